What follows belongs to an exercise in optimizing a design on an open flow for small area, a short achievable clock period and few clock cycles; a production flow would make more cautious choices. At most, simulation tests tie the RTL to the original design; equivalence was not proved. Runs are listed by start time; runs that overlapped did not see each other's results, and the first one shown may already differ from the original design. The series may have gaps, and a smaller design here may also do less where the tests do not look. The RTL of runs 4 to 12, 18, 19, 23, 25 to 42 and 44 to 47 was laid out without a check of its function. The clock cells of runs 17 to 42 and 44 to 47 come from the design's own scripts or RTL, not from TritonCTS. The clock input has no modelled driver; a real chip could not lean on it and would need a root buffer or a full tree.

**flow/constraint.sdc**
```tcl
create_clock -name core_clock -period 3.0 [get_ports {aclk}]
set_input_delay 0.6000 -clock core_clock [delete_from_list [all_inputs] [get_ports {aclk}]]
set_output_delay 0.6000 -clock core_clock [all_outputs]
set_load 0.01 [all_outputs]
```
**flow/run.sh**
```bash
#!/bin/bash
# synth_recipe.tcl (not shown) runs the flow's synth.tcl, then flattens the netlist and writes it again
# the make line also repeats each setting of config.mk as NAME=value (left out here)
make -C /OpenROAD-flow-scripts/flow DESIGN_CONFIG=/design/flow/config.mk WORK_HOME=/design/flow/orfs CLKGATE_MAP_FILE= SYNTH_SCRIPT=/design/flow/synth_recipe.tcl finish
```
**flow/config.mk**
```make
export PLATFORM = sky130hd
export DESIGN_NAME = axi4_lite_slave_wrapper
export DESIGN_NICKNAME = axi4_lite_slave_wrapper
export VERILOG_FILES = /design/flow/design.v
export SDC_FILE = /design/flow/constraint.sdc
export NUM_CORES = 4
export LEC_CHECK = 0
export CAP_MARGIN = 20
export CORE_MARGIN = 2
export CORE_UTILIZATION = 40
export SLEW_MARGIN = 20
```
**flow/design.v**
```verilog
package axi_pkg;
  typedef enum logic [1:0] {
    RESP_OKAY   = 2'b00,
    RESP_EXOKAY = 2'b01,
    RESP_SLVERR = 2'b10,
    RESP_DECERR = 2'b11
  } axi_resp_t;
  localparam int NUM_REGS = 8;
  localparam logic [7:0] REG_CTRL_OFFSET     = 8'h00;
  localparam logic [7:0] REG_STATUS_OFFSET   = 8'h04;
  localparam logic [7:0] REG_DATA_TX_OFFSET  = 8'h08;
  localparam logic [7:0] REG_DATA_RX_OFFSET  = 8'h0C;
  localparam logic [7:0] REG_IRQ_EN_OFFSET   = 8'h10;
  localparam logic [7:0] REG_IRQ_STAT_OFFSET = 8'h14;
  localparam logic [7:0] REG_SCRATCH_OFFSET  = 8'h18;
  localparam logic [7:0] REG_VERSION_OFFSET  = 8'h1C;
  localparam int REG_CTRL     = 0;
  localparam int REG_STATUS   = 1;
  localparam int REG_DATA_TX  = 2;
  localparam int REG_DATA_RX  = 3;
  localparam int REG_IRQ_EN   = 4;
  localparam int REG_IRQ_STAT = 5;
  localparam int REG_SCRATCH  = 6;
  localparam int REG_VERSION  = 7;
  localparam logic [31:0] IP_VERSION = 32'h0001_0000;
endpackage
module axi4_lite_slave #(
  parameter int ADDR_WIDTH = 32,
  parameter int DATA_WIDTH = 32
)(
  input  logic                    aclk,
  input  logic                    aresetn,
  input  logic [ADDR_WIDTH-1:0]   awaddr,
  input  logic [2:0]              awprot,
  input  logic                    awvalid,
  output logic                    awready,
  input  logic [DATA_WIDTH-1:0]   wdata,
  input  logic [DATA_WIDTH/8-1:0] wstrb,
  input  logic                    wvalid,
  output logic                    wready,
  output logic [1:0]              bresp,
  output logic                    bvalid,
  input  logic                    bready,
  input  logic [ADDR_WIDTH-1:0]   araddr,
  input  logic [2:0]              arprot,
  input  logic                    arvalid,
  output logic                    arready,
  output logic [DATA_WIDTH-1:0]   rdata,
  output logic [1:0]              rresp,
  output logic                    rvalid,
  input  logic                    rready
);
  localparam int STRB_WIDTH = DATA_WIDTH / 8;
  logic [31:0] reg_ctrl;
  logic [31:0] reg_status;
  logic [31:0] reg_data_tx;
  logic [31:0] reg_data_rx;
  logic [31:0] reg_irq_en;
  logic [31:0] reg_irq_stat;
  logic [31:0] reg_scratch;
  logic [31:0] reg_version;
  typedef enum logic [2:0] {
    S_WR_IDLE=0, S_WR_GOT_AW=1, S_WR_GOT_W=2, S_WR_WRITE=3, S_WR_RESP=4
  } wr_state_e;
  wr_state_e wr_state_q;
  logic [ADDR_WIDTH-1:0] aw_addr_q;
  logic [DATA_WIDTH-1:0] w_data_q;
  logic [STRB_WIDTH-1:0] w_strb_q;
  typedef enum logic { S_RD_IDLE=0, S_RD_RESP=1 } rd_state_e;
  rd_state_e rd_state_q;
  wire aw_fire = awvalid & awready;
  wire w_fire  = wvalid  & wready;
  wire b_fire  = bvalid  & bready;
  wire ar_fire = arvalid & arready;
  wire r_fire  = rvalid  & rready;
  assign awready = (wr_state_q == S_WR_IDLE) || (wr_state_q == S_WR_GOT_W);
  assign wready  = (wr_state_q == S_WR_IDLE) || (wr_state_q == S_WR_GOT_AW);
  assign arready = (rd_state_q == S_RD_IDLE);
  wire [2:0] wr_idx = aw_addr_q[4:2];
  wire wr_ok = (aw_addr_q[31:5] == 27'd0);
  always_ff @(posedge aclk or negedge aresetn) begin
    if (!aresetn) begin
      wr_state_q <= S_WR_IDLE;
      rd_state_q <= S_RD_IDLE;
      aw_addr_q <= '0; w_data_q <= '0; w_strb_q <= '0;
      bvalid <= 0; bresp <= 0;
      rvalid <= 0; rdata <= 0; rresp <= 0;
      reg_ctrl <= 0; reg_status <= 0; reg_data_tx <= 0; reg_data_rx <= 0;
      reg_irq_en <= 0; reg_irq_stat <= 0; reg_scratch <= 0;
      reg_version <= axi_pkg::IP_VERSION;
    end else begin
      reg_version <= axi_pkg::IP_VERSION;
      reg_status  <= {31'd0, reg_ctrl[0]};
      reg_data_rx <= reg_data_tx;
      case (wr_state_q)
        S_WR_IDLE: begin
          bvalid <= 0;
          if (aw_fire && w_fire) begin
            aw_addr_q <= awaddr; w_data_q <= wdata; w_strb_q <= wstrb;
            wr_state_q <= S_WR_WRITE;
          end else if (aw_fire) begin
            aw_addr_q <= awaddr;
            wr_state_q <= S_WR_GOT_AW;
          end else if (w_fire) begin
            w_data_q <= wdata; w_strb_q <= wstrb;
            wr_state_q <= S_WR_GOT_W;
          end
        end
        S_WR_GOT_AW: begin
          if (w_fire) begin
            w_data_q <= wdata; w_strb_q <= wstrb;
            wr_state_q <= S_WR_WRITE;
          end
        end
        S_WR_GOT_W: begin
          if (aw_fire) begin
            aw_addr_q <= awaddr;
            wr_state_q <= S_WR_WRITE;
          end
        end
        S_WR_WRITE: begin
          if (wr_ok) begin
            case (wr_idx)
              3'd0: begin
                if (w_strb_q[0]) reg_ctrl[ 7: 0] <= w_data_q[ 7: 0];
                if (w_strb_q[1]) reg_ctrl[15: 8] <= w_data_q[15: 8];
                if (w_strb_q[2]) reg_ctrl[23:16] <= w_data_q[23:16];
                if (w_strb_q[3]) reg_ctrl[31:24] <= w_data_q[31:24];
              end
              3'd1: begin end  
              3'd2: begin
                if (w_strb_q[0]) reg_data_tx[ 7: 0] <= w_data_q[ 7: 0];
                if (w_strb_q[1]) reg_data_tx[15: 8] <= w_data_q[15: 8];
                if (w_strb_q[2]) reg_data_tx[23:16] <= w_data_q[23:16];
                if (w_strb_q[3]) reg_data_tx[31:24] <= w_data_q[31:24];
              end
              3'd3: begin end  
              3'd4: begin
                if (w_strb_q[0]) reg_irq_en[ 7: 0] <= w_data_q[ 7: 0];
                if (w_strb_q[1]) reg_irq_en[15: 8] <= w_data_q[15: 8];
                if (w_strb_q[2]) reg_irq_en[23:16] <= w_data_q[23:16];
                if (w_strb_q[3]) reg_irq_en[31:24] <= w_data_q[31:24];
              end
              3'd5: begin  
                if (w_strb_q[0]) begin
                  if (w_data_q[0]) reg_irq_stat[0] <= 0;
                  if (w_data_q[1]) reg_irq_stat[1] <= 0;
                  if (w_data_q[2]) reg_irq_stat[2] <= 0;
                  if (w_data_q[3]) reg_irq_stat[3] <= 0;
                  if (w_data_q[4]) reg_irq_stat[4] <= 0;
                  if (w_data_q[5]) reg_irq_stat[5] <= 0;
                  if (w_data_q[6]) reg_irq_stat[6] <= 0;
                  if (w_data_q[7]) reg_irq_stat[7] <= 0;
                end
              end
              3'd6: begin
                if (w_strb_q[0]) reg_scratch[ 7: 0] <= w_data_q[ 7: 0];
                if (w_strb_q[1]) reg_scratch[15: 8] <= w_data_q[15: 8];
                if (w_strb_q[2]) reg_scratch[23:16] <= w_data_q[23:16];
                if (w_strb_q[3]) reg_scratch[31:24] <= w_data_q[31:24];
              end
              3'd7: begin end  
              default: begin end
            endcase
          end
          bvalid <= 1;
          bresp  <= wr_ok ? axi_pkg::RESP_OKAY : axi_pkg::RESP_SLVERR;
          wr_state_q <= S_WR_RESP;
        end
        S_WR_RESP: begin
          if (b_fire) begin bvalid <= 0; bresp <= 0; wr_state_q <= S_WR_IDLE; end
        end
        default: begin wr_state_q <= S_WR_IDLE; bvalid <= 0; end
      endcase
      case (rd_state_q)
        S_RD_IDLE: begin
          if (ar_fire) begin
            rd_state_q <= S_RD_RESP;
            rvalid <= 1;
            if (araddr[31:5] == 27'd0) begin
              rresp <= axi_pkg::RESP_OKAY;
              case (araddr[4:2])
                3'd0: rdata <= reg_ctrl;
                3'd1: rdata <= reg_status;
                3'd2: rdata <= reg_data_tx;
                3'd3: rdata <= reg_data_rx;
                3'd4: rdata <= reg_irq_en;
                3'd5: rdata <= reg_irq_stat;
                3'd6: rdata <= reg_scratch;
                3'd7: rdata <= reg_version;
                default: rdata <= 32'hDEADBEEF;
              endcase
            end else begin
              rdata <= 32'hDEADBEEF;
              rresp <= axi_pkg::RESP_SLVERR;
            end
          end
        end
        S_RD_RESP: begin
          if (r_fire) begin
            rd_state_q <= S_RD_IDLE; rvalid <= 0; rdata <= 0; rresp <= 0;
          end
        end
        default: begin rd_state_q <= S_RD_IDLE; rvalid <= 0; end
      endcase
    end
  end
endmodule
module axi4_lite_slave_wrapper #(
  parameter int ADDR_WIDTH = 32,
  parameter int DATA_WIDTH = 32
)(
  input  logic                      aclk,
  input  logic                      aresetn,
  input  logic [ADDR_WIDTH-1:0]     s_axi_awaddr,
  input  logic [2:0]                s_axi_awprot,
  input  logic                      s_axi_awvalid,
  output logic                      s_axi_awready,
  input  logic [DATA_WIDTH-1:0]     s_axi_wdata,
  input  logic [DATA_WIDTH/8-1:0]   s_axi_wstrb,
  input  logic                      s_axi_wvalid,
  output logic                      s_axi_wready,
  output logic [1:0]                s_axi_bresp,
  output logic                      s_axi_bvalid,
  input  logic                      s_axi_bready,
  input  logic [ADDR_WIDTH-1:0]     s_axi_araddr,
  input  logic [2:0]                s_axi_arprot,
  input  logic                      s_axi_arvalid,
  output logic                      s_axi_arready,
  output logic [DATA_WIDTH-1:0]     s_axi_rdata,
  output logic [1:0]                s_axi_rresp,
  output logic                      s_axi_rvalid,
  input  logic                      s_axi_rready
);
  axi4_lite_slave #(
    .ADDR_WIDTH (ADDR_WIDTH),
    .DATA_WIDTH (DATA_WIDTH)
  ) u_slave (
    .aclk    (aclk),           .aresetn (aresetn),
    .awaddr  (s_axi_awaddr),   .awprot  (s_axi_awprot),
    .awvalid (s_axi_awvalid),  .awready (s_axi_awready),
    .wdata   (s_axi_wdata),    .wstrb   (s_axi_wstrb),
    .wvalid  (s_axi_wvalid),   .wready  (s_axi_wready),
    .bresp   (s_axi_bresp),    .bvalid  (s_axi_bvalid),
    .bready  (s_axi_bready),
    .araddr  (s_axi_araddr),   .arprot  (s_axi_arprot),
    .arvalid (s_axi_arvalid),  .arready (s_axi_arready),
    .rdata   (s_axi_rdata),    .rresp   (s_axi_rresp),
    .rvalid  (s_axi_rvalid),   .rready  (s_axi_rready)
  );
endmodule
```
==> results of run 1 <==
==> worst min path at each step <==
stage                                                    from                                end  slack [ns]  cells after the start
final                     u_slave.reg_data_tx[16]$_DFFE_PN0P_  u_slave.reg_data_rx[16]$_DFF_PN0_        0.39                      0
after floorplan                                       aresetn         asynchronous set/reset pin        0.30                      0
after CTS                 u_slave.reg_data_tx[14]$_DFFE_PN0P_  u_slave.reg_data_rx[14]$_DFF_PN0_        0.40                      0
after detailed placement  u_slave.reg_data_tx[14]$_DFFE_PN0P_  u_slave.reg_data_rx[14]$_DFF_PN0_        0.38                      0
after global placement    u_slave.reg_data_tx[14]$_DFFE_PN0P_  u_slave.reg_data_rx[14]$_DFF_PN0_        0.38                      0
after global routing       u_slave.reg_data_tx[3]$_DFFE_PN0P_   u_slave.reg_data_rx[3]$_DFF_PN0_        0.41                      0
==> cell usage in the layout (no fill, tap or decap), types with 8 or more instances in the layout <==
cell                                n
sky130_fd_sc_hd__clkbuf_16         29
sky130_fd_sc_hd__dfrtp_1          267
sky130_fd_sc_hd__nand2_1           41
sky130_fd_sc_hd__mux2i_1           27
sky130_fd_sc_hd__clkbuf_8           9
sky130_fd_sc_hd__o21ai_0           31
sky130_fd_sc_hd__nor2_4             8
sky130_fd_sc_hd__a22o_1            28
sky130_fd_sc_hd__nor2_1            30
sky130_fd_sc_hd__nor4_1            12
sky130_fd_sc_hd__clkdlybuf4s50_1  139
sky130_fd_sc_hd__a2111oi_0         21
sky130_fd_sc_hd__a22oi_1           16
sky130_fd_sc_hd__buf_4             27
sky130_fd_sc_hd__mux2_2           194
==> layer usage <==
layer | GRT usage [%] | share of wire [%] | vias to the layer above
met1 | 24.8 | 46 | 3497
met5 | 0 | 0 | -
met2 | 28.4 | 46 | 154
met3 | 4.27 | 6.5 | 30
met4 | 3.68 | 1.7 | 0
li1 | - | - | 3220
==> what timing repair did <==
action | CTS | global route
gates resized for setup | 0 | 0
hold buffers | 1 | 0
endpoints found under the hold margin | 34 | 0
endpoints found under the setup margin | 0 | 0
==> cells by family after synthesis <==
logic type               after synthesis  share of synthesized area, %
adder cells (fa/ha/maj)                1                        0.0912
flip-flops                           267                          60.9
buffers and inverters                 45                          1.73
AO/OA/AOI/OAI                        112                          7.43
AND/OR/NAND/NOR                      131                          6.74
other                                  1                        0.0342
multiplexers                         228                          23.1
==> per-stage QoR <==
stage                     hold WS (ns)  instance area (sq um)  setup slack [ns]
after global placement           0.378                  12900             0.160
after CTS                        0.396                  13900             0.382
after detailed placement         0.382                  12900             0.141
after floorplan                  0.304                  11000             0.939
final                            0.394                  13900             0.460
after global routing             0.409                  13900             0.271
==> final cells by class <==
type                            instances  area (sq um)
Clock inverter                          6          80.1
Fill cell                            2296         13000
Multi-Input combinational cell        474          4130
Tap cell                              341           427
Timing Repair Buffer                  174          1720
Clock buffer                           45           876
Inverter                                6          22.5
Sequential cell                       267          6680
==> worst max-delay path, delay by kind of cell, from the launching register on <==
family           cells  cell delay [ns]
DFF                  1             0.38
and+or+nand+nor      4             1.66
muxes                1             0.37
==> results_dict.tcl, run 1 <==
set metrics [dict create \
    post_route_fraction_of_the_period_consumed_by_the_critical_path_pct 84.7 \
    netlist-cell-type-count 43 \
    cp.required_ns 3.41 \
    cts.path.max_buffers 3 \
    cts_tree "yes" \
    finalSetupViolCount 0 \
    number_of_iterations_in_the_first_detailed_routing_pass 6 \
    hold_path_class "flop to flop" \
    boundaryPins 154 \
    detail_route.drc_violations 0 \
    routed_wirelength_mm 24.9 \
    number_of_global_route_vias_before_repair 7291 \
    synth-async-reset-ratio_pct 100 \
    status "no timing/DRC/antenna violations" \
    max_freq_ghz 0.394 \
    finish.net_count 1064 \
    drt-initial-drc-count 256 \
    netlist_area_sq_um 11000 \
    list_of_most_frequent_post_synthesis_cells "sky130_fd_sc_hd__dfrtp_1 (267), sky130_fd_sc_hd__mux2_2 (194), sky130_fd_sc_hd__nand2_1 (41), sky130_fd_sc_hd__o21ai_0 (31), sky130_fd_sc_hd__nor2_1 (30)" \
    crit_path_top_delay_cell "sky130_fd_sc_hd__or3_1" \
    reg2reg_setup_slack_ns 0.46 \
    synth.largest_area_cell "sky130_fd_sc_hd__dfrtp_1" \
    synth_top_cells_by_area "sky130_fd_sc_hd__dfrtp_1 (61%), sky130_fd_sc_hd__mux2_2 (20%), sky130_fd_sc_hd__mux2i_1 (2.5%)" \
    wl_per_cell_microns 18.9 \
    grtUsageTotal_pct 17.8 \
    seq_area_frac_synth_pct 60.9 \
    final_core_utilization_pct 51.7 \
    regToRegEndpoint "u_slave.reg_irq_en[15]$_DFFE_PN0P_" \
    die_w_microns 170 \
    clock_tree.root_cell "sky130_fd_sc_hd__clkbuf_16" \
    reg2regPathDepth 5 \
    syn-mean-instance-area_sq_um 14.0 \
    dieArea_sq_um 28800 \
    synth_enable_flop_cells 0 \
    start_kind "flop" \
    worst_setup_path_endpoint "u_slave.reg_irq_en[15]$_DFFE_PN0P_" \
    slowest_delay_ns 0.64 \
    hold_violations 0 \
    synthCells 785 \
    synthMostInstantiatedCell "sky130_fd_sc_hd__dfrtp_1" \
    post-dp-hpwl_mm 16.6 \
    worst_ep_arrival_time_ns 2.96 \
    cts.sink_count 267 \
    h-tree-depth 1 \
    pin_count_of_the_biggest_net_entering_global_routing 59 \
    cp_class "flop to flop" \
    yosys_register_bits 267 \
    setup.worst_path.end_class "flop" \
    clkTransAtPathRegs_ns 0.06 \
    area.growth.synth_to_final_pct 27.0 \
    rsz0062_at_grt "no" \
    grt_pass1_wl_mm 40.3 \
    stdcell_count 1313 \
    insertedDiodeCount 0 \
    number_of_buffer_cells_added_on_primary_ports 141 \
    timing.max_cap.violations 0 \
    timing.max_slew.rel_slack_pct 35.2 \
    routed_via_density 5.26 \
    path_max_fanout 8 \
    num_rows 60 \
    clock_skew_ns 0.00657 \
    yosys_most_used_dff "sky130_fd_sc_hd__dfrtp_1" \
    clock_latency_ns 0.53 \
    start_util_pct 40.7 \
    ys_warn_count 1 \
    worst-slew-pin-transition_ns 0.967 \
    routabilityCongestion 0.733 \
    period_needed_ns 2.54 \
    core-area_sq_um 27000 \
    setup-tns-final_ns 0 \
    ant_nets 0 \
    drv_slew 0 \
    place.detailed.instances 1259 \
    synth_largest_type_area_fraction_pct 60.9 \
    path_cells "nor4_1 > nand4_1 > or3_1 > nor2_4 > mux2_2" \
    detailroute.via_count 6901 \
    cts_inserted_buffers 28 \
    grt.overflow.total 0 \
    post-cts-setup-buffers 0 \
    post_route_cells_drive_above_1_share_pct 30.1 \
    antenna_violations_before_repair 0 \
    fp.dieH_microns 170 \
]
Testbench counts, summed over its fixed seeds: cycles 9,600.
Power of run 1 is not shown: the default activity estimate is doubtful for this run.
==> run 2: changes to the inputs <==
==> flow/design.v (replaced) <==
package axi_pkg;
  typedef enum logic [1:0] {
    RESP_OKAY   = 2'b00,
    RESP_EXOKAY = 2'b01,
    RESP_SLVERR = 2'b10,
    RESP_DECERR = 2'b11
  } axi_resp_t;
  localparam int NUM_REGS = 8;
  localparam logic [7:0] REG_CTRL_OFFSET     = 8'h00;
  localparam logic [7:0] REG_STATUS_OFFSET   = 8'h04;
  localparam logic [7:0] REG_DATA_TX_OFFSET  = 8'h08;
  localparam logic [7:0] REG_DATA_RX_OFFSET  = 8'h0C;
  localparam logic [7:0] REG_IRQ_EN_OFFSET   = 8'h10;
  localparam logic [7:0] REG_IRQ_STAT_OFFSET = 8'h14;
  localparam logic [7:0] REG_SCRATCH_OFFSET  = 8'h18;
  localparam logic [7:0] REG_VERSION_OFFSET  = 8'h1C;
  localparam int REG_CTRL     = 0;
  localparam int REG_STATUS   = 1;
  localparam int REG_DATA_TX  = 2;
  localparam int REG_DATA_RX  = 3;
  localparam int REG_IRQ_EN   = 4;
  localparam int REG_IRQ_STAT = 5;
  localparam int REG_SCRATCH  = 6;
  localparam int REG_VERSION  = 7;
  localparam logic [31:0] IP_VERSION = 32'h0001_0000;
endpackage
module axi4_lite_slave #(
  parameter int ADDR_WIDTH = 32,
  parameter int DATA_WIDTH = 32
)(
  input  logic                    aclk,
  input  logic                    aresetn,
  input  logic [ADDR_WIDTH-1:0]   awaddr,
  input  logic [2:0]              awprot,
  input  logic                    awvalid,
  output logic                    awready,
  input  logic [DATA_WIDTH-1:0]   wdata,
  input  logic [DATA_WIDTH/8-1:0] wstrb,
  input  logic                    wvalid,
  output logic                    wready,
  output logic [1:0]              bresp,
  output logic                    bvalid,
  input  logic                    bready,
  input  logic [ADDR_WIDTH-1:0]   araddr,
  input  logic [2:0]              arprot,
  input  logic                    arvalid,
  output logic                    arready,
  output logic [DATA_WIDTH-1:0]   rdata,
  output logic [1:0]              rresp,
  output logic                    rvalid,
  input  logic                    rready
);
  logic [31:0] reg_ctrl;
  logic [31:0] reg_data_tx;
  logic [31:0] reg_irq_en;
  logic [31:0] reg_scratch;
  function automatic logic [31:0] rd_mux(input logic ok, input logic [2:0] idx,
                                         input logic [31:0] c, input logic [31:0] t,
                                         input logic [31:0] e, input logic [31:0] s);
    if (!ok) rd_mux = 32'hDEADBEEF;
    else begin
      case (idx)
        3'd0:    rd_mux = c;
        3'd1:    rd_mux = {31'd0, c[0]};
        3'd2:    rd_mux = t;
        3'd3:    rd_mux = t;
        3'd4:    rd_mux = e;
        3'd5:    rd_mux = 32'd0;
        3'd6:    rd_mux = s;
        default: rd_mux = axi_pkg::IP_VERSION;
      endcase
    end
  endfunction
  logic       aw_v0, aw_v1;           
  logic       aw_ok0, aw_ok1;
  logic [2:0] aw_idx0, aw_idx1;
  logic       b_v, b_err;             
  logic       bs_v, bs_err;           
  assign awready = ~aw_v1;
  assign wready  = aw_v0 & ~bs_v;
  wire aw_fire = awvalid & awready;
  wire w_fire  = wvalid & wready;
  wire b_fire  = b_v & bready;
  wire aw_ok_in = (awaddr[31:5] == 27'd0);
  always_ff @(posedge aclk or negedge aresetn) begin
    if (!aresetn) begin
      aw_v0 <= 1'b0;
      aw_v1 <= 1'b0;
    end else begin
      if (w_fire) begin
        aw_v0 <= aw_v1 | aw_fire;
        aw_v1 <= 1'b0;
      end else if (aw_fire) begin
        aw_v0 <= 1'b1;
        aw_v1 <= aw_v0;
      end
    end
  end
  always_ff @(posedge aclk) begin
    if (w_fire | ~aw_v0) begin
      aw_ok0  <= aw_v1 ? aw_ok1  : aw_ok_in;
      aw_idx0 <= aw_v1 ? aw_idx1 : awaddr[4:2];
    end
    if (~aw_v1) begin
      aw_ok1  <= aw_ok_in;
      aw_idx1 <= awaddr[4:2];
    end
  end
  always_ff @(posedge aclk or negedge aresetn) begin
    if (!aresetn) begin
      b_v <= 1'b0; b_err <= 1'b0;
      bs_v <= 1'b0; bs_err <= 1'b0;
    end else begin
      if (~b_v | bready) begin
        b_v   <= bs_v | w_fire;
        b_err <= bs_v ? bs_err : ~aw_ok0;
        bs_v  <= 1'b0;
      end else if (w_fire) begin
        bs_v   <= 1'b1;
        bs_err <= ~aw_ok0;
      end
    end
  end
  assign bvalid = b_v;
  assign bresp  = {b_err, 1'b0};
  wire wr_en = w_fire & aw_ok0;
  always_ff @(posedge aclk or negedge aresetn) begin
    if (!aresetn) begin
      reg_ctrl    <= '0;
      reg_data_tx <= '0;
      reg_irq_en  <= '0;
      reg_scratch <= '0;
    end else begin
      for (int b = 0; b < 4; b++) begin
        if (wr_en && wstrb[b]) begin
          if (aw_idx0 == 3'd0) reg_ctrl[b*8 +: 8]    <= wdata[b*8 +: 8];
          if (aw_idx0 == 3'd2) reg_data_tx[b*8 +: 8] <= wdata[b*8 +: 8];
          if (aw_idx0 == 3'd4) reg_irq_en[b*8 +: 8]  <= wdata[b*8 +: 8];
          if (aw_idx0 == 3'd6) reg_scratch[b*8 +: 8] <= wdata[b*8 +: 8];
        end
      end
    end
  end
  logic        r_v, r_err;            
  logic [31:0] r_data;
  logic        rs_v, rs_ok;           
  logic [2:0]  rs_idx;
  assign arready = ~rs_v;
  wire ar_fire = arvalid & arready;
  wire r_load  = ~r_v | rready;
  wire ar_ok_in = (araddr[31:5] == 27'd0);
  wire       sel_ok  = rs_v ? rs_ok  : ar_ok_in;
  wire [2:0] sel_idx = rs_v ? rs_idx : araddr[4:2];
  always_ff @(posedge aclk or negedge aresetn) begin
    if (!aresetn) begin
      r_v <= 1'b0; r_err <= 1'b0;
      rs_v <= 1'b0;
    end else begin
      if (r_load) begin
        r_v   <= rs_v | ar_fire;
        r_err <= ~sel_ok;
        rs_v  <= 1'b0;
      end else if (ar_fire) begin
        rs_v <= 1'b1;
      end
    end
  end
  always_ff @(posedge aclk) begin
    if (r_load) r_data <= rd_mux(sel_ok, sel_idx, reg_ctrl, reg_data_tx, reg_irq_en, reg_scratch);
    if (~rs_v) begin
      rs_ok  <= ar_ok_in;
      rs_idx <= araddr[4:2];
    end
  end
  assign rvalid = r_v;
  assign rdata  = r_data;
  assign rresp  = {r_err, 1'b0};
endmodule
module axi4_lite_slave_wrapper #(
  parameter int ADDR_WIDTH = 32,
  parameter int DATA_WIDTH = 32
)(
  input  logic                      aclk,
  input  logic                      aresetn,
  input  logic [ADDR_WIDTH-1:0]     s_axi_awaddr,
  input  logic [2:0]                s_axi_awprot,
  input  logic                      s_axi_awvalid,
  output logic                      s_axi_awready,
  input  logic [DATA_WIDTH-1:0]     s_axi_wdata,
  input  logic [DATA_WIDTH/8-1:0]   s_axi_wstrb,
  input  logic                      s_axi_wvalid,
  output logic                      s_axi_wready,
  output logic [1:0]                s_axi_bresp,
  output logic                      s_axi_bvalid,
  input  logic                      s_axi_bready,
  input  logic [ADDR_WIDTH-1:0]     s_axi_araddr,
  input  logic [2:0]                s_axi_arprot,
  input  logic                      s_axi_arvalid,
  output logic                      s_axi_arready,
  output logic [DATA_WIDTH-1:0]     s_axi_rdata,
  output logic [1:0]                s_axi_rresp,
  output logic                      s_axi_rvalid,
  input  logic                      s_axi_rready
);
  axi4_lite_slave #(
    .ADDR_WIDTH (ADDR_WIDTH),
    .DATA_WIDTH (DATA_WIDTH)
  ) u_slave (
    .aclk    (aclk),           .aresetn (aresetn),
    .awaddr  (s_axi_awaddr),   .awprot  (s_axi_awprot),
    .awvalid (s_axi_awvalid),  .awready (s_axi_awready),
    .wdata   (s_axi_wdata),    .wstrb   (s_axi_wstrb),
    .wvalid  (s_axi_wvalid),   .wready  (s_axi_wready),
    .bresp   (s_axi_bresp),    .bvalid  (s_axi_bvalid),
    .bready  (s_axi_bready),
    .araddr  (s_axi_araddr),   .arprot  (s_axi_arprot),
    .arvalid (s_axi_arvalid),  .arready (s_axi_arready),
    .rdata   (s_axi_rdata),    .rresp   (s_axi_rresp),
    .rvalid  (s_axi_rvalid),   .rready  (s_axi_rready)
  );
endmodule
==> run 2 against run 1 <==
  * Via count down 24%
  * Non-clock buffer count down 14
  * Global-route usage up 1.6 points
  * Wire length down 23%
  * Critical path depth down 3
  * Clock skew up 0.00092 ns
  * Worst hold slack worse by 0.22 ns
  * First-iteration DRC count up 39%
  * Maximum frequency up 14%
  * Design area down 28%
  * Core utilization up 1.9 points
  * Setup slack better by 0.31 ns
  * Still clean
==> results_dict.tcl, run 2 <==
set metrics [dict create \
    insertedDiodeCount 0 \
    cts.sink_count 181 \
    number_of_iterations_in_the_first_detailed_routing_pass 4 \
    start_kind "flop" \
    clock_latency_ns 0.42 \
    setup.worst_path.end_class "output pin" \
    netlist_area_sq_um 7630 \
    cts.path.max_buffers 2 \
    routed_wirelength_mm 19.1 \
    post_route_fraction_of_the_period_consumed_by_the_critical_path_pct 74.4 \
    detailroute.via_count 5229 \
    post_cts_hold_buffer_count 0 \
    cp.required_ns 2.40 \
    antenna_violations_before_repair 0 \
    seq_area_frac_synth_pct 61.2 \
    clkTransAtPathRegs_ns 0.06 \
    reg2regPathDepth 5 \
    most_common_cell_after_layout_fill_and_taps_aside "sky130_fd_sc_hd__clkdlybuf4s50_1" \
    synthMostInstantiatedCell "sky130_fd_sc_hd__dfrtp_1" \
    number_of_buffer_cells_added_on_primary_ports 141 \
    ant_nets 0 \
    cts_inserted_buffers 17 \
    synth_enable_flop_cells 36 \
    timing.max_cap.violations 0 \
    clock_tree.root_cell "sky130_fd_sc_hd__clkbuf_16" \
    finalSetupViolCount 0 \
    startpoint "u_slave.aw_v0$_DFFE_PN0P_" \
    finish.net_count 810 \
    routed_via_density 5.54 \
    grt.overflow.total 0 \
    rsz0062_at_grt "no" \
    cp_class "flop to output pin" \
    post-dp-hpwl_mm 13.4 \
    dieArea_sq_um 20200 \
    boundaryPins 154 \
    reg2reg_setup_slack_ns 0.80 \
    setup-tns-final_ns 0 \
    drv_slew 0 \
    die_w_microns 142 \
    worst-slew-pin-transition_ns 0.619 \
    synth_largest_type_area_fraction_pct 44.9 \
    synthCells 545 \
    hold_path_class "primary input to asynchronous set/reset pin" \
    yosys_most_used_dff "sky130_fd_sc_hd__dfrtp_1" \
    list_of_most_frequent_post_synthesis_cells "sky130_fd_sc_hd__dfrtp_1 (137), sky130_fd_sc_hd__mux2_2 (130), sky130_fd_sc_hd__a22oi_1 (53), sky130_fd_sc_hd__edfxtp_1 (36), sky130_fd_sc_hd__nand2_1 (30)" \
    cts_tree "yes" \
    hold_violations 0 \
    grtUsageTotal_pct 19.4 \
    max_freq_ghz 0.448 \
    fp.dieH_microns 142 \
    mostFrequentLayoutCells "sky130_fd_sc_hd__clkdlybuf4s50_1 (140), sky130_fd_sc_hd__dfrtp_1 (137), sky130_fd_sc_hd__mux2_2 (130)" \
    synth.largest_area_cell "sky130_fd_sc_hd__dfrtp_1" \
    drt-initial-drc-count 357 \
    post_route_cells_drive_above_1_share_pct 26.2 \
    number_of_global_route_vias_before_repair 5439 \
    post-cts-setup-buffers 0 \
    synth_top_cells_by_area "sky130_fd_sc_hd__dfrtp_1 (45%), sky130_fd_sc_hd__mux2_2 (19%), sky130_fd_sc_hd__edfxtp_1 (14%)" \
    path_max_fanout 6 \
    worst_ep_arrival_time_ns 1.63 \
    regToRegStartpoint "u_slave.rs_v$_DFFE_PN0P_" \
    cts.repair.resized 0 \
    routabilityCongestion 0.741 \
    core-area_sq_um 18700 \
    regToRegEndpoint "u_slave.r_data[3]$_SDFFCE_PN1N_" \
    yosys_register_bits 181 \
    pin_count_of_the_biggest_net_entering_global_routing 54 \
    num_rows 50 \
    wl_per_cell_microns 20.2 \
    layout.filler_cells 1556 \
    detail_route.drc_violations 0 \
    synth-async-reset-ratio_pct 75.7 \
    grt_pass1_wl_mm 29.4 \
    status "no timing/DRC/antenna violations" \
    h-tree-depth 4 \
    start_util_pct 40.8 \
    worst_setup_path_endpoint "s_axi_wready" \
    area.growth.synth_to_final_pct 31.4 \
    clock_skew_ns 0.00750 \
    period_needed_ns 2.23 \
    syn-mean-instance-area_sq_um 14.0 \
    timing.max_slew.rel_slack_pct 58.7 \
    netlist-cell-type-count 45 \
    ys_warn_count 1 \
]
[run 2: cell count changes in the layout (fill, tap and decap cells not counted), sizes merged, moves of 25 or more]
cell,previous run,this run
dfrtp,267,137
mux2,201,134
a22oi,16,53
nor2,42,5
edfxtp,0,36
a22o,28,1
clkbuf,45,20
mux2i,27,2
[run 2: layout make-up]
cell class | instances | area, sq um | share of cell area (%)
sequential | 181 | 4670 | 46.6
multi-input combinational | 332 | 2810 | 28.0
timing repair buffer | 160 | 1610 | 16.1
clock buffer | 20 | 467 | 4.66
tap | 234 | 293 | 2.92
clock inverter | 12 | 153 | 1.52
inverter | 5 | 18.8 | 0.187
[run 2: per-stage QoR]
step                      area [sq um]  hold slack [ns]  worst slack, ns  util (%)  std cells
after global placement            9400            0.457            0.395      50.3        912
final                            10000            0.176            0.769      53.6        944
after global routing             10000            0.212            0.689      53.6        944
after CTS                        10000            0.185            0.755      53.6        944
after floorplan                   7630            0.304            0.987         -        546
after detailed placement          9400            0.467            0.304      50.3        912
[run 2: how the worst min path moves through the flow]
| stage | slack (ns) | to |
|---|---|---|
| floorplan | 0.30 | u_slave.aw_v0$_DFFE_PN0P_ |
| global placement | 0.46 | u_slave.aw_ok1$_DFF_P_ |
| detailed placement | 0.47 | u_slave.aw_idx1[1]$_DFF_P_ |
| CTS | 0.18 | u_slave.reg_scratch[23]$_DFFE_PN0P_ |
| global route | 0.21 | u_slave.reg_scratch[23]$_DFFE_PN0P_ |
| finish | 0.18 | u_slave.reg_ctrl[23]$_DFFE_PN0P_ |
[run 2: routing by layer]
layer | global-route usage [%] | vias to the layer above | share of wire [%]
met3 | 4.74 | 18 | 6.4
li1 | - | 2375 | -
met5 | 0 | - | 0
met2 | 32.7 | 180 | 50
met4 | 6.26 | 0 | 1.5
met1 | 24.5 | 2656 | 42
[run 2: cell families (layout without fill, tap and decap cells)]
family,count (synthesis),count (layout),synth area share [%]
flip-flops,181,181,61.2
multiplexers,136,136,20.2
AO/OA/AOI/OAI,117,117,11.1
AND/OR/NAND/NOR,77,77,5.31
buffers and inverters,33,197,2.13
other,1,2,0.0492
[run 2: critical path, cell delays in order, from the launching register on]
cell                              delay [ns]
sky130_fd_sc_hd__dfrtp_1                0.42
sky130_fd_sc_hd__nor2b_1                0.21
sky130_fd_sc_hd__clkdlybuf4s50_1        0.58
Testbench counts for the RTL of run 2, summed over its fixed seeds: cycles 3,216.
Power of run 2 is not shown: the default activity estimate is doubtful for this run.
==> run 3: changes to the inputs <==
--- a/flow/config.mk
+++ b/flow/config.mk
@@ -9,3 +9,4 @@
 export CORE_MARGIN = 2
 export CORE_UTILIZATION = 40
+export SETUP_SLACK_MARGIN = 1.5
 export SLEW_MARGIN = 20
==> run 3 against run 2 <==
  * Highest routed layer unchanged
  * Synthesized area unchanged
  * Maximum frequency increased by 13%
  * Synthesized cell count unchanged
  * Design area increased by 13%
  * Setup slack improved by 0.26 ns
  * Worst hold slack improved by 0.026 ns
  * Critical path type is now flop to flop
==> results_dict.tcl, run 3 <==
set metrics [dict create \
    boundaryPins 154 \
    layout.filler_cells 1407 \
    number_of_buffer_cells_added_on_primary_ports 141 \
    synth_enable_flop_cells 36 \
    number_of_iterations_in_the_first_detailed_routing_pass 5 \
    yosys_register_bits 181 \
    grt-busiest-layer "met2" \
    post-dp-hpwl_mm 13.1 \
    cp.required_ns 3.22 \
    status "no timing/DRC/antenna violations" \
    cts_tree "yes" \
    most_common_cell_after_layout_fill_and_taps_aside "sky130_fd_sc_hd__dfrtp_1" \
    clock_skew_ns 0.00765 \
    synth_top_cells_by_area "sky130_fd_sc_hd__dfrtp_1 (45%), sky130_fd_sc_hd__mux2_2 (19%), sky130_fd_sc_hd__edfxtp_1 (14%)" \
    drt-initial-drc-count 359 \
    core-area_sq_um 18700 \
    grtUsageTotal_pct 22.0 \
    worst-slew-pin-transition_ns 0.692 \
    routabilityCongestion 0.727 \
    ys_warn_count 1 \
    insertedDiodeCount 0 \
    crit_path_top_delay_cell "sky130_fd_sc_hd__dfrtp_2" \
    grt.overflow.total 0 \
    post_route_fraction_of_the_period_consumed_by_the_critical_path_pct 65.8 \
    setup.worst_path.end_class "flop" \
    grtUsageMet3_pct 3.97 \
    hold_path_class "primary input to asynchronous set/reset pin" \
    period_needed_ns 1.97 \
    dieArea_sq_um 20200 \
    list_of_most_frequent_post_synthesis_cells "sky130_fd_sc_hd__dfrtp_1 (137), sky130_fd_sc_hd__mux2_2 (130), sky130_fd_sc_hd__a22oi_1 (53), sky130_fd_sc_hd__edfxtp_1 (36), sky130_fd_sc_hd__nand2_1 (30)" \
    global_route.usage.met2_pct 35.6 \
    setup-tns-final_ns 0 \
    area.growth.synth_to_final_pct 48.1 \
    h-tree-depth 4 \
    multiInputGateArea_sq_um 3690 \
    use_met1_pct 30.2 \
    synthMostInstantiatedCell "sky130_fd_sc_hd__dfrtp_1" \
    seq_area_frac_synth_pct 61.2 \
    routed_wirelength_mm 21.4 \
    finish.net_count 845 \
    antenna_violations_before_repair 0 \
    cp_class "flop to flop" \
    timing.max_cap.violations 0 \
    synth-async-reset-ratio_pct 75.7 \
    synthCells 545 \
    detailroute.via_count 5452 \
    start_util_pct 40.8 \
    cts.sink_count 181 \
    post_cts_hold_buffer_count 0 \
    synth.largest_area_cell "sky130_fd_sc_hd__dfrtp_1" \
    grt_pass1_wl_mm 33.3 \
    timing.max_slew.rel_slack_pct 53.8 \
    drv_slew 0 \
    syn-mean-instance-area_sq_um 14.0 \
    synth_largest_type_area_fraction_pct 44.9 \
    netlist_area_sq_um 7630 \
    finalSetupViolCount 0 \
    routed_via_density 5.57 \
    netlist-cell-type-count 45 \
    storage_cell_area_sq_um 4670 \
    die_w_microns 142 \
    detail_route.drc_violations 0 \
    slowest_delay_ns 0.44 \
    fp.dieH_microns 142 \
    wl_per_cell_microns 21.9 \
    mostFrequentLayoutCells "sky130_fd_sc_hd__dfrtp_1 (135), sky130_fd_sc_hd__mux2_4 (100), sky130_fd_sc_hd__clkdlybuf4s50_1 (72)" \
    max_freq_ghz 0.507 \
    post_route_cells_drive_above_1_share_pct 43.1 \
    clkTransAtPathRegs_ns 0.07 \
    ant_nets 0 \
    path_max_fanout 5 \
    path_cells "buf_4 > or3_4 > a21oi_4 > buf_6 > buf_12 > buf_16 > a22oi_2 > o211ai_1" \
    hold_violations 0 \
    pin_count_of_the_biggest_net_entering_global_routing 51 \
    cts.path.max_buffers 2 \
    start_kind "flop" \
    rsz0062_at_grt "yes" \
    yosys_most_used_dff "sky130_fd_sc_hd__dfrtp_1" \
    clock_tree.root_cell "sky130_fd_sc_hd__clkbuf_16" \
    number_of_global_route_vias_before_repair 5818 \
    worst_ep_arrival_time_ns 2.20 \
    num_rows 50 \
    hold_worst_slack_ns 0.202 \
    cts_inserted_buffers 17 \
    clock_latency_ns 0.43 \
]
-- run 3: cells by family (layout without fill, tap and decap cells) --
family / after synthesis / in the layout / synth area share (%)
AOI/OAI and AO/OA: 117 / 117 / 11.1
buffers and inverters: 33 / 232 / 2.13
DFF: 181 / 181 / 61.2
muxes: 136 / 136 / 20.2
other: 1 / 2 / 0.0492
and+or+nand+nor: 77 / 77 / 5.31
-- run 3: worst paths after layout --
check	slack, ns	to	cells after the start	startpoint
max in group asynchronous	2.07	u_slave.reg_irq_en[11]$_DFFE_PN0P_	2	aresetn
worst min-delay path	0.20	u_slave.reg_irq_en[2]$_DFFE_PN0P_	1	aresetn
worst max register to register	1.03	u_slave.r_data[31]$_SDFFCE_PN1N_	8	u_slave.rs_v$_DFFE_PN0P_
worst min register to register	0.48	u_slave.aw_idx1[2]$_DFF_P_	1	u_slave.aw_idx1[2]$_DFF_P_
worst max-delay path	1.03	u_slave.r_data[31]$_SDFFCE_PN1N_	8	u_slave.rs_v$_DFFE_PN0P_
min in group core_clock	0.48	u_slave.aw_idx1[2]$_DFF_P_	1	u_slave.aw_idx1[2]$_DFF_P_
-- run 3: stage by stage --
step,util (%),setup slack [ns],cell area (sq um),std cells
after floorplan,-,1.22,8380,546
after CTS,59.2,1.07,11100,971
after global placement,53.9,0.441,10100,910
after global routing,60.4,0.984,11300,979
after detailed placement,53.9,0.429,10100,910
final,60.4,1.03,11300,979
-- run 3: cell type report --
| class | count | share of cell area (%) |
|---|---|---|
| clock inverters | 13 | 1.06 |
| flip-flops and latches | 181 | 41.3 |
| inverters | 5 | 0.310 |
| multi-input cells | 332 | 32.6 |
| clock buffers | 19 | 4.02 |
| repair inverters | 2 | 0.288 |
| repair buffers | 193 | 17.7 |
| well taps | 234 | 2.59 |
-- run 3: repair_timing --
| item | 4_1_cts | 5_1_grt |
|---|---|---|
| resized for setup | 225 | 44 |
| buffers inserted | 23 | 8 |
| pin swaps | 37 | 24 |
| endpoints found under the setup margin | 233 | 203 |
| gates cloned | 6 | 0 |
-- run 3: critical path: cells and delay by family (launching register included) --
family / cells / cell delay, ns
and+or+nand+nor: 1 / 0.40
buffers and inverters: 4 / 0.52
DFF: 1 / 0.44
AOI/OAI and AO/OA: 3 / 0.40
-- run 3: per-layer routing --
layer	vias to the layer above	share of wire, %	wire length (microns)
li1	2452	-	-
met1	2798	44	9330
met2	183	50	10600
met3	19	5.4	1170
met4	0	1.3	278
met5	-	0	0
Power of run 3 is not shown: the default activity estimate is doubtful for this run.
==> run 4: changes to the inputs <==
--- a/flow/design.v
+++ b/flow/design.v
@@ -72,27 +72,38 @@
     end
   endfunction
-  logic       aw_v0, aw_v1;           
+  logic       aw_v0;                  
+  logic       awready_q, wready_q;    
+  wire        aw_v1 = ~awready_q;     
   logic       aw_ok0, aw_ok1;
   logic [2:0] aw_idx0, aw_idx1;
   logic       b_v, b_err;             
   logic       bs_v, bs_err;           
-  assign awready = ~aw_v1;
-  assign wready  = aw_v0 & ~bs_v;
+  assign awready = awready_q;
+  assign wready  = wready_q;
   wire aw_fire = awvalid & awready;
   wire w_fire  = wvalid & wready;
   wire b_fire  = b_v & bready;
   wire aw_ok_in = (awaddr[31:5] == 27'd0);
+  logic aw_v0_d, aw_v1_d, bs_v_d;
+  always_comb begin
+    aw_v0_d = aw_v0;
+    aw_v1_d = aw_v1;
+    if (w_fire) begin
+      aw_v0_d = aw_v1 | aw_fire;
+      aw_v1_d = 1'b0;
+    end else if (aw_fire) begin
+      aw_v0_d = 1'b1;
+      aw_v1_d = aw_v0;
+    end
+  end
   always_ff @(posedge aclk or negedge aresetn) begin
     if (!aresetn) begin
       aw_v0 <= 1'b0;
-      aw_v1 <= 1'b0;
-    end else begin
-      if (w_fire) begin
-        aw_v0 <= aw_v1 | aw_fire;
-        aw_v1 <= 1'b0;
-      end else if (aw_fire) begin
-        aw_v0 <= 1'b1;
-        aw_v1 <= aw_v0;
-      end
+      awready_q <= 1'b1;
+      wready_q  <= 1'b0;
+    end else begin
+      aw_v0 <= aw_v0_d;
+      awready_q <= ~aw_v1_d;
+      wready_q  <= aw_v0_d & ~bs_v_d;
     end
   end
@@ -107,4 +118,5 @@
     end
   end
+  assign bs_v_d = (~b_v | bready) ? 1'b0 : (bs_v | w_fire);
   always_ff @(posedge aclk or negedge aresetn) begin
     if (!aresetn) begin
@@ -112,10 +124,9 @@
       bs_v <= 1'b0; bs_err <= 1'b0;
     end else begin
+      bs_v <= bs_v_d;
       if (~b_v | bready) begin
         b_v   <= bs_v | w_fire;
         b_err <= bs_v ? bs_err : ~aw_ok0;
-        bs_v  <= 1'b0;
       end else if (w_fire) begin
-        bs_v   <= 1'b1;
         bs_err <= ~aw_ok0;
       end
@@ -144,7 +155,9 @@
   logic        r_v, r_err;            
   logic [31:0] r_data;
-  logic        rs_v, rs_ok;           
+  logic        rs_ok;                 
   logic [2:0]  rs_idx;
-  assign arready = ~rs_v;
+  logic        arready_q;             
+  wire         rs_v = ~arready_q;
+  assign arready = arready_q;
   wire ar_fire = arvalid & arready;
   wire r_load  = ~r_v | rready;
@@ -155,12 +168,12 @@
     if (!aresetn) begin
       r_v <= 1'b0; r_err <= 1'b0;
-      rs_v <= 1'b0;
+      arready_q <= 1'b1;
     end else begin
       if (r_load) begin
         r_v   <= rs_v | ar_fire;
         r_err <= ~sel_ok;
-        rs_v  <= 1'b0;
+        arready_q <= 1'b1;
       end else if (ar_fire) begin
-        rs_v <= 1'b1;
+        arready_q <= 1'b0;
       end
     end
==> flow/flow/run.sh (new file) <==
#!/bin/bash
# Standard ORFS layout, with buf_1 port buffers and resizing not tied to cell footprints.
set -euo pipefail
cd "$(dirname "$0")/.."
bash standard.sh \
  "BUFFER_PORTS_ARGS=-buffer_cell sky130_fd_sc_hd__buf_1" \
  MATCH_CELL_FOOTPRINT=0 \
  finish > flow_orfs.log 2>&1
==> flow/standard.sh (new file) <==
#!/bin/bash
# synth_recipe.tcl (not shown) runs the flow's synth.tcl, then flattens the netlist and writes it again
# the make line also repeats each setting of config.mk as NAME=value (left out here)
make -C /OpenROAD-flow-scripts/flow DESIGN_CONFIG=/design/flow/config.mk WORK_HOME=/design/flow/orfs CLKGATE_MAP_FILE= SYNTH_SCRIPT=/design/flow/synth_recipe.tcl "${@:-finish}"
--- a/flow/config.mk
+++ b/flow/config.mk
@@ -9,4 +9,3 @@
 export CORE_MARGIN = 2
 export CORE_UTILIZATION = 40
-export SETUP_SLACK_MARGIN = 1.5
 export SLEW_MARGIN = 20
removed: flow/run.sh
==> run 4 against run 3 <==
  * Global-route usage shrank 2.3 points
  * Setup slack lost 0.50 ns
  * Worst hold slack lost 0.049 ns
  * Synthesized cell count grew 0.37%
  * Non-clock buffer count shrank 34
  * Maximum frequency shrank 20%
  * Die area grew 1.6%
  * Design area shrank 19%
==> results_dict.tcl, run 4 <==
set metrics [dict create \
    wl_per_cell_microns 19.6 \
    drv_slew 0 \
    clock_latency_ns 0.43 \
    clock_skew_ns 0.00520 \
    routed_wirelength_mm 19.2 \
    boundaryPins 154 \
    detail_route.drc_violations 0 \
    dieArea_sq_um 20500 \
    cp.required_ns 3.27 \
    fp.dieH_microns 143 \
    number_of_buffer_cells_added_on_primary_ports 141 \
    core-area_sq_um 18900 \
    area.growth.synth_to_final_pct 18.6 \
    netlist-cell-type-count 47 \
    antenna_violations_before_repair 1 \
    ys_warn_count 1 \
    reg2reg_setup_slack_ns 0.53 \
    netlist_area_sq_um 7750 \
    number_of_global_route_vias_before_repair 5579 \
    detailroute.via_count 5214 \
    syn-mean-instance-area_sq_um 14.2 \
    grt.overflow.total 0 \
    synth.largest_area_cell "sky130_fd_sc_hd__dfrtp_1" \
    start_util_pct 41.0 \
    period_needed_ns 2.47 \
    synth_top_cells_by_area "sky130_fd_sc_hd__dfrtp_1 (44%), sky130_fd_sc_hd__mux2_2 (19%), sky130_fd_sc_hd__edfxtp_1 (14%)" \
    post-cts-setup-buffers 0 \
    routed_via_density 5.34 \
    timing.max_slew.rel_slack_pct 54.9 \
    synth-async-reset-ratio_pct 75.8 \
    worst-slew-pin-transition_ns 0.677 \
    hold_violations 0 \
    post-dp-hpwl_mm 12.8 \
    most_common_cell_after_layout_fill_and_taps_aside "sky130_fd_sc_hd__buf_1" \
    path_max_fanout 15 \
    cp_class "flop to flop" \
    setup-tns-final_ns 0 \
    ant_nets 0 \
    seq_area_frac_synth_pct 60.6 \
    post_route_fraction_of_the_period_consumed_by_the_critical_path_pct 82.5 \
    clkTransAtPathRegs_ns 0.07 \
    finish.net_count 815 \
    max_freq_ghz 0.404 \
    grtUsageTotal_pct 19.7 \
    cts.path.max_buffers 2 \
    cts_inserted_buffers 17 \
    hold_path_class "primary input to asynchronous set/reset pin" \
    yosys_register_bits 182 \
    rsz0062_at_grt "no" \
    post_route_cells_drive_above_1_share_pct 29.7 \
    list_of_most_frequent_post_synthesis_cells "sky130_fd_sc_hd__dfrtp_1 (136), sky130_fd_sc_hd__mux2_2 (134), sky130_fd_sc_hd__a22oi_1 (50), sky130_fd_sc_hd__edfxtp_1 (36), sky130_fd_sc_hd__nand2_1 (24)" \
    synth_largest_type_area_fraction_pct 43.9 \
    number_of_iterations_in_the_first_detailed_routing_pass 4 \
    status "no timing/DRC/antenna violations" \
    mostFrequentLayoutCells "sky130_fd_sc_hd__buf_1 (140), sky130_fd_sc_hd__dfrtp_1 (136), sky130_fd_sc_hd__mux2_2 (134)" \
    cts.repair.resized 0 \
    setup.worst_path.end_class "flop" \
    yosys_most_used_dff "sky130_fd_sc_hd__dfrtp_1" \
    timing.max_cap.violations 0 \
    clock_tree.root_cell "sky130_fd_sc_hd__clkbuf_16" \
    die_w_microns 143 \
    drt-initial-drc-count 327 \
    routabilityCongestion 0.778 \
    worst_ep_arrival_time_ns 2.74 \
    finalSetupViolCount 0 \
    cts.sink_count 182 \
    pin_count_of_the_biggest_net_entering_global_routing 72 \
    num_rows 50 \
    start_kind "flop" \
    h-tree-depth 4 \
    synthCells 547 \
    post_cts_hold_buffer_count 0 \
    synth_enable_flop_cells 36 \
    synthMostInstantiatedCell "sky130_fd_sc_hd__dfrtp_1" \
    grt_pass1_wl_mm 29.9 \
    cts_tree "yes" \
]
-- run 4: cell types whose count changed in the layout (fill, tap and decap cells not counted), moves of 7 or more --
cell	delta
sky130_fd_sc_hd__buf_1	+140
sky130_fd_sc_hd__mux2_2	+100
sky130_fd_sc_hd__mux2_4	-100
sky130_fd_sc_hd__clkdlybuf4s50_1	-72
sky130_fd_sc_hd__buf_2	-36
sky130_fd_sc_hd__dlymetal6s2s_1	-22
sky130_fd_sc_hd__nand2_8	-16
sky130_fd_sc_hd__buf_12	-13
sky130_fd_sc_hd__buf_6	-13
sky130_fd_sc_hd__nor2_2	+13
sky130_fd_sc_hd__nand2_1	+11
sky130_fd_sc_hd__dlygate4sd2_1	-7
-- run 4: stage by stage --
| step | area, sq um | std cells | hold slack, ns | setup WS, ns | util [%] |
|---|---|---|---|---|---|
| after global placement | 8650 | 943 | 0.458 | 0.590 | 45.8 |
| after floorplan | 7760 | 548 | 0.304 | 0.986 | - |
| after detailed placement | 8650 | 943 | 0.461 | 0.517 | 45.8 |
| after CTS | 9190 | 975 | 0.155 | 0.518 | 48.6 |
| after global routing | 9190 | 975 | 0.176 | 0.422 | 48.6 |
| final | 9190 | 976 | 0.152 | 0.525 | 48.7 |
-- run 4: critical path, cell delays in order, from the launching register on --
cell	delay, ns
sky130_fd_sc_hd__dfstp_2	0.70
sky130_fd_sc_hd__mux2i_1	0.37
sky130_fd_sc_hd__inv_2	0.10
sky130_fd_sc_hd__nor3_4	0.40
sky130_fd_sc_hd__buf_4	0.35
sky130_fd_sc_hd__a22oi_1	0.15
sky130_fd_sc_hd__a211oi_2	0.23
-- run 4: layout make-up --
type,instances,area [sq um]
Antenna cell,1,2.50
Tap cell,260,325
Multi-Input combinational cell,334,2910
Sequential cell,182,4700
Inverter,8,30.0
Fill cell,1702,9700
Timing Repair Buffer,159,693
Clock inverter,15,114
Clock buffer,17,425
-- run 4: cell families after synthesis --
kind of cell,synth area share [%]
AO/OA/AOI/OAI,11.5
buffers and inverters,2.03
flip-flops,60.6
multiplexers,20.1
other,0.0484
AND/OR/NAND/NOR,5.73
-- run 4: final timing paths --
check / start / end / cells past startpoint
worst max-delay path: u_slave.arready_q$_DFFE_PN1P_ / u_slave.r_data[24]$_SDFFCE_PN0P_ / 6
worst min-delay path: aresetn / u_slave.aw_v0$_DFF_PN0_ / 1
worst max register to register: u_slave.arready_q$_DFFE_PN1P_ / u_slave.r_data[24]$_SDFFCE_PN0P_ / 6
worst min register to register: u_slave.aw_idx1[0]$_DFF_P_ / u_slave.aw_idx1[0]$_DFF_P_ / 1
max in group asynchronous: aresetn / u_slave.reg_ctrl[21]$_DFFE_PN0P_ / 2
min in group core_clock: s_axi_arvalid / u_slave.r_v$_DFFE_PN0P_ / 3
-- run 4: layer usage --
metal	vias to the layer above	share of wire, %	wire, microns	GRT usage (%)
met1	2616	42	8010	24.4
li1	2379	-	-	-
met2	192	49	9400	33.4
met3	27	7.2	1380	5.10
met5	-	0	0	0
met4	0	1.9	366	6.91
Power of run 4 is not shown: the default activity estimate is doubtful for this run.
==> run 5: changes to the inputs <==
--- a/flow/config.mk
+++ b/flow/config.mk
@@ -9,3 +9,4 @@
 export CORE_MARGIN = 2
 export CORE_UTILIZATION = 40
+export SETUP_SLACK_MARGIN = 1.0
 export SLEW_MARGIN = 20
==> run 5 against run 4 <==
  * Cell count rose by 1.0%
  * Die area did not move
  * Still clean on timing, DRC and antenna
  * Via count rose by 1.4%
  * Largest cell class unchanged
  * Critical path depth rose by 1
  * Wire length rose by 1.5%
  * Synthesized area did not move
==> results_dict.tcl, run 5 <==
set metrics [dict create \
    rsz0062_at_grt "yes" \
    synth_enable_flop_cells 36 \
    num_rows 50 \
    period_needed_ns 2.03 \
    status "no timing/DRC/antenna violations" \
    setup.worst_path.end_class "flop" \
    detailroute.via_count 5285 \
    fp.dieH_microns 143 \
    cts_inserted_buffers 17 \
    hold_violations 0 \
    core-area_sq_um 18900 \
    synthMostInstantiatedCell "sky130_fd_sc_hd__dfrtp_1" \
    boundaryPins 154 \
    clock_latency_ns 0.43 \
    regToRegEndpoint "u_slave.r_data[4]$_SDFFCE_PN0P_" \
    die_w_microns 143 \
    detail_route.drc_violations 0 \
    clock_tree.root_cell "sky130_fd_sc_hd__clkbuf_16" \
    reg2reg_setup_slack_ns 0.97 \
    finish.net_count 825 \
    dieArea_sq_um 20500 \
    number_of_buffer_cells_added_on_primary_ports 141 \
    netlist_area_sq_um 7750 \
    worst_ep_arrival_time_ns 2.28 \
    multiInputGateArea_sq_um 3010 \
    list_of_most_frequent_post_synthesis_cells "sky130_fd_sc_hd__dfrtp_1 (136), sky130_fd_sc_hd__mux2_2 (134), sky130_fd_sc_hd__a22oi_1 (50), sky130_fd_sc_hd__edfxtp_1 (36), sky130_fd_sc_hd__nand2_1 (24)" \
    cts.path.max_buffers 2 \
    setup-tns-final_ns 0 \
    clock_skew_ns 0.0116 \
    layout.filler_cells 1655 \
    post-dp-hpwl_mm 12.9 \
    h-tree-depth 4 \
    clkTransAtPathRegs_ns 0.07 \
    synthCells 547 \
    cts_tree "yes" \
    wl_per_cell_microns 19.7 \
    ant_nets 0 \
    seq_area_frac_synth_pct 60.6 \
    path_max_fanout 13 \
    netlist-cell-type-count 47 \
    routed_via_density 5.36 \
    global_route.usage.met2_pct 33.2 \
    hold_path_class "primary input to asynchronous set/reset pin" \
    cp_class "flop to flop" \
    number_of_global_route_vias_before_repair 5538 \
    routabilityCongestion 0.772 \
    grt_pass1_wl_mm 29.7 \
    number_of_iterations_in_the_first_detailed_routing_pass 4 \
    worst-slew-pin-transition_ns 0.622 \
    finalSetupViolCount 0 \
    routed_wirelength_mm 19.4 \
    use_met1_pct 23.9 \
    syn-mean-instance-area_sq_um 14.2 \
    pin_count_of_the_biggest_net_entering_global_routing 60 \
    timing.max_cap.violations 0 \
    grtUsageMet3_pct 4.66 \
    max_freq_ghz 0.494 \
    drt-initial-drc-count 308 \
    ys_warn_count 1 \
    cp.required_ns 3.26 \
    post_route_fraction_of_the_period_consumed_by_the_critical_path_pct 67.5 \
    drv_slew 0 \
    synth_largest_type_area_fraction_pct 43.9 \
    mostFrequentLayoutCells "sky130_fd_sc_hd__buf_1 (139), sky130_fd_sc_hd__dfrtp_1 (136), sky130_fd_sc_hd__mux2_2 (134)" \
    post_cts_hold_buffer_count 0 \
    yosys_most_used_dff "sky130_fd_sc_hd__dfrtp_1" \
    area.growth.synth_to_final_pct 23.1 \
    yosys_register_bits 182 \
    start_kind "flop" \
    synth.largest_area_cell "sky130_fd_sc_hd__dfrtp_1" \
    cts.sink_count 182 \
    reg2regPathDepth 7 \
    grt-busiest-layer "met2" \
    grtUsageTotal_pct 19.3 \
    synth-async-reset-ratio_pct 75.8 \
    antenna_violations_before_repair 1 \
    start_util_pct 41.0 \
    storage_cell_area_sq_um 4700 \
    timing.max_slew.rel_slack_pct 58.6 \
    regToRegStartpoint "u_slave.arready_q$_DFFE_PN1P_" \
    most_common_cell_after_layout_fill_and_taps_aside "sky130_fd_sc_hd__buf_1" \
    post_route_cells_drive_above_1_share_pct 33.5 \
    synth_top_cells_by_area "sky130_fd_sc_hd__dfrtp_1 (44%), sky130_fd_sc_hd__mux2_2 (19%), sky130_fd_sc_hd__edfxtp_1 (14%)" \
    grt.overflow.total 0 \
]
-- run 5: area by class of cell --
cell class	instances	share of cell area [%]
clock buffers	21	4.93
inverters	8	0.367
repair buffers	169	8.70
well taps	260	3.41
diodes	1	0.0262
clock inverters	11	1.80
flip-flops and latches	182	49.2
multi-input cells	334	31.6
-- run 5: per-stage QoR --
stage | setup WS (ns) | std cells | hold WS, ns | area (sq um) | util (%)
2_1_floorplan | 1.02 | 548 | 0.304 | 7760 | -
3_3_place_gp | 0.725 | 942 | 0.459 | 8660 | 45.8
3_5_place_dp | 0.683 | 942 | 0.464 | 8660 | 45.8
4_1_cts | 0.987 | 981 | 0.185 | 9410 | 49.8
5_1_grt | 0.869 | 985 | 0.207 | 9540 | 50.5
6_report | 0.974 | 986 | 0.177 | 9550 | 50.5
-- run 5: per-layer routing --
metal / part of all wire, % / up-vias
li1: - / 2411
met1: 43 / 2669
met2: 50 / 173
met3: 5.3 / 32
met4: 2.0 / 0
met5: 0 / -
-- run 5: worst max-delay path by stage --
stage	startpoint	to	slack, ns	cells after the start
after CTS	u_slave.arready_q$_DFFE_PN1P_	u_slave.r_data[15]$_SDFFCE_PN1P_	0.99	7
after global placement	s_axi_araddr[5]	u_slave.r_data[0]$_SDFFCE_PN1P_	0.72	7
final	u_slave.arready_q$_DFFE_PN1P_	u_slave.r_data[4]$_SDFFCE_PN0P_	0.97	7
after floorplan	u_slave.arready_q$_DFFE_PN1P_	u_slave.r_data[16]$_SDFFCE_PN1P_	1.02	6
after global routing	u_slave.arready_q$_DFFE_PN1P_	u_slave.r_data[16]$_SDFFCE_PN1P_	0.87	5
after detailed placement	s_axi_araddr[5]	u_slave.r_data[0]$_SDFFCE_PN1P_	0.68	7
-- run 5: kinds of logic (layout without fill, tap and decap cells) --
logic type | after synthesis | in the layout | synth area share [%]
flip-flops | 182 | 182 | 60.6
multiplexers | 138 | 138 | 20.1
AO/OA/AOI/OAI | 116 | 116 | 11.5
AND/OR/NAND/NOR | 78 | 78 | 5.73
buffers and inverters | 32 | 209 | 2.03
other | 1 | 3 | 0.0484
-- run 5: timing repair --
item                       4_1_cts  5_1_grt
resized for setup               18       20
cloned                           0        1
pin swaps                        0        3
setup endpoints to repair       40       68
buffers inserted                 7        3
-- run 5: worst max-delay path: stages (launching register included) --
cell and delay [ns]:
sky130_fd_sc_hd__dfstp_2 0.63, sky130_fd_sc_hd__buf_4 0.15, sky130_fd_sc_hd__o21a_2 0.19, sky130_fd_sc_hd__inv_4 0.07, sky130_fd_sc_hd__nor3_4 0.23, sky130_fd_sc_hd__buf_6 0.23
sky130_fd_sc_hd__a22oi_2 0.11, sky130_fd_sc_hd__a211oi_2 0.23
Power of run 5 is not shown: the default activity estimate is doubtful for this run.
==> run 6: changes to the inputs <==
--- a/flow/config.mk
+++ b/flow/config.mk
@@ -9,4 +9,4 @@
 export CORE_MARGIN = 2
 export CORE_UTILIZATION = 40
-export SETUP_SLACK_MARGIN = 1.0
+export SETUP_SLACK_MARGIN = 1.5
 export SLEW_MARGIN = 20
==> run 6 against run 5 <==
  * Die area stayed put
  * Cell count is 2.9% higher
  * Clock skew is 0.0059 ns lower
==> results_dict.tcl, run 6 <==
set metrics [dict create \
    path_max_fanout 6 \
    yosys_most_used_dff "sky130_fd_sc_hd__dfrtp_1" \
    finish.net_count 855 \
    reg2reg_setup_slack_ns 0.99 \
    clock_tree.root_cell "sky130_fd_sc_hd__clkbuf_16" \
    drv_slew 0 \
    path_cells "buf_6 > mux2i_4 > nor3_4 > buf_12 > clkbuf_16 > a22oi_2 > a211oi_2" \
    clock_latency_ns 0.43 \
    worst_ep_arrival_time_ns 2.17 \
    synth-async-reset-ratio_pct 75.8 \
    layout.filler_cells 1506 \
    boundaryPins 154 \
    netlist_area_sq_um 7750 \
    reg2regPathDepth 7 \
    routed_via_density 5.38 \
    wl_per_cell_microns 20.2 \
    num_rows 50 \
    insertedDiodeCount 0 \
    setup-tns-final_ns 0 \
    grt_pass1_wl_mm 32.4 \
    worst-slew-pin-transition_ns 0.628 \
    number_of_global_route_vias_before_repair 5830 \
    post-dp-hpwl_mm 12.9 \
    setup.worst_path.end_class "flop" \
    routabilityCongestion 0.779 \
    routed_wirelength_mm 20.5 \
    post_route_fraction_of_the_period_consumed_by_the_critical_path_pct 66.9 \
    status "no timing/DRC/antenna violations" \
    hold_violations 0 \
    dieArea_sq_um 20500 \
    cts_tree "yes" \
    finalSetupViolCount 0 \
    cts.sink_count 182 \
    antenna_violations_before_repair 0 \
    number_of_buffer_cells_added_on_primary_ports 141 \
    h-tree-depth 4 \
    ys_warn_count 1 \
    drt-initial-drc-count 238 \
    synth.largest_area_cell "sky130_fd_sc_hd__dfrtp_1" \
    slowest_delay_ns 0.58 \
    pin_count_of_the_biggest_net_entering_global_routing 60 \
    number_of_iterations_in_the_first_detailed_routing_pass 6 \
    detail_route.drc_violations 0 \
    rsz0062_at_grt "yes" \
    timing.max_cap.violations 0 \
    most_common_cell_after_layout_fill_and_taps_aside "sky130_fd_sc_hd__dfrtp_1" \
    clock_skew_ns 0.00572 \
    grt.overflow.total 0 \
    seq_area_frac_synth_pct 60.6 \
    cp.required_ns 3.17 \
    die_w_microns 143 \
    ant_nets 0 \
    area.growth.synth_to_final_pct 38.9 \
    hold_path_class "primary input to asynchronous set/reset pin" \
    cp_class "flop to flop" \
    netlist-cell-type-count 47 \
    clkTransAtPathRegs_ns 0.07 \
    synth_largest_type_area_fraction_pct 43.9 \
    crit_path_top_delay_cell "sky130_fd_sc_hd__dfstp_2" \
    timing.max_slew.rel_slack_pct 58.2 \
    synthCells 547 \
    post_cts_hold_buffer_count 0 \
    syn-mean-instance-area_sq_um 14.2 \
    mostFrequentLayoutCells "sky130_fd_sc_hd__dfrtp_1 (136), sky130_fd_sc_hd__mux2_4 (130), sky130_fd_sc_hd__buf_1 (101)" \
    cts.path.max_buffers 2 \
    cts_inserted_buffers 17 \
    period_needed_ns 2.01 \
    start_util_pct 41.0 \
    fp.dieH_microns 143 \
    synth_enable_flop_cells 36 \
    grtUsageTotal_pct 20.9 \
    list_of_most_frequent_post_synthesis_cells "sky130_fd_sc_hd__dfrtp_1 (136), sky130_fd_sc_hd__mux2_2 (134), sky130_fd_sc_hd__a22oi_1 (50), sky130_fd_sc_hd__edfxtp_1 (36), sky130_fd_sc_hd__nand2_1 (24)" \
    synth_top_cells_by_area "sky130_fd_sc_hd__dfrtp_1 (44%), sky130_fd_sc_hd__mux2_2 (19%), sky130_fd_sc_hd__edfxtp_1 (14%)" \
    yosys_register_bits 182 \
    start_kind "flop" \
    detailroute.via_count 5464 \
    post_route_cells_drive_above_1_share_pct 45.6 \
    max_freq_ghz 0.499 \
    core-area_sq_um 18900 \
    synthMostInstantiatedCell "sky130_fd_sc_hd__dfrtp_1" \
]
-- run 6: changes by cell type in the layout (fill, tap and decap cells not counted), moves of 7 or more --
cell / delta
sky130_fd_sc_hd__a22oi_2: +20
sky130_fd_sc_hd__buf_12: +17
sky130_fd_sc_hd__nor2_2: -7
sky130_fd_sc_hd__mux2_4: +130
sky130_fd_sc_hd__clkbuf_2: +33
sky130_fd_sc_hd__nor2_4: +7
sky130_fd_sc_hd__buf_6: +13
sky130_fd_sc_hd__mux2_2: -130
sky130_fd_sc_hd__a22oi_1: -20
sky130_fd_sc_hd__buf_1: -38
sky130_fd_sc_hd__nand2_1: -7
-- run 6: worst paths after layout --
path / from / endpoint
max in group asynchronous: aresetn / u_slave.arready_q$_DFFE_PN1P_
min in group core_clock: s_axi_arvalid / u_slave.r_v$_DFFE_PN0P_
min reg2reg: u_slave.aw_idx1[2]$_DFF_P_ / u_slave.aw_idx1[2]$_DFF_P_
min: aresetn / u_slave.reg_ctrl[5]$_DFFE_PN0P_
max: u_slave.arready_q$_DFFE_PN1P_ / u_slave.r_data[24]$_SDFFCE_PN0P_
max reg2reg: u_slave.arready_q$_DFFE_PN1P_ / u_slave.r_data[24]$_SDFFCE_PN0P_
-- run 6: what timing repair did --
action,4_1_cts,5_1_grt
endpoints found under the hold margin,0,0
pin swaps,49,28
endpoints found under the setup margin,216,216
buffers inserted,38,1
gates cloned,2,0
gates resized for setup,91,31
-- run 6: layer usage --
metal | vias up | share of wire, % | track usage (%) | routed length [microns]
met5 | - | 0 | 0 | 0
met4 | 0 | 1.3 | 5.99 | 269
met3 | 20 | 4.5 | 4.69 | 921
met2 | 167 | 49 | 33.4 | 9950
met1 | 2820 | 46 | 28.9 | 9370
li1 | 2457 | - | - | -
-- run 6: final cells by class --
cell class              count  area, sq um  share of cell area [%]
multi-input cells         334         3740                    34.8
clock buffers              20          447                    4.15
flip-flops and latches    182         4700                    43.6
inverters                   8         37.5                   0.349
well taps                 260          325                    3.02
clock inverters            12          130                    1.21
repair buffers            199         1390                    12.9
-- run 6: logic make-up (layout without fill, tap and decap cells) --
group                  count (synthesis)  in the layout  share of synthesized area (%)
buffers and inverters                 32            239                           2.03
flip-flops                           182            182                           60.6
AO/OA/AOI/OAI                        116            116                           11.5
multiplexers                         138            138                           20.1
AND/OR/NAND/NOR                       78             78                           5.73
other                                  1              2                         0.0484
-- run 6: worst max-delay path, delay by kind of cell (launching register included) --
family	cells	cell delay, ns
flip-flops	1	0.58
buffers and inverters	3	0.46
multiplexers	1	0.34
AND/OR/NAND/NOR	1	0.09
AO/OA/AOI/OAI	2	0.26
-- run 6: per-stage QoR --
step           setup slack (ns)  instance area (sq um)  instances  util [%]  hold WS, ns
2_1_floorplan              1.09                   8400        548         -        0.304
3_3_place_gp              0.628                   9300        942      49.2        0.461
3_5_place_dp              0.575                   9300        942      49.2        0.462
4_1_cts                    1.03                  10700       1014      56.6        0.213
5_1_grt                   0.929                  10800       1015      57.0        0.239
6_report                  0.994                  10800       1015      57.0        0.210
Power of run 6 is not shown: the default activity estimate is doubtful for this run.
==> run 7: changes to the inputs <==
--- a/flow/design.v
+++ b/flow/design.v
@@ -55,34 +55,21 @@
   logic [31:0] reg_irq_en;
   logic [31:0] reg_scratch;
-  function automatic logic [31:0] rd_mux(input logic ok, input logic [2:0] idx,
-                                         input logic [31:0] c, input logic [31:0] t,
-                                         input logic [31:0] e, input logic [31:0] s);
-    if (!ok) rd_mux = 32'hDEADBEEF;
-    else begin
-      case (idx)
-        3'd0:    rd_mux = c;
-        3'd1:    rd_mux = {31'd0, c[0]};
-        3'd2:    rd_mux = t;
-        3'd3:    rd_mux = t;
-        3'd4:    rd_mux = e;
-        3'd5:    rd_mux = 32'd0;
-        3'd6:    rd_mux = s;
-        default: rd_mux = axi_pkg::IP_VERSION;
-      endcase
-    end
-  endfunction
   logic       aw_v0;                  
-  logic       awready_q, wready_q;    
-  wire        aw_v1 = ~awready_q;     
-  logic       aw_ok0, aw_ok1;
-  logic [2:0] aw_idx0, aw_idx1;
+  logic       awready_q;              
+  logic       wready_q;               
+  logic [4:0] aw_e0, aw_e1;
   logic       b_v, b_err;             
   logic       bs_v, bs_err;           
+  wire aw_v1 = ~awready_q;
   assign awready = awready_q;
   assign wready  = wready_q;
-  wire aw_fire = awvalid & awready;
-  wire w_fire  = wvalid & wready;
-  wire b_fire  = b_v & bready;
-  wire aw_ok_in = (awaddr[31:5] == 27'd0);
+  wire aw_fire = awvalid & awready_q;
+  wire w_fire  = wvalid & wready_q;
+  wire       aw_ok_in = (awaddr[31:5] == 27'd0);
+  wire [4:0] aw_e_in  = {~aw_ok_in,
+                         aw_ok_in & (awaddr[4:2] == 3'd6),
+                         aw_ok_in & (awaddr[4:2] == 3'd4),
+                         aw_ok_in & (awaddr[4:2] == 3'd2),
+                         aw_ok_in & (awaddr[4:2] == 3'd0)};
   logic aw_v0_d, aw_v1_d, bs_v_d;
   always_comb begin
@@ -97,43 +84,31 @@
     end
   end
-  always_ff @(posedge aclk or negedge aresetn) begin
-    if (!aresetn) begin
-      aw_v0 <= 1'b0;
-      awready_q <= 1'b1;
-      wready_q  <= 1'b0;
-    end else begin
-      aw_v0 <= aw_v0_d;
-      awready_q <= ~aw_v1_d;
-      wready_q  <= aw_v0_d & ~bs_v_d;
-    end
-  end
-  always_ff @(posedge aclk) begin
-    if (w_fire | ~aw_v0) begin
-      aw_ok0  <= aw_v1 ? aw_ok1  : aw_ok_in;
-      aw_idx0 <= aw_v1 ? aw_idx1 : awaddr[4:2];
-    end
-    if (~aw_v1) begin
-      aw_ok1  <= aw_ok_in;
-      aw_idx1 <= awaddr[4:2];
-    end
-  end
   assign bs_v_d = (~b_v | bready) ? 1'b0 : (bs_v | w_fire);
   always_ff @(posedge aclk or negedge aresetn) begin
     if (!aresetn) begin
-      b_v <= 1'b0; b_err <= 1'b0;
+      aw_v0     <= 1'b0;
+      awready_q <= 1'b1;
+      wready_q  <= 1'b0;
+      b_v  <= 1'b0; b_err  <= 1'b0;
       bs_v <= 1'b0; bs_err <= 1'b0;
     end else begin
-      bs_v <= bs_v_d;
+      aw_v0     <= aw_v0_d;
+      awready_q <= ~aw_v1_d;
+      wready_q  <= aw_v0_d & ~bs_v_d;
+      bs_v      <= bs_v_d;
       if (~b_v | bready) begin
         b_v   <= bs_v | w_fire;
-        b_err <= bs_v ? bs_err : ~aw_ok0;
+        b_err <= bs_v ? bs_err : aw_e0[4];
       end else if (w_fire) begin
-        bs_err <= ~aw_ok0;
-      end
-    end
+        bs_err <= aw_e0[4];
+      end
+    end
+  end
+  always_ff @(posedge aclk) begin
+    if (w_fire | ~aw_v0) aw_e0 <= aw_v1 ? aw_e1 : aw_e_in;
+    if (~aw_v1)          aw_e1 <= aw_e_in;
   end
   assign bvalid = b_v;
   assign bresp  = {b_err, 1'b0};
-  wire wr_en = w_fire & aw_ok0;
   always_ff @(posedge aclk or negedge aresetn) begin
     if (!aresetn) begin
@@ -144,45 +119,69 @@
     end else begin
       for (int b = 0; b < 4; b++) begin
-        if (wr_en && wstrb[b]) begin
-          if (aw_idx0 == 3'd0) reg_ctrl[b*8 +: 8]    <= wdata[b*8 +: 8];
-          if (aw_idx0 == 3'd2) reg_data_tx[b*8 +: 8] <= wdata[b*8 +: 8];
-          if (aw_idx0 == 3'd4) reg_irq_en[b*8 +: 8]  <= wdata[b*8 +: 8];
-          if (aw_idx0 == 3'd6) reg_scratch[b*8 +: 8] <= wdata[b*8 +: 8];
+        if (w_fire && wstrb[b]) begin
+          if (aw_e0[0]) reg_ctrl[b*8 +: 8]    <= wdata[b*8 +: 8];
+          if (aw_e0[1]) reg_data_tx[b*8 +: 8] <= wdata[b*8 +: 8];
+          if (aw_e0[2]) reg_irq_en[b*8 +: 8]  <= wdata[b*8 +: 8];
+          if (aw_e0[3]) reg_scratch[b*8 +: 8] <= wdata[b*8 +: 8];
         end
       end
     end
   end
+  logic        ar_v0;                 
+  logic        arready_q;             
+  logic [6:0]  ar_s0;
+  logic        ar_ok1;
+  logic [2:0]  ar_idx1;
   logic        r_v, r_err;            
   logic [31:0] r_data;
-  logic        rs_ok;                 
-  logic [2:0]  rs_idx;
-  logic        arready_q;             
-  wire         rs_v = ~arready_q;
+  wire ar_v1 = ~arready_q;
   assign arready = arready_q;
-  wire ar_fire = arvalid & arready;
+  function automatic logic [6:0] rd_sel(input logic ok, input logic [2:0] idx);
+    rd_sel = {~ok,
+              ok & (idx == 3'd7),
+              ok & (idx == 3'd6),
+              ok & (idx == 3'd4),
+              ok & (idx[2:1] == 2'd1),
+              ok & (idx == 3'd1),
+              ok & (idx == 3'd0)};
+  endfunction
+  wire ar_fire = arvalid & arready_q;
   wire r_load  = ~r_v | rready;
+  wire ar_pop  = r_load & ar_v0;
   wire ar_ok_in = (araddr[31:5] == 27'd0);
-  wire       sel_ok  = rs_v ? rs_ok  : ar_ok_in;
-  wire [2:0] sel_idx = rs_v ? rs_idx : araddr[4:2];
   always_ff @(posedge aclk or negedge aresetn) begin
     if (!aresetn) begin
-      r_v <= 1'b0; r_err <= 1'b0;
+      ar_v0     <= 1'b0;
       arready_q <= 1'b1;
+      r_v       <= 1'b0;
+      r_err     <= 1'b0;
     end else begin
-      if (r_load) begin
-        r_v   <= rs_v | ar_fire;
-        r_err <= ~sel_ok;
+      if (ar_pop) begin
+        ar_v0     <= ar_v1 | ar_fire;
         arready_q <= 1'b1;
       end else if (ar_fire) begin
-        arready_q <= 1'b0;
+        ar_v0     <= 1'b1;
+        arready_q <= ~ar_v0;
+      end
+      if (r_load) begin
+        r_v   <= ar_v0;
+        r_err <= ar_s0[6];
       end
     end
   end
   always_ff @(posedge aclk) begin
-    if (r_load) r_data <= rd_mux(sel_ok, sel_idx, reg_ctrl, reg_data_tx, reg_irq_en, reg_scratch);
-    if (~rs_v) begin
-      rs_ok  <= ar_ok_in;
-      rs_idx <= araddr[4:2];
-    end
+    if (ar_pop | ~ar_v0) ar_s0 <= ar_v1 ? rd_sel(ar_ok1, ar_idx1) : rd_sel(ar_ok_in, araddr[4:2]);
+    if (~ar_v1) begin
+      ar_ok1  <= ar_ok_in;
+      ar_idx1 <= araddr[4:2];
+    end
+    if (r_load)
+      r_data <= ({32{ar_s0[0]}} & reg_ctrl)
+              | ({32{ar_s0[1]}} & {31'd0, reg_ctrl[0]})
+              | ({32{ar_s0[2]}} & reg_data_tx)
+              | ({32{ar_s0[3]}} & reg_irq_en)
+              | ({32{ar_s0[4]}} & reg_scratch)
+              | ({32{ar_s0[5]}} & axi_pkg::IP_VERSION)
+              | ({32{ar_s0[6]}} & 32'hDEADBEEF);
   end
   assign rvalid = r_v;
--- a/flow/config.mk
+++ b/flow/config.mk
@@ -9,4 +9,4 @@
 export CORE_MARGIN = 2
 export CORE_UTILIZATION = 40
-export SETUP_SLACK_MARGIN = 1.5
+export SETUP_SLACK_MARGIN = 0
 export SLEW_MARGIN = 20
==> run 7 against run 6 <==
  * Synthesized cell count increased by 1.1%
  * Sequential share of layout area rose by 9.3 points
  * Die area grew 4.2%
  * Critical endpoint is now s_axi_arready
  * Critical path type is now flop to output pin
==> results_dict.tcl, run 7 <==
set metrics [dict create \
    synth_enable_flop_cells 48 \
    setup-tns-final_ns 0 \
    yosys_register_bits 192 \
    ant_nets 0 \
    path_max_fanout 17 \
    finish.net_count 809 \
    slowest_delay_ns 0.69 \
    yosys_most_used_dff "sky130_fd_sc_hd__dfrtp_1" \
    synth.largest_area_cell "sky130_fd_sc_hd__dfrtp_1" \
    cp.buffers_inverters 1 \
    worst-slew-pin-transition_ns 0.929 \
    detail_route.drc_violations 0 \
    most_common_cell_after_layout_fill_and_taps_aside "sky130_fd_sc_hd__buf_1" \
    synthCells 553 \
    syn-mean-instance-area_sq_um 14.6 \
    layout.filler_cells 1810 \
    drv_slew 0 \
    post_route_cells_drive_above_1_share_pct 24.7 \
    clkTransAtPathRegs_ns 0.06 \
    cts.sink_count 192 \
    path_cells "buf_1" \
    synth-async-reset-ratio_pct 72.4 \
    start_kind "flop" \
    number_of_buffer_cells_added_on_primary_ports 141 \
    rsz0062_at_grt "no" \
    post_route_fraction_of_the_period_consumed_by_the_critical_path_pct 63.4 \
    h-tree-depth 4 \
    clock_tree.root_cell "sky130_fd_sc_hd__clkbuf_16" \
    max_freq_ghz 0.526 \
    grt.overflow.total 0 \
    start_util_pct 40.4 \
    detailroute.via_count 5248 \
    number_of_iterations_in_the_first_detailed_routing_pass 5 \
    area.growth.synth_to_final_pct 17.3 \
    hold_path_class "primary input to asynchronous set/reset pin" \
    final_critical_path_setup_slack_ns 1.10 \
    drt-initial-drc-count 340 \
    seq_area_frac_synth_pct 62.1 \
    synthMostInstantiatedCell "sky130_fd_sc_hd__dfrtp_1" \
    wl_per_cell_microns 18.6 \
    post-cts-setup-buffers 0 \
    core-area_sq_um 20000 \
    routed_wirelength_mm 18.3 \
    family_of_cells_with_the_greatest_summed_delay_on_the_critical_path "flip-flops" \
    antenna_violations_before_repair 0 \
    dieArea_sq_um 21400 \
    post-dp-hpwl_mm 12.2 \
    cp_class "flop to output pin" \
    cp.required_ns 2.40 \
    cts.repair.resized 0 \
    clock_latency_ns 0.43 \
    status "no timing/DRC/antenna violations" \
    synth_largest_type_area_fraction_pct 42.4 \
    setup.worst_path.end_class "output pin" \
    pin_count_of_the_biggest_net_entering_global_routing 140 \
    period_needed_ns 1.90 \
    timing.max_cap.violations 0 \
    fp.dieH_microns 146 \
    cts_inserted_buffers 17 \
    num_rows 52 \
    post_cts_hold_buffer_count 0 \
    worst_ep_arrival_time_ns 1.30 \
    routed_via_density 5.36 \
    final_core_utilization_pct 47.3 \
    list_of_most_frequent_post_synthesis_cells "sky130_fd_sc_hd__dfrtp_1 (137), sky130_fd_sc_hd__mux2_2 (93), sky130_fd_sc_hd__edfxtp_1 (48), sky130_fd_sc_hd__nand2_1 (44), sky130_fd_sc_hd__a21oi_1 (26)" \
    grtUsageTotal_pct 17.7 \
    boundaryPins 154 \
    crit_path_top_delay_cell "sky130_fd_sc_hd__dfstp_2" \
    cts.path.max_buffers 2 \
    mostFrequentLayoutCells "sky130_fd_sc_hd__buf_1 (140), sky130_fd_sc_hd__dfrtp_1 (137), sky130_fd_sc_hd__mux2_2 (93)" \
    number_of_global_route_vias_before_repair 5677 \
    synth_top_cells_by_area "sky130_fd_sc_hd__dfrtp_1 (42%), sky130_fd_sc_hd__edfxtp_1 (18%), sky130_fd_sc_hd__mux2_2 (13%)" \
    die_w_microns 146 \
    timing.max_slew.rel_slack_pct 38.1 \
    grt_pass1_wl_mm 29.5 \
    cts_tree "yes" \
    netlist_area_sq_um 8090 \
    routabilityCongestion 0.723 \
    netlist-cell-type-count 45 \
    placement.setup.worst_slack_ns 0.981 \
    clock_skew_ns 0.00847 \
    finalSetupViolCount 0 \
    ys_warn_count 1 \
    hold_violations 0 \
]
==> run 7: path summary, 6_finish.rpt <==
| check | start | end | slack [ns] | cells past startpoint |
|---|---|---|---|---|
| setup / recovery | u_slave.arready_q$_DFFE_PN1P_ | s_axi_arready | 1.10 | 1 |
| hold / removal | aresetn | u_slave.reg_ctrl[26]$_DFFE_PN0P_ | 0.28 | 2 |
| setup reg to reg | u_slave.ar_s0[4]$_DFFE_PP_ | u_slave.r_data[2]$_DFFE_PN_ | 1.18 | 3 |
| hold reg to reg | u_slave.aw_e1[3]$_DFF_P_ | u_slave.aw_e1[3]$_DFF_P_ | 0.47 | 2 |
| max in group asynchronous | aresetn | u_slave.reg_irq_en[18]$_DFFE_PN0P_ | 2.10 | 2 |
| min in group core_clock | s_axi_awvalid | u_slave.awready_q$_DFF_PN1_ | 0.44 | 4 |
==> run 7: layout make-up <==
cell class                      count  area, sq um  area share [%]
Tap cell                          270          338            3.56
Timing Repair Buffer              148          598            6.31
Sequential cell                   192         5020            52.9
Multi-Input combinational cell    333         2920            30.7
Clock inverter                     10         98.8            1.04
Antenna cell                        1         2.50          0.0264
Clock buffer                       22          495            5.22
Inverter                            4         15.0           0.158
==> run 7: layer usage <==
| metal | wire length, microns | part of all wire [%] | track usage (%) |
|---|---|---|---|
| met1 | 7540 | 41 | 21.0 |
| met4 | 333 | 1.8 | 7.14 |
| met3 | 982 | 5.4 | 3.88 |
| met2 | 9420 | 52 | 31.4 |
| met5 | 0 | 0 | 0 |
==> run 7: kinds of logic after synthesis <==
| logic type | Yosys count | synth area share [%] |
|---|---|---|
| flops | 192 | 62.1 |
| mux | 131 | 19.2 |
| simple gates | 117 | 9.17 |
| compound gates | 83 | 7.55 |
| buf+inv | 29 | 1.93 |
| other cells | 1 | 0.0464 |
==> run 7: through the flow <==
| stage | cell area, sq um | instances | hold slack [ns] |
|---|---|---|---|
| finish | 9490 | 980 | 0.282 |
| global route | 9480 | 979 | 0.381 |
| CTS | 9480 | 979 | 0.353 |
| detailed placement | 8890 | 947 | 0.455 |
| global placement | 8890 | 947 | 0.466 |
| floorplan | 8090 | 554 | 0.304 |
Power of run 7 is not shown: the default activity estimate is doubtful for this run.
==> run 8: changes to the inputs <==
--- a/flow/config.mk
+++ b/flow/config.mk
@@ -9,4 +9,4 @@
 export CORE_MARGIN = 2
 export CORE_UTILIZATION = 40
-export SETUP_SLACK_MARGIN = 0
+export SETUP_SLACK_MARGIN = 1.0
 export SLEW_MARGIN = 20
==> run 8 against run 7 <==
  * Global-route usage grew 0.45 points
  * Highest routed layer unchanged
  * Core utilization shrank 0.11 points
  * Synthesized area is the same
==> results_dict.tcl, run 8 <==
set metrics [dict create \
    status "no timing/DRC/antenna violations" \
    clock_latency_ns 0.43 \
    synthCells 553 \
    yosys_most_used_dff "sky130_fd_sc_hd__dfrtp_1" \
    pin_count_of_the_biggest_net_entering_global_routing 51 \
    finish.net_count 811 \
    synth_largest_type_area_fraction_pct 42.4 \
    setup-tns-final_ns 0 \
    synth.largest_area_cell "sky130_fd_sc_hd__dfrtp_1" \
    post_route_fraction_of_the_period_consumed_by_the_critical_path_pct 63.5 \
    routed_wirelength_mm 18.8 \
    cts.path.max_buffers 2 \
    timing.max_slew.rel_slack_pct 30.4 \
    synth-async-reset-ratio_pct 72.4 \
    cts.repair.resized 0 \
    number_of_iterations_in_the_first_detailed_routing_pass 7 \
    cts_inserted_buffers 17 \
    post_cts_hold_buffer_count 0 \
    list_of_most_frequent_post_synthesis_cells "sky130_fd_sc_hd__dfrtp_1 (137), sky130_fd_sc_hd__mux2_2 (93), sky130_fd_sc_hd__edfxtp_1 (48), sky130_fd_sc_hd__nand2_1 (44), sky130_fd_sc_hd__a21oi_1 (26)" \
    worst-slew-pin-transition_ns 1.04 \
    cts_tree "yes" \
    post-cts-setup-buffers 0 \
    detail_route.drc_violations 0 \
    grtUsageTotal_pct 18.2 \
    multiInputGateArea_sq_um 2920 \
    die_w_microns 146 \
    cp.buffers_inverters 1 \
    most_common_cell_after_layout_fill_and_taps_aside "sky130_fd_sc_hd__buf_1" \
    clock_tree.root_cell "sky130_fd_sc_hd__clkbuf_16" \
    slowest_delay_ns 0.69 \
    layout.cell_area.non_filler_sq_um 9460 \
    max_freq_ghz 0.525 \
    storage_cell_area_sq_um 5020 \
    path_max_fanout 17 \
    h-tree-depth 4 \
    netlist_area_sq_um 8090 \
    reg2reg_setup_slack_ns 1.10 \
    hold_worst_slack_ns 0.210 \
    layout.filler_cells 1833 \
    core-area_sq_um 20000 \
    area.growth.synth_to_final_pct 17.0 \
    period_needed_ns 1.91 \
    drv_slew 0 \
    synth_enable_flop_cells 48 \
    yosys_register_bits 192 \
    placement.cell_area_sq_um 8920 \
    fp.dieH_microns 146 \
    ant_nets 0 \
    crit_path_top_delay_cell "sky130_fd_sc_hd__dfstp_2" \
    setup.worst_path.end_class "output pin" \
    routed_via_density 5.30 \
    start_kind "flop" \
    final_critical_path_setup_slack_ns 1.09 \
    start_util_pct 40.4 \
    cts.sink_count 192 \
    number_of_buffer_cells_added_on_primary_ports 141 \
    synth_top_cells_by_area "sky130_fd_sc_hd__dfrtp_1 (42%), sky130_fd_sc_hd__edfxtp_1 (18%), sky130_fd_sc_hd__mux2_2 (13%)" \
    grt_pass1_wl_mm 29.8 \
    drt-initial-drc-count 303 \
    clock_skew_ns 0.00933 \
    timing.max_cap.violations 0 \
    hold_path_class "primary input to asynchronous set/reset pin" \
    family_of_cells_with_the_greatest_summed_delay_on_the_critical_path "flip-flops" \
    clkTransAtPathRegs_ns 0.07 \
    antenna_violations_before_repair 0 \
    hold_violations 0 \
    mostFrequentLayoutCells "sky130_fd_sc_hd__buf_1 (140), sky130_fd_sc_hd__dfrtp_1 (137), sky130_fd_sc_hd__mux2_2 (93)" \
    finalSetupViolCount 0 \
    syn-mean-instance-area_sq_um 14.6 \
    synthMostInstantiatedCell "sky130_fd_sc_hd__dfrtp_1" \
    routabilityCongestion 0.745 \
    seq_area_frac_synth_pct 62.1 \
    num_rows 52 \
    worst_ep_arrival_time_ns 1.31 \
    rsz0062_at_grt "no" \
    ys_warn_count 1 \
    placement.setup.worst_slack_ns 0.964 \
    path_cells "buf_1" \
    wl_per_cell_microns 19.1 \
    number_of_global_route_vias_before_repair 5564 \
    netlist-cell-type-count 45 \
    insertedDiodeCount 0 \
    cp_class "flop to output pin" \
    detailroute.via_count 5199 \
    grt.overflow.total 0 \
    post-dp-hpwl_mm 12.5 \
    post_route_cells_drive_above_1_share_pct 24.6 \
    dieArea_sq_um 21400 \
    cp.required_ns 2.40 \
    boundaryPins 154 \
]
-- run 8: cell counts after synthesis --
No cell type changed its count.
-- run 8: area by class of cell --
| cell class | count | share of cell area (%) |
|---|---|---|
| tap | 270 | 3.57 |
| multi-input combinational | 333 | 30.8 |
| sequential | 192 | 53.1 |
| clock buffer | 24 | 5.20 |
| inverter | 4 | 0.159 |
| timing repair buffer | 150 | 6.61 |
| clock inverter | 8 | 0.595 |
-- run 8: through the flow --
stage               std cells  util [%]
floorplan                 554         -
global placement          949      44.5
detailed placement        949      44.5
CTS                       981      47.2
global route              981      47.2
finish                    981      47.2
-- run 8: cell families after synthesis --
logic type | Yosys count | synth area share [%]
AO/OA/AOI/OAI | 83 | 7.55
buffers and inverters | 29 | 1.93
other | 1 | 0.0464
AND/OR/NAND/NOR | 117 | 9.17
flip-flops | 192 | 62.1
multiplexers | 131 | 19.2
-- run 8: layer usage --
| layer | vias up | global-route usage (%) | share of wire [%] | routed length (microns) |
|---|---|---|---|---|
| met1 | 2621 | 22.2 | 42 | 7920 |
| met2 | 164 | 31.8 | 51 | 9610 |
| li1 | 2389 | - | - | - |
| met5 | - | 0 | 0 | 0 |
| met4 | 0 | 5.92 | 1.9 | 357 |
| met3 | 25 | 4.38 | 4.7 | 879 |
-- run 8: worst paths after layout --
path / depth (start not counted) / endpoint / from
min: 1 / u_slave.reg_data_tx[28]$_DFFE_PN0P_ / aresetn
min reg2reg: 1 / u_slave.aw_e1[4]$_DFF_P_ / u_slave.aw_e1[4]$_DFF_P_
min in group core_clock: 2 / u_slave.ar_v0$_DFFE_PN0P_ / s_axi_arvalid
max in group asynchronous: 2 / u_slave.arready_q$_DFFE_PN1P_ / aresetn
max: 1 / s_axi_arready / u_slave.arready_q$_DFFE_PN1P_
max reg2reg: 3 / u_slave.r_data[18]$_DFFE_PN_ / u_slave.ar_s0[4]$_DFFE_PP_
Power of run 8 is not shown: the default activity estimate is doubtful for this run.
==> run 9: changes to the inputs <==
--- a/flow/design.v
+++ b/flow/design.v
@@ -56,14 +56,15 @@
   logic [31:0] reg_scratch;
   logic       aw_v0;                  
-  logic       awready_q;              
-  logic       wready_q;               
+  logic       aw_v1;                  
+  logic       w_blk;                  
+  logic       b_idle;                 
+  logic       awready_q, wready_q;    
   logic [4:0] aw_e0, aw_e1;
   logic       b_v, b_err;             
   logic       bs_v, bs_err;           
-  wire aw_v1 = ~awready_q;
   assign awready = awready_q;
   assign wready  = wready_q;
-  wire aw_fire = awvalid & awready_q;
-  wire w_fire  = wvalid & wready_q;
+  wire aw_fire = awvalid & ~aw_v1;
+  wire w_fire  = wvalid & ~w_blk;
   wire       aw_ok_in = (awaddr[31:5] == 27'd0);
   wire [4:0] aw_e_in  = {~aw_ok_in,
@@ -84,19 +85,25 @@
     end
   end
-  assign bs_v_d = (~b_v | bready) ? 1'b0 : (bs_v | w_fire);
+  wire b_free = b_idle | bready;      
+  assign bs_v_d = b_free ? 1'b0 : (bs_v | w_fire);
   always_ff @(posedge aclk or negedge aresetn) begin
     if (!aresetn) begin
       aw_v0     <= 1'b0;
+      aw_v1     <= 1'b0;
+      w_blk     <= 1'b1;
       awready_q <= 1'b1;
       wready_q  <= 1'b0;
-      b_v  <= 1'b0; b_err  <= 1'b0;
+      b_v  <= 1'b0; b_idle <= 1'b1; b_err <= 1'b0;
       bs_v <= 1'b0; bs_err <= 1'b0;
     end else begin
       aw_v0     <= aw_v0_d;
+      aw_v1     <= aw_v1_d;
+      w_blk     <= ~(aw_v0_d & ~bs_v_d);
       awready_q <= ~aw_v1_d;
       wready_q  <= aw_v0_d & ~bs_v_d;
       bs_v      <= bs_v_d;
-      if (~b_v | bready) begin
-        b_v   <= bs_v | w_fire;
+      if (b_free) begin
+        b_v    <= bs_v | w_fire;
+        b_idle <= ~(bs_v | w_fire);
         b_err <= bs_v ? bs_err : aw_e0[4];
       end else if (w_fire) begin
@@ -129,5 +136,7 @@
   end
   logic        ar_v0;                 
+  logic        ar_v1;                 
   logic        arready_q;             
+  logic        r_idle;                
   logic [6:0]  ar_s0;
   logic        ar_ok1;
@@ -135,5 +144,4 @@
   logic        r_v, r_err;            
   logic [31:0] r_data;
-  wire ar_v1 = ~arready_q;
   assign arready = arready_q;
   function automatic logic [6:0] rd_sel(input logic ok, input logic [2:0] idx);
@@ -146,6 +154,6 @@
               ok & (idx == 3'd0)};
   endfunction
-  wire ar_fire = arvalid & arready_q;
-  wire r_load  = ~r_v | rready;
+  wire ar_fire = arvalid & ~ar_v1;
+  wire r_load  = r_idle | rready;
   wire ar_pop  = r_load & ar_v0;
   wire ar_ok_in = (araddr[31:5] == 27'd0);
@@ -153,17 +161,22 @@
     if (!aresetn) begin
       ar_v0     <= 1'b0;
+      ar_v1     <= 1'b0;
       arready_q <= 1'b1;
       r_v       <= 1'b0;
+      r_idle    <= 1'b1;
       r_err     <= 1'b0;
     end else begin
       if (ar_pop) begin
         ar_v0     <= ar_v1 | ar_fire;
+        ar_v1     <= 1'b0;
         arready_q <= 1'b1;
       end else if (ar_fire) begin
         ar_v0     <= 1'b1;
+        ar_v1     <= ar_v0;
         arready_q <= ~ar_v0;
       end
       if (r_load) begin
-        r_v   <= ar_v0;
+        r_v    <= ar_v0;
+        r_idle <= ~ar_v0;
         r_err <= ar_s0[6];
       end
==> run 9 against run 8 <==
  * Still clean
  * Worst hold slack improved by 0.064 ns
  * Synthesized area increased by 0.48%
  * Sequential cell count grew 5
  * Critical path depth rose by 2
  * Global-route usage decreased by 0.12 points
  * Count of clock-buffer cells in the layout decreased by 3
  * Design area is 0.65% higher
  * Largest cell class unchanged
==> results_dict.tcl, run 9 <==
set metrics [dict create \
    status "no timing/DRC/antenna violations" \
    dieArea_sq_um 21500 \
    cts_tree "yes" \
    cp_class "flop to flop" \
    synthMostInstantiatedCell "sky130_fd_sc_hd__dfrtp_1" \
    synth_largest_type_area_fraction_pct 42.8 \
    syn-mean-instance-area_sq_um 14.4 \
    synth_top_cells_by_area "sky130_fd_sc_hd__dfrtp_1 (43%), sky130_fd_sc_hd__mux2_2 (18%), sky130_fd_sc_hd__edfxtp_1 (18%)" \
    list_of_most_frequent_post_synthesis_cells "sky130_fd_sc_hd__dfrtp_1 (139), sky130_fd_sc_hd__mux2_2 (130), sky130_fd_sc_hd__nand2_1 (49), sky130_fd_sc_hd__edfxtp_1 (48), sky130_fd_sc_hd__a21oi_1 (26)" \
    routed_wirelength_mm 18.5 \
    boundaryPins 154 \
    netlist-cell-type-count 41 \
    clock_tree.root_cell "sky130_fd_sc_hd__clkbuf_16" \
    number_of_iterations_in_the_first_detailed_routing_pass 5 \
    wl_per_cell_microns 18.6 \
    insertedDiodeCount 0 \
    regToRegEndpoint "u_slave.reg_ctrl[4]$_DFFE_PN0P_" \
    cts_inserted_buffers 17 \
    storage_cell_area_sq_um 5150 \
    synth_enable_flop_cells 48 \
    cts.repair.resized 0 \
    grt_pass1_wl_mm 30.0 \
    timing.max_slew.rel_slack_pct 44.5 \
    number_of_global_route_vias_before_repair 5757 \
    antenna_violations_before_repair 0 \
    final_critical_path_setup_slack_ns 1.12 \
    clock_latency_ns 0.43 \
    drv_slew 0 \
    h-tree-depth 4 \
    num_rows 52 \
    ys_warn_count 1 \
    fp.dieH_microns 147 \
    area.growth.synth_to_final_pct 17.2 \
    post_route_fraction_of_the_period_consumed_by_the_critical_path_pct 62.6 \
    place.detailed.instances 962 \
    hold_violations 0 \
    most_common_cell_after_layout_fill_and_taps_aside "sky130_fd_sc_hd__buf_1" \
    post_cts_hold_buffer_count 0 \
    die_w_microns 147 \
    multiInputGateArea_sq_um 2830 \
    hold_worst_slack_ns 0.274 \
    post-dp-hpwl_mm 12.1 \
    layout.filler_cells 1814 \
    synth-async-reset-ratio_pct 73.1 \
    max_freq_ghz 0.532 \
    setup-tns-final_ns 0 \
    path_max_fanout 20 \
    cts.sink_count 197 \
    setup.worst_path.end_class "flop" \
    finalSetupViolCount 0 \
    mostFrequentLayoutCells "sky130_fd_sc_hd__buf_1 (140), sky130_fd_sc_hd__dfrtp_1 (139), sky130_fd_sc_hd__mux2_2 (130)" \
    start_util_pct 40.4 \
    hold_path_class "primary input to asynchronous set/reset pin" \
    worst_ep_arrival_time_ns 2.19 \
    clkTransAtPathRegs_ns 0.07 \
    seq_area_frac_synth_pct 63.4 \
    cp.required_ns 3.31 \
    post_route_cells_drive_above_1_share_pct 26.5 \
    core-area_sq_um 20100 \
    period_needed_ns 1.88 \
    ant_nets 0 \
    routabilityCongestion 0.764 \
    worst_setup_path_endpoint "u_slave.reg_ctrl[4]$_DFFE_PN0P_" \
    worst-slew-pin-transition_ns 0.833 \
    grtUsageTotal_pct 18.1 \
    detail_route.drc_violations 0 \
    drt-initial-drc-count 393 \
    yosys_register_bits 197 \
    startpoint "u_slave.w_blk$_DFF_PN1_" \
    timing.max_cap.violations 0 \
    rsz0062_at_grt "no" \
    grt.overflow.total 0 \
    synthCells 566 \
    stdcell_count 994 \
    post-cts-setup-buffers 0 \
    reg2regPathDepth 3 \
    yosys_most_used_dff "sky130_fd_sc_hd__dfrtp_1" \
    pin_count_of_the_biggest_net_entering_global_routing 145 \
    netlist_area_sq_um 8130 \
    number_of_buffer_cells_added_on_primary_ports 141 \
    synth.largest_area_cell "sky130_fd_sc_hd__dfrtp_1" \
    start_kind "flop" \
    regToRegStartpoint "u_slave.w_blk$_DFF_PN1_" \
    detailroute.via_count 5318 \
    reg2reg_setup_slack_ns 1.12 \
    cts.path.max_buffers 2 \
    clock_skew_ns 0.00781 \
    finish.net_count 824 \
    placement.setup.worst_slack_ns 0.699 \
    routed_via_density 5.35 \
]
## run 9: area by class of cell
class | count | area share (%)
Inverter | 5 | 0.197
Clock buffer | 21 | 4.85
Tap cell | 270 | 3.55
Sequential cell | 197 | 54.1
Multi-Input combinational cell | 341 | 29.7
Timing Repair Buffer | 149 | 6.36
Clock inverter | 11 | 1.31
## run 9: worst max-delay path: stages (launching register included)
cell                      delay (ns)
sky130_fd_sc_hd__dfstp_2        0.39
sky130_fd_sc_hd__nor2b_4        0.56
sky130_fd_sc_hd__nand3_2        0.40
sky130_fd_sc_hd__mux2_2         0.39
## run 9: worst min-delay path by stage
stage                                   from                         to  slack, ns  depth (start not counted)
CTS                                  aresetn  u_slave.ar_v1$_DFFE_PN0P_       0.35                          2
finish                               aresetn    u_slave.r_v$_DFFE_PN0P_       0.27                          2
detailed placement  u_slave.aw_e1[0]$_DFF_P_   u_slave.aw_e1[0]$_DFF_P_       0.45                          2
floorplan                            aresetn  u_slave.ar_v0$_DFFE_PN0P_       0.30                          0
global placement    u_slave.aw_e1[3]$_DFF_P_   u_slave.aw_e1[3]$_DFF_P_       0.45                          2
global route                         aresetn    u_slave.r_v$_DFFE_PN0P_       0.34                          2
## run 9: cell families (layout without fill, tap and decap cells)
logic type,after synthesis,count (layout),share of synthesized area [%]
DFF,197,197,63.4
muxes,131,131,18.1
and+or+nand+nor,123,123,9.05
AOI/OAI and AO/OA,85,85,7.48
buffers and inverters,29,186,1.89
other,1,2,0.0461
## run 9: stage by stage
step                      cell area (sq um)  utilization, %
after floorplan                        8130               -
after global placement                 8940            44.5
after detailed placement               8940            44.5
after CTS                              9530            47.4
after global routing                   9530            47.4
final                                  9530            47.4
## run 9: layer usage
layer / track usage (%) / wire length, microns / vias up
met3: 4.28 / 960 / 12
met4: 4.56 / 159 / 0
met5: 0 / 0 / -
li1: - / - / 2444
met1: 21.6 / 7600 / 2705
met2: 32.8 / 9800 / 157
Power of run 9 is not shown: the default activity estimate is doubtful for this run.
==> run 10: changes to the inputs <==
--- a/flow/config.mk
+++ b/flow/config.mk
@@ -9,4 +9,4 @@
 export CORE_MARGIN = 2
 export CORE_UTILIZATION = 40
-export SETUP_SLACK_MARGIN = 1.0
+export SETUP_SLACK_MARGIN = 0.5
 export SLEW_MARGIN = 20
==> run 10 against run 9 <==
  * Count of clock-buffer cells in the layout unchanged
  * Design area unchanged
  * Cell count unchanged
  * Still clean on timing, DRC and antenna
  * Global-route usage unchanged
  * Clock skew unchanged
==> results_dict.tcl, run 10 <==
set metrics [dict create \
    status "no timing/DRC/antenna violations" \
    yosys_most_used_dff "sky130_fd_sc_hd__dfrtp_1" \
    detailroute.via_count 5318 \
    mostFrequentLayoutCells "sky130_fd_sc_hd__buf_1 (140), sky130_fd_sc_hd__dfrtp_1 (139), sky130_fd_sc_hd__mux2_2 (130)" \
    insertedDiodeCount 0 \
    hold_path_class "primary input to asynchronous set/reset pin" \
    core-area_sq_um 20100 \
    start_util_pct 40.4 \
    layout.filler_cells 1814 \
    layout.cell_area.non_filler_sq_um 9530 \
    seq_area_frac_synth_pct 63.4 \
    drt-initial-drc-count 393 \
    setup.worst_path.end_class "flop" \
    ant_nets 0 \
    worst_ep_arrival_time_ns 2.19 \
    boundaryPins 154 \
    timing.max_cap.violations 0 \
    most_common_cell_after_layout_fill_and_taps_aside "sky130_fd_sc_hd__buf_1" \
    worst-slew-pin-transition_ns 0.833 \
    path_cells "nor2b_4 > nand3_2 > mux2_2" \
    start_kind "flop" \
    cts.path.max_buffers 2 \
    path_max_fanout 20 \
    post-dp-hpwl_mm 12.1 \
    cp_class "flop to flop" \
    cts.repair.resized 0 \
    crit_cells 3 \
    routabilityCongestion 0.764 \
    netlist-cell-type-count 41 \
    synthMostInstantiatedCell "sky130_fd_sc_hd__dfrtp_1" \
    reg2regPathDepth 3 \
    synth.largest_area_cell "sky130_fd_sc_hd__dfrtp_1" \
    placement.cell_area_sq_um 8940 \
    slowest_delay_ns 0.56 \
    family_of_cells_with_the_greatest_summed_delay_on_the_critical_path "simple AND/OR/NAND/NOR gates" \
    clkTransAtPathRegs_ns 0.07 \
    synth_largest_type_area_fraction_pct 42.8 \
    grt_pass1_wl_mm 30.0 \
    stdcell_count 994 \
    yosys_register_bits 197 \
    regToRegEndpoint "u_slave.reg_ctrl[4]$_DFFE_PN0P_" \
    ys_warn_count 1 \
    fp.dieH_microns 147 \
    num_rows 52 \
    hold_violations 0 \
    grt.overflow.total 0 \
    drv_slew 0 \
    regToRegStartpoint "u_slave.w_blk$_DFF_PN1_" \
    setup-tns-final_ns 0 \
    cts_tree "yes" \
    clock_latency_ns 0.43 \
    cp.buffers_inverters 0 \
    h-tree-depth 4 \
    routed_via_density 5.35 \
    synth-async-reset-ratio_pct 73.1 \
    area.growth.synth_to_final_pct 17.2 \
    die_w_microns 147 \
    place.detailed.instances 962 \
    startpoint "u_slave.w_blk$_DFF_PN1_" \
    crit_path_top_delay_cell "sky130_fd_sc_hd__nor2b_4" \
    routed_wirelength_mm 18.5 \
    rsz0062_at_grt "no" \
    post_route_fraction_of_the_period_consumed_by_the_critical_path_pct 62.6 \
    antenna_violations_before_repair 0 \
    netlist_area_sq_um 8130 \
    number_of_global_route_vias_before_repair 5757 \
    synth_top_cells_by_area "sky130_fd_sc_hd__dfrtp_1 (43%), sky130_fd_sc_hd__mux2_2 (18%), sky130_fd_sc_hd__edfxtp_1 (18%)" \
    dieArea_sq_um 21500 \
    period_needed_ns 1.88 \
    synthCells 566 \
    pin_count_of_the_biggest_net_entering_global_routing 145 \
    finalSetupViolCount 0 \
    grtUsageTotal_pct 18.1 \
    syn-mean-instance-area_sq_um 14.4 \
    number_of_iterations_in_the_first_detailed_routing_pass 5 \
    cts.sink_count 197 \
    max_freq_ghz 0.532 \
    reg2reg_setup_slack_ns 1.12 \
    timing.max_slew.rel_slack_pct 44.5 \
    list_of_most_frequent_post_synthesis_cells "sky130_fd_sc_hd__dfrtp_1 (139), sky130_fd_sc_hd__mux2_2 (130), sky130_fd_sc_hd__nand2_1 (49), sky130_fd_sc_hd__edfxtp_1 (48), sky130_fd_sc_hd__a21oi_1 (26)" \
    clock_skew_ns 0.00781 \
    post_cts_hold_buffer_count 0 \
    cp.required_ns 3.31 \
    clock_tree.root_cell "sky130_fd_sc_hd__clkbuf_16" \
    worst_setup_path_endpoint "u_slave.reg_ctrl[4]$_DFFE_PN0P_" \
    finish.net_count 824 \
    number_of_buffer_cells_added_on_primary_ports 141 \
    post_route_cells_drive_above_1_share_pct 26.5 \
    synth_enable_flop_cells 48 \
    wl_per_cell_microns 18.6 \
    detail_route.drc_violations 0 \
    post-cts-setup-buffers 0 \
    cts_inserted_buffers 17 \
]
[run 10: worst min path at each step]
stage / cells after the start / slack (ns) / endpoint / start
floorplan: 0 / 0.30 / u_slave.ar_v0$_DFFE_PN0P_ / aresetn
global route: 2 / 0.34 / u_slave.r_v$_DFFE_PN0P_ / aresetn
CTS: 2 / 0.35 / u_slave.ar_v1$_DFFE_PN0P_ / aresetn
detailed placement: 2 / 0.45 / u_slave.aw_e1[0]$_DFF_P_ / u_slave.aw_e1[0]$_DFF_P_
finish: 2 / 0.27 / u_slave.r_v$_DFFE_PN0P_ / aresetn
global placement: 2 / 0.45 / u_slave.aw_e1[3]$_DFF_P_ / u_slave.aw_e1[3]$_DFF_P_
[run 10: layout make-up]
type	count	area [sq um]	share of cell area [%]
Sequential cell	197	5150	54.1
Multi-Input combinational cell	341	2830	29.7
Timing Repair Buffer	149	606	6.36
Clock buffer	21	462	4.85
Tap cell	270	338	3.55
Clock inverter	11	125	1.31
Inverter	5	18.8	0.197
[run 10: logic make-up after synthesis]
kind of cell / Yosys count / share of synthesized area, %
AO/OA/AOI/OAI: 85 / 7.48
buffers and inverters: 29 / 1.89
flip-flops: 197 / 63.4
AND/OR/NAND/NOR: 123 / 9.05
multiplexers: 131 / 18.1
other: 1 / 0.0461
[run 10: per-stage QoR]
step / setup WS, ns / hold WS (ns) / utilization (%)
2_1_floorplan: 1.27 / 0.304 / -
3_3_place_gp: 0.771 / 0.448 / 44.5
3_5_place_dp: 0.699 / 0.453 / 44.5
4_1_cts: 1.11 / 0.352 / 47.4
5_1_grt: 1.02 / 0.342 / 47.4
6_report: 1.12 / 0.274 / 47.4
[run 10: metal layers]
| metal | GRT usage (%) | vias up | routed length (microns) |
|---|---|---|---|
| li1 | - | 2444 | - |
| met1 | 21.6 | 2705 | 7600 |
| met2 | 32.8 | 157 | 9800 |
| met3 | 4.28 | 12 | 960 |
| met4 | 4.56 | 0 | 159 |
| met5 | 0 | - | 0 |
Power of run 10 is not shown: the default activity estimate is doubtful for this run.
==> run 11: changes to the inputs <==
--- a/flow/design.v
+++ b/flow/design.v
@@ -60,4 +60,5 @@
   logic       b_idle;                 
   logic       awready_q, wready_q;    
+  logic [3:0] w_arm;                  
   logic [4:0] aw_e0, aw_e1;
   logic       b_v, b_err;             
@@ -74,4 +75,6 @@
                          aw_ok_in & (awaddr[4:2] == 3'd0)};
   logic aw_v0_d, aw_v1_d, bs_v_d;
+  logic [4:0] aw_e0_d;
+  assign aw_e0_d = (w_fire | ~aw_v0) ? (aw_v1 ? aw_e1 : aw_e_in) : aw_e0;
   always_comb begin
     aw_v0_d = aw_v0;
@@ -92,4 +95,5 @@
       aw_v1     <= 1'b0;
       w_blk     <= 1'b1;
+      w_arm     <= 4'd0;
       awready_q <= 1'b1;
       wready_q  <= 1'b0;
@@ -100,4 +104,5 @@
       aw_v1     <= aw_v1_d;
       w_blk     <= ~(aw_v0_d & ~bs_v_d);
+      w_arm     <= {4{aw_v0_d & ~bs_v_d}} & aw_e0_d[3:0];
       awready_q <= ~aw_v1_d;
       wready_q  <= aw_v0_d & ~bs_v_d;
@@ -113,5 +118,5 @@
   end
   always_ff @(posedge aclk) begin
-    if (w_fire | ~aw_v0) aw_e0 <= aw_v1 ? aw_e1 : aw_e_in;
+    aw_e0 <= aw_e0_d;
     if (~aw_v1)          aw_e1 <= aw_e_in;
   end
@@ -126,9 +131,9 @@
     end else begin
       for (int b = 0; b < 4; b++) begin
-        if (w_fire && wstrb[b]) begin
-          if (aw_e0[0]) reg_ctrl[b*8 +: 8]    <= wdata[b*8 +: 8];
-          if (aw_e0[1]) reg_data_tx[b*8 +: 8] <= wdata[b*8 +: 8];
-          if (aw_e0[2]) reg_irq_en[b*8 +: 8]  <= wdata[b*8 +: 8];
-          if (aw_e0[3]) reg_scratch[b*8 +: 8] <= wdata[b*8 +: 8];
+        if (wvalid && wstrb[b]) begin
+          if (w_arm[0]) reg_ctrl[b*8 +: 8]    <= wdata[b*8 +: 8];
+          if (w_arm[1]) reg_data_tx[b*8 +: 8] <= wdata[b*8 +: 8];
+          if (w_arm[2]) reg_irq_en[b*8 +: 8]  <= wdata[b*8 +: 8];
+          if (w_arm[3]) reg_scratch[b*8 +: 8] <= wdata[b*8 +: 8];
         end
       end
--- a/flow/config.mk
+++ b/flow/config.mk
@@ -9,4 +9,5 @@
 export CORE_MARGIN = 2
 export CORE_UTILIZATION = 40
-export SETUP_SLACK_MARGIN = 0.5
+export SETUP_SLACK_MARGIN = 1.4
 export SLEW_MARGIN = 20
+export TNS_END_PERCENT = 0
==> run 11 against run 10 <==
  * Critical endpoint is now s_axi_arready
  * Critical path type is now flop to output pin
  * Global-route usage down 0.38 points
  * Design area grew 1.4%
  * Via count is 2.6% higher
  * Largest cell class unchanged
==> results_dict.tcl, run 11 <==
set metrics [dict create \
    status "no timing/DRC/antenna violations" \
    rsz0062_at_grt "yes" \
    clock_tree.root_cell "sky130_fd_sc_hd__clkbuf_16" \
    timing.max_slew.rel_slack_pct 53.5 \
    layout.filler_cells 1810 \
    synth-async-reset-ratio_pct 73.6 \
    cts.sink_count 201 \
    timing.max_cap.violations 0 \
    hold_path_class "primary input to asynchronous set/reset pin" \
    boundaryPins 154 \
    synthMostInstantiatedCell "sky130_fd_sc_hd__dfrtp_1" \
    cts_inserted_buffers 21 \
    drv_slew 0 \
    syn-mean-instance-area_sq_um 13.9 \
    grtUsageTotal_pct 17.7 \
    routabilityCongestion 0.798 \
    synth_largest_type_area_fraction_pct 44.1 \
    synth-adder-area-share_pct 0 \
    grt.overflow.total 0 \
    finish.net_count 852 \
    post_route_fraction_of_the_period_consumed_by_the_critical_path_pct 58.5 \
    num_rows 52 \
    clkTransAtPathRegs_ns 0.06 \
    crit_path_top_delay_cell "sky130_fd_sc_hd__dfstp_2" \
    drt-initial-drc-count 338 \
    synth-simple-area-share_pct 7.33 \
    synth_top_cells_by_area "sky130_fd_sc_hd__dfrtp_1 (44%), sky130_fd_sc_hd__mux2_2 (18%), sky130_fd_sc_hd__edfxtp_1 (16%)" \
    yosys_register_bits 201 \
    setup-tns-final_ns 0 \
    area.growth.synth_to_final_pct 19.2 \
    cp.required_ns 2.40 \
    number_of_iterations_in_the_first_detailed_routing_pass 8 \
    cp.buffers_inverters 1 \
    yosys_most_used_dff "sky130_fd_sc_hd__dfrtp_1" \
    cp_class "flop to output pin" \
    post_cts_hold_buffer_count 0 \
    finalSetupViolCount 0 \
    synth_compound_area_share_pct 8.37 \
    path_max_fanout 2 \
    h-tree-depth 1 \
    die_w_microns 146 \
    number_of_global_route_vias_before_repair 5779 \
    clock_skew_ns 0.00996 \
    synth_enable_flop_cells 44 \
    synth.largest_area_cell "sky130_fd_sc_hd__dfrtp_1" \
    seq_area_frac_synth_pct 64.3 \
    routed_wirelength_mm 18.8 \
    detail_route.drc_violations 0 \
    path_cells "clkbuf_2" \
    dieArea_sq_um 21400 \
    start_kind "flop" \
    ys_warn_count 1 \
    post_route_cells_drive_above_1_share_pct 25.1 \
    cts_tree "yes" \
    ant_nets 0 \
    core-area_sq_um 20000 \
    cts.path.max_buffers 3 \
    list_of_most_frequent_post_synthesis_cells "sky130_fd_sc_hd__dfrtp_1 (143), sky130_fd_sc_hd__mux2_2 (130), sky130_fd_sc_hd__nand2_1 (52), sky130_fd_sc_hd__edfxtp_1 (44), sky130_fd_sc_hd__a21oi_1 (28)" \
    clock_latency_ns 0.49 \
    hold_violations 0 \
    max_freq_ghz 0.570 \
    fp.dieH_microns 146 \
    most_common_cell_after_layout_fill_and_taps_aside "sky130_fd_sc_hd__dfrtp_1" \
    synth_top_family_by_area "multiplexers" \
    routed_via_density 5.33 \
    wl_per_cell_microns 18.4 \
    detailroute.via_count 5457 \
    number_of_buffer_cells_added_on_primary_ports 141 \
    netlist_area_sq_um 8110 \
    synthCells 583 \
    post-dp-hpwl_mm 12.4 \
    post_synth_mux_area_share_pct 18.2 \
    setup.worst_path.end_class "output pin" \
    mostFrequentLayoutCells "sky130_fd_sc_hd__dfrtp_1 (143), sky130_fd_sc_hd__buf_1 (139), sky130_fd_sc_hd__mux2_2 (130)" \
    antenna_violations_before_repair 2 \
    grt_pass1_wl_mm 30.3 \
    period_needed_ns 1.76 \
    slowest_delay_ns 0.54 \
    start_util_pct 40.5 \
    pin_count_of_the_biggest_net_entering_global_routing 59 \
    synthXorXnorAreaFrac_pct 0 \
    family_of_cells_with_the_greatest_summed_delay_on_the_critical_path "flip-flops" \
    worst-slew-pin-transition_ns 0.697 \
    worst_ep_arrival_time_ns 1.16 \
    netlist-cell-type-count 40 \
]
run 11: cell count changes after synthesis, moves of 4 or more:
cell and delta:
sky130_fd_sc_hd__a31oi_1 +7, sky130_fd_sc_hd__dfrtp_1 +4, sky130_fd_sc_hd__dfxtp_1 +4, sky130_fd_sc_hd__edfxtp_1 -4, sky130_fd_sc_hd__inv_1 +5, sky130_fd_sc_hd__nand3_1 +15, sky130_fd_sc_hd__nand3_2 -14, sky130_fd_sc_hd__nand4_1 -5
sky130_fd_sc_hd__nor2_1 +7, sky130_fd_sc_hd__o21ai_0 -6, sky130_fd_sc_hd__o31ai_1 -4
run 11: final timing paths:
check / start / to / slack, ns / cells after the start
worst max-delay path: u_slave.arready_q$_DFFE_PN1P_ / s_axi_arready / 1.24 / 1
worst min-delay path: aresetn / u_slave.reg_ctrl[19]$_DFFE_PN0P_ / 0.18 / 1
worst max register to register: u_slave.ar_s0[4]$_DFFE_PN_ / u_slave.r_data[3]$_DFFE_PP_ / 1.27 / 3
worst min register to register: u_slave.aw_e1[4]$_DFF_P_ / u_slave.aw_e1[4]$_DFF_P_ / 0.46 / 2
max in group asynchronous: aresetn / u_slave.b_idle$_DFFE_PN1P_ / 1.99 / 2
min in group core_clock: s_axi_arvalid / u_slave.ar_v0$_DFFE_PN0P_ / 0.40 / 3
run 11: cell families after synthesis:
family	Yosys count
muxes	131
AOI/OAI and AO/OA	92
and+or+nand+nor	124
buffers and inverters	34
other	1
DFF	201
run 11: cell type report:
cell class / count / area, sq um / area share, %
inverter: 10 / 37.5 / 0.388
tap: 270 / 338 / 3.50
multi-input combinational: 349 / 2780 / 28.8
antenna: 1 / 2.50 / 0.0259
timing repair buffer: 156 / 672 / 6.95
sequential: 201 / 5210 / 53.9
clock buffer: 36 / 622 / 6.44
run 11: stage by stage:
| stage | cell area, sq um | utilization [%] | instances | hold slack (ns) | worst slack, ns |
|---|---|---|---|---|---|
| global route | 9660 | 48.2 | 1022 | 0.220 | 1.21 |
| global placement | 8990 | 44.9 | 981 | 0.441 | 0.891 |
| CTS | 9640 | 48.1 | 1021 | 0.196 | 1.19 |
| detailed placement | 8990 | 44.9 | 981 | 0.453 | 0.804 |
| floorplan | 8130 | - | 584 | 0.304 | 1.18 |
| finish | 9660 | 48.2 | 1023 | 0.184 | 1.24 |
run 11: timing repair:
action | 4_1_cts | 5_1_grt
gates resized for setup | 0 | 4
endpoints found under the setup margin | 55 | 99
pin swaps | 0 | 1
buffers inserted | 4 | 1
gates cloned | 0 | 0
run 11: layer usage:
layer / wire length, microns / GRT usage (%) / vias up
met5: 13 / 0 / -
met4: 230 / 4.32 / 2
met3: 1100 / 3.31 / 23
met2: 9570 / 30.9 / 172
met1: 7930 / 22.9 / 2741
li1: - / - / 2519
Power of run 11 is not shown: the default activity estimate is doubtful for this run.
==> run 12: changes to the inputs <==
--- a/flow/config.mk
+++ b/flow/config.mk
@@ -9,5 +9,3 @@
 export CORE_MARGIN = 2
 export CORE_UTILIZATION = 40
-export SETUP_SLACK_MARGIN = 1.4
 export SLEW_MARGIN = 20
-export TNS_END_PERCENT = 0
==> run 12 against run 11 <==
  * Still clean on timing, DRC and antenna
  * Core utilization shrank 0.37 points
  * Count of clock-buffer cells in the layout shrank 7
  * Die area is the same
  * Synthesized cell count is the same
  * Wire length grew 1.0%
  * Global-route usage grew 0.084 points
  * Design area shrank 0.78%
  * Via count grew 0.40%
  * Sequential share of layout area grew 0.42 points
  * Cell count shrank 0.49%
  * Setup slack lost 0.22 ns
  * Critical path type is now flop to flop
==> results_dict.tcl, run 12 <==
set metrics [dict create \
    status "no timing/DRC/antenna violations" \
    post-cts-setup-buffers 0 \
    num_rows 52 \
    finalSetupViolCount 0 \
    drt-initial-drc-count 362 \
    seq_area_frac_synth_pct 64.3 \
    cts.sink_count 201 \
    drv_slew 0 \
    post_route_cells_drive_above_1_share_pct 24.0 \
    antenna_violations_before_repair 2 \
    detailroute.via_count 5479 \
    netlist-cell-type-count 40 \
    cts_tree "yes" \
    hold_path_class "primary input to asynchronous set/reset pin" \
    h-tree-depth 1 \
    cp.required_ns 3.22 \
    cp_class "flop to flop" \
    mostFrequentLayoutCells "sky130_fd_sc_hd__dfrtp_1 (143), sky130_fd_sc_hd__buf_1 (140), sky130_fd_sc_hd__mux2_2 (130)" \
    routed_via_density 5.38 \
    rsz0062_at_grt "no" \
    wl_per_cell_microns 18.7 \
    start_util_pct 40.5 \
    number_of_global_route_vias_before_repair 5867 \
    post-dp-hpwl_mm 12.5 \
    layout.cell_area.non_filler_sq_um 9590 \
    yosys_register_bits 201 \
    pin_count_of_the_biggest_net_entering_global_routing 78 \
    synthCells 583 \
    fp.dieH_microns 146 \
    clock_tree.root_cell "sky130_fd_sc_hd__clkbuf_16" \
    synth_enable_flop_cells 44 \
    ys_warn_count 1 \
    clkTransAtPathRegs_ns 0.06 \
    grtUsageTotal_pct 17.8 \
    dieArea_sq_um 21400 \
    layout.filler_cells 1840 \
    period_needed_ns 1.97 \
    clock_skew_ns 0.00811 \
    clock_latency_ns 0.48 \
    yosys_most_used_dff "sky130_fd_sc_hd__dfrtp_1" \
    timing.max_slew.rel_slack_pct 16.7 \
    cts_inserted_buffers 21 \
    worst_ep_arrival_time_ns 2.19 \
    worst-slew-pin-transition_ns 1.25 \
    synth.largest_area_cell "sky130_fd_sc_hd__dfrtp_1" \
    ant_nets 0 \
    synth_largest_type_area_fraction_pct 44.1 \
    stdcell_count 1018 \
    routabilityCongestion 0.801 \
    place.detailed.instances 980 \
    synth_top_cells_by_area "sky130_fd_sc_hd__dfrtp_1 (44%), sky130_fd_sc_hd__mux2_2 (18%), sky130_fd_sc_hd__edfxtp_1 (16%)" \
    finish.net_count 846 \
    syn-mean-instance-area_sq_um 13.9 \
    die_w_microns 146 \
    number_of_iterations_in_the_first_detailed_routing_pass 6 \
    detail_route.drc_violations 0 \
    netlist_area_sq_um 8110 \
    max_freq_ghz 0.507 \
    grt_pass1_wl_mm 30.4 \
    boundaryPins 154 \
    timing.max_cap.violations 0 \
    list_of_most_frequent_post_synthesis_cells "sky130_fd_sc_hd__dfrtp_1 (143), sky130_fd_sc_hd__mux2_2 (130), sky130_fd_sc_hd__nand2_1 (52), sky130_fd_sc_hd__edfxtp_1 (44), sky130_fd_sc_hd__a21oi_1 (28)" \
    most_common_cell_after_layout_fill_and_taps_aside "sky130_fd_sc_hd__dfrtp_1" \
    start_kind "flop" \
    core-area_sq_um 20000 \
    setup.worst_path.end_class "flop" \
    setup-tns-final_ns 0 \
    area.growth.synth_to_final_pct 18.3 \
    grt.overflow.total 0 \
    synth-async-reset-ratio_pct 73.6 \
    synthMostInstantiatedCell "sky130_fd_sc_hd__dfrtp_1" \
    placement.cell_area_sq_um 8950 \
    path_max_fanout 23 \
    cts.path.max_buffers 3 \
    hold_violations 0 \
    post_cts_hold_buffer_count 0 \
    cts.repair.resized 0 \
    number_of_buffer_cells_added_on_primary_ports 141 \
    post_route_fraction_of_the_period_consumed_by_the_critical_path_pct 65.7 \
    routed_wirelength_mm 19.0 \
]
-- run 12: cell counts after synthesis --
No cell type changed its count.
-- run 12: kinds of logic (layout without fill, tap and decap cells) --
family	Yosys count	in the layout	synth area share [%]
AOI/OAI and AO/OA	92	92	8.37
and+or+nand+nor	124	124	7.33
muxes	131	131	18.2
buffers and inverters	34	197	1.79
DFF	201	201	64.3
other	1	3	0.0463
-- run 12: per-layer routing --
layer,share of wire (%),routed length [microns],up-vias,GRT usage [%]
met5,0.068,13,-,0
met4,1.7,322,2,4.56
met3,5.0,948,27,2.44
met2,53,10000,178,33.7
met1,40,7700,2769,21.2
li1,-,-,2503,-
-- run 12: final timing paths --
check	startpoint	to	slack, ns	cells after the start
max	u_slave.ar_s0[4]$_DFFE_PN_	u_slave.r_data[31]$_DFFE_PP_	1.03	3
min	aresetn	u_slave.r_err$_DFFE_PN0P_	0.14	1
max reg2reg	u_slave.ar_s0[4]$_DFFE_PN_	u_slave.r_data[31]$_DFFE_PP_	1.03	3
min reg2reg	u_slave.aw_e1[4]$_DFF_P_	u_slave.aw_e1[4]$_DFF_P_	0.46	2
max in group asynchronous	aresetn	u_slave.reg_ctrl[5]$_DFFE_PN0P_	2.00	2
min in group core_clock	s_axi_arvalid	u_slave.ar_v0$_DFFE_PN0P_	0.40	3
-- run 12: worst max-delay path, cell delays in order (launching register included) --
cell,delay (ns)
sky130_fd_sc_hd__edfxtp_1,0.87
sky130_fd_sc_hd__buf_4,0.41
sky130_fd_sc_hd__a222oi_1,0.30
sky130_fd_sc_hd__nand2_1,0.12
-- run 12: final cells by class --
type	instances	area, sq um	area share, %
flip-flops and latches	201	5210	54.4
multi-input cells	349	2750	28.7
repair buffers	150	613	6.39
clock buffers	29	596	6.21
well taps	270	338	3.52
inverters	10	37.5	0.391
clock inverters	8	36.3	0.378
diodes	1	2.50	0.0261
-- run 12: through the flow --
stage | util [%] | setup WS (ns) | hold slack, ns
final | 47.8 | 1.03 | 0.136
after global routing | 47.8 | 0.971 | 0.191
after CTS | 47.8 | 1.04 | 0.150
after detailed placement | 44.7 | 0.785 | 0.455
after global placement | 44.7 | 0.835 | 0.440
after floorplan | - | 1.09 | 0.304
Power of run 12 is not shown: the default activity estimate is doubtful for this run.
--- run 13: outline of the changes from run 12 ---
flow/design.v: 251 -> 274 lines; modules unchanged: 1
  axi4_lite_slave: edited, 182 -> 205 lines, shown in part
==> module axi4_lite_slave, changes in run 13, first 39 of 228 lines <==
@@ -29,17 +29,19 @@
   logic [31:0] reg_irq_en;
   logic [31:0] reg_scratch;
-  logic       aw_v0;                  
-  logic       aw_v1;                  
+  logic       aw_v0, aw_v1;           
+  logic [4:0] aw_e0, aw_e1;
+  logic       aw_blk;                 
   logic       w_blk;                  
-  logic       b_idle;                 
+  logic [3:0] w_arm;                  
   logic       awready_q, wready_q;    
-  logic [3:0] w_arm;                  
-  logic [4:0] aw_e0, aw_e1;
-  logic       b_v, b_err;             
+  logic       b_v, b_idle, b_err;     
   logic       bs_v, bs_err;           
   assign awready = awready_q;
   assign wready  = wready_q;
-  wire aw_fire = awvalid & ~aw_v1;
+  assign bvalid  = b_v;
+  assign bresp   = {b_err, 1'b0};
+  wire aw_fire = awvalid & ~aw_blk;
   wire w_fire  = wvalid & ~w_blk;
+  wire b_free  = b_idle | bready;     
   wire       aw_ok_in = (awaddr[31:5] == 27'd0);
   wire [4:0] aw_e_in  = {~aw_ok_in,
@@ -48,7 +50,6 @@
                          aw_ok_in & (awaddr[4:2] == 3'd2),
                          aw_ok_in & (awaddr[4:2] == 3'd0)};
-  logic aw_v0_d, aw_v1_d, bs_v_d;
+  logic       aw_v0_d, aw_v1_d, bs_v_d, b_v_d, w_go_d;
   logic [4:0] aw_e0_d;
-  assign aw_e0_d = (w_fire | ~aw_v0) ? (aw_v1 ? aw_e1 : aw_e_in) : aw_e0;
   always_comb begin
     aw_v0_d = aw_v0;
@@ -62,39 +63,41 @@
     end
   end
--- a/flow/config.mk
+++ b/flow/config.mk
@@ -9,3 +9,6 @@
 export CORE_MARGIN = 2
 export CORE_UTILIZATION = 40
+export CTS_BUF_LIST = sky130_fd_sc_hd__clkbuf_4
+export SETUP_SLACK_MARGIN = 1.4
 export SLEW_MARGIN = 20
+export TNS_END_PERCENT = 0
==> run 13 against run 12 <==
  * Via count rose by 2.2%
  * Clock skew grew 0.026 ns
  * Worst hold slack better by 0.14 ns
  * Sequential cell count up 7
  * Critical path type is now flop to output pin
==> results_dict.tcl, run 13 <==
set metrics [dict create \
    final_critical_path_setup_slack_ns 1.20 \
    hp-start "s_axi_wdata[9]" \
    max_freq_ghz 0.554 \
    finish.net_count 869 \
    yosys_register_bits 208 \
    crit_cells 1 \
    timing.max_cap.violations 0 \
    routed_via_density 5.26 \
    post-dp-hpwl_mm 12.4 \
    path_max_fanout 1 \
    start_kind "flop" \
    rsz0062_at_grt "yes" \
    synth-async-reset-ratio_pct 72.1 \
    yosys_most_used_dff "sky130_fd_sc_hd__dfrtp_1" \
    cp.buffers_inverters 1 \
    timing.max_slew.rel_slack_pct 43.4 \
    timing.hold.worst_path_depth 2 \
    routed_wirelength_mm 19.4 \
    start_util_pct 40.9 \
    cp_class "flop to output pin" \
    drt-initial-drc-count 370 \
    number_of_global_route_vias_before_repair 5952 \
    family_of_cells_with_the_greatest_summed_delay_on_the_critical_path "flip-flops" \
    status "no timing/DRC/antenna violations" \
    reg2regPathDepth 5 \
    synth_top_cells_by_area "sky130_fd_sc_hd__dfrtp_1 (44%), sky130_fd_sc_hd__mux2_2 (18%), sky130_fd_sc_hd__edfxtp_1 (16%)" \
    synth.largest_area_cell "sky130_fd_sc_hd__dfrtp_1" \
    antenna_violations_before_repair 1 \
    post_route_cells_drive_above_1_share_pct 30.7 \
    storage_cell_area_sq_um 5370 \
    ant_nets 0 \
    number_of_buffer_cells_added_on_primary_ports 141 \
    hold_violations 0 \
    num_rows 52 \
    synthMostInstantiatedCell "sky130_fd_sc_hd__dfrtp_1" \
    synth_largest_type_area_fraction_pct 43.7 \
    drv_slew 0 \
    finalSetupViolCount 0 \
    synthCells 575 \
    worst_ep_arrival_time_ns 1.20 \
    setup-tns-final_ns 0 \
    min_to "u_slave.reg_ctrl[9]$_DFFE_PN0P_" \
    grt.overflow.total 0 \
    wl_per_cell_microns 18.2 \
    post-cts-setup-buffers 0 \
    detail_route.drc_violations 0 \
    slowest_delay_ns 0.41 \
    regToRegEndpoint "u_slave.ar_hi_n[2]$_DFFE_PP_" \
    seq_area_frac_synth_pct 64.8 \
    reg2reg_setup_slack_ns 1.28 \
    area.growth.synth_to_final_pct 18.6 \
    clock_tree.root_cell "sky130_fd_sc_hd__clkbuf_4" \
    cts_tree "yes" \
    cp.required_ns 2.40 \
    cts_inserted_buffers 52 \
    worst-slew-pin-transition_ns 0.849 \
    h-tree-depth 2 \
    cts.path.max_buffers 3 \
    final_core_utilization_pct 48.4 \
    ys_warn_count 1 \
    detailroute.via_count 5601 \
    post_route_fraction_of_the_period_consumed_by_the_critical_path_pct 60.1 \
    synth_enable_flop_cells 45 \
    regToRegStartpoint "u_slave.ar_v1$_DFF_PN0_" \
    grtUsageTotal_pct 18.0 \
    netlist-cell-type-count 40 \
    most_common_cell_after_layout_fill_and_taps_aside "sky130_fd_sc_hd__dfrtp_1" \
    list_of_most_frequent_post_synthesis_cells "sky130_fd_sc_hd__dfrtp_1 (145), sky130_fd_sc_hd__mux2_2 (134), sky130_fd_sc_hd__edfxtp_1 (45), sky130_fd_sc_hd__nand2_1 (41), sky130_fd_sc_hd__nand3_1 (32)" \
    clock_skew_ns 0.0341 \
    fp.dieH_microns 148 \
    routabilityCongestion 0.730 \
    path_cells "clkbuf_2" \
    layout.filler_cells 1840 \
    placement.setup.worst_slack_ns 0.889 \
    netlist_area_sq_um 8300 \
    hold_worst_slack_ns 0.272 \
    dieArea_sq_um 21900 \
    mostFrequentLayoutCells "sky130_fd_sc_hd__dfrtp_1 (145), sky130_fd_sc_hd__buf_1 (139), sky130_fd_sc_hd__mux2_2 (134)" \
    multiInputGateArea_sq_um 2790 \
    pin_count_of_the_biggest_net_entering_global_routing 85 \
    syn-mean-instance-area_sq_um 14.4 \
    clkTransAtPathRegs_ns 0.07 \
    grt_pass1_wl_mm 30.8 \
    die_w_microns 148 \
    hold_path_class "primary input to flop" \
    number_of_iterations_in_the_first_detailed_routing_pass 5 \
    boundaryPins 154 \
    period_needed_ns 1.80 \
    crit_path_top_delay_cell "sky130_fd_sc_hd__edfxtp_1" \
    cts.sink_count 208 \
    startpoint "u_slave.r_data[0]$_DFFE_PN_" \
    core-area_sq_um 20300 \
    clock_latency_ns 0.64 \
    setup.worst_path.end_class "output pin" \
]
run 13: logic make-up (layout without fill, tap and decap cells):
group / Yosys count / after routing / synth area share (%)
other: 1 / 3 / 0.0452
buffers and inverters: 37 / 255 / 1.90
AO/OA/AOI/OAI: 71 / 71 / 6.77
multiplexers: 140 / 140 / 18.9
AND/OR/NAND/NOR: 118 / 118 / 7.60
flip-flops: 208 / 208 / 64.8
run 13: stage by stage:
step	instance area [sq um]	std cells
after floorplan	8320	576
after global routing	9830	1065
after global placement	9140	971
final	9830	1065
after detailed placement	9140	971
after CTS	9830	1064
run 13: repair_timing:
action                                  CTS  global route
gates resized for setup                   1             1
hold buffers                              1             0
endpoints found under the setup margin   51            63
hold endpoints to repair                  5             0
run 13: how the worst max path moves through the flow:
stage                                             to  slack, ns
final                                 s_axi_rdata[0]       1.20
after global routing                  s_axi_rdata[0]       1.11
after floorplan           u_slave.w_arm[0]$_DFF_PN0_       1.30
after global placement    u_slave.w_arm[0]$_DFF_PN0_       0.93
after CTS                             s_axi_rdata[0]       1.13
after detailed placement  u_slave.w_arm[0]$_DFF_PN0_       0.89
run 13: area by class of cell:
type,count,area share [%]
Tap cell,270,3.44
Multi-Input combinational cell,331,28.4
Timing Repair Buffer,146,5.97
Antenna cell,1,0.0254
Clock inverter,11,0.687
Clock buffer,81,6.18
Inverter,17,0.687
Sequential cell,208,54.6
run 13: per-layer routing:
layer / GRT usage [%] / part of all wire, % / vias up
li1: - / - / 2569
met1: 22.5 / 40 / 2770
met2: 31.1 / 50 / 233
met3: 4.14 / 7.6 / 29
met4: 5.62 / 1.5 / 0
met5: 0 / 0 / -
Testbench counts for the RTL of run 13, summed over its fixed seeds: cycles 3,216.
Power of run 13 is not shown: the default activity estimate is doubtful for this run.
==> run 14: changes to the inputs <==
--- a/flow/config.mk
+++ b/flow/config.mk
@@ -9,5 +9,4 @@
 export CORE_MARGIN = 2
 export CORE_UTILIZATION = 40
-export CTS_BUF_LIST = sky130_fd_sc_hd__clkbuf_4
 export SETUP_SLACK_MARGIN = 1.4
 export SLEW_MARGIN = 20
==> run 14 against run 13 <==
  * Via count fell by 3.7%
  * Synthesized cell count is the same
  * Count of clock-buffer cells in the layout shrank 52
  * First-iteration DRC count is 15% lower
  * Critical path depth stayed put
  * Register-to-register slack improved by 0.16 ns
  * Design area is 0.55% higher
  * Worst hold slack got worse by 0.12 ns
  * Setup slack improved by 0.15 ns
  * Die area is the same
  * Sequential share of layout area fell by 0.28 points
  * Non-clock buffer count unchanged
  * Critical endpoint is now s_axi_rdata[16]
==> results_dict.tcl, run 14 <==
set metrics [dict create \
    post_route_cells_drive_above_1_share_pct 27.2 \
    path_cells "clkbuf_2" \
    boundaryPins 154 \
    synth_enable_flop_cells 45 \
    cts_inserted_buffers 21 \
    synthCells 575 \
    worst-slew-pin-transition_ns 0.851 \
    ant_nets 0 \
    storage_cell_area_sq_um 5370 \
    finalSetupViolCount 0 \
    path_max_fanout 1 \
    antenna_violations_before_repair 0 \
    placement.cell_area_sq_um 9140 \
    hold_violations 0 \
    crit_path_top_delay_cell "sky130_fd_sc_hd__edfxtp_1" \
    list_of_most_frequent_post_synthesis_cells "sky130_fd_sc_hd__dfrtp_1 (145), sky130_fd_sc_hd__mux2_2 (134), sky130_fd_sc_hd__edfxtp_1 (45), sky130_fd_sc_hd__nand2_1 (41), sky130_fd_sc_hd__nand3_1 (32)" \
    area.growth.synth_to_final_pct 19.2 \
    multiInputGateArea_sq_um 2820 \
    h-tree-depth 1 \
    cts_tree "yes" \
    detailroute.via_count 5396 \
    number_of_iterations_in_the_first_detailed_routing_pass 5 \
    most_common_cell_after_layout_fill_and_taps_aside "sky130_fd_sc_hd__dfrtp_1" \
    netlist_area_sq_um 8300 \
    layout.filler_cells 1781 \
    synthMostInstantiatedCell "sky130_fd_sc_hd__dfrtp_1" \
    syn-mean-instance-area_sq_um 14.4 \
    period_needed_ns 1.65 \
    detail_route.drc_violations 0 \
    routed_via_density 5.34 \
    synth-async-reset-ratio_pct 72.1 \
    yosys_register_bits 208 \
    fp.dieH_microns 148 \
    clock_latency_ns 0.49 \
    grtUsageTotal_pct 17.5 \
    clkTransAtPathRegs_ns 0.06 \
    drv_slew 0 \
    core-area_sq_um 20300 \
    start_util_pct 40.9 \
    yosys_most_used_dff "sky130_fd_sc_hd__dfrtp_1" \
    start_kind "flop" \
    drt-initial-drc-count 315 \
    cp.buffers_inverters 1 \
    post_route_fraction_of_the_period_consumed_by_the_critical_path_pct 55.1 \
    grt_pass1_wl_mm 30.2 \
    wl_per_cell_microns 18.8 \
    setup.worst_path.end_class "output pin" \
    clock_tree.root_cell "sky130_fd_sc_hd__clkbuf_16" \
    slowest_delay_ns 0.42 \
    cp_class "flop to output pin" \
    timing.max_cap.violations 0 \
    timing.max_slew.rel_slack_pct 43.3 \
    cts.path.max_buffers 3 \
    number_of_global_route_vias_before_repair 5732 \
    synth.largest_area_cell "sky130_fd_sc_hd__dfrtp_1" \
    setup-tns-final_ns 0 \
    pin_count_of_the_biggest_net_entering_global_routing 85 \
    layout.cell_area.non_filler_sq_um 9890 \
    mostFrequentLayoutCells "sky130_fd_sc_hd__dfrtp_1 (144), sky130_fd_sc_hd__buf_1 (138), sky130_fd_sc_hd__mux2_2 (134)" \
    synth_top_cells_by_area "sky130_fd_sc_hd__dfrtp_1 (44%), sky130_fd_sc_hd__mux2_2 (18%), sky130_fd_sc_hd__edfxtp_1 (16%)" \
    grt.overflow.total 0 \
    status "no timing/DRC/antenna violations" \
    dieArea_sq_um 21900 \
    worst_ep_arrival_time_ns 1.05 \
    regToRegStartpoint "u_slave.ar_v1$_DFF_PN0_" \
    hold_path_class "primary input to asynchronous set/reset pin" \
    routed_wirelength_mm 19.0 \
    netlist-cell-type-count 40 \
    number_of_buffer_cells_added_on_primary_ports 141 \
    post-dp-hpwl_mm 12.4 \
    cts.sink_count 208 \
    family_of_cells_with_the_greatest_summed_delay_on_the_critical_path "flip-flops" \
    clock_skew_ns 0.00915 \
    max_freq_ghz 0.605 \
    num_rows 52 \
    die_w_microns 148 \
    cp.required_ns 2.40 \
    synth_largest_type_area_fraction_pct 43.7 \
    post_cts_hold_buffer_count 0 \
    ys_warn_count 1 \
    routabilityCongestion 0.730 \
    finish.net_count 838 \
    rsz0062_at_grt "yes" \
    seq_area_frac_synth_pct 64.8 \
    startpoint "u_slave.r_data[16]$_DFFE_PN_" \
]
==> run 14: cell counts after synthesis <==
Identical to the previous run, type by type.
==> run 14: logic make-up (layout without fill, tap and decap cells) <==
group           count (synthesis)  count (layout)  share of synthesized area, %
mux                           140             140                          18.9
flops                         208             208                          64.8
compound gates                 71              71                          6.77
buf+inv                        37             200                          1.90
other cells                     1               3                        0.0452
simple gates                  118             118                          7.60
==> run 14: what timing repair did <==
action	4_1_cts	5_1_grt
buffers inserted	1	0
pin swaps	0	1
setup endpoints to repair	26	64
resized for setup	4	9
==> run 14: metrics by stage <==
stage	util, %	hold WS (ns)	cells	setup WS (ns)
detailed placement	45.0	0.456	971	0.889
finish	48.7	0.152	1010	1.35
global placement	45.0	0.445	971	0.935
CTS	48.5	0.185	1009	1.33
floorplan	-	0.304	576	1.30
global route	48.7	0.185	1009	1.31
==> run 14: worst paths after layout <==
path,to,cells past startpoint,slack (ns)
setup / recovery,s_axi_rdata[16],1,1.35
hold / removal,u_slave.reg_scratch[2]$_DFFE_PN0P_,2,0.15
setup reg to reg,u_slave.ar_hi_n[0]$_DFFE_PP_,5,1.44
hold reg to reg,u_slave.aw_e1[4]$_DFF_P_,2,0.46
max in group asynchronous,u_slave.ar_v1$_DFF_PN0_,2,2.07
min in group core_clock,u_slave.reg_scratch[9]$_DFFE_PN0P_,2,0.43
==> run 14: final cells by class <==
cell class | instances | share of cell area, %
inverter | 17 | 0.734
multi-input combinational | 331 | 28.5
clock inverter | 8 | 0.886
sequential | 208 | 54.3
clock buffer | 29 | 6.02
tap | 270 | 3.42
antenna | 1 | 0.0253
timing repair buffer | 146 | 6.05
==> run 14: routing by layer <==
metal | track usage (%) | share of wire (%) | vias to the layer above | wire (microns)
met4 | 4.62 | 1.6 | 0 | 310
met5 | 0 | 0 | - | 0
met2 | 30.6 | 50 | 192 | 9520
li1 | - | - | 2476 | -
met1 | 22.8 | 42 | 2702 | 8020
met3 | 2.81 | 6.1 | 26 | 1160
Power of run 14 is not shown: the default activity estimate is doubtful for this run.
==> run 15: changes to the inputs <==
--- a/flow/config.mk
+++ b/flow/config.mk
@@ -9,4 +9,6 @@
 export CORE_MARGIN = 2
 export CORE_UTILIZATION = 40
+export CTS_CLUSTER_DIAMETER = 200
+export CTS_CLUSTER_SIZE = 30
 export SETUP_SLACK_MARGIN = 1.4
 export SLEW_MARGIN = 20
==> run 15 against run 14 <==
  * Still clean
  * Core utilization fell by 1.8 points
  * Setup slack got worse by 0.0027 ns
  * Critical path depth did not move
  * Register-to-register slack barely moved
  * Synthesized cell count did not move
  * Maximum frequency fell by 0.16%
  * Design area fell by 3.8%
==> results_dict.tcl, run 15 <==
set metrics [dict create \
    status "no timing/DRC/antenna violations" \
    cp_class "flop to output pin" \
    h-tree-depth 1 \
    finalSetupViolCount 0 \
    clock_tree.root_cell "sky130_fd_sc_hd__clkbuf_16" \
    insertedDiodeCount 0 \
    synth_enable_flop_cells 45 \
    multiInputGateArea_sq_um 2820 \
    finish.net_count 828 \
    synth.largest_area_cell "sky130_fd_sc_hd__dfrtp_1" \
    hold_violations 0 \
    drt-initial-drc-count 418 \
    timing.max_slew.rel_slack_pct 42.9 \
    fp.dieH_microns 148 \
    number_of_global_route_vias_before_repair 5575 \
    setup.worst_path.end_class "output pin" \
    clkTransAtPathRegs_ns 0.11 \
    boundaryPins 154 \
    most_common_cell_after_layout_fill_and_taps_aside "sky130_fd_sc_hd__dfrtp_1" \
    seq_area_frac_synth_pct 64.8 \
    synth_top_cells_by_area "sky130_fd_sc_hd__dfrtp_1 (44%), sky130_fd_sc_hd__mux2_2 (18%), sky130_fd_sc_hd__edfxtp_1 (16%)" \
    cts.path.max_buffers 3 \
    routabilityCongestion 0.730 \
    list_of_most_frequent_post_synthesis_cells "sky130_fd_sc_hd__dfrtp_1 (145), sky130_fd_sc_hd__mux2_2 (134), sky130_fd_sc_hd__edfxtp_1 (45), sky130_fd_sc_hd__nand2_1 (41), sky130_fd_sc_hd__nand3_1 (32)" \
    clock_latency_ns 0.47 \
    yosys_register_bits 208 \
    path_max_fanout 1 \
    pin_count_of_the_biggest_net_entering_global_routing 85 \
    hold_path_class "primary input to asynchronous set/reset pin" \
    clock_skew_ns 0.0144 \
    worst-slew-pin-transition_ns 0.857 \
    syn-mean-instance-area_sq_um 14.4 \
    wl_per_cell_microns 19.0 \
    start_util_pct 40.9 \
    post_cts_hold_buffer_count 0 \
    synth-async-reset-ratio_pct 72.1 \
    grt_pass1_wl_mm 29.7 \
    area.growth.synth_to_final_pct 14.7 \
    rsz0062_at_grt "yes" \
    mostFrequentLayoutCells "sky130_fd_sc_hd__dfrtp_1 (144), sky130_fd_sc_hd__buf_1 (139), sky130_fd_sc_hd__mux2_2 (134)" \
    number_of_iterations_in_the_first_detailed_routing_pass 5 \
    die_w_microns 148 \
    cp.buffers_inverters 1 \
    netlist_area_sq_um 8300 \
    grt.overflow.total 0 \
    timing.max_cap.violations 0 \
    storage_cell_area_sq_um 5370 \
    num_rows 52 \
    ant_nets 0 \
    dieArea_sq_um 21900 \
    layout.filler_cells 1826 \
    routed_wirelength_mm 18.8 \
    path_cells "clkbuf_2" \
    cts.sink_count 208 \
    number_of_buffer_cells_added_on_primary_ports 141 \
    netlist-cell-type-count 40 \
    antenna_violations_before_repair 0 \
    crit_path_top_delay_cell "sky130_fd_sc_hd__edfxtp_1" \
    post_route_cells_drive_above_1_share_pct 25.3 \
    grtUsageTotal_pct 17.3 \
    core-area_sq_um 20300 \
    drv_slew 0 \
    cts_inserted_buffers 10 \
    post-dp-hpwl_mm 12.4 \
    yosys_most_used_dff "sky130_fd_sc_hd__dfrtp_1" \
    cp.required_ns 2.40 \
    setup-tns-final_ns 0 \
    routed_via_density 5.33 \
    synthCells 575 \
    synthMostInstantiatedCell "sky130_fd_sc_hd__dfrtp_1" \
    slowest_delay_ns 0.44 \
    family_of_cells_with_the_greatest_summed_delay_on_the_critical_path "flip-flops" \
    worst_ep_arrival_time_ns 1.06 \
    ys_warn_count 1 \
    detail_route.drc_violations 0 \
    post_route_fraction_of_the_period_consumed_by_the_critical_path_pct 55.2 \
    synth_largest_type_area_fraction_pct 43.7 \
    max_freq_ghz 0.604 \
    detailroute.via_count 5269 \
    start_kind "flop" \
    period_needed_ns 1.66 \
    cts_tree "yes" \
]
[run 15: changes by cell type in the layout (fill, tap and decap cells not counted), moves of 2 or more]
| cell | change |
|---|---|
| sky130_fd_sc_hd__clkinv_1 | -2 |
| sky130_fd_sc_hd__clkinv_2 | -4 |
| sky130_fd_sc_hd__bufinv_16 | -2 |
| sky130_fd_sc_hd__clkbuf_8 | -3 |
| sky130_fd_sc_hd__clkbuf_16 | -10 |
[run 15: layer usage]
metal | up-vias | wire length [microns] | global-route usage (%)
li1 | 2435 | - | -
met1 | 2637 | 7960 | 22.8
met2 | 178 | 9570 | 30.5
met3 | 19 | 999 | 1.91
met4 | 0 | 289 | 4.57
met5 | - | 0 | 0
[run 15: cells by family (layout without fill, tap and decap cells)]
family	Yosys count	count (layout)	synth area share [%]
AOI/OAI and AO/OA	71	71	6.77
DFF	208	208	64.8
other	1	2	0.0452
muxes	140	140	18.9
and+or+nand+nor	118	118	7.60
buffers and inverters	37	180	1.90
[run 15: repair_timing]
item | in CTS | in global routing
endpoints found under the hold margin | 0 | 0
endpoints found under the setup margin | 29 | 68
buffers inserted | 2 | 0
resized for setup | 3 | 9
pin swaps | 1 | 2
cloned | 0 | 0
[run 15: worst reg2reg max path: stages, from the launching register on]
cell and delay [ns]:
sky130_fd_sc_hd__edfxtp_1 0.74, sky130_fd_sc_hd__a222oi_1 0.46, sky130_fd_sc_hd__nand2_1 0.11
[run 15: area by class of cell]
| class | count | area share, % |
|---|---|---|
| clock buffers | 16 | 3.20 |
| inverters | 17 | 0.763 |
| multi-input cells | 331 | 29.7 |
| flip-flops and latches | 208 | 56.5 |
| well taps | 270 | 3.55 |
| repair buffers | 147 | 6.35 |
[run 15: final timing paths]
check                                                           to  slack (ns)                          from  cells after the start
worst min register to register            u_slave.aw_e1[4]$_DFF_P_        0.47      u_slave.aw_e1[4]$_DFF_P_                      2
max in group asynchronous                  u_slave.ar_v1$_DFF_PN0_        2.06                       aresetn                      2
worst min-delay path            u_slave.reg_scratch[2]$_DFFE_PN0P_        0.16                       aresetn                      2
worst max register to register        u_slave.r_data[12]$_DFFE_PN_        1.44    u_slave.ar_lo[2]$_DFFE_PP_                      2
worst max-delay path                               s_axi_rdata[16]        1.34  u_slave.r_data[16]$_DFFE_PN_                      1
min in group core_clock            u_slave.reg_ctrl[2]$_DFFE_PN0P_        0.44                s_axi_wdata[2]                      2
[run 15: metrics by stage]
step | utilization [%] | area [sq um] | hold slack, ns | std cells | setup slack (ns)
floorplan | - | 8320 | 0.304 | 576 | 1.30
global placement | 45.0 | 9140 | 0.445 | 971 | 0.935
detailed placement | 45.0 | 9140 | 0.456 | 971 | 0.889
CTS | 46.7 | 9480 | 0.189 | 989 | 1.34
global route | 46.9 | 9510 | 0.195 | 989 | 1.31
finish | 46.9 | 9510 | 0.161 | 989 | 1.34
Power of run 15 is not shown: the default activity estimate is doubtful for this run.
==> run 16: changes to the inputs <==
--- a/flow/config.mk
+++ b/flow/config.mk
@@ -6,4 +6,5 @@
 export NUM_CORES = 4
 export LEC_CHECK = 0
+export ABC_CLOCK_PERIOD_IN_PS = 1000
 export CAP_MARGIN = 20
 export CORE_MARGIN = 2
==> run 16 against run 15 <==
  * Via count is the same
  * First-iteration DRC count is the same
  * Setup slack stayed put
  * Die area unchanged
  * Maximum frequency stayed put
  * Clock skew unchanged
  * Global-route usage unchanged
  * Wire length did not move
  * Cell count did not move
  * Critical path depth did not move
  * Critical path type unchanged
  * Highest routed layer unchanged
==> results_dict.tcl, run 16 <==
set metrics [dict create \
    status "no timing/DRC/antenna violations" \
    finalSetupViolCount 0 \
    seq_area_frac_synth_pct 64.8 \
    wl_per_cell_microns 19.0 \
    finish.net_count 828 \
    h-tree-depth 1 \
    antenna_violations_before_repair 0 \
    post_cts_hold_buffer_count 0 \
    worst_ep_arrival_time_ns 1.06 \
    post_route_cells_drive_above_1_share_pct 25.3 \
    cts_tree "yes" \
    yosys_register_bits 208 \
    ant_nets 0 \
    area.growth.synth_to_final_pct 14.7 \
    most_common_cell_after_layout_fill_and_taps_aside "sky130_fd_sc_hd__dfrtp_1" \
    cts.sink_count 208 \
    drt-initial-drc-count 418 \
    family_of_cells_with_the_greatest_summed_delay_on_the_critical_path "flip-flops" \
    netlist_area_sq_um 8300 \
    routed_via_density 5.33 \
    start_util_pct 40.9 \
    setup.worst_path.end_class "output pin" \
    yosys_most_used_dff "sky130_fd_sc_hd__dfrtp_1" \
    layout.filler_cells 1826 \
    cts_inserted_buffers 10 \
    period_needed_ns 1.66 \
    post-dp-hpwl_mm 12.4 \
    number_of_iterations_in_the_first_detailed_routing_pass 5 \
    path_max_fanout 1 \
    routabilityCongestion 0.730 \
    rsz0062_at_grt "yes" \
    grt.overflow.total 0 \
    post_route_fraction_of_the_period_consumed_by_the_critical_path_pct 55.2 \
    synthCells 575 \
    core-area_sq_um 20300 \
    hold_violations 0 \
    die_w_microns 148 \
    crit_path_top_delay_cell "sky130_fd_sc_hd__edfxtp_1" \
    cp.buffers_inverters 1 \
    path_cells "clkbuf_2" \
    cp.required_ns 2.40 \
    number_of_global_route_vias_before_repair 5575 \
    synth_enable_flop_cells 45 \
    setup-tns-final_ns 0 \
    syn-mean-instance-area_sq_um 14.4 \
    clkTransAtPathRegs_ns 0.11 \
    timing.max_slew.rel_slack_pct 42.9 \
    slowest_delay_ns 0.44 \
    placement.cell_area_sq_um 9140 \
    pin_count_of_the_biggest_net_entering_global_routing 85 \
    fp.dieH_microns 148 \
    synth_top_cells_by_area "sky130_fd_sc_hd__dfrtp_1 (44%), sky130_fd_sc_hd__mux2_2 (18%), sky130_fd_sc_hd__edfxtp_1 (16%)" \
    list_of_most_frequent_post_synthesis_cells "sky130_fd_sc_hd__dfrtp_1 (145), sky130_fd_sc_hd__mux2_2 (134), sky130_fd_sc_hd__edfxtp_1 (45), sky130_fd_sc_hd__nand2_1 (41), sky130_fd_sc_hd__nand3_1 (32)" \
    clock_latency_ns 0.47 \
    ys_warn_count 1 \
    dieArea_sq_um 21900 \
    synth.largest_area_cell "sky130_fd_sc_hd__dfrtp_1" \
    clock_tree.root_cell "sky130_fd_sc_hd__clkbuf_16" \
    cts.path.max_buffers 3 \
    routed_wirelength_mm 18.8 \
    insertedDiodeCount 0 \
    num_rows 52 \
    cp_class "flop to output pin" \
    hold_worst_slack_ns 0.161 \
    drv_slew 0 \
    clock_skew_ns 0.0144 \
    max_freq_ghz 0.604 \
    netlist-cell-type-count 40 \
    detailroute.via_count 5269 \
    synth_largest_type_area_fraction_pct 43.7 \
    grt_pass1_wl_mm 29.7 \
    start_kind "flop" \
    synthMostInstantiatedCell "sky130_fd_sc_hd__dfrtp_1" \
    detail_route.drc_violations 0 \
    layout.cell_area.non_filler_sq_um 9510 \
    grtUsageTotal_pct 17.3 \
    hold_path_class "primary input to asynchronous set/reset pin" \
    timing.max_cap.violations 0 \
    worst-slew-pin-transition_ns 0.857 \
    boundaryPins 154 \
    synth-async-reset-ratio_pct 72.1 \
    number_of_buffer_cells_added_on_primary_ports 141 \
    mostFrequentLayoutCells "sky130_fd_sc_hd__dfrtp_1 (144), sky130_fd_sc_hd__buf_1 (139), sky130_fd_sc_hd__mux2_2 (134)" \
]
==> run 16: final timing paths <==
path / start / end / slack, ns / cells past startpoint
max in group asynchronous: aresetn / u_slave.ar_v1$_DFF_PN0_ / 2.06 / 2
min: aresetn / u_slave.reg_scratch[2]$_DFFE_PN0P_ / 0.16 / 2
min in group core_clock: s_axi_wdata[2] / u_slave.reg_ctrl[2]$_DFFE_PN0P_ / 0.44 / 2
max reg2reg: u_slave.ar_lo[2]$_DFFE_PP_ / u_slave.r_data[12]$_DFFE_PN_ / 1.44 / 2
max: u_slave.r_data[16]$_DFFE_PN_ / s_axi_rdata[16] / 1.34 / 1
min reg2reg: u_slave.aw_e1[4]$_DFF_P_ / u_slave.aw_e1[4]$_DFF_P_ / 0.47 / 2
==> run 16: metal layers <==
layer | vias to the layer above | share of wire (%) | GRT usage [%]
li1 | 2435 | - | -
met1 | 2637 | 42 | 22.8
met2 | 178 | 51 | 30.5
met3 | 19 | 5.3 | 1.91
met4 | 0 | 1.5 | 4.57
met5 | - | 0 | 0
==> run 16: cells by family after synthesis <==
group,share of synthesized area (%)
other cells,0.0452
mux,18.9
flops,64.8
simple gates,7.60
buf+inv,1.90
compound gates,6.77
==> run 16: repair_timing <==
action | CTS | global route
setup buffers | 2 | 0
endpoints found under the hold margin | 0 | 0
endpoints found under the setup margin | 29 | 68
pin swaps | 1 | 2
resized for setup | 3 | 9
==> run 16: per-stage QoR <==
step	instances	utilization (%)	worst slack [ns]
after floorplan	576	-	1.30
after global placement	971	45.0	0.935
after detailed placement	971	45.0	0.889
after CTS	989	46.7	1.34
after global routing	989	46.9	1.31
final	989	46.9	1.34
==> run 16: cell type report <==
type	count	area [sq um]	share of cell area, %
Tap cell	270	338	3.55
Inverter	17	72.6	0.763
Clock buffer	16	304	3.20
Sequential cell	208	5370	56.5
Timing Repair Buffer	147	604	6.35
Multi-Input combinational cell	331	2820	29.7
==> run 16: worst register-to-register path: stages (launching register included) <==
cell	delay [ns]
sky130_fd_sc_hd__edfxtp_1	0.74
sky130_fd_sc_hd__a222oi_1	0.46
sky130_fd_sc_hd__nand2_1	0.11
Power of run 16 is not shown: the default activity estimate is doubtful for this run.
==> run 17: changes to the inputs <==
==> flow/flow/run.sh (replaced) <==
#!/bin/bash
# Standard ORFS layout, with buf_1 port buffers, resizing not tied to cell
# footprints, and a hand-built two-level clock tree (flow/cts_pre.tcl).
set -euo pipefail
cd "$(dirname "$0")/.."
export FLOW_CTS_LEAVES=16
export FLOW_CTS_LEAF=sky130_fd_sc_hd__clkbuf_8
export FLOW_CTS_ROOT=sky130_fd_sc_hd__clkbuf_16
bash standard.sh \
  "BUFFER_PORTS_ARGS=-buffer_cell sky130_fd_sc_hd__buf_1" \
  MATCH_CELL_FOOTPRINT=0 \
  "PRE_CTS_TCL=$(pwd)/flow/cts_pre.tcl" \
  finish > flow_orfs.log 2>&1
==> flow/flow/clock_tree.tcl (new file) <==
proc build_clock_tree {clk_port K leaf_master root_master} {
  set db [ord::get_db]
  set block [ord::get_db_block]
  set net [[$block findBTerm $clk_port] getNet]
  set sinks {}
  foreach it [$net getITerms] {
    if {[$it isInputSignal]} { lappend sinks $it }
  }
  set pts {}
  foreach it $sinks {
    set bb [[$it getInst] getBBox]
    lappend pts [list [expr {([$bb xMin]+[$bb xMax])/2.0}] [expr {([$bb yMin]+[$bb yMax])/2.0}]]
  }
  set n [llength $pts]
  # k-means, seeded along the x axis after sorting
  set order [lsort -real -index 0 $pts]
  set cent {}
  for {set k 0} {$k < $K} {incr k} {
    lappend cent [lindex $order [expr {int(($k + 0.5) * $n / $K)}]]
  }
  for {set iter 0} {$iter < 50} {incr iter} {
    set asg {}
    foreach p $pts {
      set best 0; set bd 1e30
      for {set k 0} {$k < $K} {incr k} {
        set c [lindex $cent $k]
        set d [expr {abs([lindex $p 0]-[lindex $c 0]) + abs([lindex $p 1]-[lindex $c 1])}]
        if {$d < $bd} { set bd $d; set best $k }
      }
      lappend asg $best
    }
    set sx {}; set sy {}; set cnt {}
    for {set k 0} {$k < $K} {incr k} { lappend sx 0.0; lappend sy 0.0; lappend cnt 0 }
    foreach p $pts a $asg {
      lset sx $a [expr {[lindex $sx $a] + [lindex $p 0]}]
      lset sy $a [expr {[lindex $sy $a] + [lindex $p 1]}]
      lset cnt $a [expr {[lindex $cnt $a] + 1}]
    }
    set new {}
    for {set k 0} {$k < $K} {incr k} {
      if {[lindex $cnt $k] > 0} {
        lappend new [list [expr {[lindex $sx $k]/[lindex $cnt $k]}] [expr {[lindex $sy $k]/[lindex $cnt $k]}]]
      } else { lappend new [lindex $cent $k] }
    }
    set cent $new
  }
  puts "clock tree: $n sinks, cluster sizes $cnt"
  set lm [$db findMaster $leaf_master]
  set feed $net
  if {$root_master ne ""} {
    set rm [$db findMaster $root_master]
    set root [odb::dbInst_create $block $rm "cts_root"]
    set cx 0.0; set cy 0.0
    foreach c $cent { set cx [expr {$cx + [lindex $c 0]}]; set cy [expr {$cy + [lindex $c 1]}] }
    $root setLocation [expr {int($cx/$K)}] [expr {int($cy/$K)}]
    $root setPlacementStatus PLACED
    [$root findITerm A] connect $net
    set feed [odb::dbNet_create $block "clknet_root"]
    $feed setSigType CLOCK
    [$root findITerm X] connect $feed
  }
  for {set k 0} {$k < $K} {incr k} {
    set b [odb::dbInst_create $block $lm "cts_leaf_$k"]
    set c [lindex $cent $k]
    $b setLocation [expr {int([lindex $c 0])}] [expr {int([lindex $c 1])}]
    $b setPlacementStatus PLACED
    [$b findITerm A] connect $feed
    set ln [odb::dbNet_create $block "clknet_leaf_$k"]
    $ln setSigType CLOCK
    [$b findITerm X] connect $ln
    set leafnet($k) $ln
  }
  foreach it $sinks a $asg {
    $it disconnect
    $it connect $leafnet($a)
  }
  $net setSigType CLOCK
}
==> flow/flow/cts_pre.tcl (new file) <==
# Sourced by ORFS's cts.tcl (PRE_CTS_TCL) after the placed design is loaded.
# Builds a shallow, balanced clock tree by hand (see clock_tree.tcl) and
# turns the clock_tree_synthesis call that follows into a no-op; the rest of
# cts.tcl (legalisation, timing repair) runs as usual.
source [file join [file dirname [info script]] clock_tree.tcl]
set K    $::env(FLOW_CTS_LEAVES)
set leaf $::env(FLOW_CTS_LEAF)
set root [expr {[info exists ::env(FLOW_CTS_ROOT)] ? $::env(FLOW_CTS_ROOT) : ""}]
build_clock_tree aclk $K $leaf $root
rename clock_tree_synthesis __unused_clock_tree_synthesis
proc clock_tree_synthesis {args} {
  puts "clock tree built by flow/clock_tree.tcl"
  set_propagated_clock [all_clocks]
}
--- a/flow/config.mk
+++ b/flow/config.mk
@@ -6,11 +6,8 @@
 export NUM_CORES = 4
 export LEC_CHECK = 0
-export ABC_CLOCK_PERIOD_IN_PS = 1000
 export CAP_MARGIN = 20
 export CORE_MARGIN = 2
 export CORE_UTILIZATION = 40
-export CTS_CLUSTER_DIAMETER = 200
-export CTS_CLUSTER_SIZE = 30
-export SETUP_SLACK_MARGIN = 1.4
+export SETUP_SLACK_MARGIN = 1.6
 export SLEW_MARGIN = 20
 export TNS_END_PERCENT = 0
==> run 17 against run 16 <==
  * Worst hold slack improved by 0.079 ns
  * Core utilization rose by 0.22 points
  * Critical path depth did not move
  * Via count rose by 1.4%
  * Maximum frequency rose by 4.0%
  * First-iteration DRC count fell by 11%
  * Cell count rose by 0.71%
  * Setup slack improved by 0.064 ns
  * Sequential cell count did not move
  * Synthesized cell count did not move
  * Global-route usage fell by 0.30 points
  * Critical endpoint unchanged
  * Highest routed layer unchanged
==> results_dict.tcl, run 17 <==
set metrics [dict create \
    synth.largest_area_cell "sky130_fd_sc_hd__dfrtp_1" \
    pin_count_of_the_biggest_net_entering_global_routing 85 \
    boundaryPins 154 \
    drt-initial-drc-count 371 \
    number_of_iterations_in_the_first_detailed_routing_pass 5 \
    yosys_most_used_dff "sky130_fd_sc_hd__dfrtp_1" \
    cp_class "flop to output pin" \
    syn-mean-instance-area_sq_um 14.4 \
    routed_wirelength_mm 18.9 \
    netlist-cell-type-count 40 \
    seq_area_frac_synth_pct 64.8 \
    cp.buffers_inverters 1 \
    start_kind "flop" \
    max_freq_ghz 0.628 \
    layout.cell_area.non_filler_sq_um 9560 \
    setup-tns-final_ns 0 \
    status "no timing/DRC/antenna violations" \
    post_cts_hold_buffer_count 0 \
    path_cells "clkbuf_2" \
    die_w_microns 148 \
    number_of_buffer_cells_added_on_primary_ports 141 \
    setup.worst_path.end_class "output pin" \
    startpoint "u_slave.r_data[16]$_DFFE_PN_" \
    rsz0062_at_grt "yes" \
    path_max_fanout 1 \
    detail_route.drc_violations 0 \
    num_rows 52 \
    synth_largest_type_area_fraction_pct 43.7 \
    mostFrequentLayoutCells "sky130_fd_sc_hd__dfrtp_1 (143), sky130_fd_sc_hd__buf_1 (139), sky130_fd_sc_hd__mux2_2 (134)" \
    number_of_global_route_vias_before_repair 5655 \
    post_route_cells_drive_above_1_share_pct 28.1 \
    ys_warn_count 1 \
    post-dp-hpwl_mm 12.4 \
    synthCells 575 \
    clock_skew_ns 0.0238 \
    netlist_area_sq_um 8300 \
    wl_per_cell_microns 19.0 \
    grt.overflow.total 0 \
    regToRegStartpoint "u_slave.ar_lo[2]$_DFFE_PP_" \
    fp.dieH_microns 148 \
    timing.max_cap.violations 0 \
    list_of_most_frequent_post_synthesis_cells "sky130_fd_sc_hd__dfrtp_1 (145), sky130_fd_sc_hd__mux2_2 (134), sky130_fd_sc_hd__edfxtp_1 (45), sky130_fd_sc_hd__nand2_1 (41), sky130_fd_sc_hd__nand3_1 (32)" \
    yosys_register_bits 208 \
    finalSetupViolCount 0 \
    synthMostInstantiatedCell "sky130_fd_sc_hd__dfrtp_1" \
    antenna_violations_before_repair 0 \
    period_needed_ns 1.59 \
    dieArea_sq_um 21900 \
    grt_pass1_wl_mm 29.8 \
    finish.net_count 841 \
    core-area_sq_um 20300 \
    clkTransAtPathRegs_ns 0.10 \
    routabilityCongestion 0.730 \
    most_common_cell_after_layout_fill_and_taps_aside "sky130_fd_sc_hd__dfrtp_1" \
    routed_via_density 5.37 \
    worst-slew-pin-transition_ns 0.849 \
    synth-async-reset-ratio_pct 72.1 \
    grtUsageTotal_pct 17.0 \
    insertedDiodeCount 0 \
    cp.required_ns 2.40 \
    synth_enable_flop_cells 45 \
    placement.cell_area_sq_um 9140 \
    post_route_fraction_of_the_period_consumed_by_the_critical_path_pct 53.1 \
    slowest_delay_ns 0.43 \
    clock_latency_ns 0.42 \
    area.growth.synth_to_final_pct 15.2 \
    crit_path_top_delay_cell "sky130_fd_sc_hd__edfxtp_1" \
    hold_violations 0 \
    start_util_pct 40.9 \
    drv_slew 0 \
    family_of_cells_with_the_greatest_summed_delay_on_the_critical_path "flip-flops" \
    hold_path_class "primary input to asynchronous set/reset pin" \
    worst_ep_arrival_time_ns 0.99 \
    detailroute.via_count 5344 \
    ant_nets 0 \
    timing.max_slew.rel_slack_pct 43.4 \
    synth_top_cells_by_area "sky130_fd_sc_hd__dfrtp_1 (44%), sky130_fd_sc_hd__mux2_2 (18%), sky130_fd_sc_hd__edfxtp_1 (16%)" \
]
## run 17: cell types whose count changed in the layout (fill, tap and decap cells not counted), moves of 2 or more
cell,change
sky130_fd_sc_hd__buf_4,+5
sky130_fd_sc_hd__clkbuf_1,-4
sky130_fd_sc_hd__clkbuf_16,-10
sky130_fd_sc_hd__clkbuf_8,+15
sky130_fd_sc_hd__clkinvlp_4,+2
sky130_fd_sc_hd__inv_1,-2
sky130_fd_sc_hd__nor3_1,-2
sky130_fd_sc_hd__nor3_2,+2
sky130_fd_sc_hd__nor4_1,-2
sky130_fd_sc_hd__nor4_2,+2
## run 17: layer usage
metal / part of all wire, % / global-route usage [%]
met1: 41 / 22.3
met3: 6.7 / 2.01
met4: 1.5 / 2.86
met2: 50 / 30.8
met5: 0 / 0
## run 17: cell families after synthesis
family	Yosys count	share of synthesized area, %
compound gates	71	6.77
buf+inv	37	1.90
flops	208	64.8
mux	140	18.9
other cells	1	0.0452
simple gates	118	7.60
## run 17: what timing repair did
action / 4_1_cts / 5_1_grt
gates resized for setup: 7 / 15
buffers inserted: 2 / 6
pin swaps: 1 / 3
endpoints found under the setup margin: 240 / 259
## run 17: per-stage QoR
step	setup slack (ns)	util (%)	std cells	hold WS [ns]
2_1_floorplan	1.30	-	576	0.304
3_3_place_gp	0.935	45.0	971	0.445
3_5_place_dp	0.889	45.0	971	0.456
4_1_cts	1.39	46.5	990	0.239
5_1_grt	1.37	47.1	996	0.247
6_report	1.41	47.1	996	0.240
## run 17: final cells by class
| class | instances | area (sq um) |
|---|---|---|
| fill | 1833 | 10700 |
| timing repair buffer | 153 | 662 |
| tap | 270 | 338 |
| multi-input combinational | 331 | 2860 |
| buffer | 17 | 245 |
| inverter | 17 | 77.6 |
| sequential | 208 | 5370 |
## run 17: final timing paths
path	end	slack (ns)	cells after the start
max in group asynchronous	u_slave.aw_v1$_DFF_PN0_	1.97	2
hold reg to reg	u_slave.aw_e1[4]$_DFF_P_	0.47	2
min in group core_clock	u_slave.aw_e1[4]$_DFF_P_	0.47	2
setup reg to reg	u_slave.r_data[9]$_DFFE_PN_	1.43	2
hold / removal	u_slave.reg_ctrl[5]$_DFFE_PN0P_	0.24	2
setup / recovery	s_axi_rdata[16]	1.41	1
## run 17: worst reg2reg max path, cell delays in order (launching register included)
cell                       delay [ns]
sky130_fd_sc_hd__edfxtp_1        0.73
sky130_fd_sc_hd__a222oi_1        0.44
sky130_fd_sc_hd__nand2_1         0.13
Power of run 17 is not shown: the default activity estimate is doubtful for this run.
==> run 18: changes to the inputs <==
--- a/flow/design.v
+++ b/flow/design.v
@@ -55,6 +55,7 @@
   logic [31:0] reg_irq_en;
   logic [31:0] reg_scratch;
-  logic       aw_v0, aw_v1;           
-  logic [4:0] aw_e0, aw_e1;
+  logic [1:0] aw_sv;                  
+  logic       aw_wp, aw_rp;           
+  logic [4:0] aw_s0, aw_s1;
   logic       aw_blk;                 
   logic       w_blk;                  
@@ -76,25 +77,25 @@
                          aw_ok_in & (awaddr[4:2] == 3'd2),
                          aw_ok_in & (awaddr[4:2] == 3'd0)};
-  logic       aw_v0_d, aw_v1_d, bs_v_d, b_v_d, w_go_d;
-  logic [4:0] aw_e0_d;
-  always_comb begin
-    aw_v0_d = aw_v0;
-    aw_v1_d = aw_v1;
-    if (w_fire) begin
-      aw_v0_d = aw_v1 | aw_fire;
-      aw_v1_d = 1'b0;
-    end else if (aw_fire) begin
-      aw_v0_d = 1'b1;
-      aw_v1_d = aw_v0;
-    end
-  end
-  assign aw_e0_d = (w_fire | ~aw_v0) ? (aw_v1 ? aw_e1 : aw_e_in) : aw_e0;
-  assign bs_v_d  = ~b_free & (bs_v | w_fire);
-  assign b_v_d   = b_free ? (bs_v | w_fire) : 1'b1;
-  assign w_go_d  = aw_v0_d & ~bs_v_d;
+  wire [4:0] aw_head   = aw_rp ? aw_s1 : aw_s0;
+  wire [4:0] aw_other  = aw_rp ? aw_s0 : aw_s1;
+  wire       aw_ov     = aw_rp ? aw_sv[0] : aw_sv[1];    
+  wire       aw_any    = aw_sv[0] | aw_sv[1];
+  wire       go_f  = (aw_ov | aw_fire) & b_free;
+  wire [3:0] arm_f = {4{go_f}} & (aw_ov ? aw_other[3:0] : aw_e_in[3:0]);
+  wire       go_n  = (aw_any | aw_fire) & (b_free | ~bs_v);
+  wire [3:0] arm_n = {4{go_n}} & (aw_any ? aw_head[3:0] : aw_e_in[3:0]);
+  wire       fire_sel = wvalid & ~w_blk;
+  wire       w_go_d   = fire_sel ? go_f  : go_n;
+  wire [3:0] w_arm_d  = fire_sel ? arm_f : arm_n;
+  wire [1:0] aw_sv_d = (aw_sv & ~({aw_rp, ~aw_rp} & {2{w_fire}}))
+                     | ({aw_wp, ~aw_wp} & {2{aw_fire}});
+  wire       aw_full_d = aw_sv_d[0] & aw_sv_d[1];
+  wire       bs_v_d  = ~b_free & (bs_v | w_fire);
+  wire       b_v_d   = ~b_free | bs_v | w_fire;
   always_ff @(posedge aclk or negedge aresetn) begin
     if (!aresetn) begin
-      aw_v0     <= 1'b0;
-      aw_v1     <= 1'b0;
+      aw_sv     <= 2'b00;
+      aw_wp     <= 1'b0;
+      aw_rp     <= 1'b0;
       aw_blk    <= 1'b1;
       w_blk     <= 1'b1;
@@ -108,21 +109,22 @@
       bs_err    <= 1'b0;
     end else begin
-      aw_v0     <= aw_v0_d;
-      aw_v1     <= aw_v1_d;
-      aw_blk    <= aw_v1_d;
+      aw_sv     <= aw_sv_d;
+      aw_wp     <= aw_wp ^ aw_fire;
+      aw_rp     <= aw_rp ^ w_fire;
+      aw_blk    <= aw_full_d;
       w_blk     <= ~w_go_d;
-      w_arm     <= {4{w_go_d}} & aw_e0_d[3:0];
-      awready_q <= ~aw_v1_d;
+      w_arm     <= w_arm_d;
+      awready_q <= ~aw_full_d;
       wready_q  <= w_go_d;
       b_v       <= b_v_d;
       b_idle    <= ~b_v_d;
       bs_v      <= bs_v_d;
-      if (b_free) b_err <= bs_v ? bs_err : aw_e0[4];
-      if (~bs_v)  bs_err <= aw_e0[4];
+      if (b_free) b_err <= bs_v ? bs_err : aw_head[4];
+      if (~bs_v)  bs_err <= aw_head[4];
     end
   end
   always_ff @(posedge aclk) begin
-    aw_e0 <= aw_e0_d;
-    if (~aw_v1) aw_e1 <= aw_e_in;
+    if (~aw_sv[0] & ~aw_wp) aw_s0 <= aw_e_in;
+    if (~aw_sv[1] &  aw_wp) aw_s1 <= aw_e_in;
   end
   always_ff @(posedge aclk or negedge aresetn) begin
--- a/flow/config.mk
+++ b/flow/config.mk
@@ -9,5 +9,5 @@
 export CORE_MARGIN = 2
 export CORE_UTILIZATION = 40
-export SETUP_SLACK_MARGIN = 1.6
+export SETUP_SLACK_MARGIN = 1.5
 export SLEW_MARGIN = 20
 export TNS_END_PERCENT = 0
==> run 18 against run 17 <==
  * Setup slack lost 0.080 ns
  * Worst hold slack lost 0.051 ns
  * Via count grew 7.7%
  * Clock skew grew 0.010 ns
  * Critical path depth grew 4
  * Die area grew 4.1%
  * Cell count grew 5.6%
  * Sequential cell count grew 2
  * First-iteration DRC count grew 2.2%
  * Wire length grew 7.2%
  * Largest cell class unchanged
  * Maximum frequency shrank 4.8%
  * Critical endpoint is now u_slave.w_arm[2]$_DFF_PN0_
  * Still clean on timing, DRC and antenna
  * Global-route usage grew 0.56 points
==> results_dict.tcl, run 18 <==
set metrics [dict create \
    cp.required_ns 3.29 \
    layout.filler_cells 1838 \
    grt.overflow.total 0 \
    number_of_buffer_cells_added_on_primary_ports 141 \
    drt-initial-drc-count 379 \
    core-area_sq_um 21200 \
    num_rows 53 \
    boundaryPins 154 \
    setup.worst_path.end_class "flop" \
    yosys_most_used_dff "sky130_fd_sc_hd__dfrtp_1" \
    timing.max_cap.violations 0 \
    number_of_iterations_in_the_first_detailed_routing_pass 7 \
    insertedDiodeCount 0 \
    clkTransAtPathRegs_ns 0.09 \
    pin_count_of_the_biggest_net_entering_global_routing 57 \
    ant_nets 0 \
    synth-async-reset-ratio_pct 72.4 \
    start_kind "primary input" \
    fp.dieH_microns 151 \
    syn-mean-instance-area_sq_um 14.1 \
    synth_largest_type_area_fraction_pct 42.5 \
    area.growth.synth_to_final_pct 16.3 \
    cp.buffers_inverters 1 \
    synth_top_cells_by_area "sky130_fd_sc_hd__dfrtp_1 (43%), sky130_fd_sc_hd__edfxtp_1 (19%), sky130_fd_sc_hd__mux2_2 (17%)" \
    ys_warn_count 1 \
    path_cells "buf_1 > or4_4 > nor3_4 > nand2_4 > o41ai_4" \
    antenna_violations_before_repair 0 \
    mostFrequentLayoutCells "sky130_fd_sc_hd__dfrtp_1 (143), sky130_fd_sc_hd__buf_1 (140), sky130_fd_sc_hd__mux2_2 (134)" \
    most_common_cell_after_layout_fill_and_taps_aside "sky130_fd_sc_hd__dfrtp_1" \
    finish.net_count 896 \
    clock_skew_ns 0.0338 \
    crit_path_top_delay_cell "sky130_fd_sc_hd__or4_4" \
    place.detailed.instances 1013 \
    finalSetupViolCount 0 \
    hold_path_class "primary input to asynchronous set/reset pin" \
    post-dp-hpwl_mm 13.5 \
    max_freq_ghz 0.598 \
    worst-slew-pin-transition_ns 0.779 \
    synth_enable_flop_cells 54 \
    synth.largest_area_cell "sky130_fd_sc_hd__dfrtp_1" \
    hold_violations 0 \
    die_w_microns 151 \
    detail_route.drc_violations 0 \
    status "no timing/DRC/antenna violations" \
    routabilityCongestion 0.771 \
    final_core_utilization_pct 47.6 \
    stdcell_count 1052 \
    start_util_pct 40.9 \
    path_max_fanout 6 \
    list_of_most_frequent_post_synthesis_cells "sky130_fd_sc_hd__dfrtp_1 (147), sky130_fd_sc_hd__mux2_2 (134), sky130_fd_sc_hd__edfxtp_1 (54), sky130_fd_sc_hd__nand2_1 (39), sky130_fd_sc_hd__nand3_1 (32)" \
    routed_wirelength_mm 20.3 \
    yosys_register_bits 210 \
    post_cts_hold_buffer_count 0 \
    setup-tns-final_ns 0 \
    hold_worst_slack_ns 0.188 \
    rsz0062_at_grt "yes" \
    wl_per_cell_microns 19.3 \
    drv_slew 0 \
    clock_latency_ns 0.42 \
    dieArea_sq_um 22800 \
    routed_via_density 5.47 \
    synthMostInstantiatedCell "sky130_fd_sc_hd__dfrtp_1" \
    cp_class "primary input to flop" \
    post_route_cells_drive_above_1_share_pct 27.4 \
    seq_area_frac_synth_pct 63.7 \
    netlist-cell-type-count 46 \
    netlist_area_sq_um 8650 \
    period_needed_ns 1.67 \
    detailroute.via_count 5755 \
    slowest_delay_ns 0.57 \
    worst_ep_arrival_time_ns 1.96 \
    grtUsageTotal_pct 17.5 \
    number_of_global_route_vias_before_repair 6006 \
    synthCells 613 \
    timing.max_slew.rel_slack_pct 48.1 \
    family_of_cells_with_the_greatest_summed_delay_on_the_critical_path "simple AND/OR/NAND/NOR gates" \
    post_route_fraction_of_the_period_consumed_by_the_critical_path_pct 55.7 \
    grt_pass1_wl_mm 31.3 \
]
-- run 18: cell count changes in the layout (fill, tap and decap cells not counted), moves of 5 or more --
cell | before | now
sky130_fd_sc_hd__buf_4 | 9 | 22
sky130_fd_sc_hd__o21ai_0 | 2 | 7
sky130_fd_sc_hd__dfxtp_1 | 13 | 4
sky130_fd_sc_hd__nor2_1 | 5 | 11
sky130_fd_sc_hd__inv_1 | 12 | 22
sky130_fd_sc_hd__edfxtp_1 | 45 | 54
-- run 18: path summary, 6_finish.rpt --
| path | startpoint | endpoint | slack [ns] | depth (start not counted) |
|---|---|---|---|---|
| min in group core_clock | s_axi_wdata[12] | u_slave.reg_ctrl[12]$_DFFE_PN0P_ | 0.50 | 2 |
| hold reg to reg | u_slave.reg_ctrl[0]$_DFFE_PN0P_ | u_slave.reg_ctrl[0]$_DFFE_PN0P_ | 0.50 | 1 |
| setup reg to reg | u_slave.w_blk$_DFF_PN1_ | u_slave.w_arm[0]$_DFF_PN0_ | 1.36 | 6 |
| max in group asynchronous | aresetn | u_slave.aw_blk$_DFF_PN1_ | 2.03 | 2 |
| setup / recovery | s_axi_awaddr[22] | u_slave.w_arm[2]$_DFF_PN0_ | 1.33 | 5 |
| hold / removal | aresetn | u_slave.reg_data_tx[5]$_DFFE_PN0P_ | 0.19 | 1 |
-- run 18: worst reg2reg max path, stage by stage, from the launching register on --
cell and delay [ns]:
sky130_fd_sc_hd__dfstp_2 0.51, sky130_fd_sc_hd__nand2b_4 0.15, sky130_fd_sc_hd__inv_6 0.04, sky130_fd_sc_hd__a2111oi_4 0.34
sky130_fd_sc_hd__buf_4 0.18, sky130_fd_sc_hd__a21oi_2 0.04, sky130_fd_sc_hd__o31ai_2 0.28
-- run 18: cell families (layout without fill, tap and decap cells) --
logic type / after synthesis / count (layout) / synth area share [%]
muxes: 139 / 139 / 18.0
and+or+nand+nor: 126 / 126 / 7.48
adders and majority gates: 4 / 4 / 0.579
DFF: 210 / 210 / 63.7
buffers and inverters: 47 / 210 / 2.26
AOI/OAI and AO/OA: 86 / 86 / 7.89
other: 1 / 2 / 0.0434
-- run 18: what timing repair did --
item,4_1_cts,5_1_grt
resized for setup,21,13
pin swaps,5,5
buffers inserted,13,9
setup endpoints to repair,105,203
-- run 18: stage by stage --
step           cell area [sq um]  worst slack (ns)
5_1_grt                    10100              1.35
6_report                   10100              1.33
2_1_floorplan               8650              1.17
3_3_place_gp                9490             0.916
4_1_cts                     9920              1.39
3_5_place_dp                9490             0.847
-- run 18: cell type report --
cell class	instances	area [sq um]	area share, %
inverters	25	105	1.04
multi-input cells	357	3060	30.4
plain buffers	17	245	2.44
flip-flops and latches	210	5520	54.8
repair buffers	168	790	7.85
well taps	275	344	3.42
-- run 18: per-layer routing --
| metal | global-route usage [%] | vias to the layer above | share of wire (%) | wire length [microns] |
|---|---|---|---|---|
| li1 | - | 2622 | - | - |
| met1 | 22.5 | 2887 | 40 | 8080 |
| met2 | 32.2 | 215 | 51 | 10400 |
| met3 | 1.93 | 31 | 6.7 | 1360 |
| met4 | 3.74 | 0 | 2.0 | 412 |
| met5 | 0 | - | 0 | 0 |
Power of run 18 is not shown: the default activity estimate is doubtful for this run.
==> run 19: changes to the inputs <==
--- a/flow/config.mk
+++ b/flow/config.mk
@@ -9,5 +9,5 @@
 export CORE_MARGIN = 2
 export CORE_UTILIZATION = 40
-export SETUP_SLACK_MARGIN = 1.5
+export SETUP_SLACK_MARGIN = 1.4
 export SLEW_MARGIN = 20
 export TNS_END_PERCENT = 0
==> run 19 against run 18 <==
  * Wire length fell by 0.20%
  * Synthesized area did not move
  * Critical path type unchanged
  * Setup slack improved by 0.017 ns
==> results_dict.tcl, run 19 <==
set metrics [dict create \
    timing.max_cap.violations 0 \
    routabilityCongestion 0.771 \
    dieArea_sq_um 22800 \
    die_w_microns 151 \
    synth_largest_type_area_fraction_pct 42.5 \
    status "no timing/DRC/antenna violations" \
    yosys_register_bits 210 \
    post_route_cells_drive_above_1_share_pct 27.0 \
    worst-slew-pin-transition_ns 0.794 \
    antenna_violations_before_repair 0 \
    post_route_fraction_of_the_period_consumed_by_the_critical_path_pct 55.2 \
    number_of_iterations_in_the_first_detailed_routing_pass 5 \
    cp_class "primary input to flop" \
    post-dp-hpwl_mm 13.5 \
    most_common_cell_after_layout_fill_and_taps_aside "sky130_fd_sc_hd__dfrtp_1" \
    placement.setup.worst_slack_ns 0.847 \
    core-area_sq_um 21200 \
    seq_area_frac_synth_pct 63.7 \
    grtUsageTotal_pct 17.4 \
    grt.overflow.total 0 \
    finish.net_count 889 \
    area.growth.synth_to_final_pct 15.9 \
    boundaryPins 154 \
    detailroute.via_count 5726 \
    yosys_most_used_dff "sky130_fd_sc_hd__dfrtp_1" \
    hold_violations 0 \
    post_cts_hold_buffer_count 0 \
    slowest_delay_ns 0.57 \
    synth_enable_flop_cells 54 \
    final_critical_path_setup_slack_ns 1.34 \
    grt_pass1_wl_mm 30.9 \
    number_of_buffer_cells_added_on_primary_ports 141 \
    synth.largest_area_cell "sky130_fd_sc_hd__dfrtp_1" \
    period_needed_ns 1.66 \
    synth-async-reset-ratio_pct 72.4 \
    clock_latency_ns 0.42 \
    max_freq_ghz 0.604 \
    routed_via_density 5.47 \
    cp.required_ns 3.29 \
    detail_route.drc_violations 0 \
    synthMostInstantiatedCell "sky130_fd_sc_hd__dfrtp_1" \
    ant_nets 0 \
    clock_skew_ns 0.0326 \
    wl_per_cell_microns 19.4 \
    stdcell_count 1046 \
    netlist_area_sq_um 8650 \
    path_cells "buf_1 > or4_4 > nor3_4 > nand2_4 > o41ai_4" \
    clkTransAtPathRegs_ns 0.09 \
    start_kind "primary input" \
    pin_count_of_the_biggest_net_entering_global_routing 57 \
    syn-mean-instance-area_sq_um 14.1 \
    number_of_global_route_vias_before_repair 5968 \
    rsz0062_at_grt "yes" \
    drt-initial-drc-count 390 \
    setup-tns-final_ns 0 \
    list_of_most_frequent_post_synthesis_cells "sky130_fd_sc_hd__dfrtp_1 (147), sky130_fd_sc_hd__mux2_2 (134), sky130_fd_sc_hd__edfxtp_1 (54), sky130_fd_sc_hd__nand2_1 (39), sky130_fd_sc_hd__nand3_1 (32)" \
    setup.worst_path.end_class "flop" \
    family_of_cells_with_the_greatest_summed_delay_on_the_critical_path "simple AND/OR/NAND/NOR gates" \
    netlist-cell-type-count 46 \
    cp.buffers_inverters 1 \
    fp.dieH_microns 151 \
    worst_ep_arrival_time_ns 1.95 \
    timing.max_slew.rel_slack_pct 47.1 \
    finalSetupViolCount 0 \
    start_util_pct 40.9 \
    place.detailed.instances 1013 \
    path_max_fanout 5 \
    num_rows 53 \
    crit_path_top_delay_cell "sky130_fd_sc_hd__or4_4" \
    ys_warn_count 1 \
    mostFrequentLayoutCells "sky130_fd_sc_hd__dfrtp_1 (143), sky130_fd_sc_hd__buf_1 (140), sky130_fd_sc_hd__mux2_2 (134)" \
    synth_top_cells_by_area "sky130_fd_sc_hd__dfrtp_1 (43%), sky130_fd_sc_hd__edfxtp_1 (19%), sky130_fd_sc_hd__mux2_2 (17%)" \
    synthCells 613 \
    drv_slew 0 \
    hold_path_class "primary input to asynchronous set/reset pin" \
    routed_wirelength_mm 20.2 \
]
-- run 19: repair_timing --
item                                    in CTS  in global routing
buffers inserted                             7                  8
resized for setup                           13                 21
pin swaps                                    2                  8
endpoints found under the setup margin      17                 39
-- run 19: per-layer routing --
layer | vias up | share of wire [%] | wire length (microns) | GRT usage [%]
li1 | 2604 | - | - | -
met1 | 2875 | 41 | 8280 | 22.3
met3 | 31 | 6.7 | 1350 | 1.93
met5 | - | 0 | 0 | 0
met2 | 216 | 50 | 10200 | 31.7
met4 | 0 | 2.1 | 420 | 3.74
-- run 19: logic make-up (layout without fill, tap and decap cells) --
logic type,Yosys count,after routing,synth area share (%)
multiplexers,139,139,18.0
AND/OR/NAND/NOR,126,126,7.48
buffers and inverters,47,203,2.26
AO/OA/AOI/OAI,86,86,7.89
flip-flops,210,210,63.7
adder cells (fa/ha/maj),4,4,0.579
other,1,3,0.0434
-- run 19: final cells by class --
class	instances	area, sq um
repair buffers	161	746
fillers	1845	11100
plain buffers	17	245
flip-flops and latches	210	5520
diodes	1	2.50
multi-input cells	357	3060
well taps	275	344
inverters	25	109
-- run 19: path summary, 6_finish.rpt --
check | slack (ns) | endpoint | cells past startpoint | from
worst max register to register | 1.41 | u_slave.w_arm[0]$_DFF_PN0_ | 5 | u_slave.aw_blk$_DFF_PN1_
worst min register to register | 0.50 | u_slave.reg_ctrl[0]$_DFFE_PN0P_ | 1 | u_slave.reg_ctrl[0]$_DFFE_PN0P_
worst max-delay path | 1.34 | u_slave.w_arm[2]$_DFF_PN0_ | 5 | s_axi_awaddr[17]
min in group core_clock | 0.49 | u_slave.reg_ctrl[12]$_DFFE_PN0P_ | 2 | s_axi_wdata[12]
max in group asynchronous | 2.03 | u_slave.aw_blk$_DFF_PN1_ | 2 | aresetn
worst min-delay path | 0.18 | u_slave.reg_data_tx[5]$_DFFE_PN0P_ | 1 | aresetn
-- run 19: per-stage QoR --
| step | util (%) | area, sq um | hold WS (ns) |
|---|---|---|---|
| final | 47.4 | 10000 | 0.184 |
| after global routing | 47.4 | 10000 | 0.199 |
| after floorplan | - | 8650 | 0.304 |
| after CTS | 46.6 | 9850 | 0.192 |
| after detailed placement | 44.9 | 9490 | 0.492 |
| after global placement | 44.9 | 9490 | 0.482 |
Power of run 19 is not shown: the default activity estimate is doubtful for this run.
==> run 20: changes to the inputs <==
==> flow/design.v: back to that of run 13 <==
--- a/flow/config.mk
+++ b/flow/config.mk
@@ -8,5 +8,5 @@
 export CAP_MARGIN = 20
 export CORE_MARGIN = 2
-export CORE_UTILIZATION = 40
+export CORE_UTILIZATION = 75
 export SETUP_SLACK_MARGIN = 1.4
 export SLEW_MARGIN = 20
==> run 20 against run 19 <==
  * Worst hold slack got worse by 0.084 ns
  * Design area decreased by 7.4%
  * Sequential cell count decreased by 2
  * Register-to-register slack worse by 0.03 ns
  * Still clean on timing, DRC and antenna
  * Global-route usage is 12 points higher
  * Core utilization is 39 points higher
  * Critical path type is now flop to flop
  * Sequential share of layout area grew 2.8 points
  * Synthesized area down 4.1%
==> results_dict.tcl, run 20 <==
set metrics [dict create \
    worst_ep_arrival_time_ns 1.82 \
    slowest_delay_ns 0.45 \
    netlist_area_sq_um 8300 \
    timing.max_cap.violations 0 \
    yosys_register_bits 208 \
    period_needed_ns 1.62 \
    post-dp-hpwl_mm 11.5 \
    rsz0062_at_grt "yes" \
    drt-initial-drc-count 584 \
    wl_per_cell_microns 20.3 \
    clock_skew_ns 0.0264 \
    seq_area_frac_synth_pct 64.8 \
    number_of_iterations_in_the_first_detailed_routing_pass 6 \
    drt-met1-wl_mm 6.82 \
    post_route_fraction_of_the_period_consumed_by_the_critical_path_pct 54.1 \
    regToRegEndpoint "u_slave.ar_lo[1]$_DFFE_PP_" \
    finalSetupViolCount 0 \
    timing.max_slew.rel_slack_pct 51.8 \
    finish.net_count 835 \
    max_freq_ghz 0.616 \
    reg2reg_setup_slack_ns 1.38 \
    setup.worst_path.end_class "flop" \
    setup-tns-final_ns 0 \
    boundaryPins 154 \
    wl_met3_mm 1.16 \
    start_kind "flop" \
    top_layer_used "met4" \
    grt.overflow.total 0 \
    detail_route.drc_violations 0 \
    netlist-cell-type-count 40 \
    cp_class "flop to flop" \
    path_max_fanout 7 \
    storage_cell_area_sq_um 5370 \
    synth.largest_area_cell "sky130_fd_sc_hd__dfrtp_1" \
    ys_warn_count 1 \
    detailroute.via_count 5482 \
    number_of_buffer_cells_added_on_primary_ports 141 \
    list_of_most_frequent_post_synthesis_cells "sky130_fd_sc_hd__dfrtp_1 (145), sky130_fd_sc_hd__mux2_2 (134), sky130_fd_sc_hd__edfxtp_1 (45), sky130_fd_sc_hd__nand2_1 (41), sky130_fd_sc_hd__nand3_1 (32)" \
    regToRegStartpoint "u_slave.ar_v1$_DFF_PN0_" \
    antenna_violations_before_repair 0 \
    crit_path_top_delay_cell "sky130_fd_sc_hd__dfrtp_2" \
    grtUsageTotal_pct 29.8 \
    yosys_most_used_dff "sky130_fd_sc_hd__dfrtp_1" \
    number_of_global_route_vias_before_repair 5670 \
    synth_top_cells_by_area "sky130_fd_sc_hd__dfrtp_1 (44%), sky130_fd_sc_hd__mux2_2 (18%), sky130_fd_sc_hd__edfxtp_1 (16%)" \
    path_cells "mux2i_1 > inv_1 > nor4_1" \
    reg2regPathDepth 3 \
    clock_latency_ns 0.41 \
    dieArea_sq_um 11900 \
    multiInputGateArea_sq_um 2820 \
    post_cts_hold_buffer_count 0 \
    num_rows 38 \
    drv_slew 0 \
    met2WireLength_mm 9.25 \
    syn-mean-instance-area_sq_um 14.4 \
    grt_pass1_wl_mm 27.7 \
    cp.required_ns 3.20 \
    ant_nets 0 \
    die_w_microns 109 \
    synth_largest_type_area_fraction_pct 43.7 \
    routabilityCongestion 0.756 \
    start_util_pct 76.9 \
    worst-slew-pin-transition_ns 0.723 \
    layout.filler_cells 554 \
    routed_wirelength_mm 17.5 \
    core-area_sq_um 10800 \
    fp.dieH_microns 109 \
    insertedDiodeCount 0 \
    most_common_cell_after_layout_fill_and_taps_aside "sky130_fd_sc_hd__dfrtp_1" \
    area.growth.synth_to_final_pct 11.9 \
    synthMostInstantiatedCell "sky130_fd_sc_hd__dfrtp_1" \
    mostFrequentLayoutCells "sky130_fd_sc_hd__dfrtp_1 (144), sky130_fd_sc_hd__buf_1 (140), sky130_fd_sc_hd__mux2_2 (134)" \
    routed_via_density 6.37 \
    synth_enable_flop_cells 45 \
    status "no timing/DRC/antenna violations" \
    post_route_cells_drive_above_1_share_pct 25.7 \
    synth-async-reset-ratio_pct 72.1 \
    hold_violations 0 \
    hold_path_class "primary input to asynchronous set/reset pin" \
    clkTransAtPathRegs_ns 0.10 \
    synthCells 575 \
    pin_count_of_the_biggest_net_entering_global_routing 80 \
]
## run 20: changes by cell type after synthesis, moves of 4 or more
cell                       before  now
sky130_fd_sc_hd__o21ai_0        8    3
sky130_fd_sc_hd__nor2_1        12    8
sky130_fd_sc_hd__inv_1         25   16
sky130_fd_sc_hd__a21oi_1       19   14
sky130_fd_sc_hd__dfxtp_1        4   13
sky130_fd_sc_hd__ha_1           4    0
sky130_fd_sc_hd__edfxtp_1      54   45
## run 20: how the worst max path moves through the flow
stage                     cells past startpoint  slack, ns                           end               startpoint
after global placement                        6       1.01      u_slave.aw_e0[2]$_DFF_P_             s_axi_wvalid
after detailed placement                      6       0.94      u_slave.aw_e0[2]$_DFF_P_             s_axi_wvalid
after CTS                                     5       1.34  u_slave.ar_hi_n[0]$_DFFE_PP_  u_slave.ar_v1$_DFF_PN0_
after global routing                          7       1.31    u_slave.w_arm[3]$_DFF_PN0_             s_axi_wvalid
final                                         3       1.38    u_slave.ar_lo[1]$_DFFE_PP_  u_slave.ar_v1$_DFF_PN0_
after floorplan                               4       1.30    u_slave.w_arm[0]$_DFF_PN0_         s_axi_awaddr[14]
## run 20: cell families after synthesis
family          after synthesis  share of synthesized area (%)
compound gates               71                           6.77
buf+inv                      37                           1.90
flops                       208                           64.8
mux                         140                           18.9
other cells                   1                         0.0452
simple gates                118                           7.60
## run 20: area by class of cell
cell class | instances | share of cell area [%]
multi-input cells | 331 | 30.3
repair buffers | 147 | 6.50
well taps | 140 | 1.89
inverters | 17 | 0.755
flip-flops and latches | 208 | 57.9
plain buffers | 17 | 2.64
## run 20: stage by stage
stage,cells,hold WS [ns],worst slack (ns),area [sq um],util (%)
after global placement,841,0.441,1.01,8990,83.3
after CTS,858,0.0970,1.34,9240,85.6
final,860,0.101,1.38,9280,86.0
after global routing,860,0.111,1.31,9280,86.0
after floorplan,576,0.304,1.30,8320,-
after detailed placement,841,0.450,0.943,8990,83.3
## run 20: critical path: cells and delay by family (launching register included)
| kind | cells | cell delay, ns |
|---|---|---|
| mux | 1 | 0.39 |
| flops | 1 | 0.45 |
| simple gates | 1 | 0.36 |
| buf+inv | 1 | 0.21 |
## run 20: per-layer routing
layer  GRT usage, %  vias to the layer above
li1               -                     2451
met1           40.3                     2783
met2           53.0                      221
met3           3.47                       27
met4           5.79                        0
met5              0                        -
## run 20: repair_timing
item                                    in CTS  in global routing
pin swaps                                    0                  3
gates resized for setup                      4                  5
setup buffers                                0                  2
endpoints found under the setup margin      13                 23
Testbench counts for the RTL of run 20, summed over its fixed seeds: cycles 3,216.
Power of run 20 is not shown: the default activity estimate is doubtful for this run.
==> run 21: changes to the inputs <==
--- a/flow/config.mk
+++ b/flow/config.mk
@@ -8,5 +8,5 @@
 export CAP_MARGIN = 20
 export CORE_MARGIN = 2
-export CORE_UTILIZATION = 75
+export CORE_UTILIZATION = 60
 export SETUP_SLACK_MARGIN = 1.4
 export SLEW_MARGIN = 20
==> run 21 against run 20 <==
  * Die area grew 24%
  * Still clean
  * Wire length shrank 1.4%
  * Sequential cell count is the same
  * Sequential share of layout area shrank 0.30 points
  * Largest cell class unchanged
  * Global-route usage shrank 6.1 points
  * Register-to-register slack gained 0.02 ns
  * Synthesized cell count is the same
==> results_dict.tcl, run 21 <==
set metrics [dict create \
    clock_latency_ns 0.41 \
    pin_count_of_the_biggest_net_entering_global_routing 79 \
    yosys_register_bits 208 \
    worst-slew-pin-transition_ns 0.774 \
    area.growth.synth_to_final_pct 12.5 \
    rsz0062_at_grt "yes" \
    ys_warn_count 1 \
    post_cts_hold_buffer_count 0 \
    setup-tns-final_ns 0 \
    final_core_utilization_pct 69.9 \
    regToRegStartpoint "u_slave.ar_hi_n[0]$_DFFE_PP_" \
    start_util_pct 62.1 \
    number_of_iterations_in_the_first_detailed_routing_pass 7 \
    insertedDiodeCount 0 \
    drt-initial-drc-count 440 \
    reg2regPathDepth 3 \
    multiInputGateArea_sq_um 2830 \
    cp.required_ns 3.10 \
    regToRegEndpoint "u_slave.r_data[16]$_DFFE_PN_" \
    finalSetupViolCount 0 \
    status "no timing/DRC/antenna violations" \
    yosys_most_used_dff "sky130_fd_sc_hd__dfrtp_1" \
    reg2reg_setup_slack_ns 1.39 \
    mostFrequentLayoutCells "sky130_fd_sc_hd__dfrtp_1 (144), sky130_fd_sc_hd__buf_1 (140), sky130_fd_sc_hd__mux2_2 (134)" \
    start_kind "flop" \
    max_freq_ghz 0.622 \
    hold_worst_slack_ns 0.226 \
    antenna_violations_before_repair 0 \
    synth-async-reset-ratio_pct 72.1 \
    timing.max_slew.rel_slack_pct 48.4 \
    layout.filler_cells 995 \
    netlist-cell-type-count 40 \
    number_of_buffer_cells_added_on_primary_ports 141 \
    storage_cell_area_sq_um 5370 \
    post_route_cells_drive_above_1_share_pct 25.9 \
    hold_violations 0 \
    period_needed_ns 1.61 \
    worst_ep_arrival_time_ns 1.71 \
    most_common_cell_after_layout_fill_and_taps_aside "sky130_fd_sc_hd__dfrtp_1" \
    routabilityCongestion 0.750 \
    wl_per_cell_microns 19.2 \
    clkTransAtPathRegs_ns 0.11 \
    clock_skew_ns 0.0311 \
    routed_via_density 5.98 \
    num_rows 42 \
    routed_wirelength_mm 17.2 \
    core-area_sq_um 13300 \
    drv_slew 0 \
    grt.overflow.total 0 \
    place.detailed.instances 877 \
    synth_largest_type_area_fraction_pct 43.7 \
    setup.worst_path.end_class "flop" \
    cp_class "flop to flop" \
    stdcell_count 895 \
    grtUsageTotal_pct 23.6 \
    fp.dieH_microns 122 \
    synth_top_cells_by_area "sky130_fd_sc_hd__dfrtp_1 (44%), sky130_fd_sc_hd__mux2_2 (18%), sky130_fd_sc_hd__edfxtp_1 (16%)" \
    die_w_microns 122 \
    path_max_fanout 16 \
    finish.net_count 834 \
    list_of_most_frequent_post_synthesis_cells "sky130_fd_sc_hd__dfrtp_1 (145), sky130_fd_sc_hd__mux2_2 (134), sky130_fd_sc_hd__edfxtp_1 (45), sky130_fd_sc_hd__nand2_1 (41), sky130_fd_sc_hd__nand3_1 (32)" \
    hold_path_class "primary input to asynchronous set/reset pin" \
    number_of_global_route_vias_before_repair 5583 \
    grt_pass1_wl_mm 27.8 \
    detail_route.drc_violations 0 \
    syn-mean-instance-area_sq_um 14.4 \
    detailroute.via_count 5353 \
    netlist_area_sq_um 8300 \
    dieArea_sq_um 14800 \
    post_route_fraction_of_the_period_consumed_by_the_critical_path_pct 53.6 \
    synth_enable_flop_cells 45 \
    seq_area_frac_synth_pct 64.8 \
    ant_nets 0 \
    post-dp-hpwl_mm 11.6 \
    synth.largest_area_cell "sky130_fd_sc_hd__dfrtp_1" \
    synthMostInstantiatedCell "sky130_fd_sc_hd__dfrtp_1" \
    timing.max_cap.violations 0 \
    boundaryPins 154 \
    synthCells 575 \
]
==> run 21: cell counts after synthesis <==
Identical to the previous run, type by type.
==> run 21: through the flow <==
step	setup WS [ns]	instance area, sq um
after floorplan	1.30	8320
after global placement	0.964	9040
after detailed placement	0.810	9040
after CTS	1.36	9300
after global routing	1.27	9330
final	1.39	9330
==> run 21: timing repair <==
| action | in CTS | in global routing |
|---|---|---|
| setup endpoints to repair | 15 | 21 |
| gates resized for setup | 5 | 6 |
| pin swaps | 0 | 2 |
| buffers inserted | 0 | 1 |
==> run 21: layout make-up <==
class | count | share of cell area (%)
sequential | 208 | 57.6
multi-input combinational | 331 | 30.3
timing repair buffer | 146 | 6.38
buffer | 17 | 2.63
tap | 176 | 2.36
inverter | 17 | 0.751
==> run 21: kinds of logic after synthesis <==
group / Yosys count / share of synthesized area, %
flip-flops: 208 / 64.8
buffers and inverters: 37 / 1.90
multiplexers: 140 / 18.9
AO/OA/AOI/OAI: 71 / 6.77
other: 1 / 0.0452
AND/OR/NAND/NOR: 118 / 7.60
==> run 21: metal layers <==
| metal | GRT usage [%] | part of all wire [%] | vias up |
|---|---|---|---|
| met5 | 0 | 0 | - |
| met4 | 4.96 | 2.0 | 0 |
| met3 | 2.34 | 6.1 | 32 |
| met2 | 40.8 | 50 | 196 |
| met1 | 33.1 | 42 | 2680 |
| li1 | - | - | 2445 |
==> run 21: worst max path at each step <==
stage,slack [ns],cells after the start,to,startpoint
2_1_floorplan,1.30,4,u_slave.w_arm[0]$_DFF_PN0_,s_axi_awaddr[14]
3_3_place_gp,0.96,6,u_slave.w_arm[0]$_DFF_PN0_,s_axi_wvalid
3_5_place_dp,0.81,6,u_slave.w_arm[0]$_DFF_PN0_,s_axi_wvalid
4_1_cts,1.36,5,u_slave.ar_hi_n[0]$_DFFE_PP_,u_slave.ar_v1$_DFF_PN0_
5_1_grt,1.27,4,u_slave.ar_lo[0]$_DFFE_PP_,u_slave.ar_v1$_DFF_PN0_
6_report,1.39,3,u_slave.r_data[16]$_DFFE_PN_,u_slave.ar_hi_n[0]$_DFFE_PP_
==> run 21: critical path: stages (launching register included) <==
cell and delay, ns:
sky130_fd_sc_hd__edfxtp_1 0.34, sky130_fd_sc_hd__inv_1 0.29, sky130_fd_sc_hd__a222oi_1 0.50, sky130_fd_sc_hd__nand4_1 0.17
Power of run 21 is not shown: the default activity estimate is doubtful for this run.
==> run 22: changes to the inputs <==
--- a/flow/config.mk
+++ b/flow/config.mk
@@ -6,7 +6,8 @@
 export NUM_CORES = 4
 export LEC_CHECK = 0
+export ABC_AREA = 1
 export CAP_MARGIN = 20
 export CORE_MARGIN = 2
-export CORE_UTILIZATION = 60
+export CORE_UTILIZATION = 40
 export SETUP_SLACK_MARGIN = 1.4
 export SLEW_MARGIN = 20
==> run 22 against run 21 <==
  * Worst hold slack worse by 0.011 ns
  * Core utilization is 23 points lower
  * Via count is 15% higher
  * Design area up 1.5%
  * Clock skew up 0.016 ns
  * Cell count up 42%
  * Critical endpoint is now s_axi_rdata[17]
  * Critical path depth shrank 2
  * Critical path type is now flop to output pin
  * Synthesized area rose by 0.89%
  * Still clean
  * Synthesized cell count increased by 52%
==> results_dict.tcl, run 22 <==
set metrics [dict create \
    syn-mean-instance-area_sq_um 9.58 \
    fp.dieH_microns 149 \
    slowest_delay_ns 0.43 \
    period_needed_ns 1.59 \
    grt_pass1_wl_mm 30.1 \
    finish.net_count 1119 \
    start_kind "flop" \
    max_freq_ghz 0.627 \
    path_max_fanout 1 \
    cp.buffers_inverters 1 \
    family_of_cells_with_the_greatest_summed_delay_on_the_critical_path "flip-flops" \
    final_critical_path_setup_slack_ns 1.41 \
    most_common_cell_after_layout_fill_and_taps_aside "sky130_fd_sc_hd__nand2_1" \
    rsz0062_at_grt "yes" \
    placement.cell_area_sq_um 9170 \
    post_cts_hold_buffer_count 0 \
    routed_wirelength_mm 18.3 \
    synth_enable_flop_cells 45 \
    yosys_most_used_dff "sky130_fd_sc_hd__dfrtp_1" \
    synthCells 874 \
    detail_route.drc_violations 0 \
    drt-initial-drc-count 356 \
    cts.repair.resized 0 \
    worst_ep_arrival_time_ns 0.99 \
    wl_per_cell_microns 14.3 \
    synth_top_cells_by_area "sky130_fd_sc_hd__dfrtp_1 (43%), sky130_fd_sc_hd__edfxtp_1 (16%), sky130_fd_sc_hd__nand2_1 (11%)" \
    cp.required_ns 2.40 \
    dieArea_sq_um 22100 \
    ant_nets 0 \
    number_of_buffer_cells_added_on_primary_ports 141 \
    number_of_global_route_vias_before_repair 5890 \
    hold_violations 0 \
    setup-tns-final_ns 0 \
    post_route_cells_drive_above_1_share_pct 5.98 \
    seq_area_frac_synth_pct 64.2 \
    grtUsageTotal_pct 16.8 \
    layout.cell_area.non_filler_sq_um 9470 \
    die_w_microns 149 \
    post_route_fraction_of_the_period_consumed_by_the_critical_path_pct 53.1 \
    setup.worst_path.end_class "output pin" \
    synth-async-reset-ratio_pct 72.1 \
    timing.max_slew.rel_slack_pct 48.2 \
    clock_skew_ns 0.0474 \
    path_cells "buf_1" \
    synth.largest_area_cell "sky130_fd_sc_hd__dfrtp_1" \
    routabilityCongestion 0.760 \
    start_util_pct 41.1 \
    core-area_sq_um 20400 \
    finalSetupViolCount 0 \
    hold_worst_slack_ns 0.215 \
    post-cts-setup-buffers 0 \
    list_of_most_frequent_post_synthesis_cells "sky130_fd_sc_hd__nand2_1 (245), sky130_fd_sc_hd__dfrtp_1 (145), sky130_fd_sc_hd__o21ai_0 (132), sky130_fd_sc_hd__inv_1 (85), sky130_fd_sc_hd__nor2_1 (46)" \
    boundaryPins 154 \
    clock_latency_ns 0.43 \
    crit_path_top_delay_cell "sky130_fd_sc_hd__edfxtp_1" \
    hold_path_class "primary input to asynchronous set/reset pin" \
    worst-slew-pin-transition_ns 0.777 \
    insertedDiodeCount 0 \
    timing.max_cap.violations 0 \
    layout.filler_cells 2035 \
    area.growth.synth_to_final_pct 13.2 \
    mostFrequentLayoutCells "sky130_fd_sc_hd__nand2_1 (244), sky130_fd_sc_hd__dfrtp_1 (145), sky130_fd_sc_hd__buf_1 (139)" \
    number_of_iterations_in_the_first_detailed_routing_pass 5 \
    netlist_area_sq_um 8370 \
    placement.setup.worst_slack_ns 0.800 \
    drv_slew 0 \
    ys_warn_count 1 \
    grt.overflow.total 0 \
    cp_class "flop to output pin" \
    synthMostInstantiatedCell "sky130_fd_sc_hd__nand2_1" \
    netlist-cell-type-count 31 \
    yosys_register_bits 208 \
    routed_via_density 4.83 \
    status "no timing/DRC/antenna violations" \
    detailroute.via_count 6152 \
    clkTransAtPathRegs_ns 0.09 \
    antenna_violations_before_repair 0 \
    post-dp-hpwl_mm 12.0 \
    num_rows 52 \
    pin_count_of_the_biggest_net_entering_global_routing 89 \
    synth_largest_type_area_fraction_pct 43.4 \
]
==> run 22: cell count changes in the layout (fill, tap and decap cells not counted), sizes merged, moves of 23 or more <==
cell	delta
nor2	+39
inv	+73
a222oi	-23
mux2	-134
nand2	+204
o21ai	+132
==> run 22: cell type report <==
type | instances | area [sq um] | share of cell area [%]
Buffer | 17 | 245 | 2.59
Inverter | 91 | 345 | 3.65
Multi-Input combinational cell | 539 | 2550 | 26.9
Sequential cell | 208 | 5370 | 56.7
Tap cell | 270 | 338 | 3.57
Timing Repair Buffer | 149 | 619 | 6.54
==> run 22: kinds of logic after synthesis <==
group	Yosys count	synth area share (%)
other	1	0.0448
AO/OA/AOI/OAI	178	12.2
AND/OR/NAND/NOR	358	17.4
multiplexers	1	0.135
flip-flops	208	64.2
buffers and inverters	128	6.08
==> run 22: worst paths after layout <==
check	start	end	slack [ns]	cells after the start
setup / recovery	u_slave.r_data[17]$_DFFE_PN_	s_axi_rdata[17]	1.41	1
hold / removal	aresetn	u_slave.reg_ctrl[30]$_DFFE_PN0P_	0.22	2
setup reg to reg	u_slave.ar_hi_n[0]$_DFFE_PP_	u_slave.r_data[16]$_DFFE_PN_	1.41	3
hold reg to reg	u_slave.aw_e1[3]$_DFF_P_	u_slave.aw_e1[3]$_DFF_P_	0.46	2
max in group asynchronous	aresetn	u_slave.reg_ctrl[0]$_DFFE_PN0P_	2.34	2
min in group core_clock	s_axi_bready	u_slave.b_err$_DFFE_PN0N_	0.41	4
==> run 22: through the flow <==
stage          util [%]  std cells
2_1_floorplan         -        875
3_3_place_gp       45.0       1257
3_5_place_dp       45.0       1257
4_1_cts            46.2       1274
5_1_grt            46.5       1274
6_report           46.5       1274
==> run 22: per-layer routing <==
metal | share of wire [%] | wire, microns | global-route usage [%] | vias to the layer above
met5 | 0 | 0 | 0 | -
met4 | 2.3 | 418 | 3.33 | 0
met3 | 5.5 | 1000 | 1.63 | 28
met2 | 45 | 8200 | 27.1 | 172
met1 | 47 | 8650 | 24.8 | 2838
li1 | - | - | - | 3114
Power of run 22 is not shown: the default activity estimate is doubtful for this run.
==> run 23: changes to the inputs <==
--- a/flow/design.v
+++ b/flow/design.v
@@ -206,26 +206,30 @@
     end
   end
-  wire [31:0] lo_word = ({32{ar_lo[0]}} & reg_ctrl)
-                      | ({32{ar_lo[1]}} & {31'd0, reg_ctrl[0]})
-                      | ({32{ar_lo[2]}} & reg_data_tx)
-                      | ({32{ar_lo[3]}} & reg_irq_en)
-                      | ({32{ar_lo[4]}} & reg_scratch)
-                      | ({32{ar_lo[5]}} & 32'hDEADBEEF);
-  wire [31:0] hi_word = ({32{~ar_hi_n[0]}} & reg_ctrl)
-                      | ({32{~ar_hi_n[1]}} & reg_data_tx)
-                      | ({32{~ar_hi_n[2]}} & reg_irq_en)
-                      | ({32{~ar_hi_n[3]}} & reg_scratch)
-                      | ({32{~ar_hi_n[4]}} & axi_pkg::IP_VERSION)
-                      | ({32{~ar_hi_n[5]}} & 32'hDEADBEEF);
+  wire        r_hold = ~r_load;
+  wire [5:0]  g_lo   = {6{r_load}} & ar_lo;
+  wire [5:0]  g_hi   = {6{r_load}} & ~ar_hi_n;
+  wire [31:0] lo_word = ({32{r_hold}}  & r_data)
+                      | ({32{g_lo[0]}} & reg_ctrl)
+                      | ({32{g_lo[1]}} & {31'd0, reg_ctrl[0]})
+                      | ({32{g_lo[2]}} & reg_data_tx)
+                      | ({32{g_lo[3]}} & reg_irq_en)
+                      | ({32{g_lo[4]}} & reg_scratch)
+                      | ({32{g_lo[5]}} & 32'hDEADBEEF);
+  wire [31:0] hi_word = ({32{r_hold}}  & r_data)
+                      | ({32{g_hi[0]}} & reg_ctrl)
+                      | ({32{g_hi[1]}} & reg_data_tx)
+                      | ({32{g_hi[2]}} & reg_irq_en)
+                      | ({32{g_hi[3]}} & reg_scratch)
+                      | ({32{g_hi[4]}} & axi_pkg::IP_VERSION)
+                      | ({32{g_hi[5]}} & 32'hDEADBEEF);
+  wire ar_ld = ar_pop | ~ar_v0;
   always_ff @(posedge aclk) begin
-    if (ar_pop | ~ar_v0) begin
-      ar_lo   <= lo_d;
-      ar_hi_n <= ~hi_d;
-    end
+    ar_lo   <= ({6{ar_ld}} & lo_d)  | ({6{~ar_ld}} & ar_lo);
+    ar_hi_n <= ({6{ar_ld}} & ~hi_d) | ({6{~ar_ld}} & ar_hi_n);
     if (~ar_v1) begin
       ar_ok1  <= ar_ok_in;
       ar_idx1 <= araddr[4:2];
     end
-    if (r_load) r_data <= {hi_word[31:16], lo_word[15:0]};
+    r_data <= {hi_word[31:16], lo_word[15:0]};
   end
 endmodule
--- a/flow/config.mk
+++ b/flow/config.mk
@@ -6,5 +6,4 @@
 export NUM_CORES = 4
 export LEC_CHECK = 0
-export ABC_AREA = 1
 export CAP_MARGIN = 20
 export CORE_MARGIN = 2
==> run 23 against run 22 <==
  * Still clean on timing, DRC and antenna
  * First-iteration DRC count fell by 40%
  * Cell count fell by 19%
  * Sequential cell count did not move
  * Global-route usage rose by 0.38 points
==> results_dict.tcl, run 23 <==
set metrics [dict create \
    status "no timing/DRC/antenna violations" \
    setup.worst_path.end_class "flop" \
    yosys_most_used_dff "sky130_fd_sc_hd__dfrtp_1" \
    netlist-cell-type-count 50 \
    worst-slew-pin-transition_ns 0.749 \
    clock_latency_ns 0.43 \
    drv_slew 0 \
    number_of_global_route_vias_before_repair 5945 \
    drt-initial-drc-count 212 \
    wl_per_cell_microns 18.5 \
    path_cells "nor4_1 > nand4_1 > buf_4 > o21ai_4 > and4_1" \
    ant_nets 0 \
    antenna_violations_before_repair 2 \
    boundaryPins 154 \
    list_of_most_frequent_post_synthesis_cells "sky130_fd_sc_hd__dfrtp_1 (145), sky130_fd_sc_hd__mux2_2 (131), sky130_fd_sc_hd__dfxtp_1 (46), sky130_fd_sc_hd__nand3_1 (35), sky130_fd_sc_hd__nor2_1 (29)" \
    most_common_cell_after_layout_fill_and_taps_aside "sky130_fd_sc_hd__dfrtp_1" \
    yosys_register_bits 208 \
    regToRegStartpoint "u_slave.ar_v1$_DFF_PN0_" \
    post_route_fraction_of_the_period_consumed_by_the_critical_path_pct 54.9 \
    clkTransAtPathRegs_ns 0.11 \
    synthCells 623 \
    family_of_cells_with_the_greatest_summed_delay_on_the_critical_path "simple AND/OR/NAND/NOR gates" \
    setup-tns-final_ns 0 \
    cp.required_ns 3.28 \
    period_needed_ns 1.65 \
    reg2reg_setup_slack_ns 1.35 \
    seq_area_frac_synth_pct 60.9 \
    fp.dieH_microns 148 \
    crit_path_top_delay_cell "sky130_fd_sc_hd__dfrtp_1" \
    hold_violations 0 \
    finish.net_count 879 \
    cp.buffers_inverters 1 \
    mostFrequentLayoutCells "sky130_fd_sc_hd__dfrtp_1 (145), sky130_fd_sc_hd__buf_1 (139), sky130_fd_sc_hd__mux2_2 (131)" \
    dieArea_sq_um 21900 \
    stdcell_count 1035 \
    layout.filler_cells 1889 \
    place.detailed.instances 1014 \
    synth_largest_type_area_fraction_pct 43.8 \
    grt.overflow.total 0 \
    routed_via_density 5.47 \
    post_cts_hold_buffer_count 0 \
    slowest_delay_ns 0.50 \
    cp_class "flop to flop" \
    ys_warn_count 1 \
    timing.max_cap.violations 0 \
    post_route_cells_drive_above_1_share_pct 27.2 \
    post-dp-hpwl_mm 12.9 \
    start_util_pct 40.8 \
    timing.max_slew.rel_slack_pct 50.0 \
    die_w_microns 148 \
    path_max_fanout 7 \
    netlist_area_sq_um 8280 \
    reg2regPathDepth 5 \
    rsz0062_at_grt "yes" \
    hold_path_class "primary input to asynchronous set/reset pin" \
    worst_ep_arrival_time_ns 1.92 \
    routabilityCongestion 0.774 \
    synth.largest_area_cell "sky130_fd_sc_hd__dfrtp_1" \
    area.growth.synth_to_final_pct 15.0 \
    synth-async-reset-ratio_pct 72.1 \
    synthMostInstantiatedCell "sky130_fd_sc_hd__dfrtp_1" \
    clock_skew_ns 0.0581 \
    number_of_buffer_cells_added_on_primary_ports 141 \
    detailroute.via_count 5660 \
    pin_count_of_the_biggest_net_entering_global_routing 69 \
    final_critical_path_setup_slack_ns 1.35 \
    start_kind "flop" \
    num_rows 52 \
    core-area_sq_um 20300 \
    synth_top_cells_by_area "sky130_fd_sc_hd__dfrtp_1 (44%), sky130_fd_sc_hd__mux2_2 (18%), sky130_fd_sc_hd__dfxtp_1 (11%)" \
    grtUsageTotal_pct 17.1 \
    detail_route.drc_violations 0 \
    syn-mean-instance-area_sq_um 13.3 \
    finalSetupViolCount 0 \
    grt_pass1_wl_mm 30.6 \
    number_of_iterations_in_the_first_detailed_routing_pass 5 \
    routed_wirelength_mm 19.2 \
    max_freq_ghz 0.607 \
    synth_enable_flop_cells 12 \
    placement.setup.worst_slack_ns 0.653 \
]
==> run 23: changes by cell type after synthesis, sizes merged, moves of 15 or more <==
cell     before  now
nand2       245   25
mux2          1  134
o21ai       135    7
inv          90   15
dfxtp        13   46
edfxtp       45   12
a22oi         0   26
nor2         47   29
a31oi         1   16
o2111ai      15    0
==> run 23: kinds of logic after synthesis <==
logic type	after synthesis	synth area share, %
flops	208	60.9
mux	139	18.8
simple gates	131	8.51
compound gates	101	9.37
buf+inv	43	2.31
other cells	1	0.0453
==> run 23: stage by stage <==
stage / utilization (%) / area, sq um / hold slack, ns
global placement: 45.0 / 9140 / 0.445
floorplan: - / 8350 / 0.304
CTS: 46.6 / 9450 / 0.210
global route: 46.9 / 9520 / 0.238
finish: 46.9 / 9520 / 0.199
detailed placement: 45.0 / 9140 / 0.448
==> run 23: how the worst max path moves through the flow <==
stage | start | end | slack (ns) | cells past startpoint
finish | u_slave.ar_v1$_DFF_PN0_ | flop | 1.35 | 5
global route | u_slave.ar_v1$_DFF_PN0_ | flop | 1.29 | 5
CTS | u_slave.ar_v1$_DFF_PN0_ | flop | 1.28 | 4
detailed placement | s_axi_wvalid | u_slave.reg_scratch[19]$_DFFE_PN0P_ | 0.65 | 3
global placement | s_axi_rready | u_slave.r_data[0]$_DFF_P_ | 0.67 | 5
floorplan | s_axi_rready | u_slave.r_data[10]$_DFF_P_ | 1.29 | 7
==> run 23: per-layer routing <==
layer	up-vias	track usage (%)	part of all wire (%)
li1	2600	-	-
met1	2882	22.4	43
met2	148	29.8	49
met3	28	3.43	6.2
met4	2	3.43	1.7
met5	-	0	0.063
==> run 23: timing repair <==
item                                    4_1_cts  5_1_grt
buffers inserted                              0        2
endpoints found under the setup margin      174      106
cloned                                        0        1
resized for setup                            19       12
hold endpoints to repair                      0        0
pin swaps                                     0        2
==> run 23: worst register-to-register path: stages, from the launching register on <==
cell and delay (ns):
sky130_fd_sc_hd__dfrtp_1 0.50, sky130_fd_sc_hd__nor4_1 0.30, sky130_fd_sc_hd__nand4_1 0.11, sky130_fd_sc_hd__buf_4 0.17
sky130_fd_sc_hd__o21ai_4 0.20, sky130_fd_sc_hd__and4_1 0.23
==> run 23: final cells by class <==
| cell class | instances | area, sq um | area share [%] |
|---|---|---|---|
| Sequential cell | 208 | 5040 | 53.0 |
| Tap cell | 270 | 338 | 3.55 |
| Inverter | 15 | 56.3 | 0.591 |
| Antenna cell | 1 | 2.50 | 0.0263 |
| Timing Repair Buffer | 150 | 622 | 6.53 |
| Buffer | 17 | 245 | 2.58 |
| Multi-Input combinational cell | 374 | 3210 | 33.8 |
Power of run 23 is not shown: the default activity estimate is doubtful for this run.
==> run 24: changes to the inputs <==
--- a/flow/design.v
+++ b/flow/design.v
@@ -206,30 +206,26 @@
     end
   end
-  wire        r_hold = ~r_load;
-  wire [5:0]  g_lo   = {6{r_load}} & ar_lo;
-  wire [5:0]  g_hi   = {6{r_load}} & ~ar_hi_n;
-  wire [31:0] lo_word = ({32{r_hold}}  & r_data)
-                      | ({32{g_lo[0]}} & reg_ctrl)
-                      | ({32{g_lo[1]}} & {31'd0, reg_ctrl[0]})
-                      | ({32{g_lo[2]}} & reg_data_tx)
-                      | ({32{g_lo[3]}} & reg_irq_en)
-                      | ({32{g_lo[4]}} & reg_scratch)
-                      | ({32{g_lo[5]}} & 32'hDEADBEEF);
-  wire [31:0] hi_word = ({32{r_hold}}  & r_data)
-                      | ({32{g_hi[0]}} & reg_ctrl)
-                      | ({32{g_hi[1]}} & reg_data_tx)
-                      | ({32{g_hi[2]}} & reg_irq_en)
-                      | ({32{g_hi[3]}} & reg_scratch)
-                      | ({32{g_hi[4]}} & axi_pkg::IP_VERSION)
-                      | ({32{g_hi[5]}} & 32'hDEADBEEF);
-  wire ar_ld = ar_pop | ~ar_v0;
+  wire [31:0] lo_word = ({32{ar_lo[0]}} & reg_ctrl)
+                      | ({32{ar_lo[1]}} & {31'd0, reg_ctrl[0]})
+                      | ({32{ar_lo[2]}} & reg_data_tx)
+                      | ({32{ar_lo[3]}} & reg_irq_en)
+                      | ({32{ar_lo[4]}} & reg_scratch)
+                      | ({32{ar_lo[5]}} & 32'hDEADBEEF);
+  wire [31:0] hi_word = ({32{~ar_hi_n[0]}} & reg_ctrl)
+                      | ({32{~ar_hi_n[1]}} & reg_data_tx)
+                      | ({32{~ar_hi_n[2]}} & reg_irq_en)
+                      | ({32{~ar_hi_n[3]}} & reg_scratch)
+                      | ({32{~ar_hi_n[4]}} & axi_pkg::IP_VERSION)
+                      | ({32{~ar_hi_n[5]}} & 32'hDEADBEEF);
   always_ff @(posedge aclk) begin
-    ar_lo   <= ({6{ar_ld}} & lo_d)  | ({6{~ar_ld}} & ar_lo);
-    ar_hi_n <= ({6{ar_ld}} & ~hi_d) | ({6{~ar_ld}} & ar_hi_n);
+    if (ar_pop | ~ar_v0) begin
+      ar_lo   <= lo_d;
+      ar_hi_n <= ~hi_d;
+    end
     if (~ar_v1) begin
       ar_ok1  <= ar_ok_in;
       ar_idx1 <= araddr[4:2];
     end
-    r_data <= {hi_word[31:16], lo_word[15:0]};
+    if (r_load) r_data <= {hi_word[31:16], lo_word[15:0]};
   end
 endmodule
==> run 24 against run 23 <==
  * First-iteration DRC count increased by 65%
  * Core utilization decreased by 0.36 points
  * Setup slack improved by 0.053 ns
  * Synthesized cell count decreased by 7.7%
  * Cell count decreased by 4.4%
  * Maximum frequency increased by 3.3%
  * Global-route usage decreased by 0.16 points
  * Clock skew decreased by 0.033 ns
  * Sequential cell count unchanged
  * Critical path type is now flop to output pin
  * Largest cell class unchanged
  * Highest routed layer is now met4
==> results_dict.tcl, run 24 <==
set metrics [dict create \
    status "no timing/DRC/antenna violations" \
    finalSetupViolCount 0 \
    clock_skew_ns 0.0247 \
    ant_nets 0 \
    grt_pass1_wl_mm 29.8 \
    hold_path_class "primary input to asynchronous set/reset pin" \
    routed_via_density 5.34 \
    cp.required_ns 2.40 \
    finish.net_count 834 \
    path_max_fanout 1 \
    dieArea_sq_um 21900 \
    synth.largest_area_cell "sky130_fd_sc_hd__dfrtp_1" \
    period_needed_ns 1.59 \
    detailroute.via_count 5283 \
    fp.dieH_microns 148 \
    post-dp-hpwl_mm 12.4 \
    clock_latency_ns 0.42 \
    ys_warn_count 1 \
    stdcell_count 989 \
    pin_count_of_the_biggest_net_entering_global_routing 85 \
    most_common_cell_after_layout_fill_and_taps_aside "sky130_fd_sc_hd__dfrtp_1" \
    clkTransAtPathRegs_ns 0.10 \
    slowest_delay_ns 0.42 \
    family_of_cells_with_the_greatest_summed_delay_on_the_critical_path "flip-flops" \
    worst_ep_arrival_time_ns 0.99 \
    routed_wirelength_mm 18.8 \
    timing.max_slew.rel_slack_pct 43.2 \
    worst-slew-pin-transition_ns 0.852 \
    antenna_violations_before_repair 0 \
    seq_area_frac_synth_pct 64.8 \
    synth_enable_flop_cells 45 \
    area.growth.synth_to_final_pct 13.9 \
    num_rows 52 \
    cp.buffers_inverters 1 \
    synthMostInstantiatedCell "sky130_fd_sc_hd__dfrtp_1" \
    grt.overflow.total 0 \
    netlist-cell-type-count 40 \
    yosys_most_used_dff "sky130_fd_sc_hd__dfrtp_1" \
    synth_top_cells_by_area "sky130_fd_sc_hd__dfrtp_1 (44%), sky130_fd_sc_hd__mux2_2 (18%), sky130_fd_sc_hd__edfxtp_1 (16%)" \
    post_route_cells_drive_above_1_share_pct 25.9 \
    timing.max_cap.violations 0 \
    post_route_fraction_of_the_period_consumed_by_the_critical_path_pct 53.1 \
    die_w_microns 148 \
    drt-initial-drc-count 349 \
    synthCells 575 \
    drv_slew 0 \
    syn-mean-instance-area_sq_um 14.4 \
    start_util_pct 40.9 \
    setup-tns-final_ns 0 \
    max_freq_ghz 0.627 \
    wl_per_cell_microns 19.0 \
    rsz0062_at_grt "yes" \
    number_of_global_route_vias_before_repair 5639 \
    cp_class "flop to output pin" \
    insertedDiodeCount 0 \
    netlist_area_sq_um 8300 \
    core-area_sq_um 20300 \
    mostFrequentLayoutCells "sky130_fd_sc_hd__dfrtp_1 (144), sky130_fd_sc_hd__buf_1 (140), sky130_fd_sc_hd__mux2_2 (134)" \
    path_cells "buf_1" \
    boundaryPins 154 \
    synth_largest_type_area_fraction_pct 43.7 \
    routabilityCongestion 0.730 \
    place.detailed.instances 971 \
    setup.worst_path.end_class "output pin" \
    number_of_buffer_cells_added_on_primary_ports 141 \
    list_of_most_frequent_post_synthesis_cells "sky130_fd_sc_hd__dfrtp_1 (145), sky130_fd_sc_hd__mux2_2 (134), sky130_fd_sc_hd__edfxtp_1 (45), sky130_fd_sc_hd__nand2_1 (41), sky130_fd_sc_hd__nand3_1 (32)" \
    hold_violations 0 \
    crit_path_top_delay_cell "sky130_fd_sc_hd__edfxtp_1" \
    post_cts_hold_buffer_count 0 \
    yosys_register_bits 208 \
    detail_route.drc_violations 0 \
    grtUsageTotal_pct 17.0 \
    number_of_iterations_in_the_first_detailed_routing_pass 5 \
    synth-async-reset-ratio_pct 72.1 \
    start_kind "flop" \
]
run 24: layout make-up:
| cell class | instances | area, sq um |
|---|---|---|
| timing repair buffer | 146 | 596 |
| buffer | 17 | 245 |
| fill | 1835 | 10900 |
| sequential | 208 | 5370 |
| inverter | 17 | 70.1 |
| multi-input combinational | 331 | 2820 |
| tap | 270 | 338 |
run 24: timing repair:
item | CTS | global route
endpoints found under the setup margin | 15 | 28
endpoints found under the hold margin | 0 | 0
setup buffers | 1 | 0
gates resized for setup | 3 | 8
pin swaps | 0 | 2
run 24: cells by family (layout without fill, tap and decap cells):
logic type | count (synthesis) | in the layout | share of synthesized area (%)
and+or+nand+nor | 118 | 118 | 7.60
other | 1 | 2 | 0.0452
muxes | 140 | 140 | 18.9
buffers and inverters | 37 | 180 | 1.90
AOI/OAI and AO/OA | 71 | 71 | 6.77
DFF | 208 | 208 | 64.8
run 24: metrics by stage:
stage	setup WS [ns]	hold WS [ns]	util (%)	cell area, sq um
after floorplan	1.30	0.304	-	8320
after global placement	0.935	0.445	45.0	9140
after detailed placement	0.889	0.456	45.0	9140
after CTS	1.34	0.239	46.4	9410
after global routing	1.33	0.247	46.5	9450
final	1.41	0.241	46.5	9450
run 24: worst paths after layout:
check / start / end / slack, ns / cells after the start
max reg2reg: u_slave.ar_lo[2]$_DFFE_PP_ / u_slave.r_data[9]$_DFFE_PN_ / 1.43 / 2
min in group core_clock: u_slave.aw_e1[4]$_DFF_P_ / u_slave.aw_e1[4]$_DFF_P_ / 0.47 / 2
min: aresetn / u_slave.reg_ctrl[5]$_DFFE_PN0P_ / 0.24 / 2
min reg2reg: u_slave.aw_e1[4]$_DFF_P_ / u_slave.aw_e1[4]$_DFF_P_ / 0.47 / 2
max in group asynchronous: aresetn / u_slave.ar_v1$_DFF_PN0_ / 1.99 / 2
max: u_slave.r_data[16]$_DFFE_PN_ / s_axi_rdata[16] / 1.41 / 1
run 24: per-layer routing:
layer	global-route usage, %	wire, microns	vias up
met4	2.86	270	0
met1	22.4	7970	2647
met2	30.7	9480	176
met5	0	0	-
met3	2.01	1110	19
li1	-	-	2441
Testbench counts for the RTL of run 24, summed over its fixed seeds: cycles 3,216.
Power of run 24 is not shown: the default activity estimate is doubtful for this run.
==> run 25: changes to the inputs <==
--- a/flow/design.v
+++ b/flow/design.v
@@ -206,16 +206,21 @@
     end
   end
-  wire [31:0] lo_word = ({32{ar_lo[0]}} & reg_ctrl)
-                      | ({32{ar_lo[1]}} & {31'd0, reg_ctrl[0]})
-                      | ({32{ar_lo[2]}} & reg_data_tx)
-                      | ({32{ar_lo[3]}} & reg_irq_en)
-                      | ({32{ar_lo[4]}} & reg_scratch)
-                      | ({32{ar_lo[5]}} & 32'hDEADBEEF);
-  wire [31:0] hi_word = ({32{~ar_hi_n[0]}} & reg_ctrl)
-                      | ({32{~ar_hi_n[1]}} & reg_data_tx)
-                      | ({32{~ar_hi_n[2]}} & reg_irq_en)
-                      | ({32{~ar_hi_n[3]}} & reg_scratch)
-                      | ({32{~ar_hi_n[4]}} & axi_pkg::IP_VERSION)
-                      | ({32{~ar_hi_n[5]}} & 32'hDEADBEEF);
+  wire        r_hold = ~r_load;
+  wire [5:0]  g_lo   = {6{r_load}} & ar_lo;
+  wire [5:0]  g_hi   = {6{r_load}} & ~ar_hi_n;
+  wire [31:0] lo_word = ({32{r_hold}}  & r_data)
+                      | ({32{g_lo[0]}} & reg_ctrl)
+                      | ({32{g_lo[1]}} & {31'd0, reg_ctrl[0]})
+                      | ({32{g_lo[2]}} & reg_data_tx)
+                      | ({32{g_lo[3]}} & reg_irq_en)
+                      | ({32{g_lo[4]}} & reg_scratch)
+                      | ({32{g_lo[5]}} & 32'hDEADBEEF);
+  wire [31:0] hi_word = ({32{r_hold}}  & r_data)
+                      | ({32{g_hi[0]}} & reg_ctrl)
+                      | ({32{g_hi[1]}} & reg_data_tx)
+                      | ({32{g_hi[2]}} & reg_irq_en)
+                      | ({32{g_hi[3]}} & reg_scratch)
+                      | ({32{g_hi[4]}} & axi_pkg::IP_VERSION)
+                      | ({32{g_hi[5]}} & 32'hDEADBEEF);
   always_ff @(posedge aclk) begin
     if (ar_pop | ~ar_v0) begin
@@ -227,5 +232,5 @@
       ar_idx1 <= araddr[4:2];
     end
-    if (r_load) r_data <= {hi_word[31:16], lo_word[15:0]};
+    r_data <= {hi_word[31:16], lo_word[15:0]};
   end
 endmodule
--- a/flow/config.mk
+++ b/flow/config.mk
@@ -9,5 +9,5 @@
 export CORE_MARGIN = 2
 export CORE_UTILIZATION = 40
-export SETUP_SLACK_MARGIN = 1.4
+export SETUP_SLACK_MARGIN = 1.5
 export SLEW_MARGIN = 20
 export TNS_END_PERCENT = 0
==> run 25 against run 24 <==
  * First-iteration DRC count increased by 4.6%
  * Worst hold slack got worse by 0.041 ns
  * Core utilization increased by 0.14 points
  * Maximum frequency increased by 2.3%
  * Clock skew increased by 0.032 ns
  * Setup slack improved by 0.036 ns
  * Design area about the same
  * Sequential share of layout area decreased by 3.4 points
  * Critical path depth increased by 3
  * Via count increased by 8.0%
  * Largest cell class unchanged
  * Highest routed layer is now met5
==> results_dict.tcl, run 25 <==
set metrics [dict create \
    grt_pass1_wl_mm 31.1 \
    detail_route.drc_violations 0 \
    path_max_fanout 5 \
    finalSetupViolCount 0 \
    boundaryPins 154 \
    status "no timing/DRC/antenna violations" \
    clock_latency_ns 0.42 \
    timing.max_cap.violations 0 \
    synth_largest_type_area_fraction_pct 44.1 \
    pin_count_of_the_biggest_net_entering_global_routing 65 \
    setup-tns-final_ns 0 \
    finish.net_count 877 \
    drv_slew 0 \
    drt-initial-drc-count 365 \
    max_freq_ghz 0.642 \
    timing.max_slew.rel_slack_pct 44.8 \
    routabilityCongestion 0.752 \
    routed_via_density 5.52 \
    clock_skew_ns 0.0570 \
    start_util_pct 40.7 \
    ant_nets 0 \
    number_of_buffer_cells_added_on_primary_ports 141 \
    worst-slew-pin-transition_ns 0.828 \
    dieArea_sq_um 21700 \
    detailroute.via_count 5705 \
    grt.overflow.total 0 \
    hold_violations 0 \
    yosys_most_used_dff "sky130_fd_sc_hd__dfrtp_1" \
    most_common_cell_after_layout_fill_and_taps_aside "sky130_fd_sc_hd__dfrtp_1" \
    fp.dieH_microns 147 \
    antenna_violations_before_repair 1 \
    number_of_global_route_vias_before_repair 5993 \
    period_needed_ns 1.56 \
    netlist_area_sq_um 8230 \
    hold_path_class "primary input to asynchronous set/reset pin" \
    setup.worst_path.end_class "flop" \
    top_layer_used "met5" \
    synth.largest_area_cell "sky130_fd_sc_hd__dfrtp_1" \
    ys_warn_count 1 \
    post_cts_hold_buffer_count 0 \
    synth_enable_flop_cells 13 \
    synth_top_cells_by_area "sky130_fd_sc_hd__dfrtp_1 (44%), sky130_fd_sc_hd__mux2_2 (18%), sky130_fd_sc_hd__dfxtp_1 (11%)" \
    rsz0062_at_grt "yes" \
    list_of_most_frequent_post_synthesis_cells "sky130_fd_sc_hd__dfrtp_1 (145), sky130_fd_sc_hd__mux2_2 (132), sky130_fd_sc_hd__dfxtp_1 (45), sky130_fd_sc_hd__nor2_1 (40), sky130_fd_sc_hd__a31oi_1 (31)" \
    yosys_register_bits 208 \
    core-area_sq_um 20200 \
    wl_per_cell_microns 18.9 \
    worst_ep_arrival_time_ns 1.86 \
    number_of_iterations_in_the_first_detailed_routing_pass 8 \
    syn-mean-instance-area_sq_um 13.3 \
    netlist-cell-type-count 43 \
    post-dp-hpwl_mm 13.0 \
    synth-async-reset-ratio_pct 72.1 \
    post_route_fraction_of_the_period_consumed_by_the_critical_path_pct 51.9 \
    grtUsageTotal_pct 17.6 \
    drt-met1-wl_mm 8.30 \
    cp.required_ns 3.30 \
    synthCells 619 \
    mostFrequentLayoutCells "sky130_fd_sc_hd__dfrtp_1 (143), sky130_fd_sc_hd__buf_1 (137), sky130_fd_sc_hd__mux2_2 (132)" \
    area.growth.synth_to_final_pct 14.7 \
    wl_met3_mm 1.30 \
    post_route_cells_drive_above_1_share_pct 26.2 \
    start_kind "flop" \
    die_w_microns 147 \
    seq_area_frac_synth_pct 61.4 \
    num_rows 52 \
    cp_class "flop to flop" \
    met2WireLength_mm 9.61 \
    clkTransAtPathRegs_ns 0.12 \
    synthMostInstantiatedCell "sky130_fd_sc_hd__dfrtp_1" \
    routed_wirelength_mm 19.6 \
]
==> run 25: changes by cell type after synthesis, sizes merged, moves of 2 or more <==
cell | previous run | this run
buf | 7 | 10
a21boi | 0 | 10
a31oi | 1 | 31
mux2 | 135 | 133
clkbuf | 13 | 17
nand2 | 41 | 16
a21oi | 14 | 16
nor2 | 8 | 40
dfxtp | 13 | 45
edfxtp | 45 | 13
nand3 | 32 | 22
==> run 25: critical path, stage by stage (launching register included) <==
cell and delay, ns:
sky130_fd_sc_hd__dfstp_2 0.55, sky130_fd_sc_hd__nor2b_1 0.09, sky130_fd_sc_hd__o211ai_1 0.39, sky130_fd_sc_hd__nand2_1 0.18
sky130_fd_sc_hd__a311oi_2 0.23
==> run 25: layer usage <==
layer  global-route usage, %  vias up
met1                    23.0     2873
met4                    3.61        2
met2                    31.1      189
li1                        -     2611
met3                    3.09       30
met5                       0        -
==> run 25: cell type report <==
cell class / count / area (sq um)
well taps: 270 / 338
inverters: 16 / 62.6
plain buffers: 17 / 245
repair buffers: 152 / 644
multi-input cells: 369 / 3100
flip-flops and latches: 208 / 5050
fillers: 1853 / 10800
diodes: 1 / 2.50
==> run 25: repair_timing <==
item                       CTS  global route
pin swaps                    1             2
setup buffers                3             2
resized for setup           17             7
setup endpoints to repair  206           137
==> run 25: path summary, 6_finish.rpt <==
| path | slack, ns | to | depth (start not counted) | start |
|---|---|---|---|---|
| setup / recovery | 1.44 | u_slave.w_arm[0]$_DFF_PN0_ | 4 | u_slave.w_blk$_DFF_PN1_ |
| max in group asynchronous | 2.04 | u_slave.reg_data_tx[1]$_DFFE_PN0P_ | 2 | aresetn |
| setup reg to reg | 1.44 | u_slave.w_arm[0]$_DFF_PN0_ | 4 | u_slave.w_blk$_DFF_PN1_ |
| hold reg to reg | 0.47 | u_slave.aw_e1[4]$_DFF_P_ | 2 | u_slave.aw_e1[4]$_DFF_P_ |
| min in group core_clock | 0.47 | u_slave.aw_e1[4]$_DFF_P_ | 2 | u_slave.aw_e1[4]$_DFF_P_ |
| hold / removal | 0.20 | u_slave.reg_ctrl[27]$_DFFE_PN0P_ | 1 | aresetn |
==> run 25: cells by family (layout without fill, tap and decap cells) <==
group | after synthesis | in the layout | synth area share, %
other cells | 1 | 3 | 0.0455
compound gates | 114 | 114 | 10.2
simple gates | 115 | 115 | 7.37
mux | 138 | 138 | 18.8
buf+inv | 43 | 185 | 2.19
flops | 208 | 208 | 61.4
==> run 25: metrics by stage <==
stage	hold slack, ns	area (sq um)	setup WS [ns]	util, %	cells
finish	0.200	9440	1.44	46.7	1033
global route	0.228	9440	1.32	46.7	1032
CTS	0.201	9390	1.43	46.4	1030
detailed placement	0.448	9070	0.758	44.8	1010
global placement	0.447	9070	0.820	44.8	1010
floorplan	0.304	8250	1.30	-	620
Power of run 25 is not shown: the default activity estimate is doubtful for this run.
==> run 26: changes to the inputs <==
--- a/flow/config.mk
+++ b/flow/config.mk
@@ -11,3 +11,3 @@
 export SETUP_SLACK_MARGIN = 1.5
 export SLEW_MARGIN = 20
-export TNS_END_PERCENT = 0
+export TNS_END_PERCENT = 100
==> run 26 against run 25 <==
  * Maximum frequency fell by 0.87%
  * Setup slack worse by 0.014 ns
  * Worst hold slack gained 0.13 ns
  * Wire length up 1.9%
  * Cell count rose by 1.9%
  * Die area is the same
  * Via count is essentially flat
  * Largest cell class unchanged
==> results_dict.tcl, run 26 <==
set metrics [dict create \
    status "no timing/DRC/antenna violations" \
    core-area_sq_um 20200 \
    synth_largest_type_area_fraction_pct 44.1 \
    list_of_most_frequent_post_synthesis_cells "sky130_fd_sc_hd__dfrtp_1 (145), sky130_fd_sc_hd__mux2_2 (132), sky130_fd_sc_hd__dfxtp_1 (45), sky130_fd_sc_hd__nor2_1 (40), sky130_fd_sc_hd__a31oi_1 (31)" \
    slowest_delay_ns 0.51 \
    fp.dieH_microns 147 \
    drv_slew 0 \
    synthCells 619 \
    ant_nets 0 \
    finish.net_count 898 \
    timing.max_cap.violations 0 \
    hold_path_class "primary input to asynchronous set/reset pin" \
    number_of_iterations_in_the_first_detailed_routing_pass 5 \
    reg2reg_setup_slack_ns 1.50 \
    setup-tns-final_ns 0 \
    area.growth.synth_to_final_pct 22.9 \
    regToRegEndpoint "u_slave.w_arm[3]$_DFF_PN0_" \
    synthMostInstantiatedCell "sky130_fd_sc_hd__dfrtp_1" \
    number_of_buffer_cells_added_on_primary_ports 141 \
    synth_top_cells_by_area "sky130_fd_sc_hd__dfrtp_1 (44%), sky130_fd_sc_hd__mux2_2 (18%), sky130_fd_sc_hd__dfxtp_1 (11%)" \
    die_w_microns 147 \
    hold_violations 0 \
    grtUsageTotal_pct 17.9 \
    cp_class "primary input to flop" \
    routed_via_density 5.42 \
    detail_route.drc_violations 0 \
    crit_path_top_delay_cell "sky130_fd_sc_hd__o31ai_1" \
    yosys_register_bits 208 \
    period_needed_ns 1.57 \
    synth.largest_area_cell "sky130_fd_sc_hd__dfrtp_1" \
    boundaryPins 154 \
    antenna_violations_before_repair 0 \
    insertedDiodeCount 0 \
    netlist_area_sq_um 8230 \
    drt-initial-drc-count 321 \
    clkTransAtPathRegs_ns 0.09 \
    ys_warn_count 1 \
    worst_setup_path_endpoint "u_slave.aw_e0[3]$_DFF_P_" \
    worst-slew-pin-transition_ns 0.823 \
    post-dp-hpwl_mm 13.0 \
    detailroute.via_count 5706 \
    seq_area_frac_synth_pct 61.4 \
    max_freq_ghz 0.636 \
    most_common_cell_after_layout_fill_and_taps_aside "sky130_fd_sc_hd__dfrtp_1" \
    wl_per_cell_microns 18.9 \
    synth_enable_flop_cells 13 \
    stdcell_count 1053 \
    final_critical_path_setup_slack_ns 1.43 \
    rsz0062_at_grt "yes" \
    routed_wirelength_mm 19.9 \
    routabilityCongestion 0.770 \
    syn-mean-instance-area_sq_um 13.3 \
    number_of_global_route_vias_before_repair 5983 \
    timing.max_slew.rel_slack_pct 45.1 \
    yosys_most_used_dff "sky130_fd_sc_hd__dfrtp_1" \
    reg2regPathDepth 5 \
    mostFrequentLayoutCells "sky130_fd_sc_hd__dfrtp_1 (143), sky130_fd_sc_hd__mux2_2 (132), sky130_fd_sc_hd__buf_1 (102)" \
    dieArea_sq_um 21700 \
    start_util_pct 40.7 \
    placement.setup.worst_slack_ns 0.920 \
    start_kind "primary input" \
    finalSetupViolCount 0 \
    synth-async-reset-ratio_pct 72.1 \
    cp.required_ns 3.35 \
    pin_count_of_the_biggest_net_entering_global_routing 151 \
    layout.filler_cells 1792 \
    clock_latency_ns 0.40 \
    path_cells "buf_1 > nor4_4 > nand4_2 > o31ai_1 > mux2_2" \
    post_route_cells_drive_above_1_share_pct 39.8 \
    grt_pass1_wl_mm 31.8 \
    startpoint "s_axi_awaddr[15]" \
    grt.overflow.total 0 \
    path_max_fanout 5 \
    post_route_fraction_of_the_period_consumed_by_the_critical_path_pct 52.4 \
    netlist-cell-type-count 43 \
    clock_skew_ns 0.0252 \
    worst_ep_arrival_time_ns 1.92 \
    regToRegStartpoint "u_slave.w_blk$_DFF_PN1_" \
    place.detailed.instances 1008 \
    setup.worst_path.end_class "flop" \
    num_rows 52 \
    post_cts_hold_buffer_count 0 \
]
-- run 26: timing repair --
item | CTS | global route
gates resized for setup | 86 | 59
pin swaps | 5 | 6
endpoints found under the setup margin | 133 | 104
setup buffers | 12 | 16
-- run 26: kinds of logic (layout without fill, tap and decap cells) --
group	Yosys count	in the layout	synth area share (%)
mux	138	138	18.8
buf+inv	43	206	2.19
other cells	1	2	0.0455
compound gates	114	114	10.2
flops	208	208	61.4
simple gates	115	115	7.37
-- run 26: worst min path at each step --
| stage | endpoint | slack (ns) | cells past startpoint |
|---|---|---|---|
| 6_report | u_slave.reg_ctrl[29]$_DFFE_PN0P_ | 0.33 | 2 |
| 5_1_grt | u_slave.reg_ctrl[29]$_DFFE_PN0P_ | 0.38 | 2 |
| 4_1_cts | u_slave.reg_ctrl[29]$_DFFE_PN0P_ | 0.40 | 2 |
| 3_5_place_dp | u_slave.aw_e0[1]$_DFF_P_ | 0.46 | 1 |
| 3_3_place_gp | u_slave.aw_e0[1]$_DFF_P_ | 0.44 | 1 |
| 2_1_floorplan | u_slave.ar_v0$_DFFE_PN0P_ | 0.30 | 0 |
-- run 26: per-stage QoR --
step / util, % / hold WS (ns) / instance area, sq um
2_1_floorplan: - / 0.304 / 8470
3_3_place_gp: 45.7 / 0.444 / 9240
3_5_place_dp: 45.7 / 0.460 / 9240
4_1_cts: 48.2 / 0.399 / 9750
5_1_grt: 50.0 / 0.379 / 10100
6_report: 50.0 / 0.329 / 10100
-- run 26: per-layer routing --
layer	part of all wire (%)	wire (microns)	track usage, %	up-vias
met2	51	10200	31.8	141
met3	6.4	1280	3.24	16
met1	41	8180	23.5	2920
met4	1.2	237	2.60	0
li1	-	-	-	2629
met5	0	0	0	-
-- run 26: final cells by class --
cell class | count | area (sq um) | area share, %
multi-input cells | 369 | 3380 | 33.4
plain buffers | 17 | 245 | 2.42
repair buffers | 173 | 1000 | 9.89
well taps | 270 | 338 | 3.34
inverters | 16 | 71.3 | 0.705
flip-flops and latches | 208 | 5090 | 50.3
-- run 26: worst max-delay path: cells and delay by family --
family	cells	cell delay [ns]
buf+inv	1	0.09
simple gates	2	0.47
mux	1	0.24
compound gates	1	0.51
Power of run 26 is not shown: the default activity estimate is doubtful for this run.
==> run 27: changes to the inputs <==
--- a/flow/config.mk
+++ b/flow/config.mk
@@ -9,5 +9,5 @@
 export CORE_MARGIN = 2
 export CORE_UTILIZATION = 40
-export SETUP_SLACK_MARGIN = 1.5
+export SETUP_SLACK_MARGIN = 1.6
 export SLEW_MARGIN = 20
 export TNS_END_PERCENT = 100
==> run 27 against run 26 <==
  * Sequential cell count is the same
  * First-iteration DRC count grew 12%
  * Register-to-register slack lost 0.04 ns
  * Synthesized cell count is the same
  * Largest cell class unchanged
==> results_dict.tcl, run 27 <==
set metrics [dict create \
    final_core_utilization_pct 53.8 \
    detail_route.drc_violations 0 \
    routed_wirelength_mm 20.9 \
    antenna_violations_before_repair 0 \
    grt.overflow.total 0 \
    detailroute.via_count 5880 \
    crit_cells 1 \
    timing.max_slew.rel_slack_pct 44.0 \
    post_route_fraction_of_the_period_consumed_by_the_critical_path_pct 51.7 \
    synth_largest_type_area_fraction_pct 44.1 \
    num_rows 52 \
    status "no timing/DRC/antenna violations" \
    dieArea_sq_um 21700 \
    syn-mean-instance-area_sq_um 13.3 \
    yosys_most_used_dff "sky130_fd_sc_hd__dfrtp_1" \
    regToRegEndpoint "u_slave.ar_hi_n[3]$_DFFE_PP_" \
    synth-async-reset-ratio_pct 72.1 \
    number_of_buffer_cells_added_on_primary_ports 141 \
    netlist-cell-type-count 43 \
    hold_path_class "primary input to asynchronous set/reset pin" \
    mostFrequentLayoutCells "sky130_fd_sc_hd__dfrtp_1 (140), sky130_fd_sc_hd__buf_1 (100), sky130_fd_sc_hd__mux2_4 (71)" \
    start_kind "flop" \
    most_common_cell_after_layout_fill_and_taps_aside "sky130_fd_sc_hd__dfrtp_1" \
    pin_count_of_the_biggest_net_entering_global_routing 151 \
    post-dp-hpwl_mm 13.3 \
    area.growth.synth_to_final_pct 32.3 \
    start_util_pct 40.7 \
    startpoint "u_slave.b_err$_DFFE_PN0N_" \
    finish.net_count 924 \
    cp_class "flop to output pin" \
    worst_setup_path_endpoint "s_axi_bresp[1]" \
    placement.cell_area_sq_um 9550 \
    max_freq_ghz 0.645 \
    number_of_iterations_in_the_first_detailed_routing_pass 5 \
    synthCells 619 \
    regToRegStartpoint "u_slave.ar_v1$_DFF_PN0_" \
    post_route_cells_drive_above_1_share_pct 44.7 \
    clock_latency_ns 0.42 \
    number_of_global_route_vias_before_repair 6245 \
    synth.largest_area_cell "sky130_fd_sc_hd__dfrtp_1" \
    yosys_register_bits 208 \
    reg2reg_setup_slack_ns 1.46 \
    hold_violations 0 \
    slowest_delay_ns 0.40 \
    netlist_area_sq_um 8230 \
    finalSetupViolCount 0 \
    period_needed_ns 1.55 \
    die_w_microns 147 \
    drt-initial-drc-count 361 \
    synthMostInstantiatedCell "sky130_fd_sc_hd__dfrtp_1" \
    seq_area_frac_synth_pct 61.4 \
    place.detailed.instances 1009 \
    grt_pass1_wl_mm 32.8 \
    fp.dieH_microns 147 \
    routabilityCongestion 0.801 \
    reg2regPathDepth 6 \
    worst-slew-pin-transition_ns 0.840 \
    list_of_most_frequent_post_synthesis_cells "sky130_fd_sc_hd__dfrtp_1 (145), sky130_fd_sc_hd__mux2_2 (132), sky130_fd_sc_hd__dfxtp_1 (45), sky130_fd_sc_hd__nor2_1 (40), sky130_fd_sc_hd__a31oi_1 (31)" \
    worst_ep_arrival_time_ns 0.95 \
    family_of_cells_with_the_greatest_summed_delay_on_the_critical_path "flip-flops" \
    rsz0062_at_grt "yes" \
    boundaryPins 154 \
    stdcell_count 1079 \
    synth_top_cells_by_area "sky130_fd_sc_hd__dfrtp_1 (44%), sky130_fd_sc_hd__mux2_2 (18%), sky130_fd_sc_hd__dfxtp_1 (11%)" \
    ys_warn_count 1 \
    grtUsageTotal_pct 18.5 \
    drv_slew 0 \
    clkTransAtPathRegs_ns 0.09 \
    path_max_fanout 2 \
    insertedDiodeCount 0 \
    synth_enable_flop_cells 13 \
    setup.worst_path.end_class "output pin" \
    clock_skew_ns 0.0288 \
    ant_nets 0 \
    crit_path_top_delay_cell "sky130_fd_sc_hd__dfrtp_1" \
    timing.max_cap.violations 0 \
    wl_per_cell_microns 19.4 \
    path_cells "clkbuf_2" \
    layout.cell_area.non_filler_sq_um 10900 \
    setup-tns-final_ns 0 \
    cp.required_ns 2.40 \
    routed_via_density 5.45 \
    core-area_sq_um 20200 \
    cp.buffers_inverters 1 \
]
==> run 27: cell counts after synthesis <==
Identical to the previous run, type by type.
==> run 27: area by class of cell <==
type | instances | area, sq um
sequential | 208 | 5100
fill | 1690 | 9350
multi-input combinational | 369 | 3730
timing repair buffer | 198 | 1380
buffer | 17 | 245
inverter | 16 | 87.6
timing repair inverter | 1 | 7.51
tap | 270 | 338
==> run 27: how the worst min path moves through the flow <==
stage	startpoint	endpoint	slack [ns]
4_1_cts	aresetn	u_slave.arready_q$_DFF_PN0_	0.37
3_3_place_gp	u_slave.aw_e0[1]$_DFF_P_	u_slave.aw_e0[1]$_DFF_P_	0.45
6_report	aresetn	u_slave.reg_scratch[5]$_DFFE_PN0P_	0.33
3_5_place_dp	u_slave.aw_e1[4]$_DFF_P_	u_slave.aw_e1[4]$_DFF_P_	0.45
2_1_floorplan	aresetn	u_slave.ar_v0$_DFFE_PN0P_	0.30
5_1_grt	aresetn	u_slave.r_err$_DFFE_PN0P_	0.40
==> run 27: through the flow <==
step	setup WS [ns]	hold WS [ns]
floorplan	1.30	0.304
global placement	0.924	0.445
detailed placement	0.815	0.450
CTS	1.42	0.369
global route	1.38	0.400
finish	1.45	0.326
==> run 27: cells by family (layout without fill, tap and decap cells) <==
| kind of cell | count (synthesis) | count (layout) | synth area share (%) |
|---|---|---|---|
| other | 1 | 2 | 0.0455 |
| buffers and inverters | 43 | 232 | 2.19 |
| DFF | 208 | 208 | 61.4 |
| AOI/OAI and AO/OA | 114 | 114 | 10.2 |
| muxes | 138 | 138 | 18.8 |
| and+or+nand+nor | 115 | 115 | 7.37 |
==> run 27: timing repair <==
item                                   CTS  global route
gates cloned                             0             1
gates resized for setup                170            40
setup buffers                           24            28
endpoints found under the hold margin    0             0
hold buffers                             0             0
pin swaps                                9            14
setup endpoints to repair              206           106
==> run 27: routing by layer <==
layer | GRT usage, % | vias to the layer above | wire [microns]
met4 | 3.89 | 0 | 505
met1 | 24.4 | 2956 | 8870
met2 | 32.7 | 195 | 10400
met5 | 0 | - | 0
li1 | - | 2694 | -
met3 | 2.65 | 35 | 1190
Power of run 27 is not shown: the default activity estimate is doubtful for this run.
==> run 28: changes to the inputs <==
--- a/flow/design.v
+++ b/flow/design.v
@@ -56,5 +56,5 @@
   logic [31:0] reg_scratch;
   logic       aw_v0, aw_v1;           
-  logic [4:0] aw_e0, aw_e1;
+  logic [2:0] aw_e0, aw_e1;
   logic       aw_blk;                 
   logic       w_blk;                  
@@ -71,11 +71,12 @@
   wire b_free  = b_idle | bready;     
   wire       aw_ok_in = (awaddr[31:5] == 27'd0);
-  wire [4:0] aw_e_in  = {~aw_ok_in,
-                         aw_ok_in & (awaddr[4:2] == 3'd6),
-                         aw_ok_in & (awaddr[4:2] == 3'd4),
-                         aw_ok_in & (awaddr[4:2] == 3'd2),
-                         aw_ok_in & (awaddr[4:2] == 3'd0)};
+  wire       aw_wr_in = aw_ok_in & ~awaddr[2];
+  wire [2:0] aw_e_in  = {aw_wr_in, awaddr[4], aw_wr_in ? awaddr[3] : ~aw_ok_in};
+  function automatic logic [3:0] we_of(input logic [2:0] e);
+    we_of = {4{e[2]}} & (4'b0001 << e[1:0]);
+  endfunction
   logic       aw_v0_d, aw_v1_d, bs_v_d, b_v_d, w_go_d;
-  logic [4:0] aw_e0_d;
+  logic [2:0] aw_e0_d;
+  wire        aw_err0 = ~aw_e0[2] & aw_e0[0];
   always_comb begin
     aw_v0_d = aw_v0;
@@ -112,5 +113,5 @@
       aw_blk    <= aw_v1_d;
       w_blk     <= ~w_go_d;
-      w_arm     <= {4{w_go_d}} & aw_e0_d[3:0];
+      w_arm     <= {4{w_go_d}} & we_of(aw_e0_d);
       awready_q <= ~aw_v1_d;
       wready_q  <= w_go_d;
@@ -118,6 +119,6 @@
       b_idle    <= ~b_v_d;
       bs_v      <= bs_v_d;
-      if (b_free) b_err <= bs_v ? bs_err : aw_e0[4];
-      if (~bs_v)  bs_err <= aw_e0[4];
+      if (b_free) b_err <= bs_v ? bs_err : aw_err0;
+      if (~bs_v)  bs_err <= aw_err0;
     end
   end
@@ -206,21 +207,16 @@
     end
   end
-  wire        r_hold = ~r_load;
-  wire [5:0]  g_lo   = {6{r_load}} & ar_lo;
-  wire [5:0]  g_hi   = {6{r_load}} & ~ar_hi_n;
-  wire [31:0] lo_word = ({32{r_hold}}  & r_data)
-                      | ({32{g_lo[0]}} & reg_ctrl)
-                      | ({32{g_lo[1]}} & {31'd0, reg_ctrl[0]})
-                      | ({32{g_lo[2]}} & reg_data_tx)
-                      | ({32{g_lo[3]}} & reg_irq_en)
-                      | ({32{g_lo[4]}} & reg_scratch)
-                      | ({32{g_lo[5]}} & 32'hDEADBEEF);
-  wire [31:0] hi_word = ({32{r_hold}}  & r_data)
-                      | ({32{g_hi[0]}} & reg_ctrl)
-                      | ({32{g_hi[1]}} & reg_data_tx)
-                      | ({32{g_hi[2]}} & reg_irq_en)
-                      | ({32{g_hi[3]}} & reg_scratch)
-                      | ({32{g_hi[4]}} & axi_pkg::IP_VERSION)
-                      | ({32{g_hi[5]}} & 32'hDEADBEEF);
+  wire [31:0] lo_word = ({32{ar_lo[0]}} & reg_ctrl)
+                      | ({32{ar_lo[1]}} & {31'd0, reg_ctrl[0]})
+                      | ({32{ar_lo[2]}} & reg_data_tx)
+                      | ({32{ar_lo[3]}} & reg_irq_en)
+                      | ({32{ar_lo[4]}} & reg_scratch)
+                      | ({32{ar_lo[5]}} & 32'hDEADBEEF);
+  wire [31:0] hi_word = ({32{~ar_hi_n[0]}} & reg_ctrl)
+                      | ({32{~ar_hi_n[1]}} & reg_data_tx)
+                      | ({32{~ar_hi_n[2]}} & reg_irq_en)
+                      | ({32{~ar_hi_n[3]}} & reg_scratch)
+                      | ({32{~ar_hi_n[4]}} & axi_pkg::IP_VERSION)
+                      | ({32{~ar_hi_n[5]}} & 32'hDEADBEEF);
   always_ff @(posedge aclk) begin
     if (ar_pop | ~ar_v0) begin
@@ -232,5 +228,5 @@
       ar_idx1 <= araddr[4:2];
     end
-    r_data <= {hi_word[31:16], lo_word[15:0]};
+    if (r_load) r_data <= {hi_word[31:16], lo_word[15:0]};
   end
 endmodule
--- a/flow/config.mk
+++ b/flow/config.mk
@@ -9,5 +9,5 @@
 export CORE_MARGIN = 2
 export CORE_UTILIZATION = 40
-export SETUP_SLACK_MARGIN = 1.6
+export SETUP_SLACK_MARGIN = 1.4
 export SLEW_MARGIN = 20
-export TNS_END_PERCENT = 100
+export TNS_END_PERCENT = 0
==> run 28 against run 27 <==
  * Sequential cell count down 4
  * Synthesized cell count down 9.5%
  * Synthesized area about the same
  * Setup slack worse by 0.019 ns
  * First-iteration DRC count up 7.5%
  * Via count down 11%
  * Maximum frequency down 1.2%
  * Critical endpoint is now s_axi_rdata[0]
  * Highest routed layer unchanged
==> results_dict.tcl, run 28 <==
set metrics [dict create \
    detailroute.via_count 5239 \
    insertedDiodeCount 0 \
    most_common_cell_after_layout_fill_and_taps_aside "sky130_fd_sc_hd__dfrtp_1" \
    seq_area_frac_synth_pct 64.1 \
    reg2reg_setup_slack_ns 1.44 \
    synthXorXnorAreaFrac_pct 0 \
    setup.worst_path.end_class "output pin" \
    clock_latency_ns 0.42 \
    clkTransAtPathRegs_ns 0.09 \
    synth_enable_flop_cells 44 \
    synth-adder-area-share_pct 0 \
    drv_slew 0 \
    number_of_iterations_in_the_first_detailed_routing_pass 5 \
    number_of_global_route_vias_before_repair 5511 \
    period_needed_ns 1.57 \
    ant_nets 0 \
    synth_compound_area_share_pct 6.62 \
    timing.max_slew.rel_slack_pct 47.8 \
    post_route_fraction_of_the_period_consumed_by_the_critical_path_pct 52.3 \
    start_kind "flop" \
    routed_via_density 5.31 \
    rsz0062_at_grt "yes" \
    num_rows 52 \
    cp.buffers_inverters 1 \
    worst_ep_arrival_time_ns 0.97 \
    placement.setup.worst_slack_ns 0.984 \
    synthCells 560 \
    hold_worst_slack_ns 0.241 \
    worst_setup_path_endpoint "s_axi_rdata[0]" \
    synth.largest_area_cell "sky130_fd_sc_hd__dfrtp_1" \
    path_max_fanout 1 \
    boundaryPins 154 \
    timing.max_cap.violations 0 \
    yosys_most_used_dff "sky130_fd_sc_hd__dfrtp_1" \
    netlist-cell-type-count 43 \
    dieArea_sq_um 21800 \
    layout.filler_cells 1824 \
    crit_path_top_delay_cell "sky130_fd_sc_hd__edfxtp_1" \
    list_of_most_frequent_post_synthesis_cells "sky130_fd_sc_hd__dfrtp_1 (145), sky130_fd_sc_hd__mux2_2 (133), sky130_fd_sc_hd__edfxtp_1 (44), sky130_fd_sc_hd__nand2_1 (38), sky130_fd_sc_hd__nand3_1 (34)" \
    slowest_delay_ns 0.42 \
    path_cells "buf_1" \
    core-area_sq_um 20200 \
    routabilityCongestion 0.749 \
    start_util_pct 40.7 \
    antenna_violations_before_repair 0 \
    post_synth_mux_area_share_pct 18.8 \
    grtUsageTotal_pct 16.6 \
    fp.dieH_microns 148 \
    final_critical_path_setup_slack_ns 1.43 \
    syn-mean-instance-area_sq_um 14.7 \
    synth-async-reset-ratio_pct 73.5 \
    finalSetupViolCount 0 \
    crit_cells 1 \
    area.growth.synth_to_final_pct 15.7 \
    wl_per_cell_microns 18.7 \
    worst-slew-pin-transition_ns 0.782 \
    max_freq_ghz 0.637 \
    storage_cell_area_sq_um 5280 \
    grt.overflow.total 0 \
    synth_top_cells_by_area "sky130_fd_sc_hd__dfrtp_1 (44%), sky130_fd_sc_hd__mux2_2 (18%), sky130_fd_sc_hd__edfxtp_1 (16%)" \
    post_cts_hold_buffer_count 0 \
    clock_skew_ns 0.0288 \
    finish.net_count 831 \
    drt-initial-drc-count 388 \
    die_w_microns 148 \
    mostFrequentLayoutCells "sky130_fd_sc_hd__dfrtp_1 (143), sky130_fd_sc_hd__buf_1 (140), sky130_fd_sc_hd__mux2_2 (133)" \
    regToRegStartpoint "u_slave.ar_v1$_DFF_PN0_" \
    synth_largest_type_area_fraction_pct 44.0 \
    reg2regPathDepth 5 \
    hold_path_class "primary input to asynchronous set/reset pin" \
    synth_top_family_by_area "multiplexers" \
    post-dp-hpwl_mm 12.4 \
    startpoint "u_slave.r_data[0]$_DFFE_PN_" \
    routed_wirelength_mm 18.5 \
    cp_class "flop to output pin" \
    multiInputGateArea_sq_um 2890 \
    family_of_cells_with_the_greatest_summed_delay_on_the_critical_path "flip-flops" \
    synthMostInstantiatedCell "sky130_fd_sc_hd__dfrtp_1" \
    regToRegEndpoint "u_slave.ar_hi_n[2]$_DFFE_PP_" \
    status "no timing/DRC/antenna violations" \
    yosys_register_bits 204 \
    detail_route.drc_violations 0 \
    number_of_buffer_cells_added_on_primary_ports 141 \
    post_route_cells_drive_above_1_share_pct 29.7 \
    setup-tns-final_ns 0 \
    cp.required_ns 2.40 \
    grt_pass1_wl_mm 29.1 \
    hold_violations 0 \
    netlist_area_sq_um 8240 \
    synth-simple-area-share_pct 8.66 \
    pin_count_of_the_biggest_net_entering_global_routing 48 \
    ys_warn_count 1 \
]
[run 28: worst min-delay path by stage]
stage | startpoint | endpoint | cells past startpoint
5_1_grt | aresetn | u_slave.reg_scratch[1]$_DFFE_PN0P_ | 1
6_report | aresetn | u_slave.reg_scratch[1]$_DFFE_PN0P_ | 1
4_1_cts | aresetn | u_slave.reg_scratch[1]$_DFFE_PN0P_ | 1
2_1_floorplan | aresetn | u_slave.ar_v0$_DFFE_PN0P_ | 0
3_3_place_gp | u_slave.ar_v0$_DFFE_PN0P_ | u_slave.r_idle$_DFFE_PN1N_ | 1
3_5_place_dp | u_slave.ar_v0$_DFFE_PN0P_ | u_slave.r_idle$_DFFE_PN1N_ | 1
[run 28: stage by stage]
step / instance area (sq um) / std cells / util (%)
6_report: 9530 / 986 / 47.1
5_1_grt: 9530 / 986 / 47.1
4_1_cts: 9400 / 979 / 46.5
2_1_floorplan: 8260 / 561 / -
3_5_place_dp: 9100 / 958 / 45.0
3_3_place_gp: 9100 / 958 / 45.0
[run 28: per-layer routing]
| layer | part of all wire (%) | track usage (%) | up-vias |
|---|---|---|---|
| met3 | 5.9 | 2.31 | 20 |
| li1 | - | - | 2392 |
| met5 | 0 | 0 | - |
| met2 | 51 | 29.3 | 181 |
| met1 | 42 | 22.4 | 2646 |
| met4 | 1.2 | 2.55 | 0 |
[run 28: worst reg2reg max path, cell delays in order (launching register included)]
cell,delay (ns)
sky130_fd_sc_hd__dfrtp_2,0.45
sky130_fd_sc_hd__nor4_2,0.26
sky130_fd_sc_hd__nand4_1,0.14
sky130_fd_sc_hd__o21a_4,0.25
sky130_fd_sc_hd__nor2_2,0.12
sky130_fd_sc_hd__nand3_1,0.09
[run 28: repair_timing]
action                                  CTS  global route
endpoints found under the setup margin   13            28
setup buffers                             4             7
pin swaps                                 2             4
hold endpoints to repair                  0             0
resized for setup                         4            13
[run 28: cell type report]
type	instances	area share (%)
inverter	15	0.748
buffer	17	2.57
sequential	204	55.4
multi-input combinational	323	30.3
timing repair buffer	157	7.42
tap	270	3.54
[run 28: kinds of logic (layout without fill, tap and decap cells)]
| group | count (synthesis) | after routing |
|---|---|---|
| AOI/OAI and AO/OA | 64 | 64 |
| buffers and inverters | 34 | 189 |
| DFF | 204 | 204 |
| muxes | 138 | 138 |
| other | 1 | 2 |
| and+or+nand+nor | 119 | 119 |
Power of run 28 is not shown: the default activity estimate is doubtful for this run.
==> run 29: changes to the inputs <==
==> flow/design.v: back to that of run 25 <==
--- a/flow/flow/run.sh
+++ b/flow/flow/run.sh
@@ -1,5 +1,6 @@
 #!/bin/bash
 # Standard ORFS layout, with buf_1 port buffers, resizing not tied to cell
-# footprints, and a hand-built two-level clock tree (flow/cts_pre.tcl).
+# footprints, a hand-built two-level clock tree (flow/cts_pre.tcl) and
+# stronger drives on high-fanout logic (flow/cts_post.tcl).
 set -euo pipefail
 cd "$(dirname "$0")/.."
@@ -11,3 +12,4 @@
   MATCH_CELL_FOOTPRINT=0 \
   "PRE_CTS_TCL=$(pwd)/flow/cts_pre.tcl" \
+  "POST_CTS_TCL=$(pwd)/flow/cts_post.tcl" \
   finish > flow_orfs.log 2>&1
==> flow/flow/cts_post.tcl (new file) <==
# Sourced by ORFS's cts.tcl (POST_CTS_TCL) after its timing repair: gives a
# stronger drive to single-drive logic cells that fan out to four or more
# pins (the wide enables and selects), then legalises the placement again.
set my_n 0
foreach inst [get_cells *] {
  set m [get_property $inst ref_name]
  if {![regexp {^sky130_fd_sc_hd__(nand|nor|and|or|a2|a3|o2|o3|inv|buf|mux2)[a-z0-9_]*_1$} $m]} continue
  set out [get_pins -of_objects $inst -filter "direction==output"]
  set fo [llength [get_pins -of_objects [get_nets -of_objects $out] -filter "direction==input"]]
  if {$fo < 4} continue
  regsub {_1$} $m {_2} m2
  set lc [get_lib_cells -quiet */$m2]
  if {[llength $lc]} { replace_cell $inst $lc; incr my_n }
}
puts "cts_post.tcl: upsized $my_n cells"
detailed_placement
estimate_parasitics -placement
==> run 29 against run 28 <==
  * Cell count grew 4.9%
  * Maximum frequency decreased by 0.93%
  * Sequential share of layout area shrank 2.4 points
  * Via count up 8.4%
  * First-iteration DRC count down 2.8%
  * Die area is essentially flat
  * Register-to-register slack worse by 0.03 ns
==> results_dict.tcl, run 29 <==
set metrics [dict create \
    synth-async-reset-ratio_pct 72.1 \
    routed_wirelength_mm 19.5 \
    number_of_iterations_in_the_first_detailed_routing_pass 7 \
    syn-mean-instance-area_sq_um 13.3 \
    synth_largest_type_area_fraction_pct 44.1 \
    finalSetupViolCount 0 \
    start_util_pct 40.7 \
    hold_violations 0 \
    drt-initial-drc-count 377 \
    yosys_most_used_dff "sky130_fd_sc_hd__dfrtp_1" \
    detail_route.drc_violations 0 \
    post-dp-hpwl_mm 13.0 \
    path_cells "nor2_2 > nand3_1 > or3_4 > a311oi_2" \
    die_w_microns 147 \
    synth-simple-area-share_pct 7.37 \
    status "no timing/DRC/antenna violations" \
    post_route_cells_drive_above_1_share_pct 33.6 \
    routabilityCongestion 0.752 \
    path_max_fanout 9 \
    boundaryPins 154 \
    regToRegEndpoint "u_slave.w_arm[0]$_DFF_PN0_" \
    seq_area_frac_synth_pct 61.4 \
    synth_top_cells_by_area "sky130_fd_sc_hd__dfrtp_1 (44%), sky130_fd_sc_hd__mux2_2 (18%), sky130_fd_sc_hd__dfxtp_1 (11%)" \
    detailroute.via_count 5678 \
    pin_count_of_the_biggest_net_entering_global_routing 65 \
    start_kind "flop" \
    grt.overflow.total 0 \
    core-area_sq_um 20200 \
    drv_slew 0 \
    area.growth.synth_to_final_pct 15.9 \
    clock_latency_ns 0.42 \
    timing.max_cap.violations 0 \
    synth-adder-area-share_pct 0 \
    synthXorXnorAreaFrac_pct 0 \
    max_freq_ghz 0.631 \
    ys_warn_count 1 \
    period_needed_ns 1.59 \
    worst_ep_arrival_time_ns 1.88 \
    cp_class "flop to flop" \
    fp.dieH_microns 147 \
    setup.worst_path.end_class "flop" \
    synthCells 619 \
    finish.net_count 875 \
    timing.max_slew.rel_slack_pct 46.8 \
    yosys_register_bits 208 \
    synth_compound_area_share_pct 10.2 \
    worst-slew-pin-transition_ns 0.799 \
    clkTransAtPathRegs_ns 0.12 \
    crit_path_top_delay_cell "sky130_fd_sc_hd__dfrtp_2" \
    antenna_violations_before_repair 5 \
    ant_nets 0 \
    slowest_delay_ns 0.49 \
    setup-tns-final_ns 0 \
    most_common_cell_after_layout_fill_and_taps_aside "sky130_fd_sc_hd__dfrtp_1" \
    post_synth_mux_area_share_pct 18.8 \
    reg2regPathDepth 4 \
    cp.required_ns 3.30 \
    netlist-cell-type-count 43 \
    reg2reg_setup_slack_ns 1.41 \
    number_of_buffer_cells_added_on_primary_ports 141 \
    num_rows 52 \
    number_of_global_route_vias_before_repair 5996 \
    dieArea_sq_um 21700 \
    routed_via_density 5.49 \
    rsz0062_at_grt "yes" \
    grt_pass1_wl_mm 31.2 \
    grtUsageTotal_pct 17.7 \
    list_of_most_frequent_post_synthesis_cells "sky130_fd_sc_hd__dfrtp_1 (145), sky130_fd_sc_hd__mux2_2 (132), sky130_fd_sc_hd__dfxtp_1 (45), sky130_fd_sc_hd__nor2_1 (40), sky130_fd_sc_hd__a31oi_1 (31)" \
    regToRegStartpoint "u_slave.aw_v1$_DFF_PN0_" \
    synth_enable_flop_cells 13 \
    synthMostInstantiatedCell "sky130_fd_sc_hd__dfrtp_1" \
    post_route_fraction_of_the_period_consumed_by_the_critical_path_pct 52.8 \
    clock_skew_ns 0.0578 \
    wl_per_cell_microns 18.8 \
    layout.filler_cells 1845 \
    hold_path_class "primary input to asynchronous set/reset pin" \
    synth_top_family_by_area "multiplexers" \
    synth.largest_area_cell "sky130_fd_sc_hd__dfrtp_1" \
    mostFrequentLayoutCells "sky130_fd_sc_hd__dfrtp_1 (143), sky130_fd_sc_hd__mux2_2 (132), sky130_fd_sc_hd__buf_1 (101)" \
    netlist_area_sq_um 8230 \
]
run 29: cell types whose count changed in the layout (fill, tap and decap cells not counted), moves of 24 or more:
cell                       change
sky130_fd_sc_hd__edfxtp_1     -31
sky130_fd_sc_hd__a31oi_1      +31
sky130_fd_sc_hd__buf_1        -39
sky130_fd_sc_hd__nand3_1      -28
sky130_fd_sc_hd__nand2_1      -24
sky130_fd_sc_hd__nor2_1       +31
sky130_fd_sc_hd__dfxtp_1      +35
sky130_fd_sc_hd__buf_2        +39
run 29: cell families after synthesis:
| family | Yosys count |
|---|---|
| compound gates | 114 |
| simple gates | 115 |
| mux | 138 |
| flops | 208 |
| other cells | 1 |
| buf+inv | 43 |
run 29: worst max path at each step:
stage	from	endpoint
final	u_slave.aw_v1$_DFF_PN0_	u_slave.w_arm[0]$_DFF_PN0_
after global routing	u_slave.ar_v1$_DFF_PN0_	u_slave.ar_lo[0]$_DFFE_PP_
after detailed placement	s_axi_wvalid	u_slave.reg_data_tx[10]$_DFFE_PN0P_
after global placement	s_axi_wvalid	u_slave.reg_data_tx[13]$_DFFE_PN0P_
after floorplan	s_axi_awaddr[14]	u_slave.w_arm[0]$_DFF_PN0_
run 29: metal layers:
metal,vias up,GRT usage (%),wire [microns]
li1,2605,-,-
met5,-,0,14
met4,4,3.61,333
met1,2871,23.0,8060
met2,164,31.2,9650
met3,34,3.06,1400
run 29: layout make-up:
type	instances	area [sq um]	area share [%]
Antenna cell	4	10.0	0.105
Timing Repair Buffer	150	674	7.07
Multi-Input combinational cell	369	3160	33.1
Sequential cell	208	5050	53.0
Buffer	17	245	2.57
Tap cell	270	338	3.54
Inverter	16	62.6	0.656
run 29: worst max-delay path, delay by kind of cell, from the launching register on:
family             cells  cell delay (ns)
AOI/OAI and AO/OA      1             0.26
and+or+nand+nor        3             0.71
DFF                    1             0.49
run 29: through the flow:
| stage | instance area (sq um) | std cells | util (%) | hold slack (ns) | setup slack, ns |
|---|---|---|---|---|---|
| final | 9540 | 1034 | 47.1 | 0.204 | 1.41 |
| after global routing | 9530 | 1032 | 47.1 | 0.228 | 1.35 |
| after detailed placement | 9070 | 1010 | 44.8 | 0.448 | 0.758 |
| after global placement | 9070 | 1010 | 44.8 | 0.447 | 0.820 |
| after floorplan | 8250 | 620 | - | 0.304 | 1.30 |
Power of run 29 is not shown: the default activity estimate is doubtful for this run.
==> run 30: changes to the inputs <==
--- a/flow/config.mk
+++ b/flow/config.mk
@@ -9,5 +9,5 @@
 export CORE_MARGIN = 2
 export CORE_UTILIZATION = 40
-export SETUP_SLACK_MARGIN = 1.4
+export SETUP_SLACK_MARGIN = 1.45
 export SLEW_MARGIN = 20
 export TNS_END_PERCENT = 0
==> run 30 against run 29 <==
  * Via count shrank 0.41%
  * Highest routed layer unchanged
  * Synthesized area did not move
  * Register-to-register slack improved by 0.05 ns
  * Critical path depth grew 1
  * Core utilization rose by 0.14 points
  * First-iteration DRC count down 4.2%
  * Critical path type is now primary input to flop
  * Critical endpoint unchanged
==> results_dict.tcl, run 30 <==
set metrics [dict create \
    status "no timing/DRC/antenna violations" \
    hold_path_class "primary input to asynchronous set/reset pin" \
    cp.required_ns 3.30 \
    post_route_cells_drive_above_1_share_pct 33.9 \
    cp_class "primary input to flop" \
    clock_skew_ns 0.0578 \
    boundaryPins 154 \
    routed_wirelength_mm 19.5 \
    clkTransAtPathRegs_ns 0.08 \
    placement.cell_area_sq_um 9070 \
    synthMostInstantiatedCell "sky130_fd_sc_hd__dfrtp_1" \
    most_common_cell_after_layout_fill_and_taps_aside "sky130_fd_sc_hd__dfrtp_1" \
    period_needed_ns 1.55 \
    hold_violations 0 \
    grt_pass1_wl_mm 31.2 \
    synthCells 619 \
    synth_enable_flop_cells 13 \
    wl_per_cell_microns 18.9 \
    synth_top_cells_by_area "sky130_fd_sc_hd__dfrtp_1 (44%), sky130_fd_sc_hd__mux2_2 (18%), sky130_fd_sc_hd__dfxtp_1 (11%)" \
    timing.max_slew.rel_slack_pct 46.6 \
    worst_setup_path_endpoint "u_slave.w_arm[0]$_DFF_PN0_" \
    detailroute.via_count 5655 \
    pin_count_of_the_biggest_net_entering_global_routing 65 \
    max_freq_ghz 0.644 \
    core-area_sq_um 20200 \
    drv_slew 0 \
    routabilityCongestion 0.752 \
    seq_area_frac_synth_pct 61.4 \
    dieArea_sq_um 21700 \
    drt-initial-drc-count 361 \
    stdcell_count 1033 \
    number_of_iterations_in_the_first_detailed_routing_pass 8 \
    number_of_global_route_vias_before_repair 5990 \
    antenna_violations_before_repair 5 \
    layout.cell_area.non_filler_sq_um 9570 \
    worst_ep_arrival_time_ns 1.85 \
    finish.net_count 875 \
    grt.overflow.total 0 \
    clock_latency_ns 0.42 \
    reg2regPathDepth 4 \
    place.detailed.instances 1010 \
    yosys_most_used_dff "sky130_fd_sc_hd__dfrtp_1" \
    regToRegEndpoint "u_slave.w_arm[0]$_DFF_PN0_" \
    path_max_fanout 5 \
    start_util_pct 40.7 \
    routed_via_density 5.47 \
    hold_worst_slack_ns 0.205 \
    start_kind "primary input" \
    finalSetupViolCount 0 \
    netlist_area_sq_um 8230 \
    number_of_buffer_cells_added_on_primary_ports 141 \
    syn-mean-instance-area_sq_um 13.3 \
    post_route_fraction_of_the_period_consumed_by_the_critical_path_pct 51.8 \
    synth.largest_area_cell "sky130_fd_sc_hd__dfrtp_1" \
    synth-async-reset-ratio_pct 72.1 \
    ys_warn_count 1 \
    ant_nets 0 \
    netlist-cell-type-count 43 \
    timing.max_cap.violations 0 \
    setup-tns-final_ns 0 \
    regToRegStartpoint "u_slave.aw_v1$_DFF_PN0_" \
    worst-slew-pin-transition_ns 0.801 \
    list_of_most_frequent_post_synthesis_cells "sky130_fd_sc_hd__dfrtp_1 (145), sky130_fd_sc_hd__mux2_2 (132), sky130_fd_sc_hd__dfxtp_1 (45), sky130_fd_sc_hd__nor2_1 (40), sky130_fd_sc_hd__a31oi_1 (31)" \
    grtUsageTotal_pct 17.6 \
    detail_route.drc_violations 0 \
    yosys_register_bits 208 \
    fp.dieH_microns 147 \
    mostFrequentLayoutCells "sky130_fd_sc_hd__dfrtp_1 (143), sky130_fd_sc_hd__mux2_2 (132), sky130_fd_sc_hd__buf_1 (101)" \
    startpoint "s_axi_awaddr[14]" \
    synth_largest_type_area_fraction_pct 44.1 \
    die_w_microns 147 \
    num_rows 52 \
    setup.worst_path.end_class "flop" \
    area.growth.synth_to_final_pct 16.2 \
    reg2reg_setup_slack_ns 1.46 \
    rsz0062_at_grt "yes" \
    post-dp-hpwl_mm 13.0 \
]
==> run 30: cell type report <==
type                    count  area (sq um)
repair buffers            150           674
inverters                  16          62.6
well taps                 270           338
plain buffers              17           245
flip-flops and latches    208          5050
diodes                      3          7.51
multi-input cells         369          3190
fillers                  1844         10700
==> run 30: logic make-up (layout without fill, tap and decap cells) <==
logic type      after synthesis  in the layout  synth area share, %
buf+inv                      43            183                 2.19
mux                         138            138                 18.8
compound gates              114            114                 10.2
other cells                   1              5               0.0455
simple gates                115            115                 7.37
flops                       208            208                 61.4
==> run 30: worst min path at each step <==
stage	slack (ns)	end	from
after floorplan	0.30	u_slave.ar_v0$_DFFE_PN0P_	aresetn
after global placement	0.45	u_slave.aw_e0[1]$_DFF_P_	u_slave.aw_e0[1]$_DFF_P_
after detailed placement	0.45	u_slave.aw_e1[4]$_DFF_P_	u_slave.aw_e1[4]$_DFF_P_
after global routing	0.23	u_slave.reg_ctrl[27]$_DFFE_PN0P_	aresetn
final	0.20	u_slave.reg_ctrl[27]$_DFFE_PN0P_	aresetn
==> run 30: metal layers <==
metal	track usage, %	wire length, microns	vias to the layer above	part of all wire, %
li1	-	-	2602	-
met1	22.9	8310	2863	43
met2	31.2	9670	151	50
met3	3.06	1160	35	5.9
met4	3.61	340	4	1.7
met5	0	21	-	0.11
==> run 30: critical path, cell delays in order <==
cell and delay, ns:
sky130_fd_sc_hd__buf_1 0.10, sky130_fd_sc_hd__nor4_4 0.28, sky130_fd_sc_hd__nand4_2 0.21, sky130_fd_sc_hd__or3_4 0.39
sky130_fd_sc_hd__a311oi_2 0.26
==> run 30: stage by stage <==
stage          setup WS (ns)  utilization [%]
2_1_floorplan           1.30                -
3_3_place_gp           0.820             44.8
3_5_place_dp           0.758             44.8
5_1_grt                 1.35             47.3
6_report                1.45             47.3
Power of run 30 is not shown: the default activity estimate is doubtful for this run.
==> run 31: changes to the inputs <==
--- a/flow/config.mk
+++ b/flow/config.mk
@@ -9,5 +9,5 @@
 export CORE_MARGIN = 2
 export CORE_UTILIZATION = 40
-export SETUP_SLACK_MARGIN = 1.45
+export SETUP_SLACK_MARGIN = 1.5
 export SLEW_MARGIN = 20
 export TNS_END_PERCENT = 0
==> run 31 against run 30 <==
  * Global-route usage grew 0.060 points
  * Die area unchanged
  * Sequential share of layout area fell by 0.20 points
  * Sequential cell count unchanged
  * Largest cell class unchanged
==> results_dict.tcl, run 31 <==
set metrics [dict create \
    yosys_register_bits 208 \
    netlist-cell-type-count 43 \
    finalSetupViolCount 0 \
    netlist_area_sq_um 8230 \
    max_freq_ghz 0.644 \
    grtUsageTotal_pct 17.7 \
    seq_area_frac_synth_pct 61.4 \
    rsz0062_at_grt "yes" \
    status "no timing/DRC/antenna violations" \
    boundaryPins 154 \
    pin_count_of_the_biggest_net_entering_global_routing 65 \
    synthCells 619 \
    reg2reg_setup_slack_ns 1.49 \
    post_route_cells_drive_above_1_share_pct 35.0 \
    hold_path_class "primary input to asynchronous set/reset pin" \
    wl_met3_mm 1.28 \
    cp_class "primary input to flop" \
    synthMostInstantiatedCell "sky130_fd_sc_hd__dfrtp_1" \
    met2WireLength_mm 9.77 \
    worst_ep_arrival_time_ns 1.85 \
    drt-initial-drc-count 386 \
    area.growth.synth_to_final_pct 16.7 \
    drt-met1-wl_mm 8.47 \
    syn-mean-instance-area_sq_um 13.3 \
    period_needed_ns 1.55 \
    timing.max_cap.violations 0 \
    synth.largest_area_cell "sky130_fd_sc_hd__dfrtp_1" \
    detail_route.drc_violations 0 \
    setup.worst_path.end_class "flop" \
    ys_warn_count 1 \
    routed_via_density 5.50 \
    start_util_pct 40.7 \
    drv_slew 0 \
    synth_largest_type_area_fraction_pct 44.1 \
    synth-async-reset-ratio_pct 72.1 \
    wl_per_cell_microns 19.3 \
    yosys_most_used_dff "sky130_fd_sc_hd__dfrtp_1" \
    start_kind "primary input" \
    routed_wirelength_mm 19.9 \
    clock_skew_ns 0.0569 \
    synth_top_cells_by_area "sky130_fd_sc_hd__dfrtp_1 (44%), sky130_fd_sc_hd__mux2_2 (18%), sky130_fd_sc_hd__dfxtp_1 (11%)" \
    number_of_buffer_cells_added_on_primary_ports 141 \
    core-area_sq_um 20200 \
    fp.dieH_microns 147 \
    grt.overflow.total 0 \
    finish.net_count 878 \
    number_of_iterations_in_the_first_detailed_routing_pass 7 \
    hold_violations 0 \
    worst-slew-pin-transition_ns 0.811 \
    number_of_global_route_vias_before_repair 6005 \
    detailroute.via_count 5697 \
    dieArea_sq_um 21700 \
    die_w_microns 147 \
    num_rows 52 \
    cp.required_ns 3.30 \
    ant_nets 0 \
    most_common_cell_after_layout_fill_and_taps_aside "sky130_fd_sc_hd__dfrtp_1" \
    list_of_most_frequent_post_synthesis_cells "sky130_fd_sc_hd__dfrtp_1 (145), sky130_fd_sc_hd__mux2_2 (132), sky130_fd_sc_hd__dfxtp_1 (45), sky130_fd_sc_hd__nor2_1 (40), sky130_fd_sc_hd__a31oi_1 (31)" \
    synth_enable_flop_cells 13 \
    top_layer_used "met5" \
    setup-tns-final_ns 0 \
    timing.max_slew.rel_slack_pct 45.9 \
    antenna_violations_before_repair 5 \
    post_route_fraction_of_the_period_consumed_by_the_critical_path_pct 51.7 \
    mostFrequentLayoutCells "sky130_fd_sc_hd__dfrtp_1 (143), sky130_fd_sc_hd__mux2_2 (132), sky130_fd_sc_hd__buf_1 (97)" \
    clock_latency_ns 0.42 \
    routabilityCongestion 0.752 \
    path_max_fanout 5 \
    grt_pass1_wl_mm 31.3 \
    clkTransAtPathRegs_ns 0.08 \
    post-dp-hpwl_mm 13.0 \
]
-- run 31: worst max-delay path, stage by stage --
cell and delay [ns]:
sky130_fd_sc_hd__buf_1 0.10, sky130_fd_sc_hd__nor4_4 0.28, sky130_fd_sc_hd__nand4_2 0.21, sky130_fd_sc_hd__or3_4 0.39
sky130_fd_sc_hd__a311oi_2 0.26
-- run 31: worst paths after layout --
check | startpoint | endpoint | cells after the start
worst max-delay path | s_axi_awaddr[14] | u_slave.w_arm[0]$_DFF_PN0_ | 5
worst min register to register | u_slave.aw_e1[4]$_DFF_P_ | u_slave.aw_e1[4]$_DFF_P_ | 2
min in group core_clock | s_axi_wdata[12] | u_slave.reg_irq_en[12]$_DFFE_PN0P_ | 2
max in group asynchronous | aresetn | u_slave.reg_irq_en[2]$_DFFE_PN0P_ | 2
worst min-delay path | aresetn | u_slave.reg_ctrl[27]$_DFFE_PN0P_ | 1
worst max register to register | u_slave.ar_lo[4]$_DFFE_PP_ | u_slave.r_data[15]$_DFF_P_ | 2
-- run 31: layer usage --
layer | GRT usage, % | up-vias
met2 | 31.3 | 156
met4 | 3.61 | 4
met3 | 3.06 | 36
met1 | 23.0 | 2884
met5 | 0 | -
li1 | - | 2617
-- run 31: layout make-up --
cell class / count / area (sq um)
fillers: 1837 / 10600
flip-flops and latches: 208 / 5050
multi-input cells: 370 / 3200
repair buffers: 152 / 694
well taps: 270 / 338
plain buffers: 17 / 245
inverters: 16 / 62.6
diodes: 3 / 7.51
-- run 31: cell families after synthesis --
kind of cell	after synthesis	share of synthesized area (%)
other	1	0.0455
buffers and inverters	43	2.19
AND/OR/NAND/NOR	115	7.37
AO/OA/AOI/OAI	114	10.2
flip-flops	208	61.4
multiplexers	138	18.8
-- run 31: through the flow --
stage | hold WS, ns | instance area [sq um] | util, % | cells | setup slack [ns]
2_1_floorplan | 0.304 | 8250 | - | 620 | 1.30
3_3_place_gp | 0.447 | 9070 | 44.8 | 1010 | 0.820
3_5_place_dp | 0.448 | 9070 | 44.8 | 1010 | 0.758
5_1_grt | 0.228 | 9600 | 47.5 | 1035 | 1.39
6_report | 0.201 | 9600 | 47.5 | 1036 | 1.45
Power of run 31 is not shown: the default activity estimate is doubtful for this run.
==> run 32: changes to the inputs <==
==> flow/flow/run.sh (replaced) <==
#!/bin/bash
# Standard ORFS layout, with buf_1 port buffers, resizing not tied to cell
# footprints, a hand-built three-level clock tree (flow/cts_pre.tcl) and
# stronger drives on high-fanout logic (flow/cts_post.tcl).
set -euo pipefail
cd "$(dirname "$0")/.."
export FLOW_CTS_LEAVES=16
export FLOW_CTS_LEAF=sky130_fd_sc_hd__clkbuf_8
export FLOW_CTS_MIDS=4
export FLOW_CTS_MID=sky130_fd_sc_hd__clkbuf_8
bash standard.sh \
  "BUFFER_PORTS_ARGS=-buffer_cell sky130_fd_sc_hd__buf_1" \
  MATCH_CELL_FOOTPRINT=0 \
  "PRE_CTS_TCL=$(pwd)/flow/cts_pre.tcl" \
  "POST_CTS_TCL=$(pwd)/flow/cts_post.tcl" \
  finish > flow_orfs.log 2>&1
--- a/flow/flow/clock_tree.tcl
+++ b/flow/flow/clock_tree.tcl
@@ -1,2 +1,38 @@
+proc kmeans {pts K} {
+  set n [llength $pts]
+  set order [lsort -real -index 0 $pts]
+  set cent {}
+  for {set k 0} {$k < $K} {incr k} {
+    lappend cent [lindex $order [expr {int(($k + 0.5) * $n / $K)}]]
+  }
+  for {set iter 0} {$iter < 50} {incr iter} {
+    set asg {}
+    foreach p $pts {
+      set best 0; set bd 1e30
+      for {set k 0} {$k < $K} {incr k} {
+        set c [lindex $cent $k]
+        set d [expr {abs([lindex $p 0]-[lindex $c 0]) + abs([lindex $p 1]-[lindex $c 1])}]
+        if {$d < $bd} { set bd $d; set best $k }
+      }
+      lappend asg $best
+    }
+    set sx {}; set sy {}; set cnt {}
+    for {set k 0} {$k < $K} {incr k} { lappend sx 0.0; lappend sy 0.0; lappend cnt 0 }
+    foreach p $pts a $asg {
+      lset sx $a [expr {[lindex $sx $a] + [lindex $p 0]}]
+      lset sy $a [expr {[lindex $sy $a] + [lindex $p 1]}]
+      lset cnt $a [expr {[lindex $cnt $a] + 1}]
+    }
+    set new {}
+    for {set k 0} {$k < $K} {incr k} {
+      if {[lindex $cnt $k] > 0} {
+        lappend new [list [expr {[lindex $sx $k]/[lindex $cnt $k]}] [expr {[lindex $sy $k]/[lindex $cnt $k]}]]
+      } else { lappend new [lindex $cent $k] }
+    }
+    set cent $new
+  }
+  return [list $cent $asg $cnt]
+}
+
 proc build_clock_tree {clk_port K leaf_master root_master} {
   set db [ord::get_db]
@@ -77,2 +113,47 @@
   $net setSigType CLOCK
 }
+
+proc build_clock_tree3 {clk_port M mid_master K leaf_master} {
+  set db [ord::get_db]
+  set block [ord::get_db_block]
+  set net [[$block findBTerm $clk_port] getNet]
+  set sinks {}
+  foreach it [$net getITerms] { if {[$it isInputSignal]} { lappend sinks $it } }
+  set pts {}
+  foreach it $sinks {
+    set bb [[$it getInst] getBBox]
+    lappend pts [list [expr {([$bb xMin]+[$bb xMax])/2.0}] [expr {([$bb yMin]+[$bb yMax])/2.0}]]
+  }
+  lassign [kmeans $pts $K] lcent lasg lcnt
+  lassign [kmeans $lcent $M] mcent masg mcnt
+  puts "clock tree: [llength $sinks] sinks, leaf clusters $lcnt, middle groups $mcnt"
+  set mm [$db findMaster $mid_master]
+  set lm [$db findMaster $leaf_master]
+  for {set m 0} {$m < $M} {incr m} {
+    set b [odb::dbInst_create $block $mm "cts_mid_$m"]
+    set c [lindex $mcent $m]
+    $b setLocation [expr {int([lindex $c 0])}] [expr {int([lindex $c 1])}]
+    $b setPlacementStatus PLACED
+    [$b findITerm A] connect $net
+    set mn [odb::dbNet_create $block "clknet_mid_$m"]
+    $mn setSigType CLOCK
+    [$b findITerm X] connect $mn
+    set midnet($m) $mn
+  }
+  for {set k 0} {$k < $K} {incr k} {
+    set b [odb::dbInst_create $block $lm "cts_leaf_$k"]
+    set c [lindex $lcent $k]
+    $b setLocation [expr {int([lindex $c 0])}] [expr {int([lindex $c 1])}]
+    $b setPlacementStatus PLACED
+    [$b findITerm A] connect $midnet([lindex $masg $k])
+    set ln [odb::dbNet_create $block "clknet_leaf_$k"]
+    $ln setSigType CLOCK
+    [$b findITerm X] connect $ln
+    set leafnet($k) $ln
+  }
+  foreach it $sinks a $lasg {
+    $it disconnect
+    $it connect $leafnet($a)
+  }
+  $net setSigType CLOCK
+}
==> flow/flow/cts_pre.tcl (replaced) <==
# Sourced by ORFS's cts.tcl (PRE_CTS_TCL) after the placed design is loaded.
# Builds a shallow, balanced clock tree by hand (see clock_tree.tcl): the
# clock port feeds FLOW_CTS_MIDS middle buffers, which feed
# FLOW_CTS_LEAVES leaf buffers placed at the centres of k-means clusters of
# the flip-flops. The clock_tree_synthesis call that follows becomes a no-op;
# the rest of cts.tcl (legalisation, timing repair) runs as usual.
source [file join [file dirname [info script]] clock_tree.tcl]
build_clock_tree3 aclk $::env(FLOW_CTS_MIDS) $::env(FLOW_CTS_MID) \
  $::env(FLOW_CTS_LEAVES) $::env(FLOW_CTS_LEAF)
rename clock_tree_synthesis __unused_clock_tree_synthesis
proc clock_tree_synthesis {args} {
  puts "clock tree built by flow/clock_tree.tcl"
  set_propagated_clock [all_clocks]
}
--- a/flow/config.mk
+++ b/flow/config.mk
@@ -9,5 +9,5 @@
 export CORE_MARGIN = 2
 export CORE_UTILIZATION = 40
-export SETUP_SLACK_MARGIN = 1.5
+export SETUP_SLACK_MARGIN = 1.45
 export SLEW_MARGIN = 20
 export TNS_END_PERCENT = 0
==> run 32 against run 31 <==
  * Still clean on timing, DRC and antenna
  * Synthesized area unchanged
  * Wire length shrank 1.8%
  * Core utilization rose by 0.11 points
  * Design area up 0.22%
  * Via count is the same
  * Global-route usage is essentially flat
  * Sequential cell count stayed put
  * Setup slack worse by 0.080 ns
  * Worst hold slack better by 0.087 ns
  * Die area unchanged
  * Clock skew rose by 0.019 ns
  * Critical path type unchanged
==> results_dict.tcl, run 32 <==
set metrics [dict create \
    netlist-cell-type-count 43 \
    antenna_violations_before_repair 5 \
    area.growth.synth_to_final_pct 16.9 \
    max_freq_ghz 0.613 \
    routed_wirelength_mm 19.6 \
    number_of_iterations_in_the_first_detailed_routing_pass 6 \
    hold_path_class "primary input to asynchronous set/reset pin" \
    grtUsageTotal_pct 17.7 \
    placement.setup.worst_slack_ns 0.758 \
    detail_route.drc_violations 0 \
    routed_via_density 5.49 \
    list_of_most_frequent_post_synthesis_cells "sky130_fd_sc_hd__dfrtp_1 (145), sky130_fd_sc_hd__mux2_2 (132), sky130_fd_sc_hd__dfxtp_1 (45), sky130_fd_sc_hd__nor2_1 (40), sky130_fd_sc_hd__a31oi_1 (31)" \
    period_needed_ns 1.63 \
    core-area_sq_um 20200 \
    boundaryPins 154 \
    grt.overflow.total 0 \
    worst_ep_arrival_time_ns 1.82 \
    setup.worst_path.end_class "flop" \
    fp.dieH_microns 147 \
    dieArea_sq_um 21700 \
    final_critical_path_setup_slack_ns 1.37 \
    timing.max_cap.violations 0 \
    stdcell_count 1037 \
    yosys_register_bits 208 \
    path_max_fanout 5 \
    grt_pass1_wl_mm 31.3 \
    synth-async-reset-ratio_pct 72.1 \
    synthCells 619 \
    clock_skew_ns 0.0761 \
    clkTransAtPathRegs_ns 0.08 \
    syn-mean-instance-area_sq_um 13.3 \
    synth_top_cells_by_area "sky130_fd_sc_hd__dfrtp_1 (44%), sky130_fd_sc_hd__mux2_2 (18%), sky130_fd_sc_hd__dfxtp_1 (11%)" \
    synth_enable_flop_cells 13 \
    status "no timing/DRC/antenna violations" \
    netlist_area_sq_um 8230 \
    ant_nets 0 \
    seq_area_frac_synth_pct 61.4 \
    crit_path_top_delay_cell "sky130_fd_sc_hd__or3_4" \
    path_cells "buf_1 > nor4_1 > nand2_2 > or3_4 > a311oi_2" \
    pin_count_of_the_biggest_net_entering_global_routing 65 \
    finalSetupViolCount 0 \
    routabilityCongestion 0.752 \
    cp_class "primary input to flop" \
    slowest_delay_ns 0.41 \
    number_of_global_route_vias_before_repair 6028 \
    layout.filler_cells 1842 \
    post_route_fraction_of_the_period_consumed_by_the_critical_path_pct 54.4 \
    synth_largest_type_area_fraction_pct 44.1 \
    setup-tns-final_ns 0 \
    hold_violations 0 \
    ys_warn_count 1 \
    die_w_microns 147 \
    clock_latency_ns 0.34 \
    most_common_cell_after_layout_fill_and_taps_aside "sky130_fd_sc_hd__dfrtp_1" \
    synthMostInstantiatedCell "sky130_fd_sc_hd__dfrtp_1" \
    start_util_pct 40.7 \
    worst-slew-pin-transition_ns 0.810 \
    wl_per_cell_microns 18.9 \
    drv_slew 0 \
    post_route_cells_drive_above_1_share_pct 34.6 \
    post-dp-hpwl_mm 13.0 \
    timing.max_slew.rel_slack_pct 46.0 \
    yosys_most_used_dff "sky130_fd_sc_hd__dfrtp_1" \
    final_core_utilization_pct 47.6 \
    start_kind "primary input" \
    mostFrequentLayoutCells "sky130_fd_sc_hd__dfrtp_1 (143), sky130_fd_sc_hd__mux2_2 (132), sky130_fd_sc_hd__buf_1 (101)" \
    number_of_buffer_cells_added_on_primary_ports 141 \
    synth.largest_area_cell "sky130_fd_sc_hd__dfrtp_1" \
    finish.net_count 878 \
    cp.required_ns 3.19 \
    place.detailed.instances 1010 \
    drt-initial-drc-count 399 \
    rsz0062_at_grt "yes" \
    detailroute.via_count 5697 \
    num_rows 52 \
]
==> run 32: cell counts after synthesis <==
No cell type changed its count.
==> run 32: cell type report <==
class | count | area, sq um | area share, %
plain buffers | 20 | 275 | 2.86
well taps | 270 | 338 | 3.51
diodes | 4 | 10.0 | 0.104
repair buffers | 150 | 674 | 7.01
multi-input cells | 369 | 3210 | 33.4
flip-flops and latches | 208 | 5050 | 52.5
inverters | 16 | 62.6 | 0.650
==> run 32: path summary, 6_finish.rpt <==
check / depth (start not counted) / slack [ns] / endpoint / from
min in group core_clock: 2 / 0.47 / u_slave.aw_e1[4]$_DFF_P_ / u_slave.aw_e1[4]$_DFF_P_
hold reg to reg: 2 / 0.47 / u_slave.aw_e1[4]$_DFF_P_ / u_slave.aw_e1[4]$_DFF_P_
hold / removal: 1 / 0.29 / u_slave.reg_ctrl[27]$_DFFE_PN0P_ / aresetn
setup / recovery: 5 / 1.37 / u_slave.w_arm[0]$_DFF_PN0_ / s_axi_awaddr[22]
max in group asynchronous: 2 / 1.98 / u_slave.reg_irq_en[2]$_DFFE_PN0P_ / aresetn
setup reg to reg: 5 / 1.42 / u_slave.ar_hi_n[0]$_DFFE_PP_ / u_slave.ar_v1$_DFF_PN0_
==> run 32: kinds of logic (layout without fill, tap and decap cells) <==
kind of cell | count (synthesis) | after routing | synth area share [%]
flops | 208 | 208 | 61.4
simple gates | 115 | 115 | 7.37
buf+inv | 43 | 186 | 2.19
mux | 138 | 138 | 18.8
compound gates | 114 | 114 | 10.2
other cells | 1 | 6 | 0.0455
==> run 32: metrics by stage <==
| stage | area, sq um | hold WS [ns] |
|---|---|---|
| finish | 9630 | 0.288 |
| global route | 9620 | 0.335 |
| detailed placement | 9070 | 0.448 |
| global placement | 9070 | 0.447 |
| floorplan | 8250 | 0.304 |
==> run 32: critical path, delay by kind of cell <==
kind / cells / cell delay (ns)
AO/OA/AOI/OAI: 1 / 0.26
buffers and inverters: 1 / 0.07
AND/OR/NAND/NOR: 3 / 0.90
==> run 32: routing by layer <==
| metal | track usage (%) | wire [microns] | up-vias |
|---|---|---|---|
| li1 | - | - | 2617 |
| met1 | 22.8 | 8200 | 2863 |
| met2 | 31.1 | 9700 | 170 |
| met3 | 3.18 | 1220 | 43 |
| met4 | 4.47 | 455 | 4 |
| met5 | 0 | 21 | - |
Power of run 32 is not shown: the default activity estimate is doubtful for this run.
==> run 33: changes to the inputs <==
--- a/flow/config.mk
+++ b/flow/config.mk
@@ -9,5 +9,5 @@
 export CORE_MARGIN = 2
 export CORE_UTILIZATION = 40
-export SETUP_SLACK_MARGIN = 1.45
+export SETUP_SLACK_MARGIN = 1.55
 export SLEW_MARGIN = 20
 export TNS_END_PERCENT = 0
==> run 33 against run 32 <==
  * Worst hold slack hardly changed
  * Synthesized cell count did not move
  * Global-route usage about the same
  * Maximum frequency is 0.68% lower
  * Critical path depth stayed put
  * Via count decreased by 0.32%
  * Synthesized area unchanged
  * Register-to-register slack about the same
  * Core utilization about the same
  * Critical endpoint unchanged
==> results_dict.tcl, run 33 <==
set metrics [dict create \
    status "no timing/DRC/antenna violations" \
    grt.overflow.total 0 \
    max_freq_ghz 0.609 \
    ant_nets 0 \
    cp.required_ns 3.19 \
    timing.max_cap.violations 0 \
    synth.largest_area_cell "sky130_fd_sc_hd__dfrtp_1" \
    drv_slew 0 \
    routabilityCongestion 0.752 \
    setup.worst_path.end_class "flop" \
    syn-mean-instance-area_sq_um 13.3 \
    setup-tns-final_ns 0 \
    wl_per_cell_microns 19.0 \
    timing.max_slew.rel_slack_pct 47.8 \
    regToRegStartpoint "u_slave.aw_v1$_DFF_PN0_" \
    yosys_most_used_dff "sky130_fd_sc_hd__dfrtp_1" \
    number_of_buffer_cells_added_on_primary_ports 141 \
    die_w_microns 147 \
    boundaryPins 154 \
    synth_enable_flop_cells 13 \
    number_of_global_route_vias_before_repair 6035 \
    post_route_cells_drive_above_1_share_pct 34.6 \
    cp_class "primary input to flop" \
    drt-initial-drc-count 387 \
    worst_ep_arrival_time_ns 1.83 \
    clock_skew_ns 0.0761 \
    crit_path_top_delay_cell "sky130_fd_sc_hd__or3_4" \
    routed_via_density 5.48 \
    reg2regPathDepth 4 \
    core-area_sq_um 20200 \
    grtUsageTotal_pct 17.8 \
    pin_count_of_the_biggest_net_entering_global_routing 65 \
    netlist_area_sq_um 8230 \
    synthMostInstantiatedCell "sky130_fd_sc_hd__dfrtp_1" \
    hold_violations 0 \
    antenna_violations_before_repair 5 \
    finish.net_count 878 \
    number_of_iterations_in_the_first_detailed_routing_pass 6 \
    num_rows 52 \
    dieArea_sq_um 21700 \
    path_cells "buf_1 > nor4_4 > nand4_4 > or3_4 > a311oi_2" \
    period_needed_ns 1.64 \
    start_kind "primary input" \
    grt_pass1_wl_mm 31.3 \
    routed_wirelength_mm 19.6 \
    regToRegEndpoint "u_slave.w_arm[0]$_DFF_PN0_" \
    slowest_delay_ns 0.38 \
    post-dp-hpwl_mm 13.0 \
    detailroute.via_count 5679 \
    synthCells 619 \
    post_route_fraction_of_the_period_consumed_by_the_critical_path_pct 54.8 \
    area.growth.synth_to_final_pct 16.9 \
    hold_path_class "primary input to asynchronous set/reset pin" \
    reg2reg_setup_slack_ns 1.42 \
    synth_top_cells_by_area "sky130_fd_sc_hd__dfrtp_1 (44%), sky130_fd_sc_hd__mux2_2 (18%), sky130_fd_sc_hd__dfxtp_1 (11%)" \
    fp.dieH_microns 147 \
    clock_latency_ns 0.34 \
    clkTransAtPathRegs_ns 0.08 \
    list_of_most_frequent_post_synthesis_cells "sky130_fd_sc_hd__dfrtp_1 (145), sky130_fd_sc_hd__mux2_2 (132), sky130_fd_sc_hd__dfxtp_1 (45), sky130_fd_sc_hd__nor2_1 (40), sky130_fd_sc_hd__a31oi_1 (31)" \
    synth-async-reset-ratio_pct 72.1 \
    detail_route.drc_violations 0 \
    start_util_pct 40.7 \
    yosys_register_bits 208 \
    rsz0062_at_grt "yes" \
    finalSetupViolCount 0 \
    seq_area_frac_synth_pct 61.4 \
    path_max_fanout 5 \
    netlist-cell-type-count 43 \
    mostFrequentLayoutCells "sky130_fd_sc_hd__dfrtp_1 (143), sky130_fd_sc_hd__mux2_2 (132), sky130_fd_sc_hd__buf_1 (101)" \
    most_common_cell_after_layout_fill_and_taps_aside "sky130_fd_sc_hd__dfrtp_1" \
    ys_warn_count 1 \
    synth_largest_type_area_fraction_pct 44.1 \
    worst-slew-pin-transition_ns 0.783 \
]
run 33: cell counts after synthesis:
No cell type changed its count.
run 33: final cells by class:
class | instances | area (sq um)
sequential | 208 | 5050
buffer | 20 | 275
inverter | 16 | 62.6
fill | 1840 | 10600
tap | 270 | 338
timing repair buffer | 150 | 674
multi-input combinational | 369 | 3210
antenna | 3 | 7.51
run 33: kinds of logic (layout without fill, tap and decap cells):
group           Yosys count  after routing  synth area share, %
flops                   208            208                 61.4
compound gates          114            114                 10.2
simple gates            115            115                 7.37
mux                     138            138                 18.8
buf+inv                  43            186                 2.19
other cells               1              5               0.0455
run 33: worst max-delay path, delay by kind of cell:
kind / cells / cell delay, ns
buffers and inverters: 1 / 0.10
AOI/OAI and AO/OA: 1 / 0.26
and+or+nand+nor: 3 / 0.88
run 33: metal layers:
metal  GRT usage, %  wire length (microns)  vias up
li1               -                      -     2606
met1           22.9                   8260     2867
met2           31.2                   9670      158
met3           3.18                   1230       44
met4           4.47                    461        4
met5              0                     21        -
run 33: metrics by stage:
step | hold WS, ns | area, sq um | instances | setup WS (ns) | utilization, %
3_5_place_dp | 0.448 | 9070 | 1010 | 0.758 | 44.8
5_1_grt | 0.335 | 9620 | 1035 | 1.32 | 47.5
6_report | 0.288 | 9620 | 1036 | 1.36 | 47.6
2_1_floorplan | 0.304 | 8250 | 620 | 1.30 | -
3_3_place_gp | 0.447 | 9070 | 1010 | 0.820 | 44.8
run 33: worst max-delay path by stage:
stage | startpoint | to | slack [ns] | cells past startpoint
finish | s_axi_awaddr[14] | u_slave.w_arm[0]$_DFF_PN0_ | 1.36 | 5
global route | s_axi_awaddr[15] | u_slave.w_arm[0]$_DFF_PN0_ | 1.32 | 5
detailed placement | s_axi_wvalid | u_slave.reg_data_tx[10]$_DFFE_PN0P_ | 0.76 | 4
global placement | s_axi_wvalid | u_slave.reg_data_tx[13]$_DFFE_PN0P_ | 0.82 | 4
floorplan | s_axi_awaddr[14] | u_slave.w_arm[0]$_DFF_PN0_ | 1.30 | 4
Power of run 33 is not shown: the default activity estimate is doubtful for this run.
==> run 34: changes to the inputs <==
--- a/flow/flow/run.sh
+++ b/flow/flow/run.sh
@@ -1,5 +1,5 @@
 #!/bin/bash
 # Standard ORFS layout, with buf_1 port buffers, resizing not tied to cell
-# footprints, a hand-built three-level clock tree (flow/cts_pre.tcl) and
+# footprints, a hand-built clock tree (port -> 4 -> 16 buffers) (flow/cts_pre.tcl) and
 # stronger drives on high-fanout logic (flow/cts_post.tcl).
 set -euo pipefail
--- a/flow/flow/clock_tree.tcl
+++ b/flow/flow/clock_tree.tcl
@@ -126,5 +126,32 @@
   }
   lassign [kmeans $pts $K] lcent lasg lcnt
-  lassign [kmeans $lcent $M] mcent masg mcnt
+  # the leaves go to the M middle buffers in equal groups: sorted by x into
+  # columns, each column sorted by y
+  set cols [expr {$M >= 4 ? 2 : 1}]
+  set per [expr {$K / $M}]
+  set idx {}
+  for {set k 0} {$k < $K} {incr k} { lappend idx [list $k {*}[lindex $lcent $k]] }
+  set idx [lsort -real -index 1 $idx]
+  set masg [lrepeat $K 0]
+  set g 0
+  set colsize [expr {$K / $cols}]
+  for {set c 0} {$c < $cols} {incr c} {
+    set col [lsort -real -index 2 [lrange $idx [expr {$c * $colsize}] [expr {($c + 1) * $colsize - 1}]]]
+    for {set i 0} {$i < [llength $col]} {incr i} {
+      lset masg [lindex $col $i 0] [expr {$g + $i / $per}]
+    }
+    incr g [expr {$colsize / $per}]
+  }
+  set mcent {}; set mcnt {}
+  for {set m 0} {$m < $M} {incr m} {
+    set sx 0.0; set sy 0.0; set n 0
+    for {set k 0} {$k < $K} {incr k} {
+      if {[lindex $masg $k] == $m} {
+        set sx [expr {$sx + [lindex $lcent $k 0]}]; set sy [expr {$sy + [lindex $lcent $k 1]}]; incr n
+      }
+    }
+    lappend mcent [list [expr {$sx / $n}] [expr {$sy / $n}]]
+    lappend mcnt $n
+  }
   puts "clock tree: [llength $sinks] sinks, leaf clusters $lcnt, middle groups $mcnt"
   set mm [$db findMaster $mid_master]
--- a/flow/flow/cts_post.tcl
+++ b/flow/flow/cts_post.tcl
@@ -1,5 +1,6 @@
 # Sourced by ORFS's cts.tcl (POST_CTS_TCL) after its timing repair: gives a
 # stronger drive to single-drive logic cells that fan out to four or more
-# pins (the wide enables and selects), then legalises the placement again.
+# pins (the wide enables and selects) and to buffers that fan out to six or
+# more, then legalises the placement again.
 set my_n 0
 foreach inst [get_cells *] {
@@ -13,4 +14,16 @@
   if {[llength $lc]} { replace_cell $inst $lc; incr my_n }
 }
+# buffers that fan out to six or more pins (port buffers and the buffers
+# placement added after them) get a buf_8
+foreach inst [get_cells *] {
+  set m [get_property $inst ref_name]
+  if {![regexp {^sky130_fd_sc_hd__(buf|clkbuf)_[124]$} $m]} continue
+  if {[string match cts_* [get_full_name $inst]]} continue
+  set out [get_pins -of_objects $inst -filter "direction==output"]
+  set fo [llength [get_pins -of_objects [get_nets -of_objects $out] -filter "direction==input"]]
+  if {$fo < 6} continue
+  set lc [get_lib_cells -quiet */sky130_fd_sc_hd__buf_8]
+  if {[llength $lc]} { replace_cell $inst $lc; incr my_n }
+}
 puts "cts_post.tcl: upsized $my_n cells"
 detailed_placement
--- a/flow/config.mk
+++ b/flow/config.mk
@@ -9,5 +9,5 @@
 export CORE_MARGIN = 2
 export CORE_UTILIZATION = 40
-export SETUP_SLACK_MARGIN = 1.55
+export SETUP_SLACK_MARGIN = 1.45
 export SLEW_MARGIN = 20
 export TNS_END_PERCENT = 0
==> run 34 against run 33 <==
  * Maximum frequency is 1.4% higher
  * Die area unchanged
  * Wire length down 0.37%
  * Synthesized area unchanged
  * Largest cell class unchanged
  * Synthesized cell count did not move
  * First-iteration DRC count fell by 7.2%
  * Critical path depth did not move
  * Still clean
==> results_dict.tcl, run 34 <==
set metrics [dict create \
    status "no timing/DRC/antenna violations" \
    wl_per_cell_microns 18.9 \
    max_freq_ghz 0.617 \
    grt_pass1_wl_mm 31.2 \
    drv_slew 0 \
    fp.dieH_microns 147 \
    area.growth.synth_to_final_pct 17.3 \
    finish.net_count 878 \
    detailroute.via_count 5684 \
    reg2regPathDepth 4 \
    routabilityCongestion 0.752 \
    layout.filler_cells 1836 \
    core-area_sq_um 20200 \
    most_common_cell_after_layout_fill_and_taps_aside "sky130_fd_sc_hd__dfrtp_1" \
    seq_area_frac_synth_pct 61.4 \
    grtUsageTotal_pct 17.6 \
    number_of_iterations_in_the_first_detailed_routing_pass 5 \
    mostFrequentLayoutCells "sky130_fd_sc_hd__dfrtp_1 (143), sky130_fd_sc_hd__mux2_2 (132), sky130_fd_sc_hd__buf_1 (101)" \
    clock_latency_ns 0.33 \
    netlist_area_sq_um 8230 \
    synthCells 619 \
    netlist-cell-type-count 43 \
    yosys_register_bits 208 \
    clkTransAtPathRegs_ns 0.08 \
    timing.max_slew.rel_slack_pct 46.8 \
    detail_route.drc_violations 0 \
    cp_class "primary input to flop" \
    syn-mean-instance-area_sq_um 13.3 \
    regToRegStartpoint "u_slave.aw_v1$_DFF_PN0_" \
    grt.overflow.total 0 \
    antenna_violations_before_repair 5 \
    worst-slew-pin-transition_ns 0.798 \
    hold_violations 0 \
    rsz0062_at_grt "yes" \
    synth_enable_flop_cells 13 \
    reg2reg_setup_slack_ns 1.42 \
    list_of_most_frequent_post_synthesis_cells "sky130_fd_sc_hd__dfrtp_1 (145), sky130_fd_sc_hd__mux2_2 (132), sky130_fd_sc_hd__dfxtp_1 (45), sky130_fd_sc_hd__nor2_1 (40), sky130_fd_sc_hd__a31oi_1 (31)" \
    number_of_buffer_cells_added_on_primary_ports 141 \
    cp.required_ns 3.21 \
    die_w_microns 147 \
    routed_via_density 5.49 \
    dieArea_sq_um 21700 \
    synth_largest_type_area_fraction_pct 44.1 \
    regToRegEndpoint "u_slave.w_arm[0]$_DFF_PN0_" \
    start_kind "primary input" \
    start_util_pct 40.7 \
    finalSetupViolCount 0 \
    yosys_most_used_dff "sky130_fd_sc_hd__dfrtp_1" \
    hold_path_class "primary input to asynchronous set/reset pin" \
    synth.largest_area_cell "sky130_fd_sc_hd__dfrtp_1" \
    num_rows 52 \
    setup.worst_path.end_class "flop" \
    routed_wirelength_mm 19.6 \
    clock_skew_ns 0.0642 \
    synth_top_cells_by_area "sky130_fd_sc_hd__dfrtp_1 (44%), sky130_fd_sc_hd__mux2_2 (18%), sky130_fd_sc_hd__dfxtp_1 (11%)" \
    synthMostInstantiatedCell "sky130_fd_sc_hd__dfrtp_1" \
    post_route_fraction_of_the_period_consumed_by_the_critical_path_pct 54.0 \
    pin_count_of_the_biggest_net_entering_global_routing 65 \
    ys_warn_count 1 \
    setup-tns-final_ns 0 \
    drt-initial-drc-count 359 \
    timing.max_cap.violations 0 \
    synth-async-reset-ratio_pct 72.1 \
    worst_ep_arrival_time_ns 1.83 \
    boundaryPins 154 \
    post_route_cells_drive_above_1_share_pct 34.6 \
    period_needed_ns 1.62 \
    ant_nets 0 \
    post-dp-hpwl_mm 13.0 \
    path_max_fanout 5 \
    number_of_global_route_vias_before_repair 6061 \
]
==> run 34: cell counts after synthesis <==
Identical to the previous run, type by type.
==> run 34: logic make-up (layout without fill, tap and decap cells) <==
kind of cell / Yosys count / count (layout) / synth area share, %
and+or+nand+nor: 115 / 115 / 7.37
other: 1 / 5 / 0.0455
AOI/OAI and AO/OA: 114 / 114 / 10.2
buffers and inverters: 43 / 186 / 2.19
DFF: 208 / 208 / 61.4
muxes: 138 / 138 / 18.8
==> run 34: worst max path at each step <==
stage,startpoint,to,slack [ns],cells after the start
global route,s_axi_awaddr[15],u_slave.w_arm[0]$_DFF_PN0_,1.33,5
global placement,s_axi_wvalid,u_slave.reg_data_tx[13]$_DFFE_PN0P_,0.82,4
detailed placement,s_axi_wvalid,u_slave.reg_data_tx[10]$_DFFE_PN0P_,0.76,4
finish,s_axi_awaddr[14],u_slave.w_arm[0]$_DFF_PN0_,1.38,5
floorplan,s_axi_awaddr[14],u_slave.w_arm[0]$_DFF_PN0_,1.30,4
==> run 34: per-stage QoR <==
| stage | hold slack, ns | instances | util (%) | cell area [sq um] | worst slack [ns] |
|---|---|---|---|---|---|
| floorplan | 0.304 | 620 | - | 8250 | 1.30 |
| global placement | 0.447 | 1010 | 44.8 | 9070 | 0.820 |
| detailed placement | 0.448 | 1010 | 44.8 | 9070 | 0.758 |
| global route | 0.169 | 1035 | 47.7 | 9660 | 1.33 |
| finish | 0.162 | 1036 | 47.7 | 9660 | 1.38 |
==> run 34: worst max-delay path: stages <==
cell and delay (ns):
sky130_fd_sc_hd__buf_1 0.10, sky130_fd_sc_hd__nor4_4 0.33, sky130_fd_sc_hd__nand4_4 0.17, sky130_fd_sc_hd__or3_4 0.38
sky130_fd_sc_hd__a311oi_2 0.26
==> run 34: area by class of cell <==
| type | instances | area, sq um | share of cell area, % |
|---|---|---|---|
| antenna | 3 | 7.51 | 0.0777 |
| buffer | 20 | 275 | 2.85 |
| inverter | 16 | 62.6 | 0.648 |
| timing repair buffer | 150 | 714 | 7.40 |
| multi-input combinational | 369 | 3210 | 33.2 |
| sequential | 208 | 5050 | 52.3 |
| tap | 270 | 338 | 3.50 |
==> run 34: per-layer routing <==
layer / up-vias / wire length [microns] / GRT usage, %
li1: 2615 / - / -
met1: 2859 / 8280 / 22.6
met2: 171 / 9710 / 31.2
met3: 35 / 1160 / 3.18
met4: 4 / 393 / 4.23
met5: - / 21 / 0
Power of run 34 is not shown: the default activity estimate is doubtful for this run.
==> run 35: changes to the inputs <==
--- a/flow/config.mk
+++ b/flow/config.mk
@@ -9,5 +9,5 @@
 export CORE_MARGIN = 2
 export CORE_UTILIZATION = 40
-export SETUP_SLACK_MARGIN = 1.45
+export SETUP_SLACK_MARGIN = 1.55
 export SLEW_MARGIN = 20
 export TNS_END_PERCENT = 0
==> run 35 against run 34 <==
  * Maximum frequency down 0.11%
  * Wire length down 0.18%
  * Largest cell class unchanged
  * Critical path depth unchanged
  * Design area about the same
  * Die area unchanged
  * Cell count unchanged
  * Core utilization about the same
==> results_dict.tcl, run 35 <==
set metrics [dict create \
    setup-tns-final_ns 0 \
    hold_violations 0 \
    list_of_most_frequent_post_synthesis_cells "sky130_fd_sc_hd__dfrtp_1 (145), sky130_fd_sc_hd__mux2_2 (132), sky130_fd_sc_hd__dfxtp_1 (45), sky130_fd_sc_hd__nor2_1 (40), sky130_fd_sc_hd__a31oi_1 (31)" \
    synth_top_cells_by_area "sky130_fd_sc_hd__dfrtp_1 (44%), sky130_fd_sc_hd__mux2_2 (18%), sky130_fd_sc_hd__dfxtp_1 (11%)" \
    wl_per_cell_microns 18.8 \
    synth_largest_type_area_fraction_pct 44.1 \
    detail_route.drc_violations 0 \
    routed_wirelength_mm 19.5 \
    grtUsageTotal_pct 17.7 \
    setup.worst_path.end_class "flop" \
    worst-slew-pin-transition_ns 0.794 \
    syn-mean-instance-area_sq_um 13.3 \
    drv_slew 0 \
    cp.required_ns 3.21 \
    path_cells "buf_1 > nor4_4 > nand4_4 > or3_4 > a311oi_2" \
    worst_ep_arrival_time_ns 1.83 \
    period_needed_ns 1.62 \
    drt-initial-drc-count 386 \
    number_of_iterations_in_the_first_detailed_routing_pass 7 \
    slowest_delay_ns 0.38 \
    core-area_sq_um 20200 \
    synth-simple-area-share_pct 7.37 \
    synth.largest_area_cell "sky130_fd_sc_hd__dfrtp_1" \
    finish.net_count 879 \
    yosys_register_bits 208 \
    die_w_microns 147 \
    synth_top_family_by_area "multiplexers" \
    final_core_utilization_pct 47.8 \
    synthCells 619 \
    routabilityCongestion 0.752 \
    placement.setup.worst_slack_ns 0.758 \
    yosys_most_used_dff "sky130_fd_sc_hd__dfrtp_1" \
    antenna_violations_before_repair 5 \
    pin_count_of_the_biggest_net_entering_global_routing 65 \
    start_util_pct 40.7 \
    fp.dieH_microns 147 \
    mostFrequentLayoutCells "sky130_fd_sc_hd__dfrtp_1 (143), sky130_fd_sc_hd__mux2_2 (132), sky130_fd_sc_hd__buf_1 (101)" \
    boundaryPins 154 \
    timing.max_cap.violations 0 \
    area.growth.synth_to_final_pct 17.4 \
    ys_warn_count 1 \
    clock_latency_ns 0.33 \
    post-dp-hpwl_mm 13.0 \
    synth_compound_area_share_pct 10.2 \
    rsz0062_at_grt "yes" \
    start_kind "primary input" \
    synthMostInstantiatedCell "sky130_fd_sc_hd__dfrtp_1" \
    finalSetupViolCount 0 \
    final_critical_path_setup_slack_ns 1.38 \
    path_max_fanout 5 \
    netlist_area_sq_um 8230 \
    ant_nets 0 \
    routed_via_density 5.48 \
    number_of_buffer_cells_added_on_primary_ports 141 \
    clkTransAtPathRegs_ns 0.08 \
    synth_enable_flop_cells 13 \
    clock_skew_ns 0.0597 \
    place.detailed.instances 1010 \
    status "no timing/DRC/antenna violations" \
    max_freq_ghz 0.617 \
    grt.overflow.total 0 \
    dieArea_sq_um 21700 \
    cp_class "primary input to flop" \
    synth-async-reset-ratio_pct 72.1 \
    seq_area_frac_synth_pct 61.4 \
    most_common_cell_after_layout_fill_and_taps_aside "sky130_fd_sc_hd__dfrtp_1" \
    num_rows 52 \
    timing.max_slew.rel_slack_pct 47.1 \
    post_route_cells_drive_above_1_share_pct 34.7 \
    number_of_global_route_vias_before_repair 6061 \
    detailroute.via_count 5680 \
    post_route_fraction_of_the_period_consumed_by_the_critical_path_pct 54.1 \
    stdcell_count 1036 \
    synth-adder-area-share_pct 0 \
    crit_path_top_delay_cell "sky130_fd_sc_hd__or3_4" \
    hold_path_class "primary input to asynchronous set/reset pin" \
    post_synth_mux_area_share_pct 18.8 \
    netlist-cell-type-count 43 \
    synthXorXnorAreaFrac_pct 0 \
    grt_pass1_wl_mm 31.2 \
]
[run 35: worst max-delay path, delay by kind of cell]
kind	cells	cell delay, ns
simple gates	3	0.88
compound gates	1	0.26
buf+inv	1	0.10
[run 35: kinds of logic (layout without fill, tap and decap cells)]
logic type | after synthesis | count (layout)
and+or+nand+nor | 115 | 115
DFF | 208 | 208
other | 1 | 4
buffers and inverters | 43 | 187
AOI/OAI and AO/OA | 114 | 114
muxes | 138 | 138
[run 35: per-layer routing]
layer | vias to the layer above | part of all wire (%) | GRT usage, %
met3 | 31 | 6.1 | 3.18
met1 | 2869 | 42 | 22.6
li1 | 2616 | - | -
met2 | 160 | 50 | 31.3
met5 | - | 0.11 | 0
met4 | 4 | 1.8 | 4.23
[run 35: cell type report]
type / count / area [sq um]
fillers: 1833 / 10600
flip-flops and latches: 208 / 5050
multi-input cells: 369 / 3210
repair buffers: 151 / 722
well taps: 270 / 338
plain buffers: 20 / 275
inverters: 16 / 62.6
diodes: 2 / 5.00
[run 35: worst paths after layout]
path / to / start / slack, ns / cells after the start
setup / recovery: u_slave.w_arm[0]$_DFF_PN0_ / s_axi_awaddr[14] / 1.38 / 5
min in group core_clock: u_slave.aw_e1[4]$_DFF_P_ / u_slave.aw_e1[4]$_DFF_P_ / 0.47 / 2
max in group asynchronous: u_slave.reg_data_tx[1]$_DFFE_PN0P_ / aresetn / 2.19 / 2
setup reg to reg: u_slave.w_arm[0]$_DFF_PN0_ / u_slave.aw_v1$_DFF_PN0_ / 1.42 / 4
hold reg to reg: u_slave.aw_e1[4]$_DFF_P_ / u_slave.aw_e1[4]$_DFF_P_ / 0.47 / 2
hold / removal: u_slave.reg_irq_en[27]$_DFFE_PN0P_ / aresetn / 0.16 / 1
[run 35: stage by stage]
step	hold slack (ns)	instance area, sq um
2_1_floorplan	0.304	8250
3_3_place_gp	0.447	9070
3_5_place_dp	0.448	9070
5_1_grt	0.169	9660
6_report	0.162	9660
Power of run 35 is not shown: the default activity estimate is doubtful for this run.
==> run 36: changes to the inputs <==
--- a/flow/design.v
+++ b/flow/design.v
@@ -59,5 +59,4 @@
   logic       aw_blk;                 
   logic       w_blk;                  
-  logic [3:0] w_arm;                  
   logic       awready_q, wready_q;    
   logic       b_v, b_idle, b_err;     
@@ -71,9 +70,10 @@
   wire b_free  = b_idle | bready;     
   wire       aw_ok_in = (awaddr[31:5] == 27'd0);
-  wire [4:0] aw_e_in  = {~aw_ok_in,
-                         aw_ok_in & (awaddr[4:2] == 3'd6),
-                         aw_ok_in & (awaddr[4:2] == 3'd4),
-                         aw_ok_in & (awaddr[4:2] == 3'd2),
-                         aw_ok_in & (awaddr[4:2] == 3'd0)};
+  wire [4:0] aw_e_in  = {aw_ok_in,
+                         awaddr[4:2] == 3'd6,
+                         awaddr[4:2] == 3'd4,
+                         awaddr[4:2] == 3'd2,
+                         awaddr[4:2] == 3'd0};
+  wire [3:0] w_sel = {4{~w_blk & aw_e0[4]}} & aw_e0[3:0];
   logic       aw_v0_d, aw_v1_d, bs_v_d, b_v_d, w_go_d;
   logic [4:0] aw_e0_d;
@@ -99,5 +99,4 @@
       aw_blk    <= 1'b1;
       w_blk     <= 1'b1;
-      w_arm     <= 4'd0;
       awready_q <= 1'b0;
       wready_q  <= 1'b0;
@@ -112,5 +111,4 @@
       aw_blk    <= aw_v1_d;
       w_blk     <= ~w_go_d;
-      w_arm     <= {4{w_go_d}} & aw_e0_d[3:0];
       awready_q <= ~aw_v1_d;
       wready_q  <= w_go_d;
@@ -118,6 +116,6 @@
       b_idle    <= ~b_v_d;
       bs_v      <= bs_v_d;
-      if (b_free) b_err <= bs_v ? bs_err : aw_e0[4];
-      if (~bs_v)  bs_err <= aw_e0[4];
+      if (b_free) b_err <= bs_v ? bs_err : ~aw_e0[4];
+      if (~bs_v)  bs_err <= ~aw_e0[4];
     end
   end
@@ -135,8 +133,8 @@
       for (int b = 0; b < 4; b++) begin
         if (wvalid && wstrb[b]) begin
-          if (w_arm[0]) reg_ctrl[b*8 +: 8]    <= wdata[b*8 +: 8];
-          if (w_arm[1]) reg_data_tx[b*8 +: 8] <= wdata[b*8 +: 8];
-          if (w_arm[2]) reg_irq_en[b*8 +: 8]  <= wdata[b*8 +: 8];
-          if (w_arm[3]) reg_scratch[b*8 +: 8] <= wdata[b*8 +: 8];
+          if (w_sel[0]) reg_ctrl[b*8 +: 8]    <= wdata[b*8 +: 8];
+          if (w_sel[1]) reg_data_tx[b*8 +: 8] <= wdata[b*8 +: 8];
+          if (w_sel[2]) reg_irq_en[b*8 +: 8]  <= wdata[b*8 +: 8];
+          if (w_sel[3]) reg_scratch[b*8 +: 8] <= wdata[b*8 +: 8];
         end
       end
==> run 36 against run 35 <==
  * Wire length rose by 0.32%
  * First-iteration DRC count down 13%
  * Critical path depth unchanged
==> results_dict.tcl, run 36 <==
set metrics [dict create \
    synthCells 606 \
    core-area_sq_um 19600 \
    netlist-cell-type-count 35 \
    start_util_pct 41.0 \
    routed_via_density 5.43 \
    final_core_utilization_pct 49.0 \
    hold_worst_slack_ns 0.160 \
    slowest_delay_ns 0.31 \
    multiInputGateArea_sq_um 3030 \
    yosys_most_used_dff "sky130_fd_sc_hd__dfrtp_1" \
    max_freq_ghz 0.596 \
    cp.buffers_inverters 1 \
    timing.max_slew.rel_slack_pct 49.0 \
    cp.required_ns 3.06 \
    drv_slew 0 \
    boundaryPins 154 \
    status "no timing/DRC/antenna violations" \
    post-dp-hpwl_mm 13.1 \
    synth-async-reset-ratio_pct 71.6 \
    grt_pass1_wl_mm 31.3 \
    synthMostInstantiatedCell "sky130_fd_sc_hd__dfrtp_1" \
    area.growth.synth_to_final_pct 19.5 \
    number_of_buffer_cells_added_on_primary_ports 141 \
    synth_largest_type_area_fraction_pct 43.9 \
    post_route_cells_drive_above_1_share_pct 33.0 \
    synth.largest_area_cell "sky130_fd_sc_hd__dfrtp_1" \
    yosys_register_bits 204 \
    finish.net_count 873 \
    grtUsageTotal_pct 18.0 \
    routed_wirelength_mm 19.6 \
    post_route_fraction_of_the_period_consumed_by_the_critical_path_pct 56.0 \
    number_of_global_route_vias_before_repair 5903 \
    ant_nets 0 \
    placement.cell_area_sq_um 8850 \
    ys_warn_count 1 \
    list_of_most_frequent_post_synthesis_cells "sky130_fd_sc_hd__dfrtp_1 (141), sky130_fd_sc_hd__mux2_2 (129), sky130_fd_sc_hd__dfxtp_1 (41), sky130_fd_sc_hd__nor2_1 (38), sky130_fd_sc_hd__a31oi_1 (30)" \
    clkTransAtPathRegs_ns 0.12 \
    mostFrequentLayoutCells "sky130_fd_sc_hd__dfrtp_1 (140), sky130_fd_sc_hd__mux2_2 (129), sky130_fd_sc_hd__buf_1 (108)" \
    path_cells "buf_1 > nor4_4 > nand4_1 > o21a_4 > or3_1" \
    number_of_iterations_in_the_first_detailed_routing_pass 5 \
    clock_skew_ns 0.0535 \
    fp.dieH_microns 146 \
    num_rows 51 \
    layout.filler_cells 1762 \
    start_kind "primary input" \
    synth_top_cells_by_area "sky130_fd_sc_hd__dfrtp_1 (44%), sky130_fd_sc_hd__mux2_2 (18%), sky130_fd_sc_hd__dfxtp_1 (10%)" \
    routabilityCongestion 0.758 \
    pin_count_of_the_biggest_net_entering_global_routing 57 \
    die_w_microns 146 \
    layout.cell_area.non_filler_sq_um 9600 \
    drt-initial-drc-count 335 \
    syn-mean-instance-area_sq_um 13.3 \
    worst-slew-pin-transition_ns 0.765 \
    detailroute.via_count 5573 \
    most_common_cell_after_layout_fill_and_taps_aside "sky130_fd_sc_hd__dfrtp_1" \
    antenna_violations_before_repair 5 \
    setup-tns-final_ns 0 \
    crit_path_top_delay_cell "sky130_fd_sc_hd__or3_1" \
    cp_class "primary input to flop" \
    rsz0062_at_grt "yes" \
    setup.worst_path.end_class "flop" \
    finalSetupViolCount 0 \
    grt.overflow.total 0 \
    detail_route.drc_violations 0 \
    path_max_fanout 9 \
    timing.max_cap.violations 0 \
    hold_violations 0 \
    period_needed_ns 1.68 \
    netlist_area_sq_um 8030 \
    synth_enable_flop_cells 17 \
    clock_latency_ns 0.34 \
    dieArea_sq_um 21200 \
    worst_ep_arrival_time_ns 1.74 \
    wl_per_cell_microns 19.1 \
    hold_path_class "primary input to asynchronous set/reset pin" \
    seq_area_frac_synth_pct 62.1 \
    storage_cell_area_sq_um 4990 \
    family_of_cells_with_the_greatest_summed_delay_on_the_critical_path "simple AND/OR/NAND/NOR gates" \
]
-- run 36: cell types whose count changed after synthesis, sizes merged, moves of 4 or more --
| cell | before | now |
|---|---|---|
| mux2 | 133 | 129 |
| o211ai | 4 | 0 |
| dfrtp | 145 | 141 |
| dfxtp | 45 | 41 |
| clkbuf | 17 | 23 |
| nand2 | 16 | 26 |
| nor2 | 40 | 47 |
| o21ai | 3 | 7 |
| edfxtp | 13 | 17 |
| inv | 16 | 11 |
| nand3 | 22 | 4 |
-- run 36: metal layers --
| layer | track usage, % | vias up | routed length [microns] |
|---|---|---|---|
| met1 | 23.1 | 2804 | 8210 |
| met5 | 0 | - | 29 |
| li1 | - | 2549 | - |
| met2 | 31.7 | 173 | 9870 |
| met3 | 2.70 | 43 | 1050 |
| met4 | 5.05 | 4 | 441 |
-- run 36: path summary, 6_finish.rpt --
kind	startpoint	to	slack [ns]	depth (start not counted)
min in group core_clock	u_slave.aw_e1[4]$_DFF_P_	u_slave.aw_e1[4]$_DFF_P_	0.48	2
hold reg to reg	u_slave.aw_e1[4]$_DFF_P_	u_slave.aw_e1[4]$_DFF_P_	0.48	2
hold / removal	aresetn	u_slave.reg_ctrl[21]$_DFFE_PN0P_	0.16	1
setup reg to reg	u_slave.ar_v1$_DFF_PN0_	u_slave.ar_hi_n[3]$_DFFE_PP_	1.33	4
setup / recovery	s_axi_araddr[31]	u_slave.ar_hi_n[3]$_DFFE_PP_	1.32	5
max in group asynchronous	aresetn	u_slave.reg_data_tx[1]$_DFFE_PN0P_	2.14	2
-- run 36: final cells by class --
cell class | count | area share [%]
tap | 265 | 3.45
inverter | 11 | 0.430
sequential | 204 | 52.0
multi-input combinational | 362 | 31.6
buffer | 20 | 2.87
antenna | 4 | 0.104
timing repair buffer | 161 | 9.54
-- run 36: cells by family after synthesis --
kind of cell	count (synthesis)	share of synthesized area (%)
DFF	204	62.1
other	1	0.0467
and+or+nand+nor	116	6.99
muxes	134	18.7
AOI/OAI and AO/OA	109	9.74
buffers and inverters	42	2.37
-- run 36: through the flow --
stage | worst slack (ns) | std cells
final | 1.32 | 1027
after global routing | 1.25 | 1026
after detailed placement | 0.786 | 988
after global placement | 0.833 | 988
after floorplan | 1.20 | 607
-- run 36: worst register-to-register path: cells and delay by family, from the launching register on --
family,cells,cell delay (ns)
buf+inv,1,0.15
flops,1,0.47
mux,1,0.33
simple gates,2,0.48
Power of run 36 is not shown: the default activity estimate is doubtful for this run.
==> run 37: changes to the inputs <==
--- a/flow/config.mk
+++ b/flow/config.mk
@@ -9,5 +9,5 @@
 export CORE_MARGIN = 2
 export CORE_UTILIZATION = 40
-export SETUP_SLACK_MARGIN = 1.55
+export SETUP_SLACK_MARGIN = 1.45
 export SLEW_MARGIN = 20
 export TNS_END_PERCENT = 0
==> run 37 against run 36 <==
  * Largest cell class unchanged
  * Setup slack worse by 0.021 ns
  * Sequential cell count did not move
  * Worst hold slack better by 0.0034 ns
  * Wire length is 0.96% lower
  * Sequential share of layout area rose by 0.25 points
==> results_dict.tcl, run 37 <==
set metrics [dict create \
    wl_per_cell_microns 19.0 \
    syn-mean-instance-area_sq_um 13.3 \
    reg2reg_setup_slack_ns 1.30 \
    core-area_sq_um 19600 \
    synthCells 606 \
    status "no timing/DRC/antenna violations" \
    area.growth.synth_to_final_pct 18.9 \
    clock_skew_ns 0.0526 \
    routed_via_density 5.41 \
    path_max_fanout 11 \
    regToRegEndpoint "u_slave.reg_ctrl[26]$_DFFE_PN0P_" \
    detail_route.drc_violations 0 \
    number_of_iterations_in_the_first_detailed_routing_pass 5 \
    reg2regPathDepth 5 \
    num_rows 51 \
    yosys_most_used_dff "sky130_fd_sc_hd__dfrtp_1" \
    ant_nets 0 \
    clock_latency_ns 0.34 \
    fp.dieH_microns 146 \
    yosys_register_bits 204 \
    cp_class "flop to flop" \
    period_needed_ns 1.70 \
    netlist_area_sq_um 8030 \
    hold_path_class "primary input to asynchronous set/reset pin" \
    synth-async-reset-ratio_pct 71.6 \
    synth_top_cells_by_area "sky130_fd_sc_hd__dfrtp_1 (44%), sky130_fd_sc_hd__mux2_2 (18%), sky130_fd_sc_hd__dfxtp_1 (10%)" \
    start_kind "flop" \
    start_util_pct 41.0 \
    timing.max_slew.rel_slack_pct 46.4 \
    synthXorXnorAreaFrac_pct 0 \
    routabilityCongestion 0.758 \
    synthMostInstantiatedCell "sky130_fd_sc_hd__dfrtp_1" \
    boundaryPins 154 \
    grtUsageTotal_pct 17.7 \
    netlist-cell-type-count 35 \
    max_freq_ghz 0.588 \
    finalSetupViolCount 0 \
    worst_ep_arrival_time_ns 1.87 \
    drv_slew 0 \
    hold_violations 0 \
    final_core_utilization_pct 48.8 \
    die_w_microns 146 \
    synth_largest_type_area_fraction_pct 43.9 \
    post_route_fraction_of_the_period_consumed_by_the_critical_path_pct 56.7 \
    mostFrequentLayoutCells "sky130_fd_sc_hd__dfrtp_1 (140), sky130_fd_sc_hd__mux2_2 (129), sky130_fd_sc_hd__buf_1 (108)" \
    seq_area_frac_synth_pct 62.1 \
    cp.required_ns 3.17 \
    setup-tns-final_ns 0 \
    number_of_global_route_vias_before_repair 5801 \
    timing.max_cap.violations 0 \
    synth_compound_area_share_pct 9.74 \
    post_route_cells_drive_above_1_share_pct 33.0 \
    antenna_violations_before_repair 4 \
    list_of_most_frequent_post_synthesis_cells "sky130_fd_sc_hd__dfrtp_1 (141), sky130_fd_sc_hd__mux2_2 (129), sky130_fd_sc_hd__dfxtp_1 (41), sky130_fd_sc_hd__nor2_1 (38), sky130_fd_sc_hd__a31oi_1 (30)" \
    regToRegStartpoint "u_slave.w_blk$_DFF_PN1_" \
    synth-simple-area-share_pct 6.99 \
    synth.largest_area_cell "sky130_fd_sc_hd__dfrtp_1" \
    number_of_buffer_cells_added_on_primary_ports 141 \
    hold_worst_slack_ns 0.163 \
    synth_enable_flop_cells 17 \
    ys_warn_count 1 \
    finish.net_count 870 \
    grt.overflow.total 0 \
    detailroute.via_count 5536 \
    synth_top_family_by_area "multiplexers" \
    dieArea_sq_um 21200 \
    post_synth_mux_area_share_pct 18.7 \
    routed_wirelength_mm 19.4 \
    synth-adder-area-share_pct 0 \
    worst-slew-pin-transition_ns 0.804 \
    setup.worst_path.end_class "flop" \
    pin_count_of_the_biggest_net_entering_global_routing 57 \
    grt_pass1_wl_mm 30.8 \
    most_common_cell_after_layout_fill_and_taps_aside "sky130_fd_sc_hd__dfrtp_1" \
    post-dp-hpwl_mm 13.1 \
    clkTransAtPathRegs_ns 0.12 \
    drt-initial-drc-count 367 \
    rsz0062_at_grt "yes" \
]
## run 37: cell counts after synthesis
Identical to the previous run, type by type.
## run 37: cell type report
class / instances / area (sq um)
diodes: 3 / 7.51
plain buffers: 20 / 275
fillers: 1763 / 10000
inverters: 11 / 41.3
multi-input cells: 361 / 3020
flip-flops and latches: 204 / 4990
well taps: 265 / 332
repair buffers: 159 / 886
## run 37: cells by family after synthesis
logic type	after synthesis
flip-flops	204
multiplexers	134
AND/OR/NAND/NOR	116
AO/OA/AOI/OAI	109
buffers and inverters	42
other	1
## run 37: routing by layer
layer / track usage [%] / vias up / wire (microns)
met5: 0 / - / 29
met4: 4.41 / 4 / 471
met3: 2.98 / 43 / 1120
met2: 31.4 / 182 / 9680
met1: 22.5 / 2768 / 8100
li1: - / 2539 / -
## run 37: worst max path at each step
stage / endpoint / slack, ns / startpoint / cells past startpoint
final: u_slave.reg_ctrl[26]$_DFFE_PN0P_ / 1.30 / u_slave.w_blk$_DFF_PN1_ / 5
after floorplan: u_slave.ar_hi_n[2]$_DFFE_PP_ / 1.20 / s_axi_araddr[5] / 5
after global placement: u_slave.reg_ctrl[18]$_DFFE_PN0P_ / 0.83 / s_axi_wvalid / 6
after global routing: u_slave.ar_hi_n[2]$_DFFE_PP_ / 1.24 / u_slave.ar_v1$_DFF_PN0_ / 4
after detailed placement: u_slave.reg_ctrl[23]$_DFFE_PN0P_ / 0.79 / s_axi_wvalid / 6
## run 37: stage by stage
step | worst slack, ns | cell area, sq um | std cells
after global placement | 0.833 | 8850 | 988
final | 1.30 | 9550 | 1023
after floorplan | 1.20 | 8080 | 607
after detailed placement | 0.786 | 8850 | 988
after global routing | 1.24 | 9550 | 1022
## run 37: worst max-delay path, stage by stage (launching register included)
cell and delay (ns):
sky130_fd_sc_hd__dfstp_2 0.52, sky130_fd_sc_hd__nor2b_1 0.05, sky130_fd_sc_hd__buf_8 0.15, sky130_fd_sc_hd__and3_2 0.26
sky130_fd_sc_hd__nand2_2 0.23, sky130_fd_sc_hd__mux2_2 0.37
Power of run 37 is not shown: the default activity estimate is doubtful for this run.
==> run 38: changes to the inputs <==
--- a/flow/design.v
+++ b/flow/design.v
@@ -76,4 +76,10 @@
                          awaddr[4:2] == 3'd0};
   wire [3:0] w_sel = {4{~w_blk & aw_e0[4]}} & aw_e0[3:0];
+  logic [3:0][3:0] w_en;
+  for (genvar r = 0; r < 4; r++) begin : g_wen_r
+    for (genvar b = 0; b < 4; b++) begin : g_wen_b
+      axi4_lite_and3 u_en (.a(w_sel[r]), .b(wstrb[b]), .late(wvalid), .y(w_en[r][b]));
+    end
+  end
   logic       aw_v0_d, aw_v1_d, bs_v_d, b_v_d, w_go_d;
   logic [4:0] aw_e0_d;
@@ -132,10 +138,8 @@
     end else begin
       for (int b = 0; b < 4; b++) begin
-        if (wvalid && wstrb[b]) begin
-          if (w_sel[0]) reg_ctrl[b*8 +: 8]    <= wdata[b*8 +: 8];
-          if (w_sel[1]) reg_data_tx[b*8 +: 8] <= wdata[b*8 +: 8];
-          if (w_sel[2]) reg_irq_en[b*8 +: 8]  <= wdata[b*8 +: 8];
-          if (w_sel[3]) reg_scratch[b*8 +: 8] <= wdata[b*8 +: 8];
-        end
+        if (w_en[0][b]) reg_ctrl[b*8 +: 8]    <= wdata[b*8 +: 8];
+        if (w_en[1][b]) reg_data_tx[b*8 +: 8] <= wdata[b*8 +: 8];
+        if (w_en[2][b]) reg_irq_en[b*8 +: 8]  <= wdata[b*8 +: 8];
+        if (w_en[3][b]) reg_scratch[b*8 +: 8] <= wdata[b*8 +: 8];
       end
     end
@@ -232,4 +236,12 @@
     r_data <= {hi_word[31:16], lo_word[15:0]};
   end
+endmodule
+module axi4_lite_and3 (
+  input  logic a,
+  input  logic b,
+  input  logic late,
+  output logic y
+);
+  assign y = a & b & late;
 endmodule
 module axi4_lite_slave_wrapper #(
--- a/flow/config.mk
+++ b/flow/config.mk
@@ -9,5 +9,6 @@
 export CORE_MARGIN = 2
 export CORE_UTILIZATION = 40
-export SETUP_SLACK_MARGIN = 1.45
+export SETUP_SLACK_MARGIN = 1.5
 export SLEW_MARGIN = 20
+export SYNTH_HIERARCHICAL = 1
 export TNS_END_PERCENT = 0
==> run 38 against run 37 <==
  * Clock skew decreased by 0.026 ns
  * Maximum frequency about the same
  * Synthesized area increased by 0.67%
  * Setup slack improved by 0.00070 ns
  * Global-route usage about the same
  * Sequential cell count unchanged
  * Sequential share of layout area increased by 0.42 points
  * Wire length decreased by 2.5%
  * Core utilization decreased by 1.5 points
  * Critical path type unchanged
==> results_dict.tcl, run 38 <==
set metrics [dict create \
    start_util_pct 40.3 \
    routed_via_density 5.18 \
    list_of_most_frequent_post_synthesis_cells "sky130_fd_sc_hd__dfrtp_1 (141), sky130_fd_sc_hd__mux2_2 (98), sky130_fd_sc_hd__nand2_1 (48), sky130_fd_sc_hd__inv_1 (42), sky130_fd_sc_hd__dfxtp_1 (41)" \
    grtUsageTotal_pct 17.7 \
    boundaryPins 154 \
    antenna_violations_before_repair 3 \
    place.detailed.instances 1056 \
    fp.dieH_microns 146 \
    synth-async-reset-ratio_pct 71.6 \
    grt_pass1_wl_mm 30.9 \
    syn-mean-instance-area_sq_um 11.9 \
    most_common_cell_after_layout_fill_and_taps_aside "sky130_fd_sc_hd__dfrtp_1" \
    regToRegEndpoint "u_slave.ar_hi_n[0]$_DFFE_PP_" \
    start_kind "flop" \
    layout.filler_cells 1881 \
    num_rows 52 \
    number_of_buffer_cells_added_on_primary_ports 141 \
    cp_class "flop to flop" \
    netlist-cell-type-count 37 \
    hold_violations 0 \
    path_max_fanout 5 \
    reg2reg_setup_slack_ns 1.30 \
    reg2regPathDepth 3 \
    clock_skew_ns 0.0268 \
    synthMostInstantiatedCell "sky130_fd_sc_hd__dfrtp_1" \
    timing.max_slew.rel_slack_pct 45.8 \
    setup.worst_path.end_class "flop" \
    worst-slew-pin-transition_ns 0.813 \
    mostFrequentLayoutCells "sky130_fd_sc_hd__dfrtp_1 (140), sky130_fd_sc_hd__buf_1 (102), sky130_fd_sc_hd__mux2_2 (97)" \
    status "no timing/DRC/antenna violations" \
    yosys_register_bits 204 \
    ant_nets 0 \
    number_of_global_route_vias_before_repair 5743 \
    storage_cell_area_sq_um 4990 \
    timing.max_cap.violations 0 \
    hold_path_class "primary input to asynchronous set/reset pin" \
    post-dp-hpwl_mm 12.4 \
    post_route_fraction_of_the_period_consumed_by_the_critical_path_pct 56.6 \
    period_needed_ns 1.70 \
    synth_largest_type_area_fraction_pct 43.6 \
    drv_slew 0 \
    core-area_sq_um 20000 \
    synth_top_cells_by_area "sky130_fd_sc_hd__dfrtp_1 (44%), sky130_fd_sc_hd__mux2_2 (14%), sky130_fd_sc_hd__dfxtp_1 (10%)" \
    seq_area_frac_synth_pct 61.7 \
    worst_ep_arrival_time_ns 1.74 \
    finish.net_count 930 \
    grt.overflow.total 0 \
    clock_latency_ns 0.32 \
    cp.required_ns 3.04 \
    crit_path_top_delay_cell "sky130_fd_sc_hd__dfrtp_2" \
    max_freq_ghz 0.588 \
    pin_count_of_the_biggest_net_entering_global_routing 65 \
    path_cells "buf_6 > mux2_4 > or4_1" \
    clkTransAtPathRegs_ns 0.09 \
    dieArea_sq_um 21400 \
    synthCells 680 \
    stdcell_count 1088 \
    drt-initial-drc-count 319 \
    die_w_microns 146 \
    slowest_delay_ns 0.50 \
    yosys_most_used_dff "sky130_fd_sc_hd__dfrtp_1" \
    netlist_area_sq_um 8090 \
    wl_per_cell_microns 17.4 \
    ys_warn_count 7 \
    synth.largest_area_cell "sky130_fd_sc_hd__dfrtp_1" \
    area.growth.synth_to_final_pct 17.2 \
    multiInputGateArea_sq_um 2930 \
    detail_route.drc_violations 0 \
    routed_wirelength_mm 18.9 \
    finalSetupViolCount 0 \
    rsz0062_at_grt "yes" \
    detailroute.via_count 5641 \
    routabilityCongestion 0.754 \
    setup-tns-final_ns 0 \
    post_route_cells_drive_above_1_share_pct 27.1 \
    number_of_iterations_in_the_first_detailed_routing_pass 6 \
    regToRegStartpoint "u_slave.ar_v1$_DFF_PN0_" \
    synth_enable_flop_cells 17 \
]
[run 38: logic make-up (layout without fill, tap and decap cells)]
group	after synthesis	count (layout)	share of synthesized area [%]
muxes	101	101	14.0
AOI/OAI and AO/OA	142	142	11.4
and+or+nand+nor	147	147	8.59
other	1	5	0.0464
DFF	204	204	61.7
buffers and inverters	85	219	4.22
[run 38: cell type report]
cell class                 count  share of cell area (%)
buffer                        20                    2.90
multi-input combinational    392                    30.9
antenna                        3                  0.0792
inverter                      43                    1.74
sequential                   204                    52.7
timing repair buffer         156                    8.15
tap                          270                    3.56
[run 38: per-layer routing]
layer	GRT usage, %	vias to the layer above	share of wire [%]
met5	0	-	0.069
met4	2.38	2	1.6
met3	4.38	29	6.6
met2	29.8	120	47
met1	23.9	2782	45
li1	-	2708	-
[run 38: stage by stage]
step | utilization (%) | area, sq um | worst slack (ns) | hold slack, ns
floorplan | - | 8140 | 1.18 | 0.304
global placement | 44.3 | 8880 | 0.840 | 0.451
detailed placement | 44.3 | 8880 | 0.798 | 0.459
global route | 47.3 | 9470 | 1.23 | 0.146
finish | 47.3 | 9480 | 1.30 | 0.145
[run 38: worst max-delay path: cells and delay by family (launching register included)]
family / cells / cell delay, ns
buf+inv: 1 / 0.15
flops: 1 / 0.50
mux: 1 / 0.29
simple gates: 1 / 0.49
[run 38: worst max path at each step]
| stage | start | end | slack [ns] | cells after the start |
|---|---|---|---|---|
| floorplan | s_axi_araddr[5] | u_slave.ar_hi_n[0]$_DFFE_PP_ | 1.18 | 4 |
| global placement | s_axi_wvalid | u_slave.reg_data_tx[16]$_DFFE_PN0P_ | 0.84 | 3 |
| detailed placement | s_axi_wvalid | u_slave.reg_data_tx[22]$_DFFE_PN0P_ | 0.80 | 3 |
| global route | u_slave.ar_v1$_DFF_PN0_ | u_slave.ar_hi_n[0]$_DFFE_PP_ | 1.23 | 4 |
| finish | u_slave.ar_v1$_DFF_PN0_ | u_slave.ar_hi_n[0]$_DFFE_PP_ | 1.30 | 3 |
Power of run 38 is not shown: the default activity estimate is doubtful for this run.
==> run 39: changes to the inputs <==
--- a/flow/design.v
+++ b/flow/design.v
@@ -76,10 +76,4 @@
                          awaddr[4:2] == 3'd0};
   wire [3:0] w_sel = {4{~w_blk & aw_e0[4]}} & aw_e0[3:0];
-  logic [3:0][3:0] w_en;
-  for (genvar r = 0; r < 4; r++) begin : g_wen_r
-    for (genvar b = 0; b < 4; b++) begin : g_wen_b
-      axi4_lite_and3 u_en (.a(w_sel[r]), .b(wstrb[b]), .late(wvalid), .y(w_en[r][b]));
-    end
-  end
   logic       aw_v0_d, aw_v1_d, bs_v_d, b_v_d, w_go_d;
   logic [4:0] aw_e0_d;
@@ -138,8 +132,10 @@
     end else begin
       for (int b = 0; b < 4; b++) begin
-        if (w_en[0][b]) reg_ctrl[b*8 +: 8]    <= wdata[b*8 +: 8];
-        if (w_en[1][b]) reg_data_tx[b*8 +: 8] <= wdata[b*8 +: 8];
-        if (w_en[2][b]) reg_irq_en[b*8 +: 8]  <= wdata[b*8 +: 8];
-        if (w_en[3][b]) reg_scratch[b*8 +: 8] <= wdata[b*8 +: 8];
+        if (wvalid && wstrb[b]) begin
+          if (w_sel[0]) reg_ctrl[b*8 +: 8]    <= wdata[b*8 +: 8];
+          if (w_sel[1]) reg_data_tx[b*8 +: 8] <= wdata[b*8 +: 8];
+          if (w_sel[2]) reg_irq_en[b*8 +: 8]  <= wdata[b*8 +: 8];
+          if (w_sel[3]) reg_scratch[b*8 +: 8] <= wdata[b*8 +: 8];
+        end
       end
     end
@@ -236,12 +232,4 @@
     r_data <= {hi_word[31:16], lo_word[15:0]};
   end
-endmodule
-module axi4_lite_and3 (
-  input  logic a,
-  input  logic b,
-  input  logic late,
-  output logic y
-);
-  assign y = a & b & late;
 endmodule
 module axi4_lite_slave_wrapper #(
==> run 39 against run 38 <==
  * Clock skew rose by 0.013 ns
  * Wire length grew 5.7%
  * Synthesized area grew 2.0%
  * Register-to-register slack gained 0.19 ns
  * First-iteration DRC count rose by 9.7%
  * Critical path depth grew 4
  * Via count fell by 0.67%
  * Design area is 5.3% higher
  * Worst hold slack worse by 0.022 ns
  * Core utilization up 2.0 points
  * Setup slack better by 0.17 ns
  * Largest cell class unchanged
==> results_dict.tcl, run 39 <==
set metrics [dict create \
    final_critical_path_setup_slack_ns 1.47 \
    synthMostInstantiatedCell "sky130_fd_sc_hd__dfrtp_1" \
    worst-slew-pin-transition_ns 0.798 \
    detailroute.via_count 5603 \
    most_common_cell_after_layout_fill_and_taps_aside "sky130_fd_sc_hd__dfrtp_1" \
    grt.overflow.total 0 \
    regToRegEndpoint "u_slave.ar_hi_n[0]$_DFFE_PP_" \
    grt_pass1_wl_mm 31.6 \
    family_of_cells_with_the_greatest_summed_delay_on_the_critical_path "simple AND/OR/NAND/NOR gates" \
    placement.setup.worst_slack_ns 0.843 \
    setup-tns-final_ns 0 \
    synth.largest_area_cell "sky130_fd_sc_hd__dfrtp_1" \
    post_route_fraction_of_the_period_consumed_by_the_critical_path_pct 50.9 \
    routed_via_density 5.38 \
    die_w_microns 148 \
    synth_largest_type_area_fraction_pct 42.8 \
    cp.required_ns 3.17 \
    list_of_most_frequent_post_synthesis_cells "sky130_fd_sc_hd__dfrtp_1 (141), sky130_fd_sc_hd__mux2_2 (98), sky130_fd_sc_hd__dfxtp_1 (41), sky130_fd_sc_hd__nor2_1 (40), sky130_fd_sc_hd__mux2_4 (32)" \
    number_of_global_route_vias_before_repair 5851 \
    grtUsageTotal_pct 17.9 \
    syn-mean-instance-area_sq_um 13.6 \
    ant_nets 0 \
    netlist_area_sq_um 8240 \
    dieArea_sq_um 21800 \
    detail_route.drc_violations 0 \
    slowest_delay_ns 0.33 \
    mostFrequentLayoutCells "sky130_fd_sc_hd__dfrtp_1 (140), sky130_fd_sc_hd__buf_1 (108), sky130_fd_sc_hd__mux2_2 (88)" \
    path_cells "buf_1 > nor2b_4 > buf_12 > nand2_8 > nor2_4 > buf_12 > mux2_2" \
    synth_top_cells_by_area "sky130_fd_sc_hd__dfrtp_1 (43%), sky130_fd_sc_hd__mux2_2 (13%), sky130_fd_sc_hd__dfxtp_1 (10%)" \
    start_util_pct 40.7 \
    timing.max_slew.rel_slack_pct 46.8 \
    yosys_most_used_dff "sky130_fd_sc_hd__dfrtp_1" \
    boundaryPins 154 \
    synthCells 606 \
    routed_wirelength_mm 20.0 \
    regToRegStartpoint "u_slave.ar_v1$_DFF_PN0_" \
    cp_class "primary input to flop" \
    worst_path_most_repeated_cell "sky130_fd_sc_hd__buf_12" \
    yosys_register_bits 204 \
    period_needed_ns 1.53 \
    synth-async-reset-ratio_pct 71.6 \
    number_of_buffer_cells_added_on_primary_ports 141 \
    layout.filler_cells 1790 \
    status "no timing/DRC/antenna violations" \
    hold_violations 0 \
    reg2regPathDepth 4 \
    reg2reg_setup_slack_ns 1.49 \
    seq_area_frac_synth_pct 60.5 \
    routabilityCongestion 0.741 \
    wl_per_cell_microns 19.2 \
    cp.buffers_inverters 3 \
    pin_count_of_the_biggest_net_entering_global_routing 54 \
    worst_ep_arrival_time_ns 1.70 \
    antenna_violations_before_repair 3 \
    drv_slew 0 \
    crit_path_top_delay_cell "sky130_fd_sc_hd__mux2_2" \
    post-dp-hpwl_mm 12.9 \
    max_freq_ghz 0.655 \
    drt-initial-drc-count 350 \
    netlist-cell-type-count 40 \
    hold_path_class "primary input to asynchronous set/reset pin" \
    clkTransAtPathRegs_ns 0.09 \
    area.growth.synth_to_final_pct 21.0 \
    clock_latency_ns 0.32 \
    clock_skew_ns 0.0402 \
    path_max_fanout 8 \
    rsz0062_at_grt "yes" \
    ys_warn_count 7 \
    finalSetupViolCount 0 \
    number_of_iterations_in_the_first_detailed_routing_pass 5 \
    finish.net_count 885 \
    setup.worst_path.end_class "flop" \
    synth_enable_flop_cells 17 \
    post_route_cells_drive_above_1_share_pct 34.7 \
    num_rows 52 \
    timing.max_cap.violations 0 \
    start_kind "primary input" \
    core-area_sq_um 20200 \
    fp.dieH_microns 148 \
]
-- run 39: cell types whose count changed after synthesis, sizes merged, moves of 12 or more --
cell,change
mux2,+32
nand2,-21
clkbuf,-18
inv,-32
o22ai,-15
o21ai,-32
a221oi,-15
and3,-14
nor2,+12
-- run 39: per-layer routing --
metal / track usage [%] / vias to the layer above / wire (microns)
met2: 30.4 / 151 / 9650
met4: 4.18 / 2 / 370
met5: 0 / - / 13
met3: 2.84 / 34 / 1270
met1: 24.3 / 2852 / 8700
li1: - / 2564 / -
-- run 39: how the worst max path moves through the flow --
stage / from / to / slack, ns / cells past startpoint
finish: s_axi_wvalid / u_slave.reg_ctrl[21]$_DFFE_PN0P_ / 1.47 / 7
floorplan: s_axi_wvalid / u_slave.reg_scratch[0]$_DFFE_PN0P_ / 1.33 / 6
detailed placement: s_axi_rready / u_slave.r_data[19]$_DFF_P_ / 0.84 / 5
global route: s_axi_wvalid / u_slave.reg_data_tx[25]$_DFFE_PN0P_ / 1.43 / 7
global placement: s_axi_rready / u_slave.r_data[17]$_DFF_P_ / 0.89 / 5
-- run 39: layout make-up --
type                            count  area, sq um  share of cell area (%)
Antenna cell                        2         5.00                  0.0502
Timing Repair inverter              1         5.00                  0.0502
Multi-Input combinational cell    365         3300                    33.1
Tap cell                          270          338                    3.39
Timing Repair Buffer              169         1010                    10.1
Buffer                             20          275                    2.76
Sequential cell                   204         4990                    50.0
Inverter                           11         46.3                   0.464
-- run 39: cells by family after synthesis --
group	after synthesis	synth area share [%]
AOI/OAI and AO/OA	110	9.56
buffers and inverters	40	2.31
DFF	204	60.5
muxes	133	19.6
other	1	0.0455
and+or+nand+nor	118	7.97
-- run 39: through the flow --
| step | cell area [sq um] | std cells | hold WS [ns] | util [%] |
|---|---|---|---|---|
| 3_5_place_dp | 9080 | 993 | 0.463 | 44.9 |
| 2_1_floorplan | 8320 | 607 | 0.304 | - |
| 6_report | 9980 | 1042 | 0.123 | 49.3 |
| 3_3_place_gp | 9080 | 993 | 0.449 | 44.9 |
| 5_1_grt | 9970 | 1040 | 0.114 | 49.3 |
Power of run 39 is not shown: the default activity estimate is doubtful for this run.
==> run 40: changes to the inputs <==
--- a/flow/design.v
+++ b/flow/design.v
@@ -76,4 +76,10 @@
                          awaddr[4:2] == 3'd0};
   wire [3:0] w_sel = {4{~w_blk & aw_e0[4]}} & aw_e0[3:0];
+  logic [3:0][3:0] w_en;
+  for (genvar r = 0; r < 4; r++) begin : g_wen_r
+    for (genvar b = 0; b < 4; b++) begin : g_wen_b
+      axi4_lite_and3 u_en (.a(w_sel[r]), .b(wstrb[b]), .late(wvalid), .y(w_en[r][b]));
+    end
+  end
   logic       aw_v0_d, aw_v1_d, bs_v_d, b_v_d, w_go_d;
   logic [4:0] aw_e0_d;
@@ -132,10 +138,8 @@
     end else begin
       for (int b = 0; b < 4; b++) begin
-        if (wvalid && wstrb[b]) begin
-          if (w_sel[0]) reg_ctrl[b*8 +: 8]    <= wdata[b*8 +: 8];
-          if (w_sel[1]) reg_data_tx[b*8 +: 8] <= wdata[b*8 +: 8];
-          if (w_sel[2]) reg_irq_en[b*8 +: 8]  <= wdata[b*8 +: 8];
-          if (w_sel[3]) reg_scratch[b*8 +: 8] <= wdata[b*8 +: 8];
-        end
+        if (w_en[0][b]) reg_ctrl[b*8 +: 8]    <= wdata[b*8 +: 8];
+        if (w_en[1][b]) reg_data_tx[b*8 +: 8] <= wdata[b*8 +: 8];
+        if (w_en[2][b]) reg_irq_en[b*8 +: 8]  <= wdata[b*8 +: 8];
+        if (w_en[3][b]) reg_scratch[b*8 +: 8] <= wdata[b*8 +: 8];
       end
     end
@@ -157,18 +161,19 @@
   wire ar_pop   = r_load & ar_v0;
   wire ar_ok_in = (araddr[31:5] == 27'd0);
-  wire       sel_ok  = ar_v1 ? ar_ok1  : ar_ok_in;
+  logic      sel_ok;
+  axi4_lite_mux2 u_sel_ok (.s(ar_v1), .a1(ar_ok1), .a0(ar_ok_in), .y(sel_ok));
   wire [2:0] sel_idx = ar_v1 ? ar_idx1 : araddr[4:2];
-  wire [5:0] lo_d = {~sel_ok,
-                     sel_ok & (sel_idx == 3'd6),
-                     sel_ok & (sel_idx == 3'd4),
-                     sel_ok & (sel_idx[2:1] == 2'd1),
-                     sel_ok & (sel_idx == 3'd1),
-                     sel_ok & (sel_idx == 3'd0)};
-  wire [5:0] hi_d = {~sel_ok,
-                     sel_ok & (sel_idx == 3'd7),
-                     sel_ok & (sel_idx == 3'd6),
-                     sel_ok & (sel_idx == 3'd4),
-                     sel_ok & (sel_idx[2:1] == 2'd1),
-                     sel_ok & (sel_idx == 3'd0)};
+  wire [5:0] lo_d = {sel_ok,
+                     sel_idx == 3'd6,
+                     sel_idx == 3'd4,
+                     sel_idx[2:1] == 2'd1,
+                     sel_idx == 3'd1,
+                     sel_idx == 3'd0};
+  wire [5:0] hi_d = {sel_ok,
+                     sel_idx == 3'd7,
+                     sel_idx == 3'd6,
+                     sel_idx == 3'd4,
+                     sel_idx[2:1] == 2'd1,
+                     sel_idx == 3'd0};
   logic ar_v0_d, ar_v1_d;
   always_comb begin
@@ -200,11 +205,11 @@
         r_v    <= ar_v0;
         r_idle <= ~ar_v0;
-        r_err  <= ar_lo[5];
+        r_err  <= ~ar_lo[5];
       end
     end
   end
   wire        r_hold = ~r_load;
-  wire [5:0]  g_lo   = {6{r_load}} & ar_lo;
-  wire [5:0]  g_hi   = {6{r_load}} & ~ar_hi_n;
+  wire [5:0]  g_lo   = {r_load & ~ar_lo[5], {5{r_load & ar_lo[5]}} & ar_lo[4:0]};
+  wire [5:0]  g_hi   = {r_load & ar_hi_n[5], {5{r_load & ~ar_hi_n[5]}} & ~ar_hi_n[4:0]};
   wire [31:0] lo_word = ({32{r_hold}}  & r_data)
                       | ({32{g_lo[0]}} & reg_ctrl)
@@ -232,4 +237,20 @@
     r_data <= {hi_word[31:16], lo_word[15:0]};
   end
+endmodule
+module axi4_lite_and3 (
+  input  logic a,
+  input  logic b,
+  input  logic late,
+  output logic y
+);
+  assign y = a & b & late;
+endmodule
+module axi4_lite_mux2 (
+  input  logic s,
+  input  logic a1,
+  input  logic a0,
+  output logic y
+);
+  assign y = s ? a1 : a0;
 endmodule
 module axi4_lite_slave_wrapper #(
--- a/flow/config.mk
+++ b/flow/config.mk
@@ -9,5 +9,5 @@
 export CORE_MARGIN = 2
 export CORE_UTILIZATION = 40
-export SETUP_SLACK_MARGIN = 1.5
+export SETUP_SLACK_MARGIN = 1.55
 export SLEW_MARGIN = 20
 export SYNTH_HIERARCHICAL = 1
==> run 40 against run 39 <==
  * Synthesized area rose by 1.4%
  * Global-route usage up 0.81 points
  * Highest routed layer is now met4
  * Still clean
  * First-iteration DRC count is the same
  * Sequential cell count unchanged
  * Worst hold slack better by 0.0038 ns
==> results_dict.tcl, run 40 <==
set metrics [dict create \
    timing.max_cap.violations 0 \
    timing.max_slew.rel_slack_pct 53.5 \
    fp.dieH_microns 149 \
    netlist-cell-type-count 39 \
    crit_path_top_delay_cell "sky130_fd_sc_hd__edfxtp_1" \
    clkTransAtPathRegs_ns 0.10 \
    yosys_register_bits 204 \
    number_of_iterations_in_the_first_detailed_routing_pass 4 \
    layout.cell_area.non_filler_sq_um 9800 \
    list_of_most_frequent_post_synthesis_cells "sky130_fd_sc_hd__dfrtp_1 (141), sky130_fd_sc_hd__mux2_2 (125), sky130_fd_sc_hd__dfxtp_1 (40), sky130_fd_sc_hd__nand2b_1 (39), sky130_fd_sc_hd__clkbuf_1 (31)" \
    detail_route.drc_violations 0 \
    stdcell_count 1060 \
    post-dp-hpwl_mm 13.7 \
    start_kind "flop" \
    placement.cell_area_sq_um 9100 \
    setup.worst_path.end_class "flop" \
    core-area_sq_um 20400 \
    synth-async-reset-ratio_pct 71.6 \
    grt_pass1_wl_mm 32.7 \
    mostFrequentLayoutCells "sky130_fd_sc_hd__dfrtp_1 (140), sky130_fd_sc_hd__mux2_2 (110), sky130_fd_sc_hd__buf_1 (102)" \
    synthCells 648 \
    most_common_cell_after_layout_fill_and_taps_aside "sky130_fd_sc_hd__dfrtp_1" \
    synthMostInstantiatedCell "sky130_fd_sc_hd__dfrtp_1" \
    ant_nets 0 \
    rsz0062_at_grt "yes" \
    seq_area_frac_synth_pct 59.8 \
    dieArea_sq_um 22100 \
    synth.largest_area_cell "sky130_fd_sc_hd__dfrtp_1" \
    place.detailed.instances 1024 \
    grtUsageTotal_pct 18.7 \
    number_of_buffer_cells_added_on_primary_ports 141 \
    syn-mean-instance-area_sq_um 12.9 \
    routed_wirelength_mm 21.0 \
    path_cells "nor2b_4 > and2_4 > and3_4 > mux2_4" \
    routed_via_density 5.43 \
    netlist_area_sq_um 8360 \
    finish.net_count 902 \
    post_route_fraction_of_the_period_consumed_by_the_critical_path_pct 52.6 \
    worst-slew-pin-transition_ns 0.697 \
    routabilityCongestion 0.754 \
    max_freq_ghz 0.633 \
    drt-initial-drc-count 350 \
    start_util_pct 41.0 \
    wl_per_cell_microns 19.8 \
    period_needed_ns 1.58 \
    slowest_delay_ns 0.38 \
    setup-tns-final_ns 0 \
    finalSetupViolCount 0 \
    die_w_microns 149 \
    synth_top_cells_by_area "sky130_fd_sc_hd__dfrtp_1 (42%), sky130_fd_sc_hd__mux2_2 (17%), sky130_fd_sc_hd__dfxtp_1 (9.6%)" \
    status "no timing/DRC/antenna violations" \
    layout.filler_cells 1814 \
    grt.overflow.total 0 \
    path_max_fanout 8 \
    drv_slew 0 \
    clock_skew_ns 0.0399 \
    worst_ep_arrival_time_ns 1.74 \
    yosys_most_used_dff "sky130_fd_sc_hd__dfrtp_1" \
    reg2reg_setup_slack_ns 1.42 \
    detailroute.via_count 5751 \
    ys_warn_count 7 \
    antenna_violations_before_repair 3 \
    hold_path_class "primary input to asynchronous set/reset pin" \
    clock_latency_ns 0.32 \
    cp_class "flop to flop" \
    pin_count_of_the_biggest_net_entering_global_routing 77 \
    number_of_global_route_vias_before_repair 6185 \
    hold_violations 0 \
    boundaryPins 154 \
    num_rows 52 \
    cp.required_ns 3.17 \
    area.growth.synth_to_final_pct 17.3 \
    synth_largest_type_area_fraction_pct 42.2 \
    post_route_cells_drive_above_1_share_pct 31.3 \
    synth_enable_flop_cells 18 \
]
[run 40: cell count changes after synthesis, sizes merged, moves of 7 or more]
cell and change:
a21boi -10, a21oi -17, a221o +23, a222oi -23, a22o +8, a31oi -17
a41oi +10, and3 +15, clkbuf +13, inv +8, nand2b +35, nor2 -41
nor3 +27, o21ai +7
[run 40: critical path, delay by kind of cell (launching register included)]
family           cells  cell delay (ns)
flip-flops           1             0.38
multiplexers         1             0.33
AND/OR/NAND/NOR      3             0.72
[run 40: final timing paths]
| path | from | endpoint | depth (start not counted) |
|---|---|---|---|
| worst max-delay path | u_slave.aw_e0[4]$_DFFE_PP_ | u_slave.reg_scratch[29]$_DFFE_PN0P_ | 4 |
| worst min-delay path | aresetn | u_slave.aw_v1$_DFF_PN0_ | 1 |
| worst max register to register | u_slave.aw_e0[4]$_DFFE_PP_ | u_slave.reg_scratch[29]$_DFFE_PN0P_ | 4 |
| worst min register to register | u_slave.bs_v$_DFF_PN0_ | u_slave.b_idle$_DFF_PN1_ | 1 |
| max in group asynchronous | aresetn | u_slave.reg_scratch[29]$_DFFE_PN0P_ | 2 |
| min in group core_clock | u_slave.bs_v$_DFF_PN0_ | u_slave.b_idle$_DFF_PN1_ | 1 |
[run 40: layout make-up]
class | instances | area [sq um] | share of cell area [%]
Sequential cell | 204 | 5010 | 51.1
Multi-Input combinational cell | 388 | 3320 | 33.9
Timing Repair Buffer | 156 | 786 | 8.02
Tap cell | 270 | 338 | 3.45
Buffer | 20 | 275 | 2.81
Inverter | 19 | 71.3 | 0.728
Antenna cell | 3 | 7.51 | 0.0766
[run 40: modules after synthesis (local to each module, per instance), a selection]
module          copies in the design  flops+latches  cell area, sq um
axi4_lite_and3                    16              0              6.26
axi4_lite_mux2                     1              0              15.0
[run 40: routing by layer]
metal  vias up  global-route usage, %  wire (microns)
li1       2642                      -               -
met1      2882                   24.5            8820
met5         -                      0               0
met4         0                   5.05             592
met2       188                   33.0           10300
met3        39                   2.42            1210
[run 40: cells by family after synthesis]
group / count (synthesis) / share of synthesized area [%]
compound gates: 95 / 9.03
buf+inv: 62 / 3.26
flops: 204 / 59.8
mux: 130 / 17.5
other cells: 1 / 0.0449
simple gates: 156 / 10.3
[run 40: metrics by stage]
stage          setup slack (ns)  hold slack, ns  utilization, %
2_1_floorplan              1.35           0.304               -
3_3_place_gp              0.618           0.437            44.7
3_5_place_dp              0.574           0.449            44.7
5_1_grt                    1.36           0.122            48.1
6_report                   1.42           0.127            48.1
Power of run 40 is not shown: the default activity estimate is doubtful for this run.
==> run 41: changes to the inputs <==
--- a/flow/config.mk
+++ b/flow/config.mk
@@ -9,5 +9,5 @@
 export CORE_MARGIN = 2
 export CORE_UTILIZATION = 40
-export SETUP_SLACK_MARGIN = 1.55
+export SETUP_SLACK_MARGIN = 1.45
 export SLEW_MARGIN = 20
 export SYNTH_HIERARCHICAL = 1
==> run 41 against run 40 <==
  * Still clean
  * Die area unchanged
  * Wire length down 0.44%
  * Worst hold slack about the same
  * First-iteration DRC count down 6.9%
  * Sequential cell count is the same
  * Setup slack worse by 0.031 ns
  * Synthesized area unchanged
  * Critical path type unchanged
  * Critical endpoint is now u_slave.r_data[1]$_DFF_P_
  * Highest routed layer unchanged
==> results_dict.tcl, run 41 <==
set metrics [dict create \
    seq_area_frac_synth_pct 59.8 \
    pin_count_of_the_biggest_net_entering_global_routing 77 \
    dieArea_sq_um 22100 \
    finalSetupViolCount 0 \
    max_freq_ghz 0.621 \
    hold_path_class "primary input to asynchronous set/reset pin" \
    die_w_microns 149 \
    post_route_cells_drive_above_1_share_pct 31.1 \
    mostFrequentLayoutCells "sky130_fd_sc_hd__dfrtp_1 (140), sky130_fd_sc_hd__mux2_2 (108), sky130_fd_sc_hd__buf_1 (102)" \
    period_needed_ns 1.61 \
    layout.filler_cells 1810 \
    grt.overflow.total 0 \
    list_of_most_frequent_post_synthesis_cells "sky130_fd_sc_hd__dfrtp_1 (141), sky130_fd_sc_hd__mux2_2 (125), sky130_fd_sc_hd__dfxtp_1 (40), sky130_fd_sc_hd__nand2b_1 (39), sky130_fd_sc_hd__clkbuf_1 (31)" \
    fp.dieH_microns 149 \
    finish.net_count 900 \
    drv_slew 0 \
    cp.required_ns 3.19 \
    worst_ep_arrival_time_ns 1.80 \
    synth_enable_flop_cells 18 \
    synthCells 648 \
    wl_per_cell_microns 19.7 \
    reg2reg_setup_slack_ns 1.39 \
    ant_nets 0 \
    detail_route.drc_violations 0 \
    yosys_most_used_dff "sky130_fd_sc_hd__dfrtp_1" \
    netlist-cell-type-count 39 \
    synth_largest_type_area_fraction_pct 42.2 \
    setup.worst_path.end_class "flop" \
    routabilityCongestion 0.754 \
    synth-async-reset-ratio_pct 71.6 \
    start_util_pct 41.0 \
    timing.max_cap.violations 0 \
    clock_latency_ns 0.32 \
    area.growth.synth_to_final_pct 17.1 \
    syn-mean-instance-area_sq_um 12.9 \
    number_of_buffer_cells_added_on_primary_ports 141 \
    start_kind "flop" \
    most_common_cell_after_layout_fill_and_taps_aside "sky130_fd_sc_hd__dfrtp_1" \
    synth.largest_area_cell "sky130_fd_sc_hd__dfrtp_1" \
    rsz0062_at_grt "yes" \
    grtUsageTotal_pct 18.3 \
    routed_wirelength_mm 20.9 \
    synth_top_cells_by_area "sky130_fd_sc_hd__dfrtp_1 (42%), sky130_fd_sc_hd__mux2_2 (17%), sky130_fd_sc_hd__dfxtp_1 (9.6%)" \
    hold_violations 0 \
    cp_class "flop to flop" \
    antenna_violations_before_repair 3 \
    post-dp-hpwl_mm 13.7 \
    detailroute.via_count 5740 \
    clock_skew_ns 0.0380 \
    number_of_global_route_vias_before_repair 6107 \
    synthMostInstantiatedCell "sky130_fd_sc_hd__dfrtp_1" \
    path_max_fanout 12 \
    setup-tns-final_ns 0 \
    clkTransAtPathRegs_ns 0.10 \
    core-area_sq_um 20400 \
    boundaryPins 154 \
    grt_pass1_wl_mm 32.2 \
    drt-initial-drc-count 326 \
    yosys_register_bits 204 \
    worst-slew-pin-transition_ns 0.711 \
    routed_via_density 5.43 \
    ys_warn_count 7 \
    num_rows 52 \
    status "no timing/DRC/antenna violations" \
    post_route_fraction_of_the_period_consumed_by_the_critical_path_pct 53.6 \
    timing.max_slew.rel_slack_pct 52.6 \
    number_of_iterations_in_the_first_detailed_routing_pass 4 \
    netlist_area_sq_um 8360 \
]
[run 41: cell counts after synthesis]
No cell type changed its count.
[run 41: logic make-up after synthesis]
| kind of cell | share of synthesized area [%] |
|---|---|
| AOI/OAI and AO/OA | 9.03 |
| and+or+nand+nor | 10.3 |
| buffers and inverters | 3.26 |
| muxes | 17.5 |
| DFF | 59.8 |
| other | 0.0449 |
[run 41: through the flow]
stage	worst slack (ns)	cell area, sq um	cells	hold slack [ns]	util (%)
after floorplan	1.35	8370	649	0.304	-
after global placement	0.618	9100	1024	0.437	44.7
after detailed placement	0.574	9100	1024	0.449	44.7
after global routing	1.37	9790	1058	0.122	48.1
final	1.39	9790	1058	0.127	48.1
[run 41: final cells by class]
| class | count | area [sq um] | area share [%] |
|---|---|---|---|
| diodes | 3 | 7.51 | 0.0767 |
| plain buffers | 20 | 275 | 2.81 |
| inverters | 19 | 71.3 | 0.729 |
| multi-input cells | 388 | 3330 | 34.0 |
| flip-flops and latches | 204 | 5010 | 51.1 |
| well taps | 270 | 338 | 3.45 |
| repair buffers | 154 | 763 | 7.80 |
[run 41: per-layer routing]
layer  GRT usage, %  part of all wire, %
met2           32.2                   49
met4           4.76                  2.7
met3           2.67                  5.5
met5              0                    0
met1           23.9                   43
[run 41: per-module statistics from Yosys, one instance, submodules excluded, excerpt]
module          cells inside  flip-flops and latches  cell area, sq um
axi4_lite_and3             1                       0              6.26
axi4_lite_mux2             1                       0              15.0
[run 41: worst paths after layout]
| path | startpoint | endpoint | cells past startpoint |
|---|---|---|---|
| setup / recovery | u_slave.r_idle$_DFFE_PN1N_ | u_slave.r_data[1]$_DFF_P_ | 3 |
| hold / removal | aresetn | u_slave.aw_v1$_DFF_PN0_ | 1 |
| setup reg to reg | u_slave.r_idle$_DFFE_PN1N_ | u_slave.r_data[1]$_DFF_P_ | 3 |
| hold reg to reg | u_slave.bs_v$_DFF_PN0_ | u_slave.b_idle$_DFF_PN1_ | 1 |
| max in group asynchronous | aresetn | u_slave.reg_irq_en[3]$_DFFE_PN0P_ | 2 |
| min in group core_clock | u_slave.bs_v$_DFF_PN0_ | u_slave.b_idle$_DFF_PN1_ | 1 |
[run 41: critical path: stages (launching register included)]
cell	delay, ns
sky130_fd_sc_hd__dfstp_4	0.54
sky130_fd_sc_hd__or2_4	0.32
sky130_fd_sc_hd__and3_4	0.28
sky130_fd_sc_hd__a221o_1	0.36
Power of run 41 is not shown: the default activity estimate is doubtful for this run.
==> run 42: changes to the inputs <==
==> flow/flow/run.sh (replaced) <==
#!/bin/bash
# Standard ORFS layout, with buf_1 port buffers, resizing not tied to cell
# footprints and a hand-built clock tree (port -> 4 -> 16 buffers, flow/cts_pre.tcl).
set -euo pipefail
cd "$(dirname "$0")/.."
export FLOW_CTS_LEAVES=16
export FLOW_CTS_LEAF=sky130_fd_sc_hd__clkbuf_8
export FLOW_CTS_MIDS=4
export FLOW_CTS_MID=sky130_fd_sc_hd__clkbuf_8
bash standard.sh \
  "BUFFER_PORTS_ARGS=-buffer_cell sky130_fd_sc_hd__buf_1" \
  MATCH_CELL_FOOTPRINT=0 \
  "PRE_CTS_TCL=$(pwd)/flow/cts_pre.tcl" \
  finish > flow_orfs.log 2>&1
--- a/flow/config.mk
+++ b/flow/config.mk
@@ -9,5 +9,5 @@
 export CORE_MARGIN = 2
 export CORE_UTILIZATION = 40
-export SETUP_SLACK_MARGIN = 1.45
+export SETUP_SLACK_MARGIN = 1.5
 export SLEW_MARGIN = 20
 export SYNTH_HIERARCHICAL = 1
removed: flow/flow/cts_post.tcl
==> run 42 against run 41 <==
  * Still clean on timing, DRC and antenna
  * Design area shrank 1.1%
  * Wire length up 0.42%
  * Cell count did not move
  * Worst hold slack gained 0.12 ns
  * Synthesized area unchanged
  * Clock skew is essentially flat
  * Critical path type unchanged
==> results_dict.tcl, run 42 <==
set metrics [dict create \
    drv_slew 0 \
    syn-mean-instance-area_sq_um 12.9 \
    drt-initial-drc-count 343 \
    synthXorXnorAreaFrac_pct 0 \
    wl_per_cell_microns 19.8 \
    detailroute.via_count 5769 \
    slowest_delay_ns 0.38 \
    post_synth_mux_area_share_pct 17.5 \
    grt-busiest-layer "met2" \
    hold_violations 0 \
    routabilityCongestion 0.754 \
    number_of_buffer_cells_added_on_primary_ports 141 \
    num_rows 52 \
    reg2reg_setup_slack_ns 1.42 \
    rsz0062_at_grt "yes" \
    die_w_microns 149 \
    worst_ep_arrival_time_ns 1.77 \
    period_needed_ns 1.58 \
    final_core_utilization_pct 47.5 \
    synth_enable_flop_cells 18 \
    finalSetupViolCount 0 \
    synth_compound_area_share_pct 9.03 \
    dieArea_sq_um 22100 \
    reg2regPathDepth 4 \
    clkTransAtPathRegs_ns 0.10 \
    grtUsageMet3_pct 2.33 \
    worst-slew-pin-transition_ns 0.702 \
    timing.max_cap.violations 0 \
    yosys_most_used_dff "sky130_fd_sc_hd__dfrtp_1" \
    synth_top_family_by_area "multiplexers" \
    grt_pass1_wl_mm 32.8 \
    ys_warn_count 7 \
    most_common_cell_after_layout_fill_and_taps_aside "sky130_fd_sc_hd__dfrtp_1" \
    area.growth.synth_to_final_pct 15.9 \
    family_of_cells_with_the_greatest_summed_delay_on_the_critical_path "simple AND/OR/NAND/NOR gates" \
    cp.buffers_inverters 0 \
    hold_path_class "primary input to asynchronous set/reset pin" \
    grtUsageTotal_pct 18.8 \
    max_freq_ghz 0.632 \
    synth_largest_type_area_fraction_pct 42.2 \
    post-dp-hpwl_mm 13.7 \
    synth-adder-area-share_pct 0 \
    fp.dieH_microns 149 \
    synth_top_cells_by_area "sky130_fd_sc_hd__dfrtp_1 (42%), sky130_fd_sc_hd__mux2_2 (17%), sky130_fd_sc_hd__dfxtp_1 (9.6%)" \
    grt.overflow.total 0 \
    post_route_cells_drive_above_1_share_pct 26.0 \
    detail_route.drc_violations 0 \
    start_kind "flop" \
    clock_latency_ns 0.32 \
    path_max_fanout 8 \
    seq_area_frac_synth_pct 59.8 \
    core-area_sq_um 20400 \
    cp.required_ns 3.19 \
    synth.largest_area_cell "sky130_fd_sc_hd__dfrtp_1" \
    post_cts_hold_buffer_count 0 \
    synthCells 648 \
    netlist_area_sq_um 8360 \
    netlist-cell-type-count 39 \
    synth-simple-area-share_pct 10.3 \
    path_cells "nor2b_4 > and2_4 > and3_4 > mux2_2" \
    global_route.usage.met2_pct 33.0 \
    clock_skew_ns 0.0384 \
    start_util_pct 41.0 \
    mostFrequentLayoutCells "sky130_fd_sc_hd__dfrtp_1 (140), sky130_fd_sc_hd__buf_1 (138), sky130_fd_sc_hd__mux2_2 (105)" \
    crit_path_top_delay_cell "sky130_fd_sc_hd__edfxtp_1" \
    boundaryPins 154 \
    finish.net_count 902 \
    setup.worst_path.end_class "flop" \
    cp_class "flop to flop" \
    number_of_iterations_in_the_first_detailed_routing_pass 4 \
    synthMostInstantiatedCell "sky130_fd_sc_hd__dfrtp_1" \
    status "no timing/DRC/antenna violations" \
    synth-async-reset-ratio_pct 71.6 \
    ant_nets 0 \
    regToRegStartpoint "u_slave.aw_e0[4]$_DFFE_PP_" \
    post_route_fraction_of_the_period_consumed_by_the_critical_path_pct 52.7 \
    pin_count_of_the_biggest_net_entering_global_routing 77 \
    routed_via_density 5.45 \
    routed_wirelength_mm 21.0 \
    timing.max_slew.rel_slack_pct 53.2 \
    regToRegEndpoint "u_slave.reg_data_tx[18]$_DFFE_PN0P_" \
    antenna_violations_before_repair 1 \
    number_of_global_route_vias_before_repair 6179 \
    hold_worst_slack_ns 0.245 \
    setup-tns-final_ns 0 \
    yosys_register_bits 204 \
    list_of_most_frequent_post_synthesis_cells "sky130_fd_sc_hd__dfrtp_1 (141), sky130_fd_sc_hd__mux2_2 (125), sky130_fd_sc_hd__dfxtp_1 (40), sky130_fd_sc_hd__nand2b_1 (39), sky130_fd_sc_hd__clkbuf_1 (31)" \
    use_met1_pct 24.6 \
]
[run 42: stage by stage]
| step | setup slack (ns) | std cells | instance area [sq um] |
|---|---|---|---|
| 2_1_floorplan | 1.35 | 649 | 8370 |
| 3_3_place_gp | 0.618 | 1024 | 9100 |
| 3_5_place_dp | 0.574 | 1024 | 9100 |
| 4_1_cts | 1.43 | 1056 | 9610 |
| 5_1_grt | 1.36 | 1058 | 9680 |
| 6_report | 1.42 | 1058 | 9680 |
[run 42: worst register-to-register path: stages (launching register included)]
cell and delay [ns]:
sky130_fd_sc_hd__edfxtp_1 0.38, sky130_fd_sc_hd__nor2b_4 0.18, sky130_fd_sc_hd__and2_4 0.22, sky130_fd_sc_hd__and3_4 0.31
sky130_fd_sc_hd__mux2_2 0.36
[run 42: logic make-up (layout without fill, tap and decap cells)]
group	after synthesis	in the layout
DFF	204	204
muxes	130	130
AOI/OAI and AO/OA	95	95
and+or+nand+nor	156	161
other	1	3
buffers and inverters	62	195
[run 42: routing by layer]
| metal | share of wire (%) | wire length (microns) | vias up |
|---|---|---|---|
| li1 | - | - | 2637 |
| met1 | 42 | 8890 | 2904 |
| met2 | 49 | 10400 | 191 |
| met3 | 5.5 | 1150 | 37 |
| met4 | 2.6 | 555 | 0 |
| met5 | 0 | 0 | - |
[run 42: worst max path at each step]
stage	startpoint	to	slack, ns	cells past startpoint
4_1_cts	u_slave.aw_e0[4]$_DFFE_PP_	u_slave.reg_ctrl[27]$_DFFE_PN0P_	1.43	4
5_1_grt	u_slave.aw_e0[4]$_DFFE_PP_	u_slave.reg_data_tx[19]$_DFFE_PN0P_	1.36	4
3_5_place_dp	s_axi_rready	u_slave.r_data[9]$_DFF_P_	0.57	4
6_report	u_slave.aw_e0[4]$_DFFE_PP_	u_slave.reg_data_tx[18]$_DFFE_PN0P_	1.42	4
3_3_place_gp	s_axi_rready	u_slave.r_data[11]$_DFF_P_	0.62	4
2_1_floorplan	s_axi_rready	u_slave.r_data[10]$_DFF_P_	1.35	5
[run 42: Yosys stat by module (local to each module, per instance), a selection]
module	flops+latches	cells inside	copies in the design	cell area, sq um
axi4_lite_and3	0	1	16	6.26
axi4_lite_mux2	0	1	1	15.0
[run 42: repair_timing]
item / in CTS / in global routing
pin swaps: 5 / 3
setup buffers: 7 / 1
hold endpoints to repair: 0 / 0
setup endpoints to repair: 192 / 175
resized for setup: 62 / 16
cloned: 5 / 0
[run 42: layout make-up]
cell class,count,area (sq um)
buffer,20,275
multi-input combinational,388,3330
inverter,19,71.3
fill,1848,10700
tap,270,338
timing repair buffer,156,663
sequential,204,5010
antenna,1,2.50
Power of run 42 is not shown: the default activity estimate is doubtful for this run.
==> run 43: changes to the inputs <==
==> flow/design.v: back to that of run 13 <==
==> flow/run.sh (new file) <==
#!/bin/bash
# synth_recipe.tcl (not shown) runs the flow's synth.tcl, then flattens the netlist and writes it again
# the make line also repeats each setting of config.mk as NAME=value (left out here)
make -C /OpenROAD-flow-scripts/flow DESIGN_CONFIG=/design/flow/config.mk WORK_HOME=/design/flow/orfs CLKGATE_MAP_FILE= SYNTH_SCRIPT=/design/flow/synth_recipe.tcl finish
--- a/flow/config.mk
+++ b/flow/config.mk
@@ -9,6 +9,7 @@
 export CORE_MARGIN = 2
 export CORE_UTILIZATION = 40
-export SETUP_SLACK_MARGIN = 1.5
+export CTS_CLUSTER_DIAMETER = 200
+export CTS_CLUSTER_SIZE = 30
+export SETUP_SLACK_MARGIN = 1.4
 export SLEW_MARGIN = 20
-export SYNTH_HIERARCHICAL = 1
 export TNS_END_PERCENT = 0
removed: flow/flow/run.sh
removed: flow/flow/clock_tree.tcl
removed: flow/flow/cts_pre.tcl
removed: flow/standard.sh
==> run 43 against run 42 <==
  * Critical endpoint is now s_axi_rdata[3]
  * Sequential share of layout area down 1.3 points
  * Design area up 10%
  * Worst hold slack lost 0.14 ns
  * Maximum frequency shrank 9.5%
  * Still clean
==> results_dict.tcl, run 43 <==
set metrics [dict create \
    status "no timing/DRC/antenna violations" \
    area.growth.synth_to_final_pct 28.5 \
    routed_via_density 5.37 \
    detail_route.drc_violations 0 \
    grtUsageTotal_pct 17.8 \
    cts_tree "yes" \
    crit_path_top_delay_cell "sky130_fd_sc_hd__edfxtp_1" \
    cts_inserted_buffers 10 \
    number_of_iterations_in_the_first_detailed_routing_pass 8 \
    worst-slew-pin-transition_ns 0.779 \
    place.detailed.instances 972 \
    wl_per_cell_microns 19.3 \
    reg2reg_setup_slack_ns 1.34 \
    ys_warn_count 1 \
    hold_path_class "primary input to asynchronous set/reset pin" \
    boundaryPins 154 \
    dieArea_sq_um 21900 \
    h-tree-depth 1 \
    detailroute.via_count 5379 \
    routed_wirelength_mm 19.3 \
    core-area_sq_um 20300 \
    post-dp-hpwl_mm 12.9 \
    number_of_global_route_vias_before_repair 5837 \
    finish.net_count 840 \
    insertedDiodeCount 0 \
    netlist-cell-type-count 40 \
    timing.max_slew.rel_slack_pct 48.1 \
    list_of_most_frequent_post_synthesis_cells "sky130_fd_sc_hd__dfrtp_1 (145), sky130_fd_sc_hd__mux2_2 (134), sky130_fd_sc_hd__edfxtp_1 (45), sky130_fd_sc_hd__nand2_1 (41), sky130_fd_sc_hd__nand3_1 (32)" \
    timing.max_cap.violations 0 \
    cp.required_ns 2.40 \
    cts.path.max_buffers 3 \
    regToRegStartpoint "u_slave.aw_v1$_DFF_PN0_" \
    slowest_delay_ns 0.39 \
    path_cells "dlygate4sd2_1" \
    rsz0062_at_grt "yes" \
    clock_skew_ns 0.00847 \
    mostFrequentLayoutCells "sky130_fd_sc_hd__dfrtp_1 (144), sky130_fd_sc_hd__mux2_2 (134), sky130_fd_sc_hd__clkdlybuf4s50_1 (76)" \
    finalSetupViolCount 0 \
    cp.buffers_inverters 1 \
    pin_count_of_the_biggest_net_entering_global_routing 68 \
    cp_class "flop to output pin" \
    post_cts_hold_buffer_count 0 \
    most_common_cell_after_layout_fill_and_taps_aside "sky130_fd_sc_hd__dfrtp_1" \
    drt-initial-drc-count 398 \
    routabilityCongestion 0.716 \
    cts.sink_count 208 \
    antenna_violations_before_repair 0 \
    path_max_fanout 1 \
    post_route_cells_drive_above_1_share_pct 30.6 \
    max_freq_ghz 0.572 \
    netlist_area_sq_um 8300 \
    number_of_buffer_cells_added_on_primary_ports 141 \
    die_w_microns 148 \
    synth_enable_flop_cells 45 \
    clock_tree.root_cell "sky130_fd_sc_hd__clkbuf_16" \
    start_kind "flop" \
    synthCells 575 \
    family_of_cells_with_the_greatest_summed_delay_on_the_critical_path "flip-flops" \
    regToRegEndpoint "u_slave.aw_e0[0]$_DFF_P_" \
    period_needed_ns 1.75 \
    reg2regPathDepth 5 \
    grt_pass1_wl_mm 30.8 \
    placement.cell_area_sq_um 10000 \
    drv_slew 0 \
    start_util_pct 40.9 \
    yosys_register_bits 208 \
    stdcell_count 1001 \
    final_core_utilization_pct 52.5 \
    synth-async-reset-ratio_pct 72.1 \
    num_rows 52 \
    synth.largest_area_cell "sky130_fd_sc_hd__dfrtp_1" \
    synth_largest_type_area_fraction_pct 43.7 \
    yosys_most_used_dff "sky130_fd_sc_hd__dfrtp_1" \
    startpoint "u_slave.r_data[3]$_DFFE_PN_" \
    grt.overflow.total 0 \
    setup.worst_path.end_class "output pin" \
    synthMostInstantiatedCell "sky130_fd_sc_hd__dfrtp_1" \
    setup-tns-final_ns 0 \
    post_route_fraction_of_the_period_consumed_by_the_critical_path_pct 58.3 \
    fp.dieH_microns 148 \
    ant_nets 0 \
    layout.cell_area.non_filler_sq_um 10700 \
    syn-mean-instance-area_sq_um 14.4 \
    crit_cells 1 \
    hold_violations 0 \
    clock_latency_ns 0.47 \
    layout.filler_cells 1715 \
    worst_ep_arrival_time_ns 1.15 \
    worst_setup_path_endpoint "s_axi_rdata[3]" \
    seq_area_frac_synth_pct 64.8 \
    synth_top_cells_by_area "sky130_fd_sc_hd__dfrtp_1 (44%), sky130_fd_sc_hd__mux2_2 (18%), sky130_fd_sc_hd__edfxtp_1 (16%)" \
    clkTransAtPathRegs_ns 0.11 \
]
==> run 43: worst min-delay path by stage <==
stage | startpoint | endpoint | slack (ns) | depth (start not counted)
6_report | aresetn | u_slave.r_err$_DFFE_PN0N_ | 0.1 | 1
5_1_grt | aresetn | u_slave.r_v$_DFFE_PN0N_ | 0.14 | 1
4_1_cts | aresetn | u_slave.arready_q$_DFF_PN0_ | 0.14 | 1
3_5_place_dp | u_slave.aw_e1[4]$_DFF_P_ | u_slave.aw_e1[4]$_DFF_P_ | 0.45 | 2
3_3_place_gp | u_slave.aw_e0[1]$_DFF_P_ | u_slave.aw_e0[1]$_DFF_P_ | 0.45 | 1
2_1_floorplan | aresetn | u_slave.ar_v0$_DFFE_PN0P_ | 0.30 | 0
==> run 43: stage by stage <==
stage / hold slack (ns) / worst slack [ns]
after CTS: 0.136 / 1.20
final: 0.0999 / 1.25
after detailed placement: 0.446 / 0.571
after global placement: 0.446 / 0.662
after floorplan: 0.304 / 1.30
after global routing: 0.143 / 1.21
==> run 43: routing by layer <==
| metal | GRT usage (%) | wire length, microns |
|---|---|---|
| met2 | 32.2 | 10100 |
| met1 | 22.6 | 8040 |
| met5 | 0 | 0 |
| met3 | 2.81 | 962 |
| met4 | 3.71 | 199 |
==> run 43: layout make-up <==
cell class | count | area (sq um) | area share (%)
clock buffer | 16 | 304 | 2.85
inverter | 17 | 70.1 | 0.657
multi-input combinational | 331 | 3020 | 28.4
sequential | 208 | 5370 | 50.4
tap | 270 | 338 | 3.17
timing repair buffer | 159 | 1550 | 14.5
==> run 43: repair_timing <==
| item | in CTS | in global routing |
|---|---|---|
| gates resized for setup | 74 | 49 |
| endpoints found under the setup margin | 216 | 201 |
| setup buffers | 6 | 7 |
| pin swaps | 8 | 18 |
==> run 43: cells by family (layout without fill, tap and decap cells) <==
logic type             after synthesis  in the layout  synth area share, %
buffers and inverters               37            192                 1.90
other                                1              2               0.0452
and+or+nand+nor                    118            118                 7.60
muxes                              140            140                 18.9
AOI/OAI and AO/OA                   71             71                 6.77
DFF                                208            208                 64.8
Testbench counts for the RTL of run 43, summed over its fixed seeds: cycles 3,216.
Power of run 43 is not shown: the default activity estimate is doubtful for this run.
==> run 44: changes to the inputs <==
--- a/flow/design.v
+++ b/flow/design.v
@@ -59,5 +59,4 @@
   logic       aw_blk;                 
   logic       w_blk;                  
-  logic [3:0] w_arm;                  
   logic       awready_q, wready_q;    
   logic       b_v, b_idle, b_err;     
@@ -71,9 +70,16 @@
   wire b_free  = b_idle | bready;     
   wire       aw_ok_in = (awaddr[31:5] == 27'd0);
-  wire [4:0] aw_e_in  = {~aw_ok_in,
+  wire [4:0] aw_e_in  = {aw_ok_in,
                          aw_ok_in & (awaddr[4:2] == 3'd6),
                          aw_ok_in & (awaddr[4:2] == 3'd4),
                          aw_ok_in & (awaddr[4:2] == 3'd2),
                          aw_ok_in & (awaddr[4:2] == 3'd0)};
+  wire [3:0] w_sel = {4{~w_blk}} & aw_e0[3:0];
+  logic [3:0][3:0] w_en;
+  for (genvar r = 0; r < 4; r++) begin : g_wen_r
+    for (genvar b = 0; b < 4; b++) begin : g_wen_b
+      axi4_lite_and3 u_en (.a(w_sel[r]), .b(wstrb[b]), .late(wvalid), .y(w_en[r][b]));
+    end
+  end
   logic       aw_v0_d, aw_v1_d, bs_v_d, b_v_d, w_go_d;
   logic [4:0] aw_e0_d;
@@ -99,5 +105,4 @@
       aw_blk    <= 1'b1;
       w_blk     <= 1'b1;
-      w_arm     <= 4'd0;
       awready_q <= 1'b0;
       wready_q  <= 1'b0;
@@ -112,5 +117,4 @@
       aw_blk    <= aw_v1_d;
       w_blk     <= ~w_go_d;
-      w_arm     <= {4{w_go_d}} & aw_e0_d[3:0];
       awready_q <= ~aw_v1_d;
       wready_q  <= w_go_d;
@@ -118,6 +122,6 @@
       b_idle    <= ~b_v_d;
       bs_v      <= bs_v_d;
-      if (b_free) b_err <= bs_v ? bs_err : aw_e0[4];
-      if (~bs_v)  bs_err <= aw_e0[4];
+      if (b_free) b_err <= bs_v ? bs_err : ~aw_e0[4];
+      if (~bs_v)  bs_err <= ~aw_e0[4];
     end
   end
@@ -134,10 +138,8 @@
     end else begin
       for (int b = 0; b < 4; b++) begin
-        if (wvalid && wstrb[b]) begin
-          if (w_arm[0]) reg_ctrl[b*8 +: 8]    <= wdata[b*8 +: 8];
-          if (w_arm[1]) reg_data_tx[b*8 +: 8] <= wdata[b*8 +: 8];
-          if (w_arm[2]) reg_irq_en[b*8 +: 8]  <= wdata[b*8 +: 8];
-          if (w_arm[3]) reg_scratch[b*8 +: 8] <= wdata[b*8 +: 8];
-        end
+        if (w_en[0][b]) reg_ctrl[b*8 +: 8]    <= wdata[b*8 +: 8];
+        if (w_en[1][b]) reg_data_tx[b*8 +: 8] <= wdata[b*8 +: 8];
+        if (w_en[2][b]) reg_irq_en[b*8 +: 8]  <= wdata[b*8 +: 8];
+        if (w_en[3][b]) reg_scratch[b*8 +: 8] <= wdata[b*8 +: 8];
       end
     end
@@ -159,5 +161,6 @@
   wire ar_pop   = r_load & ar_v0;
   wire ar_ok_in = (araddr[31:5] == 27'd0);
-  wire       sel_ok  = ar_v1 ? ar_ok1  : ar_ok_in;
+  logic      sel_ok;
+  axi4_lite_mux2 u_sel_ok (.s(ar_v1), .a1(ar_ok1), .a0(ar_ok_in), .y(sel_ok));
   wire [2:0] sel_idx = ar_v1 ? ar_idx1 : araddr[4:2];
   wire [5:0] lo_d = {~sel_ok,
@@ -206,16 +209,21 @@
     end
   end
-  wire [31:0] lo_word = ({32{ar_lo[0]}} & reg_ctrl)
-                      | ({32{ar_lo[1]}} & {31'd0, reg_ctrl[0]})
-                      | ({32{ar_lo[2]}} & reg_data_tx)
-                      | ({32{ar_lo[3]}} & reg_irq_en)
-                      | ({32{ar_lo[4]}} & reg_scratch)
-                      | ({32{ar_lo[5]}} & 32'hDEADBEEF);
-  wire [31:0] hi_word = ({32{~ar_hi_n[0]}} & reg_ctrl)
-                      | ({32{~ar_hi_n[1]}} & reg_data_tx)
-                      | ({32{~ar_hi_n[2]}} & reg_irq_en)
-                      | ({32{~ar_hi_n[3]}} & reg_scratch)
-                      | ({32{~ar_hi_n[4]}} & axi_pkg::IP_VERSION)
-                      | ({32{~ar_hi_n[5]}} & 32'hDEADBEEF);
+  wire        r_hold = ~r_load;
+  wire [5:0]  g_lo   = {6{r_load}} & ar_lo;
+  wire [5:0]  g_hi   = {6{r_load}} & ~ar_hi_n;
+  wire [31:0] lo_word = ({32{r_hold}}  & r_data)
+                      | ({32{g_lo[0]}} & reg_ctrl)
+                      | ({32{g_lo[1]}} & {31'd0, reg_ctrl[0]})
+                      | ({32{g_lo[2]}} & reg_data_tx)
+                      | ({32{g_lo[3]}} & reg_irq_en)
+                      | ({32{g_lo[4]}} & reg_scratch)
+                      | ({32{g_lo[5]}} & 32'hDEADBEEF);
+  wire [31:0] hi_word = ({32{r_hold}}  & r_data)
+                      | ({32{g_hi[0]}} & reg_ctrl)
+                      | ({32{g_hi[1]}} & reg_data_tx)
+                      | ({32{g_hi[2]}} & reg_irq_en)
+                      | ({32{g_hi[3]}} & reg_scratch)
+                      | ({32{g_hi[4]}} & axi_pkg::IP_VERSION)
+                      | ({32{g_hi[5]}} & 32'hDEADBEEF);
   always_ff @(posedge aclk) begin
     if (ar_pop | ~ar_v0) begin
@@ -227,6 +235,22 @@
       ar_idx1 <= araddr[4:2];
     end
-    if (r_load) r_data <= {hi_word[31:16], lo_word[15:0]};
-  end
+    r_data <= {hi_word[31:16], lo_word[15:0]};
+  end
+endmodule
+module axi4_lite_and3 (
+  input  logic a,
+  input  logic b,
+  input  logic late,
+  output logic y
+);
+  assign y = a & b & late;
+endmodule
+module axi4_lite_mux2 (
+  input  logic s,
+  input  logic a1,
+  input  logic a0,
+  output logic y
+);
+  assign y = s ? a1 : a0;
 endmodule
 module axi4_lite_slave_wrapper #(
==> flow/flow/run.sh (new file) <==
#!/bin/bash
# Standard ORFS layout, with buf_1 port buffers, resizing not tied to cell
# footprints, a hand-built clock tree (port -> 4 -> 16 buffers) (flow/cts_pre.tcl) and
# buf_2 output-port buffers (flow/cts_post.tcl).
set -euo pipefail
cd "$(dirname "$0")/.."
export FLOW_CTS_LEAVES=16
export FLOW_CTS_LEAF=sky130_fd_sc_hd__clkbuf_8
export FLOW_CTS_MIDS=4
export FLOW_CTS_MID=sky130_fd_sc_hd__clkbuf_8
bash standard.sh \
  "BUFFER_PORTS_ARGS=-buffer_cell sky130_fd_sc_hd__buf_1" \
  MATCH_CELL_FOOTPRINT=0 \
  "PRE_CTS_TCL=$(pwd)/flow/cts_pre.tcl" \
  "POST_CTS_TCL=$(pwd)/flow/cts_post.tcl" \
  finish > flow_orfs.log 2>&1
==> flow/flow/clock_tree.tcl: back to that of run 34 <==
==> flow/flow/cts_post.tcl (new file) <==
# Sourced by ORFS's cts.tcl (POST_CTS_TCL) after its timing repair: the
# buffers that drive the output ports get a buf_2 in place of a buf_1, then
# the placement is legalised again.
set my_n 0
foreach p [all_outputs] {
  foreach drv [get_pins -quiet -of_objects [get_nets [get_name $p]] -filter "direction==output"] {
    set inst [get_cells -of_objects $drv]
    if {[get_property $inst ref_name] eq "sky130_fd_sc_hd__buf_1"} {
      replace_cell $inst [get_lib_cells */sky130_fd_sc_hd__buf_2]
      incr my_n
    }
  }
}
puts "cts_post.tcl: upsized $my_n output buffers"
detailed_placement
estimate_parasitics -placement
==> flow/flow/cts_pre.tcl (new file) <==
# Sourced by ORFS's cts.tcl (PRE_CTS_TCL) after the placed design is loaded.
# Builds a shallow, balanced clock tree by hand (see clock_tree.tcl): the
# clock port feeds FLOW_CTS_MIDS middle buffers, which feed
# FLOW_CTS_LEAVES leaf buffers placed at the centres of k-means clusters of
# the flip-flops. The clock_tree_synthesis call that follows becomes a no-op;
# the rest of cts.tcl (legalisation, timing repair) runs as usual.
source [file join [file dirname [info script]] clock_tree.tcl]
build_clock_tree3 aclk $::env(FLOW_CTS_MIDS) $::env(FLOW_CTS_MID) \
  $::env(FLOW_CTS_LEAVES) $::env(FLOW_CTS_LEAF)
rename clock_tree_synthesis __unused_clock_tree_synthesis
proc clock_tree_synthesis {args} {
  puts "clock tree built by flow/clock_tree.tcl"
  set_propagated_clock [all_clocks]
}
==> flow/standard.sh (new file) <==
#!/bin/bash
# synth_recipe.tcl (not shown) runs the flow's synth.tcl, then flattens the netlist and writes it again
# the make line also repeats each setting of config.mk as NAME=value (left out here)
make -C /OpenROAD-flow-scripts/flow DESIGN_CONFIG=/design/flow/config.mk WORK_HOME=/design/flow/orfs CLKGATE_MAP_FILE= SYNTH_SCRIPT=/design/flow/synth_recipe.tcl "${@:-finish}"
--- a/flow/config.mk
+++ b/flow/config.mk
@@ -9,7 +9,6 @@
 export CORE_MARGIN = 2
 export CORE_UTILIZATION = 40
-export CTS_CLUSTER_DIAMETER = 200
-export CTS_CLUSTER_SIZE = 30
-export SETUP_SLACK_MARGIN = 1.4
+export SETUP_SLACK_MARGIN = 1.55
 export SLEW_MARGIN = 20
+export SYNTH_HIERARCHICAL = 1
 export TNS_END_PERCENT = 0
removed: flow/run.sh
==> run 44 against run 43 <==
  * Core utilization fell by 6.1 points
  * First-iteration DRC count up 19%
  * Critical endpoint is now u_slave.reg_ctrl[0]$_DFFE_PN0P_
  * Maximum frequency grew 7.6%
  * Via count grew 4.2%
  * Sequential cell count shrank 4
  * Global-route usage increased by 0.16 points
  * Synthesized cell count grew 9.2%
  * Register-to-register slack improved by 0.04 ns
  * Setup slack improved by 0.12 ns
  * Clock skew increased by 0.034 ns
==> results_dict.tcl, run 44 <==
set metrics [dict create \
    wl_per_cell_microns 19.0 \
    rsz0062_at_grt "yes" \
    synthCells 628 \
    finish.net_count 867 \
    clkTransAtPathRegs_ns 0.12 \
    timing.max_cap.violations 0 \
    finalSetupViolCount 0 \
    detail_route.drc_violations 0 \
    cp.required_ns 3.17 \
    core-area_sq_um 20200 \
    drv_slew 0 \
    cp.buffers_inverters 0 \
    synth.largest_area_cell "sky130_fd_sc_hd__dfrtp_1" \
    synth_largest_type_area_fraction_pct 43.0 \
    grt_pass1_wl_mm 31.4 \
    synth_top_cells_by_area "sky130_fd_sc_hd__dfrtp_1 (43%), sky130_fd_sc_hd__mux2_2 (18%), sky130_fd_sc_hd__dfxtp_1 (9.8%)" \
    grtUsageTotal_pct 18.0 \
    final_core_utilization_pct 46.4 \
    clock_skew_ns 0.0429 \
    hold_worst_slack_ns 0.177 \
    die_w_microns 147 \
    number_of_buffer_cells_added_on_primary_ports 141 \
    number_of_iterations_in_the_first_detailed_routing_pass 6 \
    hold_path_class "primary input to asynchronous set/reset pin" \
    post_route_fraction_of_the_period_consumed_by_the_critical_path_pct 54.1 \
    family_of_cells_with_the_greatest_summed_delay_on_the_critical_path "simple AND/OR/NAND/NOR gates" \
    mostFrequentLayoutCells "sky130_fd_sc_hd__dfrtp_1 (141), sky130_fd_sc_hd__mux2_2 (128), sky130_fd_sc_hd__buf_1 (100)" \
    path_cells "nor2b_2 > and3_2 > mux2_2" \
    path_max_fanout 8 \
    post-dp-hpwl_mm 12.9 \
    crit_path_top_delay_cell "sky130_fd_sc_hd__and3_2" \
    boundaryPins 154 \
    synth-async-reset-ratio_pct 71.6 \
    setup.worst_path.end_class "flop" \
    cp_class "flop to flop" \
    yosys_most_used_dff "sky130_fd_sc_hd__dfrtp_1" \
    most_common_cell_after_layout_fill_and_taps_aside "sky130_fd_sc_hd__dfrtp_1" \
    yosys_register_bits 204 \
    list_of_most_frequent_post_synthesis_cells "sky130_fd_sc_hd__dfrtp_1 (141), sky130_fd_sc_hd__mux2_2 (128), sky130_fd_sc_hd__nor2_1 (42), sky130_fd_sc_hd__dfxtp_1 (40), sky130_fd_sc_hd__nand2_1 (31)" \
    timing.max_slew.rel_slack_pct 44.6 \
    clock_latency_ns 0.33 \
    fp.dieH_microns 147 \
    antenna_violations_before_repair 2 \
    dieArea_sq_um 21700 \
    placement.setup.worst_slack_ns 0.732 \
    num_rows 52 \
    netlist-cell-type-count 41 \
    worst_ep_arrival_time_ns 1.80 \
    hold_violations 0 \
    ys_warn_count 7 \
    routed_wirelength_mm 19.4 \
    routed_via_density 5.49 \
    routabilityCongestion 0.809 \
    synth_enable_flop_cells 18 \
    synthMostInstantiatedCell "sky130_fd_sc_hd__dfrtp_1" \
    ant_nets 0 \
    start_util_pct 40.6 \
    grt.overflow.total 0 \
    max_freq_ghz 0.616 \
    status "no timing/DRC/antenna violations" \
    insertedDiodeCount 0 \
    area.growth.synth_to_final_pct 14.2 \
    worst-slew-pin-transition_ns 0.831 \
    slowest_delay_ns 0.43 \
    detailroute.via_count 5607 \
    pin_count_of_the_biggest_net_entering_global_routing 84 \
    setup-tns-final_ns 0 \
    period_needed_ns 1.62 \
    drt-initial-drc-count 472 \
    post_route_cells_drive_above_1_share_pct 32.3 \
    syn-mean-instance-area_sq_um 13.1 \
    seq_area_frac_synth_pct 61.0 \
    final_critical_path_setup_slack_ns 1.38 \
    netlist_area_sq_um 8200 \
    start_kind "flop" \
    number_of_global_route_vias_before_repair 5980 \
]
## run 44: changes by cell type in the layout (fill, tap and decap cells not counted), sizes merged, moves of 20 or more
cell,delta
nand3,-25
dlygate4sd2,-38
a31oi,+20
edfxtp,-27
dfxtp,+27
clkdlybuf4s50,-76
buf,+124
nor2,+35
## run 44: area by class of cell
| cell class | count | area (sq um) |
|---|---|---|
| Tap cell | 270 | 338 |
| Sequential cell | 204 | 5000 |
| Timing Repair Buffer | 145 | 638 |
| Buffer | 20 | 275 |
| Fill cell | 1854 | 10800 |
| Multi-Input combinational cell | 367 | 3050 |
| Inverter | 16 | 60.1 |
## run 44: through the flow
step | instances | area [sq um]
floorplan | 629 | 8250
global placement | 1001 | 8980
detailed placement | 1001 | 8980
global route | 1022 | 9360
finish | 1022 | 9360
## run 44: kinds of logic (layout without fill, tap and decap cells)
kind of cell	Yosys count	after routing	synth area share [%]
buffers and inverters	58	181	2.99
AOI/OAI and AO/OA	98	98	9.00
muxes	133	133	18.4
other	1	2	0.0457
DFF	204	204	61.0
and+or+nand+nor	134	134	8.56
## run 44: path summary, 6_finish.rpt
check,slack [ns],cells past startpoint,endpoint,from
min in group core_clock,0.46,2,u_slave.aw_e1[0]$_DFF_P_,u_slave.aw_e1[0]$_DFF_P_
max reg2reg,1.38,3,u_slave.reg_ctrl[0]$_DFFE_PN0P_,u_slave.w_blk$_DFF_PN1_
min reg2reg,0.46,2,u_slave.aw_e1[0]$_DFF_P_,u_slave.aw_e1[0]$_DFF_P_
max,1.38,3,u_slave.reg_ctrl[0]$_DFFE_PN0P_,u_slave.w_blk$_DFF_PN1_
min,0.18,1,u_slave.reg_data_tx[6]$_DFFE_PN0P_,aresetn
max in group asynchronous,1.93,2,u_slave.reg_irq_en[13]$_DFFE_PN0P_,aresetn
## run 44: layer usage
layer | global-route usage (%) | wire, microns | up-vias
met1 | 23.3 | 7990 | 2797
met5 | 0 | 27 | -
met4 | 3.37 | 352 | 4
li1 | - | - | 2550
met3 | 3.70 | 1540 | 36
met2 | 31.5 | 9490 | 220
## run 44: modules after synthesis (local to each module, per instance), excerpt
module          copies in the design  flip-flops and latches  cells  area, sq um
axi4_lite_mux2                     1                       0      1         15.0
axi4_lite_and3                    16                       0      1         6.26
Power of run 44 is not shown: the default activity estimate is doubtful for this run.
==> run 45: changes to the inputs <==
--- a/flow/flow/run.sh
+++ b/flow/flow/run.sh
@@ -13,4 +13,3 @@
   MATCH_CELL_FOOTPRINT=0 \
   "PRE_CTS_TCL=$(pwd)/flow/cts_pre.tcl" \
-  "POST_CTS_TCL=$(pwd)/flow/cts_post.tcl" \
   finish > flow_orfs.log 2>&1
removed: flow/flow/cts_post.tcl
==> run 45 against run 44 <==
  * Still clean
  * Sequential share of layout area increased by 0.28 points
  * Clock skew hardly changed
  * First-iteration DRC count increased by 0.21%
  * Core utilization fell by 0.24 points
  * Global-route usage unchanged
  * Sequential cell count unchanged
  * Worst hold slack about the same
  * Cell count is the same
==> results_dict.tcl, run 45 <==
set metrics [dict create \
    clock_skew_ns 0.0432 \
    finish.net_count 867 \
    number_of_buffer_cells_added_on_primary_ports 141 \
    start_kind "flop" \
    cp.required_ns 3.18 \
    post-dp-hpwl_mm 12.9 \
    synth_largest_type_area_fraction_pct 43.0 \
    regToRegStartpoint "u_slave.w_blk$_DFF_PN1_" \
    max_freq_ghz 0.613 \
    netlist-cell-type-count 41 \
    startpoint "u_slave.w_blk$_DFF_PN1_" \
    path_cells "nor2b_2 > and3_2 > mux2_2" \
    grtUsageTotal_pct 18.0 \
    cp_class "flop to flop" \
    timing.max_slew.rel_slack_pct 43.7 \
    core-area_sq_um 20200 \
    routabilityCongestion 0.809 \
    drt-initial-drc-count 473 \
    reg2regPathDepth 3 \
    number_of_iterations_in_the_first_detailed_routing_pass 6 \
    clkTransAtPathRegs_ns 0.12 \
    hold_violations 0 \
    post_route_fraction_of_the_period_consumed_by_the_critical_path_pct 54.4 \
    grt.overflow.total 0 \
    synth_top_cells_by_area "sky130_fd_sc_hd__dfrtp_1 (43%), sky130_fd_sc_hd__mux2_2 (18%), sky130_fd_sc_hd__dfxtp_1 (9.8%)" \
    reg2reg_setup_slack_ns 1.37 \
    die_w_microns 147 \
    synth_enable_flop_cells 18 \
    ant_nets 0 \
    dieArea_sq_um 21700 \
    finalSetupViolCount 0 \
    post_route_cells_drive_above_1_share_pct 27.1 \
    number_of_global_route_vias_before_repair 5980 \
    period_needed_ns 1.63 \
    detail_route.drc_violations 0 \
    setup.worst_path.end_class "flop" \
    synthMostInstantiatedCell "sky130_fd_sc_hd__dfrtp_1" \
    start_util_pct 40.6 \
    path_max_fanout 8 \
    mostFrequentLayoutCells "sky130_fd_sc_hd__dfrtp_1 (141), sky130_fd_sc_hd__buf_1 (139), sky130_fd_sc_hd__mux2_2 (128)" \
    wl_per_cell_microns 19.0 \
    ys_warn_count 7 \
    detailroute.via_count 5594 \
    fp.dieH_microns 147 \
    antenna_violations_before_repair 2 \
    list_of_most_frequent_post_synthesis_cells "sky130_fd_sc_hd__dfrtp_1 (141), sky130_fd_sc_hd__mux2_2 (128), sky130_fd_sc_hd__nor2_1 (42), sky130_fd_sc_hd__dfxtp_1 (40), sky130_fd_sc_hd__nand2_1 (31)" \
    routed_via_density 5.47 \
    area.growth.synth_to_final_pct 13.6 \
    status "no timing/DRC/antenna violations" \
    boundaryPins 154 \
    pin_count_of_the_biggest_net_entering_global_routing 84 \
    yosys_register_bits 204 \
    insertedDiodeCount 0 \
    crit_path_top_delay_cell "sky130_fd_sc_hd__and3_2" \
    num_rows 52 \
    most_common_cell_after_layout_fill_and_taps_aside "sky130_fd_sc_hd__dfrtp_1" \
    syn-mean-instance-area_sq_um 13.1 \
    clock_latency_ns 0.33 \
    synth-async-reset-ratio_pct 71.6 \
    setup-tns-final_ns 0 \
    timing.max_cap.violations 0 \
    netlist_area_sq_um 8200 \
    post_cts_hold_buffer_count 0 \
    drv_slew 0 \
    hold_path_class "primary input to asynchronous set/reset pin" \
    worst-slew-pin-transition_ns 0.845 \
    synth.largest_area_cell "sky130_fd_sc_hd__dfrtp_1" \
    routed_wirelength_mm 19.4 \
    grt_pass1_wl_mm 31.4 \
    worst_ep_arrival_time_ns 1.81 \
    yosys_most_used_dff "sky130_fd_sc_hd__dfrtp_1" \
    slowest_delay_ns 0.42 \
    seq_area_frac_synth_pct 61.0 \
    worst_setup_path_endpoint "u_slave.reg_ctrl[30]$_DFFE_PN0P_" \
    synthCells 628 \
    regToRegEndpoint "u_slave.reg_ctrl[30]$_DFFE_PN0P_" \
    rsz0062_at_grt "yes" \
]
[run 45: cell counts after synthesis]
No cell type changed its count.
[run 45: metal layers]
layer | vias up | track usage (%) | wire, microns
li1 | 2552 | - | -
met3 | 35 | 3.70 | 1580
met1 | 2775 | 23.3 | 7970
met2 | 228 | 31.5 | 9480
met4 | 4 | 3.37 | 343
met5 | - | 0 | 27
[run 45: cells by family after synthesis]
family,after synthesis,synth area share (%)
flops,204,61.0
simple gates,134,8.56
buf+inv,58,2.99
other cells,1,0.0457
mux,133,18.4
compound gates,98,9.00
[run 45: worst min-delay path by stage]
stage	start	endpoint	slack [ns]	cells after the start
2_1_floorplan	aresetn	u_slave.ar_v0$_DFFE_PN0P_	0.30	0
3_3_place_gp	u_slave.ar_v0$_DFFE_PN0P_	u_slave.r_idle$_DFFE_PN1P_	0.45	1
3_5_place_dp	u_slave.aw_e1[0]$_DFF_P_	u_slave.aw_e1[0]$_DFF_P_	0.45	2
4_1_cts	aresetn	u_slave.reg_ctrl[6]$_DFFE_PN0P_	0.18	1
5_1_grt	aresetn	u_slave.reg_scratch[6]$_DFFE_PN0P_	0.19	1
6_report	aresetn	u_slave.reg_data_tx[6]$_DFFE_PN0P_	0.18	1
[run 45: what timing repair did]
action	in CTS	in global routing
pin swaps	3	2
gates resized for setup	24	0
endpoints found under the setup margin	175	213
buffers inserted	1	0
[run 45: area by class of cell]
class / count / area [sq um]
fillers: 1854 / 10900
flip-flops and latches: 204 / 5000
inverters: 16 / 60.1
repair buffers: 145 / 589
multi-input cells: 367 / 3050
well taps: 270 / 338
plain buffers: 20 / 275
[run 45: stage by stage]
step	setup slack [ns]	instance area [sq um]	cells	hold slack [ns]	util (%)
3_3_place_gp	0.809	8980	1001	0.445	44.5
5_1_grt	1.28	9310	1022	0.188	46.2
6_report	1.37	9310	1022	0.177	46.2
2_1_floorplan	1.29	8250	629	0.304	-
3_5_place_dp	0.732	8980	1001	0.446	44.5
4_1_cts	1.36	9310	1022	0.181	46.2
[run 45: worst max-delay path: cells and delay by family, from the launching register on]
kind          cells  cell delay [ns]
flops             1             0.41
simple gates      2             0.72
mux               1             0.38
[run 45: modules after synthesis (local to each module, per instance), a selection]
module          copies in the design  cells
axi4_lite_and3                    16      1
axi4_lite_mux2                     1      1
Power of run 45 is not shown: the default activity estimate is doubtful for this run.
==> run 46: changes to the inputs <==
--- a/flow/design.v
+++ b/flow/design.v
@@ -59,4 +59,5 @@
   logic       aw_blk;                 
   logic       w_blk;                  
+  logic [3:0] w_arm;                  
   logic       awready_q, wready_q;    
   logic       b_v, b_idle, b_err;     
@@ -75,13 +76,25 @@
                          aw_ok_in & (awaddr[4:2] == 3'd2),
                          aw_ok_in & (awaddr[4:2] == 3'd0)};
-  wire [3:0] w_sel = {4{~w_blk}} & aw_e0[3:0];
   logic [3:0][3:0] w_en;
   for (genvar r = 0; r < 4; r++) begin : g_wen_r
     for (genvar b = 0; b < 4; b++) begin : g_wen_b
-      axi4_lite_and3 u_en (.a(w_sel[r]), .b(wstrb[b]), .late(wvalid), .y(w_en[r][b]));
+      axi4_lite_and3 u_en (.a(w_arm[r]), .b(wstrb[b]), .late(wvalid), .y(w_en[r][b]));
     end
   end
   logic       aw_v0_d, aw_v1_d, bs_v_d, b_v_d, w_go_d;
   logic [4:0] aw_e0_d;
+  logic [3:0] w_arm_d;
+  wire [4:0] e0_fire = aw_v1 ? aw_e1 : aw_e_in;
+  wire [4:0] e0_stay = aw_v0 ? aw_e0 : aw_e_in;
+  wire       go_fire = (aw_v1 | aw_fire) & b_free;
+  wire       go_stay = (aw_v0 | aw_fire) & (b_free | ~bs_v);
+  for (genvar i = 0; i < 5; i++) begin : g_e0
+    axi4_lite_mux2 u_e0 (.s(w_fire), .a1(e0_fire[i]), .a0(e0_stay[i]), .y(aw_e0_d[i]));
+  end
+  for (genvar i = 0; i < 4; i++) begin : g_arm
+    axi4_lite_mux2 u_arm (.s(w_fire), .a1(go_fire & e0_fire[i]), .a0(go_stay & e0_stay[i]),
+                          .y(w_arm_d[i]));
+  end
+  axi4_lite_mux2 u_go (.s(w_fire), .a1(go_fire), .a0(go_stay), .y(w_go_d));
   always_comb begin
     aw_v0_d = aw_v0;
@@ -95,8 +108,6 @@
     end
   end
-  assign aw_e0_d = (w_fire | ~aw_v0) ? (aw_v1 ? aw_e1 : aw_e_in) : aw_e0;
   assign bs_v_d  = ~b_free & (bs_v | w_fire);
   assign b_v_d   = b_free ? (bs_v | w_fire) : 1'b1;
-  assign w_go_d  = aw_v0_d & ~bs_v_d;
   always_ff @(posedge aclk or negedge aresetn) begin
     if (!aresetn) begin
@@ -105,4 +116,5 @@
       aw_blk    <= 1'b1;
       w_blk     <= 1'b1;
+      w_arm     <= 4'd0;
       awready_q <= 1'b0;
       wready_q  <= 1'b0;
@@ -117,4 +129,5 @@
       aw_blk    <= aw_v1_d;
       w_blk     <= ~w_go_d;
+      w_arm     <= w_arm_d;
       awready_q <= ~aw_v1_d;
       wready_q  <= w_go_d;
--- a/flow/flow/run.sh
+++ b/flow/flow/run.sh
@@ -13,3 +13,4 @@
   MATCH_CELL_FOOTPRINT=0 \
   "PRE_CTS_TCL=$(pwd)/flow/cts_pre.tcl" \
+  "POST_CTS_TCL=$(pwd)/flow/cts_post.tcl" \
   finish > flow_orfs.log 2>&1
==> flow/flow/cts_post.tcl (new file) <==
# Sourced by ORFS's cts.tcl (POST_CTS_TCL) after its timing repair: the
# buffers that drive the output ports get a buf_2 in place of a buf_1, then
# the placement is legalised again.
set my_n 0
foreach p [all_outputs] {
  foreach drv [get_pins -quiet -of_objects [get_nets [get_name $p]] -filter "direction==output"] {
    set inst [get_cells -of_objects $drv]
    if {[get_property $inst ref_name] eq "sky130_fd_sc_hd__buf_1"} {
      replace_cell $inst [get_lib_cells */sky130_fd_sc_hd__buf_2]
      incr my_n
    }
  }
}
puts "cts_post.tcl: upsized $my_n output buffers"
detailed_placement
estimate_parasitics -placement
==> run 46 against run 45 <==
  * Clock skew fell by 0.0048 ns
  * Critical endpoint is now u_slave.aw_e0[2]$_DFF_P_
  * Global-route usage down 0.73 points
  * First-iteration DRC count is 25% lower
  * Setup slack worse by 0.16 ns
  * Critical path depth grew 3
  * Register-to-register slack worse by 0.09 ns
  * Core utilization is 0.14 points lower
  * Synthesized cell count grew 17%
==> results_dict.tcl, run 46 <==
set metrics [dict create \
    status "no timing/DRC/antenna violations" \
    detail_route.drc_violations 0 \
    start_util_pct 40.5 \
    synth_top_cells_by_area "sky130_fd_sc_hd__dfrtp_1 (43%), sky130_fd_sc_hd__mux2_2 (13%), sky130_fd_sc_hd__dfxtp_1 (11%)" \
    wl_per_cell_microns 17.4 \
    setup-tns-final_ns 0 \
    most_common_cell_after_layout_fill_and_taps_aside "sky130_fd_sc_hd__dfrtp_1" \
    grt.overflow.total 0 \
    fp.dieH_microns 150 \
    netlist_area_sq_um 8490 \
    seq_area_frac_synth_pct 59.5 \
    routabilityCongestion 0.822 \
    boundaryPins 154 \
    finalSetupViolCount 0 \
    clkTransAtPathRegs_ns 0.10 \
    global_route.usage.met2_pct 28.1 \
    ant_nets 0 \
    number_of_iterations_in_the_first_detailed_routing_pass 5 \
    synth_largest_type_area_fraction_pct 42.8 \
    timing.max_slew.rel_slack_pct 45.5 \
    worst-slew-pin-transition_ns 0.818 \
    mostFrequentLayoutCells "sky130_fd_sc_hd__dfrtp_1 (145), sky130_fd_sc_hd__buf_1 (101), sky130_fd_sc_hd__mux2_2 (96)" \
    cp_class "primary input to flop" \
    number_of_global_route_vias_before_repair 5831 \
    area.growth.synth_to_final_pct 13.7 \
    num_rows 53 \
    synthCells 732 \
    dieArea_sq_um 22400 \
    drt-initial-drc-count 356 \
    setup.worst_path.end_class "flop" \
    clock_latency_ns 0.33 \
    die_w_microns 150 \
    antenna_violations_before_repair 1 \
    timing.max_cap.violations 0 \
    path_max_fanout 4 \
    cp.buffers_inverters 1 \
    post_route_fraction_of_the_period_consumed_by_the_critical_path_pct 59.6 \
    cp.required_ns 3.24 \
    path_cells "buf_1 > or4_4 > nor2_4 > nand4_1 > o21ai_1 > mux2_4" \
    period_needed_ns 1.79 \
    pin_count_of_the_biggest_net_entering_global_routing 75 \
    ys_warn_count 7 \
    max_freq_ghz 0.559 \
    yosys_most_used_dff "sky130_fd_sc_hd__dfrtp_1" \
    grt-busiest-layer "met2" \
    drv_slew 0 \
    post-dp-hpwl_mm 12.8 \
    post_route_cells_drive_above_1_share_pct 24.6 \
    rsz0062_at_grt "yes" \
    detailroute.via_count 6014 \
    number_of_buffer_cells_added_on_primary_ports 141 \
    grtUsageTotal_pct 17.2 \
    slowest_delay_ns 0.53 \
    synth-async-reset-ratio_pct 72.1 \
    use_met1_pct 24.9 \
    clock_skew_ns 0.0384 \
    hold_violations 0 \
    grt_pass1_wl_mm 31.3 \
    startpoint "s_axi_awaddr[24]" \
    synth.largest_area_cell "sky130_fd_sc_hd__dfrtp_1" \
    list_of_most_frequent_post_synthesis_cells "sky130_fd_sc_hd__dfrtp_1 (145), sky130_fd_sc_hd__mux2_2 (96), sky130_fd_sc_hd__nand2_1 (58), sky130_fd_sc_hd__inv_1 (50)" \
    regToRegStartpoint "u_slave.ar_hi_n[0]$_DFFE_PP_" \
    grtUsageMet3_pct 2.35 \
    worst_ep_arrival_time_ns 2.03 \
    routed_via_density 5.33 \
    crit_path_top_delay_cell "sky130_fd_sc_hd__or4_4" \
    reg2regPathDepth 3 \
    start_kind "primary input" \
    family_of_cells_with_the_greatest_summed_delay_on_the_critical_path "simple AND/OR/NAND/NOR gates" \
    yosys_register_bits 208 \
    finish.net_count 967 \
    routed_wirelength_mm 19.6 \
    core-area_sq_um 21000 \
    hold_path_class "primary input to asynchronous set/reset pin" \
    synthMostInstantiatedCell "sky130_fd_sc_hd__dfrtp_1" \
    crit_cells 6 \
    netlist-cell-type-count 42 \
    synth_enable_flop_cells 13 \
    syn-mean-instance-area_sq_um 11.6 \
]
-- run 46: cell types whose count changed in the layout (fill, tap and decap cells not counted), moves of 10 or more --
cell and delta:
sky130_fd_sc_hd__buf_2 +39, sky130_fd_sc_hd__a41oi_1 -10, sky130_fd_sc_hd__nand2_1 +27, sky130_fd_sc_hd__a221oi_1 +15
sky130_fd_sc_hd__a222oi_1 -11, sky130_fd_sc_hd__inv_1 +36, sky130_fd_sc_hd__o22ai_1 +22, sky130_fd_sc_hd__o21ai_0 +33
sky130_fd_sc_hd__mux2_2 -32, sky130_fd_sc_hd__mux2_4 +10, sky130_fd_sc_hd__buf_1 -38
-- run 46: area by class of cell --
class,instances,area [sq um]
multi-input cells,427,3130
flip-flops and latches,208,5050
fillers,2015,11300
well taps,275,344
plain buffers,20,275
repair buffers,146,657
diodes,1,2.50
inverters,51,191
-- run 46: routing by layer --
layer  wire length [microns]  part of all wire (%)  vias up
li1                        -                     -     2842
met1                    9040                    46     2988
met2                    9120                    46      157
met3                    1100                   5.6       27
met4                     369                   1.9        0
met5                       0                     0        -
-- run 46: path summary, 6_finish.rpt --
kind,endpoint,slack [ns]
hold / removal,u_slave.reg_irq_en[20]$_DFFE_PN0P_,0.29
setup reg to reg,u_slave.r_data[23]$_DFF_P_,1.28
hold reg to reg,u_slave.r_err$_DFFE_PN0P_,0.47
max in group asynchronous,u_slave.aw_blk$_DFF_PN1_,1.87
setup / recovery,u_slave.aw_e0[2]$_DFF_P_,1.21
min in group core_clock,u_slave.r_err$_DFFE_PN0P_,0.47
-- run 46: per-module statistics from Yosys (local to each module, per instance), a selection --
| module | flops+latches | cells | area [sq um] | copies in the design |
|---|---|---|---|---|
| axi4_lite_and3 | 0 | 1 | 6.26 | 16 |
| axi4_lite_mux2 | 0 | 1 | 15.0 | 11 |
-- run 46: kinds of logic (layout without fill, tap and decap cells) --
logic type / after synthesis / count (layout) / synth area share (%)
mux: 111 / 111 / 15.2
simple gates: 160 / 160 / 9.01
buf+inv: 98 / 217 / 4.51
flops: 208 / 208 / 59.5
compound gates: 154 / 154 / 11.8
other cells: 1 / 3 / 0.0442
-- run 46: through the flow --
step	cells	cell area, sq um	hold WS, ns	utilization [%]	setup WS [ns]
5_1_grt	1127	9650	0.314	46.0	1.16
2_1_floorplan	733	8490	0.304	-	1.10
3_5_place_dp	1107	9250	0.462	44.2	0.720
6_report	1128	9650	0.290	46.0	1.21
3_3_place_gp	1107	9250	0.457	44.2	0.719
Power of run 46 is not shown: the default activity estimate is doubtful for this run.
==> run 47: changes to the inputs <==
==> flow/flow/run.sh (replaced) <==
#!/bin/bash
# Standard ORFS layout, with buf_1 port buffers, resizing not tied to cell
# footprints, a hand-built clock tree (port -> 4 -> 16 buffers) (flow/cts_pre.tcl).
set -euo pipefail
cd "$(dirname "$0")/.."
export FLOW_CTS_LEAVES=16
export FLOW_CTS_LEAF=sky130_fd_sc_hd__clkbuf_8
export FLOW_CTS_MIDS=4
export FLOW_CTS_MID=sky130_fd_sc_hd__clkbuf_8
bash standard.sh \
  "BUFFER_PORTS_ARGS=-buffer_cell sky130_fd_sc_hd__buf_1" \
  MATCH_CELL_FOOTPRINT=0 \
  "PRE_CTS_TCL=$(pwd)/flow/cts_pre.tcl" \
  finish > flow_orfs.log 2>&1
removed: flow/flow/cts_post.tcl
==> run 47 against run 46 <==
  * Still clean on timing, DRC and antenna
  * Synthesized cell count is the same
  * First-iteration DRC count is 4.2% lower
  * Global-route usage about the same
==> results_dict.tcl, run 47 <==
set metrics [dict create \
    status "no timing/DRC/antenna violations" \
    worst-slew-pin-transition_ns 0.789 \
    worst_ep_arrival_time_ns 2.02 \
    reg2regPathDepth 3 \
    synth-async-reset-ratio_pct 72.1 \
    pin_count_of_the_biggest_net_entering_global_routing 75 \
    timing.max_cap.violations 0 \
    timing.max_slew.rel_slack_pct 47.4 \
    synthCells 732 \
    storage_cell_area_sq_um 5050 \
    setup.worst_path.end_class "flop" \
    synthMostInstantiatedCell "sky130_fd_sc_hd__dfrtp_1" \
    detailroute.via_count 6015 \
    slowest_delay_ns 0.53 \
    crit_cells 6 \
    drv_slew 0 \
    max_freq_ghz 0.562 \
    hold_violations 0 \
    post_route_cells_drive_above_1_share_pct 20.1 \
    regToRegEndpoint "u_slave.r_data[23]$_DFF_P_" \
    routed_via_density 5.33 \
    mostFrequentLayoutCells "sky130_fd_sc_hd__dfrtp_1 (145), sky130_fd_sc_hd__buf_1 (140), sky130_fd_sc_hd__mux2_2 (96)" \
    rsz0062_at_grt "yes" \
    synth_top_cells_by_area "sky130_fd_sc_hd__dfrtp_1 (43%), sky130_fd_sc_hd__mux2_2 (13%), sky130_fd_sc_hd__dfxtp_1 (11%)" \
    worst_setup_path_endpoint "u_slave.aw_e0[2]$_DFF_P_" \
    number_of_buffer_cells_added_on_primary_ports 141 \
    family_of_cells_with_the_greatest_summed_delay_on_the_critical_path "simple AND/OR/NAND/NOR gates" \
    hold_path_class "primary input to asynchronous set/reset pin" \
    cp.required_ns 3.24 \
    grt.overflow.total 0 \
    synth.largest_area_cell "sky130_fd_sc_hd__dfrtp_1" \
    startpoint "s_axi_awaddr[24]" \
    most_common_cell_after_layout_fill_and_taps_aside "sky130_fd_sc_hd__dfrtp_1" \
    clkTransAtPathRegs_ns 0.10 \
    die_w_microns 150 \
    grtUsageTotal_pct 17.2 \
    setup-tns-final_ns 0 \
    cp_class "primary input to flop" \
    finalSetupViolCount 0 \
    placement.cell_area_sq_um 9250 \
    antenna_violations_before_repair 1 \
    wl_per_cell_microns 17.4 \
    yosys_register_bits 208 \
    layout.cell_area.non_filler_sq_um 9600 \
    path_cells "buf_1 > or4_4 > nor2_4 > nand4_1 > o21ai_1 > mux2_4" \
    routed_wirelength_mm 19.6 \
    netlist-cell-type-count 42 \
    path_max_fanout 4 \
    start_kind "primary input" \
    dieArea_sq_um 22400 \
    boundaryPins 154 \
    crit_path_top_delay_cell "sky130_fd_sc_hd__or4_4" \
    fp.dieH_microns 150 \
    reg2reg_setup_slack_ns 1.26 \
    ant_nets 0 \
    clock_skew_ns 0.0379 \
    seq_area_frac_synth_pct 59.5 \
    multiInputGateArea_sq_um 3130 \
    list_of_most_frequent_post_synthesis_cells "sky130_fd_sc_hd__dfrtp_1 (145), sky130_fd_sc_hd__mux2_2 (96), sky130_fd_sc_hd__nand2_1 (58), sky130_fd_sc_hd__inv_1 (50)" \
    clock_latency_ns 0.33 \
    netlist_area_sq_um 8490 \
    synth_largest_type_area_fraction_pct 42.8 \
    period_needed_ns 1.78 \
    ys_warn_count 7 \
    synth_enable_flop_cells 13 \
    core-area_sq_um 21000 \
    cp.buffers_inverters 1 \
    start_util_pct 40.5 \
    finish.net_count 967 \
    syn-mean-instance-area_sq_um 11.6 \
    post_route_fraction_of_the_period_consumed_by_the_critical_path_pct 59.3 \
    post-cts-setup-buffers 0 \
    grt_pass1_wl_mm 31.3 \
    detail_route.drc_violations 0 \
    drt-initial-drc-count 341 \
    regToRegStartpoint "u_slave.ar_hi_n[0]$_DFFE_PP_" \
    area.growth.synth_to_final_pct 13.1 \
    post-dp-hpwl_mm 12.8 \
    layout.filler_cells 2019 \
    yosys_most_used_dff "sky130_fd_sc_hd__dfrtp_1" \
    number_of_iterations_in_the_first_detailed_routing_pass 5 \
    routabilityCongestion 0.822 \
    number_of_global_route_vias_before_repair 5826 \
    num_rows 53 \
]
run 47: cell count changes in the layout (fill, tap and decap cells not counted):
cell                    previous run  this run
sky130_fd_sc_hd__buf_1           101       140
sky130_fd_sc_hd__buf_2            39         0
run 47: final cells by class:
class | instances | area share (%)
diodes | 1 | 0.0261
well taps | 275 | 3.58
flip-flops and latches | 208 | 52.6
multi-input cells | 427 | 32.6
inverters | 51 | 1.99
plain buffers | 20 | 2.87
repair buffers | 146 | 6.33
run 47: worst min path at each step:
| stage | end | slack (ns) | cells after the start | start |
|---|---|---|---|---|
| after floorplan | u_slave.ar_v0$_DFFE_PN0P_ | 0.30 | 0 | aresetn |
| after global placement | u_slave.r_err$_DFFE_PN0P_ | 0.46 | 2 | u_slave.r_err$_DFFE_PN0P_ |
| after detailed placement | u_slave.r_v$_DFFE_PN0P_ | 0.46 | 2 | u_slave.r_v$_DFFE_PN0P_ |
| after CTS | u_slave.reg_irq_en[20]$_DFFE_PN0P_ | 0.30 | 1 | aresetn |
| after global routing | u_slave.reg_irq_en[20]$_DFFE_PN0P_ | 0.31 | 1 | aresetn |
| final | u_slave.reg_irq_en[20]$_DFFE_PN0P_ | 0.29 | 1 | aresetn |
run 47: timing repair:
action	4_1_cts	5_1_grt
cloned	0	0
pin swaps	0	2
setup endpoints to repair	198	229
endpoints found under the hold margin	0	0
hold buffers	0	0
resized for setup	23	8
run 47: cells by family (layout without fill, tap and decap cells):
logic type | after synthesis | in the layout | share of synthesized area [%]
AO/OA/AOI/OAI | 154 | 154 | 11.8
other | 1 | 3 | 0.0442
AND/OR/NAND/NOR | 160 | 160 | 9.01
multiplexers | 111 | 111 | 15.2
flip-flops | 208 | 208 | 59.5
buffers and inverters | 98 | 217 | 4.51
run 47: metal layers:
metal	vias up	GRT usage, %	share of wire [%]
li1	2840	-	-
met1	2986	24.9	46
met2	162	28.0	46
met3	27	2.35	5.6
met4	0	3.25	1.9
met5	-	0	0
run 47: per-module statistics from Yosys (local to each module, per instance), excerpt:
module,area (sq um),copies in the design,flops+latches,cells
axi4_lite_mux2,15.0,11,0,1
axi4_lite_and3,6.26,16,0,1
run 47: through the flow:
step	utilization, %	hold WS [ns]	setup slack [ns]	instances
floorplan	-	0.304	1.10	733
CTS	45.6	0.301	1.24	1127
global route	45.8	0.314	1.16	1127
global placement	44.2	0.457	0.719	1107
finish	45.8	0.288	1.22	1128
detailed placement	44.2	0.462	0.720	1107
run 47: worst reg2reg max path: cells and delay by family (launching register included):
family / cells / cell delay, ns
buffers and inverters: 1 / 0.43
AO/OA/AOI/OAI: 2 / 0.59
flip-flops: 1 / 0.56
Power of run 47 is not shown: the default activity estimate is doubtful for this run.

==> separate check: timing with driven ports <==
In the flow no input, the clock included, has a driving cell. The finished layouts below were timed again as built, in two steps.
Step 1 assumes that a clkbuf_16 drives the clock port and a buf_2 every other input.
Step 2 also shifts input and output timing later by t, the mid clock arrival at the registers, as if the neighbouring blocks saw the same clock.
Three values: no drivers, after step 1, after step 2; two values: the first two.
run	t (ns)	slack for setup (ns)	worst setup path after step 2	worst data-port slew with drivers (ns)	pins driven straight from the clock port
run 1	0.577	0.460 / 0.460 / 0.208	input to register	0.06	1
run 2	0.460	0.769 / 0.728 / 0.330	input to register	0.07	1
run 3	0.470	1.026 / 1.026 / 0.655	input to register	0.04	1
run 4	0.469	0.525 / 0.525 / 0.513	input to register	0.07	1
run 5	0.465	0.974 / 0.974 / 0.713	input to register	0.06	1
run 6	0.475	0.994 / 0.994 / 0.758	input to register	0.07	1
run 7	0.469	1.097 / 1.051 / 1.007	input to register	0.07	1
run 8	0.471	1.094 / 1.049 / 0.968	input to register	0.06	1
run 9	0.474	1.121 / 1.121 / 0.692	input to register	0.07	1
run 10	0.474	1.121 / 1.121 / 0.692	input to register	0.07	1
run 11	0.527	1.244 / 1.200 / 0.967	input to register	0.08	1
run 12	0.522	1.028 / 1.028 / 0.772	input to register	0.08	1
run 13	0.665	1.196 / 1.158 / 0.866	input to register	0.06	1
run 14	0.527	1.347 / 1.302 / 0.956	input to register	0.07	1
run 15	0.508	1.344 / 1.300 / 0.959	input to register	0.07	1
run 16	0.508	1.344 / 1.300 / 0.959	input to register	0.07	1
run 17	0.453	1.408 / 1.361 / 1.045	input to register	0.07	1
run 18	0.446	1.328 / 1.353 / 0.907	input to register	0.07	1
run 19	0.447	1.345 / 1.368 / 0.921	input to register	0.08	1
run 20	0.428	1.377 / 1.377 / 0.962	input to register	0.06	1
run 21	0.429	1.393 / 1.393 / 1.010	input to register	0.07	1
run 22	0.456	1.406 / 1.361 / 0.928	input to register	0.07	1
run 23	0.442	1.353 / 1.353 / 0.970	input to register	0.07	1
run 24	0.451	1.406 / 1.359 / 1.030	input to register	0.07	1
run 25	0.437	1.442 / 1.406 / 1.026	input to register	0.08	1
run 26	0.435	1.428 / 1.424 / 1.016	input to register	0.07	1
run 27	0.464	1.448 / 1.398 / 1.079	input to register	0.07	1
run 28	0.448	1.430 / 1.387 / 1.034	input to register	0.08	1
run 29	0.435	1.415 / 1.407 / 1.060	input to register	0.08	1
run 30	0.432	1.447 / 1.407 / 1.036	input to register	0.07	1
run 31	0.438	1.448 / 1.406 / 1.033	input to register	0.07	1
run 32	0.388	1.368 / 1.422 / 1.044	input to register	0.08	4
run 33	0.389	1.357 / 1.422 / 1.036	input to register	0.08	4
run 34	0.372	1.380 / 1.422 / 1.056	input to register	0.08	4
run 35	0.374	1.378 / 1.419 / 1.052	input to register	0.08	4
run 36	0.385	1.321 / 1.335 / 0.983	input to register	0.07	4
run 37	0.387	1.300 / 1.300 / 0.981	input to register	0.07	4
run 38	0.383	1.301 / 1.301 / 1.009	input to register	0.07	4
run 39	0.370	1.473 / 1.454 / 1.149	input to register	0.07	4
run 40	0.376	1.421 / 1.421 / 1.164	input to register	0.08	4
run 41	0.377	1.391 / 1.391 / 1.126	input to register	0.08	4
run 42	0.378	1.418 / 1.418 / 1.106	input to register	0.08	4
run 43	0.507	1.252 / 1.206 / 0.813	input to register	0.07	1
run 44	0.382	1.376 / 1.376 / 1.057	input to register	0.06	4
run 45	0.382	1.368 / 1.368 / 1.057	input to register	0.06	4
run 46	0.384	1.212 / 1.269 / 0.885	input to register	0.08	4
run 47	0.384	1.220 / 1.263 / 0.892	input to register	0.08	4
After both steps every run listed still meets setup and hold. The setup slack of run 22, which loses most, moves by -0.045 ns with the drivers and by -0.478 ns with both steps.
